What follows belongs to an exercise in optimizing a design on an open flow for small area; a production flow would make more cautious choices. Where RTL was checked, it was by simulation tests only, not by an equivalence proof against the original. Runs are listed by start time; runs that overlapped did not see each other's results, and the first one shown may already differ from the original design. Not every run is shown, and edits may drop behaviour that the tests do not exercise. The RTL of runs 1 to 6, 9 to 12, 17, 18, 26, 35, 41 to 43, 52 to 55, 58 and 62 was laid out without a check of its function. No driver is modelled on the clock port, so clock power and skew are understated where the tree is cut down; a real chip needs a root buffer or a tree. Power is estimated from default activity; no workload was simulated.

==> flow/design.v <==
module sqrt_u32
	#(
			parameter  DATA_WIDTH = 32,
			parameter  Q_WIDTH = DATA_WIDTH/2,
			parameter  R_WIDTH = Q_WIDTH + 1	)
	(
	input	wire clk,
	input	wire rst_n,
	input	wire valid_in,
	input	wire [DATA_WIDTH-1:0]	data_i,
	output	reg	valid_out,
	output	reg	[Q_WIDTH-1:0]	data_o
    );
	reg 	[DATA_WIDTH-1:0] D  [Q_WIDTH:1];
	reg 	[Q_WIDTH-1:0] Q_z	[Q_WIDTH:1]; 
	reg	 	[Q_WIDTH-1:0] Q_q	[Q_WIDTH:1];
	reg 	valid_flag		    [Q_WIDTH:1];
	always@(posedge	clk or negedge	rst_n)
		begin
			if(!rst_n)
				begin
					D[Q_WIDTH] <= 0;
					Q_z[Q_WIDTH] <= 0;
					Q_q[Q_WIDTH] <= 0;
					valid_flag[Q_WIDTH] <= 0;
				end
			else if(valid_in)
				begin
					D[Q_WIDTH] <= data_i;   
					Q_z[Q_WIDTH] <= {1'b1,{(Q_WIDTH-1){1'b0}}};  
					Q_q[Q_WIDTH] <= 0;  
					valid_flag[Q_WIDTH] <= 1;
				end
			else
				begin
					D[Q_WIDTH] <= 0;
					Q_z[Q_WIDTH] <= 0;
					Q_q[Q_WIDTH] <= 0;
					valid_flag[Q_WIDTH] <= 0;
				end
		end
		generate
			genvar i;
				for(i=Q_WIDTH-1;i>=1;i=i-1)
					begin
						always@(posedge clk or negedge	rst_n)
							begin
								if(!rst_n)
									begin
										D[i] <= 0;
										Q_z[i] <= 0;
										Q_q[i] <= 0;
										valid_flag[i] <= 0;
									end
								else	if(valid_flag[i+1])
									begin
										if(Q_z[i+1]*Q_z[i+1] > D[i+1])
											begin
												Q_z[i] <= {Q_q[i+1][Q_WIDTH-1:i],1'b1,{{i-1}{1'b0}}};
												Q_q[i] <= Q_q[i+1];
											end
										else
											begin
												Q_z[i] <= {Q_z[i+1][Q_WIDTH-1:i],1'b1,{{i-1}{1'b0}}};
												Q_q[i] <= Q_z[i+1];
											end
										D[i] <= D[i+1];
										valid_flag[i] <= 1;
									end
								else
									begin
										valid_flag[i] <= 0;
										D[i] <= 0;
										Q_q[i] <= 0;
										Q_z[i] <= 0;
									end
							end
					end
		endgenerate
		always@(posedge	clk or negedge	rst_n) 
			begin
				if(!rst_n)
					begin
						data_o <= 0;
						valid_out <= 0;
					end
				else	if(valid_flag[1])
					begin
						if(Q_z[1]*Q_z[1] > D[1])
							begin
								data_o <= Q_q[1];
								valid_out <= 1;
							end
						else
							begin
								data_o <= {Q_q[1][Q_WIDTH-1:1],Q_z[1][0]};
								valid_out <= 1;
							end
					end
				else
					begin
						data_o <= 0;
						valid_out <= 0;
					end
			end
endmodule
==> flow/run.sh <==
#!/bin/bash
# synth_recipe.tcl (not shown) runs the flow's synth.tcl, then flattens the netlist and writes it again
# the make line also repeats each setting of config.mk as NAME=value (left out here)
make -C /OpenROAD-flow-scripts/flow DESIGN_CONFIG=/design/flow/config.mk WORK_HOME=/design/flow/orfs CLKGATE_MAP_FILE= SYNTH_SCRIPT=/design/flow/synth_recipe.tcl finish
==> flow/config.mk <==
export PLATFORM = sky130hd
export DESIGN_NAME = sqrt_u32
export DESIGN_NICKNAME = sqrt_u32
export VERILOG_FILES = /design/flow/design.v
export SDC_FILE = /design/flow/constraint.sdc
export NUM_CORES = 4
export LEC_CHECK = 0
export CAP_MARGIN = 20
export CORE_MARGIN = 2
export CORE_UTILIZATION = 40
export SLEW_MARGIN = 20
==> flow/constraint.sdc <==
create_clock -name core_clock -period 9.0 [get_ports {clk}]
set_input_delay 1.8000 -clock core_clock [delete_from_list [all_inputs] [get_ports {clk}]]
set_output_delay 1.8000 -clock core_clock [all_outputs]
set_load 0.01 [all_outputs]
==> run notes, run 1 <==
unrepaired setup endpoints after global routing=false; port bufs=51; Worst path max stage delay=roughly 0.91 ns; CTS tree=built; CTS Root Cell=clkbuf_16; htree depth=3; design area=around 0.075 sq mm; critical path class=flip-flop to flip-flop; Mapped Area=~0.07 sq mm; vias in the first global route=49.6k; post-layout min period=between 7 and 8 ns; gp weighted congestion=around 0.86; synth warn=5; CORE AREA=0.173 sq mm; top-count cell post-synth=inv_1; fin crit share=approximately 89%; async set or reset register ratio after synthesis=100%; #FFs+latches synth=roughly 670; CP max-delay cell=a2111oi_0; initial core utilization=roughly two fifths; Least-Margin Pin Slew=between 1 and 1.5 ns; PD cells=between 100 and 150 mW/mm^2; die width=421 um; hold buffers post-CTS=0; Post-synth EDFFs=0; Clock Sinks=roughly 670; Max VDD drop=approximately 0.13 mV; Total GRT Usage=17.6%; antenna viol nets, final=0; drt initial violations=about 2.3k; area leader, netlist=dfrtp_1; nets=8920; later-pin clock latency in the skew report=about 0.74 ns; die area=approximately 0.18 sq mm; TritonCTS buffer count=78; Setup violations, final=0; antenna diode count=0; area grow syn2layout=8.13%; MaxCap Viol Count=0; initial antenna violation count=0; final hold vios=0; Routed WL=between 150 and 200 mm; Worst Hold Launch=D[12][15]; Non-Filler Instances=roughly 9.4k; clock skew=around 0.057 ns; Worst slew margin=28.9%; cell count after synthesis=about 7.0k; largest net degree at the start of global routing=roughly 170; PostCTS Resize Cnt=0; Synth top area share=23.9%; syn nets=8955; Max Slew Vio Count=0; Total Power=7750 uW; Leak Pwr=between 0.04 and 0.05 uW; TNS Setup=0 ns; postcts setup bufs=0; DRC=0; CP startpoint kind=flip-flop; CTS Buffer Depth=3; CP Data Arrival Time=about 8.6 ns; Mean Syn Cell Area=between 9 and 10 sq um; Cell variety after synth=between 70 and 80; first-pass GRT wire length=255 mm; status=complete, no violations; Vias=45.5k; dpl hpwl=around 120 mm; GR Overflow Total=0; die span in y=around 420 um; clk slew on worst S/H paths=0.06 ns; r2r startpoint=Q_z[1][12]; HP Class=flip-flop to flip-flop; first-pass iteration count of the detailed router=7; dpl cells=approximately 9.2k; Worst EP required=around 9.6 ns; largest cells by area after synthesis=dfrtp_1 (24%), fa_1 (23%), ha_1 (20%); number of vias per cell=4.85; WL/cell=about 16 um; I/O pins=52; most frequent cells after synthesis=inv_1 (1457), ha_1 (1106), and2_1 (899); Primary FF master, synth=dfrtp_1; worst path bufs/invs=4; Worst Setup SP=Q_z[1][12]; Worst path top cell family by delay=adder cells; maximum fanout along the worst path=15; share of cells above drive strength 1=around 2.8%; # rows=between 150 and 200; Placed Area=0.0726 sq mm; sequential area share after synthesis=23.9%; max frequency=approximately 130 MHz; Critical Path Sink Type=flip-flop
flip-flops by register name (all words and copies together), names as in the netlist:
| signal | cells |
|---|---|
| D | 512 |
| Q_q | 1 |
| valid_out | 1 |
| valid_flag | 1 |
| data_o | 16 |
| Q_z | 134 |
area by class of cell:
cell class | instances | area [sq um]
timing repair buffer | 75 | 721
tap | 2325 | 2910
multi-input combinational | 4706 | 46800
clock inverter | 38 | 592
clock buffer | 98 | 2160
sequential | 665 | 16600
inverter | 1457 | 5470
fill | 16700 | 98100
where the power goes:
group	total [uW]	switching, uW	internal [uW]
combinational	1130	621	505
sequential	3280	218	3060
clock	3340	1390	1960
routing by layer:
layer / up-vias / track usage [%] / share of wire, %
li1: 22000 / - / -
met1: 22600 / 23.3 / 45
met2: 634 / 30.4 / 49
met3: 208 / 1.95 / 2.9
met4: 0 / 4.92 / 2.7
met5: - / 0 / 0
stage by stage:
| step | setup slack (ns) | util, % | hold WS, ns |
|---|---|---|---|
| after floorplan | 1.96 | - | 0.399 |
| after global placement | 1.18 | 41.8 | 0.469 |
| after detailed placement | 1.09 | 41.8 | 0.467 |
| after CTS | 1.01 | 43.4 | 0.462 |
| after global routing | 0.600 | 43.4 | 0.478 |
| final | 1.02 | 43.4 | 0.467 |
layout by cell type (no fill, tap or decap), types with 8 or more instances in the layout:
cell / instances
a211oi_1: 24
a21o_1: 157
a21oi_1: 221
a31o_2: 8
a31oi_1: 21
and2_1: 899
and3_1: 21
and4_1: 12
buf_4: 22
bufinv_16: 8
clkbuf_16: 78
clkbuf_8: 13
clkdlybuf4s50_1: 50
clkinv_2: 16
dfrtp_1: 665
fa_1: 796
ha_1: 1106
inv_1: 1457
mux2_2: 13
nand2_1: 377
nand2b_1: 29
nand3_1: 43
nand4_1: 65
nor2_1: 156
nor2b_1: 80
nor3_1: 33
nor4_1: 55
nor4b_1: 12
o211ai_1: 12
o21a_1: 29
o21ai_0: 124
o21bai_1: 15
o31ai_1: 10
or2_2: 15
or4_1: 9
xnor2_1: 190
xor2_1: 57
worst reg2reg max path, delay by kind of cell, from the launching register on:
| family | cells | cell delay [ns] |
|---|---|---|
| buf+inv | 4 | 0.48 |
| simple gates | 4 | 0.73 |
| xor+xnor | 2 | 0.26 |
| flops | 1 | 0.75 |
| compound gates | 11 | 2.48 |
| fa+ha+maj | 8 | 3.20 |
logic make-up (layout without fill, tap and decap cells):
group,after synthesis,count (layout),synth area share [%]
mux,16,16,0.253
buf+inv,1647,1668,8.88
simple gates,1843,1843,14.7
xor+xnor,247,247,3.11
fa+ha+maj,1903,1903,42.8
compound gates,696,696,6.41
other cells,1,1,0.00538
flops,665,665,23.9
path summary, 6_finish.rpt:
path	to	slack [ns]	cells past startpoint
min in group asynchronous	D[10][26]	1.07	1
worst max-delay path	data_o[0]	1.02	29
worst min-delay path	D[11][15]	0.47	1
worst min register to register	D[11][15]	0.47	1
max in group asynchronous	Q_z[3][5]	6.06	3
worst max register to register	data_o[0]	1.02	29
## Run 2: large edit since run 1, in outline
flow/design.v: 106 -> 591 lines; modules unchanged: 0
  sqrt_u32: edited, 106 -> 591 lines, shown in part
==> module sqrt_u32 as of run 2, first 55 of 591 lines <==
module sqrt_u32 (
    input  wire        clk,
    input  wire        rst_n,
    input  wire        valid_in,
    input  wire [31:0] data_i,
    output wire        valid_out,
    output wire [15:0] data_o
);
    reg [1:0] v;
    always @(posedge clk or negedge rst_n)
        if (!rst_n) v <= 2'd0;
        else v <= {v[0], valid_in};
    assign valid_out = v[1];
    wire [31:0] x0_d, x0;
    wire [1:0] r1_d, r1;
    wire [0:0] q1_d, q1;
    wire [29:0] x1_d, x1;
    wire [2:0] r2_d, r2;
    wire [1:0] q2_d, q2;
    wire [27:0] x2_d, x2;
    wire [3:0] r3_d, r3;
    wire [2:0] q3_d, q3;
    wire [25:0] x3_d, x3;
    wire [4:0] r4_d, r4;
    wire [3:0] q4_d, q4;
    wire [23:0] x4_d, x4;
    wire [5:0] r5_d, r5;
    wire [4:0] q5_d, q5;
    wire [21:0] x5_d, x5;
    wire [6:0] r6_d, r6;
    wire [5:0] q6_d, q6;
    wire [19:0] x6_d, x6;
    wire [7:0] r7_d, r7;
    wire [6:0] q7_d, q7;
    wire [17:0] x7_d, x7;
    wire [8:0] r8_d, r8;
    wire [7:0] q8_d, q8;
    wire [15:0] x8_d, x8;
    wire [9:0] r9_d, r9;
    wire [8:0] q9_d, q9;
    wire [13:0] x9_d, x9;
    wire [10:0] r10_d, r10;
    wire [9:0] q10_d, q10;
    wire [11:0] x10_d, x10;
    wire [11:0] r11_d, r11;
    wire [10:0] q11_d, q11;
    wire [9:0] x11_d, x11;
    wire [12:0] r12_d, r12;
    wire [11:0] q12_d, q12;
    wire [7:0] x12_d, x12;
    wire [13:0] r13_d, r13;
    wire [12:0] q13_d, q13;
    wire [5:0] x13_d, x13;
    wire [14:0] r14_d, r14;
    wire [13:0] q14_d, q14;
removed: flow/run.sh
==> flow/flow/run.sh (new file) <==
#!/bin/bash
# Standard layout, but synthesis skips Yosys's full-adder extraction (ADDER_MAP_FILE empty),
# so ABC maps the carry chains itself; registers and everything else are as standard.
set -euo pipefail
export ADDER_MAP_FILE=
bash standard.sh > standard.log 2>&1
==> flow/standard.sh (new file) <==
#!/bin/bash
# synth_recipe.tcl (not shown) runs the flow's synth.tcl, then flattens the netlist and writes it again
# the make line also repeats each setting of config.mk as NAME=value (left out here)
make -C /OpenROAD-flow-scripts/flow DESIGN_CONFIG=/design/flow/config.mk WORK_HOME=/design/flow/orfs CLKGATE_MAP_FILE= SYNTH_SCRIPT=/design/flow/synth_recipe.tcl "${@:-finish}"
--- a/flow/config.mk
+++ b/flow/config.mk
@@ -7,2 +7,3 @@
 export LEC_CHECK = 0
+export ABC_AREA = 1
 export CAP_MARGIN = 20
==> run 2 against run 1 <==
Effect of this change:
- the layout now fails its checks (negative setup slack)
- hold slack got worse by 0.11 ns
- first-iteration DRC count fell by 86%
- sequential cell count is 614 lower
- critical path depth grew 60
- synthesized cell count shrank 84%
- die area fell by 90%
- global-route usage rose by 5.0 points
- fmax shrank 31%
- utilization up 26 points
- clock-buffer cell count is 93 lower
- cell area down 85%
==> run notes, run 2 <==
status=complete, but fails checks; layout check failures=negative setup slack; GRT met2 Usage=46.2% (+16 points); later-pin clock latency in the skew report=0.31 ns (-0.43 ns); clk slew on worst S/H paths=0.08 ns (+0.02 ns); Least-Margin Pin Slew=0.457 ns (-0.583 ns); sequential area share after synthesis=16.0% (-7.9 points); #FFs+latches synth=51 (-92%); # rows=46 (-70%); Largest register FFs=16 (-97%); Top Registers=q16_q x16, x10_q x12, r10_q x11; Clock Sinks=51 (-92%); worst r2r dst=q16_q[0]; number of vias per cell=4.67 (-3.9%); most common cell after layout, fill and taps aside=buf_4; I/O pins=52 (unchanged); first-pass GRT wire length=31.8 mm (-88%); Mapped Area=0.00645 sq mm (-91%); TritonCTS buffer count=5 (-94%); async set or reset register ratio after synthesis=3.92% (-96 points); postcts setup bufs=109 (+109); total stage count of the critical path=89 (+210%); HP Class=flip-flop to flip-flop; Cell variety after synth=48 (-34%); CP Data Arrival Time=11.73 ns (+3.15 ns); compound-cell area share of the yosys netlist=12.8% (+6.4 points); largest family of logic cells by synthesized area=simple AND/OR/NAND/NOR gates; Setup violations, final=15 (+15); Primary FF master, synth=dfxtp_1; Synth top area share=26.8% (+2.9 points); maximum fanout along the worst path=6 (-9); top-count cell post-synth=nand2_1; GR Overflow Total=0 (unchanged); fin crit share=128% (+40 points); slack of the critical path=-2.55 ns (-3.57 ns); Worst slew margin=69.2% (+40 points); Vias=8244 (-82%); Worst path max stage delay=0.27 ns (-0.64 ns); Total GRT Usage=22.6% (+5.0 points); cell count after synthesis=1107 (-84%); Critical Path Sink Type=flip-flop; vias in the first global route=7656 (-85%); Routed WL=21.2 mm (-86%); share of cells above drive strength 1=45.7% (+43 points); die width=131 um (-69%); CTS Root Cell=clkbuf_16; Post-synth EDFFs=0 (unchanged); port bufs=51 (unchanged); FF-to-FF setup slack=-0.89 ns (-1.91 ns)
[run 2: changes by cell type after synthesis, sizes merged, moves of 182 or more]
cell    before  now
a21oi      221   23
and2       899    1
clkbuf     187    5
dfrtp      665    2
fa         796    0
ha        1106    0
inv       1457  114
[run 2: final cells by class]
| class | instances | area, sq um |
|---|---|---|
| well taps | 216 | 270 |
| inverters | 117 | 469 |
| repair buffers | 457 | 3620 |
| multi-input cells | 918 | 5510 |
| clock inverters | 3 | 27.5 |
| clock buffers | 5 | 125 |
| flip-flops and latches | 51 | 1030 |
| fillers | 1296 | 4770 |
[run 2: routing by layer]
layer | wire, um | share of wire (%) | up-vias
li1 | - | - | 4326
met1 | 8420 | 40 | 3711
met2 | 11300 | 53 | 140
met3 | 514 | 2.4 | 67
met4 | 954 | 4.5 | 0
met5 | 0 | 0 | -
[run 2: how the worst min path moves through the flow]
stage                     depth (start not counted)  slack (ns)  startpoint  endpoint
after floorplan                                   0        0.33        v[0]      v[1]
after global placement                            0        0.33        v[0]      v[1]
after detailed placement                          0        0.34        v[0]      v[1]
after CTS                                         0        0.35        v[0]      v[1]
after global routing                              0        0.36        v[0]      v[1]
final                                             0        0.35        v[0]      v[1]
[run 2: metrics by stage]
step           utilization [%]  hold WS [ns]
3_3_place_gp              57.3         0.333
4_1_cts                   64.9         0.353
5_1_grt                   69.9         0.355
2_1_floorplan                -         0.331
3_5_place_dp              57.3         0.336
6_report                  69.9         0.353
Power of run 2 is not shown: default switching activity piles up to over one toggle a cycle in this logic, so the estimate is an artifact.
==> run 3, diff against run 2 <==
--- a/flow/design.v
+++ b/flow/design.v
@@ -80,5 +80,13 @@
     assign x6 = x6_d;
-    assign r7 = r7_d;
-    assign q7 = q7_d;
-    assign x7 = x7_d;
+    reg  [7:0] r7_q;
+    reg  [6:0] q7_q;
+    reg  [17:0] x7_q;
+    always @(posedge clk) begin
+        r7_q <= r7_d;
+        q7_q <= q7_d;
+        x7_q <= x7_d;
+    end
+    assign r7 = r7_q;
+    assign q7 = q7_q;
+    assign x7 = x7_q;
     assign r8 = r8_d;
@@ -89,13 +97,5 @@
     assign x9 = x9_d;
-    reg  [10:0] r10_q;
-    reg  [9:0] q10_q;
-    reg  [11:0] x10_q;
-    always @(posedge clk) begin
-        r10_q <= r10_d;
-        q10_q <= q10_d;
-        x10_q <= x10_d;
-    end
-    assign r10 = r10_q;
-    assign q10 = q10_q;
-    assign x10 = x10_q;
+    assign r10 = r10_d;
+    assign q10 = q10_d;
+    assign x10 = x10_d;
     assign r11 = r11_d;
@@ -103,5 +103,13 @@
     assign x11 = x11_d;
-    assign r12 = r12_d;
-    assign q12 = q12_d;
-    assign x12 = x12_d;
+    reg  [12:0] r12_q;
+    reg  [11:0] q12_q;
+    reg  [7:0] x12_q;
+    always @(posedge clk) begin
+        r12_q <= r12_d;
+        q12_q <= q12_d;
+        x12_q <= x12_d;
+    end
+    assign r12 = r12_q;
+    assign q12 = q12_q;
+    assign x12 = x12_q;
     assign r13 = r13_d;
@@ -115,7 +123,3 @@
     assign x15 = x15_d;
-    reg  [15:0] q16_q;
-    always @(posedge clk) begin
-        q16_q <= q16_d;
-    end
-    assign q16 = q16_q;
+    assign q16 = q16_d;
     wire [1:0] t0 = x0[31:30];
==> run 3 against run 2 <==
Effect of this change:
- synthesized cell count is 5.1% higher
- hold slack worse by 0.043 ns
- highest routed layer unchanged
- the layout still fails its checks (negative setup slack)
- via count down 14%
- area after synthesis up 8.4%
- critical path depth decreased by 5
- register-to-register slack better by 1.8 ns
- global-route usage down 3.1 points
- fmax grew 28%
- setup slack gained 2.5 ns
- critical endpoint is now data_o[0]
==> run notes, run 3 <==
GRT met2 Usage=35.5% (-11 points); Critical Path Sink Type=primary output; Synth top area share=25.2% (-1.6 points); sequential area share after synthesis=19.6% (+3.6 points); cell count after synthesis=1163 (+5.1%); antenna viol nets, final=0; Max Slew Vio Count=0; design area=between 0.008 and 0.009 sq mm; critical path class=flip-flop to primary output; later-pin clock latency in the skew report=0.35 ns (+0.04 ns); GR peak layer=met2; TritonCTS buffer count=9 (+4); largest net degree at the start of global routing=19; most common cell after layout, fill and taps aside=nand2_1; Setup violations, final=1 (-14); Post-synth EDFFs=0 (unchanged); Placed Area=0.00797 sq mm; port bufs=51 (unchanged); Worst slew margin=44.7% (-25 points); MaxCap Viol Count=0; Clock Sinks=68 (+33%); most frequent cells after synthesis=nand2_1 (470), inv_1 (110), nand2_2 (105); I/O pins=52 (unchanged); GR Overflow Total=0 (unchanged); post-layout min period=~9 ns; Primary FF master, synth=dfxtp_1; unrepaired setup endpoints after global routing=true; Least-Margin Pin Slew=0.830 ns (+0.373 ns); die width=136 um (+4.0%); maximum fanout along the worst path=7 (+1); Mapped Area=0.00699 sq mm (+8.4%); async set or reset register ratio after synthesis=2.94% (-0.98 points); GR Util met3=3.32%; syn nets=between 1k and 1.5k; share of cells above drive strength 1=26.5% (-19 points); clock skew=about 0.019 ns; first-pass iteration count of the detailed router=5; Top Registers=x7_q x18, r12_q x13, q12_q x12; CP startpoint kind=flip-flop; Cell variety after synth=44 (-8.3%); CP max-delay cell=dfxtp_2; HP Class=flip-flop to flip-flop; Routed WL=17.7 mm (-17%); die area=between 0.015 and 0.02 sq mm; Non-Filler Instances=1510; # rows=48 (+4.3%); vias in the first global route=6445 (-16%); status=complete, but fails checks; hold buffers post-CTS=0; clk slew on worst S/H paths=0.07 ns (about the same); fin crit share=100% (-28 points); CP Data Arrival Time=7.23 ns (-4.50 ns); first-pass GRT wire length=29.1 mm (-8.6%); number of vias per cell=4.71 (+0.89%); Total GRT Usage=19.5% (-3.1 points); die span in y=approximately 140 um; final core utilization=51.3% (-19 points); final hold vios=0; slack of the critical path=-0.0292 ns (+2.52 ns); CTS Root Cell=clkbuf_16; Vias=7108 (-14%); dpl cells=~1.5k; layout check failures=negative setup slack; Largest register FFs=18 (+2); top-count cell post-synth=nand2_1; CP most frequent cell=nand2_2; area leader, netlist=nand2_1; CORE AREA=between 0.015 and 0.02 sq mm; Fin Hold WS=0.309 ns (-0.0432 ns); Worst path max stage delay=0.33 ns (+0.06 ns); #FFs+latches synth=68 (+33%)
-- run 3: kinds of logic (layout without fill, tap and decap cells) --
logic type	Yosys count	in the layout	synth area share [%]
buf+inv	140	261	8.94
compound gates	115	115	9.80
simple gates	732	733	48.1
xor+xnor	104	104	13.0
mux	4	4	0.572
flops	68	68	19.6
-- run 3: cell type report --
type                    count  area, sq um
multi-input cells         956         5280
flip-flops and latches     68         1380
repair buffers            126         1090
fillers                  1719         8370
clock inverters             5         85.1
inverters                 119          460
clock buffers              11          243
well taps                 225          282
-- run 3: worst paths after layout --
check                         start        end  slack, ns  depth (start not counted)
max                        q12_q[1]  data_o[0]      -0.03                         84
min                         x7_q[0]   x12_q[0]       0.31                          0
max reg2reg                 q7_q[0]   r12_q[8]       0.88                         87
min reg2reg                 x7_q[0]   x12_q[0]       0.31                          0
max in group asynchronous     rst_n       v[0]       7.27                          1
min in group asynchronous     rst_n       v[1]       1.62                          1
-- run 3: metal layers --
metal  share of wire [%]  vias up
met1                  44     3125
met3                 2.9       37
met5                   0        -
met2                  50      104
li1                    -     3842
met4                 2.8        0
-- run 3: repair_timing --
item	CTS	global route
pin swaps	8	42
setup endpoints to repair	1	10
gates cloned	1	0
resized for setup	28	72
buffers inserted	17	11
-- run 3: critical path, delay by kind of cell, from the launching register on --
family,cells,cell delay (ns)
and+or+nand+nor,63,4.01
buffers and inverters,18,1.99
DFF,1,0.33
AOI/OAI and AO/OA,2,0.29
xor gates and xnor gates,1,0.25
Power of run 3 is left out for the same reason.
==> run 4, diff against run 3 <==
--- a/flow/design.v
+++ b/flow/design.v
@@ -77,16 +77,16 @@
     assign x5 = x5_d;
-    assign r6 = r6_d;
-    assign q6 = q6_d;
-    assign x6 = x6_d;
-    reg  [7:0] r7_q;
-    reg  [6:0] q7_q;
-    reg  [17:0] x7_q;
+    reg  [6:0] r6_q;
+    reg  [5:0] q6_q;
+    reg  [19:0] x6_q;
     always @(posedge clk) begin
-        r7_q <= r7_d;
-        q7_q <= q7_d;
-        x7_q <= x7_d;
+        r6_q <= r6_d;
+        q6_q <= q6_d;
+        x6_q <= x6_d;
     end
-    assign r7 = r7_q;
-    assign q7 = q7_q;
-    assign x7 = x7_q;
+    assign r6 = r6_q;
+    assign q6 = q6_q;
+    assign x6 = x6_q;
+    assign r7 = r7_d;
+    assign q7 = q7_d;
+    assign x7 = x7_d;
     assign r8 = r8_d;
==> run 4 against run 3 <==
Effect of this change:
- still fails the layout checks on negative setup slack
- utilization increased by 4.1 points
- clock-buffer cell count unchanged
- fmax down 5.6%
- cell count is 3.6% higher
- clock skew shrank 0.014 ns
- global-route usage grew 0.27 points
- via count rose by 3.7%
- sequential cell count unchanged
- hold slack improved by 0.011 ns
- critical path type unchanged
- critical endpoint unchanged
==> run notes, run 4 <==
top-count cell post-synth=nand2_1; FF-to-FF setup slack=0.97 ns (+0.09 ns); worst r2r dst=r12_q[12]; first-pass GRT wire length=29.3 mm (+0.81%); area leader, netlist=nand2_1; Setup violations, final=1 (unchanged); sequential area share after synthesis=19.9% (+0.31 points); CP Data Arrival Time=7.77 ns (+0.54 ns); HP Class=flip-flop to flip-flop; first-pass iteration count of the detailed router=5 (unchanged); die width=135 um (-0.76%); die span in y=135 um (-0.76%); Worst Hold End=x12_q[2]; Post-synth EDFFs=0 (unchanged); Routed WL=18.2 mm (+2.9%); Worst Hold Launch=x6_q[2]; final hold vios=0 (unchanged); met3 WL post-DR=539 um (+5.3%); vias in the first global route=6633 (+2.9%); Clock Sinks=68 (unchanged); r2r startpoint=q6_q[0]; #FFs+latches synth=68 (unchanged); GR peak layer=met2; Cell variety after synth=41 (-6.8%); CP startpoint kind=flip-flop; post-layout min period=9.57 ns (+0.537 ns); later-pin clock latency in the skew report=0.35 ns (about the same); Top Registers=x6_q x20, r12_q x13, q12_q x12; most frequent cells after synthesis=nand2_1 (478), inv_1 (104), nand2_2 (82); antenna viol nets, final=0 (unchanged); port bufs=51 (unchanged); most common cell after layout, fill and taps aside=nand2_1; share of cells above drive strength 1=28.5% (+1.9 points); Vias=7369 (+3.7%); Worst path top cell family by delay=simple AND/OR/NAND/NOR gates; GRT met2 Usage=36.0% (+0.53 points); MaxCap Viol Count=0 (unchanged); I/O pins=52 (unchanged); status=complete, but fails checks; critical path class=flip-flop to primary output; slack of the critical path=-0.567 ns (-0.537 ns); Max Slew Vio Count=0 (unchanged); GR Util met3=2.99% (-0.33 points); cell count after synthesis=1160 (-0.26%); hold buffers post-CTS=0 (unchanged); die area=0.0183 sq mm (-1.5%); PostCTS Resize Cnt=30 (+7.1%); layout check failures=negative setup slack; CP max-delay cell=dfxtp_2
[run 4: layout make-up]
cell class / instances / share of cell area (%)
well taps: 220 / 2.97
clock buffers: 11 / 2.73
repair buffers: 193 / 17.8
inverters: 117 / 5.04
flip-flops and latches: 68 / 14.9
multi-input cells: 952 / 56.3
clock inverters: 4 / 0.270
[run 4: worst max-delay path by stage]
| stage | start | endpoint | slack (ns) | cells after the start |
|---|---|---|---|---|
| floorplan | q12_q[1] | data_o[0] | 0.09 | 93 |
| global placement | x12_q[7] | data_o[0] | -0.51 | 90 |
| detailed placement | x12_q[7] | data_o[0] | -0.69 | 99 |
| CTS | q12_q[1] | data_o[0] | -0.37 | 95 |
| global route | x12_q[6] | data_o[0] | -1.29 | 97 |
| finish | x12_q[6] | data_o[0] | -0.57 | 86 |
[run 4: stage by stage]
stage	hold WS [ns]	worst slack (ns)	util [%]	instance area, sq um	setup TNS (ns)
global route	0.328	-1.29	55.4	9260	-1.56
floorplan	0.310	0.0890	-	6890	0
detailed placement	0.314	-0.685	49.3	8240	-0.685
global placement	0.312	-0.513	49.3	8240	-0.513
finish	0.320	-0.567	55.4	9260	-0.567
CTS	0.324	-0.367	52.6	8780	-0.367
[run 4: kinds of logic after synthesis]
| logic type | after synthesis | share of synthesized area (%) |
|---|---|---|
| buf+inv | 140 | 8.89 |
| mux | 2 | 0.291 |
| compound gates | 127 | 10.4 |
| simple gates | 720 | 47.4 |
| flops | 68 | 19.9 |
| xor+xnor | 103 | 13.1 |
Power of run 4 is left out for the same reason.
==> run 5, diff against run 4 <==
--- a/flow/design.v
+++ b/flow/design.v
@@ -77,16 +77,16 @@
     assign x5 = x5_d;
-    reg  [6:0] r6_q;
-    reg  [5:0] q6_q;
-    reg  [19:0] x6_q;
+    assign r6 = r6_d;
+    assign q6 = q6_d;
+    assign x6 = x6_d;
+    reg  [7:0] r7_q;
+    reg  [6:0] q7_q;
+    reg  [17:0] x7_q;
     always @(posedge clk) begin
-        r6_q <= r6_d;
-        q6_q <= q6_d;
-        x6_q <= x6_d;
+        r7_q <= r7_d;
+        q7_q <= q7_d;
+        x7_q <= x7_d;
     end
-    assign r6 = r6_q;
-    assign q6 = q6_q;
-    assign x6 = x6_q;
-    assign r7 = r7_d;
-    assign q7 = q7_d;
-    assign x7 = x7_d;
+    assign r7 = r7_q;
+    assign q7 = q7_q;
+    assign x7 = x7_q;
     assign r8 = r8_d;
==> flow/flow/run.sh (replaced) <==
#!/bin/bash
# Standard layout (standard.sh), with these changes:
# - synthesis skips Yosys's full-adder extraction (ADDER_MAP_FILE empty), so ABC maps the
#   carry chains itself; the registers are the standard synthesis's.
# - input and output ports get the smallest buffer (buf_1) instead of ORFS's default pick.
export BUFFER_PORTS_ARGS="-buffer_cell sky130_fd_sc_hd__buf_1"
set -euo pipefail
export ADDER_MAP_FILE=
bash standard.sh > standard.log 2>&1
--- a/flow/config.mk
+++ b/flow/config.mk
@@ -10,3 +10,4 @@
 export CORE_MARGIN = 2
-export CORE_UTILIZATION = 40
+export CORE_UTILIZATION = 65
+export PLACE_DENSITY = 0.75
 export SLEW_MARGIN = 20
==> run 5 against run 4 <==
Effect of this change:
- still fails the layout checks on negative setup slack
- first-iteration DRC count rose by 24%
- synthesized cell count grew 0.26%
- register-to-register slack improved by 0.08 ns
- non-clock buffer count decreased by 101
- hold slack improved by 0.0044 ns
- via count decreased by 3.8%
- cell area decreased by 14%
- critical endpoint unchanged
- critical path depth unchanged
==> run notes, run 5 <==
status=complete, but fails checks; layout check failures=negative setup slack; Post-synth EDFFs=0 (unchanged); fin crit share=102%; worst r2r dst=r12_q[2]; XOR/XNOR Fraction of Synth Area=13.0% (-0.079 points); #FFs+latches synth=68 (unchanged); I/O pins=52 (unchanged); critical path class=flip-flop to primary output; number of fillers in the final layout=877; die area=0.0116 sq mm (-37%); Placement Setup Slack=-0.0903 ns (+0.595 ns); Worst path top cell family by delay=simple AND/OR/NAND/NOR gates; final core utilization=77.1% (+22 points); Routed WL=16.2 mm (-11%); # rows=37; antenna diode count=0; sequential area share after synthesis=19.6% (-0.31 points); Top Registers=x7_q x18, r12_q x13, q12_q x12; area grow syn2layout=14.3%; CP max-delay cell=dfxtp_4; GRT met2 Usage=50.8% (+15 points); final hold vios=0 (unchanged); CP startpoint kind=flip-flop; most common cell after layout, fill and taps aside=nand2_1; r2r startpoint=q7_q[2]; Setup violations, final=1 (unchanged); port bufs=51 (unchanged); top-count cell post-synth=nand2_1; die span in y=108 um (-20%); antenna viol nets, final=0 (unchanged); slack of the critical path=-0.143 ns (+0.424 ns); hold buffers post-CTS=0 (unchanged); compound-cell area share of the yosys netlist=9.80% (-0.57 points); die width=108 um (-20%); Mapped Area=around 0.007 sq mm; vias in the first global route=6235 (-6.0%); CP endpoint=data_o[0]; GR Util met3=3.63% (+0.64 points); Vias=7091 (-3.8%); post-synthesis mux area share=0.572% (+0.28 points); post-synthesis adder-cell area fraction=0% (unchanged); Worst Setup SP=x12_q[7]; CP Data Arrival Time=7.34 ns (-0.43 ns); later-pin clock latency in the skew report=0.36 ns (about the same); TNS Setup=-0.143 ns (+0.424 ns); Non-Filler Instances=between 1k and 1.5k; total stage count of the critical path=86 (unchanged); MaxCap Viol Count=0 (unchanged); most frequent cells after synthesis=nand2_1 (470), inv_1 (110), nand2_2 (105); Clock Sinks=68 (unchanged); share of cells above drive strength 1=24.1% (-4.3 points); design area=0.00800 sq mm (-14%); GR peak layer=met2; Max Slew Vio Count=0 (unchanged); simple-gate portion of the synthesized area=48.1% (+0.62 points); area leader, netlist=nand2_1; maximum fanout along the worst path=8; unrepaired setup endpoints after global routing=true; post-layout min period=9.14 ns (-0.424 ns); first-pass iteration count of the detailed router=5 (unchanged); cell count after synthesis=1163 (+0.26%); largest family of logic cells by synthesized area=simple AND/OR/NAND/NOR gates; HP Class=flip-flop to flip-flop; FF-to-FF setup slack=1.05 ns (+0.08 ns); Placed Area=0.00730 sq mm (-11%); first-pass GRT wire length=25.7 mm (-12%); dpl hpwl=12.3 mm; WL/cell=11.7 um; Cell variety after synth=44 (+7.3%); Fin Hold WS=0.325 ns (+0.00444 ns)
==> run 5: area by class of cell <==
cell class,instances,share of cell area (%)
clock buffers,9,1.55
clock inverters,7,0.939
inverters,119,5.76
multi-input cells,956,65.5
flip-flops and latches,68,17.3
well taps,136,2.13
repair buffers,92,6.90
==> run 5: what timing repair did <==
action | in CTS | in global routing
pin swaps | 8 | 33
resized for setup | 35 | 53
setup buffers | 10 | 15
setup endpoints to repair | 1 | 3
gates cloned | 2 | 0
==> run 5: layer usage <==
layer	wire length, um	vias to the layer above
li1	-	3782
met1	7180	3168
met2	8180	109
met3	443	32
met4	352	0
met5	0	-
==> run 5: logic make-up (layout without fill, tap and decap cells) <==
family / count (synthesis) / in the layout
and+or+nand+nor: 732 / 733
buffers and inverters: 140 / 227
AOI/OAI and AO/OA: 115 / 115
xor gates and xnor gates: 104 / 104
DFF: 68 / 68
muxes: 4 / 4
==> run 5: worst min-delay path by stage <==
| stage | cells past startpoint | slack (ns) | to | startpoint |
|---|---|---|---|---|
| after global routing | 0 | 0.34 | x12_q[2] | x7_q[2] |
| after detailed placement | 0 | 0.31 | x12_q[7] | x7_q[7] |
| after CTS | 0 | 0.33 | x12_q[7] | x7_q[7] |
| after global placement | 0 | 0.31 | x12_q[0] | x7_q[0] |
| final | 0 | 0.32 | x12_q[6] | x7_q[6] |
| after floorplan | 0 | 0.31 | x12_q[0] | x7_q[0] |
Power of run 5 is left out for the same reason.
==> run 6, diff against run 5 <==
--- a/flow/design.v
+++ b/flow/design.v
@@ -56,3 +56,2 @@
     wire [3:0] x14_d, x14;
-    wire [15:0] r15_d, r15;
     wire [14:0] q15_d, q15;
@@ -120,3 +119,2 @@
     assign x14 = x14_d;
-    assign r15 = r15_d;
     assign q15 = q15_d;
@@ -547,47 +545,50 @@
     wire ge14 = c14[17];
-    assign r15_d = ge14 ? d14[15:0] : t14[15:0];
-    assign x15_d = x14[1:0];
     assign q15_d = {q14, ge14};
-    wire [17:0] t15 = {r15, x15[1:0]};
-    wire [18:0] c15;
-    wire [17:0] d15;
-    wire [17:0] n15 = {1'b1, ~q15, 2'b10};
-    assign c15[0] = 1'b1;
-    assign d15[0] = t15[0] ^ n15[0] ^ c15[0];
-    assign c15[1] = (t15[0] & n15[0]) | (t15[0] & c15[0]) | (n15[0] & c15[0]);
-    assign d15[1] = t15[1] ^ n15[1] ^ c15[1];
-    assign c15[2] = (t15[1] & n15[1]) | (t15[1] & c15[1]) | (n15[1] & c15[1]);
-    assign d15[2] = t15[2] ^ n15[2] ^ c15[2];
-    assign c15[3] = (t15[2] & n15[2]) | (t15[2] & c15[2]) | (n15[2] & c15[2]);
-    assign d15[3] = t15[3] ^ n15[3] ^ c15[3];
-    assign c15[4] = (t15[3] & n15[3]) | (t15[3] & c15[3]) | (n15[3] & c15[3]);
-    assign d15[4] = t15[4] ^ n15[4] ^ c15[4];
-    assign c15[5] = (t15[4] & n15[4]) | (t15[4] & c15[4]) | (n15[4] & c15[4]);
-    assign d15[5] = t15[5] ^ n15[5] ^ c15[5];
-    assign c15[6] = (t15[5] & n15[5]) | (t15[5] & c15[5]) | (n15[5] & c15[5]);
-    assign d15[6] = t15[6] ^ n15[6] ^ c15[6];
-    assign c15[7] = (t15[6] & n15[6]) | (t15[6] & c15[6]) | (n15[6] & c15[6]);
-    assign d15[7] = t15[7] ^ n15[7] ^ c15[7];
-    assign c15[8] = (t15[7] & n15[7]) | (t15[7] & c15[7]) | (n15[7] & c15[7]);
-    assign d15[8] = t15[8] ^ n15[8] ^ c15[8];
-    assign c15[9] = (t15[8] & n15[8]) | (t15[8] & c15[8]) | (n15[8] & c15[8]);
-    assign d15[9] = t15[9] ^ n15[9] ^ c15[9];
-    assign c15[10] = (t15[9] & n15[9]) | (t15[9] & c15[9]) | (n15[9] & c15[9]);
-    assign d15[10] = t15[10] ^ n15[10] ^ c15[10];
-    assign c15[11] = (t15[10] & n15[10]) | (t15[10] & c15[10]) | (n15[10] & c15[10]);
-    assign d15[11] = t15[11] ^ n15[11] ^ c15[11];
-    assign c15[12] = (t15[11] & n15[11]) | (t15[11] & c15[11]) | (n15[11] & c15[11]);
-    assign d15[12] = t15[12] ^ n15[12] ^ c15[12];
-    assign c15[13] = (t15[12] & n15[12]) | (t15[12] & c15[12]) | (n15[12] & c15[12]);
-    assign d15[13] = t15[13] ^ n15[13] ^ c15[13];
-    assign c15[14] = (t15[13] & n15[13]) | (t15[13] & c15[13]) | (n15[13] & c15[13]);
-    assign d15[14] = t15[14] ^ n15[14] ^ c15[14];
-    assign c15[15] = (t15[14] & n15[14]) | (t15[14] & c15[14]) | (n15[14] & c15[14]);
-    assign d15[15] = t15[15] ^ n15[15] ^ c15[15];
-    assign c15[16] = (t15[15] & n15[15]) | (t15[15] & c15[15]) | (n15[15] & c15[15]);
-    assign d15[16] = t15[16] ^ n15[16] ^ c15[16];
-    assign c15[17] = (t15[16] & n15[16]) | (t15[16] & c15[16]) | (n15[16] & c15[16]);
-    assign d15[17] = t15[17] ^ n15[17] ^ c15[17];
-    assign c15[18] = (t15[17] & n15[17]) | (t15[17] & c15[17]) | (n15[17] & c15[17]);
-    wire ge15 = c15[18];
+    wire [17:0] a1_a = {d14[15:0], x14[1:0]};
+    wire [17:0] a1_n = ~({1'b0, q14, 3'b101});
+    wire [18:0] a1_c;
+    assign a1_c[0] = 1'b1;
+    assign a1_c[1] = (a1_a[0] & a1_n[0]) | (a1_a[0] & a1_c[0]) | (a1_n[0] & a1_c[0]);
+    assign a1_c[2] = (a1_a[1] & a1_n[1]) | (a1_a[1] & a1_c[1]) | (a1_n[1] & a1_c[1]);
+    assign a1_c[3] = (a1_a[2] & a1_n[2]) | (a1_a[2] & a1_c[2]) | (a1_n[2] & a1_c[2]);
+    assign a1_c[4] = (a1_a[3] & a1_n[3]) | (a1_a[3] & a1_c[3]) | (a1_n[3] & a1_c[3]);
+    assign a1_c[5] = (a1_a[4] & a1_n[4]) | (a1_a[4] & a1_c[4]) | (a1_n[4] & a1_c[4]);
+    assign a1_c[6] = (a1_a[5] & a1_n[5]) | (a1_a[5] & a1_c[5]) | (a1_n[5] & a1_c[5]);
+    assign a1_c[7] = (a1_a[6] & a1_n[6]) | (a1_a[6] & a1_c[6]) | (a1_n[6] & a1_c[6]);
+    assign a1_c[8] = (a1_a[7] & a1_n[7]) | (a1_a[7] & a1_c[7]) | (a1_n[7] & a1_c[7]);
+    assign a1_c[9] = (a1_a[8] & a1_n[8]) | (a1_a[8] & a1_c[8]) | (a1_n[8] & a1_c[8]);
+    assign a1_c[10] = (a1_a[9] & a1_n[9]) | (a1_a[9] & a1_c[9]) | (a1_n[9] & a1_c[9]);
+    assign a1_c[11] = (a1_a[10] & a1_n[10]) | (a1_a[10] & a1_c[10]) | (a1_n[10] & a1_c[10]);
+    assign a1_c[12] = (a1_a[11] & a1_n[11]) | (a1_a[11] & a1_c[11]) | (a1_n[11] & a1_c[11]);
+    assign a1_c[13] = (a1_a[12] & a1_n[12]) | (a1_a[12] & a1_c[12]) | (a1_n[12] & a1_c[12]);
+    assign a1_c[14] = (a1_a[13] & a1_n[13]) | (a1_a[13] & a1_c[13]) | (a1_n[13] & a1_c[13]);
+    assign a1_c[15] = (a1_a[14] & a1_n[14]) | (a1_a[14] & a1_c[14]) | (a1_n[14] & a1_c[14]);
+    assign a1_c[16] = (a1_a[15] & a1_n[15]) | (a1_a[15] & a1_c[15]) | (a1_n[15] & a1_c[15]);
+    assign a1_c[17] = (a1_a[16] & a1_n[16]) | (a1_a[16] & a1_c[16]) | (a1_n[16] & a1_c[16]);
+    assign a1_c[18] = (a1_a[17] & a1_n[17]) | (a1_a[17] & a1_c[17]) | (a1_n[17] & a1_c[17]);
+    wire a1 = a1_c[18];
+    wire [17:0] a0_a = {t14[15:0], x14[1:0]};
+    wire [17:0] a0_n = ~({1'b0, q14, 3'b001});
+    wire [18:0] a0_c;
+    assign a0_c[0] = 1'b1;
+    assign a0_c[1] = (a0_a[0] & a0_n[0]) | (a0_a[0] & a0_c[0]) | (a0_n[0] & a0_c[0]);
+    assign a0_c[2] = (a0_a[1] & a0_n[1]) | (a0_a[1] & a0_c[1]) | (a0_n[1] & a0_c[1]);
+    assign a0_c[3] = (a0_a[2] & a0_n[2]) | (a0_a[2] & a0_c[2]) | (a0_n[2] & a0_c[2]);
+    assign a0_c[4] = (a0_a[3] & a0_n[3]) | (a0_a[3] & a0_c[3]) | (a0_n[3] & a0_c[3]);
+    assign a0_c[5] = (a0_a[4] & a0_n[4]) | (a0_a[4] & a0_c[4]) | (a0_n[4] & a0_c[4]);
+    assign a0_c[6] = (a0_a[5] & a0_n[5]) | (a0_a[5] & a0_c[5]) | (a0_n[5] & a0_c[5]);
+    assign a0_c[7] = (a0_a[6] & a0_n[6]) | (a0_a[6] & a0_c[6]) | (a0_n[6] & a0_c[6]);
+    assign a0_c[8] = (a0_a[7] & a0_n[7]) | (a0_a[7] & a0_c[7]) | (a0_n[7] & a0_c[7]);
+    assign a0_c[9] = (a0_a[8] & a0_n[8]) | (a0_a[8] & a0_c[8]) | (a0_n[8] & a0_c[8]);
+    assign a0_c[10] = (a0_a[9] & a0_n[9]) | (a0_a[9] & a0_c[9]) | (a0_n[9] & a0_c[9]);
+    assign a0_c[11] = (a0_a[10] & a0_n[10]) | (a0_a[10] & a0_c[10]) | (a0_n[10] & a0_c[10]);
+    assign a0_c[12] = (a0_a[11] & a0_n[11]) | (a0_a[11] & a0_c[11]) | (a0_n[11] & a0_c[11]);
+    assign a0_c[13] = (a0_a[12] & a0_n[12]) | (a0_a[12] & a0_c[12]) | (a0_n[12] & a0_c[12]);
+    assign a0_c[14] = (a0_a[13] & a0_n[13]) | (a0_a[13] & a0_c[13]) | (a0_n[13] & a0_c[13]);
+    assign a0_c[15] = (a0_a[14] & a0_n[14]) | (a0_a[14] & a0_c[14]) | (a0_n[14] & a0_c[14]);
+    assign a0_c[16] = (a0_a[15] & a0_n[15]) | (a0_a[15] & a0_c[15]) | (a0_n[15] & a0_c[15]);
+    assign a0_c[17] = (a0_a[16] & a0_n[16]) | (a0_a[16] & a0_c[16]) | (a0_n[16] & a0_c[16]);
+    assign a0_c[18] = (a0_a[17] & a0_n[17]) | (a0_a[17] & a0_c[17]) | (a0_n[17] & a0_c[17]);
+    wire a0 = a0_c[18];
+    wire ge15 = ge14 ? a1 : a0;
     assign q16_d = {q15, ge15};
==> run 6 against run 5 <==
Effect of this change:
- still fails the layout checks on negative setup slack
- setup slack got worse by 1.3 ns
- wire length up 40%
- sequential cell count unchanged
- critical path depth down 20
- area after synthesis fell by 0.30%
- critical path type unchanged
==> run notes, run 6 <==
Worst path top cell family by delay=simple AND/OR/NAND/NOR gates; most frequent cells after synthesis=nand2_1 (478), inv_1 (130), nand3_1 (67), o21ai_0 (67), dfxtp_1 (66); post-layout min period=10.41 ns (+1.27 ns); final core utilization=82.2% (+5.1 points); top layer in use=met4; dpl hpwl=12.3 mm (-0.31%); number of fillers in the final layout=736 (-16%); Worst Hold End=x12_q[6]; antenna viol nets, final=0 (unchanged); sequential area share after synthesis=19.7% (+0.060 points); die span in y=108 um (-0.14%); vias in the first global route=6822 (+9.4%); CP endpoint=data_o[0]; hold buffers post-CTS=0 (unchanged); port bufs=51 (unchanged); Mapped Area=0.00697 sq mm (-0.30%); met3 WL post-DR=2.39 mm (+440%); critical path class=flip-flop to primary output; Top Registers=x7_q x18, r12_q x13, q12_q x12; die width=108 um (-0.14%); XOR/XNOR Fraction of Synth Area=11.8% (-1.2 points); Max Slew Vio Count=0 (unchanged); I/O pins=52 (unchanged); GR Util met3=5.02% (+1.4 points); Cell variety after synth=48 (+9.1%); simple-gate portion of the synthesized area=47.4% (-0.64 points); unrepaired setup endpoints after global routing=true; Hold Path Depth=0 (unchanged); first-pass iteration count of the detailed router=7 (+2); area grow syn2layout=22.3%; Worst Setup SP=q12_q[0]; MaxCap Viol Count=0 (unchanged); status=complete, but fails checks; post-synthesis adder-cell area fraction=0.287% (+0.29 points); cell count after synthesis=1181 (+1.5%); GRT met2 Usage=56.6% (+5.9 points); wl on met1=8.37 mm (+17%); maximum fanout along the worst path=7 (-1); most common cell after layout, fill and taps aside=nand2_1; Setup violations, final=2 (+1); Post-synth EDFFs=0 (unchanged); CP Data Arrival Time=8.61 ns (+1.27 ns); HP Class=flip-flop to flip-flop; later-pin clock latency in the skew report=0.37 ns (about the same); worst r2r dst=r12_q[12]; met2 wire len=10.3 mm (+26%); Routed WL=22.6 mm (+40%); CP max-delay cell=o221ai_1; share of cells above drive strength 1=26.0% (+1.8 points); WL/cell=15.5 um (+33%); Worst path max stage delay=about 0.40 ns; # rows=37 (unchanged); first-pass GRT wire length=29.0 mm (+13%); area leader, netlist=nand2_1; slack of the critical path=-1.41 ns (-1.27 ns); #FFs+latches synth=68 (unchanged); die area=0.0116 sq mm (-0.29%); largest family of logic cells by synthesized area=simple AND/OR/NAND/NOR gates; compound-cell area share of the yosys netlist=11.0% (+1.2 points); CP startpoint kind=flip-flop; FF-to-FF setup slack=0.86 ns (-0.19 ns); r2r startpoint=q7_q[0]; top-count cell post-synth=nand2_1; Vias=8175 (+15%); final hold vios=0 (unchanged); fin crit share=116% (+14 points); total stage count of the critical path=66 (-23%); Clock Sinks=68 (unchanged); GR peak layer=met2; layout check failures=negative setup slack; postcts setup bufs=61 (+51)
run 6: changes by cell type in the layout (fill, tap and decap cells not counted), moves of 9 or more:
cell	change
buf_4	+58
inv_2	+9
nand3_1	+9
or2_2	-10
nor2_1	+15
nand2_4	+11
xor2_1	-14
inv_1	+10
nand2_2	-37
run 6: area by class of cell:
type | instances | share of cell area, %
multi-input cells | 956 | 62.0
flip-flops and latches | 68 | 16.2
repair buffers | 149 | 11.2
inverters | 136 | 6.13
well taps | 136 | 2.00
clock buffers | 9 | 1.45
clock inverters | 7 | 0.968
diodes | 1 | 0.0293
run 6: cells by family (layout without fill, tap and decap cells):
group	after synthesis	after routing
simple gates	725	725
buf+inv	157	301
compound gates	133	133
xor+xnor	94	94
flops	68	68
fa+ha+maj	2	2
mux	2	2
other cells	0	1
run 6: worst register-to-register path: cells and delay by family, from the launching register on:
| family | cells | cell delay [ns] |
|---|---|---|
| AND/OR/NAND/NOR | 77 | 6.33 |
| flip-flops | 1 | 0.55 |
| buffers and inverters | 1 | 0.12 |
| AO/OA/AOI/OAI | 4 | 1.06 |
run 6: metrics by stage:
step                std cells  hold slack [ns]  setup slack [ns]  setup TNS (ns)  cell area, sq um
floorplan                1181            0.310             0.772               0              6970
global placement         1361            0.311            0.0997               0              7300
detailed placement       1361            0.317            -0.151          -0.151              7300
CTS                      1438            0.337         0.0000875               0              8040
global route             1462            0.342             -1.98           -3.46              8530
finish                   1462            0.337             -1.41           -2.41              8530
Power of run 6 is left out for the same reason.
==> run 7, diff against run 6 <==
--- a/flow/design.v
+++ b/flow/design.v
@@ -79,16 +79,16 @@
     assign x6 = x6_d;
-    reg  [7:0] r7_q;
-    reg  [6:0] q7_q;
-    reg  [17:0] x7_q;
+    assign r7 = r7_d;
+    assign q7 = q7_d;
+    assign x7 = x7_d;
+    reg  [8:0] r8_q;
+    reg  [7:0] q8_q;
+    reg  [15:0] x8_q;
     always @(posedge clk) begin
-        r7_q <= r7_d;
-        q7_q <= q7_d;
-        x7_q <= x7_d;
+        r8_q <= r8_d;
+        q8_q <= q8_d;
+        x8_q <= x8_d;
     end
-    assign r7 = r7_q;
-    assign q7 = q7_q;
-    assign x7 = x7_q;
-    assign r8 = r8_d;
-    assign q8 = q8_d;
-    assign x8 = x8_d;
+    assign r8 = r8_q;
+    assign q8 = q8_q;
+    assign x8 = x8_q;
     assign r9 = r9_d;
==> flow/flow/run.sh (replaced) <==
#!/bin/bash
# Standard layout (standard.sh) with its own logic mapping:
# - synthesis skips Yosys's full-adder extraction (ADDER_MAP_FILE empty), so ABC maps the
#   carry chains itself;
# - ABC runs flow/area.abc instead of ORFS's script. Everything else in synthesis (registers,
#   flattening, renaming) is the standard synthesis script, patched only at the abc call.
export BUFFER_PORTS_ARGS="-buffer_cell sky130_fd_sc_hd__buf_1"
set -euo pipefail
here=$(pwd)
sed 's|^\(\s*\)log_cmd abc {\*}$abc_args|\1log_cmd abc {*}[lreplace $abc_args 1 1 $::env(MY_ABC_SCRIPT)]|' \
  "$FLOW_HOME/scripts/synth.tcl" > "$here/synth_abc.tcl"
grep -q 'MY_ABC_SCRIPT' "$here/synth_abc.tcl"
sed "s|\$::env(SCRIPTS_DIR)/synth.tcl|$here/synth_abc.tcl|" synth_recipe.tcl > "$here/synth_recipe_abc.tcl"
grep -q synth_abc.tcl "$here/synth_recipe_abc.tcl"
sed "s|SYNTH_SCRIPT=[^ ]*|SYNTH_SCRIPT=$here/synth_recipe_abc.tcl|" standard.sh > "$here/standard_abc.sh"
export ADDER_MAP_FILE=
export MY_ABC_SCRIPT="$here/flow/area.abc"
bash "$here/standard_abc.sh" > standard.log 2>&1
==> flow/flow/area.abc (new file) <==
strash
dc2
dch -f
map -a
topo
stime -c
buffer -c
upsize -c
dnsize -c
--- a/flow/config.mk
+++ b/flow/config.mk
@@ -10,4 +10,4 @@
 export CORE_MARGIN = 2
-export CORE_UTILIZATION = 65
-export PLACE_DENSITY = 0.75
+export CORE_UTILIZATION = 55
+export PLACE_DENSITY = 0.65
 export SLEW_MARGIN = 20
==> run 7 against run 6 <==
Effect of this change:
- the layout still fails its checks (negative setup slack)
- highest routed layer unchanged
- setup slack better by 1.3 ns
- cell area is 2.9% lower
- cell count is 6.7% lower
- hold slack worse by 0.016 ns
- global-route usage is 5.8 points lower
- largest cell class unchanged
==> run notes, run 7 <==
vias in the first global route=6376 (-6.5%); Worst Setup SP=q12_q[0]; Worst Hold End=x12_q[6]; Signal buffers=171 (+15%); top-count cell post-synth=nand2_1; # rows=40 (+8.1%); fraction of standard cell area in multi-input logic=58.1% (-4.0 points); top layer in use=met4; I/O pins=52 (unchanged); share of cells above drive strength 1=30.5% (+4.5 points); sequential area share after synthesis=20.5% (+0.85 points); later-pin clock latency in the skew report=0.34 ns (-0.03 ns); die area=0.0131 sq mm (+13%); postcts setup bufs=80 (+31%); Vias=6820 (-17%); area leader, netlist=dfxtp_1; Post-synth EDFFs=0 (unchanged); sequential cell count=68 (unchanged); final hold vios=0 (unchanged); Placement Setup Slack=-0.194 ns (-0.0426 ns); dpl hpwl=11.4 mm (-7.1%); die width=114 um (+6.2%); Final clock-cell share=3.70% (+1.3 points); slack of the critical path=-0.142 ns (+1.27 ns); HP Class=flip-flop to flip-flop; #FFs+latches synth=68 (unchanged); hold buffers post-CTS=0 (unchanged); most frequent cells in the layout=nand2_1 (284), buf_4 (119), inv_1 (105), nand2_2 (97), nor2_1 (77); Hold Path Depth=0 (unchanged); WL/cell=11.9 um (-23%); CP max-delay cell=dfxtp_4; inverter count=126 (-7.4%); die span in y=114 um (+6.2%); cell count after synthesis=1058 (-10%); Clock Sinks=68 (unchanged); number of fillers in the final layout=1063 (+44%); TNS Setup=-0.142 ns (+2.27 ns); post-layout min period=9.14 ns (-1.27 ns); antenna viol nets, final=0 (unchanged); maximum fanout along the worst path=4 (-3); met2 wire len=8.38 mm (-18%); status=complete, but fails checks; FF-to-FF setup slack=1.09 ns (+0.23 ns); unrepaired setup endpoints after global routing=true; Tapcells=147 (+8.1%); DRC=0; r2r startpoint=q8_q[1]; Worst path max stage delay=0.36 ns (-0.04 ns); Setup violations, final=1 (-1); CP Data Arrival Time=7.34 ns (-1.27 ns); met3 WL post-DR=364 um (-85%); Max Slew Vio Count=0 (unchanged); wl on met1=7.05 mm (-16%); fin crit share=102% (-14 points); MaxCap Viol Count=0 (unchanged); Seq area share=16.7% (+0.51 points); Cell variety after synth=54 (+13%); Top Registers=x8_q x16, r12_q x13, q12_q x12; layout check failures=negative setup slack; largest class=multi-input gates; PostCTS Resize Cnt=24; CP startpoint kind=flip-flop; Mapped Area=0.00669 sq mm (-4.1%); Routed WL=16.2 mm (-28%); clock buffers=9 (unchanged); most frequent cells after synthesis=nand2_1 (301), inv_1 (107), nor2_1 (89); Layout non-clock buf frac=13.3% (+2.1 points); first-pass iteration count of the detailed router=4 (-3); worst r2r dst=r12_q[9]; critical path class=flip-flop to primary output; port bufs=51 (unchanged)
run 7: cell count changes after synthesis, moves of 11 or more:
cell / delta
a21oi_1: +31
inv_1: -23
inv_2: +11
nand2_1: -177
nand2_2: +18
nand2_4: -13
nand3_1: -60
nor2_1: +42
nor2_2: +12
o21ai_0: -15
run 7: per-stage QoR:
| stage | area, sq um | cells | hold WS (ns) | utilization (%) |
|---|---|---|---|---|
| 6_report | 8280 | 1364 | 0.321 | 69.2 |
| 5_1_grt | 8280 | 1364 | 0.334 | 69.2 |
| 4_1_cts | 7990 | 1348 | 0.320 | 66.8 |
| 3_5_place_dp | 7010 | 1252 | 0.313 | 58.6 |
| 3_3_place_gp | 7010 | 1252 | 0.310 | 58.6 |
| 2_1_floorplan | 6690 | 1058 | 0.310 | - |
run 7: logic make-up after synthesis:
group                      Yosys count  synth area share (%)
xor gates and xnor gates           105                  13.9
adders and majority gates            2                 0.299
muxes                                4                 0.599
buffers and inverters              154                  10.8
DFF                                 68                  20.5
AOI/OAI and AO/OA                  182                  16.9
and+or+nand+nor                    543                  37.0
run 7: routing by layer:
metal  global-route usage [%]  vias up
met1                     28.5     3062
met4                     10.0        0
met5                        0        -
met3                     3.23       35
met2                     47.1      101
li1                         -     3622
run 7: worst max-delay path: cells and delay by family (launching register included):
family,cells,cell delay (ns)
AND/OR/NAND/NOR,44,3.05
buffers and inverters,22,2.51
XOR/XNOR,3,0.52
AO/OA/AOI/OAI,5,0.45
flip-flops,1,0.36
multiplexers,1,0.09
Power of run 7 is left out for the same reason.
==> run 8, diff against run 7 <==
--- a/flow/design.v
+++ b/flow/design.v
@@ -79,16 +79,16 @@
     assign x6 = x6_d;
-    assign r7 = r7_d;
-    assign q7 = q7_d;
-    assign x7 = x7_d;
-    reg  [8:0] r8_q;
-    reg  [7:0] q8_q;
-    reg  [15:0] x8_q;
+    reg  [7:0] r7_q;
+    reg  [6:0] q7_q;
+    reg  [17:0] x7_q;
     always @(posedge clk) begin
-        r8_q <= r8_d;
-        q8_q <= q8_d;
-        x8_q <= x8_d;
+        r7_q <= r7_d;
+        q7_q <= q7_d;
+        x7_q <= x7_d;
     end
-    assign r8 = r8_q;
-    assign q8 = q8_q;
-    assign x8 = x8_q;
+    assign r7 = r7_q;
+    assign q7 = q7_q;
+    assign x7 = x7_q;
+    assign r8 = r8_d;
+    assign q8 = q8_d;
+    assign x8 = x8_d;
     assign r9 = r9_d;
@@ -102,16 +102,16 @@
     assign x11 = x11_d;
-    reg  [12:0] r12_q;
-    reg  [11:0] q12_q;
-    reg  [7:0] x12_q;
+    assign r12 = r12_d;
+    assign q12 = q12_d;
+    assign x12 = x12_d;
+    reg  [13:0] r13_q;
+    reg  [12:0] q13_q;
+    reg  [5:0] x13_q;
     always @(posedge clk) begin
-        r12_q <= r12_d;
-        q12_q <= q12_d;
-        x12_q <= x12_d;
+        r13_q <= r13_d;
+        q13_q <= q13_d;
+        x13_q <= x13_d;
     end
-    assign r12 = r12_q;
-    assign q12 = q12_q;
-    assign x12 = x12_q;
-    assign r13 = r13_d;
-    assign q13 = q13_d;
-    assign x13 = x13_d;
+    assign r13 = r13_q;
+    assign q13 = q13_q;
+    assign x13 = x13_q;
     assign r14 = r14_d;
==> flow/flow/run.sh (replaced) <==
#!/bin/bash
# Standard layout (standard.sh), except that synthesis skips Yosys's full-adder extraction
# (ADDER_MAP_FILE empty), so ABC maps the carry chains itself.
export BUFFER_PORTS_ARGS="-buffer_cell sky130_fd_sc_hd__buf_1"
set -euo pipefail
export ADDER_MAP_FILE=
bash standard.sh > standard.log 2>&1
removed: flow/flow/area.abc
==> run 8 against run 7 <==
Effect of this change:
- highest routed layer unchanged
- cell area grew 3.0%
- die area grew 2.4%
- clock skew shrank 0.0014 ns
- non-clock buffer count shrank 23
- hold slack gained 0.0048 ns
- largest cell class unchanged
- setup slack gained 0.48 ns
- utilization grew 1.5 points
- via count grew 4.2%
- critical path type is now flip-flop to flip-flop
- the run now finishes clean
- clock-buffer cell count is the same
- fmax grew 5.6%
==> run notes, run 8 <==
Signal buffers=148 (-13%); HP Class=flip-flop to flip-flop; TNS Setup=0 ns (+0.142 ns); Vias=7104 (+4.2%); r2r startpoint=q7_q[0]; I/O pins=52 (unchanged); Non-Filler Instances=1435 (+5.2%); CP Data Arrival Time=8.89 ns (+1.55 ns); Max Slew Vio Count=0 (unchanged); Placement Setup Slack=-0.0386 ns (+0.155 ns); post-layout min period=8.66 ns (-0.485 ns); CP max-delay cell=dfxtp_4; Layout non-clock buf frac=10.9% (-2.4 points); sequential area share after synthesis=20.0% (-0.49 points); Clock Sinks=68 (unchanged); dpl hpwl=12.7 mm (+12%); hold buffers post-CTS=0 (unchanged); Final clock-cell share=4.09% (+0.39 points); Post-synth EDFFs=0 (unchanged); later-pin clock latency in the skew report=0.34 ns (about the same); maximum fanout along the worst path=8 (+4); first-pass iteration count of the detailed router=6 (+2); antenna viol nets, final=0 (unchanged); most frequent cells after synthesis=nand2_1 (417), inv_1 (108), nand2_2 (80); share of cells above drive strength 1=26.4% (-4.0 points); largest class=multi-input gates; #FFs+latches synth=68 (unchanged); inverter count=115 (-8.7%); die width=116 um (+1.2%); Mapped Area=0.00685 sq mm (+2.5%); sequential cell count=68 (unchanged); most frequent cells in the layout=nand2_1 (384), inv_1 (105), nand2_2 (102), buf_4 (94), xor2_1 (66); clock buffers=9 (unchanged); WL/cell=11.9 um (-0.26%); Placed Area=0.00747 sq mm (+6.6%); critical path class=flip-flop to flip-flop; Cell variety after synth=39 (-28%); unrepaired setup endpoints after global routing=true; status=complete, no violations; Worst Setup SP=q7_q[0]; Seq area share=16.3% (-0.45 points); MaxCap Viol Count=0 (unchanged); cell count after synthesis=1122 (+6.0%); slack of the critical path=0.343 ns (+0.485 ns); Setup violations, final=0 (-1); Tapcells=168 (+14%); design area=0.00853 sq mm (+3.0%); fraction of standard cell area in multi-input logic=61.0% (+2.9 points); area leader, netlist=nand2_1
[run 8: through the flow]
step | utilization [%] | hold slack, ns
CTS | 64.8 | 0.326
floorplan | - | 0.310
detailed placement | 61.9 | 0.313
global route | 70.7 | 0.329
finish | 70.7 | 0.326
global placement | 61.9 | 0.311
[run 8: logic make-up after synthesis]
group | synth area share [%]
muxes | 0.438
and+or+nand+nor | 45.3
xor gates and xnor gates | 13.4
AOI/OAI and AO/OA | 10.3
adders and majority gates | 1.46
buffers and inverters | 9.08
DFF | 20.0
[run 8: routing by layer]
metal	up-vias	routed length (um)	part of all wire, %	global-route usage (%)
met5	-	0	0	0
met4	0	372	2.2	7.07
met3	27	501	2.9	3.56
met2	113	8350	49	43.3
met1	3171	7830	46	30.7
li1	3793	-	-	-
[run 8: final timing paths]
check | end | slack (ns) | cells after the start
worst max register to register | r13_q[9] | 0.34 | 106
worst min-delay path | x13_q[0] | 0.33 | 0
max in group asynchronous | v[1] | 7.61 | 1
min in group asynchronous | v[0] | 1.24 | 1
worst max-delay path | r13_q[9] | 0.34 | 106
worst min register to register | x13_q[0] | 0.33 | 0
[run 8: what timing repair did]
item                       in CTS  in global routing
setup endpoints to repair      15                 25
setup buffers                   0                 44
resized for setup               4                105
pin swaps                       0                 56
cloned                          0                  4
[run 8: worst max-delay path, delay by kind of cell, from the launching register on]
kind                   cells  cell delay (ns)
AND/OR/NAND/NOR           97             6.87
buffers and inverters      7             0.87
flip-flops                 1             0.39
AO/OA/AOI/OAI              2             0.34
Power of run 8 is left out for the same reason.
==> run 9, diff against run 8 <==
--- a/flow/design.v
+++ b/flow/design.v
@@ -8,7 +8,7 @@
 );
-    reg [1:0] v;
+    reg [2:0] v;
     always @(posedge clk or negedge rst_n)
-        if (!rst_n) v <= 2'd0;
-        else v <= {v[0], valid_in};
-    assign valid_out = v[1];
+        if (!rst_n) v <= 3'd0;
+        else v <= {v[1:0], valid_in};
+    assign valid_out = v[2];
     wire [31:0] x0_d, x0;
@@ -102,16 +102,16 @@
     assign x11 = x11_d;
-    assign r12 = r12_d;
-    assign q12 = q12_d;
-    assign x12 = x12_d;
-    reg  [13:0] r13_q;
-    reg  [12:0] q13_q;
-    reg  [5:0] x13_q;
+    reg  [12:0] r12_q;
+    reg  [11:0] q12_q;
+    reg  [7:0] x12_q;
     always @(posedge clk) begin
-        r13_q <= r13_d;
-        q13_q <= q13_d;
-        x13_q <= x13_d;
+        r12_q <= r12_d;
+        q12_q <= q12_d;
+        x12_q <= x12_d;
     end
-    assign r13 = r13_q;
-    assign q13 = q13_q;
-    assign x13 = x13_q;
+    assign r12 = r12_q;
+    assign q12 = q12_q;
+    assign x12 = x12_q;
+    assign r13 = r13_d;
+    assign q13 = q13_d;
+    assign x13 = x13_d;
     assign r14 = r14_d;
@@ -121,3 +121,7 @@
     assign x15 = x15_d;
-    assign q16 = q16_d;
+    reg  [15:0] q16_q;
+    always @(posedge clk) begin
+        q16_q <= q16_d;
+    end
+    assign q16 = q16_q;
     wire [1:0] t0 = x0[31:30];
==> flow/flow/run.sh (replaced) <==
#!/bin/bash
# Standard layout (standard.sh) with its own logic mapping:
# - synthesis skips Yosys's full-adder extraction (ADDER_MAP_FILE empty), so ABC maps the
#   carry chains itself;
# - ABC runs flow/area.abc instead of ORFS's script. Everything else in synthesis (registers,
#   flattening, renaming) is the standard synthesis script, patched only at the abc call.
export BUFFER_PORTS_ARGS="-buffer_cell sky130_fd_sc_hd__buf_1"
set -euo pipefail
here=$(pwd)
sed 's|^\(\s*\)log_cmd abc {\*}$abc_args|\1log_cmd abc {*}[lreplace $abc_args 1 1 $::env(MY_ABC_SCRIPT)]|' \
  "$FLOW_HOME/scripts/synth.tcl" > "$here/synth_abc.tcl"
grep -q 'MY_ABC_SCRIPT' "$here/synth_abc.tcl"
sed "s|\$::env(SCRIPTS_DIR)/synth.tcl|$here/synth_abc.tcl|" synth_recipe.tcl > "$here/synth_recipe_abc.tcl"
grep -q synth_abc.tcl "$here/synth_recipe_abc.tcl"
sed "s|SYNTH_SCRIPT=[^ ]*|SYNTH_SCRIPT=$here/synth_recipe_abc.tcl|" standard.sh > "$here/standard_abc.sh"
export ADDER_MAP_FILE=
export MY_ABC_SCRIPT="$here/flow/area.abc"
bash "$here/standard_abc.sh" > standard.log 2>&1
==> flow/flow/area.abc (new file) <==
strash
dc2
dch -f
map -a
topo
stime -c
buffer -c
upsize -c
dnsize -c
==> run 9 against run 8 <==
Effect of this change:
- now fails the layout checks on negative setup slack
- fmax shrank 3.8%
- non-clock buffer count decreased by 30
- clock skew hardly changed
- hold slack got worse by 0.0013 ns
- wire length shrank 13%
- first-iteration DRC count shrank 24%
- synthesized cell count down 5.3%
==> run notes, run 9 <==
layout check failures=negative setup slack; Synth top area share=around a quarter; vias in the first global route=around 5.6k; clock buffers=12 (+3); PostCTS Resize Cnt=2 (-2); final hold vios=0; WL/cell=11.2 um (-6.1%); nets=approximately 1.2k; Vias=6483 (-8.7%); Clock Sinks=85 (+25%); async set or reset register ratio after synthesis=3.53%; wl on met1=6.85 mm (-12%); top layer in use=met4; critical path class=flip-flop to flip-flop; slack of the critical path=-0.00210 ns (-0.345 ns); GR Util met3=5.08% (+1.5 points); Tapcells=147 (-13%); TNS Setup=-0.00346 ns (-0.00346 ns); area leader, netlist=dfxtp_1; die width=115 um (-0.78%); FF-to-FF setup slack=-0.002 ns (-0.35 ns); later-pin clock latency in the skew report=0.35 ns (about the same); sequential area share after synthesis=25.5% (+5.5 points); postcts setup bufs=2 (+2); hold buffers post-CTS=0 (unchanged); port bufs=between 50 and 60; largest class=multi-input gates; DRC=0; post-layout min period=9.00 ns (+0.345 ns); Signal buffers=118 (-20%); status=complete, but fails checks; final core utilization=67.4% (-3.3 points); antenna viol nets, final=0 (unchanged); register area=about 0.0017 sq mm; grt met1 use=28.6% (-2.1 points); GRT met2 Usage=40.4% (-2.8 points); Fin Hold WS=0.324 ns (-0.00132 ns); Placed Area=0.00717 sq mm (-3.9%); Seq area share=21.3% (+5.1 points); #FFs+latches synth=85 (+25%); fraction of standard cell area in multi-input logic=58.2% (-2.8 points); CP max-delay cell=dfxtp_4; most frequent cells in the layout=nand2_1 (315), inv_1 (109), nor2_1 (93), o21ai_0 (78), dfxtp_1 (77); Final clock-cell share=3.43% (-0.66 points); GR peak layer=met2; CORE AREA=~0.012 sq mm; I/O pins=52 (unchanged); Layout non-clock buf frac=8.87% (-2.1 points); Non-Filler Instances=1330 (-7.3%); sequential cell count=85 (+25%); Placement Setup Slack=-0.0387 ns (-0.0000844 ns); dpl hpwl=11.3 mm (-11%); cell count after synthesis=1062 (-5.3%); Setup violations, final=2 (+2); maximum fanout along the worst path=8 (unchanged); htree depth=3; most frequent cells after synthesis=nand2_1 (331), inv_1 (109), nor2_1 (108); met3 WL post-DR=397 um (-21%); design area=0.00809 sq mm (-5.1%); met2 wire len=7.50 mm (-10%); Mapped Area=0.00674 sq mm (-1.6%); Cell variety after synth=55 (+41%); unrepaired setup endpoints after global routing=true; HP Class=flip-flop to flip-flop; Max Slew Vio Count=0 (unchanged); MaxCap Viol Count=0 (unchanged); Post-synth EDFFs=0 (unchanged); share of cells above drive strength 1=21.0% (-5.4 points); CP Data Arrival Time=9.24 ns (+0.35 ns); first-pass iteration count of the detailed router=4 (-2); inverter count=119 (+3.5%)
-- run 9: cell types whose count changed after synthesis, sizes merged, moves of 5 or more --
cell | previous run | this run
dfxtp | 66 | 82
xnor2 | 38 | 45
maj3 | 10 | 3
a21oi | 25 | 53
xor2 | 67 | 59
o221ai | 0 | 9
nand2 | 512 | 375
buf | 18 | 5
nand3 | 59 | 12
o21bai | 2 | 7
nor2 | 49 | 113
o21ai | 74 | 90
nand3b | 5 | 0
-- run 9: critical path, delay by kind of cell (launching register included) --
kind | cells | cell delay (ns)
DFF | 1 | 0.37
AOI/OAI and AO/OA | 12 | 1.55
adders and majority gates | 1 | 0.34
and+or+nand+nor | 72 | 5.40
buffers and inverters | 8 | 0.63
xor gates and xnor gates | 3 | 0.52
-- run 9: final timing paths --
| path | startpoint | endpoint | depth (start not counted) |
|---|---|---|---|
| max in group asynchronous | rst_n | v[0] | 1 |
| worst max register to register | q7_q[0] | r12_q[1] | 96 |
| worst min-delay path | x7_q[6] | x12_q[6] | 0 |
| worst max-delay path | q7_q[0] | r12_q[1] | 96 |
| worst min register to register | x7_q[6] | x12_q[6] | 0 |
| min in group asynchronous | rst_n | v[2] | 1 |
-- run 9: kinds of logic (layout without fill, tap and decap cells) --
family / after synthesis / count (layout) / synth area share, %
simple gates: 552 / 552 / 35.6
compound gates: 186 / 186 / 16.8
buf+inv: 132 / 253 / 8.17
xor+xnor: 104 / 104 / 13.5
flops: 85 / 85 / 25.5
fa+ha+maj: 3 / 3 / 0.464
Power of run 9 is left out for the same reason.
==> run 10, diff against run 9 <==
--- a/flow/config.mk
+++ b/flow/config.mk
@@ -10,4 +10,4 @@
 export CORE_MARGIN = 2
-export CORE_UTILIZATION = 55
-export PLACE_DENSITY = 0.65
+export CORE_UTILIZATION = 70
+export PLACE_DENSITY = 0.8
 export SLEW_MARGIN = 20
==> run 10 against run 9 <==
Effect of this change:
- still fails the layout checks on negative setup slack
- die area is 21% lower
- synthesized cell count stayed put
- hold slack better by 0.010 ns
- setup slack worse by 0.60 ns
- cell area is 1.4% lower
- sequential cell count stayed put
- critical endpoint is now r12_q[2]
- largest cell class unchanged
==> run notes, run 10 <==
largest family of logic cells by synthesized area=simple AND/OR/NAND/NOR gates; post-synthesis mux area share=0% (unchanged); GRT met2 Usage=49.7% (+9.3 points); initial core utilization=72.6%; worst path bufs/invs=8 (unchanged); post-layout min period=9.61 ns (+0.604 ns); area of the multi-input gates=between 0.004 and 0.005 sq mm; compound-cell area share of the yosys netlist=16.8% (unchanged); layout check failures=negative setup slack; top layer in use=met4; HP Class=flip-flop to flip-flop; first-pass GRT wire length=about 23 mm; later-pin clock latency in the skew report=0.39 ns (+0.04 ns); most frequent cells in the layout=nand2_1 (315), inv_1 (107), nor2_1 (93), dfxtp_1 (78), o21ai_0 (73); met3 WL post-DR=1.08 mm (+170%); CP max-delay cell=dfxtp_4; GR peak layer=met2; grt met1 use=33.5% (+4.8 points); nets=1204 (-0.74%); status=complete, but fails checks; area leader, netlist=dfxtp_1; GR Util met3=4.10% (-0.98 points); Worst EP required=between 9 and 10 ns; Clock Sinks=85 (unchanged); Worst path top cell family by delay=simple AND/OR/NAND/NOR gates; unrepaired setup endpoints after global routing=true; die width=102 um (-11%); #FFs+latches synth=85 (unchanged); Synth top area share=24.4% (unchanged); WL/cell=13.8 um (+24%); slack of the critical path=-0.606 ns (-0.604 ns); most frequent cells after synthesis=nand2_1 (331), inv_1 (109), nor2_1 (108); I/O pins=52 (unchanged); XOR/XNOR Fraction of Synth Area=13.5% (unchanged); Cell variety after synth=55 (unchanged); htree depth=3 (unchanged); Max Slew Vio Count=0 (unchanged); CORE AREA=0.00928 sq mm (-23%); Mapped Area=0.00674 sq mm (unchanged); async set or reset register ratio after synthesis=3.53% (unchanged); MaxCap Viol Count=0 (unchanged); antenna viol nets, final=0 (unchanged); hold buffers post-CTS=0 (unchanged); Post-synth EDFFs=0 (unchanged); met2 wire len=8.82 mm (+18%); Total GRT Usage=between 20 and 30%; first-pass iteration count of the detailed router=5 (+1); largest net degree at the start of global routing=31; simple-gate portion of the synthesized area=35.6% (unchanged); Fin Hold WS=0.334 ns (+0.0100 ns); CP Data Arrival Time=9.92 ns (+0.68 ns); final core utilization=85.9% (+19 points); Setup violations, final=14 (+12); DRC=0 (unchanged); register area=0.00172 sq mm (-0.22%); cell count after synthesis=1062 (unchanged); vias in the first global route=5578 (+0.47%); port bufs=51 (unchanged); share of cells above drive strength 1=20.7% (-0.35 points); post-synthesis adder-cell area fraction=0.464% (unchanged); final hold vios=0 (unchanged); sequential area share after synthesis=25.5% (unchanged); Vias=7181 (+11%); CTS Buffer Depth=2; number of vias per cell=5.51; wl on met1=7.19 mm (+5.0%); dpl hpwl=11.0 mm (-2.7%); TritonCTS buffer count=9; # rows=35; critical path class=flip-flop to flip-flop; maximum fanout along the worst path=7 (-1)
## run 10: cell type report
class | instances | area share, %
Multi-Input combinational cell | 846 | 60.0
Sequential cell | 85 | 21.6
Timing Repair Buffer | 108 | 8.12
Inverter | 119 | 5.94
Tap cell | 129 | 2.02
Clock buffer | 10 | 1.60
Clock inverter | 6 | 0.674
## run 10: timing repair
action / CTS / global route
buffers inserted: 1 / 43
gates cloned: 0 / 1
hold endpoints to repair: 0 / 0
resized for setup: 4 / 95
pin swaps: 0 / 41
endpoints found under the setup margin: 12 / 24
## run 10: metrics by stage
stage | TNS, ns | std cells | setup WS (ns) | area [sq um]
final | -6.59 | 1303 | -0.606 | 7980
after global routing | -13.54 | 1303 | -1.11 | 7980
after CTS | 0 | 1260 | 0.0346 | 7310
after global placement | 0 | 1243 | 0.292 | 7100
after floorplan | 0 | 1062 | 0.972 | 6740
after detailed placement | -0.176 | 1243 | -0.0593 | 7100
## run 10: path summary, 6_finish.rpt
kind | startpoint | to | slack (ns) | cells after the start
max | q7_q[0] | r12_q[2] | -0.61 | 95
min | x7_q[4] | x12_q[4] | 0.33 | 0
max reg2reg | q7_q[0] | r12_q[2] | -0.61 | 95
min reg2reg | x7_q[4] | x12_q[4] | 0.33 | 0
max in group asynchronous | rst_n | v[0] | 7.62 | 1
min in group asynchronous | rst_n | v[2] | 1.21 | 1
Power of run 10 is left out for the same reason.
==> run 11, diff against run 10 <==
--- a/flow/config.mk
+++ b/flow/config.mk
@@ -8,6 +8,8 @@
 export ABC_AREA = 1
-export CAP_MARGIN = 20
+export CAP_MARGIN = 5
 export CORE_MARGIN = 2
-export CORE_UTILIZATION = 70
-export PLACE_DENSITY = 0.8
-export SLEW_MARGIN = 20
+export CORE_UTILIZATION = 55
+export CTS_CLUSTER_DIAMETER = 100
+export CTS_CLUSTER_SIZE = 40
+export PLACE_DENSITY = 0.65
+export SLEW_MARGIN = 5
==> run 11 against run 10 <==
Effect of this change:
- the layout still fails its checks (negative setup slack)
- register-to-register slack improved by 0.60 ns
- clock-buffer cell count increased by 2
- setup slack improved by 0.60 ns
- first-iteration DRC count decreased by 37%
- via count decreased by 9.7%
- sequential cell count unchanged
==> run notes, run 11 <==
status=complete, but fails checks; layout check failures=negative setup slack; #FFs+latches synth=85 (unchanged); CP max-delay cell=dfxtp_4; die width=115 um (+12%); final hold vios=0 (unchanged); Vias=6483 (-9.7%); worst path bufs/invs=8 (unchanged); Worst EP required=9.23 ns (-0.09 ns); antenna viol nets, final=0 (unchanged); critical path class=flip-flop to flip-flop; CP Data Arrival Time=9.24 ns (-0.68 ns); I/O pins=52 (unchanged); wl on met1=6.85 mm (-4.7%); GR Util met3=5.08% (+0.98 points); sequential area share after synthesis=25.5% (unchanged); Mapped Area=0.00674 sq mm (unchanged); dpl hpwl=11.3 mm (+2.8%); Clock Sinks=85 (unchanged); TNS Setup=-0.00346 ns (+6.59 ns); Post-synth EDFFs=0 (unchanged); GR peak layer=met2; FF-to-FF setup slack=-0.002 ns (+0.60 ns); die span in y=115 um; maximum fanout along the worst path=8 (+1); later-pin clock latency in the skew report=0.35 ns (-0.04 ns); fin crit share=100%; hold buffers post-CTS=0 (unchanged); vias in the first global route=5552 (-0.47%); Max Slew Vio Count=0 (unchanged); top layer in use=met4; met2 wire len=7.50 mm (-15%); most frequent cells after synthesis=nand2_1 (331), inv_1 (109), nor2_1 (108); CORE AREA=0.0120 sq mm (+29%); unrepaired setup endpoints after global routing=true; CP startpoint kind=flip-flop; WL/cell=11.2 um (-19%); async set or reset register ratio after synthesis=3.53% (unchanged); share of cells above drive strength 1=21.0% (+0.35 points); CTS Buffer Depth=2 (unchanged); first-pass GRT wire length=24.3 mm (+4.0%); first-pass iteration count of the detailed router=4 (-1); Worst path top cell family by delay=simple AND/OR/NAND/NOR gates; Setup violations, final=2 (-12); met3 WL post-DR=397 um (-63%); TritonCTS buffer count=9 (unchanged); area leader, netlist=dfxtp_1; design area=0.00809 sq mm (+1.5%); slack of the critical path=-0.00210 ns (+0.604 ns); Synth top area share=24.4% (unchanged); cell count after synthesis=1062 (unchanged); # rows=40 (+14%); nets=1213 (+0.75%); number of vias per cell=4.87 (-12%); Placed Area=0.00717 sq mm (+1.0%); grt met1 use=28.6% (-4.8 points); largest register by flop count=x7_q; most common cell after layout, fill and taps aside=nand2_1; initial core utilization=56.1% (-16 points); most frequent cells in the layout=nand2_1 (315), inv_1 (109), nor2_1 (93), o21ai_0 (78), dfxtp_1 (77); MaxCap Viol Count=0 (unchanged); Routed WL=between 10 and 15 mm; max frequency=approximately 110 MHz; htree depth=3 (unchanged); HP Class=flip-flop to flip-flop; post-layout min period=9.00 ns (-0.604 ns); largest net degree at the start of global routing=31 (unchanged); DRC=0 (unchanged); Cell variety after synth=55 (unchanged); GRT met2 Usage=40.4% (-9.3 points); port bufs=51 (unchanged)
==> run 11: cell counts after synthesis <==
Identical to the previous run, type by type.
==> run 11: path summary, 6_finish.rpt <==
kind,startpoint,to,depth (start not counted)
min,x7_q[6],x12_q[6],0
max in group asynchronous,rst_n,v[0],1
min reg2reg,x7_q[6],x12_q[6],0
max,q7_q[0],r12_q[1],96
min in group asynchronous,rst_n,v[2],1
max reg2reg,q7_q[0],r12_q[1],96
==> run 11: final cells by class <==
cell class              count  area, sq um  share of cell area, %
clock buffers              12          246                   3.05
clock inverters             4         31.3                  0.386
inverters                 119          475                   5.87
multi-input cells         845         4710                   58.2
flip-flops and latches     85         1730                   21.3
well taps                 147          184                   2.27
repair buffers            118          718                   8.87
==> run 11: per-stage QoR <==
stage	instances	setup WS [ns]	hold slack (ns)	util, %
6_report	1330	-0.00210	0.324	67.4
5_1_grt	1330	-0.836	0.326	67.4
4_1_cts	1284	0.0118	0.325	62.2
3_5_place_dp	1266	-0.0387	0.312	59.7
3_3_place_gp	1266	0.0243	0.313	59.7
2_1_floorplan	1062	0.972	0.310	-
==> run 11: cells by family after synthesis <==
group | share of synthesized area (%)
buf+inv | 8.17
simple gates | 35.6
flops | 25.5
fa+ha+maj | 0.464
xor+xnor | 13.5
compound gates | 16.8
==> run 11: what timing repair did <==
item | 4_1_cts | 5_1_grt
setup endpoints to repair | 6 | 22
pin swaps | 0 | 47
gates resized for setup | 2 | 85
setup buffers | 2 | 46
Power of run 11 is left out for the same reason.
==> run 12, diff against run 11 <==
==> flow/flow/run.sh (replaced) <==
#!/bin/bash
# Standard layout (standard.sh), except that synthesis skips Yosys's full-adder extraction
# (ADDER_MAP_FILE empty), so ABC maps the carry chains itself.
export BUFFER_PORTS_ARGS="-buffer_cell sky130_fd_sc_hd__buf_1"
set -euo pipefail
export ADDER_MAP_FILE=
bash standard.sh > standard.log 2>&1
--- a/flow/config.mk
+++ b/flow/config.mk
@@ -8,8 +8,6 @@
 export ABC_AREA = 1
-export CAP_MARGIN = 5
+export CAP_MARGIN = 20
 export CORE_MARGIN = 2
 export CORE_UTILIZATION = 55
-export CTS_CLUSTER_DIAMETER = 100
-export CTS_CLUSTER_SIZE = 40
 export PLACE_DENSITY = 0.65
-export SLEW_MARGIN = 5
+export SLEW_MARGIN = 20
removed: flow/flow/area.abc
==> run 12 against run 11 <==
Effect of this change:
- the run now finishes clean
- register-to-register slack better by 1.1 ns
- via count grew 6.2%
- setup slack better by 0.97 ns
- fmax grew 12%
- first-iteration DRC count increased by 14%
- synthesized cell count grew 12%
- cell area is 1.6% lower
- utilization decreased by 6.8 points
- sequential cell count unchanged
- critical endpoint is now r7_q[2]
- non-clock buffer count is 63 lower
- critical path depth fell by 49
- cell count increased by 6.9%
==> run notes, run 12 <==
post-layout min period=8.04 ns (-0.966 ns); Vias=6882 (+6.2%); area leader, netlist=nand2_1; Setup violations, final=0 (-2); maximum fanout along the worst path=11 (+3); # rows=42 (+5.0%); most common cell after layout, fill and taps aside=nand2_1; total stage count of the critical path=47 (-51%); grt met1 use=28.8% (+0.16 points); I/O pins=52 (unchanged); wl on met1=7.38 mm (+7.6%); number of vias per cell=4.84 (-0.71%); later-pin clock latency in the skew report=0.34 ns (about the same); worst path bufs/invs=5 (-3); GRT met2 Usage=40.4% (-0.060 points); WL/cell=10.6 um (-4.6%); #FFs+latches synth=85 (unchanged); die width=119 um (+4.0%); met3 WL post-DR=397 um (unchanged); critical path class=primary input to flip-flop; Worst Hold Launch=x7_q[0]; GR peak layer=met2; Worst Hold End=x12_q[0]; final hold vios=0 (unchanged); postcts setup bufs=0 (-2); async set or reset register ratio after synthesis=3.53% (unchanged); TritonCTS buffer count=9 (unchanged); MaxCap Viol Count=0 (unchanged); antenna viol nets, final=0 (unchanged); largest register by flop count=x7_q; GR Util met3=3.78% (-1.3 points); status=complete, no violations; TNS Setup=0 ns (+0.00346 ns); first-pass iteration count of the detailed router=5 (+1); Routed WL=15.1 mm (+1.9%); share of cells above drive strength 1=15.0% (-6.0 points); r2r startpoint=q7_q[1]; final core utilization=60.6% (-6.8 points); vias in the first global route=6267 (+13%); Worst Setup SP=data_i[30]; Post-synth EDFFs=0 (unchanged); CP max-delay cell=or2_2; Max Slew Vio Count=0 (unchanged); first-pass GRT wire length=26.9 mm (+11%); Hold Path Depth=0 (unchanged); fin crit share=89.3% (-11 points); worst r2r path cells=87 (-9.4%); CP endpoint=r7_q[2]; CP startpoint kind=primary input
==> run 12: cell count changes in the layout (fill, tap and decap cells not counted), sizes merged, moves of 10 or more <==
cell / previous run / this run
a21oi: 53 / 26
buf: 118 / 55
inv: 118 / 136
nand2: 375 / 567
nand3: 12 / 77
nor2: 113 / 36
xnor2: 45 / 35
==> run 12: through the flow <==
stage / area, sq um / std cells / setup WS (ns)
4_1_cts: 7950 / 1422 / 0.709
5_1_grt: 7960 / 1422 / 0.0127
3_5_place_dp: 7620 / 1406 / 0.383
3_3_place_gp: 7620 / 1406 / 0.619
6_report: 7960 / 1422 / 0.964
2_1_floorplan: 7310 / 1190 / 1.52
==> run 12: cells by family (layout without fill, tap and decap cells) <==
kind of cell | after synthesis | count (layout) | synth area share (%)
and+or+nand+nor | 724 | 724 | 45.6
buffers and inverters | 151 | 207 | 9.05
AOI/OAI and AO/OA | 135 | 135 | 10.4
xor gates and xnor gates | 91 | 91 | 10.9
DFF | 85 | 85 | 23.5
adders and majority gates | 2 | 2 | 0.274
muxes | 2 | 2 | 0.274
==> run 12: cell type report <==
cell class | count | area (sq um)
Fill cell | 1330 | 5170
Inverter | 136 | 526
Multi-Input combinational cell | 954 | 4950
Clock buffer | 9 | 225
Tap cell | 176 | 220
Sequential cell | 85 | 1720
Timing Repair Buffer | 55 | 221
Clock inverter | 7 | 105
==> run 12: repair_timing <==
action,4_1_cts,5_1_grt
endpoints found under the hold margin,0,0
gates resized for setup,0,4
hold buffers,0,0
setup endpoints to repair,0,10
Power of run 12 is left out for the same reason.
==> run 13, diff against run 12 <==
--- a/flow/design.v
+++ b/flow/design.v
@@ -8,7 +8,7 @@
 );
-    reg [2:0] v;
+    reg [1:0] v;
     always @(posedge clk or negedge rst_n)
-        if (!rst_n) v <= 3'd0;
-        else v <= {v[1:0], valid_in};
-    assign valid_out = v[2];
+        if (!rst_n) v <= 2'd0;
+        else v <= {v[0], valid_in};
+    assign valid_out = v[1];
     wire [31:0] x0_d, x0;
@@ -102,16 +102,16 @@
     assign x11 = x11_d;
-    reg  [12:0] r12_q;
-    reg  [11:0] q12_q;
-    reg  [7:0] x12_q;
+    assign r12 = r12_d;
+    assign q12 = q12_d;
+    assign x12 = x12_d;
+    reg  [13:0] r13_q;
+    reg  [12:0] q13_q;
+    reg  [5:0] x13_q;
     always @(posedge clk) begin
-        r12_q <= r12_d;
-        q12_q <= q12_d;
-        x12_q <= x12_d;
+        r13_q <= r13_d;
+        q13_q <= q13_d;
+        x13_q <= x13_d;
     end
-    assign r12 = r12_q;
-    assign q12 = q12_q;
-    assign x12 = x12_q;
-    assign r13 = r13_d;
-    assign q13 = q13_d;
-    assign x13 = x13_d;
+    assign r13 = r13_q;
+    assign q13 = q13_q;
+    assign x13 = x13_q;
     assign r14 = r14_d;
@@ -121,7 +121,3 @@
     assign x15 = x15_d;
-    reg  [15:0] q16_q;
-    always @(posedge clk) begin
-        q16_q <= q16_d;
-    end
-    assign q16 = q16_q;
+    assign q16 = q16_d;
     wire [1:0] t0 = x0[31:30];
--- a/flow/config.mk
+++ b/flow/config.mk
@@ -10,4 +10,4 @@
 export CORE_MARGIN = 2
-export CORE_UTILIZATION = 55
-export PLACE_DENSITY = 0.65
+export CORE_UTILIZATION = 70
+export PLACE_DENSITY = 0.8
 export SLEW_MARGIN = 20
==> run 13 against run 12 <==
Effect of this change:
- the layout now fails its checks (negative setup slack)
- critical path type is now flip-flop to flip-flop
- sequential share of layout area is 4.9 points lower
- wire length rose by 30%
- non-clock buffer count up 81
- cell area grew 4.6%
- hold slack got worse by 0.0013 ns
- clock skew increased by 0.013 ns
- clock-buffer cell count is the same
- largest cell class unchanged
- setup slack worse by 1.0 ns
==> run notes, run 13 <==
status=complete, but fails checks; layout check failures=negative setup slack; MaxCap Viol Count=0 (unchanged); Hold Path Depth=0 (unchanged); Placed Area=0.00732 sq mm (-4.0%); share of cells above drive strength 1=27.1% (+12 points); CP startpoint kind=flip-flop; number of fillers in the final layout=627 (-53%); dpl cells=1322 (-6.0%); compound-cell area share of the yosys netlist=10.3% (-0.11 points); I/O pins=52 (unchanged); WL/cell=14.1 um (+33%); Post-synth EDFFs=0 (unchanged); CTS Root Cell=clkbuf_8; # rows=36 (-14%); DRC=0; Largest register FFs=18; design area=0.00833 sq mm (+4.6%); fin crit share=100% (+11 points); XOR/XNOR Fraction of Synth Area=13.4% (+2.5 points); CP Data Arrival Time=just over 9 ns; number of vias per cell=5.47 (+13%); final core utilization=86.4% (+26 points); initial core utilization=between 70 and 80%; post-synthesis mux area share=0.438% (+0.16 points); later-pin clock latency in the skew report=0.38 ns (+0.04 ns); Placement Setup Slack=0.0441 ns (-0.339 ns); async set or reset register ratio after synthesis=2.94% (-0.59 points); Routed WL=19.6 mm (+30%); Worst Hold Launch=x7_q[0]; simple-gate portion of the synthesized area=45.3% (-0.34 points); first-pass iteration count of the detailed router=5 (unchanged); HP Class=flip-flop to flip-flop; Max Slew Vio Count=0 (unchanged); TNS Setup=-0.0665 ns (-0.0665 ns); register area=0.00138 sq mm (-19%); final hold vios=0 (unchanged); critical path class=flip-flop to flip-flop; worst r2r path cells=107 (+23%); Non-Filler Instances=1389 (-2.3%); Vias=7591 (+10%); post-synthesis adder-cell area fraction=1.46% (+1.2 points); most common cell after layout, fill and taps aside=nand2_1; post-layout min period=9.04 ns (+1.01 ns); CTS tree=built; Setup violations, final=3 (+3); area leader, netlist=nand2_1; most frequent cells in the layout=nand2_1 (372), nand2_2 (111), inv_1 (104), buf_4 (83), xor2_1 (66); largest register by flop count=x7_q; syn nets=around 1.2k; worst r2r dst=r13_q[2]; Mapped Area=0.00685 sq mm; maximum fanout along the worst path=8 (-3); vias in the first global route=5934 (-5.3%); GR Overflow Total=0; Cell variety after synth=39; TritonCTS buffer count=9 (unchanged); #FFs+latches synth=68 (-20%); die width=103 um (-14%); Clock Sinks=68; r2r startpoint=x7_q[17]; FF-to-FF setup slack=-0.04 ns; initial antenna violation count=0; CP max-delay cell=dfxtp_2; CP most frequent cell=nand2_2; slack of the critical path=-0.0413 ns (-1.01 ns); Worst Hold End=x13_q[0]; area of the multi-input gates=0.00528 sq mm (+6.6%); antenna viol nets, final=0 (unchanged); largest family of logic cells by synthesized area=simple AND/OR/NAND/NOR gates; first-pass GRT wire length=24.8 mm (-8.0%)
run 13: worst max path at each step:
stage / from / endpoint / slack (ns) / depth (start not counted)
after floorplan: x13_q[4] / data_o[0] / 1.00 / 43
after global placement: q7_q[0] / r13_q[4] / 0.38 / 109
after detailed placement: q7_q[0] / r13_q[2] / 0.04 / 109
after CTS: x13_q[4] / data_o[0] / 0.08 / 44
after global routing: q7_q[0] / r13_q[2] / -0.57 / 112
final: x7_q[17] / r13_q[2] / -0.04 / 107
run 13: timing repair:
item,in CTS,in global routing
hold buffers,0,0
pin swaps,0,51
resized for setup,3,120
endpoints found under the setup margin,10,25
gates cloned,0,5
buffers inserted,0,46
run 13: cell type report:
type,instances,area share [%]
well taps,133,2.00
multi-input cells,921,63.4
repair buffers,136,10.2
clock buffers,9,1.49
inverters,115,5.28
clock inverters,7,1.01
flip-flops and latches,68,16.6
run 13: metal layers:
metal  track usage, %  wire length, um  vias up
met2             52.4             9440      338
met1             34.4             7590     3371
met5                0                0        -
met4             13.9             1220        0
met3             4.27             1350      109
li1                 -                -     3773
run 13: worst max-delay path: cells and delay by family (launching register included):
family          cells  cell delay [ns]
compound gates      2             0.14
flops               1             0.37
buf+inv             4             0.54
simple gates      101             7.78
run 13: cell families (layout without fill, tap and decap cells):
family,after synthesis,in the layout
buf+inv,138,267
simple gates,672,677
compound gates,126,126
fa+ha+maj,10,10
mux,3,3
flops,68,68
xor+xnor,105,105
Power of run 13 is left out for the same reason.
==> run 14, diff against run 13 <==
--- a/flow/design.v
+++ b/flow/design.v
@@ -8,7 +8,7 @@
 );
-    reg [1:0] v;
+    reg [2:0] v;
     always @(posedge clk or negedge rst_n)
-        if (!rst_n) v <= 2'd0;
-        else v <= {v[0], valid_in};
-    assign valid_out = v[1];
+        if (!rst_n) v <= 3'd0;
+        else v <= {v[1:0], valid_in};
+    assign valid_out = v[2];
     wire [31:0] x0_d, x0;
@@ -99,5 +99,13 @@
     assign x10 = x10_d;
-    assign r11 = r11_d;
-    assign q11 = q11_d;
-    assign x11 = x11_d;
+    reg  [11:0] r11_q;
+    reg  [10:0] q11_q;
+    reg  [9:0] x11_q;
+    always @(posedge clk) begin
+        r11_q <= r11_d;
+        q11_q <= q11_d;
+        x11_q <= x11_d;
+    end
+    assign r11 = r11_q;
+    assign q11 = q11_q;
+    assign x11 = x11_q;
     assign r12 = r12_d;
@@ -105,13 +113,5 @@
     assign x12 = x12_d;
-    reg  [13:0] r13_q;
-    reg  [12:0] q13_q;
-    reg  [5:0] x13_q;
-    always @(posedge clk) begin
-        r13_q <= r13_d;
-        q13_q <= q13_d;
-        x13_q <= x13_d;
-    end
-    assign r13 = r13_q;
-    assign q13 = q13_q;
-    assign x13 = x13_q;
+    assign r13 = r13_d;
+    assign q13 = q13_d;
+    assign x13 = x13_d;
     assign r14 = r14_d;
@@ -121,3 +121,7 @@
     assign x15 = x15_d;
-    assign q16 = q16_d;
+    reg  [15:0] q16_q;
+    always @(posedge clk) begin
+        q16_q <= q16_d;
+    end
+    assign q16 = q16_q;
     wire [1:0] t0 = x0[31:30];
--- a/flow/config.mk
+++ b/flow/config.mk
@@ -10,4 +10,4 @@
 export CORE_MARGIN = 2
-export CORE_UTILIZATION = 70
-export PLACE_DENSITY = 0.8
+export CORE_UTILIZATION = 55
+export PLACE_DENSITY = 0.65
 export SLEW_MARGIN = 20
==> run 14 against run 13 <==
Effect of this change:
- the run now finishes clean
- utilization is 24 points lower
- synthesized cell count grew 4.9%
- fmax grew 12%
- sequential share of layout area increased by 5.5 points
- first-iteration DRC count is 25% lower
- register-to-register slack better by 1.1 ns
- cell area fell by 6.7%
- via count is 10% lower
==> run notes, run 14 <==
CTS Root Cell=clkbuf_16; async set or reset register ratio after synthesis=3.53% (+0.59 points); share of cells above drive strength 1=11.8% (-15 points); later-pin clock latency in the skew report=0.36 ns (-0.02 ns); GR Overflow Total=0 (unchanged); CP most frequent cell=nand2_1; CORE AREA=about 0.013 sq mm; unrepaired setup endpoints after global routing=false; PostCTS Resize Cnt=0 (-3); CTS tree=built; # rows=41 (+14%); TritonCTS buffer count=9 (unchanged); Routed WL=15.6 mm (-20%); Mapped Area=0.00698 sq mm (+1.9%); antenna viol nets, final=0 (unchanged); Cell variety after synth=37 (-5.1%); Post-synth EDFFs=0 (unchanged); number of fillers in the final layout=1279 (+100%); final core utilization=62.1% (-24 points); sequential area share after synthesis=roughly 25%; die width=117 um (+13%); wl on met1=7.22 mm (-4.9%); dpl hpwl=approximately 13 mm; Clock Sinks=85 (+25%); CP startpoint kind=primary input; most frequent cells in the layout=nand2_1 (504), inv_1 (120), dfxtp_1 (81), o21ai_0 (73), nand3_1 (69); first-pass GRT wire length=26.6 mm (+7.4%); critical path class=primary input to flip-flop; GR peak layer=met2; CTS Buffer Depth=2; postcts setup bufs=0 (unchanged); MaxCap Viol Count=0 (unchanged); Largest register FFs=18 (unchanged); largest register by flop count=x7_q; top layer in use=met4; HP Class=flip-flop to flip-flop; Primary FF master, synth=dfxtp_1; final hold vios=0 (unchanged); TNS Setup=0 ns (+0.0665 ns); initial core utilization=55.8% (-15 points); GR Util met3=4.36% (+0.088 points); Placement Setup Slack=0.174 ns (+0.130 ns); #FFs+latches synth=85 (+25%); hold buffers post-CTS=0 (unchanged); initial antenna violation count=0 (unchanged); status=complete, no violations; CP Data Arrival Time=8.31 ns (-0.98 ns); WL/cell=11.0 um (-22%); worst path bufs/invs=5 (+1); most common cell after layout, fill and taps aside=nand2_1; GRT met2 Usage=42.9% (-9.5 points); Max Slew Vio Count=0 (unchanged); slack of the critical path=0.950 ns (+0.991 ns); met2 wire len=7.40 mm (-22%); Vias=6824 (-10%); Worst path top cell family by delay=simple AND/OR/NAND/NOR gates; met3 WL post-DR=520 um (-61%); grt met1 use=29.6% (-4.8 points); first-pass iteration count of the detailed router=5 (unchanged); area leader, netlist=nand2_1; number of vias per cell=4.82 (-12%); syn nets=1212 (+4.8%); CP max-delay cell=or2_2; fin crit share=89.4% (-11 points); DRC=0 (unchanged); Setup violations, final=0 (-3); post-layout min period=8.05 ns (-0.991 ns); vias in the first global route=6028 (+1.6%); maximum fanout along the worst path=14 (+6); I/O pins=52 (unchanged); Worst slew margin=about 66%
run 14: area by class of cell:
class / instances / area, sq um / area share, %
multi-input cells: 951 / 4740 / 61.0
flip-flops and latches: 85 / 1720 / 22.1
inverters: 125 / 469 / 6.04
repair buffers: 68 / 319 / 4.11
clock buffers: 11 / 254 / 3.27
well taps: 172 / 215 / 2.77
clock inverters: 4 / 55.1 / 0.709
run 14: logic make-up after synthesis:
| family | count (synthesis) | synth area share [%] |
|---|---|---|
| AOI/OAI and AO/OA | 115 | 8.91 |
| xor gates and xnor gates | 96 | 12.0 |
| adders and majority gates | 2 | 0.287 |
| buffers and inverters | 141 | 8.25 |
| DFF | 85 | 24.6 |
| muxes | 2 | 0.287 |
| and+or+nand+nor | 736 | 45.6 |
run 14: worst paths after layout:
path,from,endpoint,slack [ns],cells past startpoint
hold / removal,x7_q[8],x11_q[8],0.30,0
setup / recovery,data_i[30],r7_q[2],0.95,49
min in group asynchronous,rst_n,v[0],1.24,1
max in group asynchronous,rst_n,v[2],7.61,1
setup reg to reg,x11_q[8],q16_q[0],1.09,98
hold reg to reg,x7_q[8],x11_q[8],0.30,0
run 14: per-stage QoR:
step	instances	cell area, sq um	hold WS (ns)
after CTS	1416	7720	0.310
final	1416	7770	0.304
after global routing	1416	7770	0.326
after detailed placement	1401	7410	0.312
after floorplan	1177	6980	0.310
after global placement	1401	7410	0.311
Power of run 14 is left out for the same reason.
==> run 15, diff against run 14 <==
--- a/flow/config.mk
+++ b/flow/config.mk
@@ -10,4 +10,4 @@
 export CORE_MARGIN = 2
-export CORE_UTILIZATION = 55
-export PLACE_DENSITY = 0.65
+export CORE_UTILIZATION = 45
+export PLACE_DENSITY = 0.55
 export SLEW_MARGIN = 20
==> run 15 against run 14 <==
Effect of this change:
- register-to-register slack lost 0.04 ns
- non-clock buffer count grew 8
- fmax grew 0.47%
- sequential share of layout area shrank 0.16 points
- via count grew 0.13%
- die area grew 21%
==> run notes, run 15 <==
status=complete, no violations; WL/cell=11.6 um (+5.0%); share of cells above drive strength 1=12.3% (+0.47 points); unrepaired setup endpoints after global routing=false; GR Util met3=3.78% (-0.58 points); HP Class=flip-flop to flip-flop; async set or reset register ratio after synthesis=3.53% (unchanged); CTS tree=built; TNS Setup=0 ns (unchanged); sequential cell count=85 (unchanged); dpl cells=1422 (+1.5%); slack of the critical path=0.988 ns (+0.0374 ns); CORE AREA=0.0152 sq mm (+21%); CP most frequent cell=nand2_1; I/O pins=52 (unchanged); GR Overflow Total=0 (unchanged); vias in the first global route=6073 (+0.75%); Placed Area=0.00747 sq mm (+0.78%); Mapped Area=0.00698 sq mm (unchanged); number of fillers in the final layout=1617 (+26%); CP Data Arrival Time=8.29 ns (-0.02 ns); CTS Root Cell=clkbuf_16; die width=129 um (+10%); Primary FF master, synth=dfxtp_1; sequential area share after synthesis=24.6% (unchanged); antenna viol nets, final=0 (unchanged); DRC=0 (unchanged); Final clock-cell share=3.89% (-0.092 points); area of the multi-input gates=0.00472 sq mm (-0.42%); critical path class=primary input to flip-flop; CP startpoint kind=primary input; CP max-delay cell=or2_2; Fin Hold WS=0.325 ns (+0.0210 ns); register area=0.00172 sq mm (unchanged); largest class=multi-input gates; # rows=45 (+9.8%); fraction of standard cell area in multi-input logic=60.3% (-0.69 points); syn nets=1212 (unchanged); Vias=6833 (+0.13%); Seq area share=22.0% (-0.16 points); Post-synth EDFFs=0 (unchanged); GRT met2 Usage=37.5% (-5.5 points); initial core utilization=45.9% (-9.8 points); grt met1 use=26.2% (-3.4 points); largest register by flop count=x7_q; first-pass GRT wire length=28.0 mm (+5.0%); Non-Filler Instances=1441 (+1.8%); GR peak layer=met2; maximum fanout along the worst path=9 (-5); CTS Buffer Depth=2 (unchanged); Routed WL=16.7 mm (+6.8%); inverter count=125 (unchanged); dpl hpwl=13.5 mm (+7.1%); clock buffers=10 (-1); Placement Setup Slack=0.326 ns (+0.152 ns); later-pin clock latency in the skew report=0.35 ns (about the same); Signal buffers=76 (+12%); TritonCTS buffer count=9 (unchanged); #FFs+latches synth=85 (unchanged); most common cell after layout, fill and taps aside=nand2_1; Cell variety after synth=37 (unchanged); most frequent cells in the layout=nand2_1 (503), inv_1 (121), dfxtp_1 (81), o21ai_0 (74), nand3_1 (69); initial antenna violation count=0 (unchanged); Largest register FFs=18 (unchanged); post-layout min period=8.01 ns (-0.0374 ns); Multi-input comb cells=951 (unchanged); fin crit share=89.0% (-0.42 points); Setup violations, final=0 (unchanged); first-pass iteration count of the detailed router=5 (unchanged); area leader, netlist=nand2_1; Clock Sinks=85 (unchanged)
## run 15: worst paths after layout
kind                            start       end  slack, ns  cells past startpoint
max                        data_i[30]   r7_q[2]       0.99                     49
min                           x7_q[6]  x11_q[6]       0.33                      0
max reg2reg                  q11_q[1]  q16_q[0]       1.05                    100
min reg2reg                   x7_q[6]  x11_q[6]       0.33                      0
max in group asynchronous       rst_n      v[2]       7.62                      1
min in group asynchronous       rst_n      v[1]       1.24                      1
## run 15: metal layers
layer | part of all wire, % | vias to the layer above
met2 | 48 | 78
met3 | 2.5 | 21
met4 | 1.6 | 0
li1 | - | 3795
met5 | 0 | -
met1 | 48 | 2939
## run 15: worst max-delay path, delay by kind of cell
| kind | cells | cell delay [ns] |
|---|---|---|
| XOR/XNOR | 5 | 0.96 |
| AO/OA/AOI/OAI | 10 | 1.68 |
| AND/OR/NAND/NOR | 29 | 3.42 |
| buffers and inverters | 5 | 0.42 |
## run 15: repair_timing
action / CTS / global route
hold buffers: 0 / 0
setup buffers: 0 / 3
setup endpoints to repair: 0 / 24
gates resized for setup: 0 / 12
## run 15: logic make-up (layout without fill, tap and decap cells)
family	count (synthesis)	in the layout	synth area share, %
buffers and inverters	141	217	8.25
AND/OR/NAND/NOR	736	736	45.6
AO/OA/AOI/OAI	115	115	8.91
XOR/XNOR	96	96	12.0
adder cells (fa/ha/maj)	2	2	0.287
multiplexers	2	2	0.287
flip-flops	85	85	24.6
Power of run 15 is left out for the same reason.
==> run 16, diff against run 15 <==
--- a/flow/config.mk
+++ b/flow/config.mk
@@ -10,4 +10,5 @@
 export CORE_MARGIN = 2
-export CORE_UTILIZATION = 45
-export PLACE_DENSITY = 0.55
+export CORE_UTILIZATION = 55
+export CTS_BUF_LIST = sky130_fd_sc_hd__clkbuf_8
+export PLACE_DENSITY = 0.65
 export SLEW_MARGIN = 20
==> run 16 against run 15 <==
Effect of this change:
- register-to-register slack worse by 0.03 ns
- clock skew is 0.023 ns higher
- via count is 0.76% lower
- global-route usage is 3.4 points higher
- setup slack worse by 0.038 ns
- wire length is 6.7% lower
- die area is 18% lower
- largest cell class unchanged
==> run notes, run 16 <==
Worst Hold End=x11_q[8]; met3 WL post-DR=427 um (+2.6%); syn nets=1212 (unchanged); area leader, netlist=nand2_1; Setup violations, final=0 (unchanged); most common cell after layout, fill and taps aside=nand2_1; worst r2r path cells=100 (unchanged); CTS Root Cell=clkbuf_8; #FFs+latches synth=85 (unchanged); vias in the first global route=6000 (-1.2%); initial core utilization=55.8% (+9.8 points); worst path bufs/invs=5 (unchanged); Post-synth EDFFs=0 (unchanged); async set or reset register ratio after synthesis=3.53% (unchanged); CP startpoint kind=primary input; Cell variety after synth=37 (unchanged); slack of the critical path=0.950 ns (-0.0377 ns); CP max-delay cell=or2_2; TritonCTS buffer count=9 (unchanged); GR Overflow Total=0 (unchanged); wl on met1=7.35 mm (-7.4%); unrepaired setup endpoints after global routing=false; first-pass GRT wire length=26.5 mm (-5.2%); DRC=0 (unchanged); initial antenna violation count=0 (unchanged); total stage count of the critical path=49 (unchanged); CP most frequent cell=nand2_1; CORE AREA=0.0125 sq mm (-18%); hold buffers post-CTS=0 (unchanged); status=complete, no violations; FF-to-FF setup slack=1.02 ns (-0.03 ns); antenna viol nets, final=0 (unchanged); r2r startpoint=x11_q[8]; first-pass iteration count of the detailed router=5 (unchanged); Vias=6781 (-0.76%); HP Class=flip-flop to flip-flop; CP endpoint=r7_q[2]; dpl hpwl=12.6 mm (-6.6%); share of cells above drive strength 1=11.7% (-0.55 points); Routed WL=15.6 mm (-6.7%); Worst path top cell family by delay=simple AND/OR/NAND/NOR gates; Largest register FFs=18 (unchanged); later-pin clock latency in the skew report=0.40 ns (+0.05 ns); most frequent cells in the layout=nand2_1 (504), inv_1 (121), dfxtp_1 (81), o21ai_0 (73), nand3_1 (69); Hold Path Depth=0 (unchanged); critical path class=primary input to flip-flop; sequential area share after synthesis=24.6% (unchanged); # rows=41 (-8.9%); Worst Setup SP=data_i[30]
run 16: cell counts after synthesis:
Identical to the previous run, type by type.
run 16: through the flow:
step / cells / instance area (sq um)
floorplan: 1177 / 6980
global placement: 1401 / 7410
detailed placement: 1401 / 7410
CTS: 1416 / 7620
global route: 1416 / 7660
finish: 1416 / 7660
run 16: per-layer routing:
metal  track usage, %  vias up
met5                0        -
met2             42.8       96
met3             4.10       28
li1                 -     3773
met1             29.7     2884
met4             9.65        0
run 16: timing repair:
action	CTS	global route
resized for setup	0	15
endpoints found under the setup margin	0	24
setup buffers	0	0
run 16: final cells by class:
type | instances | area [sq um]
clock inverter | 6 | 88.8
clock buffer | 9 | 124
tap | 172 | 215
multi-input combinational | 951 | 4730
inverter | 125 | 469
fill | 1299 | 4850
sequential | 85 | 1720
timing repair buffer | 68 | 319
run 16: logic make-up (layout without fill, tap and decap cells):
| kind of cell | after synthesis | in the layout | share of synthesized area [%] |
|---|---|---|---|
| XOR/XNOR | 96 | 96 | 12.0 |
| multiplexers | 2 | 2 | 0.287 |
| AND/OR/NAND/NOR | 736 | 736 | 45.6 |
| adder cells (fa/ha/maj) | 2 | 2 | 0.287 |
| buffers and inverters | 141 | 208 | 8.25 |
| flip-flops | 85 | 85 | 24.6 |
| AO/OA/AOI/OAI | 115 | 115 | 8.91 |
run 16: worst register-to-register path: cells and delay by family, from the launching register on:
family | cells | cell delay (ns)
flops | 1 | 0.37
compound gates | 1 | 0.06
simple gates | 98 | 7.33
buf+inv | 1 | 0.12
Power of run 16 is left out for the same reason.
## Run 17: large edit since run 16, in outline
flow/design.v: 600 -> 539 lines; modules unchanged: 0
  sqrt_u32: edited, 600 -> 45 lines, not shown
  sqrt_seg0: new, 145 lines, not shown
  sqrt_seg1: new, 137 lines, not shown
  sqrt_seg2: new, 212 lines, shown in part
==> module sqrt_seg2 as of run 17, first 34 of 212 lines <==
module sqrt_seg2 (
    input  wire [11:0] r11,
    input  wire [10:0] q11,
    input  wire [9:0] x11,
    output wire [15:0] q16
);
    wire [13:0] t11 = {r11, x11[9:8]};
    wire [13:0] n11 = {1'b1, ~q11, 2'b10};
    wire [14:0] c11;
    wire [13:0] d11;
    assign c11[0] = 1'b1;
    assign d11[0] = t11[0] ^ n11[0] ^ c11[0];
    assign c11[1] = (t11[0] & n11[0]) | (t11[0] & c11[0]) | (n11[0] & c11[0]);
    assign d11[1] = t11[1] ^ n11[1] ^ c11[1];
    assign c11[2] = (t11[1] & n11[1]) | (t11[1] & c11[1]) | (n11[1] & c11[1]);
    assign d11[2] = t11[2] ^ n11[2] ^ c11[2];
    assign c11[3] = (t11[2] & n11[2]) | (t11[2] & c11[2]) | (n11[2] & c11[2]);
    assign d11[3] = t11[3] ^ n11[3] ^ c11[3];
    assign c11[4] = (t11[3] & n11[3]) | (t11[3] & c11[3]) | (n11[3] & c11[3]);
    assign d11[4] = t11[4] ^ n11[4] ^ c11[4];
    assign c11[5] = (t11[4] & n11[4]) | (t11[4] & c11[4]) | (n11[4] & c11[4]);
    assign d11[5] = t11[5] ^ n11[5] ^ c11[5];
    assign c11[6] = (t11[5] & n11[5]) | (t11[5] & c11[5]) | (n11[5] & c11[5]);
    assign d11[6] = t11[6] ^ n11[6] ^ c11[6];
    assign c11[7] = (t11[6] & n11[6]) | (t11[6] & c11[6]) | (n11[6] & c11[6]);
    assign d11[7] = t11[7] ^ n11[7] ^ c11[7];
    assign c11[8] = (t11[7] & n11[7]) | (t11[7] & c11[7]) | (n11[7] & c11[7]);
    assign d11[8] = t11[8] ^ n11[8] ^ c11[8];
    assign c11[9] = (t11[8] & n11[8]) | (t11[8] & c11[8]) | (n11[8] & c11[8]);
    assign d11[9] = t11[9] ^ n11[9] ^ c11[9];
    assign c11[10] = (t11[9] & n11[9]) | (t11[9] & c11[9]) | (n11[9] & c11[9]);
    assign d11[10] = t11[10] ^ n11[10] ^ c11[10];
    assign c11[11] = (t11[10] & n11[10]) | (t11[10] & c11[10]) | (n11[10] & c11[10]);
    assign d11[11] = t11[11] ^ n11[11] ^ c11[11];
==> flow/flow/run.sh (replaced) <==
#!/bin/bash
# Standard layout (standard.sh), except that synthesis skips Yosys's full-adder extraction
# (ADDER_MAP_FILE empty), so ABC maps the carry chains itself, and the ports get buf_1
# buffers.
export BUFFER_PORTS_ARGS="-buffer_cell sky130_fd_sc_hd__buf_1"
set -euo pipefail
export ADDER_MAP_FILE=
bash standard.sh > standard.log 2>&1
==> run 17 against run 16 <==
Effect of this change:
- now fails the layout checks on negative setup slack
- first-iteration DRC count shrank 15%
- register-to-register slack lost 1.2 ns
- via count grew 5.6%
- critical path depth grew 30
- hold slack gained 0.021 ns
- die area shrank 9.5%
- cell count shrank 2.2%
- area after synthesis shrank 9.8%
- clock-buffer cell count grew 1
- largest cell class unchanged
==> run notes, run 17 <==
vias in the first global route=6443 (+7.4%); Largest register FFs=18 (unchanged); CP max-delay cell=dfxtp_2; dpl hpwl=12.6 mm (-0.27%); DRC=0 (unchanged); most common cell after layout, fill and taps aside=nand2_1; HP Class=flip-flop to flip-flop; Routed WL=18.7 mm (+20%); worst r2r path cells=79 (-21%); sequential area share after synthesis=27.3% (+2.7 points); compound-cell area share of the yosys netlist=6.32% (-2.6 points); layout check failures=negative setup slack; FF-to-FF setup slack=-0.15 ns (-1.17 ns); worst path bufs/invs=6 (+1); hold buffers post-CTS=0 (unchanged); largest family of logic cells by synthesized area=simple AND/OR/NAND/NOR gates; dpl cells=1328 (-5.2%); TritonCTS buffer count=9 (unchanged); later-pin clock latency in the skew report=0.40 ns (about the same); GR Overflow Total=0 (unchanged); slack of the critical path=-0.154 ns (-1.10 ns); Vias=7164 (+5.6%); most frequent cells in the layout=nand2_1 (215), buf_4 (164), nand2_2 (158), inv_1 (114), nand3_1 (101); Worst Hold End=x11_q[4]; CORE AREA=0.0113 sq mm (-9.9%); r2r startpoint=x7_q[17]; CP most frequent cell=nand2_2; Total GRT Usage=27.1%; area leader, netlist=dfxtp_1; design area=0.00899 sq mm (+17%); CP startpoint kind=flip-flop; # rows=39 (-4.9%); post-synthesis mux area share=0% (-0.29 points); antenna viol nets, final=0 (unchanged); WL/cell=approximately 14 um; Placed Area=0.00754 sq mm (+1.8%); Hold Path Depth=0 (unchanged); Non-Filler Instances=1385 (-2.2%); status=complete, but fails checks; initial core utilization=55.9% (+0.099 points); unrepaired setup endpoints after global routing=true; CTS Root Cell=clkbuf_8; Setup violations, final=13 (+13); XOR/XNOR Fraction of Synth Area=13.5% (+1.4 points); number of fillers in the final layout=838 (-35%); Post-synth EDFFs=0 (unchanged); #FFs+latches synth=85 (unchanged); async set or reset register ratio after synthesis=3.53% (unchanged); initial antenna violation count=0 (unchanged)
[run 17: cell type report]
type	count	area, sq um	area share, %
Tap cell	143	179	1.99
Inverter	125	477	5.30
Multi-Input combinational cell	797	4930	54.8
Clock inverter	6	75.1	0.835
Sequential cell	85	1720	19.2
Timing Repair Buffer	219	1470	16.3
Clock buffer	10	138	1.53
[run 17: worst max path at each step]
stage	endpoint	slack (ns)	cells past startpoint
after global routing	q16_q[0]	-0.95	105
final	r11_q[2]	-0.15	79
after floorplan	q16_q[0]	0.80	109
after detailed placement	q16_q[0]	-0.26	107
after global placement	q16_q[0]	-0.12	107
after CTS	q16_q[0]	-0.003	109
[run 17: per-layer routing]
metal | wire [um] | track usage [%]
met5 | 0 | 0
met4 | 683 | 10.4
met3 | 853 | 4.70
met2 | 10000 | 51.4
met1 | 7190 | 29.8
[run 17: worst reg2reg max path, delay by kind of cell (launching register included)]
family                 cells  cell delay (ns)
flip-flops                 1             0.33
AND/OR/NAND/NOR           56             5.80
XOR/XNOR                   2             0.32
AO/OA/AOI/OAI             15             2.14
buffers and inverters      6             0.47
[run 17: what timing repair did]
item	4_1_cts	5_1_grt
setup endpoints to repair	12	24
cloned	0	0
resized for setup	58	212
pin swaps	19	88
endpoints found under the hold margin	0	0
buffers inserted	7	34
[run 17: logic make-up after synthesis]
kind of cell           after synthesis
AND/OR/NAND/NOR                    630
buffers and inverters              139
XOR/XNOR                            97
flip-flops                          85
AO/OA/AOI/OAI                       70
Power of run 17 is left out for the same reason.
==> run 18, diff against run 17 <==
--- a/flow/config.mk
+++ b/flow/config.mk
@@ -12,2 +12,3 @@
 export CTS_BUF_LIST = sky130_fd_sc_hd__clkbuf_8
+export GPL_TIMING_DRIVEN = 0
 export PLACE_DENSITY = 0.65
==> run 18 against run 17 <==
Effect of this change:
- still fails the layout checks on negative setup slack
- clock skew grew 0.0034 ns
- critical path depth shrank 4
- cell area shrank 3.2%
- critical path type unchanged
==> run notes, run 18 <==
Critical Path Sink Type=flip-flop; PostCTS Resize Cnt=146 (+150%); Hold Path Depth=0 (unchanged); sequential area share after synthesis=27.3% (unchanged); largest cells by area after synthesis=dfxtp_1 (26%), nand2_1 (21%), nand3_1 (12%); async set or reset register ratio after synthesis=3.53% (unchanged); GR Overflow Total=0 (unchanged); Worst path top cell family by delay=simple AND/OR/NAND/NOR gates; Non-Filler Instances=1301 (-6.1%); # rows=39 (unchanged); Total GRT Usage=25.4% (-1.7 points); CTS Root Cell=clkbuf_8; Worst slew margin=approximately three fifths; dpl cells=1215 (-8.5%); slack of the critical path=-0.580 ns (-0.426 ns); most common cell after layout, fill and taps aside=nand2_1; top-count cell post-synth=nand2_1; gp weighted congestion=between 0.8 and 0.9; total stage count of the critical path=75 (-5.1%); post-layout min period=roughly 9.6 ns; TNS Setup=-5.78 ns; die width=about 110 um; worst r2r path cells=75 (-5.1%); Fin Hold WS=approximately 0.33 ns; area leader, netlist=dfxtp_1; Placement Setup Slack=-0.969 ns; antenna viol nets, final=0 (unchanged); final hold vios=0; nets=approximately 1.2k; Largest register FFs=18 (unchanged); drt initial violations=293; CP startpoint kind=flip-flop; initial antenna violation count=0 (unchanged); Mean Syn Cell Area=around 6 sq um; CP max-delay cell=dfxtp_4; dpl hpwl=10.9 mm (-13%); later-pin clock latency in the skew report=0.41 ns (about the same); initial core utilization=55.9% (unchanged); layout check failures=negative setup slack; number of vias per cell=around 5.3; CP Data Arrival Time=around 9.9 ns; most frequent cells in the layout=nand2_1 (206), nand2_2 (153), inv_1 (110), nand3_1 (100), dfxtp_1 (76); CORE AREA=0.0113 sq mm (unchanged); syn nets=between 1k and 1.5k; WL/cell=13.9 um (+2.8%); worst path bufs/invs=4 (-2); postcts setup bufs=29 (+22); status=complete, but fails checks; Max Slew Vio Count=0; CP most frequent cell=nand2_2; Mapped Area=0.00630 sq mm; TritonCTS buffer count=9 (unchanged); clock skew=between 0.015 and 0.02 ns; MaxCap Viol Count=0; most frequent cells after synthesis=nand2_1 (345), nand3_1 (156), inv_1 (119); largest net degree at the start of global routing=19; Primary FF master, synth=dfxtp_1; hold buffers post-CTS=0 (unchanged); clk slew on worst S/H paths=approximately 0.1 ns; #FFs+latches synth=85 (unchanged); unrepaired setup endpoints after global routing=true; Vias=6835 (-4.6%); I/O pins=between 50 and 60; Routed WL=18.1 mm (-3.4%); Post-synth EDFFs=0 (unchanged); DRC=0 (unchanged); first-pass iteration count of the detailed router=6; vias in the first global route=5934 (-7.9%); Setup violations, final=15 (+2); max frequency=between 100 and 150 MHz; HP Class=flip-flop to flip-flop
[run 18: cell counts after synthesis]
Identical to the previous run, type by type.
[run 18: through the flow]
step / utilization, % / area [sq um]
after floorplan: - / 6300
after global placement: 59.2 / 6670
after CTS: 67.3 / 7590
final: 77.1 / 8700
after global routing: 77.1 / 8700
after detailed placement: 59.2 / 6670
[run 18: final cells by class]
class | count | area [sq um]
clock buffers | 9 | 124
multi-input cells | 798 | 5240
inverters | 125 | 500
flip-flops and latches | 85 | 1730
fillers | 838 | 2580
plain buffers | 11 | 85.1
repair buffers | 123 | 754
clock inverters | 7 | 75.1
well taps | 143 | 179
[run 18: per-layer routing]
metal / up-vias / routed length (um) / track usage (%)
met4: 0 / 704 / 9.08
met2: 165 / 9310 / 47.0
li1: 3483 / - / -
met5: - / 0 / 0
met3: 58 / 712 / 5.03
met1: 3129 / 7370 / 28.8
[run 18: path summary, 6_finish.rpt]
path,start,to,slack [ns]
max,x7_q[17],r11_q[2],-0.58
min,x7_q[7],x11_q[7],0.33
max reg2reg,x7_q[17],r11_q[2],-0.58
min reg2reg,x7_q[7],x11_q[7],0.33
max in group asynchronous,rst_n,v[2],7.68
min in group asynchronous,rst_n,v[1],1.18
[run 18: cells by family after synthesis]
group                     Yosys count  share of synthesized area [%]
xor gates and xnor gates           97                           13.5
DFF                                85                           27.3
buffers and inverters             139                           8.82
and+or+nand+nor                   630                           44.1
AOI/OAI and AO/OA                  70                           6.32
Power of run 18 is left out for the same reason.
==> run 19, diff against run 18 <==
==> flow/design.v: back to that of run 14 <==
==> flow/flow/run.sh (replaced) <==
#!/bin/bash
# Standard layout (standard.sh), except that synthesis skips Yosys's full-adder extraction
# (ADDER_MAP_FILE empty), so ABC maps the carry chains itself.
export BUFFER_PORTS_ARGS="-buffer_cell sky130_fd_sc_hd__buf_1"
set -euo pipefail
export ADDER_MAP_FILE=
bash standard.sh > standard.log 2>&1
--- a/flow/config.mk
+++ b/flow/config.mk
@@ -10,6 +10,5 @@
 export CORE_MARGIN = 2
-export CORE_UTILIZATION = 55
+export CORE_UTILIZATION = 50
 export CTS_BUF_LIST = sky130_fd_sc_hd__clkbuf_8
-export GPL_TIMING_DRIVEN = 0
-export PLACE_DENSITY = 0.65
+export PLACE_DENSITY = 0.6
 export SLEW_MARGIN = 20
==> run 19 against run 18 <==
Effect of this change:
- now clean on timing, DRC and antenna
- synthesized cell count increased by 15%
- critical path depth decreased by 24
- area after synthesis grew 11%
- setup slack better by 1.6 ns
- wire length down 11%
- hold slack got worse by 0.0092 ns
- clock-buffer cell count is 1 higher
- die area up 21%
- via count shrank 0.32%
- largest cell class unchanged
- cell count rose by 9.7%
==> run notes, run 19 <==
CP most frequent cell=nand2_1; final hold vios=0 (unchanged); Max Slew Vio Count=0 (unchanged); initial antenna violation count=0 (unchanged); sequential area share after synthesis=24.6% (-2.7 points); Worst slew margin=71.3% (+9.7 points); CP Data Arrival Time=8.27 ns (-1.64 ns); Vias=6813 (-0.32%); max frequency=125 MHz (+20%); Primary FF master, synth=dfxtp_1; design area=0.00766 sq mm (-12%); TritonCTS buffer count=9 (unchanged); Hold Path Depth=0 (unchanged); Worst Hold End=x11_q[1]; Worst Hold Launch=x7_q[1]; most frequent cells after synthesis=nand2_1 (507), inv_1 (121), dfxtp_1 (82); CP max-delay cell=or2_2; status=complete, no violations; area leader, netlist=nand2_1; total stage count of the critical path=51 (-32%); Worst path top cell family by delay=simple AND/OR/NAND/NOR gates; GR Overflow Total=0 (unchanged); Placement Setup Slack=0.372 ns (+1.34 ns); Critical Path Sink Type=flip-flop; clk slew on worst S/H paths=0.09 ns (about the same); gp weighted congestion=0.848 (+0.90%); Non-Filler Instances=1427 (+9.7%); syn nets=1212 (+15%); initial core utilization=50.7% (-5.2 points); #FFs+latches synth=85 (unchanged); vias in the first global route=5985 (+0.86%); DRC=0 (unchanged); GR Util met3=4.21% (-0.82 points); clock skew=0.0105 ns (-0.00689 ns); first-pass iteration count of the detailed router=5 (-1); worst r2r path cells=100 (+33%); TNS Setup=0 ns (+5.78 ns); Mapped Area=0.00698 sq mm (+11%); dpl hpwl=13.0 mm (+19%); later-pin clock latency in the skew report=0.38 ns (-0.03 ns); GRT met2 Usage=40.3% (-6.6 points); Largest register FFs=18 (unchanged); FF-to-FF setup slack=1.03 ns (+1.61 ns); worst path bufs/invs=6 (+2); Fin Hold WS=0.325 ns (-0.00918 ns); grt met1 use=26.7% (-2.0 points); CORE AREA=0.0138 sq mm (+22%); Mean Syn Cell Area=5.93 sq um (-3.8%); postcts setup bufs=0 (-100%)
run 19: cell types whose count changed after synthesis, moves of 4 or more:
cell,delta
nand3_1,-86
nor3_1,-4
o21ai_1,-4
or2_1,-4
o21ai_0,+50
xnor2_1,+14
xor2_1,-15
nand2_2,+30
or2_2,+18
nand2_1,+162
nand3b_1,-5
nor2_1,-13
run 19: worst max path at each step:
stage | from | endpoint | slack (ns)
6_report | data_i[30] | r7_q[2] | 1.01
4_1_cts | q11_q[1] | q16_q[0] | 0.58
3_3_place_gp | data_i[31] | r7_q[2] | 0.36
3_5_place_dp | data_i[31] | r7_q[2] | 0.37
5_1_grt | q11_q[0] | q16_q[0] | 0.01
2_1_floorplan | data_i[30] | r7_q[5] | 1.73
run 19: cell families (layout without fill, tap and decap cells):
logic type	count (synthesis)	count (layout)	share of synthesized area [%]
muxes	2	2	0.287
and+or+nand+nor	736	736	45.6
buffers and inverters	141	211	8.25
xor gates and xnor gates	96	96	12.0
adders and majority gates	2	2	0.287
DFF	85	85	24.6
AOI/OAI and AO/OA	115	115	8.91
run 19: cell type report:
cell class	count	area (sq um)	area share, %
multi-input combinational	951	4720	61.7
sequential	85	1720	22.5
inverter	125	469	6.13
timing repair buffer	70	334	4.36
tap	180	225	2.94
clock buffer	10	138	1.80
clock inverter	6	45.0	0.588
run 19: metal layers:
layer / share of wire [%] / routed length [um]
met1: 48 / 7610
met4: 1.6 / 252
met3: 2.5 / 400
met5: 0 / 0
met2: 48 / 7750
Power of run 19 is left out for the same reason.
==> run 20, diff against run 19 <==
--- a/flow/config.mk
+++ b/flow/config.mk
@@ -8,7 +8,7 @@
 export ABC_AREA = 1
-export CAP_MARGIN = 20
+export CAP_MARGIN = 5
 export CORE_MARGIN = 2
-export CORE_UTILIZATION = 50
+export CORE_UTILIZATION = 55
 export CTS_BUF_LIST = sky130_fd_sc_hd__clkbuf_8
-export PLACE_DENSITY = 0.6
-export SLEW_MARGIN = 20
+export PLACE_DENSITY = 0.65
+export SLEW_MARGIN = 5
==> run 20 against run 19 <==
Effect of this change:
- still clean
- register-to-register slack about the same
- setup slack got worse by 0.059 ns
- critical endpoint unchanged
- sequential share of layout area decreased by 0.067 points
==> run notes, run 20 <==
Critical Path Sink Type=flip-flop; Max Slew Vio Count=0 (unchanged); first-pass iteration count of the detailed router=5 (unchanged); GRT met2 Usage=42.8% (+2.5 points); Primary FF master, synth=dfxtp_1; fraction of standard cell area in multi-input logic=61.7% (about the same); Multi-input comb cells=951 (unchanged); wl on met1=7.35 mm (-3.4%); CP Data Arrival Time=8.34 ns (+0.07 ns); Routed WL=between 15 and 20 mm; Mapped Area=0.00698 sq mm (unchanged); Synth top area share=a little over a quarter; register area=0.00172 sq mm (-0.22%); FF-to-FF setup slack=1.02 ns (about the same); vias in the first global route=6000 (+0.25%); fin crit share=89.4%; clock buffers=9 (-1); final hold vios=0 (unchanged); sequential cell count=85 (unchanged); Vias=6781 (-0.47%); syn nets=1212 (unchanged); GR peak layer=met2; dpl hpwl=12.6 mm (-2.6%); GR Util met3=4.10% (-0.11 points); CP max-delay cell=or2_2; CP endpoint=r7_q[2]; max frequency=124 MHz (-0.73%); gp weighted congestion=0.895 (+5.6%); status=complete, no violations; most common cell after layout, fill and taps aside=nand2_1; WL/cell=around 11 um; first-pass GRT wire length=around 27 mm; CP most frequent cell=nand2_1; initial antenna violation count=0 (unchanged); TNS Setup=0 ns (unchanged); top layer in use=met4; area of the multi-input gates=0.00473 sq mm (+0.11%); Layout non-clock buf frac=4.16% (-0.20 points); Largest register FFs=18 (unchanged); worst r2r path cells=100 (unchanged); Non-Filler Instances=1416 (-0.77%); GR Overflow Total=0 (unchanged); Final clock-cell share=2.78% (+0.39 points); postcts setup bufs=0 (unchanged); met2 wire len=7.32 mm (-5.6%); clk slew on worst S/H paths=0.11 ns (+0.02 ns); later-pin clock latency in the skew report=0.40 ns (+0.02 ns); met3 WL post-DR=427 um (+6.8%); DRC=0 (unchanged); TritonCTS buffer count=9 (unchanged); Mean Syn Cell Area=5.93 sq um (unchanged); #FFs+latches synth=85 (unchanged); # rows=41; largest class=multi-input gates; Placement Setup Slack=0.174 ns (-0.198 ns); most frequent cells after synthesis=nand2_1 (507), inv_1 (121), dfxtp_1 (82); sequential area share after synthesis=24.6% (unchanged); Worst slew margin=61.4% (-9.9 points); inverter count=125 (unchanged); grt met1 use=29.7% (+3.0 points); Worst Setup SP=data_i[30]; Signal buffers=68 (-2.9%); largest cells by area after synthesis=nand2_1 (27%), dfxtp_1 (24%), inv_1 (6.5%); Seq area share=22.4% (-0.067 points); initial core utilization=55.8% (+5.1 points); area leader, netlist=nand2_1; CORE AREA=0.0125 sq mm (-9.1%); Hold Path Depth=0 (unchanged); clock skew=0.0313 ns (+0.0208 ns); nets=roughly 1.3k; Tapcells=172 (-4.4%)
[run 20: cell counts after synthesis]
Identical to the previous run, type by type.
[run 20: through the flow]
stage               instance area (sq um)  hold slack [ns]  util [%]
floorplan                            6980            0.310         -
global placement                     7410            0.311      59.2
detailed placement                   7410            0.312      59.2
CTS                                  7620            0.307      60.9
global route                         7660            0.329      61.2
finish                               7660            0.301      61.2
[run 20: cell families (layout without fill, tap and decap cells)]
| family | count (synthesis) | count (layout) | synth area share (%) |
|---|---|---|---|
| AOI/OAI and AO/OA | 115 | 115 | 8.91 |
| xor gates and xnor gates | 96 | 96 | 12.0 |
| adders and majority gates | 2 | 2 | 0.287 |
| buffers and inverters | 141 | 208 | 8.25 |
| DFF | 85 | 85 | 24.6 |
| muxes | 2 | 2 | 0.287 |
| and+or+nand+nor | 736 | 736 | 45.6 |
[run 20: worst max-delay path: cells and delay by family]
kind,cells,cell delay [ns]
buffers and inverters,5,0.41
AOI/OAI and AO/OA,10,1.59
and+or+nand+nor,29,3.57
xor gates and xnor gates,5,0.97
[run 20: how the worst min path moves through the flow]
stage / start / endpoint / slack, ns
finish: x7_q[8] / x11_q[8] / 0.30
global route: x7_q[8] / x11_q[8] / 0.33
CTS: x7_q[8] / x11_q[8] / 0.31
detailed placement: x7_q[2] / x11_q[2] / 0.31
global placement: x7_q[2] / x11_q[2] / 0.31
floorplan: x7_q[0] / x11_q[0] / 0.31
Power of run 20 is left out for the same reason.
==> run 21, diff against run 20 <==
--- a/flow/config.mk
+++ b/flow/config.mk
@@ -8,3 +8,3 @@
 export ABC_AREA = 1
-export CAP_MARGIN = 5
+export CAP_MARGIN = 20
 export CORE_MARGIN = 2
@@ -12,3 +12,4 @@
 export CTS_BUF_LIST = sky130_fd_sc_hd__clkbuf_8
+export GPL_TIMING_DRIVEN = 0
 export PLACE_DENSITY = 0.65
-export SLEW_MARGIN = 5
+export SLEW_MARGIN = 20
==> run 21 against run 20 <==
Effect of this change:
- non-clock buffer count shrank 1
- sequential cell count is the same
- global-route usage grew 0.63 points
- critical endpoint is now r7_q[3]
- clock-buffer cell count is the same
- critical path type unchanged
- register-to-register slack gained 0.05 ns
- setup slack gained 0.0022 ns
- highest routed layer unchanged
- still clean
- fmax is essentially flat
- clock skew shrank 0.0042 ns
- hold slack gained 0.016 ns
==> run notes, run 21 <==
clock skew=0.0271 ns (-0.00420 ns); WL/cell=11.0 um (+0.26%); simple-gate portion of the synthesized area=45.6% (unchanged); GR Overflow Total=0 (unchanged); Synth top area share=27.3% (unchanged); max frequency=124 MHz (about the same); Primary FF master, synth=dfxtp_1; compound-cell area share of the yosys netlist=8.91% (unchanged); nets=1274 (-0.078%); XOR/XNOR Fraction of Synth Area=12.0% (unchanged); first-pass GRT wire length=26.8 mm (+1.2%); area leader, netlist=nand2_1; later-pin clock latency in the skew report=0.40 ns (about the same); Mean Syn Cell Area=5.93 sq um (unchanged); largest family of logic cells by synthesized area=simple AND/OR/NAND/NOR gates; Fin Hold WS=0.317 ns (+0.0162 ns); first-pass iteration count of the detailed router=6 (+1); CORE AREA=0.0125 sq mm (unchanged); Worst path top cell family by delay=simple AND/OR/NAND/NOR gates; met3 WL post-DR=410 um (-4.0%); clk slew on worst S/H paths=0.12 ns (about the same); status=complete, no violations; Vias=6830 (+0.72%); Routed WL=15.6 mm (+0.26%); initial core utilization=55.8% (unchanged); Largest register FFs=18 (unchanged); TritonCTS buffer count=9 (unchanged); Critical Path Sink Type=flip-flop; final hold vios=0 (unchanged); worst path bufs/invs=7 (+2); largest cells by area after synthesis=nand2_1 (27%), dfxtp_1 (24%), inv_1 (6.5%); vias in the first global route=6100 (+1.7%); design area=0.00764 sq mm (-0.29%); most frequent cells after synthesis=nand2_1 (507), inv_1 (121), dfxtp_1 (82); DRC=0 (unchanged); Worst slew margin=53.7% (-7.7 points); dpl hpwl=12.4 mm (-1.4%); # rows=41 (unchanged); wl on met1=7.26 mm (-1.2%); initial antenna violation count=0 (unchanged); Non-Filler Instances=1416 (unchanged); syn nets=1212 (unchanged); Max Slew Vio Count=0 (unchanged); CP most frequent cell=nand2_1; Placed Area=0.00739 sq mm (-0.29%); most common cell after layout, fill and taps aside=nand2_1; gp weighted congestion=0.875 (-2.3%); sequential area share after synthesis=24.6% (unchanged); final core utilization=61.0% (-0.18 points)
-- run 21: changes by cell type in the layout (fill, tap and decap cells not counted), moves of 2 or more --
cell      delta
buf_2        +4
nand2_4      +2
dfxtp_1      -3
nand2_8      -2
buf_6        +4
dfxtp_2      +3
buf_4       -14
clkbuf_1     +4
-- run 21: area by class of cell --
class | count | area (sq um)
tap | 172 | 215
inverter | 125 | 475
timing repair buffer | 51 | 191
clock inverter | 7 | 105
buffer | 16 | 108
multi-input combinational | 951 | 4700
fill | 1280 | 4880
clock buffer | 9 | 124
sequential | 85 | 1720
-- run 21: worst paths after layout --
check                      startpoint  endpoint  slack (ns)  depth (start not counted)
setup / recovery           data_i[30]   r7_q[3]        0.95                         50
hold / removal                x7_q[4]  x11_q[4]        0.32                          0
setup reg to reg             q11_q[0]  q16_q[0]        1.07                        100
hold reg to reg               x7_q[4]  x11_q[4]        0.32                          0
max in group asynchronous       rst_n      v[2]        7.66                          1
min in group asynchronous       rst_n      v[0]        1.20                          1
-- run 21: cells by family after synthesis --
logic type,count (synthesis)
mux,2
xor+xnor,96
fa+ha+maj,2
flops,85
compound gates,115
buf+inv,141
simple gates,736
-- run 21: layer usage --
layer / global-route usage (%) / vias up
met1: 30.1 / 2938
met2: 44.5 / 83
met4: 8.94 / 0
met5: 0 / -
li1: - / 3783
met3: 4.72 / 26
-- run 21: repair_timing --
item / CTS / global route
endpoints found under the setup margin: 0 / 24
gates resized for setup: 0 / 17
hold endpoints to repair: 0 / 0
Power of run 21 is left out for the same reason.
==> run 22, diff against run 21 <==
==> flow/flow/run.sh (replaced) <==
#!/bin/bash
# Standard layout (standard.sh) with its own logic mapping:
# - synthesis skips Yosys's full-adder extraction (ADDER_MAP_FILE empty), so ABC maps the
#   carry chains itself;
# - ABC runs flow/area.abc instead of ORFS's script. Everything else in synthesis (registers,
#   flattening, renaming) is the standard synthesis script, patched only at the abc call.
export BUFFER_PORTS_ARGS="-buffer_cell sky130_fd_sc_hd__buf_1"
set -euo pipefail
here=$(pwd)
sed 's|^\(\s*\)log_cmd abc {\*}$abc_args|\1log_cmd abc {*}[lreplace $abc_args 1 1 $::env(MY_ABC_SCRIPT)]|' \
  "$FLOW_HOME/scripts/synth.tcl" > "$here/synth_abc.tcl"
grep -q 'MY_ABC_SCRIPT' "$here/synth_abc.tcl"
sed "s|\$::env(SCRIPTS_DIR)/synth.tcl|$here/synth_abc.tcl|" synth_recipe.tcl > "$here/synth_recipe_abc.tcl"
grep -q synth_abc.tcl "$here/synth_recipe_abc.tcl"
sed "s|SYNTH_SCRIPT=[^ ]*|SYNTH_SCRIPT=$here/synth_recipe_abc.tcl|" standard.sh > "$here/standard_abc.sh"
export ADDER_MAP_FILE=
export MY_ABC_SCRIPT="$here/flow/area.abc"
bash "$here/standard_abc.sh" > standard.log 2>&1
==> flow/flow/area.abc (new file) <==
strash
dch
map -B 0.9
topo
stime -c
buffer -c
dnsize -c
==> run 22 against run 21 <==
Effect of this change:
- still clean on timing, DRC and antenna
- cell count fell by 0.78%
- register-to-register slack got worse by 0.23 ns
- hold slack improved by 0.014 ns
- synthesized cell count did not move
- global-route usage fell by 0.52 points
- critical path depth rose by 49
- setup slack got worse by 0.12 ns
- largest cell class unchanged
==> run notes, run 22 <==
status=complete, no violations; largest cells by area after synthesis=nand2_1 (32%), dfxtp_1 (25%), inv_1 (6.9%); Routed WL=15.6 mm (about the same); clock skew=0.00714 ns (-0.0199 ns); initial core utilization=56.0% (+0.23 points); number of fillers in the final layout=1206 (-5.8%); first-pass iteration count of the detailed router=5 (-1); syn nets=1212 (unchanged); Worst path top cell family by delay=simple AND/OR/NAND/NOR gates; nets=1288 (+1.1%); fraction of standard cell area in multi-input logic=61.0% (-0.53 points); clock buffers=9 (unchanged); dpl hpwl=12.2 mm (-2.0%); DRC=0 (unchanged); gp weighted congestion=0.863 (-1.4%); largest family of logic cells by synthesized area=simple AND/OR/NAND/NOR gates; XOR/XNOR Fraction of Synth Area=12.6% (+0.51 points); area leader, netlist=nand2_1; final core utilization=63.6% (+2.6 points); most common cell after layout, fill and taps aside=nand2_1; compound-cell area share of the yosys netlist=9.06% (+0.15 points); FF-to-FF setup slack=0.84 ns (-0.23 ns); Critical Path Sink Type=flip-flop; Tapcells=147 (-15%); GR Overflow Total=0 (unchanged); simple-gate portion of the synthesized area=44.2% (-1.5 points); TritonCTS buffer count=9 (unchanged); most frequent cells after synthesis=nand2_1 (574), inv_1 (123), dfxtp_1 (82), o21ai_0 (82), nand3_1 (77); Worst Setup SP=q11_q[0]; WL/cell=11.1 um (+0.79%); area of the multi-input gates=0.00464 sq mm (-1.3%); Synth top area share=32.2% (+4.9 points); final hold vios=0 (unchanged); PostCTS Resize Cnt=20 (+20); inverter count=125 (unchanged); Layout non-clock buf frac=5.07% (+1.2 points); CP most frequent cell=nand2_1; # rows=40 (-2.4%); initial antenna violation count=0 (unchanged); Worst slew margin=51.0% (-2.7 points); Max Slew Vio Count=0 (unchanged); CORE AREA=0.0120 sq mm (-4.4%); later-pin clock latency in the skew report=0.38 ns (-0.02 ns); total stage count of the critical path=99 (+98%); sequential cell count=85 (unchanged); worst r2r dst=q16_q[0]; register area=0.00173 sq mm (+0.22%); Multi-input comb cells=951 (unchanged); CP endpoint=q16_q[0]
[run 22: cell types whose count changed after synthesis, sizes merged]
cell / previous run / this run
buf: 11 / 4
clkbuf: 5 / 12
[run 22: how the worst min path moves through the flow]
stage             from        to  slack, ns  cells after the start
2_1_floorplan  x7_q[0]  x11_q[0]       0.31                      0
3_3_place_gp   x7_q[2]  x11_q[2]       0.31                      0
3_5_place_dp   x7_q[6]  x11_q[6]       0.31                      0
4_1_cts        x7_q[4]  x11_q[4]       0.34                      0
5_1_grt        x7_q[4]  x11_q[4]       0.34                      0
6_report       x7_q[2]  x11_q[2]       0.33                      0
[run 22: stage by stage]
| step | hold slack [ns] | worst slack [ns] | instances | instance area (sq um) |
|---|---|---|---|---|
| final | 0.331 | 0.835 | 1405 | 7610 |
| after global routing | 0.338 | -0.159 | 1405 | 7610 |
| after CTS | 0.336 | 0.0108 | 1398 | 7360 |
| after detailed placement | 0.313 | -0.683 | 1375 | 7070 |
| after global placement | 0.311 | -0.531 | 1375 | 7070 |
| after floorplan | 0.310 | 1.19 | 1177 | 6700 |
[run 22: per-layer routing]
layer	wire [um]	global-route usage (%)	vias to the layer above
met2	7820	45.0	96
met4	250	5.77	0
met5	0	0	-
li1	-	-	3813
met1	7040	29.2	3018
met3	485	5.08	21
[run 22: worst reg2reg max path: cells and delay by family (launching register included)]
family / cells / cell delay [ns]
AOI/OAI and AO/OA: 2 / 0.11
buffers and inverters: 2 / 0.24
DFF: 1 / 0.39
and+or+nand+nor: 95 / 7.34
Power of run 22 is left out for the same reason.
==> run 23, diff against run 22 <==
==> flow/flow/area.abc (replaced) <==
strash
dch
map -B 0.9
topo
==> run 23 against run 22 <==
Effect of this change:
- area after synthesis down 0.95%
- critical path depth down 3
- setup slack worse by 0.11 ns
- sequential cell count unchanged
- critical path type unchanged
==> run notes, run 23 <==
antenna diode count=0; WL/cell=11.0 um (-1.1%); synth warn=1; GRT met2 Usage=44.0% (-0.97 points); grt met1 use=27.8% (-1.3 points); Worst slew margin=32.7% (-18 points); Setup violations, final=0; Routed WL=15.3 mm (-1.6%); Largest register FFs=18; CORE AREA=0.0119 sq mm (-0.42%); Worst path top cell family by delay=simple AND/OR/NAND/NOR gates; status=complete, no violations; Fin Hold WS=0.333 ns (+0.00227 ns); syn nets=1196 (-1.3%); area grow syn2layout=17.0%; # rows=40 (unchanged); area leader, netlist=nand2_1; vias in the first global route=roughly 6k; Critical Path Sink Type=flip-flop; Synth top area share=32.5% (+0.31 points); wl on met1=6.94 mm (-1.4%); dpl hpwl=11.5 mm (-5.4%); MaxCap Viol Count=0; initial core utilization=55.7% (-0.30 points); most common cell after layout, fill and taps aside=nand2_1; maximum fanout along the worst path=14; met2 wire len=7.69 mm (-1.7%); GR Util met3=4.52% (-0.57 points); CP Data Arrival Time=8.55 ns; CP most frequent cell=nand2_1; first-pass iteration count of the detailed router=8 (+3); die span in y=approximately 110 um; met3 WL post-DR=413 um (-15%); critical path class=flip-flop to flip-flop; Mean Syn Cell Area=approximately 5.7 sq um; final core utilization=65.2% (+1.6 points); TritonCTS buffer count=9 (unchanged); Mapped Area=0.00663 sq mm; nets=1281 (-0.54%); PostCTS Resize Cnt=33 (+65%); Non-Filler Instances=1398 (-0.50%); first-pass GRT wire length=roughly 25 mm; top layer in use=met4; share of cells above drive strength 1=between 10 and 15%; slack of the critical path=0.727 ns (-0.109 ns); GR peak layer=met2; Max Slew Vio Count=0 (unchanged); Worst path max stage delay=0.36 ns; largest cells by area after synthesis=nand2_1 (32%), dfxtp_1 (25%), clkinv_1 (7.1%); Hold Path Depth=0 (unchanged); total stage count of the critical path=96 (-3.0%); FF-to-FF setup slack=0.73 ns (-0.11 ns); initial antenna violation count=0 (unchanged); later-pin clock latency in the skew report=0.38 ns (about the same); CTS tree=built; gp weighted congestion=0.849 (-1.6%); dpl cells=1359 (-1.2%); postcts setup bufs=4; final hold vios=0 (unchanged); Worst EP required=a little over 9 ns; htree depth=3; clock skew=0.00986 ns (+0.00272 ns); most frequent cells after synthesis=nand2_1 (574), clkinv_1 (125), dfxtp_1 (82), o21ai_0 (82), nand3_1 (77); Placement Setup Slack=-3.03 ns (-2.35 ns); Clock Sinks=85; post-layout min period=8.27 ns; DRC=0 (unchanged); GR Overflow Total=0 (unchanged); most frequent cells in the layout=nand2_1 (517), clkinv_1 (116), dfxtp_1 (76), o21ai_0 (72), nand3_1 (68); async set or reset register ratio after synthesis=between 3 and 4%; CP startpoint kind=flip-flop
==> run 23: changes by cell type in the layout (fill, tap and decap cells not counted), moves of 4 or more <==
cell      before  now
nand2_4        2   11
nand2_1      525  517
inv_1        118    0
clkbuf_2       5    0
buf_4         14   19
clkbuf_1       8    0
a21oi_2        0    4
a21oi_1       17   13
clkinv_1       1  116
==> run 23: final timing paths <==
path,start,end
hold / removal,x7_q[0],x11_q[0]
min in group asynchronous,rst_n,v[0]
hold reg to reg,x7_q[0],x11_q[0]
max in group asynchronous,rst_n,v[1]
setup reg to reg,x11_q[8],q16_q[0]
setup / recovery,x11_q[8],q16_q[0]
==> run 23: cell type report <==
cell class              instances  area, sq um
multi-input cells             955         4810
fillers                      1173         4150
flip-flops and latches         85         1730
inverters                     125          504
repair buffers                 70          334
well taps                     147          184
clock buffers                   9          124
clock inverters                 7         73.8
==> run 23: cells by family after synthesis <==
kind of cell	count (synthesis)	share of synthesized area (%)
AOI/OAI and AO/OA	115	9.18
xor gates and xnor gates	96	12.7
adders and majority gates	2	0.302
buffers and inverters	125	7.07
DFF	85	25.9
muxes	2	0.302
and+or+nand+nor	736	44.6
==> run 23: per-stage QoR <==
step | area, sq um | setup TNS [ns]
after detailed placement | 7010 | -8.24
after global placement | 7010 | -7.13
final | 7760 | 0
after floorplan | 6630 | 0
after CTS | 7370 | 0
after global routing | 7760 | -0.223
Power of run 23 is left out for the same reason.
==> run 24, diff against run 23 <==
--- a/flow/design.v
+++ b/flow/design.v
@@ -8,7 +8,7 @@
 );
-    reg [2:0] v;
+    reg [1:0] v;
     always @(posedge clk or negedge rst_n)
-        if (!rst_n) v <= 3'd0;
-        else v <= {v[1:0], valid_in};
-    assign valid_out = v[2];
+        if (!rst_n) v <= 2'd0;
+        else v <= {v[0], valid_in};
+    assign valid_out = v[1];
     wire [31:0] x0_d, x0;
@@ -79,16 +79,16 @@
     assign x6 = x6_d;
-    reg  [7:0] r7_q;
-    reg  [6:0] q7_q;
-    reg  [17:0] x7_q;
+    assign r7 = r7_d;
+    assign q7 = q7_d;
+    assign x7 = x7_d;
+    reg  [8:0] r8_q;
+    reg  [7:0] q8_q;
+    reg  [15:0] x8_q;
     always @(posedge clk) begin
-        r7_q <= r7_d;
-        q7_q <= q7_d;
-        x7_q <= x7_d;
+        r8_q <= r8_d;
+        q8_q <= q8_d;
+        x8_q <= x8_d;
     end
-    assign r7 = r7_q;
-    assign q7 = q7_q;
-    assign x7 = x7_q;
-    assign r8 = r8_d;
-    assign q8 = q8_d;
-    assign x8 = x8_d;
+    assign r8 = r8_q;
+    assign q8 = q8_q;
+    assign x8 = x8_q;
     assign r9 = r9_d;
@@ -99,16 +99,16 @@
     assign x10 = x10_d;
-    reg  [11:0] r11_q;
-    reg  [10:0] q11_q;
-    reg  [9:0] x11_q;
+    assign r11 = r11_d;
+    assign q11 = q11_d;
+    assign x11 = x11_d;
+    reg  [12:0] r12_q;
+    reg  [11:0] q12_q;
+    reg  [7:0] x12_q;
     always @(posedge clk) begin
-        r11_q <= r11_d;
-        q11_q <= q11_d;
-        x11_q <= x11_d;
+        r12_q <= r12_d;
+        q12_q <= q12_d;
+        x12_q <= x12_d;
     end
-    assign r11 = r11_q;
-    assign q11 = q11_q;
-    assign x11 = x11_q;
-    assign r12 = r12_d;
-    assign q12 = q12_d;
-    assign x12 = x12_d;
+    assign r12 = r12_q;
+    assign q12 = q12_q;
+    assign x12 = x12_q;
     assign r13 = r13_d;
@@ -121,7 +121,3 @@
     assign x15 = x15_d;
-    reg  [15:0] q16_q;
-    always @(posedge clk) begin
-        q16_q <= q16_d;
-    end
-    assign q16 = q16_q;
+    assign q16 = q16_d;
     wire [1:0] t0 = x0[31:30];
==> flow/flow/run.sh (replaced) <==
#!/bin/bash
# Standard layout (standard.sh), except that synthesis skips Yosys's full-adder extraction
# (ADDER_MAP_FILE empty), so ABC maps the carry chains itself.
export BUFFER_PORTS_ARGS="-buffer_cell sky130_fd_sc_hd__buf_1"
set -euo pipefail
export ADDER_MAP_FILE=
bash standard.sh > standard.log 2>&1
removed: flow/flow/area.abc
==> run 24 against run 23 <==
Effect of this change:
- sequential cell count fell by 17
- cell area rose by 5.7%
- die area is 7.4% higher
- hold slack got worse by 0.0038 ns
- still clean
- cell count is 6.7% higher
- critical path depth shrank 25
- clock-buffer cell count increased by 1
- utilization is 0.40 points lower
- highest routed layer unchanged
- area after synthesis is 7.7% higher
- global-route usage rose by 0.056 points
==> run notes, run 24 <==
synth warn=1 (unchanged); CORE AREA=0.0127 sq mm (+6.4%); Routed WL=16.3 mm (+6.5%); gp weighted congestion=0.826 (-2.7%); GRT met2 Usage=43.7% (-0.35 points); TNS Setup=0 ns (unchanged); top layer in use=met4; Mapped Area=0.00714 sq mm (+7.7%); Critical Path Sink Type=primary output; CTS tree=built; number of fillers in the final layout=1267 (+8.0%); Worst path max stage delay=0.41 ns (+0.05 ns); most common cell after layout, fill and taps aside=nand2_1; final hold vios=0 (unchanged); CP startpoint kind=flip-flop; design area=0.00821 sq mm (+5.7%); initial core utilization=56.4% (+0.67 points); die span in y=118 um (+3.6%); GR peak layer=met2; Mean Syn Cell Area=5.82 sq um (+1.8%); status=complete, no violations; largest cells by area after synthesis=nand2_1 (28%), dfxtp_1 (19%), nand2_2 (7.3%); TritonCTS buffer count=9 (unchanged); syn nets=1263 (+5.6%); first-pass iteration count of the detailed router=5 (-3); grt met1 use=28.4% (+0.55 points); final core utilization=64.8% (-0.40 points); Worst Hold Launch=x8_q[4]; GR Util met3=3.59% (-0.93 points); Max Slew Vio Count=0 (unchanged); Fin Hold WS=0.330 ns (-0.00383 ns); area leader, netlist=nand2_1; CP Data Arrival Time=6.69 ns (-1.86 ns); Setup violations, final=0 (unchanged); met3 WL post-DR=404 um (-2.2%); DRC=0 (unchanged); Placed Area=0.00755 sq mm (+7.7%); later-pin clock latency in the skew report=0.37 ns (about the same); met2 wire len=8.21 mm (+6.8%); WL/cell=10.9 um (-0.23%); # rows=41 (+2.5%); maximum fanout along the worst path=8 (-6); htree depth=3 (unchanged); antenna diode count=0 (unchanged); area grow syn2layout=14.9%; Clock Sinks=68 (-20%); post-layout min period=8.49 ns (+0.219 ns); clock skew=0.0141 ns (+0.00420 ns); share of cells above drive strength 1=21.8% (+9.1 points)
[run 24: changes by cell type in the layout (fill, tap and decap cells not counted), sizes merged, moves of 11 or more]
cell,change
clkinv,-116
inv,+115
nand2,+58
buf,+27
dfxtp,-16
o21ai,-14
xnor2,-13
or2,+11
[run 24: path summary, 6_finish.rpt]
kind / endpoint / slack [ns] / cells after the start
max: data_o[0] / 0.51 / 71
min: x12_q[4] / 0.33 / 0
min in group asynchronous: v[1] / 1.22 / 1
max in group asynchronous: v[0] / 7.65 / 1
max reg2reg: r12_q[4] / 2.29 / 76
min reg2reg: x12_q[4] / 0.33 / 0
[run 24: logic make-up (layout without fill, tap and decap cells)]
logic type	count (synthesis)	count (layout)	synth area share, %
xor+xnor	86	86	10.5
compound gates	106	106	9.20
buf+inv	149	241	9.44
flops	68	68	19.2
simple gates	814	814	50.9
mux	5	5	0.701
[run 24: layout make-up]
type                            instances  area, sq um  area share (%)
Timing Repair Buffer                   76          380            4.63
Tap cell                              172          215            2.62
Inverter                              127          484            5.90
Sequential cell                        68         1380            16.8
Buffer                                 22          205            2.50
Multi-Input combinational cell       1011         5370            65.4
Clock inverter                          6         40.0           0.488
Clock buffer                           10          138            1.68
[run 24: timing repair]
| item | in CTS | in global routing |
|---|---|---|
| buffers inserted | 0 | 25 |
| endpoints found under the setup margin | 2 | 2 |
| pin swaps | 0 | 35 |
| cloned | 0 | 0 |
| gates resized for setup | 8 | 78 |
Power of run 24 is left out for the same reason.
==> run 25, diff against run 24 <==
--- a/flow/design.v
+++ b/flow/design.v
@@ -8,7 +8,7 @@
 );
-    reg [1:0] v;
+    reg [2:0] v;
     always @(posedge clk or negedge rst_n)
-        if (!rst_n) v <= 2'd0;
-        else v <= {v[0], valid_in};
-    assign valid_out = v[1];
+        if (!rst_n) v <= 3'd0;
+        else v <= {v[1:0], valid_in};
+    assign valid_out = v[2];
     wire [31:0] x0_d, x0;
@@ -79,16 +79,16 @@
     assign x6 = x6_d;
-    assign r7 = r7_d;
-    assign q7 = q7_d;
-    assign x7 = x7_d;
-    reg  [8:0] r8_q;
-    reg  [7:0] q8_q;
-    reg  [15:0] x8_q;
+    reg  [7:0] r7_q;
+    reg  [6:0] q7_q;
+    reg  [17:0] x7_q;
     always @(posedge clk) begin
-        r8_q <= r8_d;
-        q8_q <= q8_d;
-        x8_q <= x8_d;
+        r7_q <= r7_d;
+        q7_q <= q7_d;
+        x7_q <= x7_d;
     end
-    assign r8 = r8_q;
-    assign q8 = q8_q;
-    assign x8 = x8_q;
+    assign r7 = r7_q;
+    assign q7 = q7_q;
+    assign x7 = x7_q;
+    assign r8 = r8_d;
+    assign q8 = q8_d;
+    assign x8 = x8_d;
     assign r9 = r9_d;
@@ -99,16 +99,16 @@
     assign x10 = x10_d;
-    assign r11 = r11_d;
-    assign q11 = q11_d;
-    assign x11 = x11_d;
-    reg  [12:0] r12_q;
-    reg  [11:0] q12_q;
-    reg  [7:0] x12_q;
+    reg  [11:0] r11_q;
+    reg  [10:0] q11_q;
+    reg  [9:0] x11_q;
     always @(posedge clk) begin
-        r12_q <= r12_d;
-        q12_q <= q12_d;
-        x12_q <= x12_d;
+        r11_q <= r11_d;
+        q11_q <= q11_d;
+        x11_q <= x11_d;
     end
-    assign r12 = r12_q;
-    assign q12 = q12_q;
-    assign x12 = x12_q;
+    assign r11 = r11_q;
+    assign q11 = q11_q;
+    assign x11 = x11_q;
+    assign r12 = r12_d;
+    assign q12 = q12_d;
+    assign x12 = x12_d;
     assign r13 = r13_d;
@@ -121,3 +121,7 @@
     assign x15 = x15_d;
-    assign q16 = q16_d;
+    reg  [15:0] q16_q;
+    always @(posedge clk) begin
+        q16_q <= q16_d;
+    end
+    assign q16 = q16_q;
     wire [1:0] t0 = x0[31:30];
--- a/flow/flow/run.sh
+++ b/flow/flow/run.sh
@@ -3,3 +3,6 @@
 # (ADDER_MAP_FILE empty), so ABC maps the carry chains itself.
+# - input and output ports get the smallest buffer (buf_1).
 export BUFFER_PORTS_ARGS="-buffer_cell sky130_fd_sc_hd__buf_1"
+# - clock tree with larger leaf clusters and no dummy loads.
+export CTS_ARGS="-sink_clustering_enable -repair_clock_nets -buf_list sky130_fd_sc_hd__clkbuf_8 -dont_use_dummy_load -sink_clustering_size 25 -sink_clustering_max_diameter 80"
 set -euo pipefail
==> run 25 against run 24 <==
Effect of this change:
- hold slack got worse by 0.0092 ns
- sequential share of layout area grew 6.0 points
- sequential cell count grew 17
- setup slack gained 0.41 ns
- register-to-register slack got worse by 1.2 ns
- global-route usage rose by 1.2 points
- cell count down 5.6%
- synthesized cell count down 4.2%
- die area fell by 2.2%
==> run notes, run 25 <==
status=complete, no violations; area leader, netlist=nand2_1; htree depth=3 (unchanged); Fin Hold WS=0.320 ns (-0.00922 ns); post-layout min period=8.08 ns (-0.410 ns); final hold vios=0 (unchanged); most frequent cells after synthesis=nand2_1 (507), inv_1 (121), dfxtp_1 (82); worst r2r dst=q16_q[0]; clock skew=0.0215 ns (+0.00742 ns); syn nets=1212 (-4.0%); antenna diode count=0 (unchanged); CTS tree=built; Mapped Area=0.00698 sq mm (-2.3%); fraction of standard cell area in multi-input logic=62.4% (-3.0 points); GRT met2 Usage=44.4% (+0.74 points); largest class=multi-input gates; sequential cell count=85 (+25%); Max Slew Vio Count=0 (unchanged); later-pin clock latency in the skew report=0.38 ns (about the same); Worst Hold Launch=x7_q[4]; Hold Path Depth=0 (unchanged); CP startpoint kind=primary input; GR Util met3=4.46% (+0.88 points); Signal buffers=67 (-32%); met3 WL post-DR=405 um (+0.25%); Setup violations, final=0 (unchanged); WL/cell=11.0 um (+0.53%); register area=0.00172 sq mm (+25%); gp weighted congestion=0.875 (+5.9%); top-count cell post-synth=nand2_1; TritonCTS buffer count=9 (unchanged); most common cell after layout, fill and taps aside=nand2_1; area grow syn2layout=7.92%; postcts setup bufs=0 (unchanged); Mean Syn Cell Area=5.93 sq um (+2.0%); Tapcells=172 (unchanged); largest cells by area after synthesis=nand2_1 (27%), dfxtp_1 (24%), inv_1 (6.5%); Seq area share=22.8% (+6.0 points); maximum fanout along the worst path=10 (+2); die span in y=117 um (-1.1%); GR peak layer=met2; nets=1274; FF-to-FF setup slack=1.07 ns (-1.22 ns); largest net degree at the start of global routing=17; Final clock-cell share=1.64% (-0.52 points); met2 wire len=7.55 mm (-8.0%); initial core utilization=55.8% (-0.60 points); synth warn=1 (unchanged); area of the multi-input gates=0.00470 sq mm (-12%); share of cells above drive strength 1=11.2% (-11 points); Top Registers=x7_q x18, q16_q x16, r11_q x12; Multi-input comb cells=951 (-5.9%); DRC=0 (unchanged); # rows=41 (unchanged); top layer in use=met4; clock buffers=9 (-1); Worst path max stage delay=0.30 ns (-0.11 ns); Worst Hold End=x11_q[4]; grt met1 use=30.4% (+2.0 points); Least-Margin Pin Slew=about 0.69 ns; CP Data Arrival Time=8.32 ns (+1.63 ns); Primary FF master, synth=dfxtp_1; inverter count=125 (-1.6%); Clock Sinks=85 (+25%); first-pass iteration count of the detailed router=9 (+4); number of fillers in the final layout=1292 (+2.0%); number of vias per cell=4.84; Layout non-clock buf frac=3.97% (-3.2 points); worst r2r path cells=99 (+30%); antenna viol nets, final=0; Routed WL=15.5 mm (-5.1%)
-- run 25: cells by family (layout without fill, tap and decap cells) --
group                      after synthesis  after routing  synth area share (%)
DFF                                     85             85                  24.6
and+or+nand+nor                        736            736                  45.6
muxes                                    2              2                 0.287
AOI/OAI and AO/OA                      115            115                  8.91
adders and majority gates                2              2                 0.287
buffers and inverters                  141            201                  8.25
xor gates and xnor gates                96             96                  12.0
-- run 25: per-stage QoR --
| stage | instance area [sq um] | std cells | setup TNS (ns) | util (%) | setup WS [ns] |
|---|---|---|---|---|---|
| after global routing | 7530 | 1409 | -0.000465 | 60.2 | -0.000465 |
| final | 7530 | 1409 | 0 | 60.2 | 0.917 |
| after detailed placement | 7390 | 1400 | 0 | 59.0 | 0.191 |
| after floorplan | 6980 | 1177 | 0 | - | 1.73 |
| after global placement | 7390 | 1400 | 0 | 59.0 | 0.310 |
| after CTS | 7510 | 1409 | 0 | 60.0 | 0.579 |
-- run 25: worst max-delay path by stage --
stage | from | endpoint | slack, ns | cells after the start
finish | data_i[30] | r7_q[3] | 0.92 | 50
global route | x7_q[16] | r11_q[6] | -0.0005 | 74
CTS | data_i[31] | r7_q[3] | 0.58 | 49
detailed placement | data_i[31] | r7_q[3] | 0.19 | 49
global placement | data_i[31] | r7_q[3] | 0.31 | 47
floorplan | data_i[30] | r7_q[5] | 1.73 | 47
-- run 25: timing repair --
action                                  4_1_cts  5_1_grt
resized for setup                             0       18
endpoints found under the hold margin         0        0
endpoints found under the setup margin        0       24
Power of run 25 is left out for the same reason.
==> run 26, diff against run 25 <==
--- a/flow/design.v
+++ b/flow/design.v
@@ -56,2 +56,3 @@
     wire [3:0] x14_d, x14;
+    wire [15:0] r15_d, r15;
     wire [14:0] q15_d, q15;
@@ -119,2 +120,3 @@
     assign x14 = x14_d;
+    assign r15 = r15_d;
     assign q15 = q15_d;
@@ -549,50 +551,47 @@
     wire ge14 = c14[17];
+    assign r15_d = ge14 ? d14[15:0] : t14[15:0];
+    assign x15_d = x14[1:0];
     assign q15_d = {q14, ge14};
-    wire [17:0] a1_a = {d14[15:0], x14[1:0]};
-    wire [17:0] a1_n = ~({1'b0, q14, 3'b101});
-    wire [18:0] a1_c;
-    assign a1_c[0] = 1'b1;
-    assign a1_c[1] = (a1_a[0] & a1_n[0]) | (a1_a[0] & a1_c[0]) | (a1_n[0] & a1_c[0]);
-    assign a1_c[2] = (a1_a[1] & a1_n[1]) | (a1_a[1] & a1_c[1]) | (a1_n[1] & a1_c[1]);
-    assign a1_c[3] = (a1_a[2] & a1_n[2]) | (a1_a[2] & a1_c[2]) | (a1_n[2] & a1_c[2]);
-    assign a1_c[4] = (a1_a[3] & a1_n[3]) | (a1_a[3] & a1_c[3]) | (a1_n[3] & a1_c[3]);
-    assign a1_c[5] = (a1_a[4] & a1_n[4]) | (a1_a[4] & a1_c[4]) | (a1_n[4] & a1_c[4]);
-    assign a1_c[6] = (a1_a[5] & a1_n[5]) | (a1_a[5] & a1_c[5]) | (a1_n[5] & a1_c[5]);
-    assign a1_c[7] = (a1_a[6] & a1_n[6]) | (a1_a[6] & a1_c[6]) | (a1_n[6] & a1_c[6]);
-    assign a1_c[8] = (a1_a[7] & a1_n[7]) | (a1_a[7] & a1_c[7]) | (a1_n[7] & a1_c[7]);
-    assign a1_c[9] = (a1_a[8] & a1_n[8]) | (a1_a[8] & a1_c[8]) | (a1_n[8] & a1_c[8]);
-    assign a1_c[10] = (a1_a[9] & a1_n[9]) | (a1_a[9] & a1_c[9]) | (a1_n[9] & a1_c[9]);
-    assign a1_c[11] = (a1_a[10] & a1_n[10]) | (a1_a[10] & a1_c[10]) | (a1_n[10] & a1_c[10]);
-    assign a1_c[12] = (a1_a[11] & a1_n[11]) | (a1_a[11] & a1_c[11]) | (a1_n[11] & a1_c[11]);
-    assign a1_c[13] = (a1_a[12] & a1_n[12]) | (a1_a[12] & a1_c[12]) | (a1_n[12] & a1_c[12]);
-    assign a1_c[14] = (a1_a[13] & a1_n[13]) | (a1_a[13] & a1_c[13]) | (a1_n[13] & a1_c[13]);
-    assign a1_c[15] = (a1_a[14] & a1_n[14]) | (a1_a[14] & a1_c[14]) | (a1_n[14] & a1_c[14]);
-    assign a1_c[16] = (a1_a[15] & a1_n[15]) | (a1_a[15] & a1_c[15]) | (a1_n[15] & a1_c[15]);
-    assign a1_c[17] = (a1_a[16] & a1_n[16]) | (a1_a[16] & a1_c[16]) | (a1_n[16] & a1_c[16]);
-    assign a1_c[18] = (a1_a[17] & a1_n[17]) | (a1_a[17] & a1_c[17]) | (a1_n[17] & a1_c[17]);
-    wire a1 = a1_c[18];
-    wire [17:0] a0_a = {t14[15:0], x14[1:0]};
-    wire [17:0] a0_n = ~({1'b0, q14, 3'b001});
-    wire [18:0] a0_c;
-    assign a0_c[0] = 1'b1;
-    assign a0_c[1] = (a0_a[0] & a0_n[0]) | (a0_a[0] & a0_c[0]) | (a0_n[0] & a0_c[0]);
-    assign a0_c[2] = (a0_a[1] & a0_n[1]) | (a0_a[1] & a0_c[1]) | (a0_n[1] & a0_c[1]);
-    assign a0_c[3] = (a0_a[2] & a0_n[2]) | (a0_a[2] & a0_c[2]) | (a0_n[2] & a0_c[2]);
-    assign a0_c[4] = (a0_a[3] & a0_n[3]) | (a0_a[3] & a0_c[3]) | (a0_n[3] & a0_c[3]);
-    assign a0_c[5] = (a0_a[4] & a0_n[4]) | (a0_a[4] & a0_c[4]) | (a0_n[4] & a0_c[4]);
-    assign a0_c[6] = (a0_a[5] & a0_n[5]) | (a0_a[5] & a0_c[5]) | (a0_n[5] & a0_c[5]);
-    assign a0_c[7] = (a0_a[6] & a0_n[6]) | (a0_a[6] & a0_c[6]) | (a0_n[6] & a0_c[6]);
-    assign a0_c[8] = (a0_a[7] & a0_n[7]) | (a0_a[7] & a0_c[7]) | (a0_n[7] & a0_c[7]);
-    assign a0_c[9] = (a0_a[8] & a0_n[8]) | (a0_a[8] & a0_c[8]) | (a0_n[8] & a0_c[8]);
-    assign a0_c[10] = (a0_a[9] & a0_n[9]) | (a0_a[9] & a0_c[9]) | (a0_n[9] & a0_c[9]);
-    assign a0_c[11] = (a0_a[10] & a0_n[10]) | (a0_a[10] & a0_c[10]) | (a0_n[10] & a0_c[10]);
-    assign a0_c[12] = (a0_a[11] & a0_n[11]) | (a0_a[11] & a0_c[11]) | (a0_n[11] & a0_c[11]);
-    assign a0_c[13] = (a0_a[12] & a0_n[12]) | (a0_a[12] & a0_c[12]) | (a0_n[12] & a0_c[12]);
-    assign a0_c[14] = (a0_a[13] & a0_n[13]) | (a0_a[13] & a0_c[13]) | (a0_n[13] & a0_c[13]);
-    assign a0_c[15] = (a0_a[14] & a0_n[14]) | (a0_a[14] & a0_c[14]) | (a0_n[14] & a0_c[14]);
-    assign a0_c[16] = (a0_a[15] & a0_n[15]) | (a0_a[15] & a0_c[15]) | (a0_n[15] & a0_c[15]);
-    assign a0_c[17] = (a0_a[16] & a0_n[16]) | (a0_a[16] & a0_c[16]) | (a0_n[16] & a0_c[16]);
-    assign a0_c[18] = (a0_a[17] & a0_n[17]) | (a0_a[17] & a0_c[17]) | (a0_n[17] & a0_c[17]);
-    wire a0 = a0_c[18];
-    wire ge15 = ge14 ? a1 : a0;
+    wire [17:0] t15 = {r15, x15[1:0]};
+    wire [18:0] c15;
+    wire [17:0] d15;
+    wire [17:0] n15 = {1'b1, ~q15, 2'b10};
+    assign c15[0] = 1'b1;
+    assign d15[0] = t15[0] ^ n15[0] ^ c15[0];
+    assign c15[1] = (t15[0] & n15[0]) | (t15[0] & c15[0]) | (n15[0] & c15[0]);
+    assign d15[1] = t15[1] ^ n15[1] ^ c15[1];
+    assign c15[2] = (t15[1] & n15[1]) | (t15[1] & c15[1]) | (n15[1] & c15[1]);
+    assign d15[2] = t15[2] ^ n15[2] ^ c15[2];
+    assign c15[3] = (t15[2] & n15[2]) | (t15[2] & c15[2]) | (n15[2] & c15[2]);
+    assign d15[3] = t15[3] ^ n15[3] ^ c15[3];
+    assign c15[4] = (t15[3] & n15[3]) | (t15[3] & c15[3]) | (n15[3] & c15[3]);
+    assign d15[4] = t15[4] ^ n15[4] ^ c15[4];
+    assign c15[5] = (t15[4] & n15[4]) | (t15[4] & c15[4]) | (n15[4] & c15[4]);
+    assign d15[5] = t15[5] ^ n15[5] ^ c15[5];
+    assign c15[6] = (t15[5] & n15[5]) | (t15[5] & c15[5]) | (n15[5] & c15[5]);
+    assign d15[6] = t15[6] ^ n15[6] ^ c15[6];
+    assign c15[7] = (t15[6] & n15[6]) | (t15[6] & c15[6]) | (n15[6] & c15[6]);
+    assign d15[7] = t15[7] ^ n15[7] ^ c15[7];
+    assign c15[8] = (t15[7] & n15[7]) | (t15[7] & c15[7]) | (n15[7] & c15[7]);
+    assign d15[8] = t15[8] ^ n15[8] ^ c15[8];
+    assign c15[9] = (t15[8] & n15[8]) | (t15[8] & c15[8]) | (n15[8] & c15[8]);
+    assign d15[9] = t15[9] ^ n15[9] ^ c15[9];
+    assign c15[10] = (t15[9] & n15[9]) | (t15[9] & c15[9]) | (n15[9] & c15[9]);
+    assign d15[10] = t15[10] ^ n15[10] ^ c15[10];
+    assign c15[11] = (t15[10] & n15[10]) | (t15[10] & c15[10]) | (n15[10] & c15[10]);
+    assign d15[11] = t15[11] ^ n15[11] ^ c15[11];
+    assign c15[12] = (t15[11] & n15[11]) | (t15[11] & c15[11]) | (n15[11] & c15[11]);
+    assign d15[12] = t15[12] ^ n15[12] ^ c15[12];
+    assign c15[13] = (t15[12] & n15[12]) | (t15[12] & c15[12]) | (n15[12] & c15[12]);
+    assign d15[13] = t15[13] ^ n15[13] ^ c15[13];
+    assign c15[14] = (t15[13] & n15[13]) | (t15[13] & c15[13]) | (n15[13] & c15[13]);
+    assign d15[14] = t15[14] ^ n15[14] ^ c15[14];
+    assign c15[15] = (t15[14] & n15[14]) | (t15[14] & c15[14]) | (n15[14] & c15[14]);
+    assign d15[15] = t15[15] ^ n15[15] ^ c15[15];
+    assign c15[16] = (t15[15] & n15[15]) | (t15[15] & c15[15]) | (n15[15] & c15[15]);
+    assign d15[16] = t15[16] ^ n15[16] ^ c15[16];
+    assign c15[17] = (t15[16] & n15[16]) | (t15[16] & c15[16]) | (n15[16] & c15[16]);
+    assign d15[17] = t15[17] ^ n15[17] ^ c15[17];
+    assign c15[18] = (t15[17] & n15[17]) | (t15[17] & c15[17]) | (n15[17] & c15[17]);
+    wire ge15 = c15[18];
     assign q16_d = {q15, ge15};
==> flow/flow/run.sh (replaced) <==
#!/bin/bash
# Standard layout (standard.sh), except that synthesis skips Yosys's full-adder extraction
# (ADDER_MAP_FILE empty), so ABC maps the carry chains itself.
export BUFFER_PORTS_ARGS="-buffer_cell sky130_fd_sc_hd__buf_1"
set -euo pipefail
export ADDER_MAP_FILE=
bash standard.sh > standard.log 2>&1
==> run 26 against run 25 <==
Effect of this change:
- area after synthesis is 0.86% lower
- fmax is 6.2% lower
- non-clock buffer count is 28 higher
- hold slack better by 0.010 ns
- sequential share of layout area is 1.3 points lower
- via count is 0.45% higher
- setup slack worse by 0.54 ns
==> run notes, run 26 <==
slack of the critical path=0.379 ns (-0.538 ns); CP Data Arrival Time=8.89 ns (+0.57 ns); CP startpoint kind=flip-flop; share of cells above drive strength 1=19.9% (+8.7 points); most common cell after layout, fill and taps aside=nand2_1; Clock Sinks=85 (unchanged); Mapped Area=0.00692 sq mm (-0.86%); syn nets=1160 (-4.3%); met2 wire len=8.02 mm (+6.2%); WL/cell=11.3 um (+3.1%); XOR/XNOR Fraction of Synth Area=13.0% (+0.99 points); Placement Setup Slack=-0.0113 ns (-0.203 ns); area grow syn2layout=16.2%; compound-cell area share of the yosys netlist=10.3% (+1.4 points); # rows=40 (-2.4%); Least-Margin Pin Slew=0.575 ns (-0.116 ns); area leader, netlist=nand2_1; clock skew=0.00990 ns (-0.0116 ns); nets=1251 (-1.8%); post-synthesis mux area share=0.434% (+0.15 points); initial core utilization=56.9% (+1.1 points); Setup violations, final=0 (unchanged); Mean Syn Cell Area=6.15 sq um (+3.7%); largest family of logic cells by synthesized area=simple AND/OR/NAND/NOR gates; Placed Area=0.00732 sq mm (-0.88%); post-layout min period=8.62 ns (+0.538 ns); grt met1 use=26.9% (-3.4 points); GR Util met3=3.68% (-0.78 points); later-pin clock latency in the skew report=0.38 ns (about the same); maximum fanout along the worst path=7 (-3); top layer in use=met4; design area=0.00804 sq mm (+6.8%); met3 WL post-DR=408 um (+0.74%); antenna diode count=0 (unchanged); number of vias per cell=4.94 (+1.9%); top-count cell post-synth=nand2_1; CTS tree=built; Worst path max stage delay=0.40 ns (+0.10 ns); antenna viol nets, final=0 (unchanged); gp weighted congestion=0.867 (-0.93%); Routed WL=15.8 mm (+1.7%); TritonCTS buffer count=9 (unchanged); first-pass iteration count of the detailed router=5 (-4); htree depth=3 (unchanged); status=complete, no violations; Top Registers=x7_q x18, q16_q x16, r11_q x12; GR peak layer=met2; Max Slew Vio Count=0 (unchanged); post-synthesis adder-cell area fraction=0% (-0.29 points)
-- run 26: cell count changes after synthesis, moves of 5 or more --
cell | previous run | this run
nand2_1 | 507 | 474
nand3_1 | 70 | 56
or2_1 | 1 | 6
o21ai_0 | 77 | 71
inv_1 | 121 | 96
or2_2 | 25 | 36
o21ai_1 | 2 | 12
xor2_1 | 49 | 56
nor2_1 | 47 | 28
-- run 26: path summary, 6_finish.rpt --
kind	start	end	slack (ns)	cells past startpoint
max in group asynchronous	rst_n	v[2]	7.63	1
hold reg to reg	x7_q[8]	x11_q[8]	0.33	0
hold / removal	x7_q[8]	x11_q[8]	0.33	0
setup / recovery	q11_q[2]	q16_q[0]	0.38	112
min in group asynchronous	rst_n	v[0]	1.21	1
setup reg to reg	q11_q[2]	q16_q[0]	0.38	112
-- run 26: repair_timing --
item	in CTS	in global routing
cloned	0	2
buffers inserted	0	29
pin swaps	0	42
resized for setup	2	100
setup endpoints to repair	1	24
-- run 26: layout make-up --
type | instances | area [sq um]
well taps | 168 | 210
repair buffers | 80 | 409
multi-input cells | 921 | 4940
flip-flops and latches | 85 | 1740
clock inverters | 5 | 58.8
plain buffers | 15 | 131
clock buffers | 11 | 151
fillers | 1195 | 4120
inverters | 104 | 408
-- run 26: through the flow --
stage	setup TNS, ns	hold slack [ns]	std cells
after floorplan	0	0.310	1125
after global placement	0	0.311	1344
after detailed placement	-0.0113	0.314	1344
after CTS	0	0.334	1360
after global routing	-0.456	0.335	1389
final	0	0.330	1389
Power of run 26 is left out for the same reason.
==> run 27, diff against run 26 <==
==> flow/design.v: back to that of run 14 <==
--- a/flow/flow/run.sh
+++ b/flow/flow/run.sh
@@ -3,3 +3,6 @@
 # (ADDER_MAP_FILE empty), so ABC maps the carry chains itself.
+# - input and output ports get the smallest buffer (buf_1).
 export BUFFER_PORTS_ARGS="-buffer_cell sky130_fd_sc_hd__buf_1"
+# - clock tree without dummy loads.
+export CTS_ARGS="-sink_clustering_enable -repair_clock_nets -buf_list sky130_fd_sc_hd__clkbuf_8 -dont_use_dummy_load"
 set -euo pipefail
==> run 27 against run 26 <==
Effect of this change:
- synthesized cell count increased by 4.6%
- cell count increased by 1.4%
- clock-buffer cell count decreased by 2
- highest routed layer unchanged
==> run notes, run 27 <==
Worst path top cell family by delay=simple AND/OR/NAND/NOR gates; htree depth=3 (unchanged); sequential cell count=85 (unchanged); antenna diode count=0 (unchanged); Mean Syn Cell Area=5.93 sq um (-3.6%); slack of the critical path=0.917 ns (+0.538 ns); Clock Sinks=85 (unchanged); # rows=41 (+2.5%); Final clock-cell share=1.64% (-0.97 points); syn nets=1212 (+4.5%); Seq area share=22.8% (+1.3 points); Top Registers=x7_q x18, q16_q x16, r11_q x12; nets=1274 (+1.8%); Least-Margin Pin Slew=0.691 ns (+0.116 ns); first-pass iteration count of the detailed router=9 (+4); number of fillers in the final layout=1292 (+8.1%); CTS Root Cell=clkbuf_8; share of cells above drive strength 1=11.2% (-8.7 points); Placement Setup Slack=0.191 ns (+0.203 ns); top-count cell post-synth=nand2_1; FF-to-FF setup slack=1.07 ns (+0.69 ns); Worst Hold Launch=x7_q[4]; Hold Path Depth=0 (unchanged); Worst EP required=about 9.2 ns; CP Data Arrival Time=8.32 ns (-0.57 ns); post-layout min period=8.08 ns (-0.538 ns); CTS Buffer Depth=2; area grow syn2layout=7.92%; MaxCap Viol Count=0; Worst Hold End=x11_q[4]; later-pin clock latency in the skew report=0.38 ns (about the same); inverter count=125 (+20%); critical path class=primary input to flip-flop; worst r2r path cells=99 (-12%); Signal buffers=67 (-29%); vias in the first global route=just over 6k; Routed WL=15.5 mm (-1.6%); area of the multi-input gates=0.00470 sq mm (-4.9%); initial core utilization=55.8% (-1.1 points); most common cell after layout, fill and taps aside=nand2_1; register area=0.00172 sq mm (-0.86%); antenna viol nets, final=0 (unchanged); async set or reset register ratio after synthesis=between 3 and 4%; status=complete, no violations; largest class=multi-input gates; Placed Area=0.00739 sq mm (+0.89%); WL/cell=11.0 um (-3.0%); worst r2r dst=q16_q[0]; Mapped Area=0.00698 sq mm (+0.87%); Multi-input comb cells=951 (+3.3%); clock buffers=9 (-2); area leader, netlist=nand2_1; fraction of standard cell area in multi-input logic=62.4% (+0.97 points); design area=0.00753 sq mm (-6.3%); maximum fanout along the worst path=10 (+3); Setup violations, final=0 (unchanged); number of vias per cell=4.84 (-1.9%); Worst path max stage delay=0.30 ns (-0.10 ns); r2r startpoint=q11_q[0]; postcts setup bufs=0 (unchanged); CP startpoint kind=primary input; max frequency=124 MHz; Tapcells=172 (+2.4%); clock skew=0.0215 ns (+0.0116 ns); TritonCTS buffer count=9 (unchanged); Layout non-clock buf frac=3.97% (-2.8 points); CTS tree=built; gp weighted congestion=0.875 (+0.93%); Max Slew Vio Count=0 (unchanged); Synth top area share=around 27%; Vias=around 7k
run 27: what timing repair did:
item | 4_1_cts | 5_1_grt
hold endpoints to repair | 0 | 0
endpoints found under the setup margin | 0 | 24
resized for setup | 0 | 18
run 27: how the worst max path moves through the flow:
| stage | depth (start not counted) | slack (ns) | to | start |
|---|---|---|---|---|
| after detailed placement | 49 | 0.19 | r7_q[3] | data_i[31] |
| after global routing | 74 | -0.0005 | r11_q[6] | x7_q[16] |
| after global placement | 47 | 0.31 | r7_q[3] | data_i[31] |
| final | 50 | 0.92 | r7_q[3] | data_i[30] |
| after CTS | 49 | 0.58 | r7_q[3] | data_i[31] |
| after floorplan | 47 | 1.73 | r7_q[5] | data_i[30] |
run 27: routing by layer:
layer	track usage, %	up-vias	routed length, um
met3	4.46	24	405
li1	-	3781	-
met4	8.16	0	299
met5	0	-	0
met2	44.4	81	7550
met1	30.4	2938	7250
run 27: cells by family (layout without fill, tap and decap cells):
logic type,after synthesis,in the layout,synth area share (%)
compound gates,115,115,8.91
simple gates,736,736,45.6
buf+inv,141,201,8.25
flops,85,85,24.6
xor+xnor,96,96,12.0
mux,2,2,0.287
fa+ha+maj,2,2,0.287
run 27: through the flow:
stage	hold slack (ns)	TNS, ns	std cells
after floorplan	0.310	0	1177
after global placement	0.311	0	1400
after detailed placement	0.312	0	1400
after CTS	0.326	0	1409
after global routing	0.334	-0.000465	1409
final	0.320	0	1409
Power of run 27 is left out for the same reason.
==> run 28, diff against run 27 <==
--- a/flow/config.mk
+++ b/flow/config.mk
@@ -14,2 +14,3 @@
 export PLACE_DENSITY = 0.65
+export SETUP_SLACK_MARGIN = -0.4
 export SLEW_MARGIN = 20
==> run 28 against run 27 <==
Effect of this change:
- sequential share of layout area about the same
- critical path depth down 1
- setup slack worse by 0.14 ns
- first-iteration DRC count unchanged
- via count down 0.64%
- global-route usage unchanged
- fmax down 1.7%
- cell area down 0.23%
- highest routed layer unchanged
==> run notes, run 28 <==
status=complete, no violations; Worst Hold End=x11_q[4]; most common cell after layout, fill and taps aside=nand2_1; slack of the critical path=0.779 ns (-0.139 ns); WL/cell=10.9 um (-0.74%); Mean Syn Cell Area=5.93 sq um (unchanged); share of cells above drive strength 1=10.5% (-0.73 points); die width=approximately 120 um; final hold vios=0; Synth top area share=27.3% (unchanged); sequential area share after synthesis=24.6%; Worst path max stage delay=0.40 ns (+0.10 ns); later-pin clock latency in the skew report=0.38 ns (about the same); design area=0.00752 sq mm (-0.23%); CP max-delay cell=nor2_1; CP Data Arrival Time=8.45 ns (+0.13 ns); largest net degree at the start of global routing=17; CP startpoint kind=primary input; Primary FF master, synth=dfxtp_1; Worst path top cell family by delay=simple AND/OR/NAND/NOR gates; # rows=41 (unchanged); vias in the first global route=6061 (unchanged); I/O pins=52; TritonCTS buffer count=9 (unchanged); initial core utilization=55.8% (unchanged); Worst EP required=9.23 ns (about the same); area grow syn2layout=7.67%; FF-to-FF setup slack=0.87 ns (-0.20 ns); maximum fanout along the worst path=10 (unchanged); Placement Setup Slack=0.191 ns (unchanged); worst r2r dst=q16_q[0]; critical path class=primary input to flip-flop; CTS tree=built; drt initial violations=approximately 280; CTS Root Cell=clkbuf_8; TNS Setup=0 ns (unchanged); clock skew=0.0220 ns (+0.000515 ns); async set or reset register ratio after synthesis=3.53% (unchanged); antenna viol nets, final=0 (unchanged); PostCTS Resize Cnt=0 (unchanged); nets=1274 (unchanged); Vias=6780 (-0.64%); MaxCap Viol Count=0 (unchanged); dpl cells=1400 (unchanged); first-pass iteration count of the detailed router=4 (-5); area leader, netlist=nand2_1; HP Class=flip-flop to flip-flop; r2r startpoint=q11_q[0]; Placed Area=0.00739 sq mm (unchanged); Routed WL=15.4 mm (-0.74%); htree depth=3 (unchanged); number of vias per cell=4.81 (-0.64%); Mapped Area=0.00698 sq mm (unchanged); largest cells by area after synthesis=nand2_1 (27%), dfxtp_1 (24%), inv_1 (6.5%); Fin Hold WS=0.321 ns (+0.00109 ns); antenna diode count=0 (unchanged); postcts setup bufs=0 (unchanged); max frequency=122 MHz (-1.7%); gp weighted congestion=0.875 (unchanged); Worst Hold Launch=x7_q[4]; CTS Buffer Depth=2 (unchanged); syn nets=1212 (unchanged); Clock Sinks=85 (unchanged); Hold Path Depth=0 (unchanged); post-layout min period=8.22 ns (+0.139 ns); Max Slew Vio Count=0 (unchanged); Top Registers=x7_q x18, q16_q x16, r11_q x12; worst r2r path cells=99 (unchanged); Non-Filler Instances=1409 (unchanged); top-count cell post-synth=nand2_1; Least-Margin Pin Slew=0.682 ns (-0.00927 ns)
[run 28: cell type report]
class                           instances  area [sq um]  share of cell area (%)
Buffer                                 16           106                    1.42
Clock buffer                            9           124                    1.65
Inverter                              125           473                    6.29
Multi-Input combinational cell        951          4690                    62.4
Sequential cell                        85          1720                    22.9
Tap cell                              172           215                    2.86
Timing Repair Buffer                   51           191                    2.55
[run 28: per-layer routing]
| metal | global-route usage, % | routed length, um | part of all wire [%] | up-vias |
|---|---|---|---|---|
| met5 | 0 | 0 | 0 | - |
| met4 | 8.16 | 275 | 1.8 | 0 |
| met3 | 4.46 | 389 | 2.5 | 20 |
| met2 | 44.4 | 7400 | 48 | 71 |
| met1 | 30.4 | 7330 | 48 | 2913 |
| li1 | - | - | - | 3776 |
[run 28: worst max-delay path by stage]
stage	from	to	slack, ns	depth (start not counted)
final	data_i[31]	r7_q[3]	0.78	49
after global routing	q7_q[1]	r11_q[6]	-0.39	70
after CTS	data_i[31]	r7_q[3]	0.58	49
after detailed placement	data_i[31]	r7_q[3]	0.19	49
after global placement	data_i[31]	r7_q[3]	0.31	47
after floorplan	data_i[30]	r7_q[5]	1.73	47
[run 28: cells by family after synthesis]
family	count (synthesis)	share of synthesized area (%)
compound gates	115	8.91
simple gates	736	45.6
buf+inv	141	8.25
flops	85	24.6
fa+ha+maj	2	0.287
xor+xnor	96	12.0
mux	2	0.287
Power of run 28 is left out for the same reason.
==> run 29, diff against run 28 <==
==> flow/flow/run.sh (replaced) <==
#!/bin/bash
# Standard layout (standard.sh) with its own logic mapping:
# - synthesis skips Yosys's full-adder extraction (ADDER_MAP_FILE empty), so ABC maps the
#   carry chains itself;
# - ABC runs flow/area.abc instead of ORFS's script. Everything else in synthesis (registers,
#   flattening, renaming) is the standard synthesis script, patched only at the abc call.
# - input and output ports get the smallest buffer (buf_1).
export BUFFER_PORTS_ARGS="-buffer_cell sky130_fd_sc_hd__buf_1"
# - clock tree without dummy loads.
export CTS_ARGS="-sink_clustering_enable -repair_clock_nets -buf_list sky130_fd_sc_hd__clkbuf_8 -dont_use_dummy_load"
set -euo pipefail
here=$(pwd)
sed 's|^\(\s*\)log_cmd abc {\*}$abc_args|\1log_cmd abc {*}[lreplace $abc_args 1 1 $::env(MY_ABC_SCRIPT)]|' \
  "$FLOW_HOME/scripts/synth.tcl" > "$here/synth_abc.tcl"
grep -q 'MY_ABC_SCRIPT' "$here/synth_abc.tcl"
sed "s|\$::env(SCRIPTS_DIR)/synth.tcl|$here/synth_abc.tcl|" synth_recipe.tcl > "$here/synth_recipe_abc.tcl"
grep -q synth_abc.tcl "$here/synth_recipe_abc.tcl"
sed "s|SYNTH_SCRIPT=[^ ]*|SYNTH_SCRIPT=$here/synth_recipe_abc.tcl|" standard.sh > "$here/standard_abc.sh"
export ADDER_MAP_FILE=
export MY_ABC_SCRIPT="$here/flow/area.abc"
bash "$here/standard_abc.sh" > standard.log 2>&1
==> flow/flow/area.abc (new file) <==
strash
dc2
dch -f
map -a
topo
stime -c
buffer -c
upsize -c
dnsize -c
==> run 29 against run 28 <==
Effect of this change:
- now fails the layout checks on negative setup slack
- via count fell by 3.6%
- critical endpoint is now q16_q[0]
- setup slack got worse by 0.98 ns
- register-to-register slack got worse by 1.1 ns
==> run notes, run 29 <==
later-pin clock latency in the skew report=0.36 ns (-0.02 ns); largest cells by area after synthesis=dfxtp_1 (24%), nand2_1 (19%), xor2_1 (9.3%); critical path class=flip-flop to flip-flop; async set or reset register ratio after synthesis=3.53% (unchanged); Placed Area=0.00708 sq mm (-4.1%); layout check failures=negative setup slack; die width=114 um (-1.9%); Top Registers=x7_q x18, q16_q x16, r11_q x12; Worst path max stage delay=0.35 ns (-0.05 ns); cell count after synthesis=approximately 1.1k; Worst path top cell family by delay=simple AND/OR/NAND/NOR gates; nets=1202 (-5.7%); TritonCTS buffer count=9 (unchanged); Max Slew Vio Count=0 (unchanged); dpl cells=1276 (-8.9%); first-pass iteration count of the detailed router=5 (+1); area leader, netlist=dfxtp_1; FF-to-FF setup slack=-0.20 ns (-1.07 ns); largest net degree at the start of global routing=16 (-1); most common cell after layout, fill and taps aside=nand2_1; CP startpoint kind=flip-flop; Least-Margin Pin Slew=0.652 ns (-0.0302 ns); Synth top area share=24.5% (-2.8 points); CTS Buffer Depth=2 (unchanged); Non-Filler Instances=1312 (-6.9%); die area=0.0131 sq mm; maximum fanout along the worst path=7 (-3); design area=0.00764 sq mm (+1.6%); Vias=6538 (-3.6%); Placement Setup Slack=-0.444 ns (-0.636 ns); CTS Root Cell=clkbuf_8; final hold vios=0 (unchanged); r2r startpoint=r11_q[0]; WL/cell=11.5 um (+5.5%); worst r2r path cells=93 (-6.1%); Fin Hold WS=0.331 ns (+0.00976 ns); antenna diode count=0 (unchanged); TNS Setup=-0.201 ns (-0.201 ns); CTS tree=built; Hold Path Depth=0 (unchanged); initial core utilization=56.1% (+0.30 points); top-count cell post-synth=nand2_1; MaxCap Viol Count=0 (unchanged); clock skew=0.0255 ns (+0.00352 ns); worst r2r dst=q16_q[0]; CP max-delay cell=dfxtp_2; drt initial violations=260 (-6.8%); Worst Hold End=x11_q[5]; Mean Syn Cell Area=6.22 sq um (+4.9%); share of cells above drive strength 1=15.5% (+5.0 points); post-layout min period=9.20 ns (+0.979 ns); HP Class=flip-flop to flip-flop; Worst EP required=9.29 ns (+0.06 ns); synth warn=1; Critical Path Sink Type=flip-flop; slack of the critical path=-0.201 ns (-0.979 ns); Setup violations, final=1; gp weighted congestion=0.866 (-1.0%); max frequency=109 MHz (-11%); antenna viol nets, final=0 (unchanged); Primary FF master, synth=dfxtp_1; Clock Sinks=85 (unchanged); htree depth=3 (unchanged); status=complete, but fails checks; number of vias per cell=4.98 (+3.6%); Routed WL=15.1 mm (-1.8%); # rows=40 (-2.4%); Worst Hold Launch=x7_q[5]; sequential area share after synthesis=25.6% (+1.0 points); area grow syn2layout=13.9%; I/O pins=52 (unchanged)
run 29: worst max-delay path by stage:
| stage | start | to | slack [ns] |
|---|---|---|---|
| floorplan | q11_q[0] | q16_q[0] | 1.04 |
| global placement | data_i[30] | r7_q[2] | -0.39 |
| detailed placement | q7_q[0] | r11_q[8] | -0.44 |
| CTS | q11_q[3] | q16_q[0] | -0.39 |
| global route | r11_q[0] | q16_q[0] | -0.98 |
| finish | r11_q[0] | q16_q[0] | -0.20 |
run 29: kinds of logic after synthesis:
| group | share of synthesized area [%] |
|---|---|
| AOI/OAI and AO/OA | 17.0 |
| and+or+nand+nor | 35.1 |
| xor gates and xnor gates | 13.0 |
| adders and majority gates | 0.466 |
| muxes | 0.149 |
| DFF | 25.6 |
| buffers and inverters | 8.68 |
run 29: area by class of cell:
class,instances,area (sq um)
Buffer,11,60.1
Clock buffer,9,124
Fill cell,1220,4320
Inverter,137,527
Multi-Input combinational cell,843,4610
Sequential cell,85,1720
Tap cell,147,184
Timing Repair Buffer,80,409
run 29: per-layer routing:
metal | vias to the layer above | share of wire (%) | GRT usage [%] | wire length, um
met5 | - | 0 | 0 | 0
met4 | 0 | 2.9 | 8.62 | 437
met3 | 28 | 2.6 | 3.71 | 391
met2 | 78 | 49 | 41.5 | 7450
met1 | 2864 | 45 | 28.5 | 6840
li1 | 3568 | - | - | -
run 29: repair_timing:
item / 4_1_cts / 5_1_grt
setup buffers: 0 / 29
pin swaps: 0 / 45
resized for setup: 1 / 63
setup endpoints to repair: 3 / 24
Power of run 29 is left out for the same reason.
==> run 30, diff against run 29 <==
==> flow/flow/area.abc (replaced) <==
strash
dch
map -B 0.9
topo
stime -c
buffer -c
dnsize -c
==> run 30 against run 29 <==
Effect of this change:
- the run now finishes clean
- via count is 4.9% higher
- first-iteration DRC count up 5.4%
- sequential cell count unchanged
- clock-buffer cell count did not move
- fmax rose by 9.4%
- global-route usage is 0.67 points higher
- register-to-register slack gained 0.79 ns
- area after synthesis is 0.13% lower
- wire length rose by 1.7%
- highest routed layer unchanged
==> run notes, run 30 <==
Worst EP required=9.25 ns (-0.04 ns); compound-cell area share of the yosys netlist=9.06% (-7.9 points); Final clock-cell share=1.67% (+0.047 points); area grow syn2layout=10.9%; synth warn=1 (unchanged); Top Registers=x7_q x18, q16_q x16, r11_q x12; Critical Path Sink Type=flip-flop; TritonCTS buffer count=9 (unchanged); htree depth=3 (unchanged); Worst path max stage delay=0.40 ns (+0.05 ns); max frequency=119 MHz (+9.4%); async set or reset register ratio after synthesis=3.53% (unchanged); status=complete, no violations; fraction of standard cell area in multi-input logic=61.6% (+1.3 points); MaxCap Viol Count=0 (unchanged); Tapcells=147 (unchanged); Primary FF master, synth=dfxtp_1; die area=0.0131 sq mm (-0.13%); initial core utilization=56.0% (-0.073 points); first-pass iteration count of the detailed router=5 (unchanged); largest cells by area after synthesis=nand2_1 (32%), dfxtp_1 (25%), inv_1 (6.9%); drt initial violations=274 (+5.4%); Clock Sinks=85 (unchanged); CTS tree=built; HP Class=flip-flop to flip-flop; simple-gate portion of the synthesized area=44.2% (+9.1 points); sequential cell count=85 (unchanged); CP startpoint kind=flip-flop; Layout non-clock buf frac=4.55% (-1.6 points); maximum fanout along the worst path=10 (+3); CP max-delay cell=dfxtp_4; Seq area share=23.2% (+0.62 points); Multi-input comb cells=952 (+13%); XOR/XNOR Fraction of Synth Area=12.6% (-0.49 points); Setup violations, final=0 (-1); Signal buffers=75 (-18%); share of cells above drive strength 1=7.62% (-7.9 points); post-synthesis mux area share=0.299% (+0.15 points); number of fillers in the final layout=1229 (+0.74%); sequential area share after synthesis=25.6% (+0.033 points); Fin Hold WS=0.311 ns (-0.0205 ns); inverter count=125 (-8.8%); largest family of logic cells by synthesized area=simple AND/OR/NAND/NOR gates; area leader, netlist=nand2_1; most common cell after layout, fill and taps aside=nand2_1; I/O pins=52 (unchanged); area of the multi-input gates=0.00458 sq mm (-0.79%); post-synthesis adder-cell area fraction=0.299% (-0.17 points); register area=0.00172 sq mm (-0.14%)
run 30: timing repair:
item | CTS | global route
gates resized for setup | 8 | 54
cloned | 0 | 1
pin swaps | 0 | 9
setup endpoints to repair | 2 | 13
setup buffers | 0 | 10
run 30: cell families after synthesis:
group | count (synthesis)
AOI/OAI and AO/OA | 115
xor gates and xnor gates | 96
adders and majority gates | 2
buffers and inverters | 141
DFF | 85
muxes | 2
and+or+nand+nor | 736
run 30: path summary, 6_finish.rpt:
path                       cells past startpoint        to  startpoint  slack, ns
max                                           99  q16_q[0]    q11_q[0]       0.59
min                                            0  x11_q[2]     x7_q[2]       0.31
max reg2reg                                   99  q16_q[0]    q11_q[0]       0.59
min reg2reg                                    0  x11_q[2]     x7_q[2]       0.31
max in group asynchronous                      1      v[1]       rst_n       7.64
min in group asynchronous                      1      v[0]       rst_n       1.22
run 30: per-layer routing:
layer / vias up / GRT usage, % / share of wire [%]
met5: - / 0 / 0
met3: 28 / 4.92 / 2.6
met4: 0 / 5.85 / 1.8
met1: 2948 / 28.6 / 46
li1: 3799 / - / -
met2: 81 / 44.3 / 49
run 30: through the flow:
stage               cell area [sq um]  instances  setup TNS, ns  worst slack, ns
finish                           7420       1393              0            0.587
global route                     7420       1393          -6.33           -0.505
CTS                              7210       1383         -0.567           -0.348
detailed placement               7070       1375          -1.24           -0.683
global placement                 7070       1375         -0.925           -0.531
floorplan                        6700       1177              0             1.19
Power of run 30 is left out for the same reason.
==> run 31, diff against run 30 <==
==> flow/flow/area.abc (replaced) <==
strash
dch -f
map -a
topo
stime -c
buffer -c
upsize -c
dnsize -c
==> run 31 against run 30 <==
Effect of this change:
- now fails the layout checks on negative setup slack
- area after synthesis up 1.5%
- cell area up 7.3%
- global-route usage about the same
- sequential cell count unchanged
- setup slack worse by 0.97 ns
- die area up 1.5%
- fmax down 10%
- wire length down 0.48%
- largest cell class unchanged
- clock-buffer cell count unchanged
- critical path type unchanged
==> run notes, run 31 <==
status=complete, but fails checks; layout check failures=negative setup slack; Multi-input comb cells=833 (-13%); Worst EP required=9.30 ns (+0.05 ns); Placed Area=0.00720 sq mm (+1.8%); FF-to-FF setup slack=-0.39 ns (-0.97 ns); HP Class=flip-flop to flip-flop; synth warn=1 (unchanged); fraction of standard cell area in multi-input logic=58.1% (-3.6 points); largest family of logic cells by synthesized area=simple AND/OR/NAND/NOR gates; Critical Path Sink Type=flip-flop; first-pass GRT wire length=between 20 and 30 mm; DRC=0; post-synthesis mux area share=0.883% (+0.58 points); htree depth=3 (unchanged); max frequency=107 MHz (-10%); clock skew=roughly 0.033 ns; drt initial violations=265 (-3.3%); compound-cell area share of the yosys netlist=17.1% (+8.1 points); Setup violations, final=1 (+1); slack of the critical path=-0.386 ns (-0.973 ns); I/O pins=52 (unchanged); area grow syn2layout=17.2%; share of cells above drive strength 1=18.6% (+11 points); CP endpoint=q16_q[0]; Layout non-clock buf frac=9.71% (+5.2 points); TritonCTS buffer count=9 (unchanged); Primary FF master, synth=dfxtp_1; post-synthesis adder-cell area fraction=1.27% (+0.97 points); first-pass iteration count of the detailed router=4 (-1); most common cell after layout, fill and taps aside=nand2_1; largest cells by area after synthesis=dfxtp_1 (24%), nand2_1 (17%), xor2_1 (8.8%); postcts setup bufs=36 (+36); initial antenna violation count=0; Seq area share=21.6% (-1.5 points); XOR/XNOR Fraction of Synth Area=13.9% (+1.4 points); Final clock-cell share=1.56% (-0.11 points); MaxCap Viol Count=0 (unchanged); number of fillers in the final layout=1152 (-6.3%); inverter count=132 (+5.6%); initial core utilization=56.4% (+0.38 points); r2r startpoint=q11_q[0]; design area=0.00797 sq mm (+7.3%); worst r2r dst=q16_q[0]; sequential area share after synthesis=25.2% (-0.38 points); sequential cell count=85 (unchanged); Worst path max stage delay=0.37 ns (-0.03 ns); die area=0.0133 sq mm (+1.5%); register area=0.00172 sq mm (+0.15%)
[run 31: cell types whose count changed after synthesis, moves of 6 or more]
cell     delta
a21oi_1    +36
o21ai_2     +9
a31oi_1     +7
nand2_2    +25
buf_6       +6
nand3_1    -66
nand2_1   -272
nor2_1    +100
o21ai_0    -23
inv_2       +7
o21a_1      +8
xnor2_1     -7
xor2_1     +19
[run 31: worst min path at each step]
stage,cells after the start,from,endpoint
finish,0,x7_q[6],x11_q[6]
global route,0,x7_q[1],x11_q[1]
CTS,0,x7_q[6],x11_q[6]
detailed placement,0,x7_q[5],x11_q[5]
global placement,0,x7_q[2],x11_q[2]
floorplan,0,x7_q[0],x11_q[0]
[run 31: metrics by stage]
stage / setup WS, ns / util [%] / hold slack (ns) / std cells / TNS (ns)
2_1_floorplan: 0.153 / - / 0.310 / 1071 / 0
3_3_place_gp: -0.875 / 59.7 / 0.311 / 1290 / -6.83
3_5_place_dp: -0.974 / 59.7 / 0.314 / 1290 / -9.14
4_1_cts: -0.530 / 63.4 / 0.332 / 1335 / -4.06
5_1_grt: -1.15 / 66.0 / 0.344 / 1356 / -7.59
6_report: -0.386 / 66.0 / 0.330 / 1356 / -0.386
[run 31: layer usage]
metal  share of wire [%]  up-vias  GRT usage [%]
met3                 2.6       21           3.80
met5                   0        -              0
met4                 2.1        0           8.92
li1                    -     3585              -
met2                  50       81           43.5
met1                  45     2883           28.8
Power of run 31 is left out for the same reason.
==> run 32, diff against run 31 <==
--- a/flow/design.v
+++ b/flow/design.v
@@ -8,7 +8,7 @@
 );
-    reg [2:0] v;
+    reg [1:0] v;
     always @(posedge clk or negedge rst_n)
-        if (!rst_n) v <= 3'd0;
-        else v <= {v[1:0], valid_in};
-    assign valid_out = v[2];
+        if (!rst_n) v <= 2'd0;
+        else v <= {v[0], valid_in};
+    assign valid_out = v[1];
     wire [31:0] x0_d, x0;
@@ -79,16 +79,16 @@
     assign x6 = x6_d;
-    reg  [7:0] r7_q;
-    reg  [6:0] q7_q;
-    reg  [17:0] x7_q;
+    assign r7 = r7_d;
+    assign q7 = q7_d;
+    assign x7 = x7_d;
+    reg  [8:0] r8_q;
+    reg  [7:0] q8_q;
+    reg  [15:0] x8_q;
     always @(posedge clk) begin
-        r7_q <= r7_d;
-        q7_q <= q7_d;
-        x7_q <= x7_d;
+        r8_q <= r8_d;
+        q8_q <= q8_d;
+        x8_q <= x8_d;
     end
-    assign r7 = r7_q;
-    assign q7 = q7_q;
-    assign x7 = x7_q;
-    assign r8 = r8_d;
-    assign q8 = q8_d;
-    assign x8 = x8_d;
+    assign r8 = r8_q;
+    assign q8 = q8_q;
+    assign x8 = x8_q;
     assign r9 = r9_d;
@@ -99,16 +99,16 @@
     assign x10 = x10_d;
-    reg  [11:0] r11_q;
-    reg  [10:0] q11_q;
-    reg  [9:0] x11_q;
+    assign r11 = r11_d;
+    assign q11 = q11_d;
+    assign x11 = x11_d;
+    reg  [12:0] r12_q;
+    reg  [11:0] q12_q;
+    reg  [7:0] x12_q;
     always @(posedge clk) begin
-        r11_q <= r11_d;
-        q11_q <= q11_d;
-        x11_q <= x11_d;
+        r12_q <= r12_d;
+        q12_q <= q12_d;
+        x12_q <= x12_d;
     end
-    assign r11 = r11_q;
-    assign q11 = q11_q;
-    assign x11 = x11_q;
-    assign r12 = r12_d;
-    assign q12 = q12_d;
-    assign x12 = x12_d;
+    assign r12 = r12_q;
+    assign q12 = q12_q;
+    assign x12 = x12_q;
     assign r13 = r13_d;
@@ -121,7 +121,3 @@
     assign x15 = x15_d;
-    reg  [15:0] q16_q;
-    always @(posedge clk) begin
-        q16_q <= q16_d;
-    end
-    assign q16 = q16_q;
+    assign q16 = q16_d;
     wire [1:0] t0 = x0[31:30];
==> flow/flow/run.sh (replaced) <==
#!/bin/bash
# Standard layout (standard.sh), except that synthesis skips Yosys's full-adder extraction
# (ADDER_MAP_FILE empty), so ABC maps the carry chains itself.
# - input and output ports get the smallest buffer (buf_1).
export BUFFER_PORTS_ARGS="-buffer_cell sky130_fd_sc_hd__buf_1"
# - clock tree without dummy loads.
export CTS_ARGS="-sink_clustering_enable -repair_clock_nets -buf_list sky130_fd_sc_hd__clkbuf_8 -dont_use_dummy_load"
set -euo pipefail
export ADDER_MAP_FILE=
bash standard.sh > standard.log 2>&1
removed: flow/flow/area.abc
==> run 32 against run 31 <==
Effect of this change:
- now clean on timing, DRC and antenna
- synthesized cell count grew 15%
- non-clock buffer count fell by 53
- sequential share of layout area decreased by 4.0 points
- register-to-register slack better by 2.7 ns
- global-route usage decreased by 0.54 points
- clock-buffer cell count did not move
- clock skew shrank 0.018 ns
- cell count up 7.9%
- critical path depth down 12
- hold slack worse by 0.0016 ns
- die area rose by 4.9%
- cell area down 1.7%
- critical path type is now flip-flop to primary output
==> run notes, run 32 <==
status=complete, no violations; most frequent cells after synthesis=nand2_1 (540), inv_1 (114), nand3_1 (84); largest cells by area after synthesis=nand2_1 (28%), dfxtp_1 (19%), nand2_2 (7.3%); CP startpoint kind=flip-flop; dpl cells=1451 (+12%); GR Overflow Total=0; synth warn=1 (unchanged); Post-synth EDFFs=0; clk slew on worst S/H paths=approximately 0.06 ns; critical path class=flip-flop to primary output; die width=118 um; #FFs+latches synth=a little under 70; number of vias per cell=4.90; first-pass GRT wire length=27.4 mm (+6.0%); most common cell after layout, fill and taps aside=nand2_1; MaxCap Viol Count=0 (unchanged); Vias=about 7.2k; CP Data Arrival Time=~6.8 ns; I/O pins=52 (unchanged); first-pass iteration count of the detailed router=5 (+1); number of fillers in the final layout=1335 (+16%); CP most frequent cell=nand2_1; Clock Sinks=68; die area=0.0139 sq mm (+4.9%); maximum fanout along the worst path=10; Worst path max stage delay=0.38 ns (about the same); Total GRT Usage=23.6%; DRC=0 (unchanged); Synth top area share=28.4%; register area=0.00138 sq mm (-20%); htree depth=3 (unchanged); HP Class=flip-flop to flip-flop; sequential area share after synthesis=19.2% (-6.0 points); Worst slew margin=~43%; Placement Setup Slack=0.115 ns (+1.09 ns); later-pin clock latency in the skew report=0.35 ns; syn nets=~1.3k; antenna viol nets, final=0; fin crit share=a little over nine tenths; Non-Filler Instances=1463 (+7.9%); CTS Root Cell=clkbuf_8; most frequent cells in the layout=nand2_1 (528), inv_1 (112), nand2_2 (95), nand3_1 (75), dfxtp_1 (63); share of cells above drive strength 1=17.5% (-1.1 points); Fin Hold WS=0.328 ns (-0.00162 ns); area grow syn2layout=9.58%; Cell variety after synth=38; worst path bufs/invs=7; max frequency=116 MHz (+8.9%); TNS Setup=0 ns (+0.386 ns); clock skew=0.0153 ns (-0.0181 ns); top-count cell post-synth=nand2_1; design area=0.00783 sq mm (-1.7%); Hold Path Depth=0 (unchanged); async set or reset register ratio after synthesis=2.94%; vias in the first global route=approximately 6.3k; TritonCTS buffer count=9 (unchanged); initial antenna violation count=0 (unchanged); Placed Area=0.00755 sq mm (+4.8%); slack of the critical path=0.381 ns (+0.768 ns); largest net degree at the start of global routing=13; WL/cell=10.9 um; area of the multi-input gates=about 0.0052 sq mm; Least-Margin Pin Slew=0.851 ns; Setup violations, final=0 (-1); drt initial violations=292 (+10%); Primary FF master, synth=dfxtp_1; Worst EP required=7.20 ns (-2.10 ns); Mean Syn Cell Area=5.82 sq um; initial core utilization=56.4% (about the same); Critical Path Sink Type=primary output; final core utilization=61.8% (-4.3 points)
==> run 32: cell type report <==
type / count / area share, %
clock buffer: 9 / 1.58
tap: 172 / 2.75
timing repair buffer: 54 / 2.75
inverter: 127 / 6.09
sequential: 68 / 17.6
multi-input combinational: 1011 / 66.6
buffer: 22 / 2.57
==> run 32: cell families after synthesis <==
| logic type | share of synthesized area (%) |
|---|---|
| AOI/OAI and AO/OA | 9.20 |
| xor gates and xnor gates | 10.5 |
| buffers and inverters | 9.44 |
| DFF | 19.2 |
| muxes | 0.701 |
| and+or+nand+nor | 50.9 |
==> run 32: path summary, 6_finish.rpt <==
| check | slack [ns] | endpoint | from |
|---|---|---|---|
| max | 0.38 | data_o[0] | q12_q[1] |
| min | 0.33 | x12_q[7] | x8_q[7] |
| max reg2reg | 2.30 | r12_q[7] | q8_q[0] |
| min reg2reg | 0.33 | x12_q[7] | x8_q[7] |
| max in group asynchronous | 7.64 | v[1] | rst_n |
| min in group asynchronous | 1.23 | v[0] | rst_n |
==> run 32: timing repair <==
action,4_1_cts,5_1_grt
resized for setup,0,39
setup buffers,0,3
endpoints found under the setup margin,0,2
==> run 32: layer usage <==
layer | up-vias | global-route usage [%] | part of all wire (%)
met1 | 3154 | 28.2 | 46
li1 | 3934 | - | -
met3 | 10 | 3.59 | 2.4
met5 | - | 0 | 0
met2 | 71 | 43.7 | 51
met4 | 0 | 5.87 | 0.92
Power of run 32 is left out for the same reason.
==> run 33, diff against run 32 <==
--- a/flow/design.v
+++ b/flow/design.v
@@ -8,7 +8,7 @@
 );
-    reg [1:0] v;
+    reg [2:0] v;
     always @(posedge clk or negedge rst_n)
-        if (!rst_n) v <= 2'd0;
-        else v <= {v[0], valid_in};
-    assign valid_out = v[1];
+        if (!rst_n) v <= 3'd0;
+        else v <= {v[1:0], valid_in};
+    assign valid_out = v[2];
     wire [31:0] x0_d, x0;
@@ -79,16 +79,16 @@
     assign x6 = x6_d;
-    assign r7 = r7_d;
-    assign q7 = q7_d;
-    assign x7 = x7_d;
-    reg  [8:0] r8_q;
-    reg  [7:0] q8_q;
-    reg  [15:0] x8_q;
+    reg  [7:0] r7_q;
+    reg  [6:0] q7_q;
+    reg  [17:0] x7_q;
     always @(posedge clk) begin
-        r8_q <= r8_d;
-        q8_q <= q8_d;
-        x8_q <= x8_d;
+        r7_q <= r7_d;
+        q7_q <= q7_d;
+        x7_q <= x7_d;
     end
-    assign r8 = r8_q;
-    assign q8 = q8_q;
-    assign x8 = x8_q;
+    assign r7 = r7_q;
+    assign q7 = q7_q;
+    assign x7 = x7_q;
+    assign r8 = r8_d;
+    assign q8 = q8_d;
+    assign x8 = x8_d;
     assign r9 = r9_d;
@@ -99,16 +99,16 @@
     assign x10 = x10_d;
-    assign r11 = r11_d;
-    assign q11 = q11_d;
-    assign x11 = x11_d;
-    reg  [12:0] r12_q;
-    reg  [11:0] q12_q;
-    reg  [7:0] x12_q;
+    reg  [11:0] r11_q;
+    reg  [10:0] q11_q;
+    reg  [9:0] x11_q;
     always @(posedge clk) begin
-        r12_q <= r12_d;
-        q12_q <= q12_d;
-        x12_q <= x12_d;
+        r11_q <= r11_d;
+        q11_q <= q11_d;
+        x11_q <= x11_d;
     end
-    assign r12 = r12_q;
-    assign q12 = q12_q;
-    assign x12 = x12_q;
+    assign r11 = r11_q;
+    assign q11 = q11_q;
+    assign x11 = x11_q;
+    assign r12 = r12_d;
+    assign q12 = q12_d;
+    assign x12 = x12_d;
     assign r13 = r13_d;
@@ -121,3 +121,7 @@
     assign x15 = x15_d;
-    assign q16 = q16_d;
+    reg  [15:0] q16_q;
+    always @(posedge clk) begin
+        q16_q <= q16_d;
+    end
+    assign q16 = q16_q;
     wire [1:0] t0 = x0[31:30];
==> flow/flow/run.sh (replaced) <==
#!/bin/bash
# Standard layout (standard.sh) with its own logic mapping:
# - synthesis skips Yosys's full-adder extraction (ADDER_MAP_FILE empty), so ABC maps the
#   carry chains itself;
# - ABC runs flow/area.abc instead of ORFS's script. Everything else in synthesis (registers,
#   flattening, renaming) is the standard synthesis script, patched only at the abc call.
# - input and output ports get the smallest buffer (buf_1).
export BUFFER_PORTS_ARGS="-buffer_cell sky130_fd_sc_hd__buf_1"
# - clock tree without dummy loads.
export CTS_ARGS="-sink_clustering_enable -repair_clock_nets -buf_list sky130_fd_sc_hd__clkbuf_8 -dont_use_dummy_load"
set -euo pipefail
here=$(pwd)
sed 's|^\(\s*\)log_cmd abc {\*}$abc_args|\1log_cmd abc {*}[lreplace $abc_args 1 1 $::env(MY_ABC_SCRIPT)]|' \
  "$FLOW_HOME/scripts/synth.tcl" > "$here/synth_abc.tcl"
grep -q 'MY_ABC_SCRIPT' "$here/synth_abc.tcl"
sed "s|\$::env(SCRIPTS_DIR)/synth.tcl|$here/synth_abc.tcl|" synth_recipe.tcl > "$here/synth_recipe_abc.tcl"
grep -q synth_abc.tcl "$here/synth_recipe_abc.tcl"
sed "s|SYNTH_SCRIPT=[^ ]*|SYNTH_SCRIPT=$here/synth_recipe_abc.tcl|" standard.sh > "$here/standard_abc.sh"
export ADDER_MAP_FILE=
export MY_ABC_SCRIPT="$here/flow/area.abc"
bash "$here/standard_abc.sh" > standard.log 2>&1
==> flow/flow/area.abc (new file) <==
strash
dch
map -B 0.9
topo
==> run 33 against run 32 <==
Effect of this change:
- the layout now fails its checks (max-capacitance violations, max-slew violations)
- via count fell by 3.6%
- clock-buffer cell count did not move
- setup slack improved by 0.12 ns
- cell count fell by 5.2%
- hold slack got worse by 0.00052 ns
- die area fell by 6.9%
- non-clock buffer count fell by 10
- critical path type is now flip-flop to flip-flop
==> run notes, run 33 <==
simple-gate portion of the synthesized area=44.6% (-6.3 points); syn nets=1196 (-5.3%); Least-Margin Pin Slew=1.64 ns (+0.784 ns); Worst path max stage delay=0.39 ns (about the same); Post-synth EDFFs=0 (unchanged); postcts setup bufs=0 (unchanged); largest family of logic cells by synthesized area=simple AND/OR/NAND/NOR gates; I/O pins=52 (unchanged); post-synthesis mux area share=0.302% (-0.40 points); most frequent cells in the layout=nand2_1 (530), clkinv_1 (117), dfxtp_1 (78), o21ai_0 (76), nand3_1 (71); met3 WL post-DR=356 um (-5.3%); CTS Root Cell=clkbuf_8; largest net degree at the start of global routing=24 (+11); dpl cells=1359 (-6.3%); sequential area share after synthesis=25.9% (+6.7 points); drt initial violations=286 (-2.1%); layout check failures=max-capacitance violations, max-slew violations; WL/cell=10.8 um (-0.54%); worst r2r dst=q16_q[0]; Worst EP required=9.25 ns (+2.05 ns); Hold Path Depth=0 (unchanged); vias in the first global route=5789 (-7.7%); top layer in use=met4; number of vias per cell=4.98 (+1.7%); first-pass GRT wire length=24.8 mm (-9.5%); CP startpoint kind=flip-flop; compound-cell area share of the yosys netlist=9.19% (-0.012 points); Setup violations, final=0 (unchanged); final core utilization=63.6% (+1.8 points); initial antenna violation count=0 (unchanged); share of cells above drive strength 1=9.92% (-7.6 points); antenna viol nets, final=0 (unchanged); async set or reset register ratio after synthesis=3.53% (+0.59 points); post-synthesis adder-cell area fraction=0.302% (+0.30 points); Max Slew Vio Count=7; status=complete, but fails checks; FF-to-FF setup slack=0.50 ns (-1.80 ns); initial core utilization=55.7% (-0.67 points); critical path class=flip-flop to flip-flop; die area=0.0130 sq mm (-6.9%); Primary FF master, synth=dfxtp_1; Worst slew margin=-10.2% (-53 points); GR Overflow Total=0 (unchanged); Clock Sinks=85 (+25%); MaxCap Viol Count=1 (+1); worst path bufs/invs=1 (-6); wl on met1=6.98 mm (-5.1%); PostCTS Resize Cnt=22 (+22); HP Class=flip-flop to flip-flop
-- run 33: cell count changes after synthesis, moves of 10 or more --
cell	before	now
o21ai_0	45	82
nand2_1	540	574
inv_1	114	0
inv_2	12	0
nand2_2	83	0
nor2_1	37	48
or2_1	10	0
o21ai_2	13	0
xnor2_1	34	47
o21ai_1	10	0
clkinv_1	1	125
dfxtp_1	66	82
nand2_4	13	0
-- run 33: worst max path at each step --
stage,start,to,cells after the start
6_report,q11_q[0],q16_q[0],95
3_3_place_gp,q11_q[0],q16_q[0],98
2_1_floorplan,q11_q[0],q16_q[0],98
4_1_cts,q11_q[0],q16_q[0],98
3_5_place_dp,q11_q[0],q16_q[0],98
5_1_grt,q11_q[0],q16_q[0],100
-- run 33: layer usage --
layer	vias up	GRT usage, %
met4	0	6.10
met2	65	42.6
met3	11	5.10
met1	3034	28.0
met5	-	0
li1	3800	-
-- run 33: layout make-up --
type                       instances  area (sq um)
sequential                        85          1730
clock buffer                       9           124
inverter                         125           497
multi-input combinational        955          4730
tap                              147           184
fill                            1181          4340
timing repair buffer              66           317
-- run 33: metrics by stage --
stage                     setup TNS (ns)  hold WS, ns  setup slack [ns]
after global placement             -7.13        0.310             -2.92
after detailed placement           -8.24        0.314             -3.03
after CTS                         -0.742        0.329            -0.328
final                                  0        0.328             0.505
after global routing               -2.92        0.335            -0.481
after floorplan                        0        0.310            0.0406
Power of run 33 is left out for the same reason.
==> run 34, diff against run 33 <==
==> flow/flow/area.abc (replaced) <==
strash
dch
map -B 0.9
topo
stime -c
buffer -c
dnsize -c
--- a/flow/config.mk
+++ b/flow/config.mk
@@ -14,3 +14,3 @@
 export PLACE_DENSITY = 0.65
-export SETUP_SLACK_MARGIN = -0.4
+export SETUP_SLACK_MARGIN = -0.6
 export SLEW_MARGIN = 20
==> run 34 against run 33 <==
Effect of this change:
- now clean on timing, DRC and antenna
- sequential share of layout area rose by 0.39 points
- clock-buffer cell count did not move
- setup slack improved by 0.014 ns
- sequential cell count did not move
- first-iteration DRC count rose by 6.3%
- utilization fell by 1.5 points
- die area rose by 0.92%
- hold slack got worse by 0.015 ns
- critical endpoint unchanged
- largest cell class unchanged
==> run notes, run 34 <==
status=complete, no violations; syn nets=1212 (+1.3%); number of vias per cell=4.92 (-1.3%); Worst slew margin=53.5% (+64 points); CP endpoint=q16_q[0]; Placed Area=0.00707 sq mm; most frequent cells in the layout=nand2_1 (547), inv_1 (120), dfxtp_1 (80), o21ai_0 (78), nand3_1 (74); WL/cell=11.0 um (+1.2%); largest net degree at the start of global routing=16 (-33%); die area=0.0131 sq mm (+0.92%); postcts setup bufs=0 (unchanged); Worst Setup SP=q11_q[0]; share of cells above drive strength 1=7.21% (-2.7 points); # rows=40; initial antenna violation count=0 (unchanged); first-pass GRT wire length=25.4 mm (+2.7%); CP max-delay cell=dfxtp_4; port bufs=51; async set or reset register ratio after synthesis=3.53% (unchanged); Clock Sinks=85 (unchanged); worst r2r dst=q16_q[0]; I/O pins=52 (unchanged); GR Overflow Total=0 (unchanged); FF-to-FF setup slack=0.52 ns (about the same); post-layout min period=8.48 ns; vias in the first global route=5787 (-0.035%); later-pin clock latency in the skew report=roughly 0.38 ns; Max Slew Vio Count=0 (-7); Primary FF master, synth=dfxtp_1; Cell variety after synth=27; total stage count of the critical path=97 (+2.1%); Setup violations, final=0 (unchanged); worst path bufs/invs=3 (+2); Worst path max stage delay=0.40 ns (about the same); CP startpoint kind=flip-flop; TritonCTS buffer count=9; MaxCap Viol Count=0 (-1); Worst EP required=9.25 ns (about the same); Post-synth EDFFs=0 (unchanged); PostCTS Resize Cnt=3 (-86%); Least-Margin Pin Slew=0.691 ns (-0.944 ns); sequential area share after synthesis=25.6% (-0.25 points); Hold Path Depth=0 (unchanged); HP Class=flip-flop to flip-flop; critical path class=flip-flop to flip-flop; antenna viol nets, final=0 (unchanged); CTS Root Cell=clkbuf_8; drt initial violations=304 (+6.3%); initial core utilization=56.0% (+0.30 points)
-- run 34: cell types whose count changed after synthesis, sizes merged --
cell and delta:
clkinv -123, inv +123, clkbuf +12, buf +4
-- run 34: per-stage QoR --
stage               setup TNS (ns)  setup WS (ns)  util (%)  cells  hold WS [ns]
CTS                         -0.880         -0.504      60.2   1384         0.322
detailed placement           -1.24         -0.683      59.1   1375         0.313
finish                           0          0.519      62.1   1395         0.313
floorplan                        0           1.19         -   1177         0.310
global placement            -0.925         -0.531      59.1   1375         0.311
global route                 -7.73         -0.642      62.1   1395         0.317
-- run 34: layout make-up --
cell class	count	area, sq um
timing repair buffer	63	279
inverter	125	484
clock buffer	9	124
multi-input combinational	951	4550
tap	147	184
fill	1228	4530
sequential	85	1720
buffer	15	86.3
-- run 34: kinds of logic (layout without fill, tap and decap cells) --
| logic type | count (synthesis) | after routing | synth area share, % |
|---|---|---|---|
| simple gates | 736 | 736 | 44.2 |
| buf+inv | 141 | 212 | 8.00 |
| compound gates | 115 | 115 | 9.06 |
| xor+xnor | 96 | 96 | 12.6 |
| flops | 85 | 85 | 25.6 |
| fa+ha+maj | 2 | 2 | 0.299 |
| mux | 2 | 2 | 0.299 |
-- run 34: layer usage --
metal | part of all wire [%] | GRT usage [%] | vias to the layer above
met5 | 0 | 0 | -
met4 | 1.6 | 5.85 | 0
met3 | 2.9 | 4.92 | 24
met2 | 49 | 44.4 | 85
met1 | 46 | 28.7 | 2943
li1 | - | - | 3805
Power of run 34 is left out for the same reason.
==> run 35, diff against run 34 <==
--- a/flow/design.v
+++ b/flow/design.v
@@ -8,7 +8,7 @@
 );
-    reg [2:0] v;
+    reg [1:0] v;
     always @(posedge clk or negedge rst_n)
-        if (!rst_n) v <= 3'd0;
-        else v <= {v[1:0], valid_in};
-    assign valid_out = v[2];
+        if (!rst_n) v <= 2'd0;
+        else v <= {v[0], valid_in};
+    assign valid_out = v[1];
     wire [31:0] x0_d, x0;
@@ -76,16 +76,16 @@
     assign x5 = x5_d;
-    assign r6 = r6_d;
-    assign q6 = q6_d;
-    assign x6 = x6_d;
-    reg  [7:0] r7_q;
-    reg  [6:0] q7_q;
-    reg  [17:0] x7_q;
+    reg  [6:0] r6_q;
+    reg  [5:0] q6_q;
+    reg  [19:0] x6_q;
     always @(posedge clk) begin
-        r7_q <= r7_d;
-        q7_q <= q7_d;
-        x7_q <= x7_d;
+        r6_q <= r6_d;
+        q6_q <= q6_d;
+        x6_q <= x6_d;
     end
-    assign r7 = r7_q;
-    assign q7 = q7_q;
-    assign x7 = x7_q;
+    assign r6 = r6_q;
+    assign q6 = q6_q;
+    assign x6 = x6_q;
+    assign r7 = r7_d;
+    assign q7 = q7_d;
+    assign x7 = x7_d;
     assign r8 = r8_d;
@@ -99,16 +99,16 @@
     assign x10 = x10_d;
-    reg  [11:0] r11_q;
-    reg  [10:0] q11_q;
-    reg  [9:0] x11_q;
+    assign r11 = r11_d;
+    assign q11 = q11_d;
+    assign x11 = x11_d;
+    reg  [12:0] r12_q;
+    reg  [11:0] q12_q;
+    reg  [7:0] x12_q;
     always @(posedge clk) begin
-        r11_q <= r11_d;
-        q11_q <= q11_d;
-        x11_q <= x11_d;
+        r12_q <= r12_d;
+        q12_q <= q12_d;
+        x12_q <= x12_d;
     end
-    assign r11 = r11_q;
-    assign q11 = q11_q;
-    assign x11 = x11_q;
-    assign r12 = r12_d;
-    assign q12 = q12_d;
-    assign x12 = x12_d;
+    assign r12 = r12_q;
+    assign q12 = q12_q;
+    assign x12 = x12_q;
     assign r13 = r13_d;
@@ -121,7 +121,3 @@
     assign x15 = x15_d;
-    reg  [15:0] q16_q;
-    always @(posedge clk) begin
-        q16_q <= q16_d;
-    end
-    assign q16 = q16_q;
+    assign q16 = q16_d;
     wire [1:0] t0 = x0[31:30];
--- a/flow/config.mk
+++ b/flow/config.mk
@@ -14,3 +14,3 @@
 export PLACE_DENSITY = 0.65
-export SETUP_SLACK_MARGIN = -0.6
+export SETUP_SLACK_MARGIN = -0.5
 export SLEW_MARGIN = 20
==> run 35 against run 34 <==
Effect of this change:
- now fails the layout checks on negative setup slack
- cell area up 6.7%
- utilization up 7.6 points
- wire length up 8.2%
- hold slack worse by 0.012 ns
- die area down 4.9%
- global-route usage up 0.62 points
- area after synthesis down 5.1%
- first-iteration DRC count up 14%
- non-clock buffer count up 53
- clock skew down 0.0014 ns
- clock-buffer cell count unchanged
- setup slack worse by 0.83 ns
- highest routed layer unchanged
==> run notes, run 35 <==
port bufs=51 (unchanged); syn nets=1163 (-4.0%); Fin Hold WS=0.301 ns (-0.0121 ns); worst r2r dst=r12_q[5]; Post-synth EDFFs=0 (unchanged); CP startpoint kind=flip-flop; GR Overflow Total=0 (unchanged); layout check failures=negative setup slack; antenna viol nets, final=0 (unchanged); drt initial violations=347 (+14%); later-pin clock latency in the skew report=0.35 ns (-0.03 ns); MaxCap Viol Count=0 (unchanged); I/O pins=52 (unchanged); Worst path max stage delay=0.36 ns (-0.04 ns); slack of the critical path=-0.314 ns (-0.833 ns); total stage count of the critical path=61 (-37%); die area=0.0124 sq mm (-4.9%); initial core utilization=55.9% (-0.068 points); sequential area share after synthesis=21.6% (-4.1 points); HP Class=flip-flop to flip-flop; Clock Sinks=68 (-20%); Non-Filler Instances=1391 (-0.29%); FF-to-FF setup slack=0.40 ns (-0.12 ns); Hold Path Depth=0 (unchanged); r2r startpoint=q6_q[1]; Least-Margin Pin Slew=0.851 ns (+0.160 ns); Setup violations, final=1 (+1); number of fillers in the final layout=1045 (-15%); dpl cells=1322 (-3.9%); met2 wire len=8.23 mm (+9.2%); worst path bufs/invs=17 (+14); status=complete, but fails checks; async set or reset register ratio after synthesis=2.94% (-0.59 points); post-layout min period=9.31 ns (+0.833 ns); most frequent cells in the layout=nand2_1 (467), inv_1 (109), buf_4 (68), o21ai_0 (64), nand2_2 (63); Worst EP required=7.20 ns (-2.05 ns); wl on met1=7.18 mm (+1.6%); Worst Setup SP=x12_q[7]; critical path class=flip-flop to primary output; met3 WL post-DR=666 um (+52%); CP max-delay cell=dfxtp_2; number of vias per cell=5.07 (+3.2%); Placement Setup Slack=-1.60 ns (-0.922 ns); # rows=39 (-2.5%); share of cells above drive strength 1=20.3% (+13 points); Cell variety after synth=31 (+15%); vias in the first global route=5937 (+2.6%); Primary FF master, synth=dfxtp_1; top layer in use=met4
[run 35: cell count changes after synthesis, sizes merged, moves of 6 or more]
| cell | previous run | this run |
|---|---|---|
| nor2 | 48 | 38 |
| dfxtp | 82 | 66 |
| nand3 | 77 | 57 |
| xnor2 | 47 | 41 |
| xor2 | 49 | 62 |
| nand2 | 574 | 546 |
| buf | 4 | 12 |
| o221ai | 0 | 8 |
[run 35: routing by layer]
metal,GRT usage [%],vias to the layer above
met5,0,-
met1,29.5,3109
met3,4.08,41
met4,9.38,0
met2,44.6,139
li1,-,3769
[run 35: area by class of cell]
cell class	count	area, sq um	share of cell area [%]
buffer	14	82.6	1.04
timing repair buffer	117	694	8.76
inverter	120	480	6.06
tap	143	179	2.26
clock buffer	9	124	1.56
sequential	68	1400	17.6
multi-input combinational	920	4970	62.7
[run 35: kinds of logic (layout without fill, tap and decap cells)]
kind of cell	after synthesis	in the layout	synth area share, %
adder cells (fa/ha/maj)	7	7	1.10
flip-flops	68	68	21.6
XOR/XNOR	103	103	14.2
buffers and inverters	141	260	8.64
AND/OR/NAND/NOR	677	678	42.7
AO/OA/AOI/OAI	129	129	11.3
multiplexers	3	3	0.472
[run 35: what timing repair did]
action | CTS | global route
gates resized for setup | 77 | 129
buffers inserted | 45 | 21
pin swaps | 32 | 61
setup endpoints to repair | 16 | 16
gates cloned | 1 | 1
Power of run 35 is left out for the same reason.
==> run 36, diff against run 35 <==
--- a/flow/design.v
+++ b/flow/design.v
@@ -76,16 +76,16 @@
     assign x5 = x5_d;
-    reg  [6:0] r6_q;
-    reg  [5:0] q6_q;
-    reg  [19:0] x6_q;
+    assign r6 = r6_d;
+    assign q6 = q6_d;
+    assign x6 = x6_d;
+    reg  [7:0] r7_q;
+    reg  [6:0] q7_q;
+    reg  [17:0] x7_q;
     always @(posedge clk) begin
-        r6_q <= r6_d;
-        q6_q <= q6_d;
-        x6_q <= x6_d;
+        r7_q <= r7_d;
+        q7_q <= q7_d;
+        x7_q <= x7_d;
     end
-    assign r6 = r6_q;
-    assign q6 = q6_q;
-    assign x6 = x6_q;
-    assign r7 = r7_d;
-    assign q7 = q7_d;
-    assign x7 = x7_d;
+    assign r7 = r7_q;
+    assign q7 = q7_q;
+    assign x7 = x7_q;
     assign r8 = r8_d;
@@ -102,16 +102,16 @@
     assign x11 = x11_d;
-    reg  [12:0] r12_q;
-    reg  [11:0] q12_q;
-    reg  [7:0] x12_q;
+    assign r12 = r12_d;
+    assign q12 = q12_d;
+    assign x12 = x12_d;
+    reg  [13:0] r13_q;
+    reg  [12:0] q13_q;
+    reg  [5:0] x13_q;
     always @(posedge clk) begin
-        r12_q <= r12_d;
-        q12_q <= q12_d;
-        x12_q <= x12_d;
+        r13_q <= r13_d;
+        q13_q <= q13_d;
+        x13_q <= x13_d;
     end
-    assign r12 = r12_q;
-    assign q12 = q12_q;
-    assign x12 = x12_q;
-    assign r13 = r13_d;
-    assign q13 = q13_d;
-    assign x13 = x13_d;
+    assign r13 = r13_q;
+    assign q13 = q13_q;
+    assign x13 = x13_q;
     assign r14 = r14_d;
==> run 36 against run 35 <==
Effect of this change:
- the layout still fails its checks (negative setup slack)
- register-to-register slack got worse by 0.62 ns
- synthesized cell count decreased by 0.53%
- clock-buffer cell count unchanged
- highest routed layer unchanged
==> run notes, run 36 <==
async set or reset register ratio after synthesis=2.94% (unchanged); post-layout min period=9.22 ns (-0.0974 ns); post-synthesis adder-cell area fraction=1.57% (+0.47 points); antenna diode count=0; simple-gate portion of the synthesized area=42.7% (about the same); critical path class=flip-flop to flip-flop; Worst path top cell family by delay=simple AND/OR/NAND/NOR gates; largest family of logic cells by synthesized area=simple AND/OR/NAND/NOR gates; Cell variety after synth=28 (-9.7%); CP Data Arrival Time=~9.5 ns; layout check failures=negative setup slack; Critical Path Sink Type=flip-flop; # rows=39 (unchanged); status=complete, but fails checks; GRT met2 Usage=42.9% (-1.7 points); sequential area share after synthesis=21.5% (-0.085 points); Fin Hold WS=0.329 ns (+0.0289 ns); Post-synth EDFFs=0 (unchanged); Mapped Area=between 0.006 and 0.007 sq mm; Placement Setup Slack=-2.60 ns (-0.999 ns); XOR/XNOR Fraction of Synth Area=14.4% (+0.22 points); post-synthesis mux area share=0.470% (-0.0019 points); initial antenna violation count=0; TritonCTS buffer count=9; Primary FF master, synth=dfxtp_1; Worst EP required=9.23 ns (+2.03 ns); met2 wire len=7.77 mm (-5.6%); initial core utilization=56.1% (+0.22 points); drt initial violations=291 (-16%); first-pass iteration count of the detailed router=5; HP Class=flip-flop to flip-flop; CTS Root Cell=clkbuf_8; CP startpoint kind=flip-flop; GR Overflow Total=0 (unchanged); die width=about 110 um; vias in the first global route=5692 (-4.1%); slack of the critical path=-0.217 ns (+0.0974 ns); CP max-delay cell=dfxtp_4; antenna viol nets, final=0 (unchanged); GR peak layer=met2; worst path bufs/invs=2 (-15); later-pin clock latency in the skew report=0.36 ns (about the same); Worst path max stage delay=0.41 ns (+0.05 ns); wl on met1=7.14 mm (-0.57%); Top Registers=x7_q x18, r13_q x14, q13_q x13; number of vias per cell=5.00 (-1.5%); syn nets=1157 (-0.52%); area grow syn2layout=21.9%; Setup violations, final=15 (+14); share of cells above drive strength 1=21.1% (+0.85 points); final hold vios=0; met3 WL post-DR=502 um (-25%); Placed Area=around 0.0068 sq mm; I/O pins=52 (unchanged); Non-Filler Instances=1360 (-2.2%); grt met1 use=30.1% (+0.56 points); compound-cell area share of the yosys netlist=10.8% (-0.46 points); Least-Margin Pin Slew=0.769 ns (-0.0820 ns); port bufs=51 (unchanged); dpl cells=1316 (-0.45%); htree depth=3; GR Util met3=5.01% (+0.93 points); die area=0.0125 sq mm (+0.39%); max frequency=108 MHz; top layer in use=met4; DRC=0; most frequent cells in the layout=nand2_1 (407), inv_1 (102), nand2_2 (90), xor2_1 (66), dfxtp_1 (59); MaxCap Viol Count=0 (unchanged); Clock Sinks=68 (unchanged); Total GRT Usage=between 20% and 30%; Max Slew Vio Count=0
-- run 36: changes by cell type after synthesis, sizes merged, moves of 4 or more --
cell / previous run / this run
a221oi: 0 / 5
inv: 118 / 112
nand2: 546 / 512
nor2: 38 / 49
nor3: 1 / 5
o21ai: 80 / 74
o221ai: 8 / 0
o22ai: 4 / 9
or2: 31 / 42
xor2: 62 / 67
-- run 36: worst paths after layout --
check / from / end / slack [ns] / depth (start not counted)
worst min register to register: x7_q[0] / x13_q[0] / 0.33 / 0
worst max-delay path: q7_q[2] / r13_q[8] / -0.22 / 110
min in group asynchronous: rst_n / v[1] / 1.20 / 1
worst max register to register: q7_q[2] / r13_q[8] / -0.22 / 110
worst min-delay path: x7_q[0] / x13_q[0] / 0.33 / 0
max in group asynchronous: rst_n / v[0] / 7.68 / 1
-- run 36: final cells by class --
class	instances	area (sq um)
well taps	143	179
plain buffers	14	88.8
clock buffers	9	124
flip-flops and latches	68	1390
multi-input cells	916	5000
fillers	1077	3590
repair buffers	95	542
inverters	115	463
-- run 36: timing repair --
| item | in CTS | in global routing |
|---|---|---|
| buffers inserted | 15 | 29 |
| pin swaps | 5 | 48 |
| resized for setup | 80 | 149 |
| cloned | 0 | 1 |
| setup endpoints to repair | 17 | 24 |
-- run 36: worst reg2reg max path: cells and delay by family, from the launching register on --
kind | cells | cell delay [ns]
simple gates | 107 | 8.32
flops | 1 | 0.41
compound gates | 1 | 0.06
buf+inv | 2 | 0.30
Power of run 36 is left out for the same reason.
==> run 37, diff against run 36 <==
--- a/flow/design.v
+++ b/flow/design.v
@@ -79,16 +79,16 @@
     assign x6 = x6_d;
-    reg  [7:0] r7_q;
-    reg  [6:0] q7_q;
-    reg  [17:0] x7_q;
+    assign r7 = r7_d;
+    assign q7 = q7_d;
+    assign x7 = x7_d;
+    reg  [8:0] r8_q;
+    reg  [7:0] q8_q;
+    reg  [15:0] x8_q;
     always @(posedge clk) begin
-        r7_q <= r7_d;
-        q7_q <= q7_d;
-        x7_q <= x7_d;
+        r8_q <= r8_d;
+        q8_q <= q8_d;
+        x8_q <= x8_d;
     end
-    assign r7 = r7_q;
-    assign q7 = q7_q;
-    assign x7 = x7_q;
-    assign r8 = r8_d;
-    assign q8 = q8_d;
-    assign x8 = x8_d;
+    assign r8 = r8_q;
+    assign q8 = q8_q;
+    assign x8 = x8_q;
     assign r9 = r9_d;
@@ -102,16 +102,16 @@
     assign x11 = x11_d;
-    assign r12 = r12_d;
-    assign q12 = q12_d;
-    assign x12 = x12_d;
-    reg  [13:0] r13_q;
-    reg  [12:0] q13_q;
-    reg  [5:0] x13_q;
+    reg  [12:0] r12_q;
+    reg  [11:0] q12_q;
+    reg  [7:0] x12_q;
     always @(posedge clk) begin
-        r13_q <= r13_d;
-        q13_q <= q13_d;
-        x13_q <= x13_d;
+        r12_q <= r12_d;
+        q12_q <= q12_d;
+        x12_q <= x12_d;
     end
-    assign r13 = r13_q;
-    assign q13 = q13_q;
-    assign x13 = x13_q;
+    assign r12 = r12_q;
+    assign q12 = q12_q;
+    assign x12 = x12_q;
+    assign r13 = r13_d;
+    assign q13 = q13_d;
+    assign x13 = x13_d;
     assign r14 = r14_d;
--- a/flow/flow/run.sh
+++ b/flow/flow/run.sh
@@ -10,2 +10,4 @@
 export CTS_ARGS="-sink_clustering_enable -repair_clock_nets -buf_list sky130_fd_sc_hd__clkbuf_8 -dont_use_dummy_load"
+# - after global routing, downsize gates off the critical paths (ORFS power recovery).
+export RECOVER_POWER=100
 set -euo pipefail
--- a/flow/config.mk
+++ b/flow/config.mk
@@ -14,3 +14,3 @@
 export PLACE_DENSITY = 0.65
-export SETUP_SLACK_MARGIN = -0.5
+export SETUP_SLACK_MARGIN = -0.4
 export SLEW_MARGIN = 20
==> run 37 against run 36 <==
Effect of this change:
- the run now finishes clean
- utilization decreased by 6.3 points
- synthesized cell count increased by 9.4%
- highest routed layer unchanged
- cell count is 6.3% higher
- hold slack worse by 0.0034 ns
- fmax rose by 6.4%
==> run notes, run 37 <==
status=complete, no violations; worst r2r path cells=76 (-31%); I/O pins=52 (unchanged); largest family of logic cells by synthesized area=simple AND/OR/NAND/NOR gates; inverter count=127 (+10%); antenna diode count=0 (unchanged); die area=0.0130 sq mm (+3.8%); CP max-delay cell=dfxtp_4; fraction of standard cell area in multi-input logic=65.1% (+0.91 points); antenna viol nets, final=0 (unchanged); Primary FF master, synth=dfxtp_1; share of cells above drive strength 1=9.48% (-12 points); Worst Setup SP=q12_q[1]; compound-cell area share of the yosys netlist=8.53% (-2.3 points); worst r2r dst=r12_q[3]; largest net degree at the start of global routing=13; final hold vios=0 (unchanged); Layout non-clock buf frac=5.61% (-2.5 points); async set or reset register ratio after synthesis=2.94% (unchanged); Fin Hold WS=0.326 ns (-0.00338 ns); Final clock-cell share=1.67% (+0.082 points); die width=114 um (+1.9%); HP Class=flip-flop to flip-flop; area of the multi-input gates=0.00482 sq mm (-3.6%); Placed Area=0.00701 sq mm (+3.8%); Placement Setup Slack=-0.832 ns (+1.77 ns); Top Registers=x8_q x16, r12_q x13, q12_q x12; Critical Path Sink Type=primary output; initial core utilization=55.7% (-0.45 points); clock buffers=9 (unchanged); port bufs=51 (unchanged); register area=0.00138 sq mm (-0.54%); Max Slew Vio Count=0 (unchanged); Least-Margin Pin Slew=0.779 ns (+0.0107 ns); DRC=0 (unchanged); max frequency=115 MHz (+6.4%); GR Overflow Total=0 (unchanged); GRT met2 Usage=45.1% (+2.2 points); dpl cells=1426 (+8.4%); post-layout min period=8.66 ns (-0.553 ns); later-pin clock latency in the skew report=0.34 ns (-0.02 ns); syn nets=1263 (+9.2%); CP Data Arrival Time=6.86 ns (-2.59 ns); number of fillers in the final layout=1278 (+19%); XOR/XNOR Fraction of Synth Area=11.4% (-3.1 points); initial antenna violation count=0 (unchanged); most frequent cells in the layout=nand2_1 (611), inv_1 (123), nand3_1 (81), dfxtp_1 (63), o21ai_0 (61); drt initial violations=415 (+43%); Signal buffers=83 (-24%); TritonCTS buffer count=9 (unchanged); Non-Filler Instances=1445 (+6.3%); # rows=40 (+2.6%); Cell variety after synth=25 (-11%); htree depth=3 (unchanged); slack of the critical path=0.336 ns (+0.553 ns); number of vias per cell=4.90 (-2.0%); sequential area share after synthesis=20.7% (-0.81 points); grt met1 use=29.7% (-0.32 points); GR peak layer=met2; CP endpoint=data_o[0]; Worst EP required=7.20 ns (-2.03 ns); vias in the first global route=5995 (+5.3%); GR Util met3=3.93% (-1.1 points); Multi-input comb cells=1011 (+10%); Mapped Area=0.00663 sq mm (+3.9%); FF-to-FF setup slack=0.88 ns (+1.10 ns); Tapcells=147 (+2.8%); first-pass iteration count of the detailed router=5 (unchanged); Total GRT Usage=24.5% (+0.28 points); post-synthesis adder-cell area fraction=0% (-1.6 points); Worst path max stage delay=0.35 ns (-0.06 ns)
[run 37: worst min path at each step]
| stage | to | slack (ns) | depth (start not counted) |
|---|---|---|---|
| final | x12_q[6] | 0.33 | 0 |
| after global routing | x12_q[1] | 0.34 | 0 |
| after CTS | x12_q[6] | 0.33 | 0 |
| after detailed placement | x12_q[6] | 0.31 | 0 |
| after global placement | x12_q[0] | 0.31 | 0 |
| after floorplan | x12_q[0] | 0.31 | 0 |
[run 37: cell families (layout without fill, tap and decap cells)]
| family | count (synthesis) | in the layout |
|---|---|---|
| buffers and inverters | 149 | 219 |
| AND/OR/NAND/NOR | 814 | 814 |
| flip-flops | 68 | 68 |
| AO/OA/AOI/OAI | 106 | 106 |
| XOR/XNOR | 86 | 86 |
| multiplexers | 5 | 5 |
[run 37: per-layer routing]
metal	routed length (um)	up-vias
li1	-	3950
met1	7140	3029
met2	7670	85
met3	426	17
met4	175	0
met5	0	-
[run 37: timing repair]
action,CTS,global route
pin swaps,0,10
setup buffers,0,11
gates resized for setup,14,63
setup endpoints to repair,2,12
[run 37: worst max-delay path: cells and delay by family (launching register included)]
kind	cells	cell delay, ns
AOI/OAI and AO/OA	1	0.09
buffers and inverters	3	0.27
DFF	1	0.35
and+or+nand+nor	68	5.74
Power of run 37 is left out for the same reason.
==> run 38, diff against run 37 <==
--- a/flow/design.v
+++ b/flow/design.v
@@ -8,7 +8,7 @@
 );
-    reg [1:0] v;
+    reg [2:0] v;
     always @(posedge clk or negedge rst_n)
-        if (!rst_n) v <= 2'd0;
-        else v <= {v[0], valid_in};
-    assign valid_out = v[1];
+        if (!rst_n) v <= 3'd0;
+        else v <= {v[1:0], valid_in};
+    assign valid_out = v[2];
     wire [31:0] x0_d, x0;
@@ -79,16 +79,16 @@
     assign x6 = x6_d;
-    assign r7 = r7_d;
-    assign q7 = q7_d;
-    assign x7 = x7_d;
-    reg  [8:0] r8_q;
-    reg  [7:0] q8_q;
-    reg  [15:0] x8_q;
+    reg  [7:0] r7_q;
+    reg  [6:0] q7_q;
+    reg  [17:0] x7_q;
     always @(posedge clk) begin
-        r8_q <= r8_d;
-        q8_q <= q8_d;
-        x8_q <= x8_d;
+        r7_q <= r7_d;
+        q7_q <= q7_d;
+        x7_q <= x7_d;
     end
-    assign r8 = r8_q;
-    assign q8 = q8_q;
-    assign x8 = x8_q;
+    assign r7 = r7_q;
+    assign q7 = q7_q;
+    assign x7 = x7_q;
+    assign r8 = r8_d;
+    assign q8 = q8_d;
+    assign x8 = x8_d;
     assign r9 = r9_d;
@@ -99,16 +99,16 @@
     assign x10 = x10_d;
-    assign r11 = r11_d;
-    assign q11 = q11_d;
-    assign x11 = x11_d;
-    reg  [12:0] r12_q;
-    reg  [11:0] q12_q;
-    reg  [7:0] x12_q;
+    reg  [11:0] r11_q;
+    reg  [10:0] q11_q;
+    reg  [9:0] x11_q;
     always @(posedge clk) begin
-        r12_q <= r12_d;
-        q12_q <= q12_d;
-        x12_q <= x12_d;
+        r11_q <= r11_d;
+        q11_q <= q11_d;
+        x11_q <= x11_d;
     end
-    assign r12 = r12_q;
-    assign q12 = q12_q;
-    assign x12 = x12_q;
+    assign r11 = r11_q;
+    assign q11 = q11_q;
+    assign x11 = x11_q;
+    assign r12 = r12_d;
+    assign q12 = q12_d;
+    assign x12 = x12_d;
     assign r13 = r13_d;
@@ -121,3 +121,7 @@
     assign x15 = x15_d;
-    assign q16 = q16_d;
+    reg  [15:0] q16_q;
+    always @(posedge clk) begin
+        q16_q <= q16_d;
+    end
+    assign q16 = q16_q;
     wire [1:0] t0 = x0[31:30];
==> run 38 against run 37 <==
Effect of this change:
- sequential share of layout area up 4.5 points
- via count down 3.2%
- sequential cell count up 17
- fmax up 3.0%
- wire length down 0.26%
- area after synthesis up 0.96%
- still clean on timing, DRC and antenna
- clock skew up 0.015 ns
- critical path depth up 27
==> run notes, run 38 <==
status=complete, no violations; TritonCTS buffer count=9 (unchanged); wl on met1=7.08 mm (-0.87%); Post-synth EDFFs=0; CP endpoint=q16_q[0]; Max Slew Vio Count=0 (unchanged); die width=114 um (+0.46%); async set or reset register ratio after synthesis=3.53% (+0.59 points); initial antenna violation count=0 (unchanged); first-pass iteration count of the detailed router=5 (unchanged); XOR/XNOR Fraction of Synth Area=12.6% (+1.2 points); grt met1 use=28.6% (-1.2 points); Top Registers=x7_q x18, q16_q x16, r11_q x12; later-pin clock latency in the skew report=0.37 ns (+0.03 ns); Worst EP required=9.25 ns (+2.05 ns); largest family of logic cells by synthesized area=simple AND/OR/NAND/NOR gates; port bufs=51 (unchanged); GR peak layer=met2; GR Util met3=4.92% (+0.99 points); CORE AREA=approximately 0.012 sq mm; worst r2r dst=q16_q[0]; Vias=a little under 7k; htree depth=3 (unchanged); Least-Margin Pin Slew=0.832 ns (+0.0525 ns); total stage count of the critical path=99 (+38%); Critical Path Sink Type=flip-flop; number of vias per cell=4.92 (+0.44%); clk slew on worst S/H paths=0.08 ns; Cell variety after synth=27 (+8.0%); CP max-delay cell=dfxtp_4; max frequency=119 MHz (+3.0%); I/O pins=52 (unchanged); share of cells above drive strength 1=7.62% (-1.9 points); syn nets=1212 (-4.0%); Worst path top cell family by delay=simple AND/OR/NAND/NOR gates; die area=0.0131 sq mm (+0.92%); largest net degree at the start of global routing=16 (+3); post-synthesis adder-cell area fraction=0.299% (+0.30 points); CP Data Arrival Time=8.66 ns (+1.80 ns); Primary FF master, synth=dfxtp_1; top layer in use=met4; met3 WL post-DR=401 um (-5.9%); compound-cell area share of the yosys netlist=9.06% (+0.54 points); post-layout min period=8.41 ns (-0.251 ns); critical path class=flip-flop to flip-flop; DRC=0 (unchanged); antenna diode count=0 (unchanged); simple-gate portion of the synthesized area=roughly 44%; worst path bufs/invs=4 (+1); final core utilization=62.1%; Total GRT Usage=24.1% (-0.40 points); GRT met2 Usage=44.3% (-0.78 points); initial core utilization=56.0% (+0.30 points); most frequent cells in the layout=nand2_1 (541), inv_1 (120), dfxtp_1 (80), o21ai_0 (77), nand3_1 (72); HP Class=flip-flop to flip-flop; Worst Setup SP=q11_q[0]; sequential area share after synthesis=25.6% (+5.0 points); antenna viol nets, final=0 (unchanged); Worst path max stage delay=0.40 ns (+0.05 ns); postcts setup bufs=0 (unchanged); drt initial violations=274 (-34%); vias in the first global route=5786 (-3.5%); met2 wire len=7.60 mm (-0.81%); FF-to-FF setup slack=0.59 ns (-0.29 ns); worst r2r path cells=99 (+30%); most common cell after layout, fill and taps aside=nand2_1; # rows=40 (unchanged); final hold vios=0 (unchanged); Mapped Area=0.00670 sq mm (+0.96%); PostCTS Resize Cnt=8 (-6); GR Overflow Total=0 (unchanged)
[run 38: cell types whose count changed in the layout (fill, tap and decap cells not counted), sizes merged, moves of 6 or more]
cell,change
nand2,-61
dfxtp,+16
o21ai,+14
xnor2,+13
or2,-11
nand3,-10
nor2,+9
buf,-6
inv,-6
[run 38: cell type report]
class / count / area, sq um
Tap cell: 147 / 184
Inverter: 125 / 482
Sequential cell: 85 / 1720
Buffer: 14 / 71.3
Timing Repair Buffer: 61 / 267
Multi-Input combinational cell: 952 / 4580
Clock buffer: 9 / 124
Fill cell: 1229 / 4540
[run 38: per-stage QoR]
stage	hold WS, ns	setup slack, ns	cells	instance area (sq um)	setup TNS, ns
after CTS	0.322	-0.348	1383	7210	-0.567
after global placement	0.311	-0.531	1375	7070	-0.925
after global routing	0.317	-0.505	1393	7420	-6.33
final	0.311	0.587	1393	7420	0
after detailed placement	0.313	-0.683	1375	7070	-1.24
after floorplan	0.310	1.19	1177	6700	0
[run 38: worst min-delay path by stage]
stage                 start  endpoint  slack, ns  cells after the start
floorplan           x7_q[0]  x11_q[0]       0.31                      0
global placement    x7_q[2]  x11_q[2]       0.31                      0
finish              x7_q[2]  x11_q[2]       0.31                      0
CTS                 x7_q[2]  x11_q[2]       0.32                      0
detailed placement  x7_q[6]  x11_q[6]       0.31                      0
global route        x7_q[2]  x11_q[2]       0.32                      0
Power of run 38 is left out for the same reason.
==> run 39, diff against run 38 <==
--- a/flow/design.v
+++ b/flow/design.v
@@ -8,7 +8,7 @@
 );
-    reg [2:0] v;
+    reg [1:0] v;
     always @(posedge clk or negedge rst_n)
-        if (!rst_n) v <= 3'd0;
-        else v <= {v[1:0], valid_in};
-    assign valid_out = v[2];
+        if (!rst_n) v <= 2'd0;
+        else v <= {v[0], valid_in};
+    assign valid_out = v[1];
     wire [31:0] x0_d, x0;
@@ -79,16 +79,16 @@
     assign x6 = x6_d;
-    reg  [7:0] r7_q;
-    reg  [6:0] q7_q;
-    reg  [17:0] x7_q;
+    assign r7 = r7_d;
+    assign q7 = q7_d;
+    assign x7 = x7_d;
+    reg  [8:0] r8_q;
+    reg  [7:0] q8_q;
+    reg  [15:0] x8_q;
     always @(posedge clk) begin
-        r7_q <= r7_d;
-        q7_q <= q7_d;
-        x7_q <= x7_d;
+        r8_q <= r8_d;
+        q8_q <= q8_d;
+        x8_q <= x8_d;
     end
-    assign r7 = r7_q;
-    assign q7 = q7_q;
-    assign x7 = x7_q;
-    assign r8 = r8_d;
-    assign q8 = q8_d;
-    assign x8 = x8_d;
+    assign r8 = r8_q;
+    assign q8 = q8_q;
+    assign x8 = x8_q;
     assign r9 = r9_d;
@@ -99,16 +99,16 @@
     assign x10 = x10_d;
-    reg  [11:0] r11_q;
-    reg  [10:0] q11_q;
-    reg  [9:0] x11_q;
+    assign r11 = r11_d;
+    assign q11 = q11_d;
+    assign x11 = x11_d;
+    reg  [12:0] r12_q;
+    reg  [11:0] q12_q;
+    reg  [7:0] x12_q;
     always @(posedge clk) begin
-        r11_q <= r11_d;
-        q11_q <= q11_d;
-        x11_q <= x11_d;
+        r12_q <= r12_d;
+        q12_q <= q12_d;
+        x12_q <= x12_d;
     end
-    assign r11 = r11_q;
-    assign q11 = q11_q;
-    assign x11 = x11_q;
-    assign r12 = r12_d;
-    assign q12 = q12_d;
-    assign x12 = x12_d;
+    assign r12 = r12_q;
+    assign q12 = q12_q;
+    assign x12 = x12_q;
     assign r13 = r13_d;
@@ -121,7 +121,3 @@
     assign x15 = x15_d;
-    reg  [15:0] q16_q;
-    always @(posedge clk) begin
-        q16_q <= q16_d;
-    end
-    assign q16 = q16_q;
+    assign q16 = q16_d;
     wire [1:0] t0 = x0[31:30];
--- a/flow/flow/run.sh
+++ b/flow/flow/run.sh
@@ -10,4 +10,2 @@
 export CTS_ARGS="-sink_clustering_enable -repair_clock_nets -buf_list sky130_fd_sc_hd__clkbuf_8 -dont_use_dummy_load"
-# - after global routing, downsize gates off the critical paths (ORFS power recovery).
-export RECOVER_POWER=100
 set -euo pipefail
==> run 39 against run 38 <==
Effect of this change:
- setup slack got worse by 0.25 ns
- critical path depth fell by 27
- highest routed layer unchanged
- sequential cell count fell by 17
- fmax fell by 2.9%
==> run notes, run 39 <==
drt initial violations=415 (+51%); GR Util met3=3.93% (-0.99 points); htree depth=3 (unchanged); Fin Hold WS=0.326 ns (+0.0154 ns); Total GRT Usage=24.5% (+0.40 points); syn nets=1263 (+4.2%); final core utilization=62.1% (+0.072 points); Worst Hold End=x12_q[6]; first-pass iteration count of the detailed router=5 (unchanged); grt met1 use=29.7% (+1.2 points); number of vias per cell=4.90 (-0.43%); Worst EP required=7.20 ns (-2.05 ns); Least-Margin Pin Slew=0.779 ns (-0.0525 ns); Worst Setup SP=q12_q[1]; later-pin clock latency in the skew report=0.34 ns (-0.03 ns); clk slew on worst S/H paths=0.06 ns (-0.02 ns); cell count after synthesis=1228; design area=0.00740 sq mm (-0.30%); Mean Syn Cell Area=approximately 5.4 sq um; most frequent cells in the layout=nand2_1 (611), inv_1 (123), nand3_1 (81), dfxtp_1 (63), o21ai_0 (61); TritonCTS buffer count=9 (unchanged); die width=114 um (-0.46%); GRT met2 Usage=45.1% (+0.78 points); TNS Setup=0 ns (unchanged); antenna viol nets, final=0 (unchanged); vias in the first global route=5995 (+3.6%); Primary FF master, synth=dfxtp_1; port bufs=51 (unchanged); Worst path max stage delay=0.35 ns (-0.05 ns); slack of the critical path=0.336 ns (-0.251 ns); dpl cells=1426 (+3.7%); total stage count of the critical path=72 (-27%); Synth top area share=between 30% and 40%; CP max-delay cell=dfxtp_4; Worst Hold Launch=x8_q[6]; worst r2r path cells=76 (-23%); largest cells by area after synthesis=nand2_1 (36%), dfxtp_1 (20%), inv_1 (7.1%); Worst path top cell family by delay=simple AND/OR/NAND/NOR gates; Top Registers=x8_q x16, r12_q x13, q12_q x12; Vias=7081 (+3.3%); FF-to-FF setup slack=0.88 ns (+0.29 ns); Critical Path Sink Type=primary output; critical path class=flip-flop to primary output; share of cells above drive strength 1=9.48% (+1.9 points); Post-synth EDFFs=0 (unchanged); I/O pins=52 (unchanged); sequential area share after synthesis=20.7% (-5.0 points); Mapped Area=0.00663 sq mm (-0.95%); status=complete, no violations; Max Slew Vio Count=0 (unchanged); top-count cell post-synth=nand2_1; most common cell after layout, fill and taps aside=nand2_1; # rows=40 (unchanged); max frequency=115 MHz (-2.9%); HP Class=flip-flop to flip-flop; worst path bufs/invs=3 (-1); Non-Filler Instances=1445 (+3.7%); die area=0.0130 sq mm (-0.92%); GR peak layer=met2; GR Overflow Total=0 (unchanged); clock skew=just under 0.007 ns; initial core utilization=55.7% (-0.30 points); initial antenna violation count=0 (unchanged); DRC=0 (unchanged); async set or reset register ratio after synthesis=2.94% (-0.59 points); largest net degree at the start of global routing=13 (-3); CP endpoint=data_o[0]; Placed Area=0.00701 sq mm (-0.90%); Hold Path Depth=0 (unchanged); Cell variety after synth=25 (-7.4%); Placement Setup Slack=-0.832 ns (-0.149 ns)
[run 39: cell types whose count changed in the layout (fill, tap and decap cells not counted), sizes merged, moves of 5 or more]
| cell | change |
|---|---|
| nand3 | +10 |
| or2 | +11 |
| o21ai | -14 |
| a21oi | +5 |
| xnor2 | -13 |
| inv | +6 |
| dfxtp | -16 |
| buf | +6 |
| nor2 | -9 |
| nand2 | +61 |
[run 39: final cells by class]
cell class / instances / area (sq um)
tap: 147 / 184
clock buffer: 9 / 124
buffer: 21 / 136
timing repair buffer: 62 / 279
multi-input combinational: 1011 / 4820
sequential: 68 / 1380
inverter: 127 / 477
fill: 1278 / 4510
[run 39: logic make-up after synthesis]
kind of cell	count (synthesis)	synth area share, %
AOI/OAI and AO/OA	106	8.53
xor gates and xnor gates	86	11.4
buffers and inverters	149	8.83
DFF	68	20.7
muxes	5	0.754
and+or+nand+nor	814	49.9
[run 39: timing repair]
item | in CTS | in global routing
hold endpoints to repair | 0 | 0
endpoints found under the setup margin | 2 | 12
pin swaps | 0 | 10
resized for setup | 14 | 63
buffers inserted | 0 | 11
[run 39: layer usage]
layer,wire [um],up-vias
li1,-,3950
met1,7140,3029
met2,7670,85
met3,426,17
met4,175,0
met5,0,-
[run 39: worst reg2reg max path, delay by kind of cell, from the launching register on]
kind	cells	cell delay, ns
and+or+nand+nor	69	5.63
buffers and inverters	3	0.62
AOI/OAI and AO/OA	4	1.25
DFF	1	0.50
Power of run 39 is left out for the same reason.
==> run 40, diff against run 39 <==
--- a/flow/design.v
+++ b/flow/design.v
@@ -82,16 +82,16 @@
     assign x7 = x7_d;
-    reg  [8:0] r8_q;
-    reg  [7:0] q8_q;
-    reg  [15:0] x8_q;
+    assign r8 = r8_d;
+    assign q8 = q8_d;
+    assign x8 = x8_d;
+    reg  [9:0] r9_q;
+    reg  [8:0] q9_q;
+    reg  [13:0] x9_q;
     always @(posedge clk) begin
-        r8_q <= r8_d;
-        q8_q <= q8_d;
-        x8_q <= x8_d;
+        r9_q <= r9_d;
+        q9_q <= q9_d;
+        x9_q <= x9_d;
     end
-    assign r8 = r8_q;
-    assign q8 = q8_q;
-    assign x8 = x8_q;
-    assign r9 = r9_d;
-    assign q9 = q9_d;
-    assign x9 = x9_d;
+    assign r9 = r9_q;
+    assign q9 = q9_q;
+    assign x9 = x9_q;
     assign r10 = r10_d;
@@ -102,16 +102,16 @@
     assign x11 = x11_d;
-    reg  [12:0] r12_q;
-    reg  [11:0] q12_q;
-    reg  [7:0] x12_q;
+    assign r12 = r12_d;
+    assign q12 = q12_d;
+    assign x12 = x12_d;
+    reg  [13:0] r13_q;
+    reg  [12:0] q13_q;
+    reg  [5:0] x13_q;
     always @(posedge clk) begin
-        r12_q <= r12_d;
-        q12_q <= q12_d;
-        x12_q <= x12_d;
+        r13_q <= r13_d;
+        q13_q <= q13_d;
+        x13_q <= x13_d;
     end
-    assign r12 = r12_q;
-    assign q12 = q12_q;
-    assign x12 = x12_q;
-    assign r13 = r13_d;
-    assign q13 = q13_d;
-    assign x13 = x13_d;
+    assign r13 = r13_q;
+    assign q13 = q13_q;
+    assign x13 = x13_q;
     assign r14 = r14_d;
--- a/flow/config.mk
+++ b/flow/config.mk
@@ -14,3 +14,3 @@
 export PLACE_DENSITY = 0.65
-export SETUP_SLACK_MARGIN = -0.4
+export SETUP_SLACK_MARGIN = -0.5
 export SLEW_MARGIN = 20
==> run 40 against run 39 <==
Effect of this change:
- still clean on timing, DRC and antenna
- utilization increased by 1.6 points
- wire length down 5.6%
- synthesized cell count shrank 4.2%
- non-clock buffer count grew 9
- first-iteration DRC count fell by 22%
- register-to-register slack lost 0.08 ns
- fmax rose by 1.4%
- via count down 4.3%
- clock skew rose by 0.015 ns
- hold slack improved by 0.0021 ns
==> run notes, run 40 <==
Worst path max stage delay=0.21 ns (-0.14 ns); dpl cells=1371 (-3.9%); TritonCTS buffer count=9 (unchanged); Mapped Area=0.00654 sq mm (-1.4%); TNS Setup=0 ns (unchanged); number of vias per cell=4.85 (-1.1%); die width=113 um (-0.68%); CP max-delay cell=xor2_1; met3 WL post-DR=376 um (-12%); Placed Area=0.00691 sq mm (-1.4%); initial antenna violation count=0 (unchanged); wl on met1=6.38 mm (-11%); HP Class=flip-flop to flip-flop; later-pin clock latency in the skew report=0.35 ns (about the same); clk slew on worst S/H paths=0.06 ns (about the same); status=complete, no violations; htree depth=3 (unchanged); Worst EP required=9.24 ns (+2.04 ns); port bufs=51 (unchanged); Fin Hold WS=0.328 ns (+0.00205 ns); largest family of logic cells by synthesized area=simple AND/OR/NAND/NOR gates; top-count cell post-synth=nand2_1; drt initial violations=325 (-22%); Least-Margin Pin Slew=0.483 ns (-0.296 ns); top layer in use=met4; met2 wire len=7.59 mm (-0.99%); Primary FF master, synth=dfxtp_1; DRC=0 (unchanged); design area=0.00734 sq mm (-0.88%); Placement Setup Slack=-1.34 ns (-0.509 ns); cell count after synthesis=1177 (-4.2%); final core utilization=63.7% (+1.6 points); async set or reset register ratio after synthesis=2.94% (unchanged); # rows=39 (-2.5%); GR Overflow Total=0 (unchanged); worst path bufs/invs=12 (+9); number of fillers in the final layout=1185 (-7.3%); Critical Path Sink Type=flip-flop; die area=0.0128 sq mm (-1.3%); share of cells above drive strength 1=9.24% (-0.23 points); Mean Syn Cell Area=5.56 sq um (+2.9%); Total GRT Usage=23.4% (-1.1 points); antenna viol nets, final=0 (unchanged); max frequency=117 MHz (+1.4%); sequential area share after synthesis=21.0% (+0.29 points); critical path class=primary input to flip-flop; most frequent cells in the layout=nand2_1 (549), inv_1 (119), nand3_1 (83), o21ai_0 (69), dfxtp_1 (65); Vias=6778 (-4.3%); post-synthesis adder-cell area fraction=0.612% (+0.61 points)
-- run 40: cell types whose count changed after synthesis, sizes merged, moves of 4 or more --
| cell | previous run | this run |
|---|---|---|
| o21ai | 68 | 83 |
| nand2 | 636 | 570 |
| mux2i | 5 | 1 |
| nor2 | 39 | 32 |
| o211ai | 5 | 1 |
| maj3 | 0 | 4 |
| xnor2 | 34 | 41 |
| o221ai | 2 | 12 |
| a21oi | 22 | 17 |
-- run 40: layer usage --
layer | vias to the layer above | global-route usage, %
met3 | 16 | 3.59
met1 | 2843 | 26.5
li1 | 3833 | -
met4 | 0 | 6.34
met5 | - | 0
met2 | 86 | 45.1
-- run 40: cell type report --
class,count,area [sq um],share of cell area [%]
buffer,21,136,1.86
clock buffer,9,124,1.69
tap,143,179,2.44
timing repair buffer,71,345,4.71
sequential,68,1370,18.7
multi-input combinational,960,4700,64.0
inverter,126,484,6.60
-- run 40: timing repair --
item,CTS,global route
cloned,0,1
setup buffers,1,19
resized for setup,11,65
endpoints found under the setup margin,11,26
pin swaps,1,9
-- run 40: worst paths after layout --
kind                            start        end  cells past startpoint
setup / recovery           data_i[28]    r9_q[4]                     79
hold / removal                x9_q[4]   x13_q[4]                      0
setup reg to reg              q9_q[1]  r13_q[12]                     84
hold reg to reg               x9_q[4]   x13_q[4]                      0
max in group asynchronous       rst_n       v[1]                      1
min in group asynchronous       rst_n       v[0]                      1
Power of run 40 is left out for the same reason.
==> run 41, diff against run 40 <==
--- a/flow/design.v
+++ b/flow/design.v
@@ -13,121 +13,44 @@
     assign valid_out = v[1];
-    wire [31:0] x0_d, x0;
-    wire [1:0] r1_d, r1;
-    wire [0:0] q1_d, q1;
-    wire [29:0] x1_d, x1;
-    wire [2:0] r2_d, r2;
-    wire [1:0] q2_d, q2;
-    wire [27:0] x2_d, x2;
-    wire [3:0] r3_d, r3;
-    wire [2:0] q3_d, q3;
-    wire [25:0] x3_d, x3;
-    wire [4:0] r4_d, r4;
-    wire [3:0] q4_d, q4;
-    wire [23:0] x4_d, x4;
-    wire [5:0] r5_d, r5;
-    wire [4:0] q5_d, q5;
-    wire [21:0] x5_d, x5;
-    wire [6:0] r6_d, r6;
-    wire [5:0] q6_d, q6;
-    wire [19:0] x6_d, x6;
-    wire [7:0] r7_d, r7;
-    wire [6:0] q7_d, q7;
-    wire [17:0] x7_d, x7;
-    wire [8:0] r8_d, r8;
-    wire [7:0] q8_d, q8;
-    wire [15:0] x8_d, x8;
-    wire [9:0] r9_d, r9;
-    wire [8:0] q9_d, q9;
-    wire [13:0] x9_d, x9;
-    wire [10:0] r10_d, r10;
-    wire [9:0] q10_d, q10;
-    wire [11:0] x10_d, x10;
-    wire [11:0] r11_d, r11;
-    wire [10:0] q11_d, q11;
-    wire [9:0] x11_d, x11;
-    wire [12:0] r12_d, r12;
-    wire [11:0] q12_d, q12;
-    wire [7:0] x12_d, x12;
-    wire [13:0] r13_d, r13;
-    wire [12:0] q13_d, q13;
-    wire [5:0] x13_d, x13;
-    wire [14:0] r14_d, r14;
-    wire [13:0] q14_d, q14;
-    wire [3:0] x14_d, x14;
-    wire [14:0] q15_d, q15;
-    wire [1:0] x15_d, x15;
-    wire [15:0] q16_d, q16;
-    assign x0_d = data_i;
-    assign x0 = x0_d;
-    assign r1 = r1_d;
-    assign q1 = q1_d;
-    assign x1 = x1_d;
-    assign r2 = r2_d;
-    assign q2 = q2_d;
-    assign x2 = x2_d;
-    assign r3 = r3_d;
-    assign q3 = q3_d;
-    assign x3 = x3_d;
-    assign r4 = r4_d;
-    assign q4 = q4_d;
-    assign x4 = x4_d;
-    assign r5 = r5_d;
-    assign q5 = q5_d;
-    assign x5 = x5_d;
-    assign r6 = r6_d;
-    assign q6 = q6_d;
-    assign x6 = x6_d;
-    assign r7 = r7_d;
-    assign q7 = q7_d;
-    assign x7 = x7_d;
-    assign r8 = r8_d;
-    assign q8 = q8_d;
-    assign x8 = x8_d;
-    reg  [9:0] r9_q;
-    reg  [8:0] q9_q;
-    reg  [13:0] x9_q;
+    wire [8:0] r8_d;
+    reg  [8:0] r8_q;
+    wire [7:0] q8_d;
+    reg  [7:0] q8_q;
+    wire [15:0] x8_d;
+    reg  [15:0] x8_q;
     always @(posedge clk) begin
-        r9_q <= r9_d;
-        q9_q <= q9_d;
-        x9_q <= x9_d;
+        r8_q <= r8_d;
+        q8_q <= q8_d;
+        x8_q <= x8_d;
     end
-    assign r9 = r9_q;
-    assign q9 = q9_q;
-    assign x9 = x9_q;
-    assign r10 = r10_d;
-    assign q10 = q10_d;
-    assign x10 = x10_d;
-    assign r11 = r11_d;
-    assign q11 = q11_d;
-    assign x11 = x11_d;
-    assign r12 = r12_d;
-    assign q12 = q12_d;
-    assign x12 = x12_d;
-    reg  [13:0] r13_q;
-    reg  [12:0] q13_q;
-    reg  [5:0] x13_q;
+    wire [12:0] r12_d;
+    reg  [12:0] r12_q;
+    wire [11:0] q12_d;
+    reg  [11:0] q12_q;
+    wire [7:0] x12_d;
+    reg  [7:0] x12_q;
     always @(posedge clk) begin
-        r13_q <= r13_d;
-        q13_q <= q13_d;
-        x13_q <= x13_d;
+        r12_q <= r12_d;
+        q12_q <= q12_d;
+        x12_q <= x12_d;
     end
-    assign r13 = r13_q;
-    assign q13 = q13_q;
-    assign x13 = x13_q;
-    assign r14 = r14_d;
-    assign q14 = q14_d;
-    assign x14 = x14_d;
-    assign q15 = q15_d;
-    assign x15 = x15_d;
-    assign q16 = q16_d;
+    sqrt_seg0 u_seg0 (.x0(data_i), .r8(r8_d), .q8(q8_d), .x8(x8_d));
+    sqrt_seg1 u_seg1 (.r8(r8_q), .q8(q8_q), .x8(x8_q), .r12(r12_d), .q12(q12_d), .x12(x12_d));
+    sqrt_seg2 u_seg2 (.r12(r12_q), .q12(q12_q), .x12(x12_q), .q16(data_o));
+endmodule
+module sqrt_seg0 (
+    input  wire [31:0] x0,
+    output wire [8:0] r8,
+    output wire [7:0] q8,
+    output wire [15:0] x8
+);
     wire [1:0] t0 = x0[31:30];
-    wire [2:0] d0 = {1'b0, t0} - 3'd1;
-    wire ge0 = ~d0[2];
-    assign r1_d = ge0 ? d0[1:0] : t0[1:0];
-    assign x1_d = x0[29:0];
-    assign q1_d = ge0;
+    wire [1:0] d0 = t0 - 2'd1;
+    wire ge0 = |t0;
+    wire [1:0] r1 = ge0 ? d0[1:0] : t0[1:0];
+    wire [29:0] x1 = x0[29:0];
+    wire [0:0] q1 = ge0;
     wire [3:0] t1 = {r1, x1[29:28]};
+    wire [3:0] n1 = {1'b1, ~q1, 2'b10};
     wire [4:0] c1;
     wire [3:0] d1;
-    wire [3:0] n1 = {1'b1, ~q1, 2'b10};
     assign c1[0] = 1'b1;
@@ -142,9 +65,9 @@
     wire ge1 = c1[4];
-    assign r2_d = ge1 ? d1[2:0] : t1[2:0];
-    assign x2_d = x1[27:0];
-    assign q2_d = {q1, ge1};
+    wire [2:0] r2 = ge1 ? d1[2:0] : t1[2:0];
+    wire [27:0] x2 = x1[27:0];
+    wire [1:0] q2 = {q1, ge1};
     wire [4:0] t2 = {r2, x2[27:26]};
+    wire [4:0] n2 = {1'b1, ~q2, 2'b10};
     wire [5:0] c2;
     wire [4:0] d2;
-    wire [4:0] n2 = {1'b1, ~q2, 2'b10};
     assign c2[0] = 1'b1;
@@ -161,9 +84,9 @@
     wire ge2 = c2[5];
-    assign r3_d = ge2 ? d2[3:0] : t2[3:0];
-    assign x3_d = x2[25:0];
-    assign q3_d = {q2, ge2};
+    wire [3:0] r3 = ge2 ? d2[3:0] : t2[3:0];
+    wire [25:0] x3 = x2[25:0];
+    wire [2:0] q3 = {q2, ge2};
     wire [5:0] t3 = {r3, x3[25:24]};
+    wire [5:0] n3 = {1'b1, ~q3, 2'b10};
     wire [6:0] c3;
     wire [5:0] d3;
-    wire [5:0] n3 = {1'b1, ~q3, 2'b10};
     assign c3[0] = 1'b1;
@@ -182,9 +105,9 @@
     wire ge3 = c3[6];
-    assign r4_d = ge3 ? d3[4:0] : t3[4:0];
-    assign x4_d = x3[23:0];
-    assign q4_d = {q3, ge3};
+    wire [4:0] r4 = ge3 ? d3[4:0] : t3[4:0];
+    wire [23:0] x4 = x3[23:0];
+    wire [3:0] q4 = {q3, ge3};
     wire [6:0] t4 = {r4, x4[23:22]};
+    wire [6:0] n4 = {1'b1, ~q4, 2'b10};
     wire [7:0] c4;
     wire [6:0] d4;
-    wire [6:0] n4 = {1'b1, ~q4, 2'b10};
     assign c4[0] = 1'b1;
@@ -205,9 +128,9 @@
     wire ge4 = c4[7];
-    assign r5_d = ge4 ? d4[5:0] : t4[5:0];
-    assign x5_d = x4[21:0];
-    assign q5_d = {q4, ge4};
+    wire [5:0] r5 = ge4 ? d4[5:0] : t4[5:0];
+    wire [21:0] x5 = x4[21:0];
+    wire [4:0] q5 = {q4, ge4};
     wire [7:0] t5 = {r5, x5[21:20]};
+    wire [7:0] n5 = {1'b1, ~q5, 2'b10};
     wire [8:0] c5;
     wire [7:0] d5;
-    wire [7:0] n5 = {1'b1, ~q5, 2'b10};
     assign c5[0] = 1'b1;
@@ -230,9 +153,9 @@
     wire ge5 = c5[8];
-    assign r6_d = ge5 ? d5[6:0] : t5[6:0];
-    assign x6_d = x5[19:0];
-    assign q6_d = {q5, ge5};
+    wire [6:0] r6 = ge5 ? d5[6:0] : t5[6:0];
+    wire [19:0] x6 = x5[19:0];
+    wire [5:0] q6 = {q5, ge5};
     wire [8:0] t6 = {r6, x6[19:18]};
+    wire [8:0] n6 = {1'b1, ~q6, 2'b10};
     wire [9:0] c6;
     wire [8:0] d6;
-    wire [8:0] n6 = {1'b1, ~q6, 2'b10};
     assign c6[0] = 1'b1;
@@ -257,9 +180,9 @@
     wire ge6 = c6[9];
-    assign r7_d = ge6 ? d6[7:0] : t6[7:0];
-    assign x7_d = x6[17:0];
-    assign q7_d = {q6, ge6};
+    wire [7:0] r7 = ge6 ? d6[7:0] : t6[7:0];
+    wire [17:0] x7 = x6[17:0];
+    wire [6:0] q7 = {q6, ge6};
     wire [9:0] t7 = {r7, x7[17:16]};
+    wire [9:0] n7 = {1'b1, ~q7, 2'b10};
     wire [10:0] c7;
     wire [9:0] d7;
-    wire [9:0] n7 = {1'b1, ~q7, 2'b10};
     assign c7[0] = 1'b1;
@@ -286,9 +209,18 @@
     wire ge7 = c7[10];
-    assign r8_d = ge7 ? d7[8:0] : t7[8:0];
-    assign x8_d = x7[15:0];
-    assign q8_d = {q7, ge7};
+    assign r8 = ge7 ? d7[8:0] : t7[8:0];
+    assign x8 = x7[15:0];
+    assign q8 = {q7, ge7};
+endmodule
+module sqrt_seg1 (
+    input  wire [8:0] r8,
+    input  wire [7:0] q8,
+    input  wire [15:0] x8,
+    output wire [12:0] r12,
+    output wire [11:0] q12,
+    output wire [7:0] x12
+);
     wire [10:0] t8 = {r8, x8[15:14]};
+    wire [10:0] n8 = {1'b1, ~q8, 2'b10};
     wire [11:0] c8;
     wire [10:0] d8;
-    wire [10:0] n8 = {1'b1, ~q8, 2'b10};
     assign c8[0] = 1'b1;
@@ -317,9 +249,9 @@
     wire ge8 = c8[11];
-    assign r9_d = ge8 ? d8[9:0] : t8[9:0];
-    assign x9_d = x8[13:0];
-    assign q9_d = {q8, ge8};
+    wire [9:0] r9 = t8[9:0] ^ ({10{ge8}} & (n8[9:0] ^ c8[9:0]));
+    wire [13:0] x9 = x8[13:0];
+    wire [8:0] q9 = {q8, ge8};
     wire [11:0] t9 = {r9, x9[13:12]};
+    wire [11:0] n9 = {1'b1, ~q9, 2'b10};
     wire [12:0] c9;
     wire [11:0] d9;
-    wire [11:0] n9 = {1'b1, ~q9, 2'b10};
     assign c9[0] = 1'b1;
@@ -350,9 +282,9 @@
     wire ge9 = c9[12];
-    assign r10_d = ge9 ? d9[10:0] : t9[10:0];
-    assign x10_d = x9[11:0];
-    assign q10_d = {q9, ge9};
+    wire [10:0] r10 = t9[10:0] ^ ({11{ge9}} & (n9[10:0] ^ c9[10:0]));
+    wire [11:0] x10 = x9[11:0];
+    wire [9:0] q10 = {q9, ge9};
     wire [12:0] t10 = {r10, x10[11:10]};
+    wire [12:0] n10 = {1'b1, ~q10, 2'b10};
     wire [13:0] c10;
     wire [12:0] d10;
-    wire [12:0] n10 = {1'b1, ~q10, 2'b10};
     assign c10[0] = 1'b1;
@@ -385,9 +317,9 @@
     wire ge10 = c10[13];
-    assign r11_d = ge10 ? d10[11:0] : t10[11:0];
-    assign x11_d = x10[9:0];
-    assign q11_d = {q10, ge10};
+    wire [11:0] r11 = t10[11:0] ^ ({12{ge10}} & (n10[11:0] ^ c10[11:0]));
+    wire [9:0] x11 = x10[9:0];
+    wire [10:0] q11 = {q10, ge10};
     wire [13:0] t11 = {r11, x11[9:8]};
+    wire [13:0] n11 = {1'b1, ~q11, 2'b10};
     wire [14:0] c11;
     wire [13:0] d11;
-    wire [13:0] n11 = {1'b1, ~q11, 2'b10};
     assign c11[0] = 1'b1;
@@ -422,9 +354,16 @@
     wire ge11 = c11[14];
-    assign r12_d = ge11 ? d11[12:0] : t11[12:0];
-    assign x12_d = x11[7:0];
-    assign q12_d = {q11, ge11};
+    assign r12 = t11[12:0] ^ ({13{ge11}} & (n11[12:0] ^ c11[12:0]));
+    assign x12 = x11[7:0];
+    assign q12 = {q11, ge11};
+endmodule
+module sqrt_seg2 (
+    input  wire [12:0] r12,
+    input  wire [11:0] q12,
+    input  wire [7:0] x12,
+    output wire [15:0] q16
+);
     wire [14:0] t12 = {r12, x12[7:6]};
+    wire [14:0] n12 = {1'b1, ~q12, 2'b10};
     wire [15:0] c12;
     wire [14:0] d12;
-    wire [14:0] n12 = {1'b1, ~q12, 2'b10};
     assign c12[0] = 1'b1;
@@ -461,9 +400,9 @@
     wire ge12 = c12[15];
-    assign r13_d = ge12 ? d12[13:0] : t12[13:0];
-    assign x13_d = x12[5:0];
-    assign q13_d = {q12, ge12};
+    wire [13:0] r13 = ge12 ? d12[13:0] : t12[13:0];
+    wire [5:0] x13 = x12[5:0];
+    wire [12:0] q13 = {q12, ge12};
     wire [15:0] t13 = {r13, x13[5:4]};
+    wire [15:0] n13 = {1'b1, ~q13, 2'b10};
     wire [16:0] c13;
     wire [15:0] d13;
-    wire [15:0] n13 = {1'b1, ~q13, 2'b10};
     assign c13[0] = 1'b1;
@@ -502,9 +441,9 @@
     wire ge13 = c13[16];
-    assign r14_d = ge13 ? d13[14:0] : t13[14:0];
-    assign x14_d = x13[3:0];
-    assign q14_d = {q13, ge13};
+    wire [14:0] r14 = ge13 ? d13[14:0] : t13[14:0];
+    wire [3:0] x14 = x13[3:0];
+    wire [13:0] q14 = {q13, ge13};
     wire [16:0] t14 = {r14, x14[3:2]};
+    wire [16:0] n14 = {1'b1, ~q14, 2'b10};
     wire [17:0] c14;
     wire [16:0] d14;
-    wire [16:0] n14 = {1'b1, ~q14, 2'b10};
     assign c14[0] = 1'b1;
@@ -545,3 +484,2 @@
     wire ge14 = c14[17];
-    assign q15_d = {q14, ge14};
     wire [17:0] a1_a = {d14[15:0], x14[1:0]};
@@ -593,4 +531,3 @@
     wire ge15 = ge14 ? a1 : a0;
-    assign q16_d = {q15, ge15};
-    assign data_o = q16;
+    assign q16 = {q14, ge14, ge15};
 endmodule
==> run 41 against run 40 <==
Effect of this change:
- the layout now fails its checks (negative setup slack)
- sequential share of layout area is 0.59 points lower
- wire length is 6.6% higher
- via count decreased by 1.0%
- cell area increased by 4.2%
- hold slack worse by 0.012 ns
- synthesized cell count decreased by 9.7%
- register-to-register slack better by 0.24 ns
- largest cell class unchanged
==> run notes, run 41 <==
Total GRT Usage=25.0% (+1.6 points); Routed WL=15.5 mm; max frequency=108 MHz (-7.3%); dpl cells=1254 (-8.5%); die width=109 um (-3.3%); Setup violations, final=2; CTS Root Cell=clkbuf_8; Mapped Area=0.00610 sq mm (-6.8%); total stage count of the critical path=69 (-13%); Vias=6709 (-1.0%); status=complete, but fails checks; worst r2r dst=r12_q[6]; final hold vios=0; #FFs+latches synth=between 60 and 70; design area=0.00764 sq mm (+4.2%); slack of the critical path=-0.221 ns; area leader, netlist=nand2_1; port bufs=51 (unchanged); MaxCap Viol Count=0; HP Class=flip-flop to flip-flop; Placement Setup Slack=-1.30 ns (+0.0407 ns); most common cell after layout, fill and taps aside=nand2_1; Worst EP required=7.20 ns (-2.04 ns); DRC=0 (unchanged); sequential area share after synthesis=22.5% (+1.5 points); Worst path top cell family by delay=simple AND/OR/NAND/NOR gates; Worst slew margin=between 40 and 50%; Primary FF master, synth=dfxtp_1; Placed Area=0.00646 sq mm (-6.5%); cell count after synthesis=1063 (-9.7%); final core utilization=70.5% (+6.8 points); worst path bufs/invs=20 (+8); drt initial violations=289 (-11%); worst r2r path cells=78 (-7.1%); number of fillers in the final layout=1012 (-15%); CP endpoint=data_o[0]; async set or reset register ratio after synthesis=2.94% (unchanged); top-count cell post-synth=nand2_1; Worst Setup SP=x12_q[6]; r2r startpoint=q8_q[0]; TNS Setup=-0.285 ns (-0.285 ns); CP max-delay cell=dfxtp_4; # rows=38 (-2.6%); critical path class=flip-flop to primary output; htree depth=3 (unchanged); antenna viol nets, final=0 (unchanged); Fin Hold WS=0.317 ns (-0.0116 ns); GR Overflow Total=0 (unchanged); post-layout min period=approximately 9.2 ns; die area=0.0119 sq mm (-6.6%); TritonCTS buffer count=9 (unchanged); antenna diode count=0; syn nets=1098; most frequent cells in the layout=nand2_1 (399), inv_1 (111), nand3_1 (83), nand2_2 (71), buf_4 (67); initial antenna violation count=0 (unchanged); unrepaired setup endpoints after global routing=true; nets=1223; Worst path max stage delay=0.35 ns (+0.14 ns); Max Slew Vio Count=0; Least-Margin Pin Slew=0.821 ns (+0.338 ns); area grow syn2layout=25.4%; Mean Syn Cell Area=5.73 sq um (+3.2%); number of vias per cell=5.06 (+4.4%); later-pin clock latency in the skew report=0.35 ns (about the same); layout check failures=negative setup slack; vias in the first global route=around 5.8k; Critical Path Sink Type=primary output; clk slew on worst S/H paths=0.07 ns (about the same); CP startpoint kind=flip-flop; hold buffers post-CTS=0; share of cells above drive strength 1=21.8% (+13 points)
## run 41: worst min path at each step
stage	from	endpoint	slack, ns	cells past startpoint
after detailed placement	x8_q[0]	x12_q[0]	0.31	0
final	x8_q[7]	x12_q[7]	0.32	0
after CTS	x8_q[5]	x12_q[5]	0.32	0
after global placement	x8_q[3]	x12_q[3]	0.31	0
after global routing	x8_q[7]	x12_q[7]	0.33	0
after floorplan	x8_q[0]	x12_q[0]	0.31	0
## run 41: layout make-up
class / instances / area [sq um] / share of cell area, %
plain buffers: 18 / 114 / 1.49
clock buffers: 9 / 124 / 1.62
inverters: 122 / 467 / 6.10
multi-input cells: 853 / 4690 / 61.3
flip-flops and latches: 68 / 1390 / 18.1
well taps: 140 / 175 / 2.29
repair buffers: 116 / 692 / 9.05
## run 41: routing by layer
metal / part of all wire (%) / track usage [%] / vias to the layer above
li1: - / - / 3584
met1: 45 / 29.6 / 2982
met2: 49 / 46.1 / 113
met3: 2.8 / 3.47 / 30
met4: 3.1 / 8.14 / 0
met5: 0 / 0 / -
## run 41: what timing repair did
item,4_1_cts,5_1_grt
gates resized for setup,46,158
gates cloned,0,2
buffers inserted,36,37
pin swaps,16,73
setup endpoints to repair,12,26
## run 41: cells by family after synthesis
kind of cell	count (synthesis)	synth area share, %
multiplexers	2	0.349
adder cells (fa/ha/maj)	1	0.164
AND/OR/NAND/NOR	641	42.9
AO/OA/AOI/OAI	111	11.0
flip-flops	68	22.5
XOR/XNOR	97	13.9
buffers and inverters	143	9.15
Power of run 41 is left out for the same reason.
==> run 42, diff against run 41 <==
--- a/flow/design.v
+++ b/flow/design.v
@@ -13,27 +13,27 @@
     assign valid_out = v[1];
-    wire [8:0] r8_d;
-    reg  [8:0] r8_q;
-    wire [7:0] q8_d;
-    reg  [7:0] q8_q;
-    wire [15:0] x8_d;
-    reg  [15:0] x8_q;
+    wire [9:0] r9_d;
+    reg  [9:0] r9_q;
+    wire [8:0] q9_d;
+    reg  [8:0] q9_q;
+    wire [13:0] x9_d;
+    reg  [13:0] x9_q;
     always @(posedge clk) begin
-        r8_q <= r8_d;
-        q8_q <= q8_d;
-        x8_q <= x8_d;
+        r9_q <= r9_d;
+        q9_q <= q9_d;
+        x9_q <= x9_d;
     end
-    wire [12:0] r12_d;
-    reg  [12:0] r12_q;
-    wire [11:0] q12_d;
-    reg  [11:0] q12_q;
-    wire [7:0] x12_d;
-    reg  [7:0] x12_q;
+    wire [13:0] r13_d;
+    reg  [13:0] r13_q;
+    wire [12:0] q13_d;
+    reg  [12:0] q13_q;
+    wire [5:0] x13_d;
+    reg  [5:0] x13_q;
     always @(posedge clk) begin
-        r12_q <= r12_d;
-        q12_q <= q12_d;
-        x12_q <= x12_d;
+        r13_q <= r13_d;
+        q13_q <= q13_d;
+        x13_q <= x13_d;
     end
-    sqrt_seg0 u_seg0 (.x0(data_i), .r8(r8_d), .q8(q8_d), .x8(x8_d));
-    sqrt_seg1 u_seg1 (.r8(r8_q), .q8(q8_q), .x8(x8_q), .r12(r12_d), .q12(q12_d), .x12(x12_d));
-    sqrt_seg2 u_seg2 (.r12(r12_q), .q12(q12_q), .x12(x12_q), .q16(data_o));
+    sqrt_seg0 u_seg0 (.x0(data_i), .r9(r9_d), .q9(q9_d), .x9(x9_d));
+    sqrt_seg1 u_seg1 (.r9(r9_q), .q9(q9_q), .x9(x9_q), .r13(r13_d), .q13(q13_d), .x13(x13_d));
+    sqrt_seg2 u_seg2 (.r13(r13_q), .q13(q13_q), .x13(x13_q), .q16(data_o));
 endmodule
@@ -41,5 +41,5 @@
     input  wire [31:0] x0,
-    output wire [8:0] r8,
-    output wire [7:0] q8,
-    output wire [15:0] x8
+    output wire [9:0] r9,
+    output wire [8:0] q9,
+    output wire [13:0] x9
 );
@@ -153,3 +153,3 @@
     wire ge5 = c5[8];
-    wire [6:0] r6 = ge5 ? d5[6:0] : t5[6:0];
+    wire [6:0] r6 = t5[6:0] ^ ({7{ge5}} & (n5[6:0] ^ c5[6:0]));
     wire [19:0] x6 = x5[19:0];
@@ -180,3 +180,3 @@
     wire ge6 = c6[9];
-    wire [7:0] r7 = ge6 ? d6[7:0] : t6[7:0];
+    wire [7:0] r7 = t6[7:0] ^ ({8{ge6}} & (n6[7:0] ^ c6[7:0]));
     wire [17:0] x7 = x6[17:0];
@@ -209,14 +209,5 @@
     wire ge7 = c7[10];
-    assign r8 = ge7 ? d7[8:0] : t7[8:0];
-    assign x8 = x7[15:0];
-    assign q8 = {q7, ge7};
-endmodule
-module sqrt_seg1 (
-    input  wire [8:0] r8,
-    input  wire [7:0] q8,
-    input  wire [15:0] x8,
-    output wire [12:0] r12,
-    output wire [11:0] q12,
-    output wire [7:0] x12
-);
+    wire [8:0] r8 = t7[8:0] ^ ({9{ge7}} & (n7[8:0] ^ c7[8:0]));
+    wire [15:0] x8 = x7[15:0];
+    wire [7:0] q8 = {q7, ge7};
     wire [10:0] t8 = {r8, x8[15:14]};
@@ -249,5 +240,14 @@
     wire ge8 = c8[11];
-    wire [9:0] r9 = t8[9:0] ^ ({10{ge8}} & (n8[9:0] ^ c8[9:0]));
-    wire [13:0] x9 = x8[13:0];
-    wire [8:0] q9 = {q8, ge8};
+    assign r9 = t8[9:0] ^ ({10{ge8}} & (n8[9:0] ^ c8[9:0]));
+    assign x9 = x8[13:0];
+    assign q9 = {q8, ge8};
+endmodule
+module sqrt_seg1 (
+    input  wire [9:0] r9,
+    input  wire [8:0] q9,
+    input  wire [13:0] x9,
+    output wire [13:0] r13,
+    output wire [12:0] q13,
+    output wire [5:0] x13
+);
     wire [11:0] t9 = {r9, x9[13:12]};
@@ -354,12 +354,5 @@
     wire ge11 = c11[14];
-    assign r12 = t11[12:0] ^ ({13{ge11}} & (n11[12:0] ^ c11[12:0]));
-    assign x12 = x11[7:0];
-    assign q12 = {q11, ge11};
-endmodule
-module sqrt_seg2 (
-    input  wire [12:0] r12,
-    input  wire [11:0] q12,
-    input  wire [7:0] x12,
-    output wire [15:0] q16
-);
+    wire [12:0] r12 = t11[12:0] ^ ({13{ge11}} & (n11[12:0] ^ c11[12:0]));
+    wire [7:0] x12 = x11[7:0];
+    wire [11:0] q12 = {q11, ge11};
     wire [14:0] t12 = {r12, x12[7:6]};
@@ -400,5 +393,12 @@
     wire ge12 = c12[15];
-    wire [13:0] r13 = ge12 ? d12[13:0] : t12[13:0];
-    wire [5:0] x13 = x12[5:0];
-    wire [12:0] q13 = {q12, ge12};
+    assign r13 = t12[13:0] ^ ({14{ge12}} & (n12[13:0] ^ c12[13:0]));
+    assign x13 = x12[5:0];
+    assign q13 = {q12, ge12};
+endmodule
+module sqrt_seg2 (
+    input  wire [13:0] r13,
+    input  wire [12:0] q13,
+    input  wire [5:0] x13,
+    output wire [15:0] q16
+);
     wire [15:0] t13 = {r13, x13[5:4]};
==> run 42 against run 41 <==
Effect of this change:
- the layout still fails its checks (negative setup slack)
- global-route usage rose by 4.8 points
- fmax shrank 22%
- non-clock buffer count up 40
- highest routed layer unchanged
- sequential share of layout area is 1.9 points lower
- utilization grew 12 points
- area after synthesis fell by 2.5%
==> run notes, run 42 <==
hold buffers post-CTS=0 (unchanged); post-layout min period=11.85 ns (+2.63 ns); status=complete, but fails checks; top-count cell post-synth=nand2_1; GR Overflow Total=0 (unchanged); inverter count=132 (+8.2%); Fin Hold WS=0.326 ns (+0.00974 ns); #FFs+latches synth=68 (unchanged); vias in the first global route=6194 (+6.9%); Signal buffers=174 (+30%); clk slew on worst S/H paths=0.06 ns (about the same); unrepaired setup endpoints after global routing=true; cell count after synthesis=1027 (-3.4%); worst path bufs/invs=12 (-40%); final hold vios=0 (unchanged); most common cell after layout, fill and taps aside=nand2_1; design area=0.00859 sq mm (+12%); nets=1231 (+0.65%); Mapped Area=0.00595 sq mm (-2.5%); area grow syn2layout=44.5%; area of the multi-input gates=0.00518 sq mm (+11%); Multi-input comb cells=811 (-4.9%); first-pass GRT wire length=27.9 mm; fin crit share=132%; dpl cells=1214 (-3.2%); Worst slew margin=41.9% (-3.4 points); Mean Syn Cell Area=5.79 sq um (+0.96%); critical path class=primary input to flip-flop; Worst EP required=9.24 ns (+2.04 ns); drt initial violations=879 (+200%); Layout non-clock buf frac=14.1% (+3.6 points); CP startpoint kind=primary input; syn nets=1062 (-3.3%); number of vias per cell=5.95 (+18%); Routed WL=25.4 mm (+64%); htree depth=3 (unchanged); most frequent cells in the layout=nand2_1 (283), nand2_2 (119), inv_1 (115), buf_4 (107), nand3_1 (94); Worst path top cell family by delay=simple AND/OR/NAND/NOR gates; Seq area share=16.2% (-1.9 points); Primary FF master, synth=dfxtp_1; layout check failures=negative setup slack; Tapcells=136 (-2.9%); antenna diode count=0 (unchanged); area leader, netlist=nand2_1; Total GRT Usage=29.8% (+4.8 points); number of fillers in the final layout=670 (-34%); final core utilization=82.5% (+12 points); Final clock-cell share=1.44% (-0.18 points); die width=108 um (-1.2%); Vias=7907 (+18%); Placement Setup Slack=-2.40 ns (-1.10 ns); die area=0.0117 sq mm (-2.4%); MaxCap Viol Count=0 (unchanged); clock buffers=9 (unchanged); Top Registers=r13_q x14, x9_q x14, q13_q x13; initial antenna violation count=0 (unchanged); register area=0.00139 sq mm (+0.54%); CTS Root Cell=clkbuf_8; TNS Setup=-35.36 ns (-35.08 ns); most frequent cells after synthesis=nand2_1 (430), nand3_1 (142), inv_1 (132); port bufs=51 (unchanged); async set or reset register ratio after synthesis=2.94% (unchanged); # rows=37 (-2.6%); slack of the critical path=-2.85 ns (-2.63 ns); later-pin clock latency in the skew report=0.37 ns (+0.02 ns); CP max-delay cell=xor2_1; Setup violations, final=27 (+25); DRC=0 (unchanged); antenna viol nets, final=0 (unchanged); largest class=multi-input gates; Least-Margin Pin Slew=0.871 ns (+0.0504 ns)
## run 42: cell count changes in the layout (fill, tap and decap cells not counted), sizes merged, moves of 11 or more
cell,previous run,this run
maj3,1,13
inv,120,131
nand3,87,142
buf,123,167
or2,25,13
nand2,478,432
o21ai,57,35
## run 42: cells by family after synthesis
family / count (synthesis) / synth area share (%)
and+or+nand+nor: 638 / 44.6
buffers and inverters: 149 / 9.81
xor gates and xnor gates: 92 / 13.6
DFF: 68 / 23.1
AOI/OAI and AO/OA: 65 / 6.42
adders and majority gates: 13 / 2.19
muxes: 2 / 0.337
## run 42: worst paths after layout
kind / to / depth (start not counted) / from / slack, ns
setup / recovery: r9_q[8] / 79 / data_i[29] / -2.85
hold / removal: x13_q[2] / 0 / x9_q[2] / 0.33
setup reg to reg: r13_q[7] / 93 / q9_q[1] / -0.32
hold reg to reg: x13_q[2] / 0 / x9_q[2] / 0.33
max in group asynchronous: v[1] / 1 / rst_n / 7.66
min in group asynchronous: v[0] / 1 / rst_n / 1.21
## run 42: metal layers
metal | track usage, % | up-vias | part of all wire, %
met5 | 0 | - | 0
met4 | 11.4 | 0 | 11
met3 | 5.30 | 265 | 11
met2 | 52.8 | 620 | 45
met1 | 35.7 | 3463 | 33
li1 | - | 3559 | -
## run 42: repair_timing
item	in CTS	in global routing
pin swaps	61	101
hold endpoints to repair	0	0
setup buffers	74	36
cloned	1	1
setup endpoints to repair	25	27
gates resized for setup	138	253
Power of run 42 is left out for the same reason.
==> run 43, diff against run 42 <==
--- a/flow/design.v
+++ b/flow/design.v
@@ -153,3 +153,3 @@
     wire ge5 = c5[8];
-    wire [6:0] r6 = t5[6:0] ^ ({7{ge5}} & (n5[6:0] ^ c5[6:0]));
+    wire [6:0] r6 = ge5 ? d5[6:0] : t5[6:0];
     wire [19:0] x6 = x5[19:0];
@@ -282,3 +282,3 @@
     wire ge9 = c9[12];
-    wire [10:0] r10 = t9[10:0] ^ ({11{ge9}} & (n9[10:0] ^ c9[10:0]));
+    wire [10:0] r10 = ge9 ? d9[10:0] : t9[10:0];
     wire [11:0] x10 = x9[11:0];
@@ -317,3 +317,3 @@
     wire ge10 = c10[13];
-    wire [11:0] r11 = t10[11:0] ^ ({12{ge10}} & (n10[11:0] ^ c10[11:0]));
+    wire [11:0] r11 = ge10 ? d10[11:0] : t10[11:0];
     wire [9:0] x11 = x10[9:0];
@@ -354,3 +354,3 @@
     wire ge11 = c11[14];
-    wire [12:0] r12 = t11[12:0] ^ ({13{ge11}} & (n11[12:0] ^ c11[12:0]));
+    wire [12:0] r12 = ge11 ? d11[12:0] : t11[12:0];
     wire [7:0] x12 = x11[7:0];
@@ -393,3 +393,3 @@
     wire ge12 = c12[15];
-    assign r13 = t12[13:0] ^ ({14{ge12}} & (n12[13:0] ^ c12[13:0]));
+    assign r13 = ge12 ? d12[13:0] : t12[13:0];
     assign x13 = x12[5:0];
==> run 43 against run 42 <==
Effect of this change:
- now clean on timing, DRC and antenna
- setup slack better by 3.1 ns
- die area up 8.8%
- synthesized cell count up 14%
- clock-buffer cell count unchanged
- clock skew down 0.015 ns
- cell area down 13%
- critical endpoint unchanged
- largest cell class unchanged
==> run notes, run 43 <==
XOR/XNOR Fraction of Synth Area=11.7% (-1.8 points); status=complete, no violations; number of vias per cell=4.96 (-17%); most common cell after layout, fill and taps aside=nand2_1; CP max-delay cell=buf_2; # rows=39 (+5.4%); MaxCap Viol Count=0 (unchanged); Worst slew margin=56.1% (+14 points); Vias=6919 (-12%); fin crit share=97.4% (-34 points); GR Overflow Total=0 (unchanged); cell count after synthesis=1170 (+14%); antenna diode count=0 (unchanged); r2r startpoint=q9_q[1]; antenna viol nets, final=0 (unchanged); hold buffers post-CTS=0 (unchanged); vias in the first global route=6101 (-1.5%); async set or reset register ratio after synthesis=2.94% (unchanged); most frequent cells in the layout=nand2_1 (515), inv_1 (123), nand3_1 (88), dfxtp_1 (66), o21ai_0 (54); compound-cell area share of the yosys netlist=9.60% (+3.2 points); Worst Hold End=x13_q[5]; initial antenna violation count=0 (unchanged); post-layout min period=8.77 ns (-3.08 ns); Least-Margin Pin Slew=0.651 ns (-0.220 ns); Worst EP required=9.23 ns (about the same); die width=113 um (+4.3%); CP endpoint=r9_q[8]; worst r2r dst=r13_q[12]; Top Registers=r13_q x14, x9_q x14, q13_q x13; top-count cell post-synth=nand2_1; largest family of logic cells by synthesized area=simple AND/OR/NAND/NOR gates; Total GRT Usage=23.9% (-5.9 points); total stage count of the critical path=78 (-1.3%); FF-to-FF setup slack=0.82 ns (+1.14 ns); most frequent cells after synthesis=nand2_1 (553), inv_1 (131), nand3_1 (103); area leader, netlist=nand2_1; Routed WL=15.1 mm (-41%); post-synthesis mux area share=0.154% (-0.18 points); worst r2r path cells=85 (-8.6%); Worst path top cell family by delay=simple AND/OR/NAND/NOR gates; final hold vios=0 (unchanged); #FFs+latches synth=68 (unchanged); Mean Syn Cell Area=5.55 sq um (-4.2%); area grow syn2layout=15.6%; nets=1288 (+4.6%); Primary FF master, synth=dfxtp_1; die area=0.0127 sq mm (+8.8%); Setup violations, final=0 (-100%); Worst Setup SP=data_i[28]
run 43: changes by cell type after synthesis, sizes merged, moves of 4 or more:
cell | previous run | this run
o22ai | 5 | 1
xnor2 | 25 | 41
nand2 | 431 | 554
o211ai | 0 | 7
buf | 9 | 15
nor2 | 34 | 49
o21ai | 35 | 61
a21oi | 11 | 21
xor2 | 67 | 46
or2 | 13 | 21
maj3 | 13 | 7
nand3 | 142 | 103
run 43: area by class of cell:
class,instances,area (sq um)
fillers,1121,3960
inverters,132,510
plain buffers,20,146
repair buffers,72,353
clock buffers,9,124
multi-input cells,950,4820
flip-flops and latches,68,1370
well taps,143,179
run 43: repair_timing:
action,in CTS,in global routing
pin swaps,1,18
setup buffers,1,20
gates resized for setup,15,96
endpoints found under the setup margin,11,27
gates cloned,0,1
run 43: metrics by stage:
step | instances | hold slack [ns] | setup slack (ns) | TNS [ns] | cell area (sq um)
5_1_grt | 1394 | 0.331 | -0.635 | -12.01 | 7500
3_5_place_dp | 1364 | 0.314 | -1.45 | -14.69 | 6860
2_1_floorplan | 1170 | 0.310 | 0.616 | 0 | 6490
4_1_cts | 1373 | 0.316 | -0.455 | -3.77 | 7020
3_3_place_gp | 1364 | 0.310 | -1.45 | -14.69 | 6860
6_report | 1394 | 0.315 | 0.230 | 0 | 7500
run 43: per-layer routing:
layer	track usage, %	routed length, um	vias to the layer above
li1	-	-	3834
met1	27.5	6710	2987
met2	45.5	7820	81
met3	2.92	285	17
met4	7.64	251	0
met5	0	0	-
Power of run 43 is left out for the same reason.
==> run 44, diff against run 43 <==
==> flow/design.v: back to that of run 40 <==
--- a/flow/flow/run.sh
+++ b/flow/flow/run.sh
@@ -10,2 +10,5 @@
 export CTS_ARGS="-sink_clustering_enable -repair_clock_nets -buf_list sky130_fd_sc_hd__clkbuf_8 -dont_use_dummy_load"
+# - no timing repair after global routing (its parasitic estimate is pessimistic); timing is
+#   repaired after clock tree synthesis only.
+export SKIP_INCREMENTAL_REPAIR=1
 set -euo pipefail
==> run 44 against run 43 <==
Effect of this change:
- now fails the layout checks on negative setup slack
- hold slack better by 0.013 ns
- wire length fell by 5.9%
- non-clock buffer count fell by 17
- critical path depth is 3 higher
- highest routed layer unchanged
- global-route usage is 0.52 points lower
==> run notes, run 44 <==
status=complete, but fails checks; layout check failures=negative setup slack; number of vias per cell=4.83 (-2.8%); Worst Hold End=x13_q[4]; post-synthesis mux area share=0.153% (-0.0012 points); post-layout min period=9.47 ns (+0.701 ns); FF-to-FF setup slack=0.30 ns (-0.52 ns); synth warn=1; Mapped Area=~0.0065 sq mm; area leader, netlist=nand2_1; Mean Syn Cell Area=5.56 sq um (+0.19%); postcts setup bufs=1 (unchanged); most frequent cells in the layout=nand2_1 (568), inv_1 (122), nand3_1 (84), o21ai_0 (80), dfxtp_1 (66); CTS tree=built; first-pass GRT wire length=around 25 mm; largest net degree at the start of global routing=17; PostCTS Resize Cnt=11 (-4); DRC=0; register area=0.00137 sq mm (unchanged); most common cell after layout, fill and taps aside=nand2_1; Primary FF master, synth=dfxtp_1; fin crit share=105% (+7.8 points); antenna viol nets, final=0 (unchanged); largest family of logic cells by synthesized area=simple AND/OR/NAND/NOR gates; die area=0.0128 sq mm (+0.76%); I/O pins=52; simple-gate portion of the synthesized area=45.7%; top-count cell post-synth=nand2_1; # rows=39 (unchanged); TritonCTS buffer count=9; Total GRT Usage=23.4% (-0.52 points); die width=113 um (+0.38%); #FFs+latches synth=68 (unchanged); nets=1274 (-1.1%); worst r2r path cells=83 (-2.4%); Least-Margin Pin Slew=0.474 ns (-0.177 ns); Worst Hold Launch=x9_q[4]; maximum fanout along the worst path=16; CP max-delay cell=o21ai_0; MaxCap Viol Count=0 (unchanged); r2r startpoint=q9_q[0]; Top Registers=r13_q x14, x9_q x14, q13_q x13; hold buffers post-CTS=0 (unchanged); compound-cell area share of the yosys netlist=10.6% (+1.0 points); XOR/XNOR Fraction of Synth Area=12.9% (+1.1 points); Routed WL=14.2 mm (-5.9%); GR Overflow Total=0 (unchanged); initial antenna violation count=0 (unchanged); area of the multi-input gates=0.00460 sq mm (-4.6%); area grow syn2layout=7.90%; vias in the first global route=5763 (-5.5%); Clock Sinks=68; Vias=6660 (-3.7%); worst r2r dst=r13_q[12]; cell count after synthesis=1177 (+0.60%); Worst path top cell family by delay=simple AND/OR/NAND/NOR gates; antenna diode count=0 (unchanged); Critical Path Sink Type=flip-flop; Setup violations, final=11 (+11); Worst EP required=9.24 ns (about the same); final hold vios=0 (unchanged); async set or reset register ratio after synthesis=2.94% (unchanged); number of fillers in the final layout=1215 (+8.4%); dpl cells=1371 (+0.51%); Worst slew margin=68.4% (+12 points); max frequency=about 110 MHz; most frequent cells after synthesis=nand2_1 (569), inv_1 (125), nand3_1 (84); slack of the critical path=-0.472 ns (-0.701 ns); Cell variety after synth=31; Non-Filler Instances=1380 (-1.0%); total stage count of the critical path=81 (+3.8%)
## run 44: cell families after synthesis
family / count (synthesis)
AND/OR/NAND/NOR: 734
multiplexers: 1
flip-flops: 68
XOR/XNOR: 96
buffers and inverters: 150
AO/OA/AOI/OAI: 124
adder cells (fa/ha/maj): 4
## run 44: worst max-delay path by stage
stage                     startpoint  endpoint
final                     data_i[30]   r9_q[4]
after global routing      data_i[30]   r9_q[9]
after CTS                 data_i[30]   r9_q[4]
after detailed placement  data_i[28]   r9_q[4]
after global placement    data_i[28]   r9_q[2]
after floorplan           data_i[30]   r9_q[2]
## run 44: stage by stage
stage | hold slack [ns] | TNS, ns | area, sq um | setup slack (ns)
2_1_floorplan | 0.310 | 0 | 6540 | 0.555
3_3_place_gp | 0.310 | -13.92 | 6910 | -1.30
3_5_place_dp | 0.314 | -14.44 | 6910 | -1.34
4_1_cts | 0.330 | -5.15 | 7060 | -0.486
5_1_grt | 0.335 | -35.08 | 7060 | -1.83
6_report | 0.328 | -4.97 | 7060 | -0.472
## run 44: area by class of cell
class	count	share of cell area, %
Buffer	23	1.65
Sequential cell	68	19.4
Tap cell	143	2.54
Multi-Input combinational cell	959	65.1
Timing Repair Buffer	52	2.82
Clock buffer	9	1.76
Inverter	126	6.70
## run 44: routing by layer
metal  GRT usage, %  vias to the layer above  routed length, um
met4           6.34                        0                261
met5              0                        -                  0
met1           26.5                     2755               6280
met2           45.1                       95               7230
li1               -                     3791                  -
met3           3.59                       19                407
Power of run 44 is left out for the same reason.
==> run 45, diff against run 44 <==
--- a/flow/config.mk
+++ b/flow/config.mk
@@ -14,3 +14,3 @@
 export PLACE_DENSITY = 0.65
-export SETUP_SLACK_MARGIN = -0.5
+export SETUP_SLACK_MARGIN = -0.2
 export SLEW_MARGIN = 20
==> run 45 against run 44 <==
Effect of this change:
- the layout still fails its checks (negative setup slack)
- die area did not move
- clock-buffer cell count did not move
- cell count barely moved
- via count barely moved
- utilization rose by 0.11 points
- highest routed layer unchanged
- sequential cell count did not move
==> run notes, run 45 <==
postcts setup bufs=1 (unchanged); largest net degree at the start of global routing=12 (-5); Non-Filler Instances=1381 (+0.072%); final core utilization=between 60% and 70%; most frequent cells after synthesis=nand2_1 (569), inv_1 (125), nand3_1 (84); async set or reset register ratio after synthesis=2.94% (unchanged); Cell variety after synth=31 (unchanged); Mapped Area=0.00654 sq mm (unchanged); wl on met1=6.27 mm (-0.14%); CP max-delay cell=o21ai_0; cell count after synthesis=1177 (unchanged); #FFs+latches synth=68 (unchanged); Placed Area=0.00691 sq mm (unchanged); top-count cell post-synth=nand2_1; Least-Margin Pin Slew=0.480 ns (+0.00676 ns); Setup violations, final=11 (unchanged); PostCTS Resize Cnt=17 (+6); max frequency=109 MHz (+3.3%); worst path bufs/invs=13; layout check failures=negative setup slack; Worst EP required=9.24 ns (about the same); met2 wire len=7.36 mm (+1.8%); die width=113 um (unchanged); CTS Root Cell=clkbuf_8; Vias=6665 (+0.075%); Fin Hold WS=0.328 ns (+0.0000180 ns); nets=1275 (+0.078%); Critical Path Sink Type=flip-flop; maximum fanout along the worst path=10 (-6); area grow syn2layout=8.09%; first-pass GRT wire length=24.8 mm (+0.14%); CORE AREA=roughly 0.012 sq mm; fin crit share=102% (-3.4 points); dpl cells=1371 (unchanged); # rows=39 (unchanged); number of vias per cell=4.83 (about the same); design area=0.00707 sq mm (+0.18%); hold buffers post-CTS=0 (unchanged); I/O pins=52 (unchanged); Top Registers=r13_q x14, x9_q x14, q13_q x13; Placement Setup Slack=-1.34 ns (unchanged); most common cell after layout, fill and taps aside=nand2_1; Mean Syn Cell Area=5.56 sq um (unchanged); top layer in use=met4; Total GRT Usage=23.4% (+0.045 points); later-pin clock latency in the skew report=0.36 ns; post-layout min period=9.17 ns (-0.302 ns); vias in the first global route=5769 (+0.10%); met3 WL post-DR=427 um (+4.9%); DRC=0 (unchanged); MaxCap Viol Count=0 (unchanged); critical path class=primary input to flip-flop; die area=0.0128 sq mm (unchanged); TNS Setup=-1.66 ns (+3.32 ns); slack of the critical path=-0.170 ns (+0.302 ns); Routed WL=14.2 mm (+0.39%); GR Overflow Total=0 (unchanged); Primary FF master, synth=dfxtp_1; status=complete, but fails checks; area leader, netlist=nand2_1; Worst path top cell family by delay=simple AND/OR/NAND/NOR gates; Clock Sinks=68 (unchanged); antenna diode count=0 (unchanged); TritonCTS buffer count=9 (unchanged); most frequent cells in the layout=nand2_1 (567), inv_1 (121), nand3_1 (84), o21ai_0 (79), dfxtp_1 (66); CTS tree=built; initial antenna violation count=0 (unchanged); Worst slew margin=68.0% (-0.45 points); antenna viol nets, final=0 (unchanged); final hold vios=0 (unchanged); synth warn=1 (unchanged)
[run 45: cell counts after synthesis]
Identical to the previous run, type by type.
[run 45: cell type report]
class	instances	area, sq um
plain buffers	24	129
repair buffers	52	199
clock buffers	9	124
flip-flops and latches	68	1370
inverters	126	473
fillers	1218	4450
multi-input cells	959	4600
well taps	143	179
[run 45: per-layer routing]
metal  vias to the layer above  GRT usage (%)
met1                      2770           26.6
met2                        87           45.2
met5                         -              0
li1                       3795              -
met4                         0           6.34
met3                        13           3.59
[run 45: path summary, 6_finish.rpt]
check / to / startpoint / depth (start not counted) / slack, ns
max in group asynchronous: v[1] / rst_n / 1 / 7.66
worst max-delay path: r9_q[4] / data_i[30] / 82 / -0.17
worst max register to register: r13_q[12] / q9_q[0] / 83 / 0.29
worst min register to register: x13_q[4] / x9_q[4] / 0 / 0.33
min in group asynchronous: v[0] / rst_n / 1 / 1.21
worst min-delay path: x13_q[4] / x9_q[4] / 0 / 0.33
[run 45: cell families (layout without fill, tap and decap cells)]
| family | Yosys count | in the layout | share of synthesized area [%] |
|---|---|---|---|
| compound gates | 124 | 124 | 10.6 |
| fa+ha+maj | 4 | 4 | 0.612 |
| mux | 1 | 1 | 0.153 |
| flops | 68 | 68 | 21.0 |
| xor+xnor | 96 | 96 | 12.9 |
| simple gates | 734 | 734 | 45.7 |
| buf+inv | 150 | 211 | 9.09 |
Power of run 45 is left out for the same reason.
==> run 46, diff against run 45 <==
--- a/flow/flow/run.sh
+++ b/flow/flow/run.sh
@@ -10,5 +10,2 @@
 export CTS_ARGS="-sink_clustering_enable -repair_clock_nets -buf_list sky130_fd_sc_hd__clkbuf_8 -dont_use_dummy_load"
-# - no timing repair after global routing (its parasitic estimate is pessimistic); timing is
-#   repaired after clock tree synthesis only.
-export SKIP_INCREMENTAL_REPAIR=1
 set -euo pipefail
--- a/flow/config.mk
+++ b/flow/config.mk
@@ -13,4 +13,4 @@
 export GPL_TIMING_DRIVEN = 0
-export PLACE_DENSITY = 0.65
-export SETUP_SLACK_MARGIN = -0.2
+export PLACE_DENSITY = 0.75
+export SETUP_SLACK_MARGIN = -0.5
 export SLEW_MARGIN = 20
==> run 46 against run 45 <==
Effect of this change:
- the run now finishes clean
- sequential share of layout area down 0.53 points
- via count up 3.2%
- global-route usage is 0.44 points lower
- synthesized cell count unchanged
- critical path depth down 6
- utilization up 1.8 points
- first-iteration DRC count down 9.5%
- area after synthesis is the same
- critical endpoint unchanged
==> run notes, run 46 <==
final hold vios=0 (unchanged); Cell variety after synth=31 (unchanged); Routed WL=14.4 mm (+0.84%); Top Registers=r13_q x14, x9_q x14, q13_q x13; Worst Setup SP=data_i[30]; most frequent cells after synthesis=nand2_1 (569), inv_1 (125), nand3_1 (84); die width=113 um (unchanged); Mapped Area=0.00654 sq mm (unchanged); largest net degree at the start of global routing=13 (+1); nets=1284 (+0.71%); r2r startpoint=q9_q[0]; most common cell after layout, fill and taps aside=nand2_1; simple-gate portion of the synthesized area=45.7% (unchanged); Clock Sinks=68 (unchanged); hold buffers post-CTS=0 (unchanged); Least-Margin Pin Slew=0.479 ns (-0.00185 ns); die area=0.0128 sq mm (unchanged); CP endpoint=r9_q[4]; status=complete, no violations; max frequency=115 MHz (+5.8%); initial antenna violation count=0 (unchanged); # rows=39 (unchanged); post-layout min period=8.66 ns (-0.505 ns); antenna diode count=0 (unchanged); antenna viol nets, final=0 (unchanged); Worst EP required=9.23 ns (about the same); XOR/XNOR Fraction of Synth Area=12.9% (unchanged); maximum fanout along the worst path=10 (unchanged); area leader, netlist=nand2_1; Vias=6880 (+3.2%); compound-cell area share of the yosys netlist=10.6% (unchanged); largest family of logic cells by synthesized area=simple AND/OR/NAND/NOR gates; post-synthesis mux area share=0.153% (unchanged); CTS tree=built; synth warn=1 (unchanged); Worst slew margin=68.1% (+0.12 points); I/O pins=52 (unchanged); worst r2r dst=r13_q[8]; vias in the first global route=5880 (+1.9%); Fin Hold WS=0.328 ns (-0.000126 ns); fin crit share=96.3% (-5.6 points); area grow syn2layout=11.3%; later-pin clock latency in the skew report=0.35 ns (about the same); GR Overflow Total=0 (unchanged); #FFs+latches synth=68 (unchanged); slack of the critical path=0.335 ns (+0.505 ns); async set or reset register ratio after synthesis=2.94% (unchanged); Mean Syn Cell Area=5.56 sq um (unchanged); critical path class=primary input to flip-flop
[run 46: worst max-delay path: cells and delay by family]
family / cells / cell delay (ns)
compound gates: 9 / 1.07
buf+inv: 12 / 1.51
simple gates: 55 / 4.48
[run 46: worst min path at each step]
| stage | from | to | slack, ns | cells after the start |
|---|---|---|---|---|
| finish | x9_q[0] | x13_q[0] | 0.33 | 0 |
| global route | x9_q[0] | x13_q[0] | 0.34 | 0 |
| CTS | x9_q[5] | x13_q[5] | 0.33 | 0 |
| detailed placement | x9_q[5] | x13_q[5] | 0.31 | 0 |
| global placement | x9_q[2] | x13_q[2] | 0.31 | 0 |
| floorplan | x9_q[0] | x13_q[0] | 0.31 | 0 |
[run 46: area by class of cell]
type	count	area (sq um)	area share, %
Clock buffer	9	124	1.70
Sequential cell	68	1370	18.9
Buffer	22	140	1.92
Inverter	126	484	6.65
Multi-Input combinational cell	959	4690	64.5
Tap cell	143	179	2.46
Timing Repair Buffer	63	285	3.92
[run 46: routing by layer]
metal  wire length (um)  global-route usage, %  share of wire (%)
met1               6280                   25.5                 44
met2               7430                   45.3                 52
met3                411                   2.89                2.9
met4                231                   6.75                1.6
met5                  0                      0                  0
[run 46: per-stage QoR]
stage          instances  utilization (%)  cell area [sq um]  TNS, ns
2_1_floorplan       1177                -               6540        0
3_3_place_gp        1371             60.0               6910   -12.84
3_5_place_dp        1371             60.0               6910   -13.78
4_1_cts             1381             61.3               7060    -5.11
5_1_grt             1390             63.2               7280   -12.57
6_report            1390             63.2               7280        0
Power of run 46 is left out for the same reason.
==> run 47, diff against run 46 <==
--- a/flow/config.mk
+++ b/flow/config.mk
@@ -13,4 +13,4 @@
 export GPL_TIMING_DRIVEN = 0
-export PLACE_DENSITY = 0.75
-export SETUP_SLACK_MARGIN = -0.5
+export PLACE_DENSITY = 0.65
+export SETUP_SLACK_MARGIN = -0.65
 export SLEW_MARGIN = 20
==> run 47 against run 46 <==
Effect of this change:
- still clean on timing, DRC and antenna
- fmax is 0.79% higher
- area after synthesis stayed put
- clock-buffer cell count stayed put
- cell count is 0.22% higher
- hold slack hardly changed
- non-clock buffer count is 3 higher
- register-to-register slack worse by 0.03 ns
- first-iteration DRC count is 6.4% higher
- global-route usage is 0.46 points higher
- wire length is 0.56% higher
- via count is 2.4% lower
- clock skew is 0.0023 ns higher
- critical path type unchanged
- largest cell class unchanged
==> run notes, run 47 <==
Mean Syn Cell Area=5.56 sq um (unchanged); r2r startpoint=q9_q[1]; most frequent cells after synthesis=nand2_1 (569), inv_1 (125), nand3_1 (84); top layer in use=met4; Worst Setup SP=data_i[28]; most common cell after layout, fill and taps aside=nand2_1; area grow syn2layout=11.3% (about the same); Worst path top cell family by delay=simple AND/OR/NAND/NOR gates; hold buffers post-CTS=0 (unchanged); clk slew on worst S/H paths=0.06 ns; met3 WL post-DR=389 um (-5.4%); maximum fanout along the worst path=10 (unchanged); die area=0.0128 sq mm (unchanged); TritonCTS buffer count=9; GR Util met3=3.59% (+0.70 points); slack of the critical path=0.403 ns (+0.0676 ns); fin crit share=95.5% (-0.75 points); vias in the first global route=5759 (-2.1%); later-pin clock latency in the skew report=0.35 ns (about the same); Cell variety after synth=31 (unchanged); #FFs+latches synth=68 (unchanged); post-layout min period=8.60 ns (-0.0676 ns); Routed WL=14.4 mm (+0.56%); Vias=6714 (-2.4%); status=complete, no violations; Worst slew margin=68.9% (+0.80 points); Clock Sinks=68 (unchanged); initial antenna violation count=0 (unchanged); Worst EP required=9.24 ns (about the same); Least-Margin Pin Slew=0.462 ns (-0.0169 ns); GRT met2 Usage=45.2% (-0.12 points); largest net degree at the start of global routing=12 (-1); area leader, netlist=nand2_1; GR Overflow Total=0 (unchanged); max frequency=116 MHz (+0.79%); grt met1 use=26.7% (+1.2 points); final hold vios=0 (unchanged); CTS tree=built; Non-Filler Instances=1393 (+0.22%); met2 wire len=7.40 mm (-0.44%); worst path bufs/invs=13 (+1); nets=1287 (+0.23%); Top Registers=r13_q x14, x9_q x14, q13_q x13; I/O pins=52 (unchanged); synth warn=1 (unchanged); dpl cells=1371 (unchanged); antenna viol nets, final=0 (unchanged); die width=113 um (unchanged); GR peak layer=met2
[run 47: what timing repair did]
action | in CTS | in global routing
pin swaps | 1 | 8
cloned | 0 | 0
setup endpoints to repair | 11 | 26
resized for setup | 2 | 64
hold endpoints to repair | 0 | 0
setup buffers | 1 | 16
[run 47: final cells by class]
cell class | instances | area (sq um)
multi-input combinational | 959 | 4670
fill | 1198 | 4240
sequential | 68 | 1370
inverter | 126 | 484
timing repair buffer | 68 | 323
tap | 143 | 179
clock buffer | 9 | 124
buffer | 20 | 124
[run 47: cells by family (layout without fill, tap and decap cells)]
group	after synthesis	in the layout	synth area share, %
flip-flops	68	68	21.0
AND/OR/NAND/NOR	734	734	45.7
adder cells (fa/ha/maj)	4	4	0.612
multiplexers	1	1	0.153
XOR/XNOR	96	96	12.9
buffers and inverters	150	223	9.09
AO/OA/AOI/OAI	124	124	10.6
[run 47: through the flow]
step | utilization [%] | hold WS, ns | cell area, sq um | TNS [ns]
finish | 63.2 | 0.328 | 7280 | 0
global route | 63.2 | 0.335 | 7280 | -15.31
CTS | 61.2 | 0.330 | 7050 | -6.87
detailed placement | 60.0 | 0.314 | 6910 | -14.44
global placement | 60.0 | 0.310 | 6910 | -13.92
floorplan | - | 0.310 | 6540 | 0
[run 47: path summary, 6_finish.rpt]
kind,to,depth (start not counted)
min in group asynchronous,v[0],1
worst max-delay path,r9_q[4],65
worst max register to register,r13_q[12],78
worst min-delay path,x13_q[4],0
worst min register to register,x13_q[4],0
max in group asynchronous,v[1],1
Power of run 47 is left out for the same reason.
==> run 48, diff against run 47 <==
--- a/flow/config.mk
+++ b/flow/config.mk
@@ -13,3 +13,3 @@
 export GPL_TIMING_DRIVEN = 0
-export PLACE_DENSITY = 0.65
+export PLACE_DENSITY = 0.75
 export SETUP_SLACK_MARGIN = -0.65
==> run 48 against run 47 <==
Effect of this change:
- clock-buffer cell count is the same
- critical path depth up 17
- cell count fell by 0.50%
- clock skew shrank 0.0029 ns
- sequential share of layout area is 0.079 points higher
- register-to-register slack got worse by 0.09 ns
- via count up 2.1%
- hold slack barely moved
- fmax is 1.4% lower
- non-clock buffer count shrank 7
- cell area shrank 0.33%
- setup slack got worse by 0.12 ns
==> run notes, run 48 <==
CP most frequent cell=nand2_1; Worst Hold End=x13_q[0]; area grow syn2layout=10.9%; CTS Buffer Depth=2; fin crit share=96.8% (+1.3 points); Worst Setup SP=data_i[30]; Placed Area=0.00691 sq mm (unchanged); maximum fanout along the worst path=11 (+1); Mapped Area=around 0.0065 sq mm; slack of the critical path=0.285 ns (-0.118 ns); Placement Setup Slack=-1.28 ns; nets=1280 (-0.54%); CTS tree=built; Mean Syn Cell Area=5.56 sq um (unchanged); clk slew on worst S/H paths=0.06 ns (about the same); Fin Hold WS=0.328 ns (-0.0000670 ns); number of vias per cell=4.94; dpl cells=1371 (unchanged); MaxCap Viol Count=0; synth warn=1 (unchanged); Total GRT Usage=22.9%; I/O pins=52 (unchanged); antenna viol nets, final=0 (unchanged); max frequency=115 MHz (-1.4%); first-pass iteration count of the detailed router=16; Non-Filler Instances=1386 (-0.50%); Primary FF master, synth=dfxtp_1; CP endpoint=r9_q[4]; final hold vios=0 (unchanged); Critical Path Sink Type=flip-flop; worst r2r dst=r13_q[8]; GR Overflow Total=0 (unchanged); sequential area share after synthesis=a little over a fifth; Synth top area share=roughly a third; CP Data Arrival Time=9.00 ns; syn nets=about 1.2k; die area=0.0128 sq mm (unchanged); Vias=6852 (+2.1%); Hold Path Depth=0 (unchanged); most common cell after layout, fill and taps aside=nand2_1; port bufs=51; Worst slew margin=67.7% (-1.2 points); Top Registers=r13_q x14, x9_q x14, q13_q x13; Least-Margin Pin Slew=0.484 ns (+0.0223 ns); post-layout min period=8.71 ns (+0.118 ns); final core utilization=63.0% (-0.21 points); Cell variety after synth=31 (unchanged); TritonCTS buffer count=9 (unchanged); initial antenna violation count=0 (unchanged); r2r startpoint=q9_q[0]; CTS Root Cell=clkbuf_8; most frequent cells after synthesis=nand2_1 (569), inv_1 (125), nand3_1 (84); #FFs+latches synth=68 (unchanged); cell count after synthesis=~1.2k; worst r2r path cells=82 (+5.1%); Worst EP required=9.28 ns (+0.04 ns); area leader, netlist=nand2_1; later-pin clock latency in the skew report=0.34 ns (about the same); Post-synth EDFFs=0; TNS Setup=0 ns (unchanged); vias in the first global route=5865 (+1.8%); status=complete, no violations; design area=0.00725 sq mm (-0.33%); hold buffers post-CTS=0 (unchanged); CP startpoint kind=primary input; Routed WL=14.3 mm (-1.1%); Clock Sinks=68 (unchanged); HP Class=flip-flop to flip-flop; largest net degree at the start of global routing=13 (+1); clock skew=roughly 0.019 ns; die width=113 um (unchanged)
-- run 48: cell count changes in the layout (fill, tap and decap cells not counted), moves of 2 or more --
cell,previous run,this run
buf_4,21,14
nand2_1,552,554
nand2_2,15,10
nand2_8,0,2
o21ai_0,71,76
o21ai_1,11,6
-- run 48: cells by family (layout without fill, tap and decap cells) --
logic type	after synthesis	in the layout	share of synthesized area [%]
buffers and inverters	150	216	9.09
DFF	68	68	21.0
muxes	1	1	0.153
AOI/OAI and AO/OA	124	124	10.6
and+or+nand+nor	734	734	45.7
xor gates and xnor gates	96	96	12.9
adders and majority gates	4	4	0.612
-- run 48: per-layer routing --
metal	vias up	wire [um]	global-route usage, %
li1	3803	-	-
met1	2927	6240	25.4
met2	104	7360	45.1
met3	18	441	2.89
met4	0	228	6.75
met5	-	0	0
-- run 48: critical path: cells and delay by family --
| family | cells | cell delay (ns) |
|---|---|---|
| AND/OR/NAND/NOR | 65 | 5.23 |
| buffers and inverters | 10 | 1.09 |
| AO/OA/AOI/OAI | 7 | 0.84 |
-- run 48: cell type report --
type / count / area (sq um)
plain buffers: 20 / 124
clock buffers: 9 / 124
fillers: 1153 / 4260
inverters: 126 / 484
multi-input cells: 959 / 4700
flip-flops and latches: 68 / 1370
well taps: 143 / 179
repair buffers: 61 / 270
-- run 48: what timing repair did --
action | in CTS | in global routing
buffers inserted | 1 | 9
pin swaps | 0 | 7
resized for setup | 2 | 62
endpoints found under the setup margin | 11 | 26
Power of run 48 is left out for the same reason.
==> run 49, diff against run 48 <==
--- a/flow/config.mk
+++ b/flow/config.mk
@@ -13,4 +13,4 @@
 export GPL_TIMING_DRIVEN = 0
-export PLACE_DENSITY = 0.75
-export SETUP_SLACK_MARGIN = -0.65
+export PLACE_DENSITY = 0.65
+export SETUP_SLACK_MARGIN = -0.8
 export SLEW_MARGIN = 20
==> run 49 against run 48 <==
Effect of this change:
- still clean on timing, DRC and antenna
- critical path depth shrank 4
- clock-buffer cell count is the same
- die area is the same
- setup slack lost 0.041 ns
- hold slack is essentially flat
- via count shrank 1.4%
- cell area is essentially flat
- critical path type unchanged
- highest routed layer unchanged
==> run notes, run 49 <==
status=complete, no violations; Worst path max stage delay=about 0.21 ns; Clock Sinks=68 (unchanged); later-pin clock latency in the skew report=0.35 ns (about the same); I/O pins=52 (unchanged); Cell variety after synth=31 (unchanged); most frequent cells after synthesis=nand2_1 (569), inv_1 (125), nand3_1 (84); number of vias per cell=4.85 (-1.9%); TritonCTS buffer count=9 (unchanged); initial antenna violation count=0 (unchanged); Critical Path Sink Type=flip-flop; top layer in use=met4; vias in the first global route=5755 (-1.9%); postcts setup bufs=0 (-1); area grow syn2layout=10.9% (about the same); MaxCap Viol Count=0 (unchanged); nets=1287 (+0.55%); final core utilization=63.0% (about the same); port bufs=51 (unchanged); #FFs+latches synth=68 (unchanged); CORE AREA=approximately 0.012 sq mm; Placed Area=0.00691 sq mm (unchanged); PostCTS Resize Cnt=1 (-1); Fin Hold WS=0.328 ns (+0.0000690 ns); post-layout min period=8.76 ns (+0.0409 ns); max frequency=114 MHz (-0.47%); clock skew=0.0216 ns (+0.00269 ns); Mapped Area=0.00654 sq mm (unchanged); Routed WL=14.5 mm (+1.7%); CTS Root Cell=clkbuf_8; largest net degree at the start of global routing=12 (-1); Worst path top cell family by delay=simple AND/OR/NAND/NOR gates; CTS tree=built; share of cells above drive strength 1=between 7 and 8%; Total GRT Usage=23.4% (+0.50 points); Worst slew margin=67.8% (+0.087 points); syn nets=1212 (unchanged); antenna viol nets, final=0 (unchanged); Post-synth EDFFs=0 (unchanged); wl on met1=6.36 mm (+2.0%); CP Data Arrival Time=8.99 ns (about the same); Placement Setup Slack=-1.34 ns (-0.0631 ns); Vias=6755 (-1.4%); met2 wire len=7.47 mm (+1.5%); met3 WL post-DR=415 um (-5.9%); hold buffers post-CTS=0 (unchanged); die width=113 um (unchanged); sequential area share after synthesis=21.0% (unchanged); first-pass iteration count of the detailed router=15 (-1); area leader, netlist=nand2_1; HP Class=flip-flop to flip-flop; CP most frequent cell=nand2_1; die area=0.0128 sq mm (unchanged); dpl cells=1371 (unchanged); TNS Setup=0 ns (unchanged); synth warn=1 (unchanged); Synth top area share=32.7% (unchanged); Primary FF master, synth=dfxtp_1; design area=0.00725 sq mm (about the same); fin crit share=97.3% (+0.45 points); Mean Syn Cell Area=5.56 sq um (unchanged); CP startpoint kind=primary input; Non-Filler Instances=1393 (+0.51%); Least-Margin Pin Slew=0.483 ns (-0.00130 ns); Worst EP required=9.24 ns (-0.04 ns); clk slew on worst S/H paths=0.06 ns (about the same); worst path bufs/invs=12 (+2); most common cell after layout, fill and taps aside=nand2_1; GR Overflow Total=0 (unchanged); cell count after synthesis=1177 (unchanged); Top Registers=r13_q x14, x9_q x14, q13_q x13
## run 49: cell counts after synthesis
Identical to the previous run, type by type.
## run 49: path summary, 6_finish.rpt
check                            from   endpoint  depth (start not counted)
max                        data_i[28]    r9_q[4]                         78
max in group asynchronous       rst_n       v[1]                          1
max reg2reg                   q9_q[1]  r13_q[12]                         80
min in group asynchronous       rst_n       v[0]                          1
min reg2reg                   x9_q[4]   x13_q[4]                          0
min                           x9_q[4]   x13_q[4]                          0
## run 49: worst register-to-register path, delay by kind of cell (launching register included)
| family | cells | cell delay (ns) |
|---|---|---|
| DFF | 1 | 0.42 |
| buffers and inverters | 5 | 1.02 |
| and+or+nand+nor | 73 | 6.45 |
| AOI/OAI and AO/OA | 2 | 0.40 |
## run 49: layout make-up
| type | count | area [sq um] |
|---|---|---|
| buffer | 19 | 109 |
| clock buffer | 9 | 124 |
| fill | 1204 | 4260 |
| inverter | 126 | 479 |
| multi-input combinational | 960 | 4670 |
| sequential | 68 | 1370 |
| tap | 143 | 179 |
| timing repair buffer | 68 | 323 |
## run 49: kinds of logic after synthesis
| kind of cell | Yosys count | share of synthesized area (%) |
|---|---|---|
| adder cells (fa/ha/maj) | 4 | 0.612 |
| flip-flops | 68 | 21.0 |
| buffers and inverters | 150 | 9.09 |
| multiplexers | 1 | 0.153 |
| AO/OA/AOI/OAI | 124 | 10.6 |
| AND/OR/NAND/NOR | 734 | 45.7 |
| XOR/XNOR | 96 | 12.9 |
Power of run 49 is left out for the same reason.
==> run 50, diff against run 49 <==
==> flow/flow/area.abc (replaced) <==
strash
dc2
dch
map -B 0.9
topo
stime -c
buffer -c
dnsize -c
--- a/flow/config.mk
+++ b/flow/config.mk
@@ -14,3 +14,3 @@
 export PLACE_DENSITY = 0.65
-export SETUP_SLACK_MARGIN = -0.8
+export SETUP_SLACK_MARGIN = -0.65
 export SLEW_MARGIN = 20
==> run 50 against run 49 <==
Effect of this change:
- largest cell class unchanged
- die area shrank 2.1%
- utilization shrank 1.9 points
- highest routed layer unchanged
- register-to-register slack gained 0.56 ns
- still clean on timing, DRC and antenna
- global-route usage grew 0.34 points
- wire length grew 0.34%
==> run notes, run 50 <==
area leader, netlist=nand2_1; TNS Setup=0 ns (unchanged); wl on met1=7.12 mm (+12%); inverter count=131 (+4.0%); Least-Margin Pin Slew=0.485 ns (+0.00203 ns); Routed WL=14.6 mm (+0.34%); Seq area share=19.7% (+0.84 points); Critical Path Sink Type=primary output; antenna viol nets, final=0 (unchanged); Primary FF master, synth=dfxtp_1; clock skew=0.0152 ns (-0.00632 ns); largest class=multi-input gates; TritonCTS buffer count=9 (unchanged); Worst slew margin=67.7% (-0.14 points); fraction of standard cell area in multi-input logic=64.6% (+0.22 points); syn nets=1179 (-2.7%); Mean Syn Cell Area=5.59 sq um (+0.62%); Synth top area share=27.4% (-5.3 points); GR Overflow Total=0 (unchanged); area of the multi-input gates=0.00448 sq mm (-3.9%); initial antenna violation count=0 (unchanged); area grow syn2layout=8.55%; Tapcells=143 (unchanged); Mapped Area=0.00640 sq mm (-2.2%); largest net degree at the start of global routing=15 (+3); Vias=6769 (+0.21%); post-layout min period=8.71 ns (-0.0501 ns); CTS Root Cell=clkbuf_8; number of fillers in the final layout=1226 (+1.8%); synth warn=1 (unchanged); Worst Hold Launch=x9_q[3]; postcts setup bufs=0 (unchanged); vias in the first global route=5803 (+0.83%); register area=0.00137 sq mm (unchanged); later-pin clock latency in the skew report=0.35 ns (about the same); most frequent cells after synthesis=nand2_1 (467), inv_1 (131), nand3_1 (112); r2r startpoint=q9_q[0]; port bufs=51 (unchanged); clock buffers=9 (unchanged); total stage count of the critical path=50 (-36%); Worst path top cell family by delay=simple AND/OR/NAND/NOR gates; CORE AREA=0.0114 sq mm (-1.3%); MaxCap Viol Count=0 (unchanged); Worst Setup SP=r13_q[0]; HP Class=flip-flop to flip-flop; Cell variety after synth=33 (+6.5%); Worst Hold End=x13_q[3]; Hold Path Depth=0 (unchanged); Signal buffers=71 (-18%); status=complete, no violations; worst r2r path cells=47 (-41%); # rows=39; share of cells above drive strength 1=4.82% (-3.1 points); die width=112 um (-1.1%); worst r2r dst=r13_q[13]; most common cell after layout, fill and taps aside=nand2_1; clk slew on worst S/H paths=0.08 ns (+0.02 ns); top layer in use=met4; Worst path max stage delay=0.35 ns (+0.14 ns); Top Registers=r13_q x14, x9_q x14, q13_q x13; #FFs+latches synth=68 (unchanged); Multi-input comb cells=924 (-3.8%); number of vias per cell=5.03 (+3.7%); CP Data Arrival Time=6.91 ns (-2.08 ns); worst path bufs/invs=5 (-7); Worst EP required=7.20 ns (-2.04 ns); CP endpoint=data_o[0]; CTS tree=built; die area=0.0125 sq mm (-2.1%); sequential cell count=68 (unchanged); Layout non-clock buf frac=4.23% (-1.7 points)
-- run 50: cell types whose count changed after synthesis, sizes merged, moves of 7 or more --
| cell | delta |
|---|---|
| a21oi | +11 |
| nand3 | +28 |
| o21ai | +7 |
| nor2 | +31 |
| nand2 | -101 |
| xor2 | -8 |
-- run 50: worst register-to-register path, delay by kind of cell, from the launching register on --
| family | cells | cell delay [ns] |
|---|---|---|
| flip-flops | 1 | 0.39 |
| AND/OR/NAND/NOR | 38 | 4.72 |
| buffers and inverters | 6 | 1.97 |
| AO/OA/AOI/OAI | 3 | 0.61 |
-- run 50: cell families after synthesis --
logic type / after synthesis / synth area share (%)
multiplexers: 3 / 0.469
AO/OA/AOI/OAI: 145 / 12.5
XOR/XNOR: 86 / 11.8
flip-flops: 68 / 21.4
adder cells (fa/ha/maj): 1 / 0.156
AND/OR/NAND/NOR: 689 / 44.4
buffers and inverters: 152 / 9.29
-- run 50: metrics by stage --
step,instance area (sq um),utilization (%),std cells,setup WS (ns)
final,6940,61.1,1346,0.294
after global routing,6940,61.1,1346,-0.678
after CTS,6890,60.6,1347,-0.390
after detailed placement,6770,59.5,1338,-0.711
after global placement,6770,59.5,1338,-0.660
after floorplan,6400,-,1144,1.07
-- run 50: repair_timing --
action                                  4_1_cts  5_1_grt
hold buffers                                  0        0
endpoints found under the setup margin        0       11
resized for setup                             0       23
-- run 50: layer usage --
layer  up-vias  track usage (%)
li1       3738                -
met1      2928             30.1
met2        90             42.1
met3        13             4.03
met4         0             5.68
met5         -                0
Power of run 50 is left out for the same reason.
==> run 51, diff against run 50 <==
--- a/flow/config.mk
+++ b/flow/config.mk
@@ -14,3 +14,3 @@
 export PLACE_DENSITY = 0.65
-export SETUP_SLACK_MARGIN = -0.65
+export SETUP_SLACK_MARGIN = -0.5
 export SLEW_MARGIN = 20
==> run 51 against run 50 <==
Effect of this change:
- still clean
- wire length rose by 0.41%
- non-clock buffer count rose by 4
- first-iteration DRC count rose by 5.9%
- die area did not move
- register-to-register slack barely moved
- sequential share of layout area fell by 0.19 points
- via count rose by 0.83%
- utilization rose by 0.58 points
- cell area rose by 0.95%
- fmax rose by 1.8%
- critical path type is now primary input to flip-flop
- highest routed layer unchanged
==> run notes, run 51 <==
maximum fanout along the worst path=10; CORE AREA=0.0114 sq mm (unchanged); fin crit share=between 90% and 100%; largest net degree at the start of global routing=15 (unchanged); post-layout min period=8.55 ns (-0.153 ns); Routed WL=14.6 mm (+0.41%); vias in the first global route=5803 (unchanged); Worst path max stage delay=0.21 ns (-0.14 ns); share of cells above drive strength 1=5.80% (+0.98 points); clk slew on worst S/H paths=0.08 ns (about the same); die area=0.0125 sq mm (unchanged); grt met1 use=30.1% (unchanged); area grow syn2layout=9.58%; Synth top area share=27.4% (unchanged); drt initial violations=339; initial antenna violation count=0 (unchanged); Worst slew margin=68.5% (+0.83 points); die width=112 um (unchanged); Placed Area=0.00677 sq mm (unchanged); area leader, netlist=nand2_1; async set or reset register ratio after synthesis=2.94%; GR Overflow Total=0 (unchanged); port bufs=51 (unchanged); GRT met2 Usage=42.1% (unchanged); Least-Margin Pin Slew=0.472 ns (-0.0124 ns); Post-synth EDFFs=0; later-pin clock latency in the skew report=0.35 ns (about the same); GR peak layer=met2; number of vias per cell=5.06 (+0.53%); most common cell after layout, fill and taps aside=nand2_1; CP most frequent cell=nand2_1; syn nets=1179 (unchanged); Non-Filler Instances=1350 (+0.30%); CTS tree=built; slack of the critical path=0.448 ns (+0.153 ns); Mapped Area=0.00640 sq mm (unchanged); WL/cell=between 10 and 15 um; HP Class=flip-flop to flip-flop; top-count cell post-synth=nand2_1; most frequent cells after synthesis=nand2_1 (467), inv_1 (131), nand3_1 (112); TritonCTS buffer count=9 (unchanged); largest cells by area after synthesis=nand2_1 (27%), dfxtp_1 (21%), nand3_1 (8.8%); Setup violations, final=0; antenna viol nets, final=0 (unchanged); CTS Root Cell=clkbuf_8; Mean Syn Cell Area=5.59 sq um (unchanged); Vias=6825 (+0.83%); Top Registers=r13_q x14, x9_q x14, q13_q x13; max frequency=between 100 and 150 MHz; clock skew=0.0151 ns (-0.000145 ns); #FFs+latches synth=68 (unchanged); design area=0.00701 sq mm (+0.95%); Critical Path Sink Type=flip-flop; hold buffers post-CTS=0 (unchanged); MaxCap Viol Count=0 (unchanged); antenna diode count=0; status=complete, no violations; GR Util met3=4.03% (unchanged); final core utilization=61.7% (+0.58 points); CP Data Arrival Time=8.78 ns (+1.87 ns); Cell variety after synth=33 (unchanged); # rows=39 (unchanged); dpl cells=1338 (unchanged); TNS Setup=0 ns (unchanged); Primary FF master, synth=dfxtp_1; Worst EP required=9.23 ns (+2.03 ns); die span in y=between 100 and 150 um; Placement Setup Slack=-0.711 ns (unchanged); synth warn=1 (unchanged); DRC=0; CTS Buffer Depth=2
## run 51: cell counts after synthesis
No cell type changed its count.
## run 51: worst paths after layout
kind | cells past startpoint | to | from | slack, ns
min reg2reg | 0 | x13_q[3] | x9_q[3] | 0.33
min | 0 | x13_q[3] | x9_q[3] | 0.33
min in group asynchronous | 1 | v[1] | rst_n | 1.21
max in group asynchronous | 1 | v[0] | rst_n | 7.67
max | 63 | r9_q[8] | data_i[30] | 0.45
max reg2reg | 47 | r13_q[13] | q9_q[2] | 1.15
## run 51: per-layer routing
layer | part of all wire, % | routed length, um
met5 | 0 | 0
met4 | 1.4 | 203
met3 | 3.5 | 514
met2 | 47 | 6820
met1 | 48 | 7080
## run 51: kinds of logic after synthesis
family	synth area share, %
XOR/XNOR	11.8
multiplexers	0.469
buffers and inverters	9.29
AO/OA/AOI/OAI	12.5
adder cells (fa/ha/maj)	0.156
AND/OR/NAND/NOR	44.4
flip-flops	21.4
## run 51: cell type report
cell class	instances	area, sq um
fillers	1216	4360
multi-input cells	924	4510
plain buffers	21	116
clock buffers	9	124
repair buffers	54	214
flip-flops and latches	68	1370
inverters	131	495
well taps	143	179
## run 51: worst max-delay path: cells and delay by family
kind            cells  cell delay (ns)
compound gates      5             0.72
simple gates       46             4.40
buf+inv            12             1.80
## run 51: timing repair
action,4_1_cts,5_1_grt
resized for setup,0,38
endpoints found under the hold margin,0,0
setup buffers,0,3
setup endpoints to repair,0,12
Power of run 51 is left out for the same reason.
==> run 52, diff against run 51 <==
--- a/flow/design.v
+++ b/flow/design.v
@@ -13,96 +13,18 @@
     assign valid_out = v[1];
-    wire [31:0] x0_d, x0;
-    wire [1:0] r1_d, r1;
-    wire [0:0] q1_d, q1;
-    wire [29:0] x1_d, x1;
-    wire [2:0] r2_d, r2;
-    wire [1:0] q2_d, q2;
-    wire [27:0] x2_d, x2;
-    wire [3:0] r3_d, r3;
-    wire [2:0] q3_d, q3;
-    wire [25:0] x3_d, x3;
-    wire [4:0] r4_d, r4;
-    wire [3:0] q4_d, q4;
-    wire [23:0] x4_d, x4;
-    wire [5:0] r5_d, r5;
-    wire [4:0] q5_d, q5;
-    wire [21:0] x5_d, x5;
-    wire [6:0] r6_d, r6;
-    wire [5:0] q6_d, q6;
-    wire [19:0] x6_d, x6;
-    wire [7:0] r7_d, r7;
-    wire [6:0] q7_d, q7;
-    wire [17:0] x7_d, x7;
-    wire [8:0] r8_d, r8;
-    wire [7:0] q8_d, q8;
-    wire [15:0] x8_d, x8;
-    wire [9:0] r9_d, r9;
-    wire [8:0] q9_d, q9;
-    wire [13:0] x9_d, x9;
-    wire [10:0] r10_d, r10;
-    wire [9:0] q10_d, q10;
-    wire [11:0] x10_d, x10;
-    wire [11:0] r11_d, r11;
-    wire [10:0] q11_d, q11;
-    wire [9:0] x11_d, x11;
-    wire [12:0] r12_d, r12;
-    wire [11:0] q12_d, q12;
-    wire [7:0] x12_d, x12;
-    wire [13:0] r13_d, r13;
-    wire [12:0] q13_d, q13;
-    wire [5:0] x13_d, x13;
-    wire [14:0] r14_d, r14;
-    wire [13:0] q14_d, q14;
-    wire [3:0] x14_d, x14;
-    wire [14:0] q15_d, q15;
-    wire [1:0] x15_d, x15;
-    wire [15:0] q16_d, q16;
-    assign x0_d = data_i;
-    assign x0 = x0_d;
-    assign r1 = r1_d;
-    assign q1 = q1_d;
-    assign x1 = x1_d;
-    assign r2 = r2_d;
-    assign q2 = q2_d;
-    assign x2 = x2_d;
-    assign r3 = r3_d;
-    assign q3 = q3_d;
-    assign x3 = x3_d;
-    assign r4 = r4_d;
-    assign q4 = q4_d;
-    assign x4 = x4_d;
-    assign r5 = r5_d;
-    assign q5 = q5_d;
-    assign x5 = x5_d;
-    assign r6 = r6_d;
-    assign q6 = q6_d;
-    assign x6 = x6_d;
-    assign r7 = r7_d;
-    assign q7 = q7_d;
-    assign x7 = x7_d;
-    assign r8 = r8_d;
-    assign q8 = q8_d;
-    assign x8 = x8_d;
-    reg  [9:0] r9_q;
-    reg  [8:0] q9_q;
-    reg  [13:0] x9_q;
+    wire [8:0] r8_d;
+    reg  [8:0] r8_q;
+    wire [7:0] q8_d;
+    reg  [7:0] q8_q;
+    wire [15:0] x8_d;
+    reg  [15:0] x8_q;
     always @(posedge clk) begin
-        r9_q <= r9_d;
-        q9_q <= q9_d;
-        x9_q <= x9_d;
+        r8_q <= r8_d;
+        q8_q <= q8_d;
+        x8_q <= x8_d;
     end
-    assign r9 = r9_q;
-    assign q9 = q9_q;
-    assign x9 = x9_q;
-    assign r10 = r10_d;
-    assign q10 = q10_d;
-    assign x10 = x10_d;
-    assign r11 = r11_d;
-    assign q11 = q11_d;
-    assign x11 = x11_d;
-    assign r12 = r12_d;
-    assign q12 = q12_d;
-    assign x12 = x12_d;
+    wire [13:0] r13_d;
     reg  [13:0] r13_q;
+    wire [12:0] q13_d;
     reg  [12:0] q13_q;
+    wire [5:0] x13_d;
     reg  [5:0] x13_q;
@@ -113,21 +35,22 @@
     end
-    assign r13 = r13_q;
-    assign q13 = q13_q;
-    assign x13 = x13_q;
-    assign r14 = r14_d;
-    assign q14 = q14_d;
-    assign x14 = x14_d;
-    assign q15 = q15_d;
-    assign x15 = x15_d;
-    assign q16 = q16_d;
+    sqrt_seg0 u_seg0 (.x0(data_i), .r8(r8_d), .q8(q8_d), .x8(x8_d));
+    sqrt_seg1 u_seg1 (.r8(r8_q), .q8(q8_q), .x8(x8_q), .r13(r13_d), .q13(q13_d), .x13(x13_d));
+    sqrt_seg2 u_seg2 (.r13(r13_q), .q13(q13_q), .x13(x13_q), .q16(data_o));
+endmodule
+module sqrt_seg0 (
+    input  wire [31:0] x0,
+    output wire [8:0] r8,
+    output wire [7:0] q8,
+    output wire [15:0] x8
+);
     wire [1:0] t0 = x0[31:30];
-    wire [2:0] d0 = {1'b0, t0} - 3'd1;
-    wire ge0 = ~d0[2];
-    assign r1_d = ge0 ? d0[1:0] : t0[1:0];
-    assign x1_d = x0[29:0];
-    assign q1_d = ge0;
+    wire [1:0] d0 = t0 - 2'd1;
+    wire ge0 = |t0;
+    wire [1:0] r1 = ge0 ? d0[1:0] : t0[1:0];
+    wire [29:0] x1 = x0[29:0];
+    wire [0:0] q1 = ge0;
     wire [3:0] t1 = {r1, x1[29:28]};
+    wire [3:0] n1 = {1'b1, ~q1, 2'b10};
     wire [4:0] c1;
     wire [3:0] d1;
-    wire [3:0] n1 = {1'b1, ~q1, 2'b10};
     assign c1[0] = 1'b1;
@@ -142,9 +65,9 @@
     wire ge1 = c1[4];
-    assign r2_d = ge1 ? d1[2:0] : t1[2:0];
-    assign x2_d = x1[27:0];
-    assign q2_d = {q1, ge1};
+    wire [2:0] r2 = ge1 ? d1[2:0] : t1[2:0];
+    wire [27:0] x2 = x1[27:0];
+    wire [1:0] q2 = {q1, ge1};
     wire [4:0] t2 = {r2, x2[27:26]};
+    wire [4:0] n2 = {1'b1, ~q2, 2'b10};
     wire [5:0] c2;
     wire [4:0] d2;
-    wire [4:0] n2 = {1'b1, ~q2, 2'b10};
     assign c2[0] = 1'b1;
@@ -161,9 +84,9 @@
     wire ge2 = c2[5];
-    assign r3_d = ge2 ? d2[3:0] : t2[3:0];
-    assign x3_d = x2[25:0];
-    assign q3_d = {q2, ge2};
+    wire [3:0] r3 = ge2 ? d2[3:0] : t2[3:0];
+    wire [25:0] x3 = x2[25:0];
+    wire [2:0] q3 = {q2, ge2};
     wire [5:0] t3 = {r3, x3[25:24]};
+    wire [5:0] n3 = {1'b1, ~q3, 2'b10};
     wire [6:0] c3;
     wire [5:0] d3;
-    wire [5:0] n3 = {1'b1, ~q3, 2'b10};
     assign c3[0] = 1'b1;
@@ -182,9 +105,9 @@
     wire ge3 = c3[6];
-    assign r4_d = ge3 ? d3[4:0] : t3[4:0];
-    assign x4_d = x3[23:0];
-    assign q4_d = {q3, ge3};
+    wire [4:0] r4 = ge3 ? d3[4:0] : t3[4:0];
+    wire [23:0] x4 = x3[23:0];
+    wire [3:0] q4 = {q3, ge3};
     wire [6:0] t4 = {r4, x4[23:22]};
+    wire [6:0] n4 = {1'b1, ~q4, 2'b10};
     wire [7:0] c4;
     wire [6:0] d4;
-    wire [6:0] n4 = {1'b1, ~q4, 2'b10};
     assign c4[0] = 1'b1;
@@ -205,9 +128,9 @@
     wire ge4 = c4[7];
-    assign r5_d = ge4 ? d4[5:0] : t4[5:0];
-    assign x5_d = x4[21:0];
-    assign q5_d = {q4, ge4};
+    wire [5:0] r5 = ge4 ? d4[5:0] : t4[5:0];
+    wire [21:0] x5 = x4[21:0];
+    wire [4:0] q5 = {q4, ge4};
     wire [7:0] t5 = {r5, x5[21:20]};
+    wire [7:0] n5 = {1'b1, ~q5, 2'b10};
     wire [8:0] c5;
     wire [7:0] d5;
-    wire [7:0] n5 = {1'b1, ~q5, 2'b10};
     assign c5[0] = 1'b1;
@@ -230,9 +153,9 @@
     wire ge5 = c5[8];
-    assign r6_d = ge5 ? d5[6:0] : t5[6:0];
-    assign x6_d = x5[19:0];
-    assign q6_d = {q5, ge5};
+    wire [6:0] r6 = t5[6:0] ^ ({7{ge5}} & (n5[6:0] ^ c5[6:0]));
+    wire [19:0] x6 = x5[19:0];
+    wire [5:0] q6 = {q5, ge5};
     wire [8:0] t6 = {r6, x6[19:18]};
+    wire [8:0] n6 = {1'b1, ~q6, 2'b10};
     wire [9:0] c6;
     wire [8:0] d6;
-    wire [8:0] n6 = {1'b1, ~q6, 2'b10};
     assign c6[0] = 1'b1;
@@ -257,9 +180,9 @@
     wire ge6 = c6[9];
-    assign r7_d = ge6 ? d6[7:0] : t6[7:0];
-    assign x7_d = x6[17:0];
-    assign q7_d = {q6, ge6};
+    wire [7:0] r7 = t6[7:0] ^ ({8{ge6}} & (n6[7:0] ^ c6[7:0]));
+    wire [17:0] x7 = x6[17:0];
+    wire [6:0] q7 = {q6, ge6};
     wire [9:0] t7 = {r7, x7[17:16]};
+    wire [9:0] n7 = {1'b1, ~q7, 2'b10};
     wire [10:0] c7;
     wire [9:0] d7;
-    wire [9:0] n7 = {1'b1, ~q7, 2'b10};
     assign c7[0] = 1'b1;
@@ -286,9 +209,18 @@
     wire ge7 = c7[10];
-    assign r8_d = ge7 ? d7[8:0] : t7[8:0];
-    assign x8_d = x7[15:0];
-    assign q8_d = {q7, ge7};
+    assign r8 = t7[8:0] ^ ({9{ge7}} & (n7[8:0] ^ c7[8:0]));
+    assign x8 = x7[15:0];
+    assign q8 = {q7, ge7};
+endmodule
+module sqrt_seg1 (
+    input  wire [8:0] r8,
+    input  wire [7:0] q8,
+    input  wire [15:0] x8,
+    output wire [13:0] r13,
+    output wire [12:0] q13,
+    output wire [5:0] x13
+);
     wire [10:0] t8 = {r8, x8[15:14]};
+    wire [10:0] n8 = {1'b1, ~q8, 2'b10};
     wire [11:0] c8;
     wire [10:0] d8;
-    wire [10:0] n8 = {1'b1, ~q8, 2'b10};
     assign c8[0] = 1'b1;
@@ -317,9 +249,9 @@
     wire ge8 = c8[11];
-    assign r9_d = ge8 ? d8[9:0] : t8[9:0];
-    assign x9_d = x8[13:0];
-    assign q9_d = {q8, ge8};
+    wire [9:0] r9 = ge8 ? d8[9:0] : t8[9:0];
+    wire [13:0] x9 = x8[13:0];
+    wire [8:0] q9 = {q8, ge8};
     wire [11:0] t9 = {r9, x9[13:12]};
+    wire [11:0] n9 = {1'b1, ~q9, 2'b10};
     wire [12:0] c9;
     wire [11:0] d9;
-    wire [11:0] n9 = {1'b1, ~q9, 2'b10};
     assign c9[0] = 1'b1;
@@ -350,9 +282,9 @@
     wire ge9 = c9[12];
-    assign r10_d = ge9 ? d9[10:0] : t9[10:0];
-    assign x10_d = x9[11:0];
-    assign q10_d = {q9, ge9};
+    wire [10:0] r10 = ge9 ? d9[10:0] : t9[10:0];
+    wire [11:0] x10 = x9[11:0];
+    wire [9:0] q10 = {q9, ge9};
     wire [12:0] t10 = {r10, x10[11:10]};
+    wire [12:0] n10 = {1'b1, ~q10, 2'b10};
     wire [13:0] c10;
     wire [12:0] d10;
-    wire [12:0] n10 = {1'b1, ~q10, 2'b10};
     assign c10[0] = 1'b1;
@@ -385,9 +317,9 @@
     wire ge10 = c10[13];
-    assign r11_d = ge10 ? d10[11:0] : t10[11:0];
-    assign x11_d = x10[9:0];
-    assign q11_d = {q10, ge10};
+    wire [11:0] r11 = ge10 ? d10[11:0] : t10[11:0];
+    wire [9:0] x11 = x10[9:0];
+    wire [10:0] q11 = {q10, ge10};
     wire [13:0] t11 = {r11, x11[9:8]};
+    wire [13:0] n11 = {1'b1, ~q11, 2'b10};
     wire [14:0] c11;
     wire [13:0] d11;
-    wire [13:0] n11 = {1'b1, ~q11, 2'b10};
     assign c11[0] = 1'b1;
@@ -422,9 +354,9 @@
     wire ge11 = c11[14];
-    assign r12_d = ge11 ? d11[12:0] : t11[12:0];
-    assign x12_d = x11[7:0];
-    assign q12_d = {q11, ge11};
+    wire [12:0] r12 = ge11 ? d11[12:0] : t11[12:0];
+    wire [7:0] x12 = x11[7:0];
+    wire [11:0] q12 = {q11, ge11};
     wire [14:0] t12 = {r12, x12[7:6]};
+    wire [14:0] n12 = {1'b1, ~q12, 2'b10};
     wire [15:0] c12;
     wire [14:0] d12;
-    wire [14:0] n12 = {1'b1, ~q12, 2'b10};
     assign c12[0] = 1'b1;
@@ -461,9 +393,16 @@
     wire ge12 = c12[15];
-    assign r13_d = ge12 ? d12[13:0] : t12[13:0];
-    assign x13_d = x12[5:0];
-    assign q13_d = {q12, ge12};
+    assign r13 = ge12 ? d12[13:0] : t12[13:0];
+    assign x13 = x12[5:0];
+    assign q13 = {q12, ge12};
+endmodule
+module sqrt_seg2 (
+    input  wire [13:0] r13,
+    input  wire [12:0] q13,
+    input  wire [5:0] x13,
+    output wire [15:0] q16
+);
     wire [15:0] t13 = {r13, x13[5:4]};
+    wire [15:0] n13 = {1'b1, ~q13, 2'b10};
     wire [16:0] c13;
     wire [15:0] d13;
-    wire [15:0] n13 = {1'b1, ~q13, 2'b10};
     assign c13[0] = 1'b1;
@@ -502,9 +441,9 @@
     wire ge13 = c13[16];
-    assign r14_d = ge13 ? d13[14:0] : t13[14:0];
-    assign x14_d = x13[3:0];
-    assign q14_d = {q13, ge13};
+    wire [14:0] r14 = ge13 ? d13[14:0] : t13[14:0];
+    wire [3:0] x14 = x13[3:0];
+    wire [13:0] q14 = {q13, ge13};
     wire [16:0] t14 = {r14, x14[3:2]};
+    wire [16:0] n14 = {1'b1, ~q14, 2'b10};
     wire [17:0] c14;
     wire [16:0] d14;
-    wire [16:0] n14 = {1'b1, ~q14, 2'b10};
     assign c14[0] = 1'b1;
@@ -545,3 +484,2 @@
     wire ge14 = c14[17];
-    assign q15_d = {q14, ge14};
     wire [17:0] a1_a = {d14[15:0], x14[1:0]};
@@ -593,4 +531,3 @@
     wire ge15 = ge14 ? a1 : a0;
-    assign q16_d = {q15, ge15};
-    assign data_o = q16;
+    assign q16 = {q14, ge14, ge15};
 endmodule
==> run 52 against run 51 <==
Effect of this change:
- largest cell class unchanged
- critical path type unchanged
- still clean
- sequential share of layout area rose by 0.20 points
- highest routed layer unchanged
- cell area fell by 0.75%
- die area fell by 2.5%
==> run notes, run 52 <==
status=complete, no violations; antenna viol nets, final=0 (unchanged); Worst EP required=9.23 ns (about the same); r2r startpoint=q8_q[0]; clk slew on worst S/H paths=0.07 ns (about the same); compound-cell area share of the yosys netlist=13.5% (+1.0 points); XOR/XNOR Fraction of Synth Area=12.9% (+1.2 points); antenna diode count=0 (unchanged); syn nets=1125 (-4.6%); FF-to-FF setup slack=0.79 ns (-0.36 ns); CP endpoint=r8_q[2]; hold buffers post-CTS=0 (unchanged); fin crit share=97.2% (+2.1 points); TritonCTS buffer count=9 (unchanged); Vias=6505 (-4.7%); largest family of logic cells by synthesized area=simple AND/OR/NAND/NOR gates; Routed WL=14.1 mm (-3.7%); CP Data Arrival Time=8.97 ns (+0.19 ns); die area=0.0122 sq mm (-2.5%); Primary FF master, synth=dfxtp_1; Post-synth EDFFs=0 (unchanged); die span in y=110 um (-1.3%); design area=0.00696 sq mm (-0.75%); top-count cell post-synth=nand2_1; slack of the critical path=0.256 ns (-0.192 ns); Worst Hold End=x13_q[2]; CTS Root Cell=clkbuf_8; largest cells by area after synthesis=nand2_1 (25%), dfxtp_1 (21%), inv_1 (8.8%); later-pin clock latency in the skew report=0.36 ns (about the same); final hold vios=0; share of cells above drive strength 1=8.86% (+3.1 points); vias in the first global route=5645 (-2.7%); Mean Syn Cell Area=5.71 sq um (+2.2%); Hold Path Depth=0 (unchanged); Placed Area=0.00660 sq mm (-2.6%); DRC=0 (unchanged); area grow syn2layout=11.7%; post-synthesis mux area share=0.502% (+0.033 points); Placement Setup Slack=-1.36 ns (-0.645 ns); drt initial violations=339 (unchanged); # rows=38 (-2.6%); initial antenna violation count=0 (unchanged); post-synthesis adder-cell area fraction=0.161% (+0.0042 points); HP Class=flip-flop to flip-flop; Mapped Area=0.00623 sq mm (-2.6%); most frequent cells after synthesis=nand2_1 (409), inv_1 (146), nand3_1 (100); CORE AREA=0.0109 sq mm (-3.8%); #FFs+latches synth=68 (unchanged); GR Overflow Total=0 (unchanged); Synth top area share=24.6% (-2.8 points); Critical Path Sink Type=flip-flop; port bufs=51 (unchanged); most common cell after layout, fill and taps aside=nand2_1; maximum fanout along the worst path=10 (unchanged); max frequency=114 MHz (-2.2%); MaxCap Viol Count=0 (unchanged); Worst path max stage delay=0.43 ns (+0.22 ns); number of vias per cell=4.99 (-1.3%); post-layout min period=8.74 ns (+0.192 ns); worst r2r dst=r13_q[7]; CTS Buffer Depth=2 (unchanged); die width=110 um (-1.3%); WL/cell=10.8 um (-0.23%); Top Registers=x8_q x16, r13_q x14, q13_q x13; Worst slew margin=64.8% (-3.7 points); largest net degree at the start of global routing=14 (-1); Cell variety after synth=35 (+6.1%); CTS tree=built; Setup violations, final=0 (unchanged); synth warn=1 (unchanged); Worst Setup SP=data_i[31]
[run 52: routing by layer]
layer / track usage (%) / routed length (um) / share of wire, % / vias to the layer above
met1: 28.4 / 6770 / 48 / 2806
met5: 0 / 0 / 0 / -
met3: 4.67 / 528 / 3.8 / 21
met2: 40.0 / 6500 / 46 / 84
li1: - / - / - / 3594
met4: 8.33 / 281 / 2.0 / 0
[run 52: what timing repair did]
action	CTS	global route
gates resized for setup	4	60
setup buffers	4	10
setup endpoints to repair	10	25
pin swaps	2	9
[run 52: area by class of cell]
| cell class | instances | area, sq um |
|---|---|---|
| well taps | 140 | 175 |
| flip-flops and latches | 68 | 1380 |
| repair buffers | 65 | 300 |
| fillers | 1122 | 3980 |
| inverters | 146 | 548 |
| multi-input cells | 861 | 4360 |
| plain buffers | 14 | 71.3 |
| clock buffers | 9 | 124 |
[run 52: through the flow]
stage	util, %	setup TNS, ns	instances	hold slack [ns]
floorplan	-	0	1090	0.310
global placement	60.3	-12.56	1281	0.310
detailed placement	60.3	-13.55	1281	0.312
CTS	61.8	-5.84	1294	0.329
global route	63.6	-10.56	1303	0.339
finish	63.6	0	1303	0.328
[run 52: critical path, delay by kind of cell]
kind / cells / cell delay (ns)
XOR/XNOR: 2 / 0.38
AO/OA/AOI/OAI: 12 / 1.72
buffers and inverters: 7 / 0.91
AND/OR/NAND/NOR: 39 / 4.11
Power of run 52 is left out for the same reason.
==> run 53, diff against run 52 <==
--- a/flow/design.v
+++ b/flow/design.v
@@ -13,7 +13,73 @@
     assign valid_out = v[1];
-    wire [8:0] r8_d;
+    wire [31:0] x0_d, x0;
+    wire [1:0] r1_d, r1;
+    wire [0:0] q1_d, q1;
+    wire [29:0] x1_d, x1;
+    wire [2:0] r2_d, r2;
+    wire [1:0] q2_d, q2;
+    wire [27:0] x2_d, x2;
+    wire [3:0] r3_d, r3;
+    wire [2:0] q3_d, q3;
+    wire [25:0] x3_d, x3;
+    wire [4:0] r4_d, r4;
+    wire [3:0] q4_d, q4;
+    wire [23:0] x4_d, x4;
+    wire [5:0] r5_d, r5;
+    wire [4:0] q5_d, q5;
+    wire [21:0] x5_d, x5;
+    wire [6:0] r6_d, r6;
+    wire [5:0] q6_d, q6;
+    wire [19:0] x6_d, x6;
+    wire [7:0] r7_d, r7;
+    wire [6:0] q7_d, q7;
+    wire [17:0] x7_d, x7;
+    wire [8:0] r8_d, r8;
+    wire [7:0] q8_d, q8;
+    wire [15:0] x8_d, x8;
+    wire [9:0] r9_d, r9;
+    wire [8:0] q9_d, q9;
+    wire [13:0] x9_d, x9;
+    wire [10:0] r10_d, r10;
+    wire [9:0] q10_d, q10;
+    wire [11:0] x10_d, x10;
+    wire [11:0] r11_d, r11;
+    wire [10:0] q11_d, q11;
+    wire [9:0] x11_d, x11;
+    wire [12:0] r12_d, r12;
+    wire [11:0] q12_d, q12;
+    wire [7:0] x12_d, x12;
+    wire [13:0] r13_d, r13;
+    wire [12:0] q13_d, q13;
+    wire [5:0] x13_d, x13;
+    wire [14:0] r14_d, r14;
+    wire [13:0] q14_d, q14;
+    wire [3:0] x14_d, x14;
+    wire [14:0] q15_d, q15;
+    wire [1:0] x15_d, x15;
+    wire [15:0] q16_d, q16;
+    assign x0_d = data_i;
+    assign x0 = x0_d;
+    assign r1 = r1_d;
+    assign q1 = q1_d;
+    assign x1 = x1_d;
+    assign r2 = r2_d;
+    assign q2 = q2_d;
+    assign x2 = x2_d;
+    assign r3 = r3_d;
+    assign q3 = q3_d;
+    assign x3 = x3_d;
+    assign r4 = r4_d;
+    assign q4 = q4_d;
+    assign x4 = x4_d;
+    assign r5 = r5_d;
+    assign q5 = q5_d;
+    assign x5 = x5_d;
+    assign r6 = r6_d;
+    assign q6 = q6_d;
+    assign x6 = x6_d;
+    assign r7 = r7_d;
+    assign q7 = q7_d;
+    assign x7 = x7_d;
     reg  [8:0] r8_q;
-    wire [7:0] q8_d;
     reg  [7:0] q8_q;
-    wire [15:0] x8_d;
     reg  [15:0] x8_q;
@@ -24,7 +90,19 @@
     end
-    wire [13:0] r13_d;
+    assign r8 = r8_q;
+    assign q8 = q8_q;
+    assign x8 = x8_q;
+    assign r9 = r9_d;
+    assign q9 = q9_d;
+    assign x9 = x9_d;
+    assign r10 = r10_d;
+    assign q10 = q10_d;
+    assign x10 = x10_d;
+    assign r11 = r11_d;
+    assign q11 = q11_d;
+    assign x11 = x11_d;
+    assign r12 = r12_d;
+    assign q12 = q12_d;
+    assign x12 = x12_d;
     reg  [13:0] r13_q;
-    wire [12:0] q13_d;
     reg  [12:0] q13_q;
-    wire [5:0] x13_d;
     reg  [5:0] x13_q;
@@ -35,22 +113,21 @@
     end
-    sqrt_seg0 u_seg0 (.x0(data_i), .r8(r8_d), .q8(q8_d), .x8(x8_d));
-    sqrt_seg1 u_seg1 (.r8(r8_q), .q8(q8_q), .x8(x8_q), .r13(r13_d), .q13(q13_d), .x13(x13_d));
-    sqrt_seg2 u_seg2 (.r13(r13_q), .q13(q13_q), .x13(x13_q), .q16(data_o));
-endmodule
-module sqrt_seg0 (
-    input  wire [31:0] x0,
-    output wire [8:0] r8,
-    output wire [7:0] q8,
-    output wire [15:0] x8
-);
+    assign r13 = r13_q;
+    assign q13 = q13_q;
+    assign x13 = x13_q;
+    assign r14 = r14_d;
+    assign q14 = q14_d;
+    assign x14 = x14_d;
+    assign q15 = q15_d;
+    assign x15 = x15_d;
+    assign q16 = q16_d;
     wire [1:0] t0 = x0[31:30];
-    wire [1:0] d0 = t0 - 2'd1;
-    wire ge0 = |t0;
-    wire [1:0] r1 = ge0 ? d0[1:0] : t0[1:0];
-    wire [29:0] x1 = x0[29:0];
-    wire [0:0] q1 = ge0;
+    wire [2:0] d0 = {1'b0, t0} - 3'd1;
+    wire ge0 = ~d0[2];
+    assign r1_d = ge0 ? d0[1:0] : t0[1:0];
+    assign x1_d = x0[29:0];
+    assign q1_d = ge0;
     wire [3:0] t1 = {r1, x1[29:28]};
-    wire [3:0] n1 = {1'b1, ~q1, 2'b10};
     wire [4:0] c1;
     wire [3:0] d1;
+    wire [3:0] n1 = {1'b1, ~q1, 2'b10};
     assign c1[0] = 1'b1;
@@ -65,9 +142,9 @@
     wire ge1 = c1[4];
-    wire [2:0] r2 = ge1 ? d1[2:0] : t1[2:0];
-    wire [27:0] x2 = x1[27:0];
-    wire [1:0] q2 = {q1, ge1};
+    assign r2_d = ge1 ? d1[2:0] : t1[2:0];
+    assign x2_d = x1[27:0];
+    assign q2_d = {q1, ge1};
     wire [4:0] t2 = {r2, x2[27:26]};
-    wire [4:0] n2 = {1'b1, ~q2, 2'b10};
     wire [5:0] c2;
     wire [4:0] d2;
+    wire [4:0] n2 = {1'b1, ~q2, 2'b10};
     assign c2[0] = 1'b1;
@@ -84,9 +161,9 @@
     wire ge2 = c2[5];
-    wire [3:0] r3 = ge2 ? d2[3:0] : t2[3:0];
-    wire [25:0] x3 = x2[25:0];
-    wire [2:0] q3 = {q2, ge2};
+    assign r3_d = ge2 ? d2[3:0] : t2[3:0];
+    assign x3_d = x2[25:0];
+    assign q3_d = {q2, ge2};
     wire [5:0] t3 = {r3, x3[25:24]};
-    wire [5:0] n3 = {1'b1, ~q3, 2'b10};
     wire [6:0] c3;
     wire [5:0] d3;
+    wire [5:0] n3 = {1'b1, ~q3, 2'b10};
     assign c3[0] = 1'b1;
@@ -105,9 +182,9 @@
     wire ge3 = c3[6];
-    wire [4:0] r4 = ge3 ? d3[4:0] : t3[4:0];
-    wire [23:0] x4 = x3[23:0];
-    wire [3:0] q4 = {q3, ge3};
+    assign r4_d = ge3 ? d3[4:0] : t3[4:0];
+    assign x4_d = x3[23:0];
+    assign q4_d = {q3, ge3};
     wire [6:0] t4 = {r4, x4[23:22]};
-    wire [6:0] n4 = {1'b1, ~q4, 2'b10};
     wire [7:0] c4;
     wire [6:0] d4;
+    wire [6:0] n4 = {1'b1, ~q4, 2'b10};
     assign c4[0] = 1'b1;
@@ -128,9 +205,9 @@
     wire ge4 = c4[7];
-    wire [5:0] r5 = ge4 ? d4[5:0] : t4[5:0];
-    wire [21:0] x5 = x4[21:0];
-    wire [4:0] q5 = {q4, ge4};
+    assign r5_d = ge4 ? d4[5:0] : t4[5:0];
+    assign x5_d = x4[21:0];
+    assign q5_d = {q4, ge4};
     wire [7:0] t5 = {r5, x5[21:20]};
-    wire [7:0] n5 = {1'b1, ~q5, 2'b10};
     wire [8:0] c5;
     wire [7:0] d5;
+    wire [7:0] n5 = {1'b1, ~q5, 2'b10};
     assign c5[0] = 1'b1;
@@ -153,9 +230,9 @@
     wire ge5 = c5[8];
-    wire [6:0] r6 = t5[6:0] ^ ({7{ge5}} & (n5[6:0] ^ c5[6:0]));
-    wire [19:0] x6 = x5[19:0];
-    wire [5:0] q6 = {q5, ge5};
+    assign r6_d = ge5 ? d5[6:0] : t5[6:0];
+    assign x6_d = x5[19:0];
+    assign q6_d = {q5, ge5};
     wire [8:0] t6 = {r6, x6[19:18]};
-    wire [8:0] n6 = {1'b1, ~q6, 2'b10};
     wire [9:0] c6;
     wire [8:0] d6;
+    wire [8:0] n6 = {1'b1, ~q6, 2'b10};
     assign c6[0] = 1'b1;
@@ -180,9 +257,9 @@
     wire ge6 = c6[9];
-    wire [7:0] r7 = t6[7:0] ^ ({8{ge6}} & (n6[7:0] ^ c6[7:0]));
-    wire [17:0] x7 = x6[17:0];
-    wire [6:0] q7 = {q6, ge6};
+    assign r7_d = ge6 ? d6[7:0] : t6[7:0];
+    assign x7_d = x6[17:0];
+    assign q7_d = {q6, ge6};
     wire [9:0] t7 = {r7, x7[17:16]};
-    wire [9:0] n7 = {1'b1, ~q7, 2'b10};
     wire [10:0] c7;
     wire [9:0] d7;
+    wire [9:0] n7 = {1'b1, ~q7, 2'b10};
     assign c7[0] = 1'b1;
@@ -209,18 +286,9 @@
     wire ge7 = c7[10];
-    assign r8 = t7[8:0] ^ ({9{ge7}} & (n7[8:0] ^ c7[8:0]));
-    assign x8 = x7[15:0];
-    assign q8 = {q7, ge7};
-endmodule
-module sqrt_seg1 (
-    input  wire [8:0] r8,
-    input  wire [7:0] q8,
-    input  wire [15:0] x8,
-    output wire [13:0] r13,
-    output wire [12:0] q13,
-    output wire [5:0] x13
-);
+    assign r8_d = ge7 ? d7[8:0] : t7[8:0];
+    assign x8_d = x7[15:0];
+    assign q8_d = {q7, ge7};
     wire [10:0] t8 = {r8, x8[15:14]};
-    wire [10:0] n8 = {1'b1, ~q8, 2'b10};
     wire [11:0] c8;
     wire [10:0] d8;
+    wire [10:0] n8 = {1'b1, ~q8, 2'b10};
     assign c8[0] = 1'b1;
@@ -249,9 +317,9 @@
     wire ge8 = c8[11];
-    wire [9:0] r9 = ge8 ? d8[9:0] : t8[9:0];
-    wire [13:0] x9 = x8[13:0];
-    wire [8:0] q9 = {q8, ge8};
+    assign r9_d = ge8 ? d8[9:0] : t8[9:0];
+    assign x9_d = x8[13:0];
+    assign q9_d = {q8, ge8};
     wire [11:0] t9 = {r9, x9[13:12]};
-    wire [11:0] n9 = {1'b1, ~q9, 2'b10};
     wire [12:0] c9;
     wire [11:0] d9;
+    wire [11:0] n9 = {1'b1, ~q9, 2'b10};
     assign c9[0] = 1'b1;
@@ -282,9 +350,9 @@
     wire ge9 = c9[12];
-    wire [10:0] r10 = ge9 ? d9[10:0] : t9[10:0];
-    wire [11:0] x10 = x9[11:0];
-    wire [9:0] q10 = {q9, ge9};
+    assign r10_d = ge9 ? d9[10:0] : t9[10:0];
+    assign x10_d = x9[11:0];
+    assign q10_d = {q9, ge9};
     wire [12:0] t10 = {r10, x10[11:10]};
-    wire [12:0] n10 = {1'b1, ~q10, 2'b10};
     wire [13:0] c10;
     wire [12:0] d10;
+    wire [12:0] n10 = {1'b1, ~q10, 2'b10};
     assign c10[0] = 1'b1;
@@ -317,9 +385,9 @@
     wire ge10 = c10[13];
-    wire [11:0] r11 = ge10 ? d10[11:0] : t10[11:0];
-    wire [9:0] x11 = x10[9:0];
-    wire [10:0] q11 = {q10, ge10};
+    assign r11_d = ge10 ? d10[11:0] : t10[11:0];
+    assign x11_d = x10[9:0];
+    assign q11_d = {q10, ge10};
     wire [13:0] t11 = {r11, x11[9:8]};
-    wire [13:0] n11 = {1'b1, ~q11, 2'b10};
     wire [14:0] c11;
     wire [13:0] d11;
+    wire [13:0] n11 = {1'b1, ~q11, 2'b10};
     assign c11[0] = 1'b1;
@@ -354,9 +422,9 @@
     wire ge11 = c11[14];
-    wire [12:0] r12 = ge11 ? d11[12:0] : t11[12:0];
-    wire [7:0] x12 = x11[7:0];
-    wire [11:0] q12 = {q11, ge11};
+    assign r12_d = ge11 ? d11[12:0] : t11[12:0];
+    assign x12_d = x11[7:0];
+    assign q12_d = {q11, ge11};
     wire [14:0] t12 = {r12, x12[7:6]};
-    wire [14:0] n12 = {1'b1, ~q12, 2'b10};
     wire [15:0] c12;
     wire [14:0] d12;
+    wire [14:0] n12 = {1'b1, ~q12, 2'b10};
     assign c12[0] = 1'b1;
@@ -393,16 +461,9 @@
     wire ge12 = c12[15];
-    assign r13 = ge12 ? d12[13:0] : t12[13:0];
-    assign x13 = x12[5:0];
-    assign q13 = {q12, ge12};
-endmodule
-module sqrt_seg2 (
-    input  wire [13:0] r13,
-    input  wire [12:0] q13,
-    input  wire [5:0] x13,
-    output wire [15:0] q16
-);
+    assign r13_d = ge12 ? d12[13:0] : t12[13:0];
+    assign x13_d = x12[5:0];
+    assign q13_d = {q12, ge12};
     wire [15:0] t13 = {r13, x13[5:4]};
-    wire [15:0] n13 = {1'b1, ~q13, 2'b10};
     wire [16:0] c13;
     wire [15:0] d13;
+    wire [15:0] n13 = {1'b1, ~q13, 2'b10};
     assign c13[0] = 1'b1;
@@ -441,9 +502,9 @@
     wire ge13 = c13[16];
-    wire [14:0] r14 = ge13 ? d13[14:0] : t13[14:0];
-    wire [3:0] x14 = x13[3:0];
-    wire [13:0] q14 = {q13, ge13};
+    assign r14_d = ge13 ? d13[14:0] : t13[14:0];
+    assign x14_d = x13[3:0];
+    assign q14_d = {q13, ge13};
     wire [16:0] t14 = {r14, x14[3:2]};
-    wire [16:0] n14 = {1'b1, ~q14, 2'b10};
     wire [17:0] c14;
     wire [16:0] d14;
+    wire [16:0] n14 = {1'b1, ~q14, 2'b10};
     assign c14[0] = 1'b1;
@@ -484,2 +545,3 @@
     wire ge14 = c14[17];
+    assign q15_d = {q14, ge14};
     wire [17:0] a1_a = {d14[15:0], x14[1:0]};
@@ -531,3 +593,4 @@
     wire ge15 = ge14 ? a1 : a0;
-    assign q16 = {q14, ge14, ge15};
+    assign q16_d = {q15, ge15};
+    assign data_o = q16;
 endmodule
==> flow/flow/area.abc (replaced) <==
strash
balance
dc2
dch
map -B 0.9
topo
stime -c
buffer -c
dnsize -c
==> run 53 against run 52 <==
Effect of this change:
- still clean
- clock skew decreased by 0.0074 ns
- utilization shrank 1.7 points
- die area up 1.2%
- global-route usage increased by 1.7 points
- register-to-register slack got worse by 0.17 ns
- fmax up 2.2%
- first-iteration DRC count is 25% higher
- largest cell class unchanged
==> run notes, run 53 <==
Synth top area share=25.2% (+0.52 points); area of the multi-input gates=0.00436 sq mm (-0.11%); Vias=6620 (+1.8%); hold buffers post-CTS=0 (unchanged); initial antenna violation count=0 (unchanged); dpl cells=1311 (+2.3%); Worst slew margin=60.1% (-4.7 points); DRC=0 (unchanged); WL/cell=11.1 um (+2.3%); Placed Area=0.00668 sq mm (+1.3%); Layout non-clock buf frac=5.67% (+0.33 points); number of vias per cell=4.96 (-0.67%); Post-synth EDFFs=0 (unchanged); worst r2r dst=r13_q[11]; largest net degree at the start of global routing=14 (unchanged); register area=0.00138 sq mm (+0.18%); Worst path max stage delay=0.31 ns (-0.12 ns); clock buffers=9 (unchanged); Worst EP required=9.22 ns (about the same); fin crit share=95.0% (-2.1 points); Mean Syn Cell Area=5.65 sq um (-1.2%); slack of the critical path=0.448 ns (+0.192 ns); CP Data Arrival Time=8.78 ns (-0.19 ns); worst path bufs/invs=12 (+5); Placement Setup Slack=-1.29 ns (+0.0631 ns); CTS Root Cell=clkbuf_8; later-pin clock latency in the skew report=0.35 ns (about the same); share of cells above drive strength 1=7.72% (-1.1 points); Tapcells=143 (+2.1%); MaxCap Viol Count=0 (unchanged); Multi-input comb cells=882 (+2.4%); die area=0.0123 sq mm (+1.2%); die width=111 um (+0.62%); final hold vios=0 (unchanged); Non-Filler Instances=1335 (+2.5%); port bufs=51 (unchanged); top-count cell post-synth=nand2_1; HP Class=flip-flop to flip-flop; synth warn=1 (unchanged); number of fillers in the final layout=1178 (+5.0%); Mapped Area=0.00631 sq mm (+1.3%); drt initial violations=425 (+25%); # rows=39 (+2.6%); inverter count=151 (+3.4%); Routed WL=14.8 mm (+4.8%); area grow syn2layout=11.2%; Hold Path Depth=0 (unchanged); antenna viol nets, final=0 (unchanged); status=complete, no violations; postcts setup bufs=0 (-4); Primary FF master, synth=dfxtp_1; FF-to-FF setup slack=0.62 ns (-0.17 ns); design area=0.00702 sq mm (+0.83%); Worst path top cell family by delay=simple AND/OR/NAND/NOR gates; r2r startpoint=q8_q[0]; GR Overflow Total=0 (unchanged); CORE AREA=0.0113 sq mm (+3.5%); vias in the first global route=5712 (+1.2%); CTS tree=built; Setup violations, final=0 (unchanged); Critical Path Sink Type=flip-flop; Cell variety after synth=36 (+2.9%); syn nets=1152 (+2.4%); clk slew on worst S/H paths=0.07 ns (about the same); post-layout min period=8.55 ns (-0.192 ns); Top Registers=x8_q x16, r13_q x14, q13_q x13; largest cells by area after synthesis=nand2_1 (25%), dfxtp_1 (21%), inv_1 (8.8%); Worst Hold End=x13_q[4]; fraction of standard cell area in multi-input logic=62.1% (-0.59 points); TritonCTS buffer count=9 (unchanged); CTS Buffer Depth=2 (unchanged)
## run 53: changes by cell type in the layout (fill, tap and decap cells not counted), sizes merged, moves of 3 or more
cell,before,now
nand3,103,82
buf,68,75
clkbuf,20,16
a21oi,22,28
nand4,1,5
nand2,411,424
o21ai,100,106
nor2,60,76
clkinvlp,0,3
## run 53: per-stage QoR
| stage | hold WS, ns | setup TNS [ns] |
|---|---|---|
| finish | 0.324 | 0 |
| global route | 0.323 | -10.77 |
| CTS | 0.327 | -4.54 |
| detailed placement | 0.312 | -11.06 |
| global placement | 0.312 | -9.95 |
| floorplan | 0.310 | 0 |
## run 53: worst max path at each step
stage               slack, ns       start  depth (start not counted)      end
floorplan                0.58  data_i[31]                         70  r8_q[2]
global placement        -1.23  data_i[31]                         71  r8_q[2]
detailed placement      -1.29  data_i[30]                         71  r8_q[2]
CTS                     -0.43  data_i[30]                         74  r8_q[2]
global route            -0.59  data_i[30]                         65  r8_q[2]
finish                   0.45  data_i[31]                         65  r8_q[2]
## run 53: per-layer routing
metal,routed length (um),global-route usage [%],up-vias
li1,-,-,3679
met1,7360,33.1,2839
met2,6720,41.9,88
met3,474,4.32,14
met4,196,6.01,0
met5,0,0,-
## run 53: cell families after synthesis
logic type / after synthesis / synth area share, %
compound gates: 164 / 14.3
xor+xnor: 92 / 12.8
fa+ha+maj: 2 / 0.317
buf+inv: 167 / 10.3
flops: 68 / 21.7
mux: 1 / 0.159
simple gates: 623 / 40.5
Power of run 53 is left out for the same reason.
## Run 54: large edit since run 53, in outline
flow/design.v: 596 -> 533 lines; modules unchanged: 0
  sqrt_u32: edited, 596 -> 39 lines, not shown
  sqrt_seg0: new, 205 lines, not shown
  sqrt_seg1: new, 153 lines, not shown
  sqrt_seg2: new, 136 lines, not shown
removed: flow/flow/area.abc
==> flow/flow/run.sh (replaced) <==
#!/bin/bash
# Standard layout (standard.sh) with its own logic mapping:
# - synthesis keeps the pipeline-stage modules apart until after ABC (SYNTH_HIERARCHICAL=1)
#   and maps each with its own ABC script (flow/*.abc), so a stage with timing to spare is
#   mapped for area and one without is mapped for speed; the standard flow's synthesis script then
#   flattens the design as usual. The registers all sit in the top module, as in the RTL.
# - Yosys's full-adder extraction is skipped (ADDER_MAP_FILE empty), so ABC maps the carry
#   chains itself.
# - input and output ports get the smallest buffer (buf_1).
export BUFFER_PORTS_ARGS="-buffer_cell sky130_fd_sc_hd__buf_1"
# - clock tree without dummy loads.
export CTS_ARGS="-sink_clustering_enable -repair_clock_nets -buf_list sky130_fd_sc_hd__clkbuf_8 -dont_use_dummy_load"
set -euo pipefail
here=$(pwd)
sed 's|^\(\s*\)log_cmd abc {\*}$abc_args|\1source $::env(MY_ABC_TCL)|' \
  "$FLOW_HOME/scripts/synth.tcl" > "$here/synth_abc.tcl"
grep -q 'MY_ABC_TCL' "$here/synth_abc.tcl"
sed "s|\$::env(SCRIPTS_DIR)/synth.tcl|$here/synth_abc.tcl|" synth_recipe.tcl > "$here/synth_recipe_abc.tcl"
grep -q synth_abc.tcl "$here/synth_recipe_abc.tcl"
sed "s|SYNTH_SCRIPT=[^ ]*|SYNTH_SCRIPT=$here/synth_recipe_abc.tcl|" standard.sh > "$here/standard_abc.sh"
export ADDER_MAP_FILE=
export SYNTH_HIERARCHICAL=1
export MY_ABC_TCL="$here/flow/abc_per_module.tcl"
export MY_ABC_MOD=" sqrt_seg0 $here/flow/t6.abc sqrt_seg1 $here/flow/t6.abc sqrt_seg2 $here/flow/s11.abc"
bash "$here/standard_abc.sh" > standard.log 2>&1
==> flow/flow/abc_per_module.tcl (new file) <==
# Sourced by synth_abc.tcl in place of ORFS's single abc call: each pipeline-stage module gets
# its own ABC script (MY_ABC_MOD is "module script ..."), then the top module (registers only)
# gets ORFS's script.
foreach {mod scr} $::env(MY_ABC_MOD) {
  log_cmd abc {*}[lreplace $abc_args 1 1 $scr] $mod
}
log_cmd abc {*}$abc_args $::env(DESIGN_NAME)
==> flow/flow/s11.abc (new file) <==
strash
dc2
dch -f
map -a
topo
stime -c
buffer -c
upsize -c
dnsize -c
==> flow/flow/t6.abc (new file) <==
strash
dc2
dch
map -B 0.9
topo
stime -c
buffer -c
dnsize -c
==> run 54 against run 53 <==
Effect of this change:
- utilization grew 3.6 points
- area after synthesis is 4.4% higher
- still clean
- hold slack improved by 0.034 ns
- fmax decreased by 1.8%
- via count fell by 0.60%
- global-route usage shrank 3.0 points
- first-iteration DRC count down 35%
- sequential share of layout area is 1.4 points lower
- clock skew up 0.0087 ns
==> run notes, run 54 <==
Routed WL=14.0 mm (-5.3%); number of vias per cell=4.91 (-0.98%); CORE AREA=0.0116 sq mm (+2.2%); CP endpoint=r13_q[4]; Top Registers=r13_q x14, x9_q x14, q13_q x13; GR peak layer=met2; Synth top area share=26.5% (+1.3 points); number of fillers in the final layout=1174 (-0.34%); wl on met1=6.23 mm (-15%); Cell variety after synth=44 (+22%); drt initial violations=275 (-35%); FF-to-FF setup slack=0.29 ns (-0.33 ns); post-layout min period=8.71 ns (+0.155 ns); design area=0.00758 sq mm (+8.0%); MaxCap Viol Count=0 (unchanged); port bufs=37 (-27%); CTS Buffer Depth=2 (unchanged); worst path bufs/invs=2 (-10); hold buffers post-CTS=0 (unchanged); synth warn=7 (+6); Placed Area=0.00691 sq mm (+3.4%); r2r startpoint=q9_q[0]; # rows=39 (unchanged); Worst path max stage delay=0.38 ns (+0.07 ns); Worst Setup SP=q9_q[0]; top-count cell post-synth=nand2_1; fin crit share=96.7% (+1.7 points); area grow syn2layout=15.0%; met2 wire len=6.99 mm (+3.9%); antenna viol nets, final=0 (unchanged); Mean Syn Cell Area=5.78 sq um (+2.4%); die area=0.0129 sq mm (+4.3%); grt met1 use=25.1% (-8.0 points); worst r2r dst=r13_q[4]; Placement Setup Slack=-0.783 ns (+0.510 ns); register area=0.00138 sq mm (+0.18%); Setup violations, final=0 (unchanged); largest cells by area after synthesis=nand2_1 (26%), dfxtp_1 (20%), nand3_1 (11%); Worst slew margin=40.2% (-20 points); met3 WL post-DR=315 um (-34%); final hold vios=0 (unchanged); vias in the first global route=5713 (+0.018%); Fin Hold WS=0.359 ns (+0.0341 ns); Primary FF master, synth=dfxtp_1; dpl cells=1319 (+0.61%); CTS Root Cell=clkbuf_8; clk slew on worst S/H paths=0.06 ns (about the same); WL/cell=10.4 um (-5.6%); share of cells above drive strength 1=20.1% (+12 points); area of the multi-input gates=0.00463 sq mm (+6.3%); TNS Setup=0 ns (unchanged); CTS tree=built; GR Util met3=3.24% (-1.1 points); syn nets=1174 (+1.9%); Mapped Area=0.00659 sq mm (+4.4%); TritonCTS buffer count=9 (unchanged); status=complete, no violations; later-pin clock latency in the skew report=0.35 ns (about the same); die width=113 um (+2.1%); total stage count of the critical path=90 (+38%); Worst path top cell family by delay=simple AND/OR/NAND/NOR gates; Worst EP required=9.24 ns (+0.02 ns); GRT met2 Usage=40.3% (-1.6 points); CP Data Arrival Time=8.95 ns (+0.17 ns); Worst Hold End=v[1]; slack of the critical path=0.293 ns (-0.155 ns); Vias=6580 (-0.60%); top layer in use=met4; GR Overflow Total=0 (unchanged); HP Class=flip-flop to flip-flop; Hold Path Depth=0 (unchanged)
run 54: cell count changes in the layout (fill, tap and decap cells not counted), moves of 10 or more:
cell / change
a21oi_1: -10
buf_1: -14
buf_4: +50
inv_1: -22
nand2_1: -18
nand2_2: +67
nand3_1: +32
nand3_2: +30
nor2_1: -38
o21ai_0: -53
or2_2: -16
xnor2_1: -10
run 54: cell families after synthesis:
| family | share of synthesized area, % |
|---|---|
| buffers and inverters | 14.9 |
| multiplexers | 0.304 |
| adder cells (fa/ha/maj) | 1.01 |
| AO/OA/AOI/OAI | 9.06 |
| flip-flops | 20.8 |
| AND/OR/NAND/NOR | 43.6 |
| XOR/XNOR | 10.4 |
run 54: cell type report:
type | instances | area share [%]
clock buffers | 9 | 1.63
well taps | 143 | 2.36
inverters | 126 | 6.37
plain buffers | 73 | 7.08
repair inverters | 1 | 0.0991
repair buffers | 48 | 3.12
flip-flops and latches | 68 | 18.2
multi-input cells | 872 | 61.1
run 54: modules after synthesis (local to each module, per instance):
module / cell area [sq um] / flip-flops and latches / cells inside / times used
sqrt_u32: 1370 / 68 / 68 / 1
sqrt_seg2: 1560 / 0 / 291 / 1
sqrt_seg0: 1900 / 0 / 400 / 1
sqrt_seg1: 1760 / 0 / 380 / 1
run 54: timing repair:
item / in CTS / in global routing
buffers inserted: 0 / 9
setup endpoints to repair: 0 / 26
gates resized for setup: 0 / 147
Power of run 54 is left out for the same reason.
==> run 55, diff against run 54 <==
--- a/flow/flow/run.sh
+++ b/flow/flow/run.sh
@@ -5,3 +5,4 @@
 #   mapped for area and one without is mapped for speed; the standard flow's synthesis script then
-#   flattens the design as usual. The registers all sit in the top module, as in the RTL.
+#   flattens the design as usual (no pass-through buffers: SYNTH_INSBUF=0). The registers all
+#   sit in the top module, as in the RTL.
 # - Yosys's full-adder extraction is skipped (ADDER_MAP_FILE empty), so ABC maps the carry
@@ -22,2 +23,3 @@
 export SYNTH_HIERARCHICAL=1
+export SYNTH_INSBUF=0
 export MY_ABC_TCL="$here/flow/abc_per_module.tcl"
==> run 55 against run 54 <==
Effect of this change:
- clock skew increased by 0.0067 ns
- area after synthesis decreased by 6.6%
- synthesized cell count decreased by 5.1%
- wire length decreased by 2.4%
- sequential cell count unchanged
- critical path type unchanged
- critical endpoint is now r13_q[0]
==> run notes, run 55 <==
Cell variety after synth=44 (unchanged); Worst path top cell family by delay=simple AND/OR/NAND/NOR gates; drt initial violations=308 (+12%); Placement Setup Slack=-0.755 ns (+0.0280 ns); top layer in use=met4; top-count cell post-synth=nand2_1; GR peak layer=met2; fin crit share=96.0% (-0.72 points); dpl cells=1272 (-3.6%); synth warn=7 (unchanged); wl on met1=6.27 mm (+0.63%); most frequent cells in the layout=nand2_1 (405), inv_1 (121), nand3_1 (110), nand2_2 (68), dfxtp_1 (64); Setup violations, final=0 (unchanged); antenna viol nets, final=0 (unchanged); Worst path max stage delay=0.36 ns (-0.02 ns); Synth top area share=28.4% (+1.9 points); TritonCTS buffer count=9 (unchanged); HP Class=flip-flop to flip-flop; number of vias per cell=4.93 (+0.37%); CP Data Arrival Time=8.89 ns (-0.06 ns); Max Slew Vio Count=0; Routed WL=13.6 mm (-2.4%); number of fillers in the final layout=1123 (-4.3%); port bufs=51 (+38%); CORE AREA=0.0109 sq mm (-5.9%); htree depth=3; post-layout min period=8.64 ns (-0.0646 ns); area grow syn2layout=16.9%; Critical Path Sink Type=flip-flop; Mapped Area=0.00615 sq mm (-6.6%); Worst EP required=9.25 ns (about the same); grt met1 use=26.4% (+1.3 points); cell count after synthesis=about 1.1k; clk slew on worst S/H paths=0.07 ns (about the same); #FFs+latches synth=between 60 and 70; GR Util met3=2.67% (-0.57 points); register area=0.00138 sq mm (about the same); TNS Setup=0 ns (unchanged); die area=0.0120 sq mm (-6.4%); GR Overflow Total=0 (unchanged); MaxCap Viol Count=0 (unchanged); syn nets=1116 (-4.9%); area of the multi-input gates=0.00461 sq mm (-0.46%); share of cells above drive strength 1=15.1% (-5.0 points); design area=0.00719 sq mm (-5.1%); met2 wire len=6.80 mm (-2.7%); die width=110 um (-3.2%); CTS Buffer Depth=2 (unchanged); Mean Syn Cell Area=5.69 sq um (-1.6%); later-pin clock latency in the skew report=0.35 ns (about the same); status=complete, no violations; Fin Hold WS=0.315 ns (-0.0437 ns); Least-Margin Pin Slew=just under 0.9 ns; final hold vios=0 (unchanged); Top Registers=r13_q x14, x9_q x14, q13_q x13; Primary FF master, synth=dfxtp_1; Worst slew margin=41.6% (+1.4 points); worst path bufs/invs=1 (-1); vias in the first global route=5306 (-7.1%); Vias=6368 (-3.2%); GRT met2 Usage=43.0% (+2.7 points); slack of the critical path=0.358 ns (+0.0646 ns); largest cells by area after synthesis=nand2_1 (28%), dfxtp_1 (21%), nand3_1 (12%); WL/cell=10.6 um (+1.3%); met3 WL post-DR=266 um (-16%); # rows=38 (-2.6%); CTS tree=built; CTS Root Cell=clkbuf_8; CP most frequent cell=nand2_1; Placed Area=0.00652 sq mm (-5.6%); Post-synth EDFFs=0
run 55: cell families after synthesis:
family          count (synthesis)  synth area share (%)
buf+inv                       141                  8.87
flops                          68                  22.3
fa+ha+maj                       6                  1.08
mux                             2                 0.325
compound gates                100                  9.70
xor+xnor                       77                  11.1
simple gates                  687                  46.7
run 55: path summary, 6_finish.rpt:
check / from / end / slack [ns] / cells after the start
min reg2reg: x9_q[2] / x13_q[2] / 0.31 / 0
max in group asynchronous: rst_n / v[0] / 7.61 / 1
min in group asynchronous: rst_n / v[1] / 1.24 / 1
max: x9_q[12] / r13_q[0] / 0.36 / 90
max reg2reg: x9_q[12] / r13_q[0] / 0.36 / 90
min: x9_q[2] / x13_q[2] / 0.31 / 0
run 55: area by class of cell:
| class | instances | share of cell area, % |
|---|---|---|
| multi-input combinational | 872 | 64.1 |
| sequential | 68 | 19.2 |
| inverter | 126 | 6.72 |
| timing repair buffer | 61 | 4.19 |
| tap | 140 | 2.44 |
| clock buffer | 9 | 1.72 |
| buffer | 15 | 1.55 |
| timing repair inverter | 1 | 0.0696 |
run 55: repair_timing:
item / CTS / global route
hold buffers: 0 / 0
setup endpoints to repair: 0 / 26
buffers inserted: 0 / 8
gates resized for setup: 0 / 143
run 55: Yosys stat by module (local to each module, per instance):
module	cells inside	flops+latches	area, sq um	times used
sqrt_seg1	361	0	1620	1
sqrt_seg0	377	0	1720	1
sqrt_u32	68	68	1370	1
sqrt_seg2	275	0	1440	1
Power of run 55 is left out for the same reason.
==> run 56, diff against run 55 <==
--- a/flow/design.v
+++ b/flow/design.v
@@ -282,3 +282,3 @@
     wire ge9 = c9[12];
-    wire [10:0] r10 = t9[10:0] ^ ({11{ge9}} & (n9[10:0] ^ c9[10:0]));
+    wire [10:0] r10 = ge9 ? d9[10:0] : t9[10:0];
     wire [11:0] x10 = x9[11:0];
==> run 56 against run 55 <==
Effect of this change:
- non-clock buffer count fell by 7
- register-to-register slack improved by 0.30 ns
- synthesized cell count rose by 3.1%
- first-iteration DRC count fell by 7.5%
- still clean
- sequential cell count did not move
- clock-buffer cell count did not move
- critical path type is now primary input to flip-flop
- cell count rose by 2.2%
- hold slack got worse by 0.0018 ns
- sequential share of layout area rose by 0.65 points
==> run notes, run 56 <==
status=complete, no violations; HP Class=flip-flop to flip-flop; Cell variety after synth=45 (+2.3%); clk slew on worst S/H paths=0.08 ns (about the same); total stage count of the critical path=62 (-31%); worst r2r path cells=78 (-13%); area of the multi-input gates=0.00439 sq mm (-4.7%); CP Data Arrival Time=8.77 ns (-0.12 ns); WL/cell=10.5 um (-0.59%); Synth top area share=28.1% (-0.29 points); sequential cell count=68 (unchanged); fin crit share=94.9% (-1.1 points); Placement Setup Slack=-0.875 ns (-0.120 ns); GRT met2 Usage=45.7% (+2.7 points); Worst path top cell family by delay=simple AND/OR/NAND/NOR gates; fraction of standard cell area in multi-input logic=63.4% (-0.77 points); area grow syn2layout=10.2%; number of vias per cell=4.98 (+1.1%); die area=0.0123 sq mm (+2.2%); inverter count=144 (+13%); Setup violations, final=0 (unchanged); met2 wire len=6.92 mm (+1.8%); Primary FF master, synth=dfxtp_1; MaxCap Viol Count=0 (unchanged); Worst path max stage delay=0.28 ns (-0.08 ns); worst path bufs/invs=11 (+10); DRC=0; Seq area share=19.8% (+0.65 points); Final clock-cell share=1.79% (+0.063 points); Worst EP required=9.22 ns (-0.03 ns); syn nets=1150 (+3.0%); GR peak layer=met2; share of cells above drive strength 1=7.90% (-7.2 points); Layout non-clock buf frac=4.53% (-1.2 points); Signal buffers=69 (-9.2%); clock buffers=9 (unchanged); Post-synth EDFFs=0 (unchanged); clock skew=around 0.018 ns; htree depth=3 (unchanged); die width=111 um (+1.1%); cell count after synthesis=1115 (+3.1%); largest cells by area after synthesis=nand2_1 (28%), dfxtp_1 (21%), nand3_1 (11%); GR Util met3=3.12% (+0.45 points); top-count cell post-synth=nand2_1; Fin Hold WS=0.313 ns (-0.00183 ns); Max Slew Vio Count=0 (unchanged); post-layout min period=8.54 ns (-0.100 ns); later-pin clock latency in the skew report=0.35 ns (about the same); GR Overflow Total=0 (unchanged); CORE AREA=0.0113 sq mm (+3.5%); CTS tree=built; Vias=6580 (+3.3%); synth warn=7 (unchanged); # rows=39 (+2.6%); Hold Path Depth=0 (unchanged); Routed WL=13.9 mm (+1.6%); top layer in use=met4; Tapcells=143 (+2.1%); register area=0.00138 sq mm (-0.27%); port bufs=51 (unchanged); drt initial violations=285 (-7.5%); Worst slew margin=67.8% (+26 points); Multi-input comb cells=887 (+1.7%); Mean Syn Cell Area=5.65 sq um (-0.80%); CTS Buffer Depth=2 (unchanged); TritonCTS buffer count=9 (unchanged); most frequent cells in the layout=nand2_1 (460), inv_1 (138), nand3_1 (129), dfxtp_1 (63), buf_1 (51); Mapped Area=0.00629 sq mm (+2.3%); final hold vios=0 (unchanged); Critical Path Sink Type=flip-flop; #FFs+latches synth=68 (unchanged)
-- run 56: cell types whose count changed after synthesis, moves of 4 or more --
cell and change:
nand3_1 -10, xnor2_1 +4, o21ai_0 +8, nand2_1 +6, nor2_1 +4, inv_1 +18
-- run 56: cells by family after synthesis --
family	Yosys count	share of synthesized area (%)
compound gates	111	10.4
xor+xnor	78	11.0
fa+ha+maj	6	1.05
buf+inv	160	9.80
flops	68	21.8
mux	1	0.159
simple gates	691	45.8
-- run 56: path summary, 6_finish.rpt --
check	slack [ns]	from	to
max	0.46	data_i[30]	r9_q[6]
max in group asynchronous	7.63	rst_n	v[1]
min in group asynchronous	1.24	rst_n	v[0]
min	0.31	x9_q[0]	x13_q[0]
max reg2reg	0.66	q9_q[1]	r13_q[8]
min reg2reg	0.31	x9_q[0]	x13_q[0]
-- run 56: timing repair --
item / in CTS / in global routing
hold buffers: 0 / 0
hold endpoints to repair: 0 / 0
buffers inserted: 0 / 3
pin swaps: 0 / 3
gates resized for setup: 1 / 59
endpoints found under the setup margin: 3 / 26
-- run 56: per-stage QoR --
step	instances	utilization (%)	cell area (sq um)	setup TNS, ns
finish	1320	61.5	6940	0
floorplan	1115	-	6290	0
detailed placement	1309	59.1	6670	-7.25
CTS	1318	60.2	6790	-2.88
global placement	1309	59.1	6670	-6.98
global route	1320	61.5	6940	-11.90
Power of run 56 is left out for the same reason.
==> run 57, diff against run 56 <==
--- a/flow/flow/run.sh
+++ b/flow/flow/run.sh
@@ -25,3 +25,3 @@
 export MY_ABC_TCL="$here/flow/abc_per_module.tcl"
-export MY_ABC_MOD=" sqrt_seg0 $here/flow/t6.abc sqrt_seg1 $here/flow/t6.abc sqrt_seg2 $here/flow/s11.abc"
+export MY_ABC_MOD=" sqrt_seg0 $here/flow/v6.abc sqrt_seg1 $here/flow/u3.abc sqrt_seg2 $here/flow/s11.abc"
 bash "$here/standard_abc.sh" > standard.log 2>&1
==> flow/flow/u3.abc (new file) <==
strash
dc2
dch -f
map -B 0.9
topo
stime -c
buffer -c
dnsize -c
==> flow/flow/v6.abc (new file) <==
strash
dc2
dch -f
map -B 0.9
strash
dc2
dch
map -B 0.9
topo
stime -c
buffer -c
dnsize -c
removed: flow/flow/t6.abc
==> run 57 against run 56 <==
Effect of this change:
- hold slack worse by 0.0088 ns
- sequential share of layout area is 0.23 points lower
- synthesized cell count is 2.8% lower
- clock skew is 0.00086 ns lower
- area after synthesis is 1.6% lower
- die area is 1.5% lower
- wire length is 3.4% higher
- utilization is 2.6 points higher
==> run notes, run 57 <==
MaxCap Viol Count=0 (unchanged); synth warn=7 (unchanged); fin crit share=97.5% (+2.6 points); Worst slew margin=61.8% (-6.0 points); CTS Buffer Depth=2 (unchanged); worst r2r path cells=79 (+1.3%); Mean Syn Cell Area=5.72 sq um (+1.3%); Non-Filler Instances=1304 (-1.2%); Max Slew Vio Count=0 (unchanged); drt initial violations=371 (+30%); Worst EP required=9.22 ns (about the same); CP Data Arrival Time=8.99 ns (+0.22 ns); Critical Path Sink Type=flip-flop; Multi-input comb cells=878 (-1.0%); port bufs=51 (unchanged); area grow syn2layout=13.1%; CTS tree=built; worst r2r dst=r13_q[12]; fraction of standard cell area in multi-input logic=63.4% (about the same); CORE AREA=0.0109 sq mm (-3.0%); Layout non-clock buf frac=5.69% (+1.2 points); HP Class=flip-flop to flip-flop; Synth top area share=27.9% (-0.22 points); Worst Setup SP=data_i[28]; most frequent cells in the layout=nand2_1 (445), inv_1 (122), nand3_1 (118), dfxtp_1 (64), o21ai_0 (51); die width=110 um (-0.75%); WL/cell=11.0 um (+4.7%); clock skew=0.0176 ns (-0.000857 ns); # rows=38 (-2.6%); Seq area share=19.6% (-0.23 points); cell count after synthesis=1084 (-2.8%); largest cells by area after synthesis=nand2_1 (28%), dfxtp_1 (21%), nand3_1 (10%); Primary FF master, synth=dfxtp_1; die area=0.0121 sq mm (-1.5%); DRC=0 (unchanged); r2r startpoint=q9_q[0]; inverter count=129 (-10%); CP endpoint=r9_q[7]; Cell variety after synth=46 (+2.2%); Worst Hold Launch=x9_q[2]; largest net degree at the start of global routing=14; Signal buffers=80 (+16%); GR Overflow Total=0 (unchanged); maximum fanout along the worst path=10; final hold vios=0 (unchanged); Routed WL=14.3 mm (+3.4%); Vias=6573 (-0.11%); Mapped Area=0.00620 sq mm (-1.6%); share of cells above drive strength 1=10.1% (+2.2 points); sequential cell count=68 (unchanged); clock buffers=9 (unchanged); dpl cells=1275 (-2.6%); later-pin clock latency in the skew report=0.35 ns (about the same); final core utilization=64.1% (+2.6 points); design area=0.00701 sq mm (+1.1%); Worst Hold End=x13_q[2]; Placement Setup Slack=-1.25 ns (-0.375 ns); Final clock-cell share=1.77% (-0.019 points); Placed Area=0.00656 sq mm (-1.5%); number of vias per cell=5.04 (+1.1%); CP max-delay cell=or2_2; #FFs+latches synth=68 (unchanged); htree depth=3 (unchanged); Worst path max stage delay=0.32 ns (+0.04 ns); clk slew on worst S/H paths=0.07 ns (about the same); Setup violations, final=0 (unchanged); status=complete, no violations; register area=0.00137 sq mm (about the same); post-layout min period=8.77 ns (+0.231 ns); Post-synth EDFFs=0 (unchanged); syn nets=1119 (-2.7%)
-- run 57: cell count changes after synthesis, moves of 4 or more --
cell | previous run | this run
or2_2 | 14 | 10
xor2_1 | 47 | 43
nand4_1 | 4 | 8
inv_1 | 141 | 127
nand2_1 | 471 | 460
nand3_1 | 135 | 127
xnor2_1 | 30 | 35
nor3_1 | 4 | 9
-- run 57: kinds of logic after synthesis --
family / count (synthesis) / synth area share [%]
compound gates: 108 / 10.3
mux: 1 / 0.162
fa+ha+maj: 6 / 1.07
xor+xnor: 79 / 11.3
simple gates: 682 / 46.4
flops: 68 / 22.1
buf+inv: 140 / 8.64
-- run 57: metal layers --
| metal | part of all wire (%) | GRT usage, % | up-vias |
|---|---|---|---|
| li1 | - | - | 3608 |
| met1 | 44 | 27.3 | 2838 |
| met2 | 50 | 46.3 | 97 |
| met3 | 3.0 | 3.23 | 30 |
| met4 | 2.7 | 8.13 | 0 |
| met5 | 0 | 0 | - |
-- run 57: worst max-delay path: cells and delay by family --
family                 cells  cell delay (ns)
AND/OR/NAND/NOR           47             5.12
buffers and inverters     10             1.40
AO/OA/AOI/OAI              6             0.68
-- run 57: what timing repair did --
| item | in CTS | in global routing |
|---|---|---|
| setup endpoints to repair | 11 | 26 |
| setup buffers | 3 | 17 |
| resized for setup | 6 | 54 |
| pin swaps | 1 | 8 |
| hold buffers | 0 | 0 |
| cloned | 0 | 2 |
Power of run 57 is left out for the same reason.
==> run 58, diff against run 57 <==
--- a/flow/design.v
+++ b/flow/design.v
@@ -153,3 +153,3 @@
     wire ge5 = c5[8];
-    wire [6:0] r6 = ge5 ? d5[6:0] : t5[6:0];
+    wire [6:0] r6 = t5[6:0] ^ ({7{ge5}} & (n5[6:0] ^ c5[6:0]));
     wire [19:0] x6 = x5[19:0];
@@ -180,3 +180,3 @@
     wire ge6 = c6[9];
-    wire [7:0] r7 = ge6 ? d6[7:0] : t6[7:0];
+    wire [7:0] r7 = t6[7:0] ^ ({8{ge6}} & (n6[7:0] ^ c6[7:0]));
     wire [17:0] x7 = x6[17:0];
@@ -209,3 +209,3 @@
     wire ge7 = c7[10];
-    wire [8:0] r8 = ge7 ? d7[8:0] : t7[8:0];
+    wire [8:0] r8 = t7[8:0] ^ ({9{ge7}} & (n7[8:0] ^ c7[8:0]));
     wire [15:0] x8 = x7[15:0];
--- a/flow/flow/run.sh
+++ b/flow/flow/run.sh
@@ -25,3 +25,3 @@
 export MY_ABC_TCL="$here/flow/abc_per_module.tcl"
-export MY_ABC_MOD=" sqrt_seg0 $here/flow/v6.abc sqrt_seg1 $here/flow/u3.abc sqrt_seg2 $here/flow/s11.abc"
+export MY_ABC_MOD=" sqrt_seg0 $here/flow/t6.abc sqrt_seg1 $here/flow/u3.abc sqrt_seg2 $here/flow/s11.abc"
 bash "$here/standard_abc.sh" > standard.log 2>&1
==> flow/flow/t6.abc (new file) <==
strash
dc2
dch
map -B 0.9
topo
stime -c
buffer -c
dnsize -c
removed: flow/flow/v6.abc
==> run 58 against run 57 <==
Effect of this change:
- still clean
- non-clock buffer count down 5
- utilization down 0.52 points
- global-route usage down 0.65 points
- setup slack better by 0.13 ns
- sequential cell count unchanged
- sequential share of layout area up 0.42 points
- clock-buffer cell count unchanged
- hold slack better by 0.0052 ns
- die area down 2.2%
- area after synthesis down 2.3%
- critical path type unchanged
- critical endpoint is now r9_q[2]
- largest cell class unchanged
==> run notes, run 58 <==
syn nets=1088 (-2.8%); grt met1 use=25.8% (-1.5 points); most frequent cells in the layout=nand2_1 (436), nand3_1 (120), inv_1 (112), dfxtp_1 (64), buf_1 (47); PostCTS Resize Cnt=4 (-2); GRT met2 Usage=46.4% (+0.087 points); worst path bufs/invs=10 (unchanged); status=complete, no violations; share of cells above drive strength 1=11.0% (+0.93 points); WL/cell=10.9 um (-1.2%); Placement Setup Slack=-1.16 ns (+0.0898 ns); fin crit share=96.0% (-1.5 points); met3 WL post-DR=293 um (-31%); Non-Filler Instances=1269 (-2.7%); number of vias per cell=5.03 (-0.13%); Mapped Area=0.00606 sq mm (-2.3%); die width=109 um (-1.1%); final core utilization=63.6% (-0.52 points); # rows=38 (unchanged); GR Util met3=3.41% (+0.17 points); I/O pins=between 50 and 60; cell count after synthesis=1053 (-2.9%); Worst EP required=9.23 ns (about the same); final hold vios=0 (unchanged); Vias=6388 (-2.8%); Worst slew margin=64.1% (+2.3 points); port bufs=51 (unchanged); GR Overflow Total=0 (unchanged); later-pin clock latency in the skew report=0.35 ns (about the same); die area=0.0119 sq mm (-2.2%); Worst path top cell family by delay=simple AND/OR/NAND/NOR gates; maximum fanout along the worst path=10 (unchanged); Routed WL=13.8 mm (-3.9%); synth warn=7 (unchanged); dpl cells=1244 (-2.4%); area grow syn2layout=13.3%; Mean Syn Cell Area=5.75 sq um (+0.62%); CTS tree=built; first-pass GRT wire length=about 22 mm; CORE AREA=0.0108 sq mm (-1.3%); Post-synth EDFFs=0 (unchanged); Cell variety after synth=43 (-6.5%); MaxCap Viol Count=0 (unchanged); clk slew on worst S/H paths=0.08 ns (about the same); Primary FF master, synth=dfxtp_1; CP max-delay cell=or2_2; Placed Area=0.00642 sq mm (-2.1%); design area=0.00686 sq mm (-2.1%); post-layout min period=8.64 ns (-0.133 ns); htree depth=3 (unchanged); CTS Buffer Depth=2 (unchanged); HP Class=flip-flop to flip-flop; wl on met1=6.14 mm (-3.0%); largest net degree at the start of global routing=15 (+1); top layer in use=met4; hold buffers post-CTS=0 (unchanged); Critical Path Sink Type=flip-flop; clock skew=0.0265 ns (+0.00894 ns); dpl hpwl=around 11 mm; CP Data Arrival Time=8.87 ns (-0.12 ns); DRC=0 (unchanged); largest cells by area after synthesis=nand2_1 (28%), dfxtp_1 (22%), nand3_1 (10%); postcts setup bufs=2 (-1); sequential area share after synthesis=between 20% and 30%; Setup violations, final=0 (unchanged); met2 wire len=7.18 mm (about the same); Synth top area share=28.3% (+0.46 points); drt initial violations=300 (-19%); CP startpoint kind=primary input; #FFs+latches synth=68 (unchanged); Max Slew Vio Count=0 (unchanged); GR peak layer=met2
==> run 58: worst paths after layout <==
check / startpoint / endpoint / slack [ns] / depth (start not counted)
min in group asynchronous: rst_n / v[1] / 1.24 / 1
worst min-delay path: x9_q[1] / x13_q[1] / 0.31 / 0
worst min register to register: x9_q[1] / x13_q[1] / 0.31 / 0
worst max-delay path: data_i[28] / r9_q[2] / 0.36 / 69
worst max register to register: q9_q[1] / r13_q[12] / 0.72 / 80
max in group asynchronous: rst_n / v[0] / 7.62 / 1
==> run 58: final cells by class <==
cell class	count	area, sq um
Tap cell	140	175
Timing Repair Buffer	65	302
Clock buffer	9	124
Sequential cell	68	1370
Fill cell	1131	3930
Buffer	10	62.6
Inverter	119	449
Multi-Input combinational cell	858	4380
==> run 58: logic make-up (layout without fill, tap and decap cells) <==
logic type | Yosys count | count (layout) | synth area share [%]
adders and majority gates | 6 | 6 | 1.09
AOI/OAI and AO/OA | 92 | 92 | 9.03
muxes | 1 | 1 | 0.165
xor gates and xnor gates | 78 | 78 | 11.4
and+or+nand+nor | 679 | 681 | 47.5
buffers and inverters | 129 | 203 | 8.18
DFF | 68 | 68 | 22.6
==> run 58: Yosys stat by module, one instance, submodules excluded <==
module     cell area, sq um  flip-flops and latches
sqrt_seg0              1540                       0
sqrt_seg1              1710                       0
sqrt_seg2              1440                       0
sqrt_u32               1370                      68
Power of run 58 is left out for the same reason.
==> run 59, diff against run 58 <==
--- a/flow/design.v
+++ b/flow/design.v
@@ -65,3 +65,3 @@
     wire ge1 = c1[4];
-    wire [2:0] r2 = ge1 ? d1[2:0] : t1[2:0];
+    wire [2:0] r2 = t1[2:0] ^ ({3{ge1}} & (n1[2:0] ^ c1[2:0]));
     wire [27:0] x2 = x1[27:0];
@@ -84,3 +84,3 @@
     wire ge2 = c2[5];
-    wire [3:0] r3 = ge2 ? d2[3:0] : t2[3:0];
+    wire [3:0] r3 = t2[3:0] ^ ({4{ge2}} & (n2[3:0] ^ c2[3:0]));
     wire [25:0] x3 = x2[25:0];
@@ -105,3 +105,3 @@
     wire ge3 = c3[6];
-    wire [4:0] r4 = ge3 ? d3[4:0] : t3[4:0];
+    wire [4:0] r4 = t3[4:0] ^ ({5{ge3}} & (n3[4:0] ^ c3[4:0]));
     wire [23:0] x4 = x3[23:0];
@@ -128,3 +128,3 @@
     wire ge4 = c4[7];
-    wire [5:0] r5 = ge4 ? d4[5:0] : t4[5:0];
+    wire [5:0] r5 = t4[5:0] ^ ({6{ge4}} & (n4[5:0] ^ c4[5:0]));
     wire [21:0] x5 = x4[21:0];
==> run 59 against run 58 <==
Effect of this change:
- sequential cell count unchanged
- synthesized cell count down 1.1%
- sequential share of layout area up 0.15 points
- clock-buffer cell count unchanged
- cell area down 0.29%
==> run notes, run 59 <==
Worst slew margin=64.2% (+0.11 points); GR Overflow Total=0 (unchanged); top layer in use=met4; first-pass GRT wire length=22.4 mm (-0.18%); Routed WL=13.9 mm (+0.57%); Mapped Area=0.00600 sq mm (-0.97%); post-synthesis adder-cell area fraction=1.11% (+0.011 points); hold buffers post-CTS=0 (unchanged); most frequent cells in the layout=nand2_1 (432), nand3_1 (111), inv_1 (109), dfxtp_1 (63), buf_1 (50); r2r startpoint=q9_q[1]; simple-gate portion of the synthesized area=47.5% (about the same); MaxCap Viol Count=0 (unchanged); I/O pins=52 (unchanged); dpl hpwl=11.3 mm (+0.39%); final hold vios=0 (unchanged); Setup violations, final=0 (unchanged); CP startpoint kind=primary input; GR Util met3=3.07% (-0.33 points); FF-to-FF setup slack=0.76 ns (+0.04 ns); maximum fanout along the worst path=10 (unchanged); GRT met2 Usage=46.7% (+0.33 points); Mean Syn Cell Area=5.76 sq um (+0.17%); number of fillers in the final layout=1135 (+0.35%); area of the multi-input gates=0.00436 sq mm (-0.46%); Vias=6305 (-1.3%); # rows=38 (unchanged); worst r2r dst=r13_q[12]; largest net degree at the start of global routing=14 (-1); PostCTS Resize Cnt=8 (+4); cell count after synthesis=1041 (-1.1%); Synth top area share=28.7% (+0.40 points); Cell variety after synth=42 (-2.3%); postcts setup bufs=0 (-2); DRC=0 (unchanged); dpl cells=1232 (-0.96%); CP endpoint=r9_q[8]; die width=108 um (-0.47%); Non-Filler Instances=1257 (-0.95%); WL/cell=11.0 um (+1.5%); port bufs=51 (unchanged); largest family of logic cells by synthesized area=simple AND/OR/NAND/NOR gates; GR peak layer=met2; met3 WL post-DR=296 um (+1.0%); clock skew=0.0223 ns (-0.00425 ns); total stage count of the critical path=75 (+8.7%); Worst Hold Launch=x9_q[0]; CTS tree=built; synth warn=7 (unchanged); Post-synth EDFFs=0 (unchanged); register area=0.00138 sq mm (+0.45%); met2 wire len=7.45 mm (+3.7%); drt initial violations=257 (-14%); Critical Path Sink Type=flip-flop; Max Slew Vio Count=0 (unchanged); fin crit share=96.6% (+0.59 points); CP max-delay cell=buf_4; wl on met1=6.04 mm (-1.6%); grt met1 use=25.9% (+0.11 points); post-layout min period=8.69 ns (+0.0535 ns); Worst Setup SP=data_i[31]; syn nets=1076 (-1.1%); Worst Hold End=x13_q[0]; Worst EP required=9.23 ns (about the same); later-pin clock latency in the skew report=0.35 ns (about the same); HP Class=flip-flop to flip-flop; worst path bufs/invs=7 (-3); #FFs+latches synth=68 (unchanged); htree depth=3 (unchanged); clk slew on worst S/H paths=0.07 ns (about the same); CP Data Arrival Time=8.92 ns (+0.05 ns); status=complete, no violations
[run 59: changes by cell type in the layout (fill, tap and decap cells not counted), moves of 3 or more]
| cell | previous run | this run |
|---|---|---|
| nand3_1 | 120 | 111 |
| nand2_1 | 436 | 432 |
| buf_1 | 47 | 50 |
| clkbuf_2 | 5 | 2 |
| inv_1 | 112 | 109 |
[run 59: cell families after synthesis]
logic type	after synthesis
AND/OR/NAND/NOR	672
AO/OA/AOI/OAI	90
multiplexers	1
buffers and inverters	127
XOR/XNOR	77
flip-flops	68
adder cells (fa/ha/maj)	6
[run 59: layout make-up]
| cell class | instances | share of cell area [%] |
|---|---|---|
| Clock buffer | 9 | 1.81 |
| Multi-Input combinational cell | 848 | 63.7 |
| Buffer | 10 | 0.896 |
| Tap cell | 140 | 2.56 |
| Inverter | 117 | 6.53 |
| Sequential cell | 68 | 20.2 |
| Timing Repair Buffer | 65 | 4.37 |
[run 59: metrics by stage]
stage / hold slack (ns) / cell area (sq um) / setup WS, ns / utilization (%)
CTS: 0.308 / 6520 / -0.479 / 60.7
finish: 0.307 / 6840 / 0.307 / 63.7
detailed placement: 0.312 / 6360 / -1.33 / 59.2
global placement: 0.311 / 6360 / -1.28 / 59.2
floorplan: 0.310 / 6000 / 0.652 / -
global route: 0.312 / 6840 / -0.603 / 63.7
[run 59: per-module statistics from Yosys (local to each module, per instance)]
module,copies in the design,flops+latches
sqrt_seg0,1,0
sqrt_seg1,1,0
sqrt_seg2,1,0
sqrt_u32,1,68
Power of run 59 is left out for the same reason.
==> run 60, diff against run 59 <==
--- a/flow/config.mk
+++ b/flow/config.mk
@@ -13,3 +13,3 @@
 export GPL_TIMING_DRIVEN = 0
-export PLACE_DENSITY = 0.65
+export PLACE_DENSITY = 0.75
 export SETUP_SLACK_MARGIN = -0.5
==> run 60 against run 59 <==
Effect of this change:
- hold slack better by 0.0064 ns
- register-to-register slack about the same
- clock skew down 0.0062 ns
- clock-buffer cell count unchanged
- synthesized cell count unchanged
- still clean
- area after synthesis unchanged
- non-clock buffer count up 2
- first-iteration DRC count up 33%
- die area unchanged
- largest cell class unchanged
- setup slack worse by 0.023 ns
==> run notes, run 60 <==
Routed WL=13.7 mm (-1.2%); postcts setup bufs=0 (unchanged); Critical Path Sink Type=flip-flop; port bufs=51 (unchanged); Placement Setup Slack=-1.13 ns (+0.197 ns); status=complete, no violations; cell count after synthesis=1041 (unchanged); post-synthesis adder-cell area fraction=1.11% (unchanged); design area=0.00688 sq mm (+0.49%); Setup violations, final=0 (unchanged); # rows=38 (unchanged); dpl cells=1232 (unchanged); CP max-delay cell=buf_4; Primary FF master, synth=dfxtp_1; Synth top area share=28.7% (unchanged); largest family of logic cells by synthesized area=simple AND/OR/NAND/NOR gates; post-synthesis mux area share=less than 1%; CP Data Arrival Time=8.95 ns (+0.03 ns); GR Overflow Total=0 (unchanged); Cell variety after synth=42 (unchanged); Max Slew Vio Count=0 (unchanged); later-pin clock latency in the skew report=0.35 ns (about the same); critical path class=primary input to flip-flop; maximum fanout along the worst path=10 (unchanged); final hold vios=0 (unchanged); slack of the critical path=0.284 ns (-0.0230 ns); Worst slew margin=60.1% (-4.1 points); CP startpoint kind=primary input; syn nets=1076 (unchanged); drt initial violations=341 (+33%); vias in the first global route=roughly 5.7k; Post-synth EDFFs=0 (unchanged); final core utilization=64.0% (+0.31 points); clk slew on worst S/H paths=0.07 ns (about the same); Placed Area=0.00636 sq mm (unchanged); fin crit share=96.8% (+0.26 points); GR peak layer=met2; HP Class=flip-flop to flip-flop; gp weighted congestion=0.843; clock skew=0.0161 ns (-0.00620 ns); post-layout min period=8.72 ns (+0.0230 ns); Non-Filler Instances=1259 (+0.16%); most frequent cells after synthesis=nand2_1 (459), nand3_1 (119), inv_1 (116); MaxCap Viol Count=0 (unchanged); grt met1 use=26.4% (+0.52 points); initial core utilization=between 50% and 60%; GR Util met3=3.19% (+0.12 points); htree depth=3 (unchanged); worst path bufs/invs=6 (-1); I/O pins=52 (unchanged); GRT met2 Usage=46.3% (-0.36 points); PostCTS Resize Cnt=6 (-2); synth warn=7 (unchanged); Mapped Area=0.00600 sq mm (unchanged); die width=108 um (unchanged); nets=roughly 1.2k; compound-cell area share of the yosys netlist=under 10%; most frequent cells in the layout=nand2_1 (434), inv_1 (108), nand3_1 (108), dfxtp_1 (64), buf_1 (49); hold buffers post-CTS=0 (unchanged); CTS tree=built; Worst EP required=9.24 ns (about the same); first-pass GRT wire length=23.0 mm (+2.4%); WL/cell=10.9 um (-1.3%); simple-gate portion of the synthesized area=47.5% (unchanged); Fin Hold WS=0.313 ns (+0.00643 ns); dpl hpwl=10.8 mm (-4.3%); largest net degree at the start of global routing=13 (-1); Vias=6424 (+1.9%); DRC=0 (unchanged); #FFs+latches synth=68 (unchanged); Mean Syn Cell Area=5.76 sq um (unchanged)
-- run 60: cell counts after synthesis --
Identical to the previous run, type by type.
-- run 60: layout make-up --
class | count | area, sq um
multi-input combinational | 848 | 4370
fill | 1125 | 3870
sequential | 68 | 1380
inverter | 117 | 444
timing repair buffer | 67 | 318
tap | 140 | 175
clock buffer | 9 | 124
buffer | 10 | 61.3
-- run 60: worst paths after layout --
check,start,endpoint,slack [ns],cells past startpoint
max in group asynchronous,rst_n,v[1],7.65,1
worst max register to register,q9_q[1],r13_q[12],0.76,74
worst max-delay path,data_i[28],r9_q[8],0.28,73
worst min-delay path,x9_q[0],x13_q[0],0.31,0
worst min register to register,x9_q[0],x13_q[0],0.31,0
min in group asynchronous,rst_n,v[0],1.23,1
-- run 60: kinds of logic after synthesis --
group	after synthesis
simple gates	672
mux	1
xor+xnor	77
buf+inv	127
fa+ha+maj	6
flops	68
compound gates	90
-- run 60: layer usage --
| layer | wire, um | vias to the layer above |
|---|---|---|
| met2 | 7120 | 114 |
| met3 | 466 | 22 |
| li1 | - | 3487 |
| met4 | 278 | 0 |
| met5 | 0 | - |
| met1 | 5830 | 2801 |
-- run 60: modules after synthesis (local to each module, per instance) --
module     cells  flip-flops and latches  cell area, sq um
sqrt_u32      68                      68              1370
sqrt_seg0    322                       0              1480
sqrt_seg1    376                       0              1710
sqrt_seg2    275                       0              1440
Power of run 60 is left out for the same reason.
==> run 61, diff against run 60 <==
--- a/flow/config.mk
+++ b/flow/config.mk
@@ -12,4 +12,4 @@
 export CTS_BUF_LIST = sky130_fd_sc_hd__clkbuf_8
-export GPL_TIMING_DRIVEN = 0
-export PLACE_DENSITY = 0.75
+export GPL_TIMING_DRIVEN = 1
+export PLACE_DENSITY = 0.65
 export SETUP_SLACK_MARGIN = -0.5
==> run 61 against run 60 <==
Effect of this change:
- still clean
- non-clock buffer count rose by 2
- fmax is 2.8% higher
- critical path depth decreased by 4
- utilization rose by 0.45 points
- hold slack gained 0.0059 ns
- first-iteration DRC count grew 5.6%
- wire length up 5.5%
- die area unchanged
- setup slack better by 0.24 ns
- register-to-register slack worse by 0.09 ns
==> run notes, run 61 <==
GR Overflow Total=0 (unchanged); PostCTS Resize Cnt=0 (-6); WL/cell=11.5 um (+5.4%); number of fillers in the final layout=1084 (-3.6%); Worst slew margin=65.8% (+5.7 points); Post-synth EDFFs=0 (unchanged); synth warn=7 (unchanged); die width=108 um (unchanged); # rows=38 (unchanged); Non-Filler Instances=1261 (+0.16%); fin crit share=94.2% (-2.6 points); cell count after synthesis=1041 (unchanged); vias in the first global route=5656 (+0.053%); largest family of logic cells by synthesized area=simple AND/OR/NAND/NOR gates; worst path bufs/invs=5 (-1); largest class=multi-input gates; most frequent cells after synthesis=nand2_1 (459), nand3_1 (119), inv_1 (116); DRC=0 (unchanged); final hold vios=0 (unchanged); critical path class=primary input to flip-flop; largest net degree at the start of global routing=25 (+12); Mean Syn Cell Area=5.76 sq um (unchanged); hold buffers post-CTS=0 (unchanged); CP max-delay cell=xnor2_1; CP Data Arrival Time=8.66 ns (-0.29 ns); status=complete, no violations; area of the multi-input gates=0.00436 sq mm (-0.26%); HP Class=flip-flop to flip-flop; simple-gate portion of the synthesized area=47.5% (unchanged); dpl cells=1239 (+0.57%); sequential cell count=68 (unchanged); clock skew=0.0309 ns (+0.0148 ns); Final clock-cell share=1.79% (-0.013 points); post-synthesis adder-cell area fraction=1.11% (unchanged); post-layout min period=8.48 ns (-0.236 ns); Cell variety after synth=42 (unchanged); CP startpoint kind=primary input; inverter count=117 (unchanged); Max Slew Vio Count=0 (unchanged); nets=1158 (+0.17%); most frequent cells in the layout=nand2_1 (433), inv_1 (111), nand3_1 (106), dfxtp_1 (62), buf_1 (49); Worst EP required=9.18 ns (-0.06 ns); Critical Path Sink Type=flip-flop; fraction of standard cell area in multi-input logic=63.0% (-0.61 points); CTS tree=built; Setup violations, final=0 (unchanged); gp weighted congestion=0.894 (+6.0%); port bufs=51 (unchanged); I/O pins=52 (unchanged)
## run 61: cell counts after synthesis
No cell type changed its count.
## run 61: kinds of logic (layout without fill, tap and decap cells)
kind of cell	Yosys count	in the layout
xor+xnor	77	77
fa+ha+maj	6	6
mux	1	1
compound gates	90	90
buf+inv	127	205
simple gates	672	674
flops	68	68
## run 61: stage by stage
| step | utilization (%) | setup slack (ns) | hold WS (ns) | cell area, sq um |
|---|---|---|---|---|
| after CTS | 61.2 | 0.110 | 0.318 | 6580 |
| after global routing | 64.4 | -0.572 | 0.321 | 6920 |
| after floorplan | - | 0.652 | 0.310 | 6000 |
| final | 64.4 | 0.520 | 0.319 | 6920 |
| after detailed placement | 60.1 | -0.221 | 0.314 | 6460 |
| after global placement | 60.1 | 0.00349 | 0.310 | 6460 |
## run 61: per-layer routing
layer	vias up	routed length (um)	track usage, %
li1	3471	-	-
met1	2795	6310	28.6
met2	119	7480	47.4
met3	26	397	2.95
met4	0	265	7.05
met5	-	0	0
## run 61: worst paths after layout
path / from / end / slack [ns] / depth (start not counted)
setup / recovery: data_i[31] / r9_q[7] / 0.52 / 69
setup reg to reg: q9_q[1] / r13_q[2] / 0.67 / 81
min in group asynchronous: rst_n / v[0] / 1.23 / 1
max in group asynchronous: rst_n / v[1] / 7.65 / 1
hold / removal: x9_q[1] / x13_q[1] / 0.32 / 0
hold reg to reg: x9_q[1] / x13_q[1] / 0.32 / 0
Power of run 61 is left out for the same reason.
==> run 62, diff against run 61 <==
--- a/flow/design.v
+++ b/flow/design.v
@@ -282,3 +282,3 @@
     wire ge9 = c9[12];
-    wire [10:0] r10 = ge9 ? d9[10:0] : t9[10:0];
+    wire [10:0] r10 = t9[10:0] ^ ({11{ge9}} & (n9[10:0] ^ c9[10:0]));
     wire [11:0] x10 = x9[11:0];
--- a/flow/config.mk
+++ b/flow/config.mk
@@ -12,3 +12,3 @@
 export CTS_BUF_LIST = sky130_fd_sc_hd__clkbuf_8
-export GPL_TIMING_DRIVEN = 1
+export GPL_TIMING_DRIVEN = 0
 export PLACE_DENSITY = 0.65
==> run 62 against run 61 <==
Effect of this change:
- non-clock buffer count down 1
- hold slack worse by 0.0095 ns
- via count down 3.0%
- sequential cell count is the same
- wire length fell by 4.0%
- clock-buffer cell count unchanged
- fmax shrank 2.1%
- register-to-register slack got worse by 0.33 ns
- clock skew fell by 0.0079 ns
- area after synthesis is 1.6% lower
- synthesized cell count is 2.1% lower
- critical path depth grew 22
- critical path type is now flip-flop to flip-flop
==> run notes, run 62 <==
status=complete, no violations; later-pin clock latency in the skew report=0.36 ns; met2 wire len=6.97 mm (-6.8%); # rows=37 (-2.6%); largest cells by area after synthesis=nand2_1 (29%), dfxtp_1 (22%), nand3_1 (11%); most frequent cells in the layout=nand2_1 (372), inv_1 (103), nand3_1 (96), nand2_2 (85), dfxtp_1 (63); hold buffers post-CTS=0 (unchanged); design area=0.00710 sq mm (+2.6%); Fin Hold WS=0.309 ns (-0.00946 ns); nets=1135 (-2.0%); final core utilization=68.5% (+4.1 points); Max Slew Vio Count=0 (unchanged); Placed Area=0.00626 sq mm (-3.0%); Cell variety after synth=41 (-2.4%); vias in the first global route=5517 (-2.5%); GR Util met3=3.57% (+0.62 points); clk slew on worst S/H paths=around 0.07 ns; initial antenna violation count=0; CP max-delay cell=dfxtp_4; cell count after synthesis=1019 (-2.1%); number of fillers in the final layout=1009 (-6.9%); final hold vios=0 (unchanged); Post-synth EDFFs=0 (unchanged); met3 WL post-DR=330 um (-17%); GR Overflow Total=0 (unchanged); CP startpoint kind=flip-flop; die width=108 um (-0.78%); DRC=0 (unchanged); largest class=multi-input gates; Worst slew margin=62.3% (-3.5 points); I/O pins=52 (unchanged); Non-Filler Instances=1234 (-2.1%); fin crit share=96.2% (+2.0 points); WL/cell=11.2 um (-1.9%); post-layout min period=8.66 ns (+0.181 ns); HP Class=flip-flop to flip-flop; clock skew=0.0230 ns (-0.00787 ns); Total GRT Usage=a little under a quarter; area of the multi-input gates=0.00460 sq mm (+5.4%); first-pass iteration count of the detailed router=5; Critical Path Sink Type=flip-flop; Final clock-cell share=1.74% (-0.045 points); GR peak layer=met2; inverter count=111 (-5.1%); die area=between 0.01 and 0.015 sq mm; worst path bufs/invs=2 (-3); Mean Syn Cell Area=5.79 sq um (+0.50%); Worst path max stage delay=0.36 ns; MaxCap Viol Count=0; first-pass GRT wire length=about 23 mm; grt met1 use=27.3% (-1.3 points); fraction of standard cell area in multi-input logic=64.8% (+1.7 points); dpl cells=1206 (-2.7%); top layer in use=met4; most frequent cells after synthesis=nand2_1 (450), nand3_1 (133), inv_1 (110); wl on met1=6.21 mm (-1.5%); Signal buffers=78; async set or reset register ratio after synthesis=under 10%; CTS tree=built; Setup violations, final=0 (unchanged); gp weighted congestion=0.860 (-3.8%); critical path class=flip-flop to flip-flop; Primary FF master, synth=dfxtp_1; CP Data Arrival Time=8.91 ns (+0.25 ns); synth warn=7 (unchanged); Worst EP required=9.25 ns (+0.07 ns); largest net degree at the start of global routing=14 (-44%); sequential cell count=68 (unchanged); top-count cell post-synth=nand2_1; GRT met2 Usage=45.5% (-1.9 points); Placement Setup Slack=-1.36 ns (-1.13 ns)
run 62: changes by cell type after synthesis, sizes merged:
cell    delta
a21oi      -1
a21boi     +1
buf        -1
nand4      -2
o21ai      -7
nor2       -5
xnor2      -5
nand3b     -3
xor2       +4
nand3     +14
or2        -2
nand2      -9
inv        -6
run 62: logic make-up after synthesis:
| kind of cell | after synthesis | share of synthesized area [%] |
|---|---|---|
| buf+inv | 120 | 7.82 |
| compound gates | 83 | 8.46 |
| mux | 1 | 0.170 |
| xor+xnor | 76 | 11.4 |
| fa+ha+maj | 6 | 1.12 |
| flops | 68 | 23.2 |
| simple gates | 665 | 47.8 |
run 62: path summary, 6_finish.rpt:
| check | start | end | slack (ns) | cells after the start |
|---|---|---|---|---|
| setup / recovery | x9_q[12] | r13_q[6] | 0.34 | 91 |
| hold / removal | x9_q[0] | x13_q[0] | 0.31 | 0 |
| setup reg to reg | x9_q[12] | r13_q[6] | 0.34 | 91 |
| hold reg to reg | x9_q[0] | x13_q[0] | 0.31 | 0 |
| max in group asynchronous | rst_n | v[0] | 7.64 | 1 |
| min in group asynchronous | rst_n | v[1] | 1.23 | 1 |
run 62: repair_timing:
action / 4_1_cts / 5_1_grt
buffers inserted: 0 / 18
endpoints found under the setup margin: 23 / 26
cloned: 0 / 2
gates resized for setup: 9 / 166
pin swaps: 0 / 29
Power of run 62 is left out for the same reason.
==> run 63, diff against run 62 <==
--- a/flow/design.v
+++ b/flow/design.v
@@ -282,3 +282,3 @@
     wire ge9 = c9[12];
-    wire [10:0] r10 = t9[10:0] ^ ({11{ge9}} & (n9[10:0] ^ c9[10:0]));
+    wire [10:0] r10 = ge9 ? d9[10:0] : t9[10:0];
     wire [11:0] x10 = x9[11:0];
--- a/flow/flow/run.sh
+++ b/flow/flow/run.sh
@@ -25,3 +25,3 @@
 export MY_ABC_TCL="$here/flow/abc_per_module.tcl"
-export MY_ABC_MOD=" sqrt_seg0 $here/flow/t6.abc sqrt_seg1 $here/flow/u3.abc sqrt_seg2 $here/flow/s11.abc"
+export MY_ABC_MOD=" sqrt_seg0 $here/flow/u3.abc sqrt_seg1 $here/flow/u3.abc sqrt_seg2 $here/flow/s2.abc"
 bash "$here/standard_abc.sh" > standard.log 2>&1
==> flow/flow/s2.abc (new file) <==
strash
dch
map -a
topo
stime -c
buffer -c
upsize -c
dnsize -c
removed: flow/flow/s11.abc
removed: flow/flow/t6.abc
==> run 63 against run 62 <==
Effect of this change:
- the layout now fails its checks (negative setup slack)
- critical path depth down 45
- fmax is 4.1% lower
- via count increased by 3.3%
- area after synthesis increased by 1.2%
- clock-buffer cell count stayed put
- wire length rose by 4.9%
- critical endpoint is now data_o[0]
==> run notes, run 63 <==
gp weighted congestion=0.859 (-0.12%); CP startpoint kind=flip-flop; WL/cell=11.6 um (+2.9%); cell count after synthesis=1027 (+0.79%); final hold vios=0 (unchanged); Mean Syn Cell Area=5.81 sq um (+0.40%); clock buffers=9; Primary FF master, synth=dfxtp_1; Signal buffers=89 (+14%); clock skew=0.0265 ns (+0.00353 ns); Fin Hold WS=0.331 ns (+0.0216 ns); I/O pins=52 (unchanged); HP Class=flip-flop to flip-flop; GR peak layer=met2; initial antenna violation count=0 (unchanged); sequential cell count=68 (unchanged); GR Overflow Total=0 (unchanged); Worst slew margin=58.0% (-4.3 points); fin crit share=100% (+4.1 points); post-layout min period=9.03 ns (+0.371 ns); most frequent cells after synthesis=nand2_1 (420), nand3_1 (118), inv_1 (107); Cell variety after synth=40 (-2.4%); vias in the first global route=5480 (-0.67%); top layer in use=met4; Critical Path Sink Type=primary output; Final clock-cell share=1.78% (+0.040 points); grt met1 use=26.9% (-0.39 points); GR Util met3=3.86% (+0.29 points); largest family of logic cells by synthesized area=simple AND/OR/NAND/NOR gates; DRC=0 (unchanged); design area=0.00694 sq mm (-2.3%); number of fillers in the final layout=1082 (+7.2%); status=complete, but fails checks; area leader, netlist=nand2_1; simple-gate portion of the synthesized area=46.8% (-1.0 points); largest class=multi-input gates; # rows=38 (+2.7%); largest net degree at the start of global routing=13 (-1); top-count cell post-synth=nand2_1; Max Slew Vio Count=0 (unchanged); Non-Filler Instances=1258 (+1.9%); worst path bufs/invs=4 (+2); Post-synth EDFFs=0 (unchanged); Placed Area=0.00634 sq mm (+1.2%); post-synthesis adder-cell area fraction=2.43% (+1.3 points); final core utilization=64.9% (-3.6 points); Worst path max stage delay=0.36 ns (about the same); slack of the critical path=-0.0326 ns; clk slew on worst S/H paths=0.08 ns (about the same); post-synthesis mux area share=0% (-0.17 points); die area=0.0117 sq mm (+1.1%); later-pin clock latency in the skew report=0.35 ns (about the same); postcts setup bufs=0 (unchanged); PostCTS Resize Cnt=7 (-2); FF-to-FF setup slack=0.61 ns (+0.27 ns); inverter count=110 (-0.90%); nets=1155 (+1.8%); met3 WL post-DR=382 um (+16%); CP max-delay cell=dfxtp_2; Setup violations, final=1 (+1); MaxCap Viol Count=0 (unchanged); fraction of standard cell area in multi-input logic=63.2% (-1.6 points); synth warn=7 (unchanged); area of the multi-input gates=0.00439 sq mm (-4.6%); XOR/XNOR Fraction of Synth Area=11.6% (+0.18 points); die width=108 um (+0.57%); Placement Setup Slack=-1.25 ns (+0.108 ns); layout check failures=negative setup slack; GRT met2 Usage=46.6% (+1.1 points); compound-cell area share of the yosys netlist=8.47% (about the same); Total GRT Usage=24.0% (+0.054 points)
==> run 63: cell count changes in the layout (fill, tap and decap cells not counted), moves of 4 or more <==
| cell | before | now |
|---|---|---|
| nand2_1 | 372 | 397 |
| maj3_2 | 5 | 12 |
| nand3_2 | 35 | 13 |
| inv_1 | 103 | 99 |
| o21ai_2 | 6 | 2 |
| or2_2 | 6 | 11 |
| a221oi_1 | 7 | 1 |
| buf_4 | 17 | 29 |
| nand2_2 | 85 | 31 |
| nand3_1 | 96 | 108 |
| nor2_1 | 30 | 57 |
| a21oi_1 | 13 | 19 |
==> run 63: worst paths after layout <==
kind | from | to | depth (start not counted)
min in group asynchronous | rst_n | v[0] | 1
worst min-delay path | x9_q[0] | x13_q[0] | 0
worst min register to register | x9_q[0] | x13_q[0] | 0
worst max-delay path | q13_q[0] | data_o[0] | 46
max in group asynchronous | rst_n | v[1] | 1
worst max register to register | q9_q[1] | r13_q[12] | 70
==> run 63: Yosys stat by module (local to each module, per instance) <==
| module | cells | copies in the design |
|---|---|---|
| sqrt_seg0 | 324 | 1 |
| sqrt_seg1 | 376 | 1 |
| sqrt_seg2 | 259 | 1 |
| sqrt_u32 | 68 | 1 |
==> run 63: kinds of logic after synthesis <==
| family | Yosys count |
|---|---|
| and+or+nand+nor | 658 |
| buffers and inverters | 121 |
| AOI/OAI and AO/OA | 88 |
| xor gates and xnor gates | 79 |
| DFF | 68 |
| adders and majority gates | 13 |
Power of run 63 is left out for the same reason.
==> run 64, diff against run 63 <==
--- a/flow/flow/run.sh
+++ b/flow/flow/run.sh
@@ -25,3 +25,3 @@
 export MY_ABC_TCL="$here/flow/abc_per_module.tcl"
-export MY_ABC_MOD=" sqrt_seg0 $here/flow/u3.abc sqrt_seg1 $here/flow/u3.abc sqrt_seg2 $here/flow/s2.abc"
+export MY_ABC_MOD=" sqrt_seg0 $here/flow/u3.abc sqrt_seg1 $here/flow/u3.abc sqrt_seg2 $here/flow/s11.abc"
 bash "$here/standard_abc.sh" > standard.log 2>&1
==> flow/flow/s11.abc (new file) <==
strash
dc2
dch -f
map -a
topo
stime -c
buffer -c
upsize -c
dnsize -c
removed: flow/flow/s2.abc
==> run 64 against run 63 <==
Effect of this change:
- the run now finishes clean
- register-to-register slack improved by 0.20 ns
- via count fell by 1.3%
- cell count rose by 0.32%
- utilization fell by 1.2 points
- critical path depth rose by 26
- global-route usage fell by 0.69 points
- cell area fell by 1.4%
==> run notes, run 64 <==
status=complete, no violations; area of the multi-input gates=0.00435 sq mm (-0.83%); top layer in use=met4; CP max-delay cell=a21oi_2; clock skew=0.0176 ns (-0.00896 ns); Least-Margin Pin Slew=0.571 ns; Worst Setup SP=data_i[28]; Routed WL=13.8 mm; vias in the first global route=5485 (+0.091%); # rows=38 (unchanged); inverter count=119 (+8.2%); wl on met1=a little over 6 mm; area leader, netlist=nand2_1; Signal buffers=76 (-15%); Placed Area=0.00637 sq mm (+0.49%); HP Class=flip-flop to flip-flop; Post-synth EDFFs=0 (unchanged); Primary FF master, synth=dfxtp_1; CP startpoint kind=primary input; worst r2r dst=r13_q[11]; FF-to-FF setup slack=0.81 ns (+0.20 ns); GR Util met3=3.32% (-0.54 points); Setup violations, final=0 (-1); r2r startpoint=q9_q[1]; CP most frequent cell=nand2_1; hold buffers post-CTS=0; design area=0.00685 sq mm (-1.4%); largest net degree at the start of global routing=14 (+1); GR Overflow Total=0 (unchanged); largest class=multi-input gates; fraction of standard cell area in multi-input logic=63.5% (+0.34 points); Worst Hold Launch=x9_q[1]; Placement Setup Slack=-1.23 ns (+0.0144 ns); post-layout min period=8.67 ns (-0.360 ns); initial antenna violation count=0 (unchanged); WL/cell=11.0 um (-5.2%); GRT met2 Usage=45.6% (-1.0 points); Cell variety after synth=41 (+2.5%); synth warn=7 (unchanged); Worst path max stage delay=0.18 ns (-0.18 ns); cell count after synthesis=1043 (+1.6%); Worst slew margin=61.9% (+3.9 points); die width=108 um (+0.25%); clock buffers=9 (unchanged); die area=0.0118 sq mm (+0.51%); clk slew on worst S/H paths=0.07 ns (about the same); Critical Path Sink Type=flip-flop; DRC=0 (unchanged); met3 WL post-DR=202 um (-47%); slack of the critical path=0.327 ns (+0.360 ns); Final clock-cell share=1.81% (+0.024 points); final hold vios=0 (unchanged); MaxCap Viol Count=0 (unchanged); later-pin clock latency in the skew report=0.35 ns (about the same); die span in y=approximately 110 um; most frequent cells after synthesis=nand2_1 (460), nand3_1 (119), inv_1 (118); Mean Syn Cell Area=5.75 sq um (-1.0%); Max Slew Vio Count=0 (unchanged); top-count cell post-synth=nand2_1; final core utilization=63.8% (-1.2 points); I/O pins=52 (unchanged); worst path bufs/invs=5 (+1); number of fillers in the final layout=1130 (+4.4%); gp weighted congestion=0.879 (+2.4%); nets=1159 (+0.35%); worst r2r path cells=81 (+16%); sequential cell count=68 (unchanged); GR peak layer=met2; first-pass GRT wire length=approximately 23 mm; grt met1 use=26.4% (-0.55 points); Fin Hold WS=0.313 ns (-0.0181 ns)
==> run 64: cell count changes in the layout (fill, tap and decap cells not counted), sizes merged, moves of 5 or more <==
cell	before	now
a21oi	22	17
o21ai	46	53
xor2	45	40
inv	109	119
nor2	62	36
nand2	434	476
a221oi	1	7
maj3	13	6
buf	78	69
==> run 64: what timing repair did <==
| item | CTS | global route |
|---|---|---|
| pin swaps | 1 | 11 |
| resized for setup | 7 | 72 |
| setup buffers | 2 | 14 |
| endpoints found under the setup margin | 11 | 26 |
| cloned | 0 | 3 |
==> run 64: worst max path at each step <==
stage          slack [ns]  cells after the start  endpoint
5_1_grt             -0.62                     74   r9_q[8]
3_3_place_gp        -1.24                     69   r9_q[8]
2_1_floorplan        0.73                     68   r9_q[8]
3_5_place_dp        -1.23                     68   r9_q[4]
6_report             0.33                     72   r9_q[8]
4_1_cts             -0.41                     70   r9_q[4]
==> run 64: per-module statistics from Yosys, one instance, submodules excluded <==
| module | cells | flip-flops and latches | times used |
|---|---|---|---|
| sqrt_seg2 | 275 | 0 | 1 |
| sqrt_seg0 | 324 | 0 | 1 |
| sqrt_seg1 | 376 | 0 | 1 |
| sqrt_u32 | 68 | 68 | 1 |
==> run 64: logic make-up (layout without fill, tap and decap cells) <==
logic type	after synthesis	after routing	synth area share, %
AOI/OAI and AO/OA	89	89	8.78
xor gates and xnor gates	77	77	11.4
adders and majority gates	6	6	1.10
buffers and inverters	128	204	8.13
DFF	68	68	22.8
muxes	1	1	0.167
and+or+nand+nor	674	677	47.6
Power of run 64 is left out for the same reason.
==> run 65, diff against run 64 <==
--- a/flow/flow/run.sh
+++ b/flow/flow/run.sh
@@ -25,3 +25,3 @@
 export MY_ABC_TCL="$here/flow/abc_per_module.tcl"
-export MY_ABC_MOD=" sqrt_seg0 $here/flow/u3.abc sqrt_seg1 $here/flow/u3.abc sqrt_seg2 $here/flow/s11.abc"
+export MY_ABC_MOD=" sqrt_seg0 $here/flow/t6.abc sqrt_seg1 $here/flow/u3.abc sqrt_seg2 $here/flow/s11.abc"
 bash "$here/standard_abc.sh" > standard.log 2>&1
==> flow/flow/t6.abc (new file) <==
strash
dc2
dch
map -B 0.9
topo
stime -c
buffer -c
dnsize -c
--- a/flow/config.mk
+++ b/flow/config.mk
@@ -14,3 +14,3 @@
 export PLACE_DENSITY = 0.65
-export SETUP_SLACK_MARGIN = -0.5
+export SETUP_SLACK_MARGIN = -0.55
 export SLEW_MARGIN = 20
==> run 65 against run 64 <==
Effect of this change:
- still clean
- sequential share of layout area is 0.18 points higher
- largest cell class unchanged
- clock-buffer cell count stayed put
- non-clock buffer count down 1
- via count fell by 0.65%
- clock skew grew 0.0050 ns
- first-iteration DRC count grew 1.8%
- critical path depth is 2 lower
- critical path type unchanged
==> run notes, run 65 <==
Placement Setup Slack=-1.33 ns (-0.0916 ns); clock skew=0.0226 ns (+0.00504 ns); Fin Hold WS=0.307 ns (-0.00639 ns); Post-synth EDFFs=0 (unchanged); Worst slew margin=64.7% (+2.8 points); status=complete, no violations; Routed WL=13.9 mm (+0.19%); top-count cell post-synth=nand2_1; cell count after synthesis=1041 (-0.19%); GRT met2 Usage=46.7% (+1.1 points); inverter count=117 (-1.7%); GR Util met3=3.07% (-0.24 points); first-pass GRT wire length=22.4 mm (-0.70%); DRC=0 (unchanged); HP Class=flip-flop to flip-flop; Setup violations, final=0 (unchanged); top layer in use=met4; die width=108 um (about the same); area leader, netlist=nand2_1; grt met1 use=25.9% (-0.42 points); die area=0.0118 sq mm (about the same); MaxCap Viol Count=0 (unchanged); Final clock-cell share=1.82% (+0.0093 points); die span in y=108 um (about the same); nets=1154 (-0.43%); Least-Margin Pin Slew=0.524 ns (-0.0478 ns); wl on met1=6.11 mm (about the same); Primary FF master, synth=dfxtp_1; post-synthesis adder-cell area fraction=1.11% (about the same); synth warn=7 (unchanged); largest net degree at the start of global routing=14 (unchanged); worst path bufs/invs=7 (+2); Worst path max stage delay=0.36 ns (+0.18 ns); GR Overflow Total=0 (unchanged); XOR/XNOR Fraction of Synth Area=11.4% (about the same); final hold vios=0 (unchanged); Cell variety after synth=42 (+2.4%); clk slew on worst S/H paths=0.07 ns (about the same); # rows=38 (unchanged); CP most frequent cell=nand2_1; GR peak layer=met2; Mean Syn Cell Area=5.76 sq um (+0.13%); later-pin clock latency in the skew report=0.35 ns (about the same); Signal buffers=75 (-1.3%); compound-cell area share of the yosys netlist=8.87% (+0.089 points); Max Slew Vio Count=0 (unchanged); hold buffers post-CTS=0 (unchanged); met3 WL post-DR=236 um (+17%); Critical Path Sink Type=flip-flop
run 65: cell count changes after synthesis:
cell     previous run  this run
inv_1             118       116
buf_4               1         2
nand2_1           460       459
nand2_2            14        13
nand4_1            10         9
nor3b_1             0         1
o21ai_0            43        44
xnor2_1            37        36
xor2_1             39        40
run 65: through the flow:
step / utilization, % / TNS, ns / cell area, sq um / instances
6_report: 63.4 / 0 / 6820 / 1257
5_1_grt: 63.4 / -13.42 / 6820 / 1257
4_1_cts: 60.7 / -4.19 / 6520 / 1241
3_5_place_dp: 59.2 / -13.51 / 6360 / 1232
3_3_place_gp: 59.2 / -13.03 / 6360 / 1232
2_1_floorplan: - / 0 / 6000 / 1041
run 65: worst paths after layout:
kind / from / to / slack, ns / cells after the start
setup / recovery: data_i[30] / r9_q[8] / 0.30 / 70
hold reg to reg: x9_q[0] / x13_q[0] / 0.31 / 0
hold / removal: x9_q[0] / x13_q[0] / 0.31 / 0
max in group asynchronous: rst_n / v[0] / 7.61 / 1
min in group asynchronous: rst_n / v[1] / 1.24 / 1
setup reg to reg: x9_q[12] / r13_q[12] / 0.72 / 73
run 65: logic make-up after synthesis:
kind of cell    count (synthesis)
buf+inv                       127
flops                          68
simple gates                  672
compound gates                 90
fa+ha+maj                       6
mux                             1
xor+xnor                       77
run 65: worst register-to-register path, delay by kind of cell, from the launching register on:
kind | cells | cell delay, ns
buf+inv | 4 | 1.05
flops | 1 | 0.38
simple gates | 67 | 6.26
xor+xnor | 2 | 0.46
Power of run 65 is left out for the same reason.
==> run 66, diff against run 65 <==
--- a/flow/flow/run.sh
+++ b/flow/flow/run.sh
@@ -25,3 +25,3 @@
 export MY_ABC_TCL="$here/flow/abc_per_module.tcl"
-export MY_ABC_MOD=" sqrt_seg0 $here/flow/t6.abc sqrt_seg1 $here/flow/u3.abc sqrt_seg2 $here/flow/s11.abc"
+export MY_ABC_MOD=" sqrt_seg0 $here/flow/u3.abc sqrt_seg1 $here/flow/u3.abc sqrt_seg2 $here/flow/s11.abc"
 bash "$here/standard_abc.sh" > standard.log 2>&1
removed: flow/flow/t6.abc
==> run 66 against run 65 <==
Effect of this change:
- still clean
- hold slack improved by 0.0064 ns
- die area hardly changed
- setup slack got worse by 0.010 ns
- non-clock buffer count grew 1
- via count up 0.64%
- cell area increased by 0.39%
==> run notes, run 66 <==
status=complete, no violations; Worst path max stage delay=0.18 ns (-0.18 ns); met3 WL post-DR=258 um (+9.3%); GR Util met3=3.32% (+0.24 points); wl on met1=6.10 mm (-0.28%); synth warn=7 (unchanged); nets=1159 (+0.43%); # rows=38 (unchanged); Primary FF master, synth=dfxtp_1; FF-to-FF setup slack=0.78 ns (+0.06 ns); met2 wire len=7.29 mm; Top Registers=r13_q x14, x9_q x14, q13_q x13; Worst Hold End=x13_q[1]; final hold vios=0 (unchanged); Least-Margin Pin Slew=0.575 ns (+0.0512 ns); die area=0.0118 sq mm (about the same); async set or reset register ratio after synthesis=about 2.9%; design area=0.00684 sq mm (+0.39%); worst r2r dst=r13_q[12]; MaxCap Viol Count=0 (unchanged); GR Overflow Total=0 (unchanged); worst r2r path cells=81 (+11%); top-count cell post-synth=nand2_1; vias in the first global route=~5.5k; Routed WL=13.8 mm (-0.25%); Cell variety after synth=41 (-2.4%); Placed Area=0.00637 sq mm (about the same); share of cells above drive strength 1=10.9%; largest net degree at the start of global routing=14 (unchanged); htree depth=3; GR peak layer=met2; grt met1 use=26.4% (+0.42 points); GRT met2 Usage=45.6% (-1.1 points); drt initial violations=just over 300; HP Class=flip-flop to flip-flop; Worst Setup SP=data_i[28]; most frequent cells after synthesis=nand2_1 (460), nand3_1 (119), inv_1 (118); total stage count of the critical path=71 (+1.4%); hold buffers post-CTS=0 (unchanged); Setup violations, final=0 (unchanged); top layer in use=met4; initial core utilization=~56%; Max Slew Vio Count=0 (unchanged); most common cell after layout, fill and taps aside=nand2_1; first-pass iteration count of the detailed router=5; CP most frequent cell=nand2_1; area leader, netlist=nand2_1; final core utilization=63.7% (+0.24 points); r2r startpoint=q9_q[1]; clock skew=0.0175 ns (-0.00511 ns); die width=108 um (about the same); Mean Syn Cell Area=5.75 sq um (-0.13%); Worst slew margin=61.7% (-3.0 points); Post-synth EDFFs=0 (unchanged); later-pin clock latency in the skew report=0.35 ns (about the same); I/O pins=52; cell count after synthesis=1043 (+0.19%); Mapped Area=~0.006 sq mm; CP endpoint=r9_q[8]; Hold Path Depth=0 (unchanged); worst path bufs/invs=5 (-2); die span in y=108 um (about the same); maximum fanout along the worst path=10; DRC=0 (unchanged); WL/cell=~11 um; first-pass GRT wire length=22.6 mm (+0.70%); Critical Path Sink Type=flip-flop; Worst Hold Launch=x9_q[1]; clk slew on worst S/H paths=0.07 ns (about the same); TNS Setup=0 ns (unchanged); port bufs=between 50 and 60
## run 66: cell families after synthesis
logic type               synth area share [%]
buffers and inverters                    8.13
adder cells (fa/ha/maj)                  1.10
flip-flops                               22.8
multiplexers                            0.167
AO/OA/AOI/OAI                            8.78
AND/OR/NAND/NOR                          47.6
XOR/XNOR                                 11.4
## run 66: layout make-up
| class | instances | area, sq um |
|---|---|---|
| plain buffers | 8 | 50.0 |
| clock buffers | 9 | 124 |
| fillers | 1135 | 3900 |
| inverters | 119 | 452 |
| multi-input cells | 850 | 4340 |
| flip-flops and latches | 68 | 1370 |
| well taps | 140 | 175 |
| repair buffers | 68 | 323 |
## run 66: modules after synthesis (local to each module, per instance)
module | flops+latches | cell area [sq um]
sqrt_seg0 | 0 | 1490
sqrt_seg1 | 0 | 1710
sqrt_u32 | 68 | 1370
sqrt_seg2 | 0 | 1440
## run 66: what timing repair did
action / in CTS / in global routing
resized for setup: 7 / 66
pin swaps: 1 / 11
endpoints found under the hold margin: 0 / 0
cloned: 0 / 3
setup buffers: 2 / 15
setup endpoints to repair: 11 / 26
## run 66: metrics by stage
stage / hold WS (ns) / worst slack, ns / cells
after global routing: 0.335 / -0.646 / 1262
after detailed placement: 0.312 / -1.23 / 1234
after global placement: 0.311 / -1.24 / 1234
after floorplan: 0.310 / 0.725 / 1043
after CTS: 0.312 / -0.406 / 1245
final: 0.313 / 0.295 / 1262
Power of run 66 is left out for the same reason.
==> run 67, diff against run 66 <==
--- a/flow/flow/run.sh
+++ b/flow/flow/run.sh
@@ -13,2 +13,4 @@
 export CTS_ARGS="-sink_clustering_enable -repair_clock_nets -buf_list sky130_fd_sc_hd__clkbuf_8 -dont_use_dummy_load"
+# - after clock tree synthesis, registers of nearby clock-tree leaf buffers are moved onto one
+#   buffer until 6 leaf buffers remain (flow/merge_clk.tcl, ORFS's POST_CTS_TCL hook).
 set -euo pipefail
@@ -21,2 +23,3 @@
 sed "s|SYNTH_SCRIPT=[^ ]*|SYNTH_SCRIPT=$here/synth_recipe_abc.tcl|" standard.sh > "$here/standard_abc.sh"
+export POST_CTS_TCL="$here/flow/merge_clk.tcl"
 export ADDER_MAP_FILE=
@@ -25,3 +28,3 @@
 export MY_ABC_TCL="$here/flow/abc_per_module.tcl"
-export MY_ABC_MOD=" sqrt_seg0 $here/flow/u3.abc sqrt_seg1 $here/flow/u3.abc sqrt_seg2 $here/flow/s11.abc"
+export MY_ABC_MOD=" sqrt_seg0 $here/flow/t6.abc sqrt_seg1 $here/flow/u3.abc sqrt_seg2 $here/flow/s11.abc"
 bash "$here/standard_abc.sh" > standard.log 2>&1
==> flow/flow/merge_clk.tcl (new file) <==
# Merge clock-tree leaf buffers: CTS builds an H-tree whose leaves drive at most 15 registers
# each; this moves the registers of nearby leaves onto one buffer until at most
# MERGE_CLK_LEAVES leaves remain, and deletes the emptied buffers.
proc merge_clk_leaves { target } {
  set block [ord::get_db_block]
  set leaves {}
  foreach inst [$block getInsts] {
    set m [[$inst getMaster] getName]
    if { ![string match "sky130_fd_sc_hd__clkbuf_*" $m] } { continue }
    set out [$inst findITerm X]
    set net [$out getNet]
    if { $net == "NULL" } { continue }
    set drives_ff 0
    foreach it [$net getITerms] {
      if { [[$it getMTerm] getName] eq "CLK" } { set drives_ff 1 }
    }
    if { $drives_ff } { lappend leaves $inst }
  }
  puts "merge_clk: [llength $leaves] leaf buffers"
  while { [llength $leaves] > $target } {
    set best {}
    set bestd 1e30
    for { set i 0 } { $i < [llength $leaves] } { incr i } {
      for { set j [expr {$i + 1}] } { $j < [llength $leaves] } { incr j } {
        set a [lindex $leaves $i]; set b [lindex $leaves $j]
        set pa [$a getLocation]; set pb [$b getLocation]
        set d [expr {abs([lindex $pa 0] - [lindex $pb 0]) + abs([lindex $pa 1] - [lindex $pb 1])}]
        if { $d < $bestd } { set bestd $d; set best [list $i $j] }
      }
    }
    set a [lindex $leaves [lindex $best 0]]
    set b [lindex $leaves [lindex $best 1]]
    set anet [[$a findITerm X] getNet]
    set bnet [[$b findITerm X] getNet]
    foreach it [$bnet getITerms] {
      if { [$it getInst] == $b } { continue }
      $it disconnect
      $it connect $anet
    }
    foreach it [$b getITerms] { if { [$it getNet] != "NULL" } { $it disconnect } }
    odb::dbInst_destroy $b
    if { [llength [$bnet getITerms]] == 0 && [llength [$bnet getBTerms]] == 0 } { odb::dbNet_destroy $bnet }
    set leaves [lreplace $leaves [lindex $best 1] [lindex $best 1]]
  }
  puts "merge_clk: [llength $leaves] leaf buffers left"
}
merge_clk_leaves 6
==> flow/flow/t6.abc (new file) <==
strash
dc2
dch
map -B 0.9
topo
stime -c
buffer -c
dnsize -c
==> run 67 against run 66 <==
Effect of this change:
- still clean
- wire length grew 0.44%
- sequential share of layout area grew 0.24 points
- first-iteration DRC count shrank 14%
- clock skew grew 0.012 ns
- clock-buffer cell count shrank 2
- highest routed layer unchanged
==> run notes, run 67 <==
FF-to-FF setup slack=0.70 ns (-0.08 ns); HP Class=flip-flop to flip-flop; clock skew=0.0296 ns (+0.0121 ns); most common cell after layout, fill and taps aside=nand2_1; GR Overflow Total=0 (unchanged); r2r startpoint=q9_q[0]; clock buffers=7 (-2); DRC=0 (unchanged); Top Registers=r13_q x14, x9_q x14, q13_q x13; Placement Setup Slack=-1.33 ns (-0.0916 ns); async set or reset register ratio after synthesis=2.94% (unchanged); Signal buffers=77 (+1.3%); number of fillers in the final layout=1144 (+0.79%); die span in y=108 um (about the same); # rows=38 (unchanged); share of cells above drive strength 1=10.6% (-0.31 points); die area=0.0118 sq mm (about the same); Worst Setup SP=data_i[30]; slack of the critical path=0.299 ns (+0.00418 ns); sequential cell count=68 (unchanged); drt initial violations=259 (-14%); Setup violations, final=0 (unchanged); worst path bufs/invs=7 (+2); CP most frequent cell=nand2_1; first-pass GRT wire length=22.4 mm (-0.89%); top-count cell post-synth=nand2_1; Seq area share=20.3% (+0.24 points); inverter count=117 (-1.7%); Final clock-cell share=1.42% (-0.39 points); Cell variety after synth=42 (+2.4%); Placed Area=0.00636 sq mm (about the same); compound-cell area share of the yosys netlist=8.87% (+0.089 points); vias in the first global route=5380 (-1.9%); largest class=multi-input gates; Mean Syn Cell Area=5.76 sq um (+0.13%); Least-Margin Pin Slew=0.542 ns (-0.0323 ns); port bufs=51 (unchanged); largest net degree at the start of global routing=18 (+4); first-pass iteration count of the detailed router=4 (-1); clk slew on worst S/H paths=0.09 ns (+0.02 ns); XOR/XNOR Fraction of Synth Area=11.4% (about the same); post-synthesis mux area share=0.167% (about the same); final core utilization=63.2% (-0.45 points); TNS Setup=0 ns (unchanged); Post-synth EDFFs=0 (unchanged); Critical Path Sink Type=flip-flop; maximum fanout along the worst path=10 (unchanged); largest family of logic cells by synthesized area=simple AND/OR/NAND/NOR gates; status=complete, no violations
[run 67: cell types whose count changed after synthesis, sizes merged]
cell / previous run / this run
nor3b: 0 / 1
xor2: 40 / 41
nand4: 10 / 9
nand2: 476 / 474
buf: 5 / 6
xnor2: 37 / 36
inv: 119 / 117
o21ai: 53 / 54
[run 67: cell families after synthesis]
family / after synthesis
AO/OA/AOI/OAI: 90
XOR/XNOR: 77
adder cells (fa/ha/maj): 6
buffers and inverters: 127
flip-flops: 68
multiplexers: 1
AND/OR/NAND/NOR: 672
[run 67: modules after synthesis, one instance, submodules excluded]
module     times used  flip-flops and latches  cell area [sq um]
sqrt_seg0           1                       0               1480
sqrt_seg1           1                       0               1710
sqrt_seg2           1                       0               1440
sqrt_u32            1                      68               1370
[run 67: routing by layer]
layer  GRT usage (%)  routed length [um]  vias to the layer above
li1                -                   -                     3476
met1            25.9                6090                     2776
met2            46.8                7400                       60
met3            3.07                 302                       10
met4            4.30                 105                        0
met5               0                   0                        -
[run 67: worst reg2reg max path: cells and delay by family, from the launching register on]
family | cells | cell delay (ns)
simple gates | 66 | 6.15
xor+xnor | 2 | 0.46
buf+inv | 4 | 1.17
flops | 1 | 0.38
[run 67: worst paths after layout]
check | end | cells past startpoint
min in group asynchronous | v[1] | 1
max | r9_q[8] | 70
min reg2reg | x13_q[0] | 0
min | x13_q[0] | 0
max reg2reg | r13_q[6] | 72
max in group asynchronous | v[0] | 1
Power of run 67 is left out for the same reason.
==> run 68, diff against run 67 <==
--- a/flow/flow/run.sh
+++ b/flow/flow/run.sh
@@ -14,3 +14,3 @@
 # - after clock tree synthesis, registers of nearby clock-tree leaf buffers are moved onto one
-#   buffer until 6 leaf buffers remain (flow/merge_clk.tcl, ORFS's POST_CTS_TCL hook).
+#   buffer until 5 leaf buffers remain (flow/merge_clk.tcl, ORFS's POST_CTS_TCL hook).
 set -euo pipefail
--- a/flow/flow/merge_clk.tcl
+++ b/flow/flow/merge_clk.tcl
@@ -46,2 +46,2 @@
 }
-merge_clk_leaves 6
+merge_clk_leaves 5
==> run 68 against run 67 <==
Effect of this change:
- still clean on timing, DRC and antenna
- sequential share of layout area barely moved
- fmax grew 0.12%
- critical path depth stayed put
- critical path type unchanged
- critical endpoint unchanged
- largest cell class unchanged
- highest routed layer unchanged
==> run notes, run 68 <==
XOR/XNOR Fraction of Synth Area=11.4% (unchanged); Mapped Area=~0.0060 sq mm; port bufs=51 (unchanged); Routed WL=13.8 mm; initial core utilization=between 50% and 60%; MaxCap Viol Count=0; # rows=38 (unchanged); unrepaired setup endpoints after global routing=true; design area=between 0.006 and 0.007 sq mm; Max Slew Vio Count=0; Setup violations, final=0 (unchanged); synth warn=7; first-pass iteration count of the detailed router=5 (+1); async set or reset register ratio after synthesis=2.94% (unchanged); largest net degree at the start of global routing=22 (+4); largest family of logic cells by synthesized area=simple AND/OR/NAND/NOR gates; most common cell after layout, fill and taps aside=nand2_1; Signal buffers=77 (unchanged); Placed Area=0.00636 sq mm (unchanged); number of fillers in the final layout=1146 (+0.17%); Least-Margin Pin Slew=0.524 ns (-0.0189 ns); first-pass GRT wire length=22.4 mm (about the same); area of the multi-input gates=roughly 0.0043 sq mm; Primary FF master, synth=dfxtp_1; die span in y=108 um (unchanged); Critical Path Sink Type=flip-flop; max frequency=roughly 120 MHz; area grow syn2layout=13.1%; clk slew on worst S/H paths=0.11 ns (+0.02 ns); DRC=0 (unchanged); Clock Sinks=~70; GR Overflow Total=0 (unchanged); clock skew=0.0454 ns (+0.0158 ns); largest cells by area after synthesis=nand2_1 (29%), dfxtp_1 (22%), nand3_1 (9.9%); Final clock-cell share=1.22% (-0.20 points); vias in the first global route=5377 (-0.056%); fin crit share=between 90% and 100%; Mean Syn Cell Area=5.76 sq um (unchanged); CP Data Arrival Time=roughly 8.9 ns; status=complete, no violations; final core utilization=63.1% (-0.082 points); Total GRT Usage=between 20% and 30%; most frequent cells in the layout=nand2_1 (436), nand3_1 (112), inv_1 (110), dfxtp_1 (63), buf_1 (50); die width=around 110 um; sequential cell count=68 (unchanged); CP max-delay cell=o21ai_2; drt initial violations=232 (-10%); antenna diode count=0; simple-gate portion of the synthesized area=between 40% and 50%; CORE AREA=~0.011 sq mm; top-count cell post-synth=nand2_1; TNS Setup=0 ns (unchanged); share of cells above drive strength 1=10.6% (about the same); syn nets=approximately 1.1k; inverter count=117 (unchanged); Non-Filler Instances=~1.3k; Post-synth EDFFs=0 (unchanged); Worst slew margin=between 60 and 70%; post-synthesis mux area share=0.167% (unchanged); Seq area share=20.3% (+0.026 points); CP most frequent cell=nand2_1; clock buffers=6 (-1); die area=0.0118 sq mm (unchanged); initial antenna violation count=0; later-pin clock latency in the skew report=0.34 ns; compound-cell area share of the yosys netlist=8.87% (unchanged); Top Registers=r13_q x14, x9_q x14, q13_q x13; HP Class=flip-flop to flip-flop; Cell variety after synth=42 (unchanged); maximum fanout along the worst path=10 (unchanged); largest class=multi-input gates
[run 68: cell types whose count changed in the layout (fill, tap and decap cells not counted)]
cell,change
nand3_2,+1
clkbuf_8,-1
nand3_1,-1
[run 68: per-module statistics from Yosys, one instance, submodules excluded]
module	cells inside	copies in the design
sqrt_seg0	322	1
sqrt_seg2	275	1
sqrt_u32	68	1
sqrt_seg1	376	1
[run 68: routing by layer]
layer  GRT usage, %  vias up  share of wire, %
li1               -     3468                 -
met2           46.7       48                53
met1           26.0     2753                45
met5              0        -                 0
met4           4.30        0              0.75
met3           2.71        9               1.6
[run 68: through the flow]
step                      worst slack [ns]  hold WS, ns
after floorplan                      0.652        0.310
after global placement               -1.28        0.311
after detailed placement             -1.33        0.312
after global routing                -0.614        0.346
final                                0.309        0.339
[run 68: worst paths after layout]
path,slack [ns],cells past startpoint,endpoint,from
worst max-delay path,0.31,70,r9_q[8],data_i[30]
worst min-delay path,0.34,0,x13_q[0],x9_q[0]
worst max register to register,0.69,70,r13_q[6],q9_q[1]
worst min register to register,0.34,0,x13_q[0],x9_q[0]
max in group asynchronous,7.58,1,v[1],rst_n
min in group asynchronous,1.23,1,v[0],rst_n
[run 68: critical path: cells and delay by family]
family	cells	cell delay [ns]
AND/OR/NAND/NOR	60	5.64
buffers and inverters	7	0.88
AO/OA/AOI/OAI	2	0.43
XOR/XNOR	1	0.18
Power of run 68 is left out for the same reason.
==> run 69, diff against run 68 <==
--- a/flow/flow/run.sh
+++ b/flow/flow/run.sh
@@ -15,2 +15,4 @@
 #   buffer until 5 leaf buffers remain (flow/merge_clk.tcl, ORFS's POST_CTS_TCL hook).
+# - timing repair uses only these moves: sizeup,swap,buffer.
+export SETUP_MOVE_SEQUENCE="sizeup,swap,buffer"
 set -euo pipefail
==> run 69 against run 68 <==
Effect of this change:
- still clean
- first-iteration DRC count increased by 22%
- clock skew down 0.0016 ns
- clock-buffer cell count unchanged
- cell area fell by 0.61%
- critical path depth is 5 higher
- die area stayed put
- area after synthesis is the same
- wire length shrank 2.0%
- hold slack barely moved
- sequential share of layout area grew 0.12 points
- largest cell class unchanged
==> run notes, run 69 <==
Worst Hold Launch=x9_q[0]; worst r2r path cells=70 (unchanged); top-count cell post-synth=nand2_1; drt initial violations=282 (+22%); Critical Path Sink Type=flip-flop; area grow syn2layout=12.4%; GR Overflow Total=0 (unchanged); Post-synth EDFFs=0 (unchanged); Cell variety after synth=42 (unchanged); Max Slew Vio Count=0 (unchanged); first-pass GRT wire length=22.4 mm (unchanged); Routed WL=13.5 mm (-2.0%); FF-to-FF setup slack=0.71 ns (+0.02 ns); unrepaired setup endpoints after global routing=true; Setup violations, final=0 (unchanged); share of cells above drive strength 1=10.3% (-0.29 points); Total GRT Usage=23.2% (unchanged); TNS Setup=0 ns (unchanged); most frequent cells in the layout=nand2_1 (435), nand3_1 (112), inv_1 (110), dfxtp_1 (63), buf_1 (49); most common cell after layout, fill and taps aside=nand2_1; CP most frequent cell=nand2_1; Worst slew margin=64.9% (+0.21 points); largest net degree at the start of global routing=22 (unchanged); async set or reset register ratio after synthesis=2.94% (unchanged); Worst Hold End=x13_q[0]; CP max-delay cell=buf_4; CP Data Arrival Time=8.97 ns (+0.05 ns); clock skew=0.0438 ns (-0.00155 ns); die area=0.0118 sq mm (unchanged); r2r startpoint=q9_q[1]; initial core utilization=55.8% (unchanged); initial antenna violation count=0 (unchanged); MaxCap Viol Count=0 (unchanged); antenna diode count=0 (unchanged); later-pin clock latency in the skew report=0.35 ns (about the same); status=complete, no violations; worst r2r dst=r13_q[6]; Least-Margin Pin Slew=0.520 ns (-0.00318 ns); HP Class=flip-flop to flip-flop; DRC=0 (unchanged); Top Registers=r13_q x14, x9_q x14, q13_q x13; die width=108 um (unchanged); # rows=38 (unchanged); synth warn=7 (unchanged); Hold Path Depth=0 (unchanged); vias in the first global route=5377 (unchanged); syn nets=1076 (unchanged); CP endpoint=r9_q[8]; Worst Setup SP=data_i[31]
[run 69: per-stage QoR]
step	hold WS, ns	worst slack [ns]	utilization, %	instance area [sq um]	cells
5_1_grt	0.346	-0.644	62.8	6740	1249
3_5_place_dp	0.312	-1.33	59.2	6360	1232
2_1_floorplan	0.310	0.652	-	6000	1041
6_report	0.339	0.269	62.8	6740	1249
3_3_place_gp	0.311	-1.28	59.2	6360	1232
[run 69: cells by family (layout without fill, tap and decap cells)]
kind of cell / after synthesis / in the layout / synth area share [%]
multiplexers: 1 / 1 / 0.167
flip-flops: 68 / 68 / 22.9
adder cells (fa/ha/maj): 6 / 6 / 1.11
AND/OR/NAND/NOR: 672 / 672 / 47.5
XOR/XNOR: 77 / 77 / 11.4
AO/OA/AOI/OAI: 90 / 90 / 8.87
buffers and inverters: 127 / 195 / 8.13
[run 69: cell type report]
type                    instances  area, sq um  area share, %
flip-flops and latches         68         1380           20.5
inverters                     117          444           6.59
repair buffers                 62          278           4.12
multi-input cells             846         4320           64.1
well taps                     140          175           2.60
plain buffers                  10         61.3          0.909
clock buffers                   6         82.6           1.22
[run 69: metal layers]
metal,GRT usage [%],part of all wire [%]
met3,2.71,1.5
met4,4.30,0.73
met2,46.7,53
met5,0,0
met1,26.0,45
[run 69: worst max-delay path, delay by kind of cell]
family	cells	cell delay, ns
buf+inv	7	0.78
xor+xnor	1	0.17
simple gates	64	5.87
compound gates	3	0.32
Power of run 69 is left out for the same reason.
==> run 70, diff against run 69 <==
--- a/flow/flow/run.sh
+++ b/flow/flow/run.sh
@@ -15,4 +15,4 @@
 #   buffer until 5 leaf buffers remain (flow/merge_clk.tcl, ORFS's POST_CTS_TCL hook).
-# - timing repair uses only these moves: sizeup,swap,buffer.
-export SETUP_MOVE_SEQUENCE="sizeup,swap,buffer"
+# - timing repair uses only these moves: sizeup,buffer.
+export SETUP_MOVE_SEQUENCE="sizeup,buffer"
 set -euo pipefail
==> run 70 against run 69 <==
Effect of this change:
- still clean on timing, DRC and antenna
- area after synthesis is the same
- critical path depth stayed put
- wire length shrank 0.32%
- setup slack improved by 0.013 ns
- cell area increased by 0.28%
- global-route usage is the same
- first-iteration DRC count fell by 8.5%
- clock skew about the same
- synthesized cell count stayed put
- sequential cell count unchanged
- fmax rose by 0.15%
==> run notes, run 70 <==
status=complete, no violations; CP max-delay cell=buf_4; later-pin clock latency in the skew report=0.34 ns (about the same); first-pass GRT wire length=22.4 mm (unchanged); share of cells above drive strength 1=10.6% (+0.27 points); HP Class=flip-flop to flip-flop; final core utilization=62.9% (+0.17 points); Routed WL=13.5 mm (-0.32%); most common cell after layout, fill and taps aside=nand2_1; CP endpoint=r9_q[8]; Worst Hold End=x13_q[0]; Least-Margin Pin Slew=0.520 ns (unchanged); most frequent cells in the layout=nand2_1 (433), nand3_1 (111), inv_1 (110), dfxtp_1 (63), buf_1 (49); largest net degree at the start of global routing=22 (unchanged); Critical Path Sink Type=flip-flop; slack of the critical path=0.281 ns (+0.0128 ns); die width=108 um (unchanged); Total GRT Usage=23.2% (unchanged); TNS Setup=0 ns (unchanged); die area=0.0118 sq mm (unchanged); clock skew=0.0439 ns (+0.0000345 ns); Setup violations, final=0 (unchanged); CP most frequent cell=nand2_1; Worst Setup SP=data_i[31]; Max Slew Vio Count=0 (unchanged); # rows=38 (unchanged); MaxCap Viol Count=0 (unchanged); I/O pins=52; Cell variety after synth=42 (unchanged); FF-to-FF setup slack=0.71 ns (about the same); Post-synth EDFFs=0 (unchanged); async set or reset register ratio after synthesis=2.94% (unchanged); initial core utilization=55.8% (unchanged); Worst slew margin=64.9% (unchanged); DRC=0 (unchanged); Placement Setup Slack=-1.33 ns (unchanged); GR Overflow Total=0 (unchanged); worst r2r path cells=73 (+4.3%); Worst Hold Launch=x9_q[0]; CP Data Arrival Time=8.95 ns (-0.02 ns); worst r2r dst=r13_q[6]; Fin Hold WS=0.339 ns (+0.0000590 ns); Top Registers=r13_q x14, x9_q x14, q13_q x13; synth warn=7 (unchanged); initial antenna violation count=0 (unchanged); area grow syn2layout=12.7%; Hold Path Depth=0 (unchanged); top-count cell post-synth=nand2_1; drt initial violations=258 (-8.5%)
run 70: cell counts after synthesis:
Identical to the previous run, type by type.
run 70: logic make-up after synthesis:
| group | synth area share (%) |
|---|---|
| simple gates | 47.5 |
| mux | 0.167 |
| fa+ha+maj | 1.11 |
| xor+xnor | 11.4 |
| compound gates | 8.87 |
| flops | 22.9 |
| buf+inv | 8.13 |
run 70: metrics by stage:
| step | cells | area [sq um] |
|---|---|---|
| floorplan | 1041 | 6000 |
| global placement | 1232 | 6360 |
| detailed placement | 1232 | 6360 |
| global route | 1249 | 6760 |
| finish | 1249 | 6760 |
run 70: modules after synthesis (local to each module, per instance):
module     times used  cells  area [sq um]
sqrt_seg0           1    322          1480
sqrt_seg2           1    275          1440
sqrt_seg1           1    376          1710
sqrt_u32            1     68          1370
run 70: layout make-up:
| cell class | count | area (sq um) |
|---|---|---|
| plain buffers | 10 | 65.1 |
| fillers | 1140 | 3980 |
| well taps | 140 | 175 |
| flip-flops and latches | 68 | 1380 |
| repair buffers | 62 | 278 |
| clock buffers | 6 | 82.6 |
| multi-input cells | 846 | 4340 |
| inverters | 117 | 444 |
run 70: critical path: cells and delay by family:
family | cells | cell delay [ns]
buf+inv | 7 | 0.78
simple gates | 64 | 5.88
compound gates | 3 | 0.32
xor+xnor | 1 | 0.18
run 70: layer usage:
layer	vias to the layer above	global-route usage, %	part of all wire [%]
li1	3452	-	-
met1	2708	26.0	45
met2	42	46.7	53
met3	8	2.71	1.5
met4	0	4.30	0.72
met5	-	0	0
Power of run 70 is left out for the same reason.
==> run 71, diff against run 70 <==
--- a/flow/flow/run.sh
+++ b/flow/flow/run.sh
@@ -15,4 +15,4 @@
 #   buffer until 5 leaf buffers remain (flow/merge_clk.tcl, ORFS's POST_CTS_TCL hook).
-# - timing repair uses only these moves: sizeup,buffer.
-export SETUP_MOVE_SEQUENCE="sizeup,buffer"
+# - timing repair uses only these moves: sizeup,swap,buffer.
+export SETUP_MOVE_SEQUENCE="sizeup,swap,buffer"
 set -euo pipefail
--- a/flow/config.mk
+++ b/flow/config.mk
@@ -16 +16,2 @@
 export SLEW_MARGIN = 20
+export TNS_END_PERCENT = 0
==> run 71 against run 70 <==
Effect of this change:
- still clean on timing, DRC and antenna
- area after synthesis stayed put
- highest routed layer unchanged
- register-to-register slack about the same
- non-clock buffer count unchanged
- sequential share of layout area up 0.057 points
- hold slack hardly changed
- critical endpoint unchanged
==> run notes, run 71 <==
number of fillers in the final layout=1143 (+0.26%); Routed WL=13.5 mm (+0.32%); GRT met2 Usage=46.7% (unchanged); GR Util met3=2.71% (unchanged); I/O pins=52 (unchanged); Top Registers=r13_q x14, x9_q x14, q13_q x13; Max Slew Vio Count=0 (unchanged); async set or reset register ratio after synthesis=2.94% (unchanged); wl on met1=6.07 mm (+0.31%); met3 WL post-DR=209 um (+5.6%); first-pass GRT wire length=22.4 mm (unchanged); Non-Filler Instances=1249 (unchanged); most frequent cells in the layout=nand2_1 (435), nand3_1 (112), inv_1 (110), dfxtp_1 (63), buf_1 (49); Worst Hold End=x13_q[0]; later-pin clock latency in the skew report=0.35 ns (about the same); Placement Setup Slack=-1.33 ns (unchanged); GR peak layer=met2; DRC=0 (unchanged); TNS Setup=0 ns (unchanged); CP Data Arrival Time=8.97 ns (+0.02 ns); Total GRT Usage=23.2% (unchanged); Setup violations, final=0 (unchanged); status=complete, no violations; area grow syn2layout=12.4%; HP Class=flip-flop to flip-flop; Fin Hold WS=0.339 ns (-0.0000590 ns); die width=108 um (unchanged); slack of the critical path=0.269 ns (-0.0128 ns); Worst path max stage delay=between 0.15 and 0.2 ns; # rows=38 (unchanged); die area=0.0118 sq mm (unchanged); Post-synth EDFFs=0 (unchanged); Placed Area=0.00636 sq mm (unchanged); dpl cells=1232 (unchanged); MaxCap Viol Count=0 (unchanged); worst r2r dst=r13_q[6]; gp weighted congestion=~0.85; Worst Hold Launch=x9_q[0]; FF-to-FF setup slack=0.71 ns (about the same); clk slew on worst S/H paths=0.11 ns; top-count cell post-synth=nand2_1; drt initial violations=282 (+9.3%); Worst slew margin=64.9% (unchanged); Critical Path Sink Type=flip-flop; largest net degree at the start of global routing=22 (unchanged); clock skew=0.0438 ns (-0.0000345 ns); worst r2r path cells=70 (-4.1%); max frequency=115 MHz; antenna diode count=0; first-pass iteration count of the detailed router=4; Cell variety after synth=42 (unchanged); final core utilization=62.8% (-0.17 points); initial core utilization=55.8% (unchanged); top layer in use=met4; CP most frequent cell=nand2_1; Hold Path Depth=0 (unchanged); Least-Margin Pin Slew=0.520 ns (unchanged); met2 wire len=7.17 mm (+0.15%); CP max-delay cell=buf_4; synth warn=7 (unchanged); most common cell after layout, fill and taps aside=nand2_1; number of vias per cell=4.98; Clock Sinks=between 60 and 70; #FFs+latches synth=between 60 and 70; Mean Syn Cell Area=5.76 sq um; GR Overflow Total=0 (unchanged); initial antenna violation count=0 (unchanged); share of cells above drive strength 1=10.3% (-0.27 points); design area=0.00674 sq mm (-0.28%); r2r startpoint=q9_q[1]; grt met1 use=26.0% (unchanged)
## run 71: cells by family (layout without fill, tap and decap cells)
family	Yosys count	count (layout)	share of synthesized area [%]
AO/OA/AOI/OAI	90	90	8.87
XOR/XNOR	77	77	11.4
adder cells (fa/ha/maj)	6	6	1.11
buffers and inverters	127	195	8.13
flip-flops	68	68	22.9
multiplexers	1	1	0.167
AND/OR/NAND/NOR	672	672	47.5
## run 71: worst max path at each step
stage                     startpoint       to  slack [ns]  cells after the start
final                     data_i[31]  r9_q[8]        0.27                     75
after global routing      data_i[31]  r9_q[8]       -0.64                     76
after detailed placement  data_i[31]  r9_q[8]       -1.33                     70
after global placement    data_i[31]  r9_q[8]       -1.28                     70
after floorplan           data_i[26]  r9_q[8]        0.65                     68
## run 71: modules after synthesis (local to each module, per instance)
module | copies in the design | cell area, sq um | cells | flops+latches
sqrt_seg2 | 1 | 1440 | 275 | 0
sqrt_seg0 | 1 | 1480 | 322 | 0
sqrt_seg1 | 1 | 1710 | 376 | 0
sqrt_u32 | 1 | 1370 | 68 | 68
## run 71: area by class of cell
type	count	area, sq um	share of cell area (%)
timing repair buffer	62	278	4.12
inverter	117	444	6.59
sequential	68	1380	20.5
buffer	10	61.3	0.909
tap	140	175	2.60
multi-input combinational	846	4320	64.1
clock buffer	6	82.6	1.22
## run 71: worst max-delay path: cells and delay by family
family	cells	cell delay, ns
xor+xnor	1	0.17
buf+inv	7	0.78
compound gates	3	0.32
simple gates	64	5.87
Power of run 71 is left out for the same reason.
==> run 72, diff against run 71 <==
--- a/flow/config.mk
+++ b/flow/config.mk
@@ -16,2 +16,2 @@
 export SLEW_MARGIN = 20
-export TNS_END_PERCENT = 0
+export TNS_END_PERCENT = 20
==> run 72 against run 71 <==
Effect of this change:
- wire length stayed put
- register-to-register slack is essentially flat
- highest routed layer unchanged
- largest cell class unchanged
- area after synthesis stayed put
- critical endpoint unchanged
- sequential cell count unchanged
- synthesized cell count unchanged
- clock skew stayed put
- hold slack unchanged
- non-clock buffer count is the same
- critical path type unchanged
==> run notes, run 72 <==
antenna diode count=0 (unchanged); HP Class=flip-flop to flip-flop; Worst Hold End=x13_q[0]; Placed Area=0.00636 sq mm (unchanged); first-pass iteration count of the detailed router=4 (unchanged); share of cells above drive strength 1=10.3% (unchanged); # rows=38 (unchanged); largest net degree at the start of global routing=22 (unchanged); worst r2r dst=r13_q[6]; wl on met1=6.07 mm (unchanged); #FFs+latches synth=68 (unchanged); final core utilization=62.8% (unchanged); Least-Margin Pin Slew=0.520 ns (unchanged); Routed WL=13.5 mm (unchanged); GR Overflow Total=0 (unchanged); Top Registers=r13_q x14, x9_q x14, q13_q x13; synth warn=7 (unchanged); Worst Hold Launch=x9_q[0]; area grow syn2layout=12.4% (unchanged); post-synthesis mux area share=0.167% (unchanged); compound-cell area share of the yosys netlist=8.87% (unchanged); worst r2r path cells=70 (unchanged); clock skew=0.0438 ns (unchanged); number of fillers in the final layout=1143 (unchanged); Clock Sinks=68 (unchanged); Worst path max stage delay=0.19 ns (about the same); DRC=0 (unchanged); MaxCap Viol Count=0 (unchanged); clk slew on worst S/H paths=0.11 ns (about the same); Hold Path Depth=0 (unchanged); post-synthesis adder-cell area fraction=1.11% (unchanged); met3 WL post-DR=209 um (unchanged); Max Slew Vio Count=0 (unchanged); gp weighted congestion=0.850 (unchanged); Mean Syn Cell Area=5.76 sq um (unchanged); design area=0.00674 sq mm (unchanged); most frequent cells in the layout=nand2_1 (435), nand3_1 (112), inv_1 (110), dfxtp_1 (63), buf_1 (49); most common cell after layout, fill and taps aside=nand2_1; Total GRT Usage=23.2% (unchanged); I/O pins=52 (unchanged); status=complete, no violations; Post-synth EDFFs=0 (unchanged); die width=108 um (unchanged); top layer in use=met4; Setup violations, final=0 (unchanged); top-count cell post-synth=nand2_1; XOR/XNOR Fraction of Synth Area=11.4% (unchanged); max frequency=115 MHz (unchanged); largest family of logic cells by synthesized area=simple AND/OR/NAND/NOR gates
[run 72: cell counts in the layout (fill, tap and decap cells not counted)]
No cell type changed its count.
[run 72: worst max-delay path by stage]
stage,startpoint,endpoint,slack (ns)
2_1_floorplan,data_i[26],r9_q[8],0.65
3_3_place_gp,data_i[31],r9_q[8],-1.28
3_5_place_dp,data_i[31],r9_q[8],-1.33
5_1_grt,data_i[31],r9_q[8],-0.64
6_report,data_i[31],r9_q[8],0.27
[run 72: routing by layer]
metal / GRT usage [%] / vias up
met1: 26.0 / 2722
met3: 2.71 / 7
li1: - / 3454
met5: 0 / -
met4: 4.30 / 0
met2: 46.7 / 42
[run 72: worst max-delay path: cells and delay by family]
| family | cells | cell delay [ns] |
|---|---|---|
| buffers and inverters | 7 | 0.78 |
| AOI/OAI and AO/OA | 3 | 0.32 |
| xor gates and xnor gates | 1 | 0.17 |
| and+or+nand+nor | 64 | 5.87 |
[run 72: layout make-up]
type	instances	area, sq um	area share (%)
flip-flops and latches	68	1380	20.5
repair buffers	62	278	4.12
inverters	117	444	6.59
multi-input cells	846	4320	64.1
clock buffers	6	82.6	1.22
well taps	140	175	2.60
plain buffers	10	61.3	0.909
[run 72: metrics by stage]
step / TNS (ns) / hold slack (ns) / instances / setup slack [ns]
detailed placement: -13.51 / 0.312 / 1232 / -1.33
global placement: -13.03 / 0.311 / 1232 / -1.28
floorplan: 0 / 0.310 / 1041 / 0.652
finish: 0 / 0.339 / 1249 / 0.269
global route: -13.57 / 0.346 / 1249 / -0.644
Power of run 72 is left out for the same reason.
==> run 73, diff against run 72 <==
--- a/flow/design.v
+++ b/flow/design.v
@@ -65,3 +65,3 @@
     wire ge1 = c1[4];
-    wire [2:0] r2 = t1[2:0] ^ ({3{ge1}} & (n1[2:0] ^ c1[2:0]));
+    wire [2:0] r2 = ge1 ? d1[2:0] : t1[2:0];
     wire [27:0] x2 = x1[27:0];
@@ -84,3 +84,3 @@
     wire ge2 = c2[5];
-    wire [3:0] r3 = t2[3:0] ^ ({4{ge2}} & (n2[3:0] ^ c2[3:0]));
+    wire [3:0] r3 = ge2 ? d2[3:0] : t2[3:0];
     wire [25:0] x3 = x2[25:0];
@@ -105,3 +105,3 @@
     wire ge3 = c3[6];
-    wire [4:0] r4 = t3[4:0] ^ ({5{ge3}} & (n3[4:0] ^ c3[4:0]));
+    wire [4:0] r4 = ge3 ? d3[4:0] : t3[4:0];
     wire [23:0] x4 = x3[23:0];
@@ -128,3 +128,3 @@
     wire ge4 = c4[7];
-    wire [5:0] r5 = t4[5:0] ^ ({6{ge4}} & (n4[5:0] ^ c4[5:0]));
+    wire [5:0] r5 = ge4 ? d4[5:0] : t4[5:0];
     wire [21:0] x5 = x4[21:0];
@@ -153,3 +153,3 @@
     wire ge5 = c5[8];
-    wire [6:0] r6 = t5[6:0] ^ ({7{ge5}} & (n5[6:0] ^ c5[6:0]));
+    wire [6:0] r6 = ge5 ? d5[6:0] : t5[6:0];
     wire [19:0] x6 = x5[19:0];
@@ -180,3 +180,3 @@
     wire ge6 = c6[9];
-    wire [7:0] r7 = t6[7:0] ^ ({8{ge6}} & (n6[7:0] ^ c6[7:0]));
+    wire [7:0] r7 = ge6 ? d6[7:0] : t6[7:0];
     wire [17:0] x7 = x6[17:0];
@@ -209,3 +209,3 @@
     wire ge7 = c7[10];
-    wire [8:0] r8 = t7[8:0] ^ ({9{ge7}} & (n7[8:0] ^ c7[8:0]));
+    wire [8:0] r8 = ge7 ? d7[8:0] : t7[8:0];
     wire [15:0] x8 = x7[15:0];
--- a/flow/config.mk
+++ b/flow/config.mk
@@ -16,2 +16 @@
 export SLEW_MARGIN = 20
-export TNS_END_PERCENT = 20
==> run 73 against run 72 <==
Effect of this change:
- still clean on timing, DRC and antenna
- die area grew 3.9%
- non-clock buffer count is 1 lower
- sequential cell count unchanged
- setup slack improved by 0.12 ns
- register-to-register slack worse by 0.03 ns
- clock-buffer cell count is the same
- cell count is 3.8% higher
- area after synthesis rose by 4.0%
- hold slack lost 0.0083 ns
- first-iteration DRC count is 37% higher
- wire length about the same
- critical path type unchanged
==> run notes, run 73 <==
wl on met1=6.22 mm (+2.5%); worst r2r path cells=74 (+5.7%); top-count cell post-synth=nand2_1; Mean Syn Cell Area=5.69 sq um (-1.2%); dpl hpwl=around 12 mm; number of vias per cell=a little under 5; Placement Setup Slack=-0.755 ns (+0.570 ns); CP startpoint kind=primary input; die width=111 um (+1.9%); final core utilization=62.6% (-0.13 points); met3 WL post-DR=240 um (+15%); met2 wire len=6.91 mm; status=complete, no violations; top layer in use=met4; HP Class=flip-flop to flip-flop; design area=0.00685 sq mm (+1.6%); antenna viol nets, final=0; max frequency=116 MHz (+1.4%); # rows=38 (unchanged); first-pass iteration count of the detailed router=4 (unchanged); vias in the first global route=5908; gp weighted congestion=0.838 (-1.4%); Worst Hold End=x13_q[4]; GR Overflow Total=0 (unchanged); Worst slew margin=approximately 67%; Total GRT Usage=23.4% (+0.17 points); Max Slew Vio Count=0 (unchanged); Hold Path Depth=0 (unchanged); Worst path max stage delay=0.28 ns (+0.09 ns); initial antenna violation count=0; most frequent cells after synthesis=nand2_1 (470), nand3_1 (129), inv_1 (125); worst r2r dst=r13_q[12]; I/O pins=52 (unchanged); clk slew on worst S/H paths=0.10 ns (about the same); total stage count of the critical path=63 (-16%); antenna diode count=0 (unchanged); Placed Area=0.00661 sq mm (+3.8%); dpl cells=1287 (+4.5%); most common cell after layout, fill and taps aside=nand2_1; most frequent cells in the layout=nand2_1 (457), nand3_1 (123), inv_1 (121), dfxtp_1 (62), buf_1 (51); Clock Sinks=68 (unchanged); Worst Setup SP=data_i[30]; Critical Path Sink Type=flip-flop; Post-synth EDFFs=0 (unchanged); slack of the critical path=0.392 ns (+0.123 ns); DRC=0 (unchanged); area grow syn2layout=9.75%; CP endpoint=r9_q[0]; TNS Setup=0 ns (unchanged); Least-Margin Pin Slew=0.493 ns (-0.0271 ns); die span in y=approximately 110 um; Worst Hold Launch=x9_q[4]; synth warn=7 (unchanged); CP most frequent cell=nand2_1; Non-Filler Instances=1297 (+3.8%); Worst path top cell family by delay=simple AND/OR/NAND/NOR gates; Routed WL=13.6 mm (about the same); Setup violations, final=0 (unchanged); GRT met2 Usage=45.4% (-1.3 points); GR peak layer=met2; share of cells above drive strength 1=8.21% (-2.1 points); grt met1 use=27.2% (+1.2 points); Fin Hold WS=0.330 ns (-0.00833 ns); Cell variety after synth=45; Top Registers=r13_q x14, x9_q x14, q13_q x13; worst path bufs/invs=16 (+9); GR Util met3=2.74% (+0.032 points); clock skew=0.0357 ns (-0.00814 ns); MaxCap Viol Count=0 (unchanged); #FFs+latches synth=68 (unchanged); largest net degree at the start of global routing=19 (-14%)
## run 73: cell count changes after synthesis, moves of 5 or more
cell,previous run,this run
nand3_2,5,0
nand2_1,459,470
nand4_1,9,4
nand3_1,119,129
inv_1,116,125
or2_2,8,14
o21ai_0,44,54
## run 73: layout make-up
cell class / count / area, sq um
Timing Repair Buffer: 55 / 223
Buffer: 16 / 108
Multi-Input combinational cell: 884 / 4390
Fill cell: 1142 / 4090
Tap cell: 140 / 175
Inverter: 128 / 490
Clock buffer: 6 / 82.6
Sequential cell: 68 / 1380
## run 73: worst register-to-register path: cells and delay by family, from the launching register on
family | cells | cell delay, ns
AO/OA/AOI/OAI | 1 | 0.09
flip-flops | 1 | 0.39
buffers and inverters | 5 | 1.00
AND/OR/NAND/NOR | 67 | 6.43
XOR/XNOR | 1 | 0.28
## run 73: logic make-up (layout without fill, tap and decap cells)
kind of cell             after synthesis  in the layout  share of synthesized area, %
buffers and inverters                144            205                          8.92
flip-flops                            68             68                          22.0
multiplexers                           1              1                         0.160
adder cells (fa/ha/maj)                6              6                          1.06
AND/OR/NAND/NOR                      688            688                          46.3
AO/OA/AOI/OAI                        110            110                          10.4
XOR/XNOR                              79             79                          11.2
## run 73: Yosys stat by module (local to each module, per instance)
module     flops+latches  cells inside  times used
sqrt_u32              68            68           1
sqrt_seg1              0           376           1
sqrt_seg2              0           275           1
sqrt_seg0              0           377           1
Power of run 73 is left out for the same reason.
==> run 74, diff against run 73 <==
--- a/flow/design.v
+++ b/flow/design.v
@@ -65,3 +65,3 @@
     wire ge1 = c1[4];
-    wire [2:0] r2 = ge1 ? d1[2:0] : t1[2:0];
+    wire [2:0] r2 = t1[2:0] ^ ({3{ge1}} & (n1[2:0] ^ c1[2:0]));
     wire [27:0] x2 = x1[27:0];
@@ -84,3 +84,3 @@
     wire ge2 = c2[5];
-    wire [3:0] r3 = ge2 ? d2[3:0] : t2[3:0];
+    wire [3:0] r3 = t2[3:0] ^ ({4{ge2}} & (n2[3:0] ^ c2[3:0]));
     wire [25:0] x3 = x2[25:0];
@@ -105,3 +105,3 @@
     wire ge3 = c3[6];
-    wire [4:0] r4 = ge3 ? d3[4:0] : t3[4:0];
+    wire [4:0] r4 = t3[4:0] ^ ({5{ge3}} & (n3[4:0] ^ c3[4:0]));
     wire [23:0] x4 = x3[23:0];
@@ -128,3 +128,3 @@
     wire ge4 = c4[7];
-    wire [5:0] r5 = ge4 ? d4[5:0] : t4[5:0];
+    wire [5:0] r5 = t4[5:0] ^ ({6{ge4}} & (n4[5:0] ^ c4[5:0]));
     wire [21:0] x5 = x4[21:0];
@@ -153,3 +153,3 @@
     wire ge5 = c5[8];
-    wire [6:0] r6 = ge5 ? d5[6:0] : t5[6:0];
+    wire [6:0] r6 = t5[6:0] ^ ({7{ge5}} & (n5[6:0] ^ c5[6:0]));
     wire [19:0] x6 = x5[19:0];
@@ -180,3 +180,3 @@
     wire ge6 = c6[9];
-    wire [7:0] r7 = ge6 ? d6[7:0] : t6[7:0];
+    wire [7:0] r7 = t6[7:0] ^ ({8{ge6}} & (n6[7:0] ^ c6[7:0]));
     wire [17:0] x7 = x6[17:0];
@@ -209,3 +209,3 @@
     wire ge7 = c7[10];
-    wire [8:0] r8 = ge7 ? d7[8:0] : t7[8:0];
+    wire [8:0] r8 = t7[8:0] ^ ({9{ge7}} & (n7[8:0] ^ c7[8:0]));
     wire [15:0] x8 = x7[15:0];
--- a/flow/flow/run.sh
+++ b/flow/flow/run.sh
@@ -30,3 +30,3 @@
 export MY_ABC_TCL="$here/flow/abc_per_module.tcl"
-export MY_ABC_MOD=" sqrt_seg0 $here/flow/t6.abc sqrt_seg1 $here/flow/u3.abc sqrt_seg2 $here/flow/s11.abc"
+export MY_ABC_MOD=" sqrt_seg0 $here/flow/u3.abc sqrt_seg1 $here/flow/u3.abc sqrt_seg2 $here/flow/s11.abc"
 bash "$here/standard_abc.sh" > standard.log 2>&1
removed: flow/flow/t6.abc
==> run 74 against run 73 <==
Effect of this change:
- fmax down 0.94%
- synthesized cell count down 4.8%
- cell count down 3.4%
- non-clock buffer count up 2
- area after synthesis down 3.8%
- sequential cell count unchanged
- first-iteration DRC count down 30%
- critical endpoint is now r9_q[8]
- setup slack worse by 0.081 ns
- highest routed layer unchanged
- sequential share of layout area up 0.35 points
- critical path type unchanged
- register-to-register slack better by 0.14 ns
- via count down 1.8%
==> run notes, run 74 <==
synth warn=7 (unchanged); clock skew=0.0502 ns (+0.0145 ns); wl on met1=6.00 mm (-3.6%); Placed Area=0.00637 sq mm (-3.6%); CP most frequent cell=nand2_1; max frequency=115 MHz (-0.94%); DRC=0 (unchanged); largest net degree at the start of global routing=23 (+4); Max Slew Vio Count=0 (unchanged); Worst path top cell family by delay=simple AND/OR/NAND/NOR gates; #FFs+latches synth=68 (unchanged); Placement Setup Slack=-1.23 ns (-0.478 ns); design area=0.00673 sq mm (-1.7%); slack of the critical path=0.310 ns (-0.0813 ns); antenna diode count=0 (unchanged); HP Class=flip-flop to flip-flop; Mean Syn Cell Area=5.75 sq um (+1.1%); MaxCap Viol Count=0 (unchanged); initial antenna violation count=0 (unchanged); Top Registers=r13_q x14, x9_q x14, q13_q x13; Total GRT Usage=23.1% (-0.26 points); clk slew on worst S/H paths=0.11 ns (about the same); Clock Sinks=68 (unchanged); GR Overflow Total=0 (unchanged); Worst Setup SP=data_i[28]; most common cell after layout, fill and taps aside=nand2_1; dpl cells=1234 (-4.1%); antenna viol nets, final=0 (unchanged); Cell variety after synth=41 (-8.9%); die width=108 um (-1.9%); Least-Margin Pin Slew=0.475 ns (-0.0187 ns); Post-synth EDFFs=0 (unchanged); number of vias per cell=5.03 (+1.6%); CP startpoint kind=primary input; share of cells above drive strength 1=9.88% (+1.7 points); final core utilization=62.6% (about the same); worst path bufs/invs=5 (-11); vias in the first global route=5449 (-7.8%); Worst slew margin=68.4% (+1.2 points); gp weighted congestion=0.879 (+5.0%); met2 wire len=6.91 mm (about the same); # rows=38 (unchanged); Worst Hold Launch=x9_q[4]; status=complete, no violations; Fin Hold WS=0.338 ns (+0.00765 ns); most frequent cells after synthesis=nand2_1 (460), nand3_1 (119), inv_1 (118); top-count cell post-synth=nand2_1; Worst path max stage delay=0.24 ns (-0.04 ns); Non-Filler Instances=1253 (-3.4%)
==> run 74: kinds of logic after synthesis <==
| group | synth area share [%] |
|---|---|
| adders and majority gates | 1.10 |
| and+or+nand+nor | 47.6 |
| muxes | 0.167 |
| buffers and inverters | 8.13 |
| DFF | 22.8 |
| AOI/OAI and AO/OA | 8.78 |
| xor gates and xnor gates | 11.4 |
==> run 74: per-layer routing <==
metal	global-route usage (%)	up-vias
li1	-	3467
met1	26.5	2754
met2	45.4	76
met3	2.77	10
met4	4.85	0
met5	0	-
==> run 74: per-module statistics from Yosys (local to each module, per instance) <==
module	flip-flops and latches	area, sq um
sqrt_seg1	0	1710
sqrt_seg0	0	1490
sqrt_seg2	0	1440
sqrt_u32	68	1370
==> run 74: cell type report <==
cell class	count	area (sq um)	area share [%]
inverters	119	452	6.71
flip-flops and latches	68	1380	20.4
well taps	140	175	2.60
clock buffers	6	82.6	1.23
repair buffers	64	293	4.35
multi-input cells	847	4300	63.8
plain buffers	9	57.6	0.855
==> run 74: path summary, 6_finish.rpt <==
kind / to / slack (ns) / depth (start not counted)
hold / removal: x13_q[4] / 0.34 / 0
setup reg to reg: r13_q[7] / 0.82 / 78
hold reg to reg: x13_q[4] / 0.34 / 0
min in group asynchronous: v[0] / 1.21 / 1
setup / recovery: r9_q[8] / 0.31 / 71
max in group asynchronous: v[1] / 7.66 / 1
Power of run 74 is left out for the same reason.
==> run 75, diff against run 74 <==
--- a/flow/config.mk
+++ b/flow/config.mk
@@ -14,3 +14,3 @@
 export PLACE_DENSITY = 0.65
-export SETUP_SLACK_MARGIN = -0.55
+export SETUP_SLACK_MARGIN = -0.6
 export SLEW_MARGIN = 20
==> run 75 against run 74 <==
Effect of this change:
- still clean
- register-to-register slack worse by 0.05 ns
- sequential share of layout area up 0.10 points
- global-route usage down 0.088 points
- critical endpoint unchanged
==> run notes, run 75 <==
die span in y=108 um; Hold Path Depth=0 (unchanged); final core utilization=62.3% (-0.31 points); vias in the first global route=5433 (-0.29%); CP startpoint kind=primary input; Non-Filler Instances=1251 (-0.16%); sequential area share after synthesis=a little under a quarter; TNS Setup=0 ns; CP max-delay cell=xor2_1; share of cells above drive strength 1=9.09% (-0.79 points); async set or reset register ratio after synthesis=2.94%; Clock Sinks=68 (unchanged); HP Class=flip-flop to flip-flop; area grow syn2layout=11.6%; initial antenna violation count=0 (unchanged); critical path class=primary input to flip-flop; largest net degree at the start of global routing=23 (unchanged); #FFs+latches synth=68 (unchanged); clock skew=0.0507 ns (+0.000463 ns); most common cell after layout, fill and taps aside=nand2_1; first-pass GRT wire length=between 20 and 25 mm; Mean Syn Cell Area=5.75 sq um (unchanged); max frequency=115 MHz (+0.17%); Max Slew Vio Count=0 (unchanged); most frequent cells after synthesis=nand2_1 (460), nand3_1 (119), inv_1 (118); cell count after synthesis=~1.0k; synth warn=7 (unchanged); MaxCap Viol Count=0 (unchanged); gp weighted congestion=0.879 (unchanged); top layer in use=met4; maximum fanout along the worst path=10; wl on met1=6.01 mm (+0.30%); Placement Setup Slack=-1.23 ns (unchanged); CP most frequent cell=nand2_1; post-layout min period=approximately 8.7 ns; Synth top area share=around 29%; dpl hpwl=11.1 mm; status=complete, no violations; Worst path max stage delay=0.18 ns (-0.06 ns); top-count cell post-synth=nand2_1; met2 wire len=6.80 mm (-1.6%); design area=0.00670 sq mm (-0.50%); later-pin clock latency in the skew report=approximately 0.34 ns; total stage count of the critical path=70 (-1.4%); Fin Hold WS=0.338 ns (-0.00000200 ns); fin crit share=96.4%; dpl cells=1234 (unchanged); Post-synth EDFFs=0 (unchanged); area leader, netlist=nand2_1; number of vias per cell=4.98 (-1.0%); Total GRT Usage=23.1% (-0.088 points); GR Overflow Total=0 (unchanged); slack of the critical path=0.325 ns (+0.0144 ns); Placed Area=0.00637 sq mm (unchanged); syn nets=approximately 1.1k; clk slew on worst S/H paths=0.11 ns (about the same); antenna viol nets, final=0 (unchanged); met3 WL post-DR=217 um; worst path bufs/invs=5 (unchanged); DRC=0 (unchanged); die width=108 um (unchanged); worst r2r path cells=77 (-1.3%); Cell variety after synth=41 (unchanged); antenna diode count=0 (unchanged); FF-to-FF setup slack=0.77 ns (-0.05 ns); # rows=38 (unchanged); Least-Margin Pin Slew=0.478 ns (+0.00353 ns); Mapped Area=between 0.006 and 0.007 sq mm; Worst slew margin=68.1% (-0.24 points); Top Registers=r13_q x14, x9_q x14, q13_q x13; Worst path top cell family by delay=simple AND/OR/NAND/NOR gates
## run 75: cell counts after synthesis
No cell type changed its count.
## run 75: cells by family (layout without fill, tap and decap cells)
logic type	count (synthesis)	after routing	synth area share, %
adders and majority gates	6	6	1.10
muxes	1	1	0.167
buffers and inverters	128	196	8.13
AOI/OAI and AO/OA	89	89	8.78
DFF	68	68	22.8
xor gates and xnor gates	77	77	11.4
and+or+nand+nor	674	674	47.6
## run 75: cell type report
cell class | count | area [sq um]
plain buffers | 9 | 57.6
inverters | 119 | 452
flip-flops and latches | 68 | 1380
multi-input cells | 847 | 4280
well taps | 140 | 175
clock buffers | 6 | 82.6
fillers | 1153 | 4050
repair buffers | 62 | 278
## run 75: per-layer routing
layer / GRT usage (%) / vias up
met3: 2.77 / 10
li1: - / 3461
met4: 4.85 / 0
met1: 26.6 / 2709
met5: 0 / -
met2: 45.0 / 54
## run 75: final timing paths
kind | from | to
hold reg to reg | x9_q[4] | x13_q[4]
min in group asynchronous | rst_n | v[0]
setup reg to reg | q9_q[1] | r13_q[7]
setup / recovery | data_i[31] | r9_q[8]
hold / removal | x9_q[4] | x13_q[4]
max in group asynchronous | rst_n | v[1]
## run 75: modules after synthesis, one instance, submodules excluded
module / cells inside / flip-flops and latches / copies in the design
sqrt_u32: 68 / 68 / 1
sqrt_seg2: 275 / 0 / 1
sqrt_seg1: 376 / 0 / 1
sqrt_seg0: 324 / 0 / 1
Power of run 75 is left out for the same reason.
==> run 76, diff against run 75 <==
--- a/flow/config.mk
+++ b/flow/config.mk
@@ -14,3 +14,3 @@
 export PLACE_DENSITY = 0.65
-export SETUP_SLACK_MARGIN = -0.6
+export SETUP_SLACK_MARGIN = -0.7
 export SLEW_MARGIN = 20
==> run 76 against run 75 <==
Effect of this change:
- via count rose by 0.35%
- still clean
- cell area down 0.65%
- first-iteration DRC count rose by 17%
- clock skew barely moved
- area after synthesis unchanged
- sequential cell count unchanged
==> run notes, run 76 <==
initial antenna violation count=0 (unchanged); Post-synth EDFFs=0 (unchanged); DRC=0 (unchanged); antenna diode count=0 (unchanged); #FFs+latches synth=68 (unchanged); Top Registers=r13_q x14, x9_q x14, q13_q x13; synth warn=7 (unchanged); CP max-delay cell=inv_1; Synth top area share=28.8% (unchanged); FF-to-FF setup slack=0.69 ns (-0.08 ns); Worst Hold End=x13_q[4]; fin crit share=96.8% (+0.41 points); most frequent cells after synthesis=nand2_1 (460), nand3_1 (119), inv_1 (118); XOR/XNOR Fraction of Synth Area=11.4% (unchanged); max frequency=115 MHz (-0.42%); die width=108 um (unchanged); top-count cell post-synth=nand2_1; area grow syn2layout=10.9%; clock skew=0.0508 ns (+0.000108 ns); post-layout min period=8.71 ns (+0.0368 ns); area leader, netlist=nand2_1; Hold Path Depth=0 (unchanged); Mean Syn Cell Area=5.75 sq um (unchanged); async set or reset register ratio after synthesis=2.94% (unchanged); Worst Hold Launch=x9_q[4]; simple-gate portion of the synthesized area=47.6% (unchanged); cell count after synthesis=1043 (unchanged); vias in the first global route=5429 (-0.074%); number of vias per cell=5.00 (+0.43%); compound-cell area share of the yosys netlist=8.78% (unchanged); gp weighted congestion=0.879 (unchanged); Worst path max stage delay=0.24 ns (+0.06 ns); antenna viol nets, final=0 (unchanged); maximum fanout along the worst path=10 (unchanged); post-synthesis mux area share=0.167% (unchanged); Placed Area=0.00637 sq mm (unchanged); Mapped Area=0.00600 sq mm (unchanged); Least-Margin Pin Slew=0.481 ns (+0.00295 ns); MaxCap Viol Count=0 (unchanged); Worst slew margin=67.9% (-0.20 points); largest family of logic cells by synthesized area=simple AND/OR/NAND/NOR gates; most common cell after layout, fill and taps aside=nand2_1; design area=0.00665 sq mm (-0.65%); share of cells above drive strength 1=8.38% (-0.71 points); final core utilization=61.9% (-0.41 points); critical path class=primary input to flip-flop; syn nets=1078 (unchanged); sequential area share after synthesis=22.8% (unchanged); status=complete, no violations; CP most frequent cell=nand2_1; Clock Sinks=68 (unchanged); worst r2r path cells=79 (+2.6%); most frequent cells in the layout=nand2_1 (445), nand3_1 (116), inv_1 (114), dfxtp_1 (64), buf_1 (50); later-pin clock latency in the skew report=0.34 ns (about the same); first-pass GRT wire length=22.5 mm (about the same); HP Class=flip-flop to flip-flop; CP startpoint kind=primary input; largest net degree at the start of global routing=23 (unchanged); Total GRT Usage=23.1% (about the same); CORE AREA=between 0.01 and 0.015 sq mm; die span in y=108 um (unchanged); post-synthesis adder-cell area fraction=1.10% (unchanged); dpl hpwl=11.1 mm (unchanged); # rows=38 (unchanged); clk slew on worst S/H paths=0.11 ns (about the same); Cell variety after synth=41 (unchanged); r2r startpoint=q9_q[0]; worst r2r dst=r13_q[7]; Worst path top cell family by delay=simple AND/OR/NAND/NOR gates; GR Overflow Total=0 (unchanged); Max Slew Vio Count=0 (unchanged)
## run 76: cell counts after synthesis
No cell type changed its count.
## run 76: cell type report
type	instances	area, sq um	share of cell area, %
Inverter	119	452	6.79
Timing Repair Buffer	61	268	4.02
Sequential cell	68	1370	20.6
Clock buffer	6	82.6	1.24
Buffer	9	50.0	0.752
Multi-Input combinational cell	847	4250	63.9
Tap cell	140	175	2.63
## run 76: worst max path at each step
stage | depth (start not counted) | to | slack, ns | from
5_1_grt | 74 | r9_q[8] | -0.75 | data_i[31]
3_5_place_dp | 68 | r9_q[4] | -1.23 | data_i[31]
2_1_floorplan | 68 | r9_q[8] | 0.73 | data_i[30]
6_report | 69 | r9_q[8] | 0.29 | data_i[28]
3_3_place_gp | 69 | r9_q[8] | -1.24 | data_i[31]
## run 76: stage by stage
step	hold slack [ns]	std cells	worst slack [ns]	setup TNS (ns)
after global placement	0.311	1234	-1.24	-12.59
final	0.338	1250	0.288	0
after global routing	0.345	1250	-0.746	-16.62
after floorplan	0.310	1043	0.725	0
after detailed placement	0.312	1234	-1.23	-12.46
## run 76: per-layer routing
layer / up-vias / GRT usage, % / part of all wire, %
li1: 3460 / - / -
met5: - / 0 / 0
met1: 2725 / 26.7 / 46
met2: 62 / 44.9 / 52
met3: 9 / 2.77 / 1.9
met4: 0 / 4.85 / 0.95
Power of run 76 is left out for the same reason.
==> run 77, diff against run 76 <==
--- a/flow/config.mk
+++ b/flow/config.mk
@@ -14,3 +14,3 @@
 export PLACE_DENSITY = 0.65
-export SETUP_SLACK_MARGIN = -0.7
+export SETUP_SLACK_MARGIN = -0.77
 export SLEW_MARGIN = 20
==> run 77 against run 76 <==
Effect of this change:
- still clean
- cell count about the same
- area after synthesis unchanged
- hold slack about the same
- synthesized cell count unchanged
- setup slack worse by 0.020 ns
- first-iteration DRC count down 0.77%
- register-to-register slack worse by 0.03 ns
- highest routed layer unchanged
==> run notes, run 77 <==
met2 wire len=6.79 mm (-0.29%); vias in the first global route=5429 (unchanged); area grow syn2layout=10.4%; CP max-delay cell=xor2_1; dpl hpwl=11.1 mm (unchanged); Post-synth EDFFs=0 (unchanged); Max Slew Vio Count=0 (unchanged); clk slew on worst S/H paths=0.11 ns (about the same); Mean Syn Cell Area=5.75 sq um (unchanged); first-pass iteration count of the detailed router=5; CP startpoint kind=primary input; die area=between 0.01 and 0.015 sq mm; async set or reset register ratio after synthesis=2.94% (unchanged); Clock Sinks=68 (unchanged); grt met1 use=26.7% (unchanged); DRC=0 (unchanged); GR peak layer=met2; Critical Path Sink Type=flip-flop; most common cell after layout, fill and taps aside=nand2_1; FF-to-FF setup slack=0.66 ns (-0.03 ns); Worst path top cell family by delay=simple AND/OR/NAND/NOR gates; wl on met1=6.03 mm (+0.27%); synth warn=7 (unchanged); sequential area share after synthesis=22.8% (unchanged); GR Util met3=2.77% (unchanged); clock skew=0.0488 ns (-0.00201 ns); syn nets=1078 (unchanged); Cell variety after synth=41 (unchanged); final core utilization=61.7% (-0.26 points); HP Class=flip-flop to flip-flop; gp weighted congestion=0.879 (unchanged); first-pass GRT wire length=22.5 mm (unchanged); Least-Margin Pin Slew=0.481 ns (-0.0000241 ns); total stage count of the critical path=72 (+4.3%); GRT met2 Usage=44.9% (unchanged); register area=0.00137 sq mm (unchanged); most frequent cells after synthesis=nand2_1 (460), nand3_1 (119), inv_1 (118); area leader, netlist=nand2_1; CP most frequent cell=nand2_1; die width=108 um (unchanged); met3 WL post-DR=198 um (-22%); critical path class=primary input to flip-flop; max frequency=115 MHz (-0.22%); Mapped Area=0.00600 sq mm (unchanged); most frequent cells in the layout=nand2_1 (452), nand3_1 (116), inv_1 (114), dfxtp_1 (64), buf_1 (50); status=complete, no violations; MaxCap Viol Count=0 (unchanged); area of the multi-input gates=0.00424 sq mm (-0.41%); largest net degree at the start of global routing=23 (unchanged); number of vias per cell=4.97 (-0.62%); Top Registers=r13_q x14, x9_q x14, q13_q x13; initial antenna violation count=0 (unchanged); antenna viol nets, final=0 (unchanged); worst r2r path cells=80 (+1.3%); Synth top area share=28.8% (unchanged); fin crit share=97.0% (+0.22 points); cell count after synthesis=1043 (unchanged); CORE AREA=0.0107 sq mm (unchanged); top-count cell post-synth=nand2_1; top layer in use=met4; later-pin clock latency in the skew report=0.34 ns (about the same); GR Overflow Total=0 (unchanged); #FFs+latches synth=68 (unchanged); Worst path max stage delay=0.18 ns (-0.06 ns); number of fillers in the final layout=around 1.2k; Total GRT Usage=23.1% (unchanged); Worst slew margin=67.9% (about the same); antenna diode count=0 (unchanged); maximum fanout along the worst path=10 (unchanged); drt initial violations=~260; # rows=38 (unchanged)
==> run 77: changes by cell type in the layout (fill, tap and decap cells not counted), sizes merged <==
cell and change:
buf -1
==> run 77: logic make-up after synthesis <==
logic type,Yosys count,synth area share [%]
adders and majority gates,6,1.10
buffers and inverters,128,8.13
muxes,1,0.167
AOI/OAI and AO/OA,89,8.78
and+or+nand+nor,674,47.6
DFF,68,22.8
xor gates and xnor gates,77,11.4
==> run 77: final timing paths <==
path                       startpoint        to
min reg2reg                   x9_q[4]  x13_q[4]
max                        data_i[28]   r9_q[8]
min in group asynchronous       rst_n      v[0]
max in group asynchronous       rst_n      v[1]
max reg2reg                   q9_q[1]  r13_q[7]
min                           x9_q[4]  x13_q[4]
==> run 77: layout make-up <==
type / instances / share of cell area, %
multi-input cells: 847 / 63.9
flip-flops and latches: 68 / 20.7
inverters: 119 / 6.78
repair buffers: 60 / 3.93
well taps: 140 / 2.64
clock buffers: 6 / 1.25
plain buffers: 9 / 0.755
==> run 77: through the flow <==
step / area [sq um] / hold WS (ns) / worst slack (ns) / cells / TNS (ns)
2_1_floorplan: 6000 / 0.310 / 0.725 / 1043 / 0
3_3_place_gp: 6370 / 0.311 / -1.24 / 1234 / -12.59
3_5_place_dp: 6370 / 0.312 / -1.23 / 1234 / -12.46
5_1_grt: 6630 / 0.345 / -0.820 / 1249 / -18.33
6_report: 6630 / 0.338 / 0.268 / 1249 / 0
Power of run 77 is left out for the same reason.

[afterwards: timing with drivers on the ports]
The results above use ideal ports. As a check the final layouts listed here were re-extracted and re-timed, cells and wires unchanged. Step 1 sets driving cells, clkbuf_16 on the clock port and buf_2 on the other inputs (assumed; they add their load-dependent delay and slew). Step 2 also shifts input and output timing later by t, the mid clock arrival at the registers, as if the neighbouring blocks saw the same clock. a / b / c = ideal ports / drivers / drivers and shift; a / b = the first two.
| run | shift t [ns] | slack for setup (ns) | worst hold slack (ns) |
|---|---|---|---|
| run 1 | 0.765 | 1.019 / 1.019 / 1.019 | 0.467 / 0.467 / 0.467 |
| run 2 | 0.341 | -2.546 / -2.556 / -2.896 | 0.353 / 0.353 / 0.353 |
| run 3 | 0.385 | -0.029 / -0.070 / 0.315 | 0.309 / 0.309 / 0.309 |
| run 4 | 0.382 | -0.567 / -0.607 / -0.225 | 0.320 / 0.320 / 0.320 |
| run 5 | 0.385 | -0.143 / -0.179 / 0.206 | 0.325 / 0.325 / 0.325 |
| run 6 | 0.401 | -1.412 / -1.449 / -1.048 | 0.337 / 0.337 / 0.337 |
| run 7 | 0.371 | -0.142 / -0.179 / 0.192 | 0.321 / 0.321 / 0.321 |
| run 8 | 0.381 | 0.343 / 0.343 / 0.343 | 0.326 / 0.326 / 0.326 |
| run 9 | 0.389 | -0.002 / -0.002 / -0.002 | 0.324 / 0.324 / 0.324 |
| run 10 | 0.418 | -0.606 / -0.606 / -0.606 | 0.334 / 0.334 / 0.334 |
| run 11 | 0.389 | -0.002 / -0.002 / -0.002 | 0.324 / 0.324 / 0.324 |
| run 12 | 0.386 | 0.964 / 0.990 / 0.604 | 0.327 / 0.327 / 0.327 |
| run 13 | 0.401 | -0.041 / -0.041 / -0.041 | 0.326 / 0.326 / 0.326 |
| run 14 | 0.386 | 0.950 / 0.969 / 0.583 | 0.304 / 0.304 / 0.304 |
| run 15 | 0.390 | 0.988 / 1.010 / 0.620 | 0.325 / 0.325 / 0.325 |
| run 16 | 0.419 | 0.950 / 0.967 / 0.548 | 0.301 / 0.301 / 0.301 |
| run 17 | 0.428 | -0.154 / -0.154 / -0.154 | 0.322 / 0.322 / 0.322 |
| run 18 | 0.435 | -0.580 / -0.580 / -0.580 | 0.334 / 0.334 / 0.334 |
| run 19 | 0.414 | 1.009 / 1.029 / 0.615 | 0.325 / 0.325 / 0.325 |
| run 20 | 0.419 | 0.950 / 0.967 / 0.548 | 0.301 / 0.301 / 0.301 |
| run 21 | 0.429 | 0.952 / 0.973 / 0.544 | 0.317 / 0.317 / 0.317 |
| run 22 | 0.410 | 0.835 / 0.835 / 0.580 | 0.331 / 0.331 / 0.331 |
| run 23 | 0.416 | 0.727 / 0.727 / 0.585 | 0.333 / 0.333 / 0.333 |
| run 24 | 0.399 | 0.507 / 0.470 / 0.762 | 0.330 / 0.330 / 0.330 |
| run 25 | 0.413 | 0.917 / 0.938 / 0.525 | 0.320 / 0.320 / 0.320 |
| run 26 | 0.414 | 0.379 / 0.379 / 0.379 | 0.330 / 0.330 / 0.330 |
| run 27 | 0.413 | 0.917 / 0.938 / 0.525 | 0.320 / 0.320 / 0.320 |
| run 28 | 0.409 | 0.779 / 0.798 / 0.389 | 0.321 / 0.321 / 0.321 |
| run 29 | 0.387 | -0.201 / -0.201 / -0.201 | 0.331 / 0.331 / 0.331 |
| run 30 | 0.401 | 0.587 / 0.587 / 0.241 | 0.311 / 0.311 / 0.311 |
| run 31 | 0.391 | -0.386 / -0.386 / -0.386 | 0.330 / 0.330 / 0.330 |
| run 32 | 0.384 | 0.381 / 0.344 / 0.728 | 0.328 / 0.328 / 0.328 |
| run 33 | 0.400 | 0.505 / 0.505 / 0.287 | 0.328 / 0.328 / 0.328 |
| run 34 | 0.405 | 0.519 / 0.519 / 0.246 | 0.313 / 0.313 / 0.313 |
| run 35 | 0.373 | -0.314 / -0.351 / 0.022 | 0.301 / 0.301 / 0.301 |
| run 36 | 0.391 | -0.217 / -0.217 / -0.217 | 0.329 / 0.329 / 0.329 |
| run 37 | 0.379 | 0.336 / 0.301 / 0.159 | 0.326 / 0.326 / 0.326 |
| run 38 | 0.401 | 0.587 / 0.587 / 0.241 | 0.311 / 0.311 / 0.311 |
| run 39 | 0.379 | 0.336 / 0.301 / 0.159 | 0.326 / 0.326 / 0.326 |
| run 40 | 0.370 | 0.452 / 0.463 / 0.093 | 0.328 / 0.328 / 0.328 |
| run 41 | 0.370 | -0.221 / -0.256 / -0.298 | 0.317 / 0.317 / 0.317 |
| run 42 | 0.398 | -2.852 / -2.850 / -3.248 | 0.326 / 0.326 / 0.326 |
| run 43 | 0.366 | 0.230 / 0.248 / -0.118 | 0.315 / 0.315 / 0.315 |
| run 44 | 0.371 | -0.472 / -0.464 / -0.835 | 0.328 / 0.328 / 0.328 |
| run 45 | 0.376 | -0.170 / -0.165 / -0.541 | 0.328 / 0.328 / 0.328 |
| run 46 | 0.372 | 0.335 / 0.349 / -0.024 | 0.328 / 0.328 / 0.328 |
| run 47 | 0.370 | 0.403 / 0.414 / 0.044 | 0.328 / 0.328 / 0.328 |
| run 48 | 0.373 | 0.285 / 0.297 / -0.076 | 0.328 / 0.328 / 0.328 |
| run 49 | 0.371 | 0.244 / 0.254 / -0.117 | 0.328 / 0.328 / 0.328 |
| run 50 | 0.379 | 0.294 / 0.260 / -0.043 | 0.330 / 0.330 / 0.330 |
| run 51 | 0.378 | 0.448 / 0.424 / 0.084 | 0.329 / 0.329 / 0.329 |
| run 52 | 0.388 | 0.256 / 0.271 / -0.117 | 0.328 / 0.328 / 0.328 |
| run 53 | 0.381 | 0.448 / 0.464 / 0.084 | 0.324 / 0.324 / 0.324 |
| run 54 | 0.370 | 0.293 / 0.293 / 0.057 | 0.359 / 0.359 / 0.359 |
| run 55 | 0.369 | 0.358 / 0.358 / 0.035 | 0.315 / 0.315 / 0.315 |
| run 56 | 0.362 | 0.458 / 0.468 / 0.106 | 0.313 / 0.313 / 0.313 |
| run 57 | 0.376 | 0.227 / 0.241 / -0.134 | 0.304 / 0.304 / 0.304 |
| run 58 | 0.371 | 0.361 / 0.372 / 0.001 | 0.310 / 0.310 / 0.310 |
| run 59 | 0.369 | 0.307 / 0.317 / -0.052 | 0.307 / 0.307 / 0.307 |
| run 60 | 0.371 | 0.284 / 0.293 / -0.078 | 0.313 / 0.313 / 0.313 |
| run 61 | 0.365 | 0.520 / 0.532 / 0.166 | 0.319 / 0.319 / 0.319 |
| run 62 | 0.371 | 0.339 / 0.339 / 0.004 | 0.309 / 0.309 / 0.309 |
| run 63 | 0.370 | -0.033 / -0.068 / -0.067 | 0.331 / 0.331 / 0.331 |
| run 64 | 0.364 | 0.327 / 0.336 / -0.028 | 0.313 / 0.313 / 0.313 |
| run 65 | 0.370 | 0.305 / 0.315 / -0.056 | 0.307 / 0.307 / 0.307 |
| run 66 | 0.365 | 0.295 / 0.306 / -0.059 | 0.313 / 0.313 / 0.313 |
| run 67 | 0.358 | 0.299 / 0.306 / -0.052 | 0.307 / 0.307 / 0.307 |
| run 68 | 0.351 | 0.309 / 0.316 / -0.035 | 0.339 / 0.339 / 0.339 |
| run 69 | 0.354 | 0.269 / 0.276 / -0.078 | 0.339 / 0.339 / 0.339 |
| run 70 | 0.351 | 0.281 / 0.289 / -0.062 | 0.339 / 0.339 / 0.339 |
| run 71 | 0.354 | 0.269 / 0.276 / -0.078 | 0.339 / 0.339 / 0.339 |
| run 72 | 0.354 | 0.269 / 0.276 / -0.078 | 0.339 / 0.339 / 0.339 |
| run 73 | 0.350 | 0.392 / 0.403 / 0.053 | 0.330 / 0.330 / 0.330 |
| run 74 | 0.348 | 0.310 / 0.321 / -0.027 | 0.338 / 0.338 / 0.338 |
| run 75 | 0.349 | 0.325 / 0.336 / -0.013 | 0.338 / 0.338 / 0.338 |
| run 76 | 0.352 | 0.288 / 0.299 / -0.052 | 0.338 / 0.338 / 0.338 |
| run 77 | 0.350 | 0.268 / 0.278 / -0.072 | 0.338 / 0.338 / 0.338 |
With both steps, setup timing fails in 22 of these runs, where it was met with ideal ports. For run 21, which loses most, drivers alone change the setup slack by +0.021 ns; drivers and shift together by -0.408 ns.
